Source: an optimization exercise on an open RTL-to-GDS flow (aim: small area and a short achievable clock period). Production flows keep margins and buffers that such runs may drop. RTL that was checked went through simulation tests only; none was proved equivalent to the original. Order is by start time. A run may have started before the one above it ended, and the first run may already hold edits. Some runs may be left out. An edit can pass the tests and still lose a function that they never use. Function not checked in runs 1, 6, 8, 9, 15 to 19 and 22: the RTL went through the layout flow alone. Power is estimated from default activity; no workload was simulated.

--- flow/design.v ---
module axis_hdr_insert_top (
	input          clk,
	input          rst_n,
	input          valid_in,
	input  [127:0] data_in,
	input  [15:0]  keep_in,
	input          last_in,
	output         ready_in,
	output         valid_out,
	output [127:0] data_out,
	output [15:0]  keep_out,
	output         last_out,
	input          ready_out,
	input          valid_insert,
	input  [127:0] data_insert,
	input  [15:0]  keep_insert,
	input  [3:0]   byte_insert_cnt,
	output         ready_insert
);
axi_stream_insert_header #(
	.DATA_WD      (128),
	.DATA_BYTE_WD (16),
	.BYTE_CNT_WD  (4)
) u_core (
	.clk             (clk),
	.rst_n           (rst_n),
	.valid_in        (valid_in),
	.data_in         (data_in),
	.keep_in         (keep_in),
	.last_in         (last_in),
	.ready_in        (ready_in),
	.valid_out       (valid_out),
	.data_out        (data_out),
	.keep_out        (keep_out),
	.last_out        (last_out),
	.ready_out       (ready_out),
	.valid_insert    (valid_insert),
	.data_insert     (data_insert),
	.keep_insert     (keep_insert),
	.byte_insert_cnt (byte_insert_cnt),
	.ready_insert    (ready_insert)
);
endmodule

`timescale 1ns / 1ps
module axi_stream_insert_header 
#(
	parameter 						DATA_WD = 32,
	parameter 						DATA_BYTE_WD = DATA_WD / 8, 
	parameter 						BYTE_CNT_WD = $clog2(DATA_BYTE_WD) 
)(
	input 							clk,
	input 							rst_n,
	input 							valid_in,
	input 	[DATA_WD-1 : 0] 		data_in,
	input 	[DATA_BYTE_WD-1 : 0] 	keep_in,
	input 							last_in,
	output 							ready_in,
	output 							valid_out,
	output 	[DATA_WD-1 : 0] 		data_out,
	output 	[DATA_BYTE_WD-1 : 0] 	keep_out,
	output 							last_out,
	input 							ready_out,
	input 							valid_insert,
	input 	[DATA_WD-1 : 0] 		data_insert,
	input 	[DATA_BYTE_WD-1 : 0] 	keep_insert,
	input	[BYTE_CNT_WD-1 : 0]		byte_insert_cnt,
	output 							ready_insert
);
function [DATA_WD:0]swar;
    input [DATA_WD:0] data_in;
    reg [DATA_WD:0] i;
    begin
        i = data_in;
        i = (i & 32'h55555555) + ({0, i[DATA_WD:1]} & 32'h55555555);
        i = (i & 32'h33333333) + ({0, i[DATA_WD:2]} & 32'h33333333);
        i = (i & 32'h0F0F0F0F) + ({0, i[DATA_WD:4]} & 32'h0F0F0F0F);
        i = i * (32'h01010101);
        swar = i[31:24];    
    end        
endfunction
wire	w_insert_active;
wire	w_in_active;
wire	w_out_active;
wire	w_in_active_flag;
wire	w_out_cnt_active;
reg						r_ready_insert;
reg	[DATA_BYTE_WD-1:0]	r_keep_insert;
reg	[DATA_WD-1:0]		r_data;
reg	[DATA_WD-1:0]		r_data1;
reg	[DATA_BYTE_WD-1:0]	r_keep;
reg	[DATA_BYTE_WD-1:0]	r_keep1;
reg						r_in_active1;
reg						r_in_active2;
reg	[4:0]				r_out_cnt;
reg	[DATA_WD*2-1:0]		r_data01_out;
reg 					r_valid_out;
reg	[DATA_BYTE_WD-1:0]	r_keep_out;
reg 					r_last_out;
assign	w_insert_active = 	valid_insert && ready_insert;
assign  w_in_active 	= 	valid_in && ready_in;
assign	w_out_active 	= 	valid_out && ready_out;
assign	ready_insert 	= 	r_ready_insert;
assign	ready_in 		= 	~ready_insert;
assign	data_out 		= 	r_data01_out[DATA_WD-1:0];
assign	last_out		= 	r_last_out;
assign	keep_out		= 	r_keep_out;
assign	valid_out		= 	r_valid_out;
always@(posedge clk or negedge rst_n)begin
	if(!rst_n)
		r_ready_insert <= 1'b1;
	else if(w_insert_active)
		r_ready_insert <= 1'b0;
	else if(last_in)
		r_ready_insert <= 1'b1;
	else
		r_ready_insert <= r_ready_insert;
end
always@(posedge clk or negedge rst_n)begin
	if(!rst_n)
		r_keep_insert <= {DATA_BYTE_WD{1'b0}}; 
	else if(w_insert_active)
		r_keep_insert <= keep_insert;
	else
		r_keep_insert <= r_keep_insert;
end
always@(posedge clk or negedge rst_n)begin
	if(!rst_n)begin
		r_in_active1 <= 0;
		r_in_active2 <= 0;
	end
	else begin
		r_in_active1 <= w_in_active;
		r_in_active2 <= r_in_active1;
	end
end
assign w_in_active_flag = r_in_active1 && (~r_in_active2);
always@(posedge clk or negedge rst_n)begin
	if(!rst_n)begin
		r_data <= 0;
		r_keep <= 0;
	end
	else if(w_insert_active)begin
		r_data <= data_insert;
		r_keep <= keep_insert;
	end
	else if(w_in_active)begin
		r_data <= data_in;
		r_keep <= keep_in;
	end
	else begin
		r_data <= r_data;
		r_keep <= r_keep;
	end
end
always@(posedge clk or negedge rst_n)begin
	if(!rst_n)begin
		r_data1 <= 0;
		r_keep1 <= 0;
	end
	else begin
		r_data1 <= r_data;
		r_keep1 <= r_keep;
	end
end
always@(posedge clk or negedge rst_n)begin
	if(!rst_n)
		r_valid_out <= 1'b0;
	else if(w_in_active_flag)
		r_valid_out <= 1'b1;
	else if(last_out)
		r_valid_out <= 1'b0;
	else
		r_valid_out <= r_valid_out;
end
always@(posedge clk or negedge rst_n)begin
	if(!rst_n)
		r_out_cnt <= 0;
	else if(valid_out && last_out)
		r_out_cnt <= 0;
	else if(w_in_active_flag)
		r_out_cnt <= 0;
	else
		r_out_cnt <= r_out_cnt +1;
end
always@(posedge clk or negedge rst_n)begin
	if(!rst_n)
		r_last_out <= 1'b0;
	else if(valid_out && (r_out_cnt == 4))
		r_last_out <= 1'b1;
	else
		r_last_out <= 1'b0;
end
always@(posedge clk or negedge rst_n)begin
	if(!rst_n)
		r_data01_out <= 0;
	else if(w_in_active_flag || valid_out)
		r_data01_out <= {r_data1,r_data} >> swar(r_keep_insert)*8;
	else
		r_data01_out <= r_data01_out;
end
always@(posedge clk or negedge rst_n)begin
	if(!rst_n)
		r_keep_out <= 0;
	else if(w_in_active_flag)
		r_keep_out <= {DATA_BYTE_WD{1'b1}};
	else if( (r_out_cnt == 4) && w_out_active )
		r_keep_out <= r_keep1 << ( DATA_BYTE_WD - swar(r_keep_insert) );
	else 
		r_keep_out <= r_keep_out;
end
endmodule
--- flow/run.sh ---
#!/bin/bash
# synth_recipe.tcl (not shown) runs the flow's synth.tcl, then flattens the netlist and writes it again
# the make line also repeats each setting of config.mk as NAME=value (left out here)
make -C /OpenROAD-flow-scripts/flow DESIGN_CONFIG=/design/flow/config.mk WORK_HOME=/design/flow/orfs CLKGATE_MAP_FILE= SYNTH_SCRIPT=/design/flow/synth_recipe.tcl finish
--- flow/config.mk ---
export PLATFORM = sky130hd
export DESIGN_NAME = axis_hdr_insert_top
export DESIGN_NICKNAME = axis_hdr_insert_top
export VERILOG_FILES = /design/flow/design.v
export SDC_FILE = /design/flow/constraint.sdc
export NUM_CORES = 4
export LEC_CHECK = 0
export CAP_MARGIN = 20
export CORE_MARGIN = 2
export CORE_UTILIZATION = 40
export SLEW_MARGIN = 20
--- flow/constraint.sdc ---
create_clock -name core_clock -period 7.0 [get_ports {clk}]
set_input_delay 1.4000 -clock core_clock [delete_from_list [all_inputs] [get_ports {clk}]]
set_output_delay 1.4000 -clock core_clock [all_outputs]
set_load 0.01 [all_outputs]
==> results.sh, run 1 <==
export IMPL_area_growth_pct=26.5
export IMPL_end_kind="register"
export IMPL_routed_wl_um=150000
export IMPL_worst_ep_arrival_time_ps=7230
export IMPL_ctsResizeCount=0
export IMPL_critPathRequiredTime_ps=7540
export IMPL_htree_levels=2
export IMPL_rrSetupSlack_ps=310
export IMPL_path_class="register to register"
export IMPL_syn_num_nets=3130
export IMPL_antenna_found_initial=7
export IMPL_drtAntennaViolNets=0
export IMPL_maxSlewHeadroom=0.239
export IMPL_reg2reg_depth=21
export IMPL_ys_seq_area_frac=0.383
export IMPL_clk_pin_slew_worst_paths_ps=60
export IMPL_dieWidth_um=278
export IMPL_grt_pass1_vias=26951
export IMPL_wl_per_cell_um=35.5
export IMPL_tightest_slew_ps=1140
export IMPL_cp_depth=21
export IMPL_syn_area_um2=30000
export IMPL_finalHoldViolCount=0
export IMPL_crit_family="adder cells"
export IMPL_max_cap_violations=0
export IMPL_place_area_um2=36000
export IMPL_dpl_hpwl_um=113000
export IMPL_min_path_type="register to register"
export IMPL_crit_start="u_core.r_keep_insert[14]"
export IMPL_synth_yosys_warnings=1
export IMPL_core_region_area_um2=74300
export IMPL_max_freq_mhz=150
export IMPL_cts_buffer_depth=3
export IMPL_synthDistinctLibCells=75
export IMPL_tritoncts="done"
export IMPL_cp_max_fo=24
export IMPL_start_util=0.403
export IMPL_drtIter0Drc=4263
export IMPL_cts_buffers=54
export IMPL_cp_start_kind="register"
export IMPL_r2r_start="u_core.r_keep_insert[14]"
export IMPL_final_min_clock_period_ps=6690
export IMPL_critPathSlowestCell="fa_4"
export IMPL_grt_max_degree=211
export IMPL_ys_async_sr_fraction=1.00
export IMPL_gp_congestion=0.993
export IMPL_nNetsFinal=3544
export IMPL_tns_ps=0
export IMPL_slew_violations=0
export IMPL_mostFrequentLayoutCells="nand2_1 (473), dfrtp_1 (457), clkdlybuf4s50_1 (440)"
export IMPL_clock_skew_ps=32.7
export IMPL_row_count=100
export IMPL_final_area_um2=37900
export IMPL_synth_fa_ha_area_frac=0.0215
export IMPL_port_buffers=441
export IMPL_cp_num_buf_inv=5
export IMPL_syn_inst=2786
export IMPL_vias_per_cell=6.67
export IMPL_die_area_um2=77100
export IMPL_avgSynthCellArea_um2=10.8
export IMPL_layout_commonest_cell="nand2_1"
export IMPL_synth_top_family_by_area="multiplexers"
export IMPL_synth_compound_area_frac=0.152
export IMPL_root_buffer="clkbuf_16"
export IMPL_grt_usage=0.381
export IMPL_post_route_period_util=0.955
export IMPL_endpoint="u_core.r_data01_out[14]"
export IMPL_pin_count=446
export IMPL_synth_xor_area_share=0.00292
export IMPL_synth_area_mux_share=0.299
export IMPL_synth_edf_count=0
export IMPL_status="timing/DRC/antenna clean"
export IMPL_hold_slack_ps=372
export IMPL_cts_sinks=458
export IMPL_clkLatencyLatePin_ps=640
export IMPL_ys_flop_type="dfrtp_1"
export IMPL_yosys_register_bits=458
export IMPL_vias=28137
export IMPL_drc=0
export IMPL_layout_drive_gt1_share=0.177
export IMPL_grt_overflow_total=0
export IMPL_ctsHoldBuffers=0
export IMPL_die_y_um=278
export IMPL_r2r_end="u_core.r_data01_out[14]"
export IMPL_cp_slowest_stage_delay_ps=730
export IMPL_synth_simple_area_share=0.0994
export IMPL_rsz0062_at_grt="no"
export IMPL_path_cells="ha_1 > ha_1 > fa_1 > fa_1 > xor2_1 > ha_1 > inv_1 > fa_1 > inv_1 > ha_1 > inv_1 > fa_1 > inv_1 > ha_4 > fa_4 > buf_4 > nand2b_1 > o22ai_1 > a22o_1 > a221oi_1 > a21oi_1"
export IMPL_first_pass_iters=8
export IMPL_grt_first_pass_wirelength_um=210000
export IMPL_setup_viol_count_final=0
export IMPL_cts_setup_buffers=0
-- cell type report --
class                   instances  area [um^2]
multi-input cells            2062        17300
clock inverters                25          335
clock buffers                  76         1610
diodes                          3         7.51
flip-flops and latches        458        11500
well taps                     969         1210
repair buffers                597         5850
fillers                      6670        36400
inverters                      27          103
-- worst reg2reg max path, stage by stage, from the launching register on --
cell and delay [ps]:
dfrtp_1 380, ha_1 310, ha_1 240, fa_1 530
fa_1 420, xor2_1 220, ha_1 220, inv_1 70
fa_1 460, inv_1 70, ha_1 160, inv_1 70
fa_1 530, inv_1 60, ha_4 160, fa_4 730
buf_4 320, nand2b_1 500, o22ai_1 650, a22o_1 280
a221oi_1 90, a21oi_1 150
-- sequential cells by signal (all words and copies together) (netlist names) --
signal                 cells
u_core.r_data01_out      128
u_core.r_data1           128
u_core.r_data            128
u_core.r_keep1            16
u_core.r_keep             16
u_core.r_keep_insert      16
u_core.r_keep_out         16
u_core.r_out_cnt           5
u_core.r_in_active1        1
u_core.r_in_active2        1
u_core.r_last_out          1
u_core.r_ready_insert      1
u_core.r_valid_out         1
-- Yosys cell counts, drive strengths merged, types with 4 or more instances --
cell,instances,area (um^2)
nand2,473,1780
dfrtp,457,11400
mux2i,329,3290
o21ai,242,1210
mux4,233,5250
buf,129,781
a21oi,126,631
clkbuf,110,413
nor2,94,353
a22oi,57,428
o22ai,44,275
nor3,42,215
ha,37,463
mux2,36,413
nand3,31,155
o211ai,29,218
a221oi,28,251
inv,27,101
a211oi,26,195
a221o,25,250
o221ai,17,149
nand2b,15,93.8
o221a,14,158
nor2b,13,81.3
a22o,12,105
a21o,9,67.6
a2bb2oi,9,78.8
a31oi,9,56.3
fa,9,180
or2,8,50.1
or3,8,50.1
and2,7,43.8
o2111ai,7,61.3
o22a,7,61.3
a222oi,6,60.1
xor2,6,52.6
a2111oi,4,35.0
a32oi,4,35.0
o2bb2ai,4,35.0
o32a,4,40.0
xnor2,4,35.0
-- worst min path at each step --
stage                      from                 to  slack, ps  cells after the start
6_report       u_core.r_keep[8]  u_core.r_keep1[8]        370                      0
5_1_grt        u_core.r_keep[8]  u_core.r_keep1[8]        380                      0
4_1_cts        u_core.r_keep[8]  u_core.r_keep1[8]        370                      0
3_5_place_dp   u_core.r_keep[8]  u_core.r_keep1[8]        360                      0
3_3_place_gp   u_core.r_keep[7]  u_core.r_keep1[7]        360                      0
2_1_floorplan  u_core.r_keep[0]  u_core.r_keep1[0]        350                      0
-- cell families after synthesis --
kind of cell,after synthesis
and+or+nand+nor,709
AOI/OAI and AO/OA,699
muxes,598
DFF,458
buffers and inverters,266
adders and majority gates,46
xor gates and xnor gates,10
-- metal layers --
layer,vias up,part of all wire,GRT usage
li1,11430,-,-
met1,14342,0.44,0.588
met2,2085,0.40,0.513
met3,278,0.13,0.110
met4,2,0.033,0.110
met5,-,0.000047,0
-- metrics by stage --
stage / worst slack [ps] / instances / utilization
after floorplan: 1310 / 2786 / -
after global placement: 525 / 4113 / 0.484
after detailed placement: 507 / 4113 / 0.484
after CTS: 497 / 4214 / 0.510
after global routing: 93.5 / 4214 / 0.510
final: 312 / 4217 / 0.510
Power of run 1 is left out: the tool's default activity adds up to more than one toggle a clock period on the data nets, which glitch-free logic cannot reach.
==> run 2: changes to the inputs <==
==> flow/design.v (replaced) <==
module axis_hdr_insert_top (
	input          clk,
	input          rst_n,
	input          valid_in,
	input  [127:0] data_in,
	input  [15:0]  keep_in,
	input          last_in,
	output         ready_in,
	output         valid_out,
	output [127:0] data_out,
	output [15:0]  keep_out,
	output         last_out,
	input          ready_out,
	input          valid_insert,
	input  [127:0] data_insert,
	input  [15:0]  keep_insert,
	input  [3:0]   byte_insert_cnt,
	output         ready_insert
);
axi_stream_insert_header #(
	.DATA_WD      (128),
	.DATA_BYTE_WD (16),
	.BYTE_CNT_WD  (4)
) u_core (
	.clk             (clk),
	.rst_n           (rst_n),
	.valid_in        (valid_in),
	.data_in         (data_in),
	.keep_in         (keep_in),
	.last_in         (last_in),
	.ready_in        (ready_in),
	.valid_out       (valid_out),
	.data_out        (data_out),
	.keep_out        (keep_out),
	.last_out        (last_out),
	.ready_out       (ready_out),
	.valid_insert    (valid_insert),
	.data_insert     (data_insert),
	.keep_insert     (keep_insert),
	.byte_insert_cnt (byte_insert_cnt),
	.ready_insert    (ready_insert)
);
endmodule

module axi_stream_insert_header
#(
	parameter 						DATA_WD = 32,
	parameter 						DATA_BYTE_WD = DATA_WD / 8,
	parameter 						BYTE_CNT_WD = $clog2(DATA_BYTE_WD)
)(
	input 							clk,
	input 							rst_n,
	input 							valid_in,
	input 	[DATA_WD-1 : 0] 		data_in,
	input 	[DATA_BYTE_WD-1 : 0] 	keep_in,
	input 							last_in,
	output 							ready_in,
	output 							valid_out,
	output 	[DATA_WD-1 : 0] 		data_out,
	output 	[DATA_BYTE_WD-1 : 0] 	keep_out,
	output 							last_out,
	input 							ready_out,
	input 							valid_insert,
	input 	[DATA_WD-1 : 0] 		data_insert,
	input 	[DATA_BYTE_WD-1 : 0] 	keep_insert,
	input	[BYTE_CNT_WD-1 : 0]		byte_insert_cnt,
	output 							ready_insert
);
localparam NB = DATA_BYTE_WD;           
localparam SW = $clog2(NB + 1);         
function [SW-1:0] popcnt;
	input [NB-1:0] k;
	integer b;
	begin
		popcnt = 0;
		for (b = 0; b < NB; b = b + 1)
			popcnt = popcnt + k[b];
	end
endfunction
reg				r_ready_insert;
reg				r_in_active1;
reg				r_in_active2;
reg				r_valid_out;
reg				r_last_out;
reg	[2:0]		r_cnt;           
reg	[SW-1:0]	r_nhdr;          
reg	[DATA_WD-1:0]		r_data;
reg	[DATA_WD-1:0]		r_data1;
reg	[NB-1:0]	r_keep;
reg	[NB-1:0]	r_keep1;
reg	[DATA_WD-1:0]		r_data_out;
reg	[NB-1:0]	r_keep_out;
wire w_insert_active = valid_insert & r_ready_insert;
wire w_load         = r_ready_insert ? valid_insert : valid_in;
wire w_in_active    = valid_in & ~r_ready_insert;
wire w_flag         = r_in_active1 & ~r_in_active2;
wire w_out_en       = w_flag | r_valid_out;
assign ready_insert = r_ready_insert;
assign ready_in     = ~r_ready_insert;
assign valid_out    = r_valid_out;
assign last_out     = r_last_out;
assign data_out     = r_data_out;
assign keep_out     = r_keep_out;
always @(posedge clk or negedge rst_n) begin
	if (!rst_n) begin
		r_ready_insert <= 1'b1;
		r_in_active1   <= 1'b0;
		r_in_active2   <= 1'b0;
		r_valid_out    <= 1'b0;
		r_last_out     <= 1'b0;
	end else begin
		if (w_insert_active)
			r_ready_insert <= 1'b0;
		else if (last_in)
			r_ready_insert <= 1'b1;
		r_in_active1 <= w_in_active;
		r_in_active2 <= r_in_active1;
		if (w_flag)
			r_valid_out <= 1'b1;
		else if (r_last_out)
			r_valid_out <= 1'b0;
		r_last_out <= r_valid_out & (r_cnt == 3'd4);
	end
end
always @(posedge clk) begin
	if (w_flag)
		r_cnt <= 3'd0;
	else
		r_cnt <= r_cnt + 3'd1;
	if (w_insert_active)
		r_nhdr <= popcnt(keep_insert);
	if (w_load) begin
		r_data <= r_ready_insert ? data_insert : data_in;
		r_keep <= r_ready_insert ? keep_insert : keep_in;
	end
	r_data1 <= r_data;
	r_keep1 <= r_keep;
end
wire [2*DATA_WD-1:0] w_win = {r_data1, r_data};
wire [2*DATA_WD-1:0] w_s4  = {r_data1, r_nhdr[SW-1] ? r_data1 : r_data};
wire [2*DATA_WD-1:0] w_shift = w_s4 >> {r_nhdr[SW-2:0], 3'b000};
wire [2*NB-1:0] w_kwin = {r_keep1, {NB{1'b0}}};
wire [2*NB-1:0] w_kshift = w_kwin >> r_nhdr;
always @(posedge clk or negedge rst_n) begin
	if (!rst_n) begin
		r_data_out <= {DATA_WD{1'b0}};
		r_keep_out <= {NB{1'b0}};
	end else begin
		if (w_out_en)
			r_data_out <= w_shift[DATA_WD-1:0];
		if (w_flag)
			r_keep_out <= {NB{1'b1}};
		else if ((r_cnt == 3'd4) && r_valid_out && ready_out)
			r_keep_out <= w_kshift[NB-1:0];
	end
end
endmodule
==> results.sh, run 2 <==
export IMPL_yosys_register_bits=445
export IMPL_final_min_clock_period_ps=4790
export IMPL_use_met2=0.452
export IMPL_cp_num_buf_inv=2
export IMPL_row_count=93
export IMPL_cts_setup_buffers=0
export IMPL_cts_buffer_depth=3
export IMPL_r2r_end="u_core.r_data_out[114]"
export IMPL_end_kind="register"
export IMPL_syn_area_um2=25800
export IMPL_ir_drop_mv=0.187
export IMPL_clkLatencyLatePin_ps=610
export IMPL_tritoncts="done"
export IMPL_busiest_layer="met2"
export IMPL_synthTopCellsByCount="mux2_2 (264), nand2_1 (235), mux2i_1 (182)"
export IMPL_gp_congestion=0.980
export IMPL_grt_max_degree=134
export IMPL_mostFrequentLayoutCells="clkdlybuf4s50_1 (440), mux2_2 (264), nand2_1 (233)"
export IMPL_cp_max_fo=2
export IMPL_drc=0
export IMPL_avgSynthCellArea_um2=12.0
export IMPL_syn_num_nets=2462
export IMPL_rsz0062_at_grt="no"
export IMPL_clk_pin_slew_worst_paths_ps=60
export IMPL_wl_per_cell_um=29.4
export IMPL_fill_cells=5594
export IMPL_clock_skew_ps=15.2
export IMPL_yosys_area_top_type="edfxtp_1"
export IMPL_yosysMostFrequentCell="mux2_2"
export IMPL_cts_sinks=445
export IMPL_max_freq_mhz=209
export IMPL_crit_family="adder cells"
export IMPL_p_leak_nw=12.3
export IMPL_power_density_nw_per_um2=412
export IMPL_cts_buffers=48
export IMPL_path_class="primary input to register"
export IMPL_reg2reg_depth=6
export IMPL_status="timing/DRC/antenna clean"
export IMPL_slew_violations=0
export IMPL_ctsHoldBuffers=0
export IMPL_synth_yosys_warnings=1
export IMPL_start_util=0.402
export IMPL_layout_commonest_cell="clkdlybuf4s50_1"
export IMPL_grt_overflow_total=0
export IMPL_finalHoldViolCount=0
export IMPL_area_growth_pct=25.1
export IMPL_post_route_period_util=0.684
export IMPL_pin_count=446
export IMPL_r2r_start="u_core.r_nhdr[1]"
export IMPL_min_path_type="register to register"
export IMPL_layout_drive_gt1_share=0.224
export IMPL_synth_edf_count=149
export IMPL_ctsResizeCount=0
export IMPL_hp_start="u_core.r_keep[1]"
export IMPL_nNetsFinal=2799
export IMPL_crit_top_cell="fa_1"
export IMPL_min_to="u_core.r_keep1[1]"
export IMPL_grt_usage=0.296
export IMPL_die_y_um=258
export IMPL_root_buffer="clkbuf_16"
export IMPL_synthDistinctLibCells=57
export IMPL_grtUsageMet1=0.413
export IMPL_finalWorstSetupSlack_ps=2210
export IMPL_syn_inst=2147
export IMPL_antenna_found_initial=6
export IMPL_grt_pass1_vias=20079
export IMPL_path_cells="clkdlybuf4s50_1 > ha_1 > inv_1 > fa_1 > fa_1 > fa_1 > fa_1 > fa_1 > fa_1 > xnor2_1"
export IMPL_first_pass_iters=6
export IMPL_core_region_area_um2=64100
export IMPL_dp_slack_ps=1580
export IMPL_maxSlewHeadroom=0.194
export IMPL_tightest_slew_ps=1190
export IMPL_setup_viol_count_final=0
export IMPL_hold_depth=0
export IMPL_htree_levels=2
export IMPL_ys_seq_area_frac=0.432
export IMPL_cp_start_kind="primary input"
export IMPL_dieWidth_um=258
export IMPL_drtIter0Drc=1907
export IMPL_critPathRequiredTime_ps=7350
export IMPL_synth_top_area_frac=0.174
export IMPL_vias_per_cell=6.01
export IMPL_grt_first_pass_wirelength_um=143000
export IMPL_ys_top_cells_by_area="edfxtp_1 (17%), mux4_2 (15%), dfrtp_1 (14%)"
export IMPL_ys_flop_type="edfxtp_1"
export IMPL_tns_ps=0
export IMPL_ys_async_sr_fraction=0.335
export IMPL_rrSetupSlack_ps=3320
export IMPL_use_met3=0.0688
export IMPL_routed_wl_um=99400
export IMPL_drtAntennaViolNets=0
export IMPL_port_buffers=441
export IMPL_worst_ep_arrival_time_ps=5140
export IMPL_cp_slowest_stage_delay_ps=510
export IMPL_dpl_hpwl_um=76300
export IMPL_critPathSlowestCell="fa_1"
export IMPL_max_cap_violations=0
export IMPL_largestRegisters="u_core.r_data1 x128, u_core.r_data x128, u_core.r_data_out x128"
export IMPL_die_area_um2=66500
export IMPL_vias=20309
==> run 2: changes by cell type after synthesis, sizes merged, moves of 35 or more <==
cell,previous run,this run
a21oi,126,60
buf,129,91
dfrtp,457,148
dfxtp,0,147
edfxtp,0,149
mux2,36,272
mux2i,329,182
mux4,233,171
nand2,473,241
nor3,42,7
o21ai,242,109
==> run 2: metrics by stage <==
step	hold WS (ps)	util	area, um^2	instances	total power, mW
after floorplan	323	-	25800	2147	7.77
after detailed placement	328	0.479	30700	3289	10.6
after global routing	333	0.503	32200	3379	13.9
after CTS	334	0.503	32200	3379	13.2
final	338	0.503	32300	3381	13.3
after global placement	329	0.479	30700	3289	10.6
==> run 2: kinds of logic (layout without fill, tap and decap cells) <==
group	after synthesis	count (layout)	share of synthesized area
xor+xnor	3	3	0.00102
compound gates	377	377	0.0975
fa+ha+maj	17	17	0.0112
other cells	0	2	0
flops	445	445	0.432
mux	625	625	0.340
simple gates	452	452	0.0766
buf+inv	228	605	0.0414
==> run 2: worst max-delay path by stage <==
stage | slack [ps] | to | depth (start not counted) | startpoint
after floorplan | 2230 | u_core.r_nhdr[2] | 9 | keep_insert[0]
after global placement | 1590 | u_core.r_nhdr[2] | 10 | keep_insert[0]
after detailed placement | 1580 | u_core.r_nhdr[2] | 10 | keep_insert[0]
after CTS | 2210 | u_core.r_nhdr[2] | 10 | keep_insert[0]
after global routing | 2110 | u_core.r_nhdr[2] | 10 | keep_insert[0]
final | 2210 | u_core.r_nhdr[2] | 10 | keep_insert[0]
==> run 2: layout make-up <==
class	count	area, um^2	share of cell area
multi-input cells	1474	13600	0.421
flip-flops and latches	445	11200	0.346
repair buffers	471	4700	0.146
clock buffers	57	1270	0.0393
well taps	855	1070	0.0332
clock inverters	33	293	0.00908
inverters	44	173	0.00535
diodes	2	5.00	0.000155
==> run 2: power breakdown <==
group / switching [mW] / internal [mW]
sequential: 0.780 / 3.43
clock: 1.11 / 1.45
combinational: 3.56 / 2.93
total: 5.46 / 7.82
==> run 2: metal layers <==
metal / up-vias / part of all wire
met1: 10322 / 0.42
li1: 8858 / -
met5: - / 0
met4: 0 / 0.038
met2: 973 / 0.45
met3: 156 / 0.092
==> run 2: worst reg2reg max path: cells and delay by family, from the launching register on <==
family / cells / cell delay (ps)
AO/OA/AOI/OAI: 3 / 1840
buffers and inverters: 2 / 1280
flip-flops: 1 / 320
AND/OR/NAND/NOR: 1 / 160
==> run 3: changes to the inputs <==
--- a/flow/design.v
+++ b/flow/design.v
@@ -68,15 +68,6 @@
 );
 localparam NB = DATA_BYTE_WD;           
 localparam SW = $clog2(NB + 1);         
-function [SW-1:0] popcnt;
-	input [NB-1:0] k;
-	integer b;
-	begin
-		popcnt = 0;
-		for (b = 0; b < NB; b = b + 1)
-			popcnt = popcnt + k[b];
-	end
-endfunction
 reg				r_ready_insert;
 reg				r_in_active1;
 reg				r_in_active2;
@@ -93,6 +84,141 @@
 wire w_insert_active = valid_insert & r_ready_insert;
 wire w_load         = r_ready_insert ? valid_insert : valid_in;
 wire w_in_active    = valid_in & ~r_ready_insert;
+wire w_hold         = ~w_load;
+wire [NB-1:0] w_s0 = keep_insert;
+wire w_c0_h = w_s0[0] | w_s0[1];
+wire w_c0_l = w_s0[0] & w_s0[1];
+wire w_c1_h = w_s0[2] | w_s0[3];
+wire w_c1_l = w_s0[2] & w_s0[3];
+wire w_c2_h = w_c0_h | w_c1_h;
+wire w_c2_l = w_c0_h & w_c1_h;
+wire w_c3_h = w_c0_l | w_c1_l;
+wire w_c3_l = w_c0_l & w_c1_l;
+wire w_c4_h = w_c3_h | w_c2_l;
+wire w_c4_l = w_c3_h & w_c2_l;
+wire w_c5_h = w_s0[4] | w_s0[5];
+wire w_c5_l = w_s0[4] & w_s0[5];
+wire w_c6_h = w_s0[6] | w_s0[7];
+wire w_c6_l = w_s0[6] & w_s0[7];
+wire w_c7_h = w_c5_h | w_c6_h;
+wire w_c7_l = w_c5_h & w_c6_h;
+wire w_c8_h = w_c5_l | w_c6_l;
+wire w_c8_l = w_c5_l & w_c6_l;
+wire w_c9_h = w_c8_h | w_c7_l;
+wire w_c9_l = w_c8_h & w_c7_l;
+wire w_c10_h = w_c2_h | w_c7_h;
+wire w_c10_l = w_c2_h & w_c7_h;
+wire w_c11_h = w_c4_l | w_c9_l;
+wire w_c11_l = w_c4_l & w_c9_l;
+wire w_c12_h = w_c11_h | w_c10_l;
+wire w_c12_l = w_c11_h & w_c10_l;
+wire w_c13_h = w_c4_h | w_c9_h;
+wire w_c13_l = w_c4_h & w_c9_h;
+wire w_c14_h = w_c3_l | w_c8_l;
+wire w_c14_l = w_c3_l & w_c8_l;
+wire w_c15_h = w_c14_h | w_c13_l;
+wire w_c15_l = w_c14_h & w_c13_l;
+wire w_c16_h = w_c13_h | w_c12_h;
+wire w_c16_l = w_c13_h & w_c12_h;
+wire w_c17_h = w_c15_h | w_c12_l;
+wire w_c17_l = w_c15_h & w_c12_l;
+wire w_c18_h = w_c15_l | w_c11_l;
+wire w_c18_l = w_c15_l & w_c11_l;
+wire w_c19_h = w_s0[8] | w_s0[9];
+wire w_c19_l = w_s0[8] & w_s0[9];
+wire w_c20_h = w_s0[10] | w_s0[11];
+wire w_c20_l = w_s0[10] & w_s0[11];
+wire w_c21_h = w_c19_h | w_c20_h;
+wire w_c21_l = w_c19_h & w_c20_h;
+wire w_c22_h = w_c19_l | w_c20_l;
+wire w_c22_l = w_c19_l & w_c20_l;
+wire w_c23_h = w_c22_h | w_c21_l;
+wire w_c23_l = w_c22_h & w_c21_l;
+wire w_c24_h = w_s0[12] | w_s0[13];
+wire w_c24_l = w_s0[12] & w_s0[13];
+wire w_c25_h = w_s0[14] | w_s0[15];
+wire w_c25_l = w_s0[14] & w_s0[15];
+wire w_c26_h = w_c24_h | w_c25_h;
+wire w_c26_l = w_c24_h & w_c25_h;
+wire w_c27_h = w_c24_l | w_c25_l;
+wire w_c27_l = w_c24_l & w_c25_l;
+wire w_c28_h = w_c27_h | w_c26_l;
+wire w_c28_l = w_c27_h & w_c26_l;
+wire w_c29_h = w_c21_h | w_c26_h;
+wire w_c29_l = w_c21_h & w_c26_h;
+wire w_c30_h = w_c23_l | w_c28_l;
+wire w_c30_l = w_c23_l & w_c28_l;
+wire w_c31_h = w_c30_h | w_c29_l;
+wire w_c31_l = w_c30_h & w_c29_l;
+wire w_c32_h = w_c23_h | w_c28_h;
+wire w_c32_l = w_c23_h & w_c28_h;
+wire w_c33_h = w_c22_l | w_c27_l;
+wire w_c33_l = w_c22_l & w_c27_l;
+wire w_c34_h = w_c33_h | w_c32_l;
+wire w_c34_l = w_c33_h & w_c32_l;
+wire w_c35_h = w_c32_h | w_c31_h;
+wire w_c35_l = w_c32_h & w_c31_h;
+wire w_c36_h = w_c34_h | w_c31_l;
+wire w_c36_l = w_c34_h & w_c31_l;
+wire w_c37_h = w_c34_l | w_c30_l;
+wire w_c37_l = w_c34_l & w_c30_l;
+wire w_c38_h = w_c10_h | w_c29_h;
+wire w_c38_l = w_c10_h & w_c29_h;
+wire w_c39_h = w_c17_l | w_c36_l;
+wire w_c39_l = w_c17_l & w_c36_l;
+wire w_c40_h = w_c39_h | w_c38_l;
+wire w_c40_l = w_c39_h & w_c38_l;
+wire w_c41_h = w_c16_l | w_c35_l;
+wire w_c41_l = w_c16_l & w_c35_l;
+wire w_c42_h = w_c18_l | w_c37_l;
+wire w_c42_l = w_c18_l & w_c37_l;
+wire w_c43_h = w_c42_h | w_c41_l;
+wire w_c43_l = w_c42_h & w_c41_l;
+wire w_c44_h = w_c41_h | w_c40_h;
+wire w_c44_l = w_c41_h & w_c40_h;
+wire w_c45_h = w_c43_h | w_c40_l;
+wire w_c45_l = w_c43_h & w_c40_l;
+wire w_c46_h = w_c43_l | w_c39_l;
+wire w_c46_l = w_c43_l & w_c39_l;
+wire w_c47_h = w_c16_h | w_c35_h;
+wire w_c47_l = w_c16_h & w_c35_h;
+wire w_c48_h = w_c18_h | w_c37_h;
+wire w_c48_l = w_c18_h & w_c37_h;
+wire w_c49_h = w_c48_h | w_c47_l;
+wire w_c49_l = w_c48_h & w_c47_l;
+wire w_c50_h = w_c17_h | w_c36_h;
+wire w_c50_l = w_c17_h & w_c36_h;
+wire w_c51_h = w_c14_l | w_c33_l;
+wire w_c51_l = w_c14_l & w_c33_l;
+wire w_c52_h = w_c51_h | w_c50_l;
+wire w_c52_l = w_c51_h & w_c50_l;
+wire w_c53_h = w_c50_h | w_c49_h;
+wire w_c53_l = w_c50_h & w_c49_h;
+wire w_c54_h = w_c52_h | w_c49_l;
+wire w_c54_l = w_c52_h & w_c49_l;
+wire w_c55_h = w_c52_l | w_c48_l;
+wire w_c55_l = w_c52_l & w_c48_l;
+wire w_c56_h = w_c47_h | w_c44_h;
+wire w_c56_l = w_c47_h & w_c44_h;
+wire w_c57_h = w_c53_h | w_c44_l;
+wire w_c57_l = w_c53_h & w_c44_l;
+wire w_c58_h = w_c53_l | w_c45_h;
+wire w_c58_l = w_c53_l & w_c45_h;
+wire w_c59_h = w_c54_h | w_c45_l;
+wire w_c59_l = w_c54_h & w_c45_l;
+wire w_c60_h = w_c54_l | w_c46_h;
+wire w_c60_l = w_c54_l & w_c46_h;
+wire w_c61_h = w_c55_h | w_c46_l;
+wire w_c61_l = w_c55_h & w_c46_l;
+wire w_c62_h = w_c55_l | w_c42_l;
+wire w_c62_l = w_c55_l & w_c42_l;
+wire [NB-1:0] w_srt = {w_c51_l, w_c62_l, w_c62_h, w_c61_l, w_c61_h, w_c60_l, w_c60_h, w_c59_l, w_c59_h, w_c58_l, w_c58_h, w_c57_l, w_c57_h, w_c56_l, w_c56_h, w_c38_h};
+wire [SW-1:0] w_hdr_cnt;
+assign w_hdr_cnt[0] = (w_srt[0] & ~w_srt[1]) | (w_srt[2] & ~w_srt[3]) | (w_srt[4] & ~w_srt[5]) | (w_srt[6] & ~w_srt[7]) | (w_srt[8] & ~w_srt[9]) | (w_srt[10] & ~w_srt[11]) | (w_srt[12] & ~w_srt[13]) | (w_srt[14] & ~w_srt[15]);
+assign w_hdr_cnt[1] = (w_srt[1] & ~w_srt[3]) | (w_srt[5] & ~w_srt[7]) | (w_srt[9] & ~w_srt[11]) | (w_srt[13] & ~w_srt[15]);
+assign w_hdr_cnt[2] = (w_srt[3] & ~w_srt[7]) | (w_srt[11] & ~w_srt[15]);
+assign w_hdr_cnt[3] = (w_srt[7] & ~w_srt[15]);
+assign w_hdr_cnt[4] = (w_srt[15]);
 wire w_flag         = r_in_active1 & ~r_in_active2;
 wire w_out_en       = w_flag | r_valid_out;
 assign ready_insert = r_ready_insert;
@@ -128,11 +254,13 @@
 	else
 		r_cnt <= r_cnt + 3'd1;
 	if (w_insert_active)
-		r_nhdr <= popcnt(keep_insert);
-	if (w_load) begin
-		r_data <= r_ready_insert ? data_insert : data_in;
-		r_keep <= r_ready_insert ? keep_insert : keep_in;
-	end
+		r_nhdr <= w_hdr_cnt;
+	r_data <= ({DATA_WD{w_insert_active}} & data_insert) |
+	          ({DATA_WD{w_in_active}} & data_in) |
+	          ({DATA_WD{w_hold}} & r_data);
+	r_keep <= ({NB{w_insert_active}} & keep_insert) |
+	          ({NB{w_in_active}} & keep_in) |
+	          ({NB{w_hold}} & r_keep);
 	r_data1 <= r_data;
 	r_keep1 <= r_keep;
 end
==> results.sh, run 3 <==
export IMPL_dp_slack_ps=2550
export IMPL_drtIter0Drc=2124
export IMPL_ys_flop_type="dfxtp_1"
export IMPL_post_route_period_util=0.556
export IMPL_gp_congestion=0.989
export IMPL_cp_num_buf_inv=1
export IMPL_synth_top_area_frac=0.236
export IMPL_cp_max_fo=8
export IMPL_syn_area_um2=24700
export IMPL_synth_fa_ha_area_frac=0.00273
export IMPL_clkLatencyLatePin_ps=610
export IMPL_nNetsFinal=3493
export IMPL_ys_async_sr_fraction=0.335
export IMPL_clock_skew_ps=31.8
export IMPL_port_buffers=441
export IMPL_yosys_register_bits=445
export IMPL_yosysMostFrequentCell="nand2_1"
export IMPL_sequentialPowerShare=0.368
export IMPL_dr_max_layer_used="met4"
export IMPL_synth_simple_area_share=0.161
export IMPL_dieWidth_um=253
export IMPL_crit_top_cell="a21oi_1"
export IMPL_vias=22843
export IMPL_final_area_um2=31100
export IMPL_fin_cells=4024
export IMPL_cts_buffer_depth=3
export IMPL_first_pass_iters=6
export IMPL_core_region_area_um2=61400
export IMPL_fin_util=0.507
export IMPL_grt_overflow_total=0
export IMPL_ir_drop_mv=0.185
export IMPL_path_class="primary input to register"
export IMPL_sw_frac_of_total=0.385
export IMPL_place_area_um2=29400
export IMPL_path_cells="clkdlybuf4s50_1 > maj3_2 > a21oi_1 > a21oi_1 > nor4_1 > nor2_1 > nor3_1 > o22ai_1 > or3b_1"
export IMPL_antenna_found_initial=3
export IMPL_finalWorstSetupSlack_ps=3110
export IMPL_pin_count=446
export IMPL_synth_yosys_warnings=1
export IMPL_critPathRequiredTime_ps=7350
export IMPL_comb_power_share=0.398
export IMPL_cp_slowest_stage_delay_ps=580
export IMPL_hold_slack_ps=347
export IMPL_tns_ps=0
export IMPL_power_density_nw_per_um2=368
export IMPL_pwr_share_clk=0.234
export IMPL_grt_usage=0.279
export IMPL_routed_wl_um=91500
export IMPL_status="timing/DRC/antenna clean"
export IMPL_rsz0062_at_grt="no"
export IMPL_clk_pin_slew_worst_paths_ps=60
export IMPL_layout_drive_gt1_share=0.0916
export IMPL_p_leak_nw=12.8
export IMPL_crit_family="simple AND/OR/NAND/NOR gates"
export IMPL_final_min_clock_period_ps=3890
export IMPL_wl_met2_um=41000
export IMPL_layout_commonest_cell="nand2_1"
export IMPL_ctsResizeCount=0
export IMPL_min_path_type="register to register"
export IMPL_max_cap_violations=0
export IMPL_cp_start_kind="primary input"
export IMPL_slew_violations=0
export IMPL_grt_max_degree=157
export IMPL_cts_setup_buffers=0
export IMPL_vias_per_cell=5.68
export IMPL_die_y_um=253
export IMPL_tightest_slew_ps=1010
export IMPL_ctsHoldBuffers=0
export IMPL_setup_viol_count_final=0
export IMPL_syn_num_nets=3226
export IMPL_intPower_mw=7.03
export IMPL_row_count=91
export IMPL_tritoncts="done"
export IMPL_switchingPower_mw=4.40
export IMPL_ys_top_cells_by_area="dfxtp_1 (24%), dfrtp_1 (15%), mux2i_1 (11%)"
export IMPL_dpl_hpwl_um=71400
export IMPL_finalHoldViolCount=0
export IMPL_max_freq_mhz=257
export IMPL_yosys_area_top_type="dfxtp_1"
export IMPL_synth_compound_area_frac=0.197
export IMPL_place_inst=3933
export IMPL_wl_met1_um=42300
export IMPL_drc=0
export IMPL_drtAntennaViolNets=0
export IMPL_wl_per_cell_um=22.7
export IMPL_mostFrequentLayoutCells="nand2_1 (593), clkdlybuf4s50_1 (440), dfxtp_1 (291)"
export IMPL_end_kind="register"
export IMPL_grt_first_pass_wirelength_um=135000
export IMPL_finalPower_mw=11.4
export IMPL_synth_xor_area_share=0.00106
export IMPL_area_growth_pct=25.7
export IMPL_synth_edf_count=5
export IMPL_worst_ep_arrival_time_ps=4240
export IMPL_htree_levels=2
export IMPL_critPathSlowestCell="clkdlybuf4s50_1"
export IMPL_root_buffer="clkbuf_16"
export IMPL_maxSlewHeadroom=0.322
export IMPL_synthTopCellsByCount="nand2_1 (594), dfxtp_1 (291), mux2i_1 (282), nor2_1 (282), o21ai_0 (268)"
export IMPL_synth_area_mux_share=0.203
export IMPL_avgSynthCellArea_um2=8.45
export IMPL_syn_inst=2926
export IMPL_ys_seq_area_frac=0.392
export IMPL_met3WireLength_um=6190
export IMPL_die_area_um2=63800
export IMPL_cts_sinks=445
export IMPL_grt_pass1_vias=21199
export IMPL_start_util=0.403
export IMPL_largestRegisters="u_core.r_data1 x128, u_core.r_data x128, u_core.r_data_out x128"
export IMPL_synth_top_family_by_area="multiplexers"
export IMPL_cts_buffers=48
export IMPL_synthDistinctLibCells=67
## run 3: cell count changes in the layout (fill, tap and decap cells not counted), sizes merged, moves of 39 or more
cell	change
nand2	+353
nor2	+200
o21ai	+163
mux2	-145
dfxtp	+144
edfxtp	-144
mux4	-137
a22oi	+114
a21oi	+100
mux2i	+100
a211oi	+61
nand3	-40
inv	-39
## run 3: final cells by class
cell class,instances,area [um^2]
inverters,7,35.0
diodes,1,2.50
repair buffers,471,4690
flip-flops and latches,445,9710
multi-input cells,2220,14000
fillers,5807,30300
clock inverters,22,268
well taps,790,988
clock buffers,68,1390
## run 3: worst paths after layout
kind	from	to	slack, ps	depth (start not counted)
max	keep_insert[8]	u_core.r_nhdr[1]	3110	9
min	u_core.r_keep[15]	u_core.r_keep1[15]	350	0
max reg2reg	u_core.r_nhdr[0]	u_core.r_data_out[67]	3270	9
min reg2reg	u_core.r_keep[15]	u_core.r_keep1[15]	350	0
max in group asynchronous	rst_n	u_core.r_keep_out[9]	4690	2
min in group asynchronous	rst_n	u_core.r_data_out[94]	880	1
## run 3: per-layer routing
layer  up-vias  track usage
met5         -            0
met4         0       0.0651
met3        93       0.0423
met2       833        0.437
met1     10949        0.402
li1      10968            -
## run 3: power groups by stage
stage	sequential (mW)	clock [mW]	combinational (mW)
5_1_grt	4.28	2.82	4.94
3_5_place_dp	4.25	0	4.51
2_1_floorplan	4.02	0	2.41
6_report	4.20	2.68	4.55
4_1_cts	4.20	2.71	4.53
3_3_place_gp	4.22	0	4.47
## run 3: kinds of logic after synthesis
logic type,after synthesis
simple gates,982
xor+xnor,3
compound gates,786
buf+inv,261
flops,445
mux,443
fa+ha+maj,6
==> run 4: changes to the inputs <==
--- a/flow/config.mk
+++ b/flow/config.mk
@@ -8,4 +8,5 @@
 export CAP_MARGIN = 20
 export CORE_MARGIN = 2
 export CORE_UTILIZATION = 40
+export SETUP_SLACK_MARGIN = 4.3
 export SLEW_MARGIN = 20
==> results.sh, run 4 <==
export IMPL_pwr_share_clk=0.231
export IMPL_critPathSlowestCell="or4b_4"
export IMPL_vias=23729
export IMPL_port_buffers=441
export IMPL_clk_pin_slew_worst_paths_ps=60
export IMPL_die_y_um=253
export IMPL_cp_num_buf_inv=1
export IMPL_core_region_area_um2=61400
export IMPL_die_area_um2=63800
export IMPL_setup_viol_count_final=0
export IMPL_ys_seq_area_frac=0.392
export IMPL_intPower_mw=7.00
export IMPL_path_cells="buf_8 > maj3_2 > o21ai_4 > or4b_4 > o211a_1 > nor4_4 > or3_4 > o22ai_1 > or3b_1"
export IMPL_worst_ep_arrival_time_ps=3530
export IMPL_end_kind="register"
export IMPL_cts_buffer_depth=3
export IMPL_routed_wl_um=98700
export IMPL_rrSetupSlack_ps=4270
export IMPL_final_min_clock_period_ps=3200
export IMPL_mostFrequentLayoutCells="nand2_1 (592), dfxtp_1 (291), nor2_1 (278)"
export IMPL_drc=0
export IMPL_cp_start_kind="primary input"
export IMPL_critPathRequiredTime_ps=7340
export IMPL_sw_frac_of_total=0.394
export IMPL_row_count=91
export IMPL_htree_levels=2
export IMPL_grt_pass1_vias=21959
export IMPL_path_class="primary input to register"
export IMPL_ys_async_sr_fraction=0.335
export IMPL_grt_overflow_total=0
export IMPL_max_cap_violations=0
export IMPL_nNetsFinal=3571
export IMPL_pin_count=446
export IMPL_layout_commonest_cell="nand2_1"
export IMPL_grt_usage=0.295
export IMPL_power_density_nw_per_um2=354
export IMPL_ys_top_cells_by_area="dfxtp_1 (24%), dfrtp_1 (15%), mux2i_1 (11%)"
export IMPL_sequentialPowerShare=0.366
export IMPL_syn_num_nets=3226
export IMPL_hold_slack_ps=350
export IMPL_cp_max_fo=8
export IMPL_start_util=0.403
export IMPL_syn_area_um2=24700
export IMPL_syn_inst=2926
export IMPL_layout_drive_gt1_share=0.151
export IMPL_rsz0062_at_grt="yes"
export IMPL_ir_drop_mv=0.196
export IMPL_post_route_period_util=0.457
export IMPL_yosys_register_bits=445
export IMPL_clock_skew_ps=21.5
export IMPL_synth_yosys_warnings=1
export IMPL_status="timing/DRC/antenna clean"
export IMPL_tightest_slew_ps=928
export IMPL_comb_power_share=0.403
export IMPL_dpl_hpwl_um=71100
export IMPL_max_freq_mhz=313
export IMPL_dieWidth_um=253
export IMPL_antenna_found_initial=9
export IMPL_root_buffer="clkbuf_16"
export IMPL_cp_slowest_stage_delay_ps=560
export IMPL_grt_max_degree=127
export IMPL_tns_ps=0
export IMPL_drtIter0Drc=2067
export IMPL_synth_top_area_frac=0.236
export IMPL_p_leak_nw=13.7
export IMPL_min_path_type="register to register"
export IMPL_ctsHoldBuffers=0
export IMPL_gp_congestion=0.983
export IMPL_finalHoldViolCount=0
export IMPL_synthTopCellsByCount="nand2_1 (594), dfxtp_1 (291), mux2i_1 (282), nor2_1 (282), o21ai_0 (268)"
export IMPL_wl_per_cell_um=24.1
export IMPL_slew_violations=0
export IMPL_synthDistinctLibCells=67
export IMPL_largestRegisters="u_core.r_data1 x128, u_core.r_data x128, u_core.r_data_out x128"
export IMPL_yosys_area_top_type="dfxtp_1"
export IMPL_ys_flop_type="dfxtp_1"
export IMPL_vias_per_cell=5.79
export IMPL_yosysMostFrequentCell="nand2_1"
export IMPL_synth_edf_count=5
export IMPL_first_pass_iters=6
export IMPL_cts_buffers=48
export IMPL_clkLatencyLatePin_ps=600
export IMPL_avgSynthCellArea_um2=8.45
export IMPL_drtAntennaViolNets=0
export IMPL_switchingPower_mw=4.56
export IMPL_grt_first_pass_wirelength_um=142000
export IMPL_area_growth_pct=32.0
export IMPL_crit_family="simple AND/OR/NAND/NOR gates"
export IMPL_cts_sinks=445
export IMPL_maxSlewHeadroom=0.380
export IMPL_tritoncts="done"
-- run 4: cell counts after synthesis --
No cell type changed its count.
-- run 4: worst paths after layout --
check                                  startpoint                     end  cells past startpoint
worst max-delay path              keep_insert[15]        u_core.r_nhdr[1]                      9
worst min-delay path            u_core.r_keep[11]      u_core.r_keep1[11]                      0
worst max register to register   u_core.r_nhdr[0]   u_core.r_data_out[38]                     10
worst min register to register  u_core.r_keep[11]      u_core.r_keep1[11]                      0
max in group asynchronous                   rst_n   u_core.r_data_out[73]                      2
min in group asynchronous                   rst_n  u_core.r_data_out[109]                      1
-- run 4: kinds of logic after synthesis --
logic type / count (synthesis) / share of synthesized area
DFF: 445 / 0.392
xor gates and xnor gates: 3 / 0.00106
and+or+nand+nor: 982 / 0.161
adders and majority gates: 6 / 0.00273
muxes: 443 / 0.203
buffers and inverters: 261 / 0.0422
AOI/OAI and AO/OA: 786 / 0.197
-- run 4: layout make-up --
| type | count | area [um^2] |
|---|---|---|
| multi-input cells | 2222 | 14500 |
| repair buffers | 546 | 5720 |
| repair inverters | 1 | 8.76 |
| fillers | 5703 | 28700 |
| diodes | 1 | 2.50 |
| clock buffers | 69 | 1400 |
| well taps | 790 | 988 |
| inverters | 7 | 67.6 |
| flip-flops and latches | 445 | 9720 |
| clock inverters | 20 | 250 |
-- run 4: timing repair --
item                                    in CTS  in global routing
gates cloned                                 9                  9
resized for setup                          490                100
buffers inserted                            51                 15
pin swaps                                   37                  9
endpoints found under the setup margin     414                189
-- run 4: layer usage --
layer  GRT usage  wire (um)  part of all wire
met1       0.417      44100              0.45
met2       0.460      43800              0.44
met3      0.0548       7730             0.078
met4      0.0801       3030             0.031
met5           0         66           0.00067
-- run 4: power groups by stage --
stage	clock [mW]	sequential, mW	combinational [mW]
2_1_floorplan	0	4.02	2.41
3_3_place_gp	0	4.23	4.44
3_5_place_dp	0	4.26	4.49
4_1_cts	2.71	4.20	4.48
5_1_grt	2.81	4.29	5.03
6_report	2.67	4.23	4.66
-- run 4: stage by stage --
stage	utilization	worst slack, ps	cell area (um^2)	power (mW)	std cells
after floorplan	-	3450	24800	6.44	2926
after global placement	0.480	2580	29400	8.67	3927
after detailed placement	0.480	2590	29400	8.75	3927
after CTS	0.524	3910	32100	11.4	4076
after global routing	0.532	3720	32600	12.1	4100
final	0.532	3800	32600	11.6	4101
==> run 5: changes to the inputs <==
==> flow/flow/run.sh (new file) <==
#!/bin/bash
# Standard ORFS layout (standard.sh), except that the port buffers that
# global placement inserts on every input and output use a plain buffer cell.
set -euo pipefail
bash standard.sh "BUFFER_PORTS_ARGS=-buffer_cell sky130_fd_sc_hd__buf_2" finish > standard.log 2>&1
==> flow/standard.sh (new file) <==
#!/bin/bash
# synth_recipe.tcl (not shown) runs the flow's synth.tcl, then flattens the netlist and writes it again
# the make line also repeats each setting of config.mk as NAME=value (left out here)
make -C /OpenROAD-flow-scripts/flow DESIGN_CONFIG=/design/flow/config.mk WORK_HOME=/design/flow/orfs CLKGATE_MAP_FILE= SYNTH_SCRIPT=/design/flow/synth_recipe.tcl "${@:-finish}"
--- a/flow/config.mk
+++ b/flow/config.mk
@@ -8,5 +8,4 @@
 export CAP_MARGIN = 20
 export CORE_MARGIN = 2
 export CORE_UTILIZATION = 40
-export SETUP_SLACK_MARGIN = 4.3
 export SLEW_MARGIN = 20
removed: flow/run.sh
==> results.sh, run 5 <==
export IMPL_path_cells="buf_4 > inv_8 > buf_4 > nor2_1 > a21oi_1 > o21ai_0 > o21ai_0 > a21oi_1"
export IMPL_pin_count=446
export IMPL_clock_skew_ps=25.4
export IMPL_status="timing/DRC/antenna clean"
export IMPL_power_density_nw_per_um2=380
export IMPL_grt_usage=0.278
export IMPL_vias_per_cell=5.71
export IMPL_max_freq_mhz=258
export IMPL_yosysMostFrequentCell="nand2_1"
export IMPL_syn_area_um2=24700
export IMPL_dpl_hpwl_um=71100
export IMPL_grt_overflow_total=0
export IMPL_synth_yosys_warnings=1
export IMPL_finalWorstSetupSlack_ps=3130
export IMPL_tritoncts="done"
export IMPL_ctsHoldBuffers=0
export IMPL_r2r_end="u_core.r_data_out[113]"
export IMPL_area_growth_pct=17.0
export IMPL_rsz0062_at_grt="no"
export IMPL_avgSynthCellArea_um2=8.45
export IMPL_nNetsFinal=3489
export IMPL_clkLatencyLatePin_ps=610
export IMPL_r2r_start="u_core.r_nhdr[1]"
export IMPL_cts_sinks=445
export IMPL_ys_async_sr_fraction=0.335
export IMPL_drtIter0Drc=1994
export IMPL_drc=0
export IMPL_max_cap_violations=0
export IMPL_die_area_um2=63800
export IMPL_fin_cells=4023
export IMPL_row_count=91
export IMPL_syn_inst=2926
export IMPL_tightest_slew_ps=1140
export IMPL_slew_violations=0
export IMPL_layout_commonest_cell="nand2_1"
export IMPL_ir_drop_mv=0.189
export IMPL_mostFrequentLayoutCells="nand2_1 (593), buf_2 (440), dfxtp_1 (291)"
export IMPL_crit_start="u_core.r_nhdr[1]"
export IMPL_htree_levels=2
export IMPL_port_buffers=441
export IMPL_fin_util=0.471
export IMPL_critPathRequiredTime_ps=7440
export IMPL_cp_start_kind="register"
export IMPL_synth_edf_count=5
export IMPL_drtAntennaViolNets=0
export IMPL_clk_pin_slew_worst_paths_ps=60
export IMPL_syn_num_nets=3226
export IMPL_synthTopCellsByCount="nand2_1 (594), dfxtp_1 (291), mux2i_1 (282), nor2_1 (282), o21ai_0 (268)"
export IMPL_die_y_um=253
export IMPL_dieWidth_um=253
export IMPL_maxSlewHeadroom=0.230
export IMPL_core_region_area_um2=61400
export IMPL_endpoint="u_core.r_data_out[113]"
export IMPL_finalHoldViolCount=0
export IMPL_critPathSlowestCell="buf_4"
export IMPL_ys_seq_area_frac=0.392
export IMPL_cts_setup_buffers=0
export IMPL_setup_viol_count_final=0
export IMPL_cp_slowest_stage_delay_ps=880
export IMPL_end_kind="register"
export IMPL_dp_slack_ps=2980
export IMPL_gp_congestion=0.956
export IMPL_vias=22980
export IMPL_p_leak_nw=12.9
export IMPL_reg2reg_depth=8
export IMPL_yosys_register_bits=445
export IMPL_cts_buffer_depth=3
export IMPL_wl_per_cell_um=22.8
export IMPL_first_pass_iters=6
export IMPL_antenna_found_initial=8
export IMPL_grt_max_degree=251
export IMPL_min_path_type="register to register"
export IMPL_grt_pass1_vias=21031
export IMPL_worst_ep_arrival_time_ps=4310
export IMPL_yosys_area_top_type="dfxtp_1"
export IMPL_tns_ps=0
export IMPL_synthDistinctLibCells=67
export IMPL_path_class="register to register"
export IMPL_rrSetupSlack_ps=3130
export IMPL_grt_first_pass_wirelength_um=134000
export IMPL_cp_max_fo=140
export IMPL_root_buffer="clkbuf_16"
export IMPL_ys_flop_type="dfxtp_1"
export IMPL_cts_buffers=49
export IMPL_start_util=0.403
export IMPL_layout_drive_gt1_share=0.228
export IMPL_ctsResizeCount=0
export IMPL_routed_wl_um=91800
export IMPL_largestRegisters="u_core.r_data1 x128, u_core.r_data x128, u_core.r_data_out x128"
export IMPL_ys_top_cells_by_area="dfxtp_1 (24%), dfrtp_1 (15%), mux2i_1 (11%)"
export IMPL_post_route_period_util=0.553
export IMPL_synth_top_area_frac=0.236
export IMPL_final_min_clock_period_ps=3870
export IMPL_place_inst=3928
## run 5: cell counts after synthesis
Identical to the previous run, type by type.
## run 5: routing by layer
| layer | routed length (um) | vias to the layer above | global-route usage |
|---|---|---|---|
| li1 | - | 10974 | - |
| met1 | 42600 | 11024 | 0.404 |
| met2 | 40100 | 867 | 0.425 |
| met3 | 6540 | 113 | 0.0444 |
| met4 | 2560 | 2 | 0.0796 |
| met5 | 12 | - | 0 |
## run 5: worst min-delay path by stage
stage                           start                  to  depth (start not counted)
detailed placement   u_core.r_keep[4]   u_core.r_keep1[4]                          0
finish              u_core.r_keep[12]  u_core.r_keep1[12]                          0
CTS                 u_core.r_keep[12]  u_core.r_keep1[12]                          0
global route        u_core.r_keep[14]  u_core.r_keep1[14]                          0
global placement    u_core.r_keep[14]  u_core.r_keep1[14]                          0
floorplan            u_core.r_keep[0]   u_core.r_keep1[0]                          0
## run 5: power breakdown
group / switching, mW / internal, mW / leakage (nW)
Sequential: 0.806 / 3.38 / 4.25
Clock: 1.10 / 1.61 / 0.837
Combinational: 2.53 / 1.58 / 7.79
## run 5: metrics by stage
step           hold slack (ps)  total power, mW  instance area, um^2
2_1_floorplan              331             6.43                24700
6_report                   348             11.0                28900
3_3_place_gp               341             8.19                27200
5_1_grt                    355             11.6                28900
4_1_cts                    349             11.0                28900
3_5_place_dp               338             8.28                27200
## run 5: cell families (layout without fill, tap and decap cells)
| kind of cell | Yosys count | count (layout) | synth area share |
|---|---|---|---|
| buffers and inverters | 261 | 565 | 0.0422 |
| flip-flops | 445 | 445 | 0.392 |
| XOR/XNOR | 3 | 3 | 0.00106 |
| AND/OR/NAND/NOR | 982 | 982 | 0.161 |
| other | 0 | 3 | 0 |
| adder cells (fa/ha/maj) | 6 | 6 | 0.00273 |
| multiplexers | 443 | 443 | 0.203 |
| AO/OA/AOI/OAI | 786 | 786 | 0.197 |
## run 5: cell type report
cell class	count	area [um^2]
Tap cell	790	988
Clock inverter	19	198
Clock buffer	73	1510
Multi-Input combinational cell	2220	14000
Sequential cell	445	9710
Fill cell	6001	32400
Antenna cell	3	7.51
Timing Repair Buffer	466	2460
Inverter	7	35.0
## run 5: worst max-delay path, delay by kind of cell, from the launching register on
| kind | cells | cell delay (ps) |
|---|---|---|
| flops | 1 | 370 |
| simple gates | 1 | 120 |
| compound gates | 4 | 1140 |
| buf+inv | 3 | 2040 |
==> run 6: changes to the inputs <==
==> flow/design.v (replaced) <==
module axis_hdr_insert_top (
	input          clk,
	input          rst_n,
	input          valid_in,
	input  [127:0] data_in,
	input  [15:0]  keep_in,
	input          last_in,
	output         ready_in,
	output         valid_out,
	output [127:0] data_out,
	output [15:0]  keep_out,
	output         last_out,
	input          ready_out,
	input          valid_insert,
	input  [127:0] data_insert,
	input  [15:0]  keep_insert,
	input  [3:0]   byte_insert_cnt,
	output         ready_insert
);
axi_stream_insert_header #(
	.DATA_WD      (128),
	.DATA_BYTE_WD (16),
	.BYTE_CNT_WD  (4)
) u_core (
	.clk             (clk),
	.rst_n           (rst_n),
	.valid_in        (valid_in),
	.data_in         (data_in),
	.keep_in         (keep_in),
	.last_in         (last_in),
	.ready_in        (ready_in),
	.valid_out       (valid_out),
	.data_out        (data_out),
	.keep_out        (keep_out),
	.last_out        (last_out),
	.ready_out       (ready_out),
	.valid_insert    (valid_insert),
	.data_insert     (data_insert),
	.keep_insert     (keep_insert),
	.byte_insert_cnt (byte_insert_cnt),
	.ready_insert    (ready_insert)
);
endmodule

module axi_stream_insert_header
#(
	parameter 						DATA_WD = 32,
	parameter 						DATA_BYTE_WD = DATA_WD / 8,
	parameter 						BYTE_CNT_WD = $clog2(DATA_BYTE_WD)
)(
	input 							clk,
	input 							rst_n,
	input 							valid_in,
	input 	[DATA_WD-1 : 0] 		data_in,
	input 	[DATA_BYTE_WD-1 : 0] 	keep_in,
	input 							last_in,
	output 							ready_in,
	output 							valid_out,
	output 	[DATA_WD-1 : 0] 		data_out,
	output 	[DATA_BYTE_WD-1 : 0] 	keep_out,
	output 							last_out,
	input 							ready_out,
	input 							valid_insert,
	input 	[DATA_WD-1 : 0] 		data_insert,
	input 	[DATA_BYTE_WD-1 : 0] 	keep_insert,
	input	[BYTE_CNT_WD-1 : 0]		byte_insert_cnt,
	output 							ready_insert
);
localparam NB = DATA_BYTE_WD;           
localparam SW = $clog2(NB + 1);         
reg				r_ready_insert;
reg				r_in_active1;
reg				r_in_active2;
reg				r_valid_out;
reg				r_last_out;
reg	[2:0]		r_cnt;           
reg	[7:0]		r_tlo;           
reg	[7:0]		r_thi;           
reg	[DATA_WD-1:0]		r_data;
reg	[DATA_WD-1:0]		r_data1;
reg	[NB-1:0]	r_keep;
reg	[NB-1:0]	r_keep1;
reg	[DATA_WD-1:0]		r_data_out;
reg	[NB-1:0]	r_keep_out;
wire w_insert_active = valid_insert & r_ready_insert;
wire w_load         = r_ready_insert ? valid_insert : valid_in;
wire w_in_active    = valid_in & ~r_ready_insert;
wire w_hold         = ~w_load;
wire w_tlo_0_h = keep_insert[0] | keep_insert[1];
wire w_tlo_0_l = keep_insert[0] & keep_insert[1];
wire w_tlo_1_h = keep_insert[2] | keep_insert[3];
wire w_tlo_1_l = keep_insert[2] & keep_insert[3];
wire w_tlo_2_h = w_tlo_0_h | w_tlo_1_h;
wire w_tlo_2_l = w_tlo_0_h & w_tlo_1_h;
wire w_tlo_3_h = w_tlo_0_l | w_tlo_1_l;
wire w_tlo_3_l = w_tlo_0_l & w_tlo_1_l;
wire w_tlo_4_h = w_tlo_3_h | w_tlo_2_l;
wire w_tlo_4_l = w_tlo_3_h & w_tlo_2_l;
wire w_tlo_5_h = keep_insert[4] | keep_insert[5];
wire w_tlo_5_l = keep_insert[4] & keep_insert[5];
wire w_tlo_6_h = keep_insert[6] | keep_insert[7];
wire w_tlo_6_l = keep_insert[6] & keep_insert[7];
wire w_tlo_7_h = w_tlo_5_h | w_tlo_6_h;
wire w_tlo_7_l = w_tlo_5_h & w_tlo_6_h;
wire w_tlo_8_h = w_tlo_5_l | w_tlo_6_l;
wire w_tlo_8_l = w_tlo_5_l & w_tlo_6_l;
wire w_tlo_9_h = w_tlo_8_h | w_tlo_7_l;
wire w_tlo_9_l = w_tlo_8_h & w_tlo_7_l;
wire w_tlo_10_h = w_tlo_2_h | w_tlo_7_h;
wire w_tlo_10_l = w_tlo_2_h & w_tlo_7_h;
wire w_tlo_11_h = w_tlo_4_l | w_tlo_9_l;
wire w_tlo_11_l = w_tlo_4_l & w_tlo_9_l;
wire w_tlo_12_h = w_tlo_11_h | w_tlo_10_l;
wire w_tlo_12_l = w_tlo_11_h & w_tlo_10_l;
wire w_tlo_13_h = w_tlo_4_h | w_tlo_9_h;
wire w_tlo_13_l = w_tlo_4_h & w_tlo_9_h;
wire w_tlo_14_h = w_tlo_3_l | w_tlo_8_l;
wire w_tlo_14_l = w_tlo_3_l & w_tlo_8_l;
wire w_tlo_15_h = w_tlo_14_h | w_tlo_13_l;
wire w_tlo_15_l = w_tlo_14_h & w_tlo_13_l;
wire w_tlo_16_h = w_tlo_13_h | w_tlo_12_h;
wire w_tlo_16_l = w_tlo_13_h & w_tlo_12_h;
wire w_tlo_17_h = w_tlo_15_h | w_tlo_12_l;
wire w_tlo_17_l = w_tlo_15_h & w_tlo_12_l;
wire w_tlo_18_h = w_tlo_15_l | w_tlo_11_l;
wire w_tlo_18_l = w_tlo_15_l & w_tlo_11_l;
wire [7:0] w_tlo = {w_tlo_14_l, w_tlo_18_l, w_tlo_18_h, w_tlo_17_l, w_tlo_17_h, w_tlo_16_l, w_tlo_16_h, w_tlo_10_h};
wire w_thi_0_h = keep_insert[8] | keep_insert[9];
wire w_thi_0_l = keep_insert[8] & keep_insert[9];
wire w_thi_1_h = keep_insert[10] | keep_insert[11];
wire w_thi_1_l = keep_insert[10] & keep_insert[11];
wire w_thi_2_h = w_thi_0_h | w_thi_1_h;
wire w_thi_2_l = w_thi_0_h & w_thi_1_h;
wire w_thi_3_h = w_thi_0_l | w_thi_1_l;
wire w_thi_3_l = w_thi_0_l & w_thi_1_l;
wire w_thi_4_h = w_thi_3_h | w_thi_2_l;
wire w_thi_4_l = w_thi_3_h & w_thi_2_l;
wire w_thi_5_h = keep_insert[12] | keep_insert[13];
wire w_thi_5_l = keep_insert[12] & keep_insert[13];
wire w_thi_6_h = keep_insert[14] | keep_insert[15];
wire w_thi_6_l = keep_insert[14] & keep_insert[15];
wire w_thi_7_h = w_thi_5_h | w_thi_6_h;
wire w_thi_7_l = w_thi_5_h & w_thi_6_h;
wire w_thi_8_h = w_thi_5_l | w_thi_6_l;
wire w_thi_8_l = w_thi_5_l & w_thi_6_l;
wire w_thi_9_h = w_thi_8_h | w_thi_7_l;
wire w_thi_9_l = w_thi_8_h & w_thi_7_l;
wire w_thi_10_h = w_thi_2_h | w_thi_7_h;
wire w_thi_10_l = w_thi_2_h & w_thi_7_h;
wire w_thi_11_h = w_thi_4_l | w_thi_9_l;
wire w_thi_11_l = w_thi_4_l & w_thi_9_l;
wire w_thi_12_h = w_thi_11_h | w_thi_10_l;
wire w_thi_12_l = w_thi_11_h & w_thi_10_l;
wire w_thi_13_h = w_thi_4_h | w_thi_9_h;
wire w_thi_13_l = w_thi_4_h & w_thi_9_h;
wire w_thi_14_h = w_thi_3_l | w_thi_8_l;
wire w_thi_14_l = w_thi_3_l & w_thi_8_l;
wire w_thi_15_h = w_thi_14_h | w_thi_13_l;
wire w_thi_15_l = w_thi_14_h & w_thi_13_l;
wire w_thi_16_h = w_thi_13_h | w_thi_12_h;
wire w_thi_16_l = w_thi_13_h & w_thi_12_h;
wire w_thi_17_h = w_thi_15_h | w_thi_12_l;
wire w_thi_17_l = w_thi_15_h & w_thi_12_l;
wire w_thi_18_h = w_thi_15_l | w_thi_11_l;
wire w_thi_18_l = w_thi_15_l & w_thi_11_l;
wire [7:0] w_thi = {w_thi_14_l, w_thi_18_l, w_thi_18_h, w_thi_17_l, w_thi_17_h, w_thi_16_l, w_thi_16_h, w_thi_10_h};
wire w_flag         = r_in_active1 & ~r_in_active2;
wire w_out_en       = w_flag | r_valid_out;
assign ready_insert = r_ready_insert;
assign ready_in     = ~r_ready_insert;
assign valid_out    = r_valid_out;
assign last_out     = r_last_out;
assign data_out     = r_data_out;
assign keep_out     = r_keep_out;
always @(posedge clk or negedge rst_n) begin
	if (!rst_n) begin
		r_ready_insert <= 1'b1;
		r_in_active1   <= 1'b0;
		r_in_active2   <= 1'b0;
		r_valid_out    <= 1'b0;
		r_last_out     <= 1'b0;
	end else begin
		if (w_insert_active)
			r_ready_insert <= 1'b0;
		else if (last_in)
			r_ready_insert <= 1'b1;
		r_in_active1 <= w_in_active;
		r_in_active2 <= r_in_active1;
		if (w_flag)
			r_valid_out <= 1'b1;
		else if (r_last_out)
			r_valid_out <= 1'b0;
		r_last_out <= r_valid_out & (r_cnt == 3'd4);
	end
end
always @(posedge clk) begin
	if (w_flag)
		r_cnt <= 3'd0;
	else
		r_cnt <= r_cnt + 3'd1;
	if (w_insert_active) begin
		r_tlo <= w_tlo;
		r_thi <= w_thi;
	end
	r_data <= ({DATA_WD{w_insert_active}} & data_insert) |
	          ({DATA_WD{w_in_active}} & data_in) |
	          ({DATA_WD{w_hold}} & r_data);
	r_keep <= ({NB{w_insert_active}} & keep_insert) |
	          ({NB{w_in_active}} & keep_in) |
	          ({NB{w_hold}} & r_keep);
	r_data1 <= r_data;
	r_keep1 <= r_keep;
end
wire [8:0] w_ga = {r_tlo, 1'b1};    
wire [8:0] w_gb = {r_thi, 1'b1};
wire [16:1] w_tsum;
assign w_tsum[1] = (w_ga[0] & w_gb[1]) | (w_ga[1] & w_gb[0]);
assign w_tsum[2] = (w_ga[0] & w_gb[2]) | (w_ga[1] & w_gb[1]) | (w_ga[2] & w_gb[0]);
assign w_tsum[3] = (w_ga[0] & w_gb[3]) | (w_ga[1] & w_gb[2]) | (w_ga[2] & w_gb[1]) | (w_ga[3] & w_gb[0]);
assign w_tsum[4] = (w_ga[0] & w_gb[4]) | (w_ga[1] & w_gb[3]) | (w_ga[2] & w_gb[2]) | (w_ga[3] & w_gb[1]) | (w_ga[4] & w_gb[0]);
assign w_tsum[5] = (w_ga[0] & w_gb[5]) | (w_ga[1] & w_gb[4]) | (w_ga[2] & w_gb[3]) | (w_ga[3] & w_gb[2]) | (w_ga[4] & w_gb[1]) | (w_ga[5] & w_gb[0]);
assign w_tsum[6] = (w_ga[0] & w_gb[6]) | (w_ga[1] & w_gb[5]) | (w_ga[2] & w_gb[4]) | (w_ga[3] & w_gb[3]) | (w_ga[4] & w_gb[2]) | (w_ga[5] & w_gb[1]) | (w_ga[6] & w_gb[0]);
assign w_tsum[7] = (w_ga[0] & w_gb[7]) | (w_ga[1] & w_gb[6]) | (w_ga[2] & w_gb[5]) | (w_ga[3] & w_gb[4]) | (w_ga[4] & w_gb[3]) | (w_ga[5] & w_gb[2]) | (w_ga[6] & w_gb[1]) | (w_ga[7] & w_gb[0]);
assign w_tsum[8] = (w_ga[0] & w_gb[8]) | (w_ga[1] & w_gb[7]) | (w_ga[2] & w_gb[6]) | (w_ga[3] & w_gb[5]) | (w_ga[4] & w_gb[4]) | (w_ga[5] & w_gb[3]) | (w_ga[6] & w_gb[2]) | (w_ga[7] & w_gb[1]) | (w_ga[8] & w_gb[0]);
assign w_tsum[9] = (w_ga[1] & w_gb[8]) | (w_ga[2] & w_gb[7]) | (w_ga[3] & w_gb[6]) | (w_ga[4] & w_gb[5]) | (w_ga[5] & w_gb[4]) | (w_ga[6] & w_gb[3]) | (w_ga[7] & w_gb[2]) | (w_ga[8] & w_gb[1]);
assign w_tsum[10] = (w_ga[2] & w_gb[8]) | (w_ga[3] & w_gb[7]) | (w_ga[4] & w_gb[6]) | (w_ga[5] & w_gb[5]) | (w_ga[6] & w_gb[4]) | (w_ga[7] & w_gb[3]) | (w_ga[8] & w_gb[2]);
assign w_tsum[11] = (w_ga[3] & w_gb[8]) | (w_ga[4] & w_gb[7]) | (w_ga[5] & w_gb[6]) | (w_ga[6] & w_gb[5]) | (w_ga[7] & w_gb[4]) | (w_ga[8] & w_gb[3]);
assign w_tsum[12] = (w_ga[4] & w_gb[8]) | (w_ga[5] & w_gb[7]) | (w_ga[6] & w_gb[6]) | (w_ga[7] & w_gb[5]) | (w_ga[8] & w_gb[4]);
assign w_tsum[13] = (w_ga[5] & w_gb[8]) | (w_ga[6] & w_gb[7]) | (w_ga[7] & w_gb[6]) | (w_ga[8] & w_gb[5]);
assign w_tsum[14] = (w_ga[6] & w_gb[8]) | (w_ga[7] & w_gb[7]) | (w_ga[8] & w_gb[6]);
assign w_tsum[15] = (w_ga[7] & w_gb[8]) | (w_ga[8] & w_gb[7]);
assign w_tsum[16] = (w_ga[8] & w_gb[8]);
wire [SW-1:0] w_nhdr;
assign w_nhdr[0] = (w_tsum[1] & ~w_tsum[2]) | (w_tsum[3] & ~w_tsum[4]) | (w_tsum[5] & ~w_tsum[6]) | (w_tsum[7] & ~w_tsum[8]) | (w_tsum[9] & ~w_tsum[10]) | (w_tsum[11] & ~w_tsum[12]) | (w_tsum[13] & ~w_tsum[14]) | (w_tsum[15] & ~w_tsum[16]);
assign w_nhdr[1] = (w_tsum[2] & ~w_tsum[4]) | (w_tsum[6] & ~w_tsum[8]) | (w_tsum[10] & ~w_tsum[12]) | (w_tsum[14] & ~w_tsum[16]);
assign w_nhdr[2] = (w_tsum[4] & ~w_tsum[8]) | (w_tsum[12] & ~w_tsum[16]);
assign w_nhdr[3] = (w_tsum[8] & ~w_tsum[16]);
assign w_nhdr[4] = (w_tsum[16]);
wire [2*DATA_WD-1:0] w_win = {r_data1, r_data};
wire [2*DATA_WD-1:0] w_s4  = {r_data1, w_nhdr[SW-1] ? r_data1 : r_data};
wire [2*DATA_WD-1:0] w_shift = w_s4 >> {w_nhdr[SW-2:0], 3'b000};
wire [2*NB-1:0] w_kwin = {r_keep1, {NB{1'b0}}};
wire [2*NB-1:0] w_kshift = w_kwin >> w_nhdr;
always @(posedge clk or negedge rst_n) begin
	if (!rst_n) begin
		r_data_out <= {DATA_WD{1'b0}};
		r_keep_out <= {NB{1'b0}};
	end else begin
		if (w_out_en)
			r_data_out <= w_shift[DATA_WD-1:0];
		if (w_flag)
			r_keep_out <= {NB{1'b1}};
		else if ((r_cnt == 3'd4) && r_valid_out && ready_out)
			r_keep_out <= w_kshift[NB-1:0];
	end
end
endmodule
--- a/flow/config.mk
+++ b/flow/config.mk
@@ -8,4 +8,5 @@
 export CAP_MARGIN = 20
 export CORE_MARGIN = 2
 export CORE_UTILIZATION = 40
+export SETUP_SLACK_MARGIN = 4.4
 export SLEW_MARGIN = 20
==> results.sh, run 6 <==
export IMPL_nNetsFinal=3662
export IMPL_ys_top_cells_by_area="dfxtp_1 (23%), mux2i_1 (16%), dfrtp_1 (15%)"
export IMPL_maxSlewHeadroom=0.309
export IMPL_htree_levels=2
export IMPL_clkLatencyLatePin_ps=620
export IMPL_slew_violations=0
export IMPL_dieWidth_um=256
export IMPL_p_leak_nw=15.4
export IMPL_port_buffers=441
export IMPL_tritoncts="done"
export IMPL_pwr_share_clk=0.200
export IMPL_row_count=92
export IMPL_yosys_area_top_type="dfxtp_1"
export IMPL_grt_overflow_total=0
export IMPL_avgSynthCellArea_um2=8.95
export IMPL_cts_buffers=50
export IMPL_syn_inst=2831
export IMPL_final_min_clock_period_ps=3410
export IMPL_cts_buffer_depth=3
export IMPL_ys_seq_area_frac=0.396
export IMPL_synthDistinctLibCells=57
export IMPL_mostFrequentLayoutCells="nand2_1 (646), buf_2 (401), dfxtp_1 (291)"
export IMPL_die_area_um2=65400
export IMPL_r2r_end="u_core.r_data_out[65]"
export IMPL_layout_drive_gt1_share=0.395
export IMPL_dp_slack_ps=2690
export IMPL_wl_per_cell_um=30.5
export IMPL_yosysMostFrequentCell="nand2_1"
export IMPL_dpl_hpwl_um=84000
export IMPL_synth_edf_count=16
export IMPL_syn_area_um2=25300
export IMPL_fin_util=0.570
export IMPL_drc=0
export IMPL_synth_top_area_frac=0.230
export IMPL_cp_start_kind="register"
export IMPL_ir_drop_mv=0.192
export IMPL_clk_pin_slew_worst_paths_ps=70
export IMPL_largestRegisters="u_core.r_data1 x128, u_core.r_data x128, u_core.r_data_out x128"
export IMPL_synthTopCellsByCount="nand2_1 (669), mux2i_1 (417), dfxtp_1 (291)"
export IMPL_die_y_um=256
export IMPL_crit_start="u_core.r_thi[5]"
export IMPL_sw_frac_of_total=0.427
export IMPL_worst_ep_arrival_time_ps=3870
export IMPL_min_path_type="register to register"
export IMPL_tns_ps=0
export IMPL_grt_pass1_vias=24834
export IMPL_path_class="register to register"
export IMPL_endpoint="u_core.r_data_out[65]"
export IMPL_max_freq_mhz=293
export IMPL_vias_per_cell=6.25
export IMPL_setup_viol_count_final=0
export IMPL_r2r_start="u_core.r_thi[5]"
export IMPL_critPathRequiredTime_ps=7450
export IMPL_ys_async_sr_fraction=0.327
export IMPL_antenna_found_initial=5
export IMPL_power_density_nw_per_um2=396
export IMPL_fill_cells=5543
export IMPL_core_region_area_um2=62900
export IMPL_max_cap_violations=0
export IMPL_finalHoldViolCount=0
export IMPL_rrSetupSlack_ps=3590
export IMPL_area_growth_pct=41.4
export IMPL_cts_sinks=456
export IMPL_root_buffer="clkbuf_16"
export IMPL_ys_flop_type="dfxtp_1"
export IMPL_drtIter0Drc=3013
export IMPL_rsz0062_at_grt="yes"
export IMPL_pin_count=446
export IMPL_vias=26582
export IMPL_first_pass_iters=6
export IMPL_layout_commonest_cell="nand2_1"
export IMPL_status="timing/DRC/antenna clean"
export IMPL_yosys_register_bits=456
export IMPL_finalWorstSetupSlack_ps=3590
export IMPL_switchingPower_mw=6.07
export IMPL_grt_first_pass_wirelength_um=177000
export IMPL_intPower_mw=8.14
export IMPL_routed_wl_um=130000
export IMPL_start_util=0.403
export IMPL_clock_skew_ps=26.3
export IMPL_synth_yosys_warnings=1
export IMPL_cp_max_fo=11
export IMPL_tightest_slew_ps=1040
export IMPL_sequentialPowerShare=0.320
export IMPL_syn_num_nets=3131
export IMPL_grt_max_degree=110
export IMPL_reg2reg_depth=13
export IMPL_end_kind="register"
export IMPL_post_route_period_util=0.488
export IMPL_comb_power_share=0.480
export IMPL_grt_usage=0.369
export IMPL_drtAntennaViolNets=0
export IMPL_gp_congestion=1.00
run 6: what timing repair did:
item | in CTS | in global routing
setup endpoints to repair | 292 | 210
buffers inserted | 119 | 72
gates resized for setup | 479 | 257
pin swaps | 46 | 89
hold buffers | 0 | 0
cloned | 28 | 19
hold endpoints to repair | 0 | 0
run 6: routing by layer:
| layer | up-vias | part of all wire | global-route usage | wire (um) |
|---|---|---|---|---|
| met5 | - | 0 | 0 | 0 |
| met4 | 0 | 0.058 | 0.179 | 7470 |
| met3 | 346 | 0.12 | 0.0960 | 14900 |
| met2 | 1733 | 0.43 | 0.563 | 56400 |
| met1 | 13089 | 0.39 | 0.487 | 51000 |
| li1 | 11414 | - | - | - |
run 6: worst max-delay path, stage by stage, from the launching register on:
cell and delay, ps:
edfxtp_1 500, buf_4 190, a22oi_1 190, and3_1 310, a32oi_4 200, buf_6 160, nand3_4 100, buf_12 200
clkbuf_16 240, mux2_2 390, mux2i_2 210, o21ai_2 120, mux2i_4 280, a21oi_1 110
run 6: worst min path at each step:
stage	cells past startpoint	from	to	slack [ps]
after global routing	0	u_core.r_keep[10]	u_core.r_keep1[10]	360
final	0	u_core.r_keep[10]	u_core.r_keep1[10]	350
after CTS	0	u_core.r_keep[10]	u_core.r_keep1[10]	360
after detailed placement	0	u_core.r_keep[10]	u_core.r_keep1[10]	340
after global placement	0	u_core.r_keep[11]	u_core.r_keep1[11]	340
after floorplan	0	u_core.r_keep[0]	u_core.r_keep1[0]	330
run 6: kinds of logic (layout without fill, tap and decap cells):
group	count (synthesis)	after routing	synth area share
AND/OR/NAND/NOR	953	961	0.151
AO/OA/AOI/OAI	650	653	0.181
multiplexers	515	515	0.221
flip-flops	456	456	0.396
buffers and inverters	251	813	0.0486
adder cells (fa/ha/maj)	4	4	0.00178
XOR/XNOR	2	2	0.000691
other	0	5	0
run 6: power by group through the flow:
stage	sequential, mW	combinational, mW	clock [mW]
floorplan	4.11	2.82	0
global placement	4.40	4.66	0
detailed placement	4.43	4.68	0
CTS	4.44	5.92	2.86
global route	4.59	7.11	2.98
finish	4.55	6.82	2.84
run 6: final cells by class:
| type | instances | area [um^2] | area share |
|---|---|---|---|
| inverters | 11 | 45.0 | 0.00126 |
| flip-flops and latches | 456 | 10100 | 0.281 |
| repair buffers | 708 | 5790 | 0.161 |
| diodes | 5 | 12.5 | 0.000349 |
| clock buffers | 71 | 1550 | 0.0432 |
| well taps | 846 | 1060 | 0.0295 |
| clock inverters | 23 | 221 | 0.00618 |
| multi-input cells | 2135 | 17100 | 0.477 |
run 6: metrics by stage:
stage                     hold slack [ps]  instance area (um^2)  power [mW]  instances
after global routing                  359                 35800        14.7       4251
final                                 349                 35800        14.2       4255
after global placement                339                 28000        9.06       3918
after CTS                             355                 33500        13.2       4159
after detailed placement              341                 28000        9.11       3918
after floorplan                       331                 25500        6.93       2831
==> run 7: changes to the inputs <==
==> flow/design.v: back to that of run 3 <==
--- a/flow/config.mk
+++ b/flow/config.mk
@@ -8,5 +8,5 @@
 export CAP_MARGIN = 20
 export CORE_MARGIN = 2
 export CORE_UTILIZATION = 40
-export SETUP_SLACK_MARGIN = 4.4
+export SETUP_SLACK_MARGIN = 3.8
 export SLEW_MARGIN = 20
==> results.sh, run 7 <==
export IMPL_grt_first_pass_wirelength_um=134000
export IMPL_area_growth_pct=18.7
export IMPL_tightest_slew_ps=1140
export IMPL_final_min_clock_period_ps=3260
export IMPL_syn_area_um2=24700
export IMPL_clk_pin_slew_worst_paths_ps=70
export IMPL_path_cells="buf_4 > buf_12 > mux2i_1 > a21oi_1 > mux2_2 > nor2_1 > o311ai_0 > o21a_1"
export IMPL_end_kind="register"
export IMPL_max_freq_mhz=307
export IMPL_cp_start_kind="register"
export IMPL_cp_slowest_stage_delay_ps=970
export IMPL_ys_flop_type="dfxtp_1"
export IMPL_grt_pass1_vias=21290
export IMPL_grt_overflow_total=0
export IMPL_first_pass_iters=5
export IMPL_ys_async_sr_fraction=0.335
export IMPL_avgSynthCellArea_um2=8.45
export IMPL_vias=22931
export IMPL_cts_buffers=48
export IMPL_grt_usage=0.278
export IMPL_cp_max_fo=111
export IMPL_grt_max_degree=186
export IMPL_drtAntennaViolNets=0
export IMPL_worst_ep_arrival_time_ps=3820
export IMPL_met3WireLength_um=6670
export IMPL_status="timing/DRC/antenna clean"
export IMPL_synthDistinctLibCells=67
export IMPL_min_path_type="register to register"
export IMPL_die_y_um=253
export IMPL_wl_met2_um=40000
export IMPL_finalHoldViolCount=0
export IMPL_die_area_um2=63800
export IMPL_ys_top_cells_by_area="dfxtp_1 (24%), dfrtp_1 (15%), mux2i_1 (11%)"
export IMPL_finalWorstSetupSlack_ps=3740
export IMPL_drtIter0Drc=1995
export IMPL_syn_inst=2926
export IMPL_wl_met1_um=42900
export IMPL_dp_slack_ps=3050
export IMPL_ir_drop_mv=0.179
export IMPL_drc=0
export IMPL_syn_num_nets=3226
export IMPL_tritoncts="done"
export IMPL_routed_wl_um=92600
export IMPL_clkLatencyLatePin_ps=620
export IMPL_cts_sinks=445
export IMPL_mostFrequentLayoutCells="nand2_1 (593), buf_2 (424), dfxtp_1 (291)"
export IMPL_maxSlewHeadroom=0.227
export IMPL_core_region_area_um2=61400
export IMPL_port_buffers=441
export IMPL_max_cap_violations=0
export IMPL_row_count=91
export IMPL_clock_skew_ps=24.5
export IMPL_p_leak_nw=13.0
export IMPL_slew_violations=0
export IMPL_yosys_area_top_type="dfxtp_1"
export IMPL_dr_max_layer_used="met5"
export IMPL_start_util=0.403
export IMPL_hold_slack_ps=355
export IMPL_cts_buffer_depth=3
export IMPL_dieWidth_um=253
export IMPL_synthTopCellsByCount="nand2_1 (594), dfxtp_1 (291), mux2i_1 (282), nor2_1 (282), o21ai_0 (268)"
export IMPL_synth_edf_count=5
export IMPL_nNetsFinal=3507
export IMPL_critPathRequiredTime_ps=7560
export IMPL_wl_per_cell_um=22.9
export IMPL_path_class="register to register"
export IMPL_yosysMostFrequentCell="nand2_1"
export IMPL_synth_yosys_warnings=1
export IMPL_dpl_hpwl_um=70800
export IMPL_largestRegisters="u_core.r_data1 x128, u_core.r_data x128, u_core.r_data_out x128"
export IMPL_htree_levels=2
export IMPL_layout_drive_gt1_share=0.244
export IMPL_critPathSlowestCell="o311ai_0"
export IMPL_root_buffer="clkbuf_16"
export IMPL_power_density_nw_per_um2=372
export IMPL_pin_count=446
export IMPL_gp_congestion=0.939
export IMPL_antenna_found_initial=9
export IMPL_tns_ps=0
export IMPL_ys_seq_area_frac=0.392
export IMPL_rsz0062_at_grt="yes"
export IMPL_yosys_register_bits=445
export IMPL_layout_commonest_cell="nand2_1"
export IMPL_fin_util=0.478
export IMPL_synth_top_area_frac=0.236
export IMPL_setup_viol_count_final=0
export IMPL_vias_per_cell=5.68
export IMPL_post_route_period_util=0.466
run 7: power breakdown:
| part | total (mW) | internal (mW) | leakage, nW | switching, mW |
|---|---|---|---|---|
| sequential | 4.19 | 3.38 | 4.25 | 0.805 |
| clock | 2.59 | 1.45 | 0.776 | 1.14 |
| combinational | 4.16 | 1.61 | 7.99 | 2.55 |
| total | 10.9 | 6.44 | 13.0 | 4.49 |
run 7: final cells by class:
| type | count | area, um^2 |
|---|---|---|
| Antenna cell | 1 | 2.50 |
| Clock buffer | 62 | 1350 |
| Clock inverter | 26 | 255 |
| Fill cell | 5926 | 32000 |
| Inverter | 7 | 57.6 |
| Multi-Input combinational cell | 2221 | 14300 |
| Sequential cell | 445 | 9710 |
| Tap cell | 790 | 988 |
| Timing Repair Buffer | 483 | 2710 |
| Timing Repair inverter | 1 | 11.3 |
run 7: worst paths after layout:
kind                                  start                      to  slack (ps)  depth (start not counted)
max in group asynchronous             rst_n    u_core.r_keep_out[8]        4660                          2
min                        u_core.r_keep[3]       u_core.r_keep1[3]         350                          0
max                        u_core.r_nhdr[0]   u_core.r_data_out[37]        3740                          8
min in group asynchronous             rst_n  u_core.r_data_out[110]         900                          1
max reg2reg                u_core.r_nhdr[0]   u_core.r_data_out[37]        3740                          8
min reg2reg                u_core.r_keep[3]       u_core.r_keep1[3]         350                          0
run 7: critical path: cells and delay by family, from the launching register on:
kind | cells | cell delay, ps
compound gates | 3 | 1540
buf+inv | 2 | 640
mux | 2 | 520
flops | 1 | 320
simple gates | 1 | 40
run 7: repair_timing:
action | in CTS | in global routing
cloned | 0 | 3
setup endpoints to repair | 119 | 105
setup buffers | 4 | 12
resized for setup | 16 | 72
hold buffers | 0 | 0
pin swaps | 1 | 17
run 7: routing by layer:
metal / global-route usage / vias to the layer above
met1: 0.400 / 10932
met4: 0.0850 / 4
met2: 0.424 / 862
met3: 0.0473 / 130
li1: - / 11003
met5: 0 / -
run 7: stage by stage:
step           cells  power (mW)  instance area, um^2
2_1_floorplan   2926        6.44                24800
3_3_place_gp    3927        8.19                27300
3_5_place_dp    3927        8.27                27300
4_1_cts         4019        10.9                28900
5_1_grt         4035        11.5                29400
6_report        4036        10.9                29400
run 7: kinds of logic (layout without fill, tap and decap cells):
logic type	Yosys count	count (layout)	synth area share
muxes	443	443	0.203
other	0	1	0
and+or+nand+nor	982	983	0.161
xor gates and xnor gates	3	3	0.00106
DFF	445	445	0.392
buffers and inverters	261	579	0.0422
AOI/OAI and AO/OA	786	786	0.197
adders and majority gates	6	6	0.00273
==> run 8: changes to the inputs <==
==> flow/design.v (replaced) <==
module axis_hdr_insert_top (
	input          clk,
	input          rst_n,
	input          valid_in,
	input  [127:0] data_in,
	input  [15:0]  keep_in,
	input          last_in,
	output         ready_in,
	output         valid_out,
	output [127:0] data_out,
	output [15:0]  keep_out,
	output         last_out,
	input          ready_out,
	input          valid_insert,
	input  [127:0] data_insert,
	input  [15:0]  keep_insert,
	input  [3:0]   byte_insert_cnt,
	output         ready_insert
);
axi_stream_insert_header #(
	.DATA_WD      (128),
	.DATA_BYTE_WD (16),
	.BYTE_CNT_WD  (4)
) u_core (
	.clk             (clk),
	.rst_n           (rst_n),
	.valid_in        (valid_in),
	.data_in         (data_in),
	.keep_in         (keep_in),
	.last_in         (last_in),
	.ready_in        (ready_in),
	.valid_out       (valid_out),
	.data_out        (data_out),
	.keep_out        (keep_out),
	.last_out        (last_out),
	.ready_out       (ready_out),
	.valid_insert    (valid_insert),
	.data_insert     (data_insert),
	.keep_insert     (keep_insert),
	.byte_insert_cnt (byte_insert_cnt),
	.ready_insert    (ready_insert)
);
endmodule

module axi_stream_insert_header
#(
	parameter 						DATA_WD = 32,
	parameter 						DATA_BYTE_WD = DATA_WD / 8,
	parameter 						BYTE_CNT_WD = $clog2(DATA_BYTE_WD)
)(
	input 							clk,
	input 							rst_n,
	input 							valid_in,
	input 	[DATA_WD-1 : 0] 		data_in,
	input 	[DATA_BYTE_WD-1 : 0] 	keep_in,
	input 							last_in,
	output 							ready_in,
	output 							valid_out,
	output 	[DATA_WD-1 : 0] 		data_out,
	output 	[DATA_BYTE_WD-1 : 0] 	keep_out,
	output 							last_out,
	input 							ready_out,
	input 							valid_insert,
	input 	[DATA_WD-1 : 0] 		data_insert,
	input 	[DATA_BYTE_WD-1 : 0] 	keep_insert,
	input	[BYTE_CNT_WD-1 : 0]		byte_insert_cnt,
	output 							ready_insert
);
localparam NB = DATA_BYTE_WD;           
localparam SW = $clog2(NB + 1);         
reg				r_ready_insert;
reg				r_in_active1;
reg				r_in_active2;
reg				r_valid_out;
reg				r_last_out;
reg	[2:0]		r_cnt;           
reg	[7:0]		r_tlo;           
reg	[7:0]		r_thi;           
reg				r_n16;           
reg				r_n8;            
reg	[DATA_WD-1:0]		r_data;
reg	[DATA_WD-1:0]		r_data1;
reg	[NB-1:0]	r_keep;
reg	[NB-1:0]	r_keep1;
reg	[DATA_WD-1:0]		r_data_out;
reg	[NB-1:0]	r_keep_out;
wire w_insert_active = valid_insert & r_ready_insert;
wire w_load         = r_ready_insert ? valid_insert : valid_in;
wire w_in_active    = valid_in & ~r_ready_insert;
wire w_hold         = ~w_load;
wire w_tlo_0_h = keep_insert[0] | keep_insert[1];
wire w_tlo_0_l = keep_insert[0] & keep_insert[1];
wire w_tlo_1_h = keep_insert[2] | keep_insert[3];
wire w_tlo_1_l = keep_insert[2] & keep_insert[3];
wire w_tlo_2_h = w_tlo_0_h | w_tlo_1_h;
wire w_tlo_2_l = w_tlo_0_h & w_tlo_1_h;
wire w_tlo_3_h = w_tlo_0_l | w_tlo_1_l;
wire w_tlo_3_l = w_tlo_0_l & w_tlo_1_l;
wire w_tlo_4_h = w_tlo_3_h | w_tlo_2_l;
wire w_tlo_4_l = w_tlo_3_h & w_tlo_2_l;
wire w_tlo_5_h = keep_insert[4] | keep_insert[5];
wire w_tlo_5_l = keep_insert[4] & keep_insert[5];
wire w_tlo_6_h = keep_insert[6] | keep_insert[7];
wire w_tlo_6_l = keep_insert[6] & keep_insert[7];
wire w_tlo_7_h = w_tlo_5_h | w_tlo_6_h;
wire w_tlo_7_l = w_tlo_5_h & w_tlo_6_h;
wire w_tlo_8_h = w_tlo_5_l | w_tlo_6_l;
wire w_tlo_8_l = w_tlo_5_l & w_tlo_6_l;
wire w_tlo_9_h = w_tlo_8_h | w_tlo_7_l;
wire w_tlo_9_l = w_tlo_8_h & w_tlo_7_l;
wire w_tlo_10_h = w_tlo_2_h | w_tlo_7_h;
wire w_tlo_10_l = w_tlo_2_h & w_tlo_7_h;
wire w_tlo_11_h = w_tlo_4_l | w_tlo_9_l;
wire w_tlo_11_l = w_tlo_4_l & w_tlo_9_l;
wire w_tlo_12_h = w_tlo_11_h | w_tlo_10_l;
wire w_tlo_12_l = w_tlo_11_h & w_tlo_10_l;
wire w_tlo_13_h = w_tlo_4_h | w_tlo_9_h;
wire w_tlo_13_l = w_tlo_4_h & w_tlo_9_h;
wire w_tlo_14_h = w_tlo_3_l | w_tlo_8_l;
wire w_tlo_14_l = w_tlo_3_l & w_tlo_8_l;
wire w_tlo_15_h = w_tlo_14_h | w_tlo_13_l;
wire w_tlo_15_l = w_tlo_14_h & w_tlo_13_l;
wire w_tlo_16_h = w_tlo_13_h | w_tlo_12_h;
wire w_tlo_16_l = w_tlo_13_h & w_tlo_12_h;
wire w_tlo_17_h = w_tlo_15_h | w_tlo_12_l;
wire w_tlo_17_l = w_tlo_15_h & w_tlo_12_l;
wire w_tlo_18_h = w_tlo_15_l | w_tlo_11_l;
wire w_tlo_18_l = w_tlo_15_l & w_tlo_11_l;
wire [7:0] w_tlo = {w_tlo_14_l, w_tlo_18_l, w_tlo_18_h, w_tlo_17_l, w_tlo_17_h, w_tlo_16_l, w_tlo_16_h, w_tlo_10_h};
wire w_thi_0_h = keep_insert[8] | keep_insert[9];
wire w_thi_0_l = keep_insert[8] & keep_insert[9];
wire w_thi_1_h = keep_insert[10] | keep_insert[11];
wire w_thi_1_l = keep_insert[10] & keep_insert[11];
wire w_thi_2_h = w_thi_0_h | w_thi_1_h;
wire w_thi_2_l = w_thi_0_h & w_thi_1_h;
wire w_thi_3_h = w_thi_0_l | w_thi_1_l;
wire w_thi_3_l = w_thi_0_l & w_thi_1_l;
wire w_thi_4_h = w_thi_3_h | w_thi_2_l;
wire w_thi_4_l = w_thi_3_h & w_thi_2_l;
wire w_thi_5_h = keep_insert[12] | keep_insert[13];
wire w_thi_5_l = keep_insert[12] & keep_insert[13];
wire w_thi_6_h = keep_insert[14] | keep_insert[15];
wire w_thi_6_l = keep_insert[14] & keep_insert[15];
wire w_thi_7_h = w_thi_5_h | w_thi_6_h;
wire w_thi_7_l = w_thi_5_h & w_thi_6_h;
wire w_thi_8_h = w_thi_5_l | w_thi_6_l;
wire w_thi_8_l = w_thi_5_l & w_thi_6_l;
wire w_thi_9_h = w_thi_8_h | w_thi_7_l;
wire w_thi_9_l = w_thi_8_h & w_thi_7_l;
wire w_thi_10_h = w_thi_2_h | w_thi_7_h;
wire w_thi_10_l = w_thi_2_h & w_thi_7_h;
wire w_thi_11_h = w_thi_4_l | w_thi_9_l;
wire w_thi_11_l = w_thi_4_l & w_thi_9_l;
wire w_thi_12_h = w_thi_11_h | w_thi_10_l;
wire w_thi_12_l = w_thi_11_h & w_thi_10_l;
wire w_thi_13_h = w_thi_4_h | w_thi_9_h;
wire w_thi_13_l = w_thi_4_h & w_thi_9_h;
wire w_thi_14_h = w_thi_3_l | w_thi_8_l;
wire w_thi_14_l = w_thi_3_l & w_thi_8_l;
wire w_thi_15_h = w_thi_14_h | w_thi_13_l;
wire w_thi_15_l = w_thi_14_h & w_thi_13_l;
wire w_thi_16_h = w_thi_13_h | w_thi_12_h;
wire w_thi_16_l = w_thi_13_h & w_thi_12_h;
wire w_thi_17_h = w_thi_15_h | w_thi_12_l;
wire w_thi_17_l = w_thi_15_h & w_thi_12_l;
wire w_thi_18_h = w_thi_15_l | w_thi_11_l;
wire w_thi_18_l = w_thi_15_l & w_thi_11_l;
wire [7:0] w_thi = {w_thi_14_l, w_thi_18_l, w_thi_18_h, w_thi_17_l, w_thi_17_h, w_thi_16_l, w_thi_16_h, w_thi_10_h};
wire [8:0] w_ia = {w_tlo, 1'b1};
wire [8:0] w_ib = {w_thi, 1'b1};
wire w_in_n16 = w_tlo[7] & w_thi[7];
wire w_in_n8 = ((w_ia[0] & w_ib[8]) | (w_ia[1] & w_ib[7]) | (w_ia[2] & w_ib[6]) | (w_ia[3] & w_ib[5]) | (w_ia[4] & w_ib[4]) | (w_ia[5] & w_ib[3]) | (w_ia[6] & w_ib[2]) | (w_ia[7] & w_ib[1]) | (w_ia[8] & w_ib[0])) & ~w_in_n16;
wire w_flag         = r_in_active1 & ~r_in_active2;
wire w_out_en       = w_flag | r_valid_out;
assign ready_insert = r_ready_insert;
assign ready_in     = ~r_ready_insert;
assign valid_out    = r_valid_out;
assign last_out     = r_last_out;
assign data_out     = r_data_out;
assign keep_out     = r_keep_out;
always @(posedge clk or negedge rst_n) begin
	if (!rst_n) begin
		r_ready_insert <= 1'b1;
		r_in_active1   <= 1'b0;
		r_in_active2   <= 1'b0;
		r_valid_out    <= 1'b0;
		r_last_out     <= 1'b0;
	end else begin
		if (w_insert_active)
			r_ready_insert <= 1'b0;
		else if (last_in)
			r_ready_insert <= 1'b1;
		r_in_active1 <= w_in_active;
		r_in_active2 <= r_in_active1;
		if (w_flag)
			r_valid_out <= 1'b1;
		else if (r_last_out)
			r_valid_out <= 1'b0;
		r_last_out <= r_valid_out & (r_cnt == 3'd4);
	end
end
always @(posedge clk) begin
	if (w_flag)
		r_cnt <= 3'd0;
	else
		r_cnt <= r_cnt + 3'd1;
	if (w_insert_active) begin
		r_tlo <= w_tlo;
		r_thi <= w_thi;
		r_n16 <= w_in_n16;
		r_n8  <= w_in_n8;
	end
	r_data <= ({DATA_WD{w_insert_active}} & data_insert) |
	          ({DATA_WD{w_in_active}} & data_in) |
	          ({DATA_WD{w_hold}} & r_data);
	r_keep <= ({NB{w_insert_active}} & keep_insert) |
	          ({NB{w_in_active}} & keep_in) |
	          ({NB{w_hold}} & r_keep);
	r_data1 <= r_data;
	r_keep1 <= r_keep;
end
wire [8:0] w_ga = {r_tlo, 1'b1};    
wire [8:0] w_gb = {r_thi, 1'b1};
wire [16:1] w_tsum;
assign w_tsum[1] = (w_ga[0] & w_gb[1]) | (w_ga[1] & w_gb[0]);
assign w_tsum[2] = (w_ga[0] & w_gb[2]) | (w_ga[1] & w_gb[1]) | (w_ga[2] & w_gb[0]);
assign w_tsum[3] = (w_ga[0] & w_gb[3]) | (w_ga[1] & w_gb[2]) | (w_ga[2] & w_gb[1]) | (w_ga[3] & w_gb[0]);
assign w_tsum[4] = (w_ga[0] & w_gb[4]) | (w_ga[1] & w_gb[3]) | (w_ga[2] & w_gb[2]) | (w_ga[3] & w_gb[1]) | (w_ga[4] & w_gb[0]);
assign w_tsum[5] = (w_ga[0] & w_gb[5]) | (w_ga[1] & w_gb[4]) | (w_ga[2] & w_gb[3]) | (w_ga[3] & w_gb[2]) | (w_ga[4] & w_gb[1]) | (w_ga[5] & w_gb[0]);
assign w_tsum[6] = (w_ga[0] & w_gb[6]) | (w_ga[1] & w_gb[5]) | (w_ga[2] & w_gb[4]) | (w_ga[3] & w_gb[3]) | (w_ga[4] & w_gb[2]) | (w_ga[5] & w_gb[1]) | (w_ga[6] & w_gb[0]);
assign w_tsum[7] = (w_ga[0] & w_gb[7]) | (w_ga[1] & w_gb[6]) | (w_ga[2] & w_gb[5]) | (w_ga[3] & w_gb[4]) | (w_ga[4] & w_gb[3]) | (w_ga[5] & w_gb[2]) | (w_ga[6] & w_gb[1]) | (w_ga[7] & w_gb[0]);
assign w_tsum[8] = r_n8 | r_n16;
assign w_tsum[9] = (w_ga[1] & w_gb[8]) | (w_ga[2] & w_gb[7]) | (w_ga[3] & w_gb[6]) | (w_ga[4] & w_gb[5]) | (w_ga[5] & w_gb[4]) | (w_ga[6] & w_gb[3]) | (w_ga[7] & w_gb[2]) | (w_ga[8] & w_gb[1]);
assign w_tsum[10] = (w_ga[2] & w_gb[8]) | (w_ga[3] & w_gb[7]) | (w_ga[4] & w_gb[6]) | (w_ga[5] & w_gb[5]) | (w_ga[6] & w_gb[4]) | (w_ga[7] & w_gb[3]) | (w_ga[8] & w_gb[2]);
assign w_tsum[11] = (w_ga[3] & w_gb[8]) | (w_ga[4] & w_gb[7]) | (w_ga[5] & w_gb[6]) | (w_ga[6] & w_gb[5]) | (w_ga[7] & w_gb[4]) | (w_ga[8] & w_gb[3]);
assign w_tsum[12] = (w_ga[4] & w_gb[8]) | (w_ga[5] & w_gb[7]) | (w_ga[6] & w_gb[6]) | (w_ga[7] & w_gb[5]) | (w_ga[8] & w_gb[4]);
assign w_tsum[13] = (w_ga[5] & w_gb[8]) | (w_ga[6] & w_gb[7]) | (w_ga[7] & w_gb[6]) | (w_ga[8] & w_gb[5]);
assign w_tsum[14] = (w_ga[6] & w_gb[8]) | (w_ga[7] & w_gb[7]) | (w_ga[8] & w_gb[6]);
assign w_tsum[15] = (w_ga[7] & w_gb[8]) | (w_ga[8] & w_gb[7]);
assign w_tsum[16] = r_n16;
wire [SW-1:0] w_nhdr;
assign w_nhdr[4] = r_n16;
assign w_nhdr[3] = r_n8;
assign w_nhdr[0] = (w_tsum[1] & ~w_tsum[2]) | (w_tsum[3] & ~w_tsum[4]) | (w_tsum[5] & ~w_tsum[6]) | (w_tsum[7] & ~w_tsum[8]) | (w_tsum[9] & ~w_tsum[10]) | (w_tsum[11] & ~w_tsum[12]) | (w_tsum[13] & ~w_tsum[14]) | (w_tsum[15] & ~w_tsum[16]);
assign w_nhdr[1] = (w_tsum[2] & ~w_tsum[4]) | (w_tsum[6] & ~w_tsum[8]) | (w_tsum[10] & ~w_tsum[12]) | (w_tsum[14] & ~w_tsum[16]);
assign w_nhdr[2] = (w_tsum[4] & ~w_tsum[8]) | (w_tsum[12] & ~w_tsum[16]);
wire [2*DATA_WD-1:0] w_win  = {r_data1, r_data};
wire [2*NB-1:0]      w_kwin = {r_keep1, {NB{1'b0}}};
reg  [8*(2*NB-1)-1:0] w_s16;
reg  [8*(NB+7)-1:0]   w_s8;
reg  [8*(NB+3)-1:0]   w_s4;
reg  [8*(NB+1)-1:0]   w_s2;
reg  [8*NB-1:0]       w_shift;
reg  [2*NB-2:0]       w_k16;
reg  [NB+6:0]         w_k8;
reg  [NB+2:0]         w_k4;
reg  [NB:0]           w_k2;
reg  [NB-1:0]         w_kshift;
integer j;
always @* begin
	for (j = 0; j < NB; j = j + 1) begin
		w_s16[8*j +: 8] = w_nhdr[4] ? w_win[8*(j+NB) +: 8] : w_win[8*j +: 8];
		w_k16[j]        = w_nhdr[4] ? w_kwin[j+NB] : w_kwin[j];
	end
	for (j = NB; j < 2*NB-1; j = j + 1) begin
		w_s16[8*j +: 8] = w_win[8*j +: 8];
		w_k16[j]        = w_kwin[j];
	end
	for (j = 0; j < NB+7; j = j + 1) begin
		w_s8[8*j +: 8] = w_nhdr[3] ? w_s16[8*(j+8) +: 8] : w_s16[8*j +: 8];
		w_k8[j]        = w_nhdr[3] ? w_k16[j+8] : w_k16[j];
	end
	for (j = 0; j < NB+3; j = j + 1) begin
		w_s4[8*j +: 8] = w_nhdr[2] ? w_s8[8*(j+4) +: 8] : w_s8[8*j +: 8];
		w_k4[j]        = w_nhdr[2] ? w_k8[j+4] : w_k8[j];
	end
	for (j = 0; j < NB+1; j = j + 1) begin
		w_s2[8*j +: 8] = w_nhdr[1] ? w_s4[8*(j+2) +: 8] : w_s4[8*j +: 8];
		w_k2[j]        = w_nhdr[1] ? w_k4[j+2] : w_k4[j];
	end
	for (j = 0; j < NB; j = j + 1) begin
		w_shift[8*j +: 8] = w_nhdr[0] ? w_s2[8*(j+1) +: 8] : w_s2[8*j +: 8];
		w_kshift[j]       = w_nhdr[0] ? w_k2[j+1] : w_k2[j];
	end
end
always @(posedge clk or negedge rst_n) begin
	if (!rst_n) begin
		r_data_out <= {DATA_WD{1'b0}};
		r_keep_out <= {NB{1'b0}};
	end else begin
		if (w_out_en)
			r_data_out <= w_shift;
		if (w_flag)
			r_keep_out <= {NB{1'b1}};
		else if ((r_cnt == 3'd4) && r_valid_out && ready_out)
			r_keep_out <= w_kshift;
	end
end
endmodule
--- a/flow/config.mk
+++ b/flow/config.mk
@@ -8,5 +8,5 @@
 export CAP_MARGIN = 20
 export CORE_MARGIN = 2
 export CORE_UTILIZATION = 40
-export SETUP_SLACK_MARGIN = 3.8
+export SETUP_SLACK_MARGIN = 4.2
 export SLEW_MARGIN = 20
==> results.sh, run 8 <==
export IMPL_yosysMostFrequentCell="nand2_1"
export IMPL_mostFrequentLayoutCells="nand2_1 (589), buf_2 (439), dfxtp_1 (291)"
export IMPL_cp_start_kind="register"
export IMPL_ctsHoldBuffers=0
export IMPL_sw_frac_of_total=0.403
export IMPL_multi_input_area_um2=16000
export IMPL_avgSynthCellArea_um2=9.24
export IMPL_syn_area_um2=24100
export IMPL_post_route_period_util=0.455
export IMPL_drc=0
export IMPL_cts_buffers=49
export IMPL_root_buffer="clkbuf_16"
export IMPL_cp_max_fo=7
export IMPL_synth_yosys_warnings=1
export IMPL_ir_drop_mv=0.195
export IMPL_dpl_hpwl_um=68000
export IMPL_drtAntennaViolNets=0
export IMPL_layout_commonest_cell="nand2_1"
export IMPL_syn_inst=2607
export IMPL_sequentialPowerShare=0.336
export IMPL_cts_sinks=458
export IMPL_max_cap_violations=0
export IMPL_grt_max_degree=103
export IMPL_yosys_area_top_type="dfxtp_1"
export IMPL_yosys_register_bits=458
export IMPL_clk_pin_slew_worst_paths_ps=60
export IMPL_critPathRequiredTime_ps=7470
export IMPL_fin_cells=3872
export IMPL_clock_skew_ps=31.8
export IMPL_fin_util=0.570
export IMPL_p_leak_nw=14.4
export IMPL_ys_async_sr_fraction=0.325
export IMPL_pin_count=446
export IMPL_synth_top_area_frac=0.242
export IMPL_core_region_area_um2=59200
export IMPL_place_inst=3616
export IMPL_grt_overflow_total=0
export IMPL_antenna_found_initial=1
export IMPL_synthDistinctLibCells=79
export IMPL_grt_first_pass_wirelength_um=145000
export IMPL_grt_usage=0.309
export IMPL_htree_levels=2
export IMPL_path_class="register to register"
export IMPL_row_count=89
export IMPL_slew_violations=0
export IMPL_synth_edf_count=18
export IMPL_port_buffers=441
export IMPL_max_freq_mhz=314
export IMPL_power_density_nw_per_um2=367
export IMPL_final_min_clock_period_ps=3180
export IMPL_layout_drive_gt1_share=0.372
export IMPL_intPower_mw=7.39
export IMPL_ys_flop_type="dfxtp_1"
export IMPL_clkLatencyLatePin_ps=620
export IMPL_tns_ps=0
export IMPL_finalHoldViolCount=0
export IMPL_ys_top_cells_by_area="dfxtp_1 (24%), dfrtp_1 (15%), mux2i_1 (15%)"
export IMPL_worst_ep_arrival_time_ps=3650
export IMPL_tightest_slew_ps=1210
export IMPL_min_path_type="register to register"
export IMPL_synthTopCellsByCount="nand2_1 (591), mux2i_1 (358), dfxtp_1 (291)"
export IMPL_tritoncts="done"
export IMPL_ys_seq_area_frac=0.419
export IMPL_gp_congestion=1.00
export IMPL_cts_buffer_depth=3
export IMPL_wl_per_cell_um=26.6
export IMPL_syn_num_nets=2907
export IMPL_routed_wl_um=103000
export IMPL_status="timing/DRC/antenna clean"
export IMPL_nNetsFinal=3359
export IMPL_rsz0062_at_grt="yes"
export IMPL_setup_viol_count_final=0
export IMPL_grt_pass1_vias=21886
export IMPL_hold_slack_ps=352
export IMPL_drtIter0Drc=2860
export IMPL_switchingPower_mw=5.00
export IMPL_maxSlewHeadroom=0.187
export IMPL_first_pass_iters=7
export IMPL_fill_cells=5039
export IMPL_vias_per_cell=6.12
export IMPL_largestRegisters="u_core.r_data1 x128, u_core.r_data x128, u_core.r_data_out x128"
export IMPL_dieWidth_um=249
export IMPL_vias=23713
export IMPL_reg2reg_depth=12
export IMPL_regArea_um2=10100
export IMPL_end_kind="register"
export IMPL_area_growth_pct=40.2
export IMPL_die_area_um2=62200
export IMPL_comb_power_share=0.444
export IMPL_start_util=0.407
export IMPL_pwr_share_clk=0.220
export IMPL_die_y_um=249
export IMPL_hold_depth=0
## run 8: power groups by stage
| stage | registers, mW | logic (mW) | clock network, mW |
|---|---|---|---|
| after global placement | 4.15 | 3.74 | 0 |
| after detailed placement | 4.19 | 3.78 | 0 |
| final | 4.16 | 5.50 | 2.73 |
| after global routing | 4.23 | 5.73 | 2.86 |
| after floorplan | 4.08 | 2.20 | 0 |
| after CTS | 4.13 | 4.77 | 2.76 |
## run 8: logic make-up after synthesis
family,Yosys count,share of synthesized area
AND/OR/NAND/NOR,786,0.134
AO/OA/AOI/OAI,685,0.198
flip-flops,458,0.419
multiplexers,420,0.193
buffers and inverters,246,0.0499
adder cells (fa/ha/maj),10,0.00436
XOR/XNOR,2,0.000727
## run 8: cell type report
class | count | area share
repair buffers | 622 | 0.147
diodes | 1 | 0.0000741
well taps | 773 | 0.0286
clock buffers | 68 | 0.0411
multi-input cells | 1917 | 0.474
flip-flops and latches | 458 | 0.299
clock inverters | 22 | 0.00867
inverters | 11 | 0.00133
## run 8: path summary, 6_finish.rpt
check	start	slack, ps	to
worst max-delay path	u_core.r_thi[5]	3820	u_core.r_data_out[112]
worst min-delay path	u_core.r_keep[5]	350	u_core.r_keep1[5]
min in group asynchronous	rst_n	660	u_core.r_data_out[17]
worst max register to register	u_core.r_thi[5]	3820	u_core.r_data_out[112]
max in group asynchronous	rst_n	5040	u_core.r_data_out[103]
worst min register to register	u_core.r_keep[5]	350	u_core.r_keep1[5]
## run 8: per-layer routing
metal / wire [um] / global-route usage
met1: 41900 / 0.426
met2: 45200 / 0.463
met3: 10200 / 0.0658
met4: 5560 / 0.141
met5: 0 / 0
## run 8: per-stage QoR
| step | cell area [um^2] | power, mW | worst slack [ps] |
|---|---|---|---|
| 3_5_place_dp | 26500 | 7.97 | 2610 |
| 4_1_cts | 31900 | 11.7 | 4100 |
| 5_1_grt | 33800 | 12.8 | 3850 |
| 2_1_floorplan | 24100 | 6.29 | 3880 |
| 3_3_place_gp | 26500 | 7.88 | 2640 |
| 6_report | 33800 | 12.4 | 3820 |
## run 8: timing repair
item	CTS	global route
setup buffers	83	32
resized for setup	409	230
pin swaps	37	84
gates cloned	38	10
endpoints found under the setup margin	243	240
## run 8: critical path: stages, from the launching register on
cell       delay [ps]
edfxtp_1          390
a222oi_1          470
bufbuf_16         350
nand2_8            60
o21ai_4           140
buf_12            160
buf_12            110
buf_16            130
buf_16            160
mux2i_4           490
mux2i_2           210
mux2i_2           250
a21oi_1            90
==> run 9: changes to the inputs <==
==> flow/design.v (replaced) <==
module axis_hdr_insert_top (
	input          clk,
	input          rst_n,
	input          valid_in,
	input  [127:0] data_in,
	input  [15:0]  keep_in,
	input          last_in,
	output         ready_in,
	output         valid_out,
	output [127:0] data_out,
	output [15:0]  keep_out,
	output         last_out,
	input          ready_out,
	input          valid_insert,
	input  [127:0] data_insert,
	input  [15:0]  keep_insert,
	input  [3:0]   byte_insert_cnt,
	output         ready_insert
);
axi_stream_insert_header #(
	.DATA_WD      (128),
	.DATA_BYTE_WD (16),
	.BYTE_CNT_WD  (4)
) u_core (
	.clk             (clk),
	.rst_n           (rst_n),
	.valid_in        (valid_in),
	.data_in         (data_in),
	.keep_in         (keep_in),
	.last_in         (last_in),
	.ready_in        (ready_in),
	.valid_out       (valid_out),
	.data_out        (data_out),
	.keep_out        (keep_out),
	.last_out        (last_out),
	.ready_out       (ready_out),
	.valid_insert    (valid_insert),
	.data_insert     (data_insert),
	.keep_insert     (keep_insert),
	.byte_insert_cnt (byte_insert_cnt),
	.ready_insert    (ready_insert)
);
endmodule

module axi_stream_insert_header
#(
	parameter 						DATA_WD = 32,
	parameter 						DATA_BYTE_WD = DATA_WD / 8,
	parameter 						BYTE_CNT_WD = $clog2(DATA_BYTE_WD)
)(
	input 							clk,
	input 							rst_n,
	input 							valid_in,
	input 	[DATA_WD-1 : 0] 		data_in,
	input 	[DATA_BYTE_WD-1 : 0] 	keep_in,
	input 							last_in,
	output 							ready_in,
	output 							valid_out,
	output 	[DATA_WD-1 : 0] 		data_out,
	output 	[DATA_BYTE_WD-1 : 0] 	keep_out,
	output 							last_out,
	input 							ready_out,
	input 							valid_insert,
	input 	[DATA_WD-1 : 0] 		data_insert,
	input 	[DATA_BYTE_WD-1 : 0] 	keep_insert,
	input	[BYTE_CNT_WD-1 : 0]		byte_insert_cnt,
	output 							ready_insert
);
localparam NB = DATA_BYTE_WD;           
localparam SW = $clog2(NB + 1);         
reg				r_ready_insert;
reg				r_in_active1;
reg				r_in_active2;
reg				r_valid_out;
reg				r_last_out;
reg	[2:0]		r_cnt;           
reg	[SW-1:0]	r_nhdr;          
reg	[DATA_WD-1:0]		r_data;
reg	[DATA_WD-1:0]		r_data1;
reg	[NB-1:0]	r_keep;
reg	[NB-1:0]	r_keep1;
reg	[DATA_WD-1:0]		r_data_out;
reg	[NB-1:0]	r_keep_out;
wire w_insert_active = valid_insert & r_ready_insert;
wire w_load         = r_ready_insert ? valid_insert : valid_in;
wire w_in_active    = valid_in & ~r_ready_insert;
wire w_hold         = ~w_load;
wire [NB-1:0] w_s0 = keep_insert;
wire w_c0_h = w_s0[0] | w_s0[1];
wire w_c0_l = w_s0[0] & w_s0[1];
wire w_c1_h = w_s0[2] | w_s0[3];
wire w_c1_l = w_s0[2] & w_s0[3];
wire w_c2_h = w_c0_h | w_c1_h;
wire w_c2_l = w_c0_h & w_c1_h;
wire w_c3_h = w_c0_l | w_c1_l;
wire w_c3_l = w_c0_l & w_c1_l;
wire w_c4_h = w_c3_h | w_c2_l;
wire w_c4_l = w_c3_h & w_c2_l;
wire w_c5_h = w_s0[4] | w_s0[5];
wire w_c5_l = w_s0[4] & w_s0[5];
wire w_c6_h = w_s0[6] | w_s0[7];
wire w_c6_l = w_s0[6] & w_s0[7];
wire w_c7_h = w_c5_h | w_c6_h;
wire w_c7_l = w_c5_h & w_c6_h;
wire w_c8_h = w_c5_l | w_c6_l;
wire w_c8_l = w_c5_l & w_c6_l;
wire w_c9_h = w_c8_h | w_c7_l;
wire w_c9_l = w_c8_h & w_c7_l;
wire w_c10_h = w_c2_h | w_c7_h;
wire w_c10_l = w_c2_h & w_c7_h;
wire w_c11_h = w_c4_l | w_c9_l;
wire w_c11_l = w_c4_l & w_c9_l;
wire w_c12_h = w_c11_h | w_c10_l;
wire w_c12_l = w_c11_h & w_c10_l;
wire w_c13_h = w_c4_h | w_c9_h;
wire w_c13_l = w_c4_h & w_c9_h;
wire w_c14_h = w_c3_l | w_c8_l;
wire w_c14_l = w_c3_l & w_c8_l;
wire w_c15_h = w_c14_h | w_c13_l;
wire w_c15_l = w_c14_h & w_c13_l;
wire w_c16_h = w_c13_h | w_c12_h;
wire w_c16_l = w_c13_h & w_c12_h;
wire w_c17_h = w_c15_h | w_c12_l;
wire w_c17_l = w_c15_h & w_c12_l;
wire w_c18_h = w_c15_l | w_c11_l;
wire w_c18_l = w_c15_l & w_c11_l;
wire w_c19_h = w_s0[8] | w_s0[9];
wire w_c19_l = w_s0[8] & w_s0[9];
wire w_c20_h = w_s0[10] | w_s0[11];
wire w_c20_l = w_s0[10] & w_s0[11];
wire w_c21_h = w_c19_h | w_c20_h;
wire w_c21_l = w_c19_h & w_c20_h;
wire w_c22_h = w_c19_l | w_c20_l;
wire w_c22_l = w_c19_l & w_c20_l;
wire w_c23_h = w_c22_h | w_c21_l;
wire w_c23_l = w_c22_h & w_c21_l;
wire w_c24_h = w_s0[12] | w_s0[13];
wire w_c24_l = w_s0[12] & w_s0[13];
wire w_c25_h = w_s0[14] | w_s0[15];
wire w_c25_l = w_s0[14] & w_s0[15];
wire w_c26_h = w_c24_h | w_c25_h;
wire w_c26_l = w_c24_h & w_c25_h;
wire w_c27_h = w_c24_l | w_c25_l;
wire w_c27_l = w_c24_l & w_c25_l;
wire w_c28_h = w_c27_h | w_c26_l;
wire w_c28_l = w_c27_h & w_c26_l;
wire w_c29_h = w_c21_h | w_c26_h;
wire w_c29_l = w_c21_h & w_c26_h;
wire w_c30_h = w_c23_l | w_c28_l;
wire w_c30_l = w_c23_l & w_c28_l;
wire w_c31_h = w_c30_h | w_c29_l;
wire w_c31_l = w_c30_h & w_c29_l;
wire w_c32_h = w_c23_h | w_c28_h;
wire w_c32_l = w_c23_h & w_c28_h;
wire w_c33_h = w_c22_l | w_c27_l;
wire w_c33_l = w_c22_l & w_c27_l;
wire w_c34_h = w_c33_h | w_c32_l;
wire w_c34_l = w_c33_h & w_c32_l;
wire w_c35_h = w_c32_h | w_c31_h;
wire w_c35_l = w_c32_h & w_c31_h;
wire w_c36_h = w_c34_h | w_c31_l;
wire w_c36_l = w_c34_h & w_c31_l;
wire w_c37_h = w_c34_l | w_c30_l;
wire w_c37_l = w_c34_l & w_c30_l;
wire w_c38_h = w_c10_h | w_c29_h;
wire w_c38_l = w_c10_h & w_c29_h;
wire w_c39_h = w_c17_l | w_c36_l;
wire w_c39_l = w_c17_l & w_c36_l;
wire w_c40_h = w_c39_h | w_c38_l;
wire w_c40_l = w_c39_h & w_c38_l;
wire w_c41_h = w_c16_l | w_c35_l;
wire w_c41_l = w_c16_l & w_c35_l;
wire w_c42_h = w_c18_l | w_c37_l;
wire w_c42_l = w_c18_l & w_c37_l;
wire w_c43_h = w_c42_h | w_c41_l;
wire w_c43_l = w_c42_h & w_c41_l;
wire w_c44_h = w_c41_h | w_c40_h;
wire w_c44_l = w_c41_h & w_c40_h;
wire w_c45_h = w_c43_h | w_c40_l;
wire w_c45_l = w_c43_h & w_c40_l;
wire w_c46_h = w_c43_l | w_c39_l;
wire w_c46_l = w_c43_l & w_c39_l;
wire w_c47_h = w_c16_h | w_c35_h;
wire w_c47_l = w_c16_h & w_c35_h;
wire w_c48_h = w_c18_h | w_c37_h;
wire w_c48_l = w_c18_h & w_c37_h;
wire w_c49_h = w_c48_h | w_c47_l;
wire w_c49_l = w_c48_h & w_c47_l;
wire w_c50_h = w_c17_h | w_c36_h;
wire w_c50_l = w_c17_h & w_c36_h;
wire w_c51_h = w_c14_l | w_c33_l;
wire w_c51_l = w_c14_l & w_c33_l;
wire w_c52_h = w_c51_h | w_c50_l;
wire w_c52_l = w_c51_h & w_c50_l;
wire w_c53_h = w_c50_h | w_c49_h;
wire w_c53_l = w_c50_h & w_c49_h;
wire w_c54_h = w_c52_h | w_c49_l;
wire w_c54_l = w_c52_h & w_c49_l;
wire w_c55_h = w_c52_l | w_c48_l;
wire w_c55_l = w_c52_l & w_c48_l;
wire w_c56_h = w_c47_h | w_c44_h;
wire w_c56_l = w_c47_h & w_c44_h;
wire w_c57_h = w_c53_h | w_c44_l;
wire w_c57_l = w_c53_h & w_c44_l;
wire w_c58_h = w_c53_l | w_c45_h;
wire w_c58_l = w_c53_l & w_c45_h;
wire w_c59_h = w_c54_h | w_c45_l;
wire w_c59_l = w_c54_h & w_c45_l;
wire w_c60_h = w_c54_l | w_c46_h;
wire w_c60_l = w_c54_l & w_c46_h;
wire w_c61_h = w_c55_h | w_c46_l;
wire w_c61_l = w_c55_h & w_c46_l;
wire w_c62_h = w_c55_l | w_c42_l;
wire w_c62_l = w_c55_l & w_c42_l;
wire [NB-1:0] w_srt = {w_c51_l, w_c62_l, w_c62_h, w_c61_l, w_c61_h, w_c60_l, w_c60_h, w_c59_l, w_c59_h, w_c58_l, w_c58_h, w_c57_l, w_c57_h, w_c56_l, w_c56_h, w_c38_h};
wire [SW-1:0] w_hdr_cnt;
assign w_hdr_cnt[0] = (w_srt[0] & ~w_srt[1]) | (w_srt[2] & ~w_srt[3]) | (w_srt[4] & ~w_srt[5]) | (w_srt[6] & ~w_srt[7]) | (w_srt[8] & ~w_srt[9]) | (w_srt[10] & ~w_srt[11]) | (w_srt[12] & ~w_srt[13]) | (w_srt[14] & ~w_srt[15]);
assign w_hdr_cnt[1] = (w_srt[1] & ~w_srt[3]) | (w_srt[5] & ~w_srt[7]) | (w_srt[9] & ~w_srt[11]) | (w_srt[13] & ~w_srt[15]);
assign w_hdr_cnt[2] = (w_srt[3] & ~w_srt[7]) | (w_srt[11] & ~w_srt[15]);
assign w_hdr_cnt[3] = (w_srt[7] & ~w_srt[15]);
assign w_hdr_cnt[4] = (w_srt[15]);
wire w_flag         = r_in_active1 & ~r_in_active2;
wire w_out_en       = w_flag | r_valid_out;
assign ready_insert = r_ready_insert;
assign ready_in     = ~r_ready_insert;
assign valid_out    = r_valid_out;
assign last_out     = r_last_out;
assign data_out     = r_data_out;
assign keep_out     = r_keep_out;
always @(posedge clk or negedge rst_n) begin
	if (!rst_n) begin
		r_ready_insert <= 1'b1;
		r_in_active1   <= 1'b0;
		r_in_active2   <= 1'b0;
		r_valid_out    <= 1'b0;
		r_last_out     <= 1'b0;
	end else begin
		if (w_insert_active)
			r_ready_insert <= 1'b0;
		else if (last_in)
			r_ready_insert <= 1'b1;
		r_in_active1 <= w_in_active;
		r_in_active2 <= r_in_active1;
		if (w_flag)
			r_valid_out <= 1'b1;
		else if (r_last_out)
			r_valid_out <= 1'b0;
		r_last_out <= r_valid_out & (r_cnt == 3'd4);
	end
end
always @(posedge clk) begin
	if (w_flag)
		r_cnt <= 3'd0;
	else
		r_cnt <= r_cnt + 3'd1;
	if (w_insert_active)
		r_nhdr <= w_hdr_cnt;
	r_data <= ({DATA_WD{w_insert_active}} & data_insert) |
	          ({DATA_WD{w_in_active}} & data_in) |
	          ({DATA_WD{w_hold}} & r_data);
	r_keep <= ({NB{w_insert_active}} & keep_insert) |
	          ({NB{w_in_active}} & keep_in) |
	          ({NB{w_hold}} & r_keep);
	r_data1 <= r_data;
	r_keep1 <= r_keep;
end
wire [2*DATA_WD-1:0] w_win  = {r_data1, r_data};
wire [2*NB-1:0]      w_kwin = {r_keep1, {NB{1'b0}}};
reg  [8*(2*NB-1)-1:0] w_s16;
reg  [8*(NB+7)-1:0]   w_s8;
reg  [8*(NB+3)-1:0]   w_s4;
reg  [8*(NB+1)-1:0]   w_s2;
reg  [8*NB-1:0]       w_shift;
reg  [2*NB-2:0]       w_k16;
reg  [NB+6:0]         w_k8;
reg  [NB+2:0]         w_k4;
reg  [NB:0]           w_k2;
reg  [NB-1:0]         w_kshift;
integer j;
always @* begin
	for (j = 0; j < NB; j = j + 1) begin
		w_s16[8*j +: 8] = r_nhdr[4] ? w_win[8*(j+NB) +: 8] : w_win[8*j +: 8];
		w_k16[j]        = r_nhdr[4] ? w_kwin[j+NB] : w_kwin[j];
	end
	for (j = NB; j < 2*NB-1; j = j + 1) begin
		w_s16[8*j +: 8] = w_win[8*j +: 8];
		w_k16[j]        = w_kwin[j];
	end
	for (j = 0; j < NB+7; j = j + 1) begin
		w_s8[8*j +: 8] = r_nhdr[3] ? w_s16[8*(j+8) +: 8] : w_s16[8*j +: 8];
		w_k8[j]        = r_nhdr[3] ? w_k16[j+8] : w_k16[j];
	end
	for (j = 0; j < NB+3; j = j + 1) begin
		w_s4[8*j +: 8] = r_nhdr[2] ? w_s8[8*(j+4) +: 8] : w_s8[8*j +: 8];
		w_k4[j]        = r_nhdr[2] ? w_k8[j+4] : w_k8[j];
	end
	for (j = 0; j < NB+1; j = j + 1) begin
		w_s2[8*j +: 8] = r_nhdr[1] ? w_s4[8*(j+2) +: 8] : w_s4[8*j +: 8];
		w_k2[j]        = r_nhdr[1] ? w_k4[j+2] : w_k4[j];
	end
	for (j = 0; j < NB; j = j + 1) begin
		w_shift[8*j +: 8] = r_nhdr[0] ? w_s2[8*(j+1) +: 8] : w_s2[8*j +: 8];
		w_kshift[j]       = r_nhdr[0] ? w_k2[j+1] : w_k2[j];
	end
end
always @(posedge clk or negedge rst_n) begin
	if (!rst_n) begin
		r_data_out <= {DATA_WD{1'b0}};
		r_keep_out <= {NB{1'b0}};
	end else begin
		if (w_out_en)
			r_data_out <= w_shift;
		if (w_flag)
			r_keep_out <= {NB{1'b1}};
		else if ((r_cnt == 3'd4) && r_valid_out && ready_out)
			r_keep_out <= w_kshift;
	end
end
endmodule
--- a/flow/config.mk
+++ b/flow/config.mk
@@ -8,5 +8,5 @@
 export CAP_MARGIN = 20
 export CORE_MARGIN = 2
 export CORE_UTILIZATION = 40
-export SETUP_SLACK_MARGIN = 4.2
+export SETUP_SLACK_MARGIN = 3.9
 export SLEW_MARGIN = 20
==> results.sh, run 9 <==
export IMPL_hold_slack_ps=352
export IMPL_yosys_register_bits=445
export IMPL_row_count=88
export IMPL_antenna_found_initial=6
export IMPL_die_area_um2=59700
export IMPL_crit_start="keep_insert[8]"
export IMPL_clock_skew_ps=24.5
export IMPL_sequentialPowerShare=0.395
export IMPL_root_buffer="clkbuf_16"
export IMPL_multi_input_area_um2=12800
export IMPL_syn_num_nets=2886
export IMPL_finalHoldViolCount=0
export IMPL_core_region_area_um2=57400
export IMPL_pin_count=446
export IMPL_grt_pass1_vias=18577
export IMPL_r2r_start="u_core.r_nhdr[3]"
export IMPL_slew_violations=0
export IMPL_max_freq_mhz=309
export IMPL_synth_edf_count=5
export IMPL_post_route_period_util=0.462
export IMPL_end_kind="register"
export IMPL_tritoncts="done"
export IMPL_cp_start_kind="primary input"
export IMPL_port_buffers=441
export IMPL_p_leak_nw=12.6
export IMPL_gp_congestion=0.964
export IMPL_sw_frac_of_total=0.390
export IMPL_ys_flop_type="dfxtp_1"
export IMPL_layout_commonest_cell="nand2_1"
export IMPL_rsz0062_at_grt="yes"
export IMPL_fill_cells=5523
export IMPL_grt_overflow_total=0
export IMPL_mostFrequentLayoutCells="nand2_1 (539), buf_2 (433), nor2_1 (300)"
export IMPL_comb_power_share=0.356
export IMPL_vias=20414
export IMPL_ys_top_cells_by_area="dfxtp_1 (25%), dfrtp_1 (16%), mux2i_1 (13%)"
export IMPL_yosysMostFrequentCell="nand2_1"
export IMPL_synthDistinctLibCells=61
export IMPL_htree_levels=2
export IMPL_setup_viol_count_final=0
export IMPL_syn_inst=2586
export IMPL_clk_pin_slew_worst_paths_ps=60
export IMPL_grt_max_degree=241
export IMPL_worst_ep_arrival_time_ps=3560
export IMPL_min_path_type="register to register"
export IMPL_max_cap_violations=0
export IMPL_cp_max_fo=7
export IMPL_critPathRequiredTime_ps=7330
export IMPL_wl_per_cell_um=22.1
export IMPL_dieWidth_um=244
export IMPL_synth_top_area_frac=0.252
export IMPL_area_growth_pct=20.3
export IMPL_yosys_area_top_type="dfxtp_1"
export IMPL_crit_top_cell="buf_4"
export IMPL_cts_buffers=49
export IMPL_tns_ps=0
export IMPL_status="timing/DRC/antenna clean"
export IMPL_switchingPower_mw=3.97
export IMPL_start_util=0.402
export IMPL_largestRegisters="u_core.r_data1 x128, u_core.r_data x128, u_core.r_data_out x128"
export IMPL_pwr_share_clk=0.249
export IMPL_vias_per_cell=5.47
export IMPL_maxSlewHeadroom=0.332
export IMPL_ys_seq_area_frac=0.420
export IMPL_dpl_hpwl_um=62800
export IMPL_nNetsFinal=3225
export IMPL_path_cells="buf_6 > maj3_2 > buf_4 > o21ai_4 > o211ai_4 > nor4_4 > buf_4 > nor4_2 > a311o_1 > a211o_1"
export IMPL_drtAntennaViolNets=0
export IMPL_synthTopCellsByCount="nand2_1 (539), nor2_1 (305), dfxtp_1 (291)"
export IMPL_clkLatencyLatePin_ps=610
export IMPL_cts_buffer_depth=3
export IMPL_final_min_clock_period_ps=3230
export IMPL_final_area_um2=27800
export IMPL_grt_first_pass_wirelength_um=118000
export IMPL_grt_usage=0.263
export IMPL_path_class="primary input to register"
export IMPL_ys_async_sr_fraction=0.335
export IMPL_first_pass_iters=6
export IMPL_synth_yosys_warnings=1
export IMPL_power_density_nw_per_um2=366
export IMPL_syn_area_um2=23100
export IMPL_ir_drop_mv=0.235
export IMPL_drtIter0Drc=2070
export IMPL_regArea_um2=9710
export IMPL_cp_num_buf_inv=3
export IMPL_crit_family="compound AO/OA/AOI/OAI gates"
export IMPL_routed_wl_um=82400
export IMPL_layout_drive_gt1_share=0.264
export IMPL_place_area_um2=25700
export IMPL_avgSynthCellArea_um2=8.93
export IMPL_hp_start="u_core.r_keep[0]"
export IMPL_tightest_slew_ps=992
export IMPL_critPathSlowestCell="maj3_2"
export IMPL_intPower_mw=6.21
export IMPL_cts_sinks=445
export IMPL_cp_slowest_stage_delay_ps=360
export IMPL_die_y_um=244
export IMPL_drc=0
==> run 9: cell types whose count changed in the layout (fill, tap and decap cells not counted), sizes merged, moves of 26 or more <==
cell    before  now
o21ai      164  234
mux2i      358  289
a211oi      60    2
mux2        29  103
a21oi       58  133
buf        605  486
a22oi      246  147
mux4        33   59
nand2      599  539
nor2        91  305
==> run 9: final cells by class <==
type,count,share of cell area
Clock inverter,26,0.00743
Tap cell,765,0.0345
Timing Repair Buffer,488,0.0981
Inverter,7,0.00140
Multi-Input combinational cell,1934,0.459
Antenna cell,2,0.000180
Sequential cell,445,0.349
Clock buffer,65,0.0495
==> run 9: cell families after synthesis <==
logic type,Yosys count,synth area share
AND/OR/NAND/NOR,898,0.153
AO/OA/AOI/OAI,574,0.153
multiplexers,451,0.233
flip-flops,445,0.420
buffers and inverters,207,0.0357
adder cells (fa/ha/maj),6,0.00303
XOR/XNOR,5,0.00190
==> run 9: power by group through the flow <==
stage	Sequential, mW	Clock, mW	Combinational [mW]
global route	4.11	2.68	3.91
floorplan	4.00	0	2.00
global placement	4.02	0	3.50
CTS	4.02	2.58	3.56
detailed placement	4.07	0	3.53
finish	4.02	2.53	3.62
==> run 9: worst paths after layout <==
kind,end,slack (ps),cells after the start
setup / recovery,u_core.r_nhdr[0],3770,10
hold / removal,u_core.r_keep1[0],350,0
setup reg to reg,u_core.r_data_out[13],3900,7
min in group asynchronous,u_core.r_valid_out,870,1
max in group asynchronous,u_core.r_data_out[102],4760,2
hold reg to reg,u_core.r_keep1[0],350,0
==> run 9: what timing repair did <==
action	in CTS	in global routing
gates cloned	0	3
buffers inserted	16	8
pin swaps	16	13
hold buffers	0	0
resized for setup	35	32
endpoints found under the setup margin	104	73
==> run 9: metrics by stage <==
stage | setup WS [ps] | std cells | util | power, mW
final | 3770 | 3732 | 0.484 | 10.2
after global routing | 3730 | 3732 | 0.484 | 10.7
after CTS | 3830 | 3719 | 0.481 | 10.2
after detailed placement | 3010 | 3612 | 0.448 | 7.60
after global placement | 3030 | 3612 | 0.448 | 7.52
after floorplan | 3470 | 2586 | - | 6.00
==> run 9: metal layers <==
layer	GRT usage	up-vias	wire [um]
li1	-	9805	-
met3	0.0409	108	5890
met1	0.389	9760	38400
met2	0.400	739	36200
met4	0.0660	2	1920
met5	0	-	10
==> run 10: changes to the inputs <==
--- a/flow/design.v
+++ b/flow/design.v
@@ -74,7 +74,7 @@
 reg				r_valid_out;
 reg				r_last_out;
 reg	[2:0]		r_cnt;           
-reg	[SW-1:0]	r_nhdr;          
+reg	[NB-1:0]	r_thdr;          
 reg	[DATA_WD-1:0]		r_data;
 reg	[DATA_WD-1:0]		r_data1;
 reg	[NB-1:0]	r_keep;
@@ -213,12 +213,6 @@
 wire w_c62_h = w_c55_l | w_c42_l;
 wire w_c62_l = w_c55_l & w_c42_l;
 wire [NB-1:0] w_srt = {w_c51_l, w_c62_l, w_c62_h, w_c61_l, w_c61_h, w_c60_l, w_c60_h, w_c59_l, w_c59_h, w_c58_l, w_c58_h, w_c57_l, w_c57_h, w_c56_l, w_c56_h, w_c38_h};
-wire [SW-1:0] w_hdr_cnt;
-assign w_hdr_cnt[0] = (w_srt[0] & ~w_srt[1]) | (w_srt[2] & ~w_srt[3]) | (w_srt[4] & ~w_srt[5]) | (w_srt[6] & ~w_srt[7]) | (w_srt[8] & ~w_srt[9]) | (w_srt[10] & ~w_srt[11]) | (w_srt[12] & ~w_srt[13]) | (w_srt[14] & ~w_srt[15]);
-assign w_hdr_cnt[1] = (w_srt[1] & ~w_srt[3]) | (w_srt[5] & ~w_srt[7]) | (w_srt[9] & ~w_srt[11]) | (w_srt[13] & ~w_srt[15]);
-assign w_hdr_cnt[2] = (w_srt[3] & ~w_srt[7]) | (w_srt[11] & ~w_srt[15]);
-assign w_hdr_cnt[3] = (w_srt[7] & ~w_srt[15]);
-assign w_hdr_cnt[4] = (w_srt[15]);
 wire w_flag         = r_in_active1 & ~r_in_active2;
 wire w_out_en       = w_flag | r_valid_out;
 assign ready_insert = r_ready_insert;
@@ -254,7 +248,7 @@
 	else
 		r_cnt <= r_cnt + 3'd1;
 	if (w_insert_active)
-		r_nhdr <= w_hdr_cnt;
+		r_thdr <= w_srt;
 	r_data <= ({DATA_WD{w_insert_active}} & data_insert) |
 	          ({DATA_WD{w_in_active}} & data_in) |
 	          ({DATA_WD{w_hold}} & r_data);
@@ -264,43 +258,36 @@
 	r_data1 <= r_data;
 	r_keep1 <= r_keep;
 end
-wire [2*DATA_WD-1:0] w_win  = {r_data1, r_data};
-wire [2*NB-1:0]      w_kwin = {r_keep1, {NB{1'b0}}};
-reg  [8*(2*NB-1)-1:0] w_s16;
-reg  [8*(NB+7)-1:0]   w_s8;
-reg  [8*(NB+3)-1:0]   w_s4;
-reg  [8*(NB+1)-1:0]   w_s2;
-reg  [8*NB-1:0]       w_shift;
-reg  [2*NB-2:0]       w_k16;
-reg  [NB+6:0]         w_k8;
-reg  [NB+2:0]         w_k4;
-reg  [NB:0]           w_k2;
-reg  [NB-1:0]         w_kshift;
+wire [NB:1] w_t = r_thdr;        
+wire [3:0]  w_rot;               
+assign w_rot[3] = w_t[8] & ~w_t[16];
+assign w_rot[2] = (w_t[4] & ~w_t[8]) | (w_t[12] & ~w_t[16]);
+assign w_rot[1] = (w_t[2] & ~w_t[4]) | (w_t[6] & ~w_t[8]) | (w_t[10] & ~w_t[12]) | (w_t[14] & ~w_t[16]);
+assign w_rot[0] = (w_t[1] & ~w_t[2]) | (w_t[3] & ~w_t[4]) | (w_t[5] & ~w_t[6]) | (w_t[7] & ~w_t[8]) |
+                  (w_t[9] & ~w_t[10]) | (w_t[11] & ~w_t[12]) | (w_t[13] & ~w_t[14]) | (w_t[15] & ~w_t[16]);
+reg [DATA_WD-1:0] w_mix, w_r8, w_r4, w_r2, w_shift;
+reg [NB-1:0]      w_kmix, w_k8, w_k4, w_k2, w_kshift;
 integer j;
 always @* begin
 	for (j = 0; j < NB; j = j + 1) begin
-		w_s16[8*j +: 8] = r_nhdr[4] ? w_win[8*(j+NB) +: 8] : w_win[8*j +: 8];
-		w_k16[j]        = r_nhdr[4] ? w_kwin[j+NB] : w_kwin[j];
+		w_mix[8*j +: 8] = w_t[j+1] ? r_data1[8*j +: 8] : r_data[8*j +: 8];
+		w_kmix[j]       = w_t[j+1] & r_keep1[j];
 	end
-	for (j = NB; j < 2*NB-1; j = j + 1) begin
-		w_s16[8*j +: 8] = w_win[8*j +: 8];
-		w_k16[j]        = w_kwin[j];
-	end
-	for (j = 0; j < NB+7; j = j + 1) begin
-		w_s8[8*j +: 8] = r_nhdr[3] ? w_s16[8*(j+8) +: 8] : w_s16[8*j +: 8];
-		w_k8[j]        = r_nhdr[3] ? w_k16[j+8] : w_k16[j];
-	end
-	for (j = 0; j < NB+3; j = j + 1) begin
-		w_s4[8*j +: 8] = r_nhdr[2] ? w_s8[8*(j+4) +: 8] : w_s8[8*j +: 8];
-		w_k4[j]        = r_nhdr[2] ? w_k8[j+4] : w_k8[j];
-	end
-	for (j = 0; j < NB+1; j = j + 1) begin
-		w_s2[8*j +: 8] = r_nhdr[1] ? w_s4[8*(j+2) +: 8] : w_s4[8*j +: 8];
-		w_k2[j]        = r_nhdr[1] ? w_k4[j+2] : w_k4[j];
+	for (j = 0; j < NB; j = j + 1) begin
+		w_r8[8*j +: 8] = w_rot[3] ? w_mix[8*((j+8)%NB) +: 8] : w_mix[8*j +: 8];
+		w_k8[j]        = w_rot[3] ? w_kmix[(j+8)%NB] : w_kmix[j];
+	end
+	for (j = 0; j < NB; j = j + 1) begin
+		w_r4[8*j +: 8] = w_rot[2] ? w_r8[8*((j+4)%NB) +: 8] : w_r8[8*j +: 8];
+		w_k4[j]        = w_rot[2] ? w_k8[(j+4)%NB] : w_k8[j];
+	end
+	for (j = 0; j < NB; j = j + 1) begin
+		w_r2[8*j +: 8] = w_rot[1] ? w_r4[8*((j+2)%NB) +: 8] : w_r4[8*j +: 8];
+		w_k2[j]        = w_rot[1] ? w_k4[(j+2)%NB] : w_k4[j];
 	end
 	for (j = 0; j < NB; j = j + 1) begin
-		w_shift[8*j +: 8] = r_nhdr[0] ? w_s2[8*(j+1) +: 8] : w_s2[8*j +: 8];
-		w_kshift[j]       = r_nhdr[0] ? w_k2[j+1] : w_k2[j];
+		w_shift[8*j +: 8] = w_rot[0] ? w_r2[8*((j+1)%NB) +: 8] : w_r2[8*j +: 8];
+		w_kshift[j]       = w_rot[0] ? w_k2[(j+1)%NB] : w_k2[j];
 	end
 end
 always @(posedge clk or negedge rst_n) begin
--- a/flow/config.mk
+++ b/flow/config.mk
@@ -8,5 +8,4 @@
 export CAP_MARGIN = 20
 export CORE_MARGIN = 2
 export CORE_UTILIZATION = 40
-export SETUP_SLACK_MARGIN = 3.9
 export SLEW_MARGIN = 20
==> results.sh, run 10 <==
export IMPL_vias=17705
export IMPL_core_region_area_um2=55400
export IMPL_layout_drive_gt1_share=0.216
export IMPL_worst_ep_arrival_time_ps=4490
export IMPL_post_route_period_util=0.582
export IMPL_ys_flop_type="dfxtp_1"
export IMPL_grt_first_pass_wirelength_um=108000
export IMPL_path_class="register to register"
export IMPL_antenna_found_initial=0
export IMPL_synth_edf_count=16
export IMPL_grt_max_degree=123
export IMPL_clock_skew_ps=16.7
export IMPL_grtUsageMet1=0.370
export IMPL_intPower_mw=6.49
export IMPL_layout_commonest_cell="mux2i_1"
export IMPL_clkLatencyLatePin_ps=590
export IMPL_max_freq_mhz=245
export IMPL_tns_ps=0
export IMPL_grt_pass1_vias=16910
export IMPL_switchingPower_mw=3.94
export IMPL_use_met3=0.0256
export IMPL_drtIter0Drc=1255
export IMPL_diodes=0
export IMPL_min_path_type="register to register"
export IMPL_cp_start_kind="register"
export IMPL_die_area_um2=58200
export IMPL_tritoncts="done"
export IMPL_dpl_hpwl_um=59100
export IMPL_sw_frac_of_total=0.378
export IMPL_gp_congestion=0.967
export IMPL_vias_per_cell=5.29
export IMPL_ys_top_cells_by_area="mux2i_1 (30%), dfxtp_1 (26%), dfrtp_1 (16%)"
export IMPL_critPathRequiredTime_ps=7420
export IMPL_status="timing/DRC/antenna clean"
export IMPL_yosysMostFrequentCell="mux2i_1"
export IMPL_clk_pin_slew_worst_paths_ps=60
export IMPL_dieWidth_um=241
export IMPL_use_met2=0.394
export IMPL_ys_seq_area_frac=0.446
export IMPL_row_count=86
export IMPL_pin_count=446
export IMPL_syn_inst=2215
export IMPL_finalHoldViolCount=0
export IMPL_yosys_register_bits=456
export IMPL_tightest_slew_ps=1090
export IMPL_drtAntennaViolNets=0
export IMPL_mostFrequentLayoutCells="mux2i_1 (684), buf_2 (440), nand2_1 (324)"
export IMPL_busiest_layer="met2"
export IMPL_power_density_nw_per_um2=394
export IMPL_pwr_share_clk=0.267
export IMPL_maxSlewHeadroom=0.273
export IMPL_slew_violations=0
export IMPL_setup_viol_count_final=0
export IMPL_final_min_clock_period_ps=4070
export IMPL_routed_wl_um=74600
export IMPL_fin_util=0.478
export IMPL_ys_async_sr_fraction=0.327
export IMPL_drc=0
export IMPL_grt_usage=0.252
export IMPL_ir_drop_mv=0.176
export IMPL_syn_area_um2=22500
export IMPL_cts_buffers=48
export IMPL_cts_sinks=456
export IMPL_hold_depth=0
export IMPL_synthTopCellsByCount="mux2i_1 (684), nand2_1 (325), dfxtp_1 (291)"
export IMPL_sequentialPowerShare=0.385
export IMPL_max_cap_violations=0
export IMPL_cp_max_fo=42
export IMPL_area_growth_pct=17.6
export IMPL_yosys_area_top_type="mux2i_1"
export IMPL_syn_num_nets=2515
export IMPL_rsz0062_at_grt="no"
export IMPL_synth_top_area_frac=0.304
export IMPL_comb_power_share=0.348
export IMPL_start_util=0.406
export IMPL_cts_setup_buffers=0
export IMPL_p_leak_nw=12.8
export IMPL_grt_overflow_total=0
export IMPL_end_kind="register"
export IMPL_avgSynthCellArea_um2=10.2
export IMPL_port_buffers=441
export IMPL_synthDistinctLibCells=45
export IMPL_cts_buffer_depth=3
export IMPL_ctsHoldBuffers=0
export IMPL_root_buffer="clkbuf_16"
export IMPL_reg2reg_depth=7
export IMPL_htree_levels=2
export IMPL_die_y_um=241
export IMPL_largestRegisters="u_core.r_data1 x128, u_core.r_data x128, u_core.r_data_out x128"
export IMPL_ctsResizeCount=0
export IMPL_finalPower_mw=10.4
export IMPL_nNetsFinal=2862
export IMPL_first_pass_iters=7
export IMPL_wl_per_cell_um=22.3
export IMPL_synth_yosys_warnings=1
[run 10: power by group through the flow]
stage	Clock, mW	Combinational (mW)	Sequential, mW
after floorplan	0	2.02	4.07
after global placement	0	3.54	4.04
after detailed placement	0	3.58	4.08
after CTS	2.84	3.60	4.03
after global routing	2.95	3.93	4.11
final	2.79	3.63	4.02
[run 10: path summary, 6_finish.rpt]
kind | startpoint | endpoint | slack, ps
setup / recovery | u_core.r_thdr[15] | u_core.r_data_out[80] | 2930
hold / removal | u_core.r_keep[7] | u_core.r_keep1[7] | 350
setup reg to reg | u_core.r_thdr[15] | u_core.r_data_out[80] | 2930
hold reg to reg | u_core.r_keep[7] | u_core.r_keep1[7] | 350
max in group asynchronous | rst_n | u_core.r_keep_out[6] | 4820
min in group asynchronous | rst_n | u_core.r_data_out[71] | 920
[run 10: layout make-up]
class                      instances  area (um^2)
multi-input combinational       1585        11300
tap                              748          936
inverter                          12         45.0
sequential                       456        10000
clock inverter                    30          443
timing repair buffer             459         2370
clock buffer                      59         1310
fill                            5316        28900
[run 10: logic make-up (layout without fill, tap and decap cells)]
family / after synthesis / count (layout) / synth area share
AO/OA/AOI/OAI: 354 / 354 / 0.0994
XOR/XNOR: 1 / 1 / 0.000389
adder cells (fa/ha/maj): 2 / 2 / 0.00111
buffers and inverters: 174 / 560 / 0.0533
flip-flops: 456 / 456 / 0.446
multiplexers: 684 / 684 / 0.304
AND/OR/NAND/NOR: 544 / 544 / 0.0962
[run 10: per-stage QoR]
| stage | setup slack, ps | std cells | cell area [um^2] | hold WS, ps |
|---|---|---|---|---|
| floorplan | 4030 | 2215 | 22500 | 331 |
| global placement | 3100 | 3260 | 24700 | 338 |
| detailed placement | 3050 | 3260 | 24700 | 336 |
| CTS | 3020 | 3349 | 26500 | 349 |
| global route | 2810 | 3349 | 26500 | 359 |
| finish | 2930 | 3349 | 26500 | 351 |
[run 10: layer usage]
metal / vias to the layer above / wire [um]
met1: 8536 / 36600
met2: 508 / 33200
met3: 72 / 3130
met4: 0 / 1640
met5: - / 0
li1: 8589 / -
[run 10: worst max-delay path: stages (launching register included)]
cell and delay, ps:
edfxtp_1 990, nand2b_1 270, and2_4 650, buf_4 670, mux2i_1 560, mux2i_1 190
mux2i_1 440, a21oi_1 130
==> run 11: changes to the inputs <==
--- a/flow/config.mk
+++ b/flow/config.mk
@@ -8,4 +8,5 @@
 export CAP_MARGIN = 20
 export CORE_MARGIN = 2
 export CORE_UTILIZATION = 40
+export SETUP_SLACK_MARGIN = 3.9
 export SLEW_MARGIN = 20
==> results.sh, run 11 <==
export IMPL_finalHoldViolCount=0
export IMPL_grt_pass1_vias=17067
export IMPL_core_region_area_um2=55400
export IMPL_cts_sinks=456
export IMPL_root_buffer="clkbuf_16"
export IMPL_layout_drive_gt1_share=0.231
export IMPL_setup_viol_count_final=0
export IMPL_vias_per_cell=5.27
export IMPL_ys_top_cells_by_area="mux2i_1 (30%), dfxtp_1 (26%), dfrtp_1 (16%)"
export IMPL_yosys_register_bits=456
export IMPL_rsz0062_at_grt="yes"
export IMPL_cp_num_buf_inv=2
export IMPL_fin_util=0.483
export IMPL_syn_num_nets=2515
export IMPL_pwr_share_clk=0.265
export IMPL_pin_count=446
export IMPL_path_cells="buf_4 > nand2b_4 > buf_8 > mux2i_1 > mux2i_1 > mux2i_1 > mux2i_1 > a21oi_1"
export IMPL_fill_cells=5281
export IMPL_sw_frac_of_total=0.379
export IMPL_avgSynthCellArea_um2=10.2
export IMPL_path_class="register to register"
export IMPL_layout_commonest_cell="mux2i_1"
export IMPL_area_growth_pct=19.0
export IMPL_gp_congestion=0.967
export IMPL_dieWidth_um=241
export IMPL_post_route_period_util=0.435
export IMPL_cts_buffers=48
export IMPL_htree_levels=2
export IMPL_drtIter0Drc=1266
export IMPL_intPower_mw=6.52
export IMPL_vias=17773
export IMPL_critPathSlowestCell="buf_8"
export IMPL_routed_wl_um=75600
export IMPL_multi_input_area_um2=11400
export IMPL_mostFrequentLayoutCells="mux2i_1 (663), buf_2 (440), nand2_1 (324)"
export IMPL_end_kind="register"
export IMPL_synthDistinctLibCells=45
export IMPL_cp_max_fo=56
export IMPL_cp_start_kind="register"
export IMPL_largestRegisters="u_core.r_data1 x128, u_core.r_data x128, u_core.r_data_out x128"
export IMPL_switchingPower_mw=3.97
export IMPL_syn_inst=2215
export IMPL_crit_top_cell="mux2i_1"
export IMPL_power_density_nw_per_um2=392
export IMPL_clk_pin_slew_worst_paths_ps=60
export IMPL_grt_overflow_total=0
export IMPL_synth_yosys_warnings=1
export IMPL_diodes=0
export IMPL_regArea_um2=10000
export IMPL_tritoncts="done"
export IMPL_slew_violations=0
export IMPL_synthTopCellsByCount="mux2i_1 (684), nand2_1 (325), dfxtp_1 (291)"
export IMPL_final_min_clock_period_ps=3050
export IMPL_die_area_um2=58200
export IMPL_port_buffers=441
export IMPL_ys_seq_area_frac=0.446
export IMPL_antenna_found_initial=1
export IMPL_ys_async_sr_fraction=0.327
export IMPL_clock_skew_ps=14.3
export IMPL_cp_slowest_stage_delay_ps=490
export IMPL_maxSlewHeadroom=0.331
export IMPL_die_y_um=241
export IMPL_tightest_slew_ps=999
export IMPL_cts_buffer_depth=3
export IMPL_first_pass_iters=6
export IMPL_tns_ps=0
export IMPL_status="timing/DRC/antenna clean"
export IMPL_yosysMostFrequentCell="mux2i_1"
export IMPL_nNetsFinal=2883
export IMPL_grt_first_pass_wirelength_um=109000
export IMPL_crit_family="multiplexers"
export IMPL_sequentialPowerShare=0.382
export IMPL_worst_ep_arrival_time_ps=3530
export IMPL_synth_top_area_frac=0.304
export IMPL_synth_edf_count=16
export IMPL_row_count=86
export IMPL_syn_area_um2=22500
export IMPL_dpl_hpwl_um=59100
export IMPL_p_leak_nw=12.9
export IMPL_wl_per_cell_um=22.4
export IMPL_drtAntennaViolNets=0
export IMPL_critPathRequiredTime_ps=7480
export IMPL_ys_flop_type="dfxtp_1"
export IMPL_max_freq_mhz=328
export IMPL_yosys_area_top_type="mux2i_1"
export IMPL_start_util=0.406
export IMPL_comb_power_share=0.352
export IMPL_min_path_type="register to register"
export IMPL_grt_max_degree=123
export IMPL_ir_drop_mv=0.174
export IMPL_max_cap_violations=0
export IMPL_drc=0
export IMPL_clkLatencyLatePin_ps=590
export IMPL_grt_usage=0.254
==> run 11: cell counts after synthesis <==
Identical to the previous run, type by type.
==> run 11: path summary, 6_finish.rpt <==
path / startpoint / endpoint / slack [ps] / cells after the start
worst min-delay path: u_core.r_keep[7] / u_core.r_keep1[7] / 350 / 0
max in group asynchronous: rst_n / u_core.r_data_out[94] / 4830 / 2
worst min register to register: u_core.r_keep[7] / u_core.r_keep1[7] / 350 / 0
min in group asynchronous: rst_n / u_core.r_data_out[71] / 910 / 1
worst max-delay path: u_core.r_thdr[7] / u_core.r_data_out[26] / 3950 / 8
worst max register to register: u_core.r_thdr[7] / u_core.r_data_out[26] / 3950 / 8
==> run 11: area by class of cell <==
class | instances | area share
well taps | 748 | 0.0349
multi-input cells | 1587 | 0.427
clock inverters | 30 | 0.0165
clock buffers | 59 | 0.0490
repair buffers | 478 | 0.0964
inverters | 12 | 0.00168
flip-flops and latches | 456 | 0.375
==> run 11: cell families (layout without fill, tap and decap cells) <==
family,count (synthesis),count (layout),synth area share
buf+inv,174,579,0.0533
mux,684,684,0.304
compound gates,354,354,0.0994
simple gates,544,546,0.0962
fa+ha+maj,2,2,0.00111
flops,456,456,0.446
xor+xnor,1,1,0.000389
==> run 11: timing repair <==
item,4_1_cts,5_1_grt
pin swaps,2,0
resized for setup,24,14
cloned,2,0
hold buffers,0,0
endpoints found under the setup margin,158,65
setup buffers,14,5
==> run 11: power by group through the flow <==
stage	clock (mW)	sequential (mW)	combinational [mW]
2_1_floorplan	0	4.07	2.02
3_3_place_gp	0	4.04	3.54
3_5_place_dp	0	4.08	3.58
4_1_cts	2.84	4.02	3.64
5_1_grt	2.95	4.10	3.99
6_report	2.79	4.01	3.69
==> run 11: per-layer routing <==
metal / vias to the layer above / global-route usage / wire (um)
li1: 8624 / - / -
met1: 8518 / 0.371 / 36600
met2: 546 / 0.399 / 33800
met3: 83 / 0.0279 / 3430
met4: 2 / 0.0731 / 1810
met5: - / 0 / 13
==> run 11: metrics by stage <==
| step | total power [mW] | hold slack (ps) | cell area (um^2) | std cells | setup WS (ps) |
|---|---|---|---|---|---|
| floorplan | 6.09 | 331 | 22500 | 2215 | 4030 |
| global placement | 7.58 | 338 | 24700 | 3260 | 3100 |
| detailed placement | 7.66 | 336 | 24700 | 3260 | 3050 |
| CTS | 10.5 | 349 | 26700 | 3365 | 3930 |
| global route | 11.1 | 359 | 26800 | 3370 | 3860 |
| finish | 10.5 | 349 | 26800 | 3370 | 3950 |
==> run 12: changes to the inputs <==
--- a/flow/config.mk
+++ b/flow/config.mk
@@ -8,5 +8,5 @@
 export CAP_MARGIN = 20
 export CORE_MARGIN = 2
 export CORE_UTILIZATION = 40
-export SETUP_SLACK_MARGIN = 3.9
+export SETUP_SLACK_MARGIN = 4.6
 export SLEW_MARGIN = 20
==> results.sh, run 12 <==
export IMPL_drc=0
export IMPL_grt_max_degree=145
export IMPL_tritoncts="done"
export IMPL_die_y_um=241
export IMPL_yosysMostFrequentCell="mux2i_1"
export IMPL_tns_ps=0
export IMPL_worst_ep_arrival_time_ps=1310
export IMPL_syn_num_nets=2515
export IMPL_layout_drive_gt1_share=0.448
export IMPL_yosys_register_bits=456
export IMPL_p_leak_nw=14.6
export IMPL_tightest_slew_ps=1070
export IMPL_dpl_hpwl_um=58600
export IMPL_grt_usage=0.277
export IMPL_busiest_layer="met2"
export IMPL_pin_count=446
export IMPL_hold_depth=0
export IMPL_critPathRequiredTime_ps=5600
export IMPL_largestRegisters="u_core.r_data1 x128, u_core.r_data x128, u_core.r_data_out x128"
export IMPL_die_area_um2=58200
export IMPL_end_kind="output port"
export IMPL_cp_max_fo=3
export IMPL_path_class="register to output port"
export IMPL_dieWidth_um=241
export IMPL_place_inst=3257
export IMPL_area_growth_pct=51.7
export IMPL_ctsHoldBuffers=0
export IMPL_gp_congestion=0.956
export IMPL_clk_pin_slew_worst_paths_ps=60
export IMPL_vias_per_cell=5.63
export IMPL_yosys_area_top_type="mux2i_1"
export IMPL_cts_buffers=50
export IMPL_avgSynthCellArea_um2=10.2
export IMPL_slew_violations=0
export IMPL_min_path_type="register to register"
export IMPL_synth_edf_count=16
export IMPL_cp_start_kind="register"
export IMPL_syn_inst=2215
export IMPL_ys_flop_type="dfxtp_1"
export IMPL_row_count=86
export IMPL_maxSlewHeadroom=0.281
export IMPL_grt_pass1_vias=18214
export IMPL_rsz0062_at_grt="yes"
export IMPL_antenna_found_initial=0
export IMPL_max_freq_mhz=370
export IMPL_layout_commonest_cell="buf_2"
export IMPL_use_met2=0.429
export IMPL_final_min_clock_period_ps=2710
export IMPL_cts_buffer_depth=3
export IMPL_vias=20506
export IMPL_rrSetupSlack_ps=4340
export IMPL_ys_seq_area_frac=0.446
export IMPL_start_util=0.406
export IMPL_ys_top_cells_by_area="mux2i_1 (30%), dfxtp_1 (26%), dfrtp_1 (16%)"
export IMPL_final_area_um2=34200
export IMPL_drtIter0Drc=1871
export IMPL_root_buffer="clkbuf_16"
export IMPL_port_buffers=441
export IMPL_synth_yosys_warnings=1
export IMPL_cts_sinks=456
export IMPL_min_to="u_core.r_keep1[14]"
export IMPL_first_pass_iters=5
export IMPL_nNetsFinal=3157
export IMPL_grt_first_pass_wirelength_um=118000
export IMPL_dp_slack_ps=3090
export IMPL_wl_per_cell_um=25.6
export IMPL_ir_drop_mv=0.215
export IMPL_power_density_nw_per_um2=371
export IMPL_hp_start="u_core.r_keep[14]"
export IMPL_drtAntennaViolNets=0
export IMPL_max_cap_violations=0
export IMPL_finalHoldViolCount=0
export IMPL_clock_skew_ps=32.6
export IMPL_synth_top_area_frac=0.304
export IMPL_r2r_end="u_core.r_data_out[25]"
export IMPL_routed_wl_um=93400
export IMPL_status="timing/DRC/antenna clean"
export IMPL_finalWorstSetupSlack_ps=4290
export IMPL_reg2reg_depth=12
export IMPL_core_region_area_um2=55400
export IMPL_mostFrequentLayoutCells="buf_2 (400), nand2_1 (320), mux2i_1 (293)"
export IMPL_synthTopCellsByCount="mux2i_1 (684), nand2_1 (325), dfxtp_1 (291)"
export IMPL_fin_cells=3644
export IMPL_r2r_start="u_core.r_thdr[7]"
export IMPL_use_met3=0.0370
export IMPL_htree_levels=2
export IMPL_grt_overflow_total=0
export IMPL_post_route_period_util=0.386
export IMPL_clkLatencyLatePin_ps=610
export IMPL_place_area_um2=24900
export IMPL_diodes=0
export IMPL_synthDistinctLibCells=45
export IMPL_setup_viol_count_final=0
export IMPL_fin_util=0.616
export IMPL_syn_area_um2=22500
export IMPL_grtUsageMet1=0.391
export IMPL_ys_async_sr_fraction=0.327
-- run 12: layer usage --
| layer | up-vias | wire length (um) |
|---|---|---|
| li1 | 9224 | - |
| met1 | 9991 | 38900 |
| met2 | 1060 | 42400 |
| met3 | 231 | 7240 |
| met4 | 0 | 4850 |
| met5 | - | 0 |
-- run 12: area by class of cell --
class                           count  area, um^2
Fill cell                        4296       21300
Timing Repair Buffer              746        6150
Inverter                           12        47.5
Sequential cell                   456       10000
Clock buffer                       66        1340
Multi-Input combinational cell   1591       15400
Clock inverter                     25         220
Tap cell                          748         936
-- run 12: repair_timing --
action,in CTS,in global routing
gates resized for setup,326,540
endpoints found under the setup margin,393,464
pin swaps,14,121
gates cloned,23,17
setup buffers,133,123
-- run 12: cell families after synthesis --
kind of cell / synth area share
flip-flops: 0.446
AND/OR/NAND/NOR: 0.0962
adder cells (fa/ha/maj): 0.00111
AO/OA/AOI/OAI: 0.0994
multiplexers: 0.304
buffers and inverters: 0.0533
XOR/XNOR: 0.000389
-- run 12: worst max-delay path: stages (launching register included) --
cell and delay, ps:
dfstp_2 560, inv_2 50, buf_6 110
-- run 12: through the flow --
| step | power (mW) | hold WS [ps] |
|---|---|---|
| floorplan | 6.11 | 331 |
| global placement | 7.58 | 339 |
| CTS | 11.1 | 351 |
| detailed placement | 7.67 | 338 |
| finish | 12.7 | 350 |
| global route | 13.1 | 352 |
-- run 12: worst max-delay path by stage --
stage | start | slack [ps] | to | cells after the start
floorplan | keep_insert[7] | 4240 | u_core.r_thdr[5] | 7
finish | u_core.r_ready_insert | 4290 | ready_in | 2
global placement | u_core.r_thdr[15] | 3110 | u_core.r_data_out[65] | 7
global route | u_core.r_ready_insert | 4260 | ready_in | 2
detailed placement | u_core.r_thdr[15] | 3090 | u_core.r_data_out[65] | 7
CTS | u_core.r_ready_insert | 4270 | ready_in | 2
-- run 12: where the power goes --
part | internal [mW] | leakage [nW] | switching [mW]
Sequential | 3.47 | 4.30 | 0.584
Clock | 1.43 | 0.772 | 1.14
Combinational | 2.70 | 9.52 | 3.33
Total | 7.61 | 14.6 | 5.05
==> run 13: changes to the inputs <==
--- a/flow/config.mk
+++ b/flow/config.mk
@@ -8,5 +8,5 @@
 export CAP_MARGIN = 20
 export CORE_MARGIN = 2
 export CORE_UTILIZATION = 40
-export SETUP_SLACK_MARGIN = 4.6
+export SETUP_SLACK_MARGIN = 4.9
 export SLEW_MARGIN = 20
==> results.sh, run 13 <==
export IMPL_status="timing/DRC/antenna clean"
export IMPL_p_leak_nw=14.9
export IMPL_multi_input_area_um2=16600
export IMPL_post_route_period_util=0.400
export IMPL_ys_async_sr_fraction=0.327
export IMPL_nNetsFinal=3187
export IMPL_synth_xor_area_share=0.000389
export IMPL_layout_drive_gt1_share=0.526
export IMPL_synth_area_mux_share=0.304
export IMPL_drc=0
export IMPL_syn_area_um2=22500
export IMPL_rsz0062_at_grt="yes"
export IMPL_maxSlewHeadroom=0.384
export IMPL_tightest_slew_ps=898
export IMPL_synth_top_area_frac=0.304
export IMPL_slew_violations=0
export IMPL_root_buffer="clkbuf_16"
export IMPL_ys_flop_type="dfxtp_1"
export IMPL_ys_seq_area_frac=0.446
export IMPL_cts_buffer_depth=3
export IMPL_synthTopCellsByCount="mux2i_1 (684), nand2_1 (325), dfxtp_1 (291)"
export IMPL_path_class="register to register"
export IMPL_tns_ps=0
export IMPL_synth_top_family_by_area="multiplexers"
export IMPL_area_growth_pct=59.5
export IMPL_start_util=0.406
export IMPL_drtIter0Drc=1630
export IMPL_routed_wl_um=96600
export IMPL_grt_first_pass_wirelength_um=125000
export IMPL_synthDistinctLibCells=45
export IMPL_yosys_area_top_type="mux2i_1"
export IMPL_setup_viol_count_final=0
export IMPL_wl_per_cell_um=26.3
export IMPL_cp_max_fo=6
export IMPL_worst_ep_arrival_time_ps=3310
export IMPL_grt_pass1_vias=19206
export IMPL_synth_fa_ha_area_frac=0.00111
export IMPL_ir_drop_mv=0.208
export IMPL_tritoncts="done"
export IMPL_synth_compound_area_frac=0.0994
export IMPL_synth_edf_count=16
export IMPL_grt_max_degree=145
export IMPL_mostFrequentLayoutCells="buf_2 (402), nand2_1 (318), dfxtp_1 (291)"
export IMPL_finalWorstSetupSlack_ps=4200
export IMPL_power_density_nw_per_um2=363
export IMPL_clkLatencyLatePin_ps=600
export IMPL_die_y_um=241
export IMPL_synth_yosys_warnings=1
export IMPL_drtAntennaViolNets=0
export IMPL_htree_levels=2
export IMPL_cts_sinks=456
export IMPL_ys_top_cells_by_area="mux2i_1 (30%), dfxtp_1 (26%), dfrtp_1 (16%)"
export IMPL_hp_start="u_core.r_keep[3]"
export IMPL_synth_simple_area_share=0.0962
export IMPL_antenna_found_initial=2
export IMPL_first_pass_iters=5
export IMPL_crit_start="u_core.r_thdr[15]"
export IMPL_max_cap_violations=0
export IMPL_gp_congestion=0.976
export IMPL_critPathRequiredTime_ps=7510
export IMPL_clock_skew_ps=16.6
export IMPL_row_count=86
export IMPL_final_min_clock_period_ps=2800
export IMPL_cts_buffers=48
export IMPL_dpl_hpwl_um=59200
export IMPL_dieWidth_um=241
export IMPL_r2r_start="u_core.r_thdr[15]"
export IMPL_largestRegisters="u_core.r_data1 x128, u_core.r_data x128, u_core.r_data_out x128"
export IMPL_syn_inst=2215
export IMPL_dp_slack_ps=3120
export IMPL_regArea_um2=10000
export IMPL_cp_start_kind="register"
export IMPL_core_region_area_um2=55400
export IMPL_fill_cells=4105
export IMPL_layout_commonest_cell="buf_2"
export IMPL_grt_usage=0.293
export IMPL_yosysMostFrequentCell="mux2i_1"
export IMPL_min_path_type="register to register"
export IMPL_max_freq_mhz=357
export IMPL_vias_per_cell=5.58
export IMPL_grt_overflow_total=0
export IMPL_end_kind="register"
export IMPL_port_buffers=441
export IMPL_finalHoldViolCount=0
export IMPL_syn_num_nets=2515
export IMPL_avgSynthCellArea_um2=10.2
export IMPL_yosys_register_bits=456
export IMPL_vias=20499
export IMPL_die_area_um2=58200
export IMPL_clk_pin_slew_worst_paths_ps=60
export IMPL_pin_count=446
[run 13: kinds of logic (layout without fill, tap and decap cells)]
group,after synthesis,in the layout
xor+xnor,1,1
other cells,0,1
simple gates,544,547
flops,456,456
buf+inv,174,882
mux,684,684
fa+ha+maj,2,2
compound gates,354,354
[run 13: path summary, 6_finish.rpt]
path	to	slack (ps)	cells past startpoint
hold / removal	u_core.r_keep1[3]	350	0
max in group asynchronous	u_core.r_data_out[56]	5140	2
setup reg to reg	u_core.r_data_out[87]	4200	10
setup / recovery	u_core.r_data_out[87]	4200	10
hold reg to reg	u_core.r_keep1[3]	350	0
min in group asynchronous	u_core.r_valid_out	850	1
[run 13: timing repair]
action,CTS,global route
hold buffers,0,0
resized for setup,739,251
buffers inserted,190,92
endpoints found under the setup margin,520,520
gates cloned,27,19
pin swaps,164,66
[run 13: layout make-up]
cell class / instances / share of cell area
clock buffers: 69 / 0.0379
flip-flops and latches: 456 / 0.279
clock inverters: 20 / 0.00745
repair buffers: 781 / 0.185
well taps: 748 / 0.0260
multi-input cells: 1588 / 0.463
diodes: 1 / 0.0000696
inverters: 12 / 0.00132
[run 13: where the power goes]
group / internal, mW / total [mW] / switching (mW)
Combinational: 2.87 / 6.34 / 3.47
Sequential: 3.47 / 4.05 / 0.575
Clock: 1.55 / 2.66 / 1.10
[run 13: worst max-delay path: stages (launching register included)]
cell and delay, ps:
edfxtp_1 410, buf_4 160, buf_6 110, buf_6 100, nand2b_4 220, buf_16 190, mux2i_1 510, mux2i_1 350
mux2i_2 360, mux2i_1 150, a21oi_1 140
[run 13: metal layers]
layer	global-route usage	vias to the layer above	part of all wire
li1	-	9292	-
met1	0.401	10027	0.42
met2	0.459	933	0.46
met3	0.0488	245	0.066
met4	0.131	2	0.050
met5	0	-	0.00012
[run 13: metrics by stage]
| stage | hold slack [ps] | util | total power [mW] | cells | cell area (um^2) |
|---|---|---|---|---|---|
| after detailed placement | 337 | 0.463 | 7.75 | 3257 | 25600 |
| after CTS | 352 | 0.603 | 12.0 | 3563 | 33400 |
| after global placement | 339 | 0.463 | 7.66 | 3257 | 25600 |
| final | 351 | 0.648 | 13.0 | 3675 | 35900 |
| after global routing | 362 | 0.648 | 13.5 | 3674 | 35900 |
| after floorplan | 331 | - | 6.22 | 2215 | 23900 |
==> run 14: changes to the inputs <==
--- a/flow/config.mk
+++ b/flow/config.mk
@@ -8,5 +8,5 @@
 export CAP_MARGIN = 20
 export CORE_MARGIN = 2
 export CORE_UTILIZATION = 40
-export SETUP_SLACK_MARGIN = 4.9
+export SETUP_SLACK_MARGIN = 4.3
 export SLEW_MARGIN = 20
==> results.sh, run 14 <==
export IMPL_ir_drop_mv=0.200
export IMPL_synth_top_area_frac=0.304
export IMPL_clk_pin_slew_worst_paths_ps=60
export IMPL_grt_pass1_vias=17296
export IMPL_switchingPower_mw=4.07
export IMPL_crit_start="u_core.r_thdr[7]"
export IMPL_avgSynthCellArea_um2=10.2
export IMPL_clock_skew_ps=29.3
export IMPL_path_class="register to register"
export IMPL_tritoncts="done"
export IMPL_syn_area_um2=22500
export IMPL_die_y_um=241
export IMPL_r2r_start="u_core.r_thdr[7]"
export IMPL_layout_drive_gt1_share=0.272
export IMPL_post_route_period_util=0.395
export IMPL_sw_frac_of_total=0.389
export IMPL_grt_max_degree=139
export IMPL_syn_inst=2215
export IMPL_intPower_mw=6.40
export IMPL_synthDistinctLibCells=45
export IMPL_largestRegisters="u_core.r_data1 x128, u_core.r_data x128, u_core.r_data_out x128"
export IMPL_min_path_type="register to register"
export IMPL_comb_power_share=0.374
export IMPL_grt_first_pass_wirelength_um=113000
export IMPL_end_kind="register"
export IMPL_place_inst=3257
export IMPL_finalWorstSetupSlack_ps=4230
export IMPL_power_density_nw_per_um2=381
export IMPL_max_cap_violations=0
export IMPL_tns_ps=0
export IMPL_place_area_um2=24800
export IMPL_status="timing/DRC/antenna clean"
export IMPL_die_area_um2=58200
export IMPL_port_buffers=441
export IMPL_cp_max_fo=32
export IMPL_area_growth_pct=21.9
export IMPL_r2r_end="u_core.r_data_out[110]"
export IMPL_maxSlewHeadroom=0.332
export IMPL_start_util=0.406
export IMPL_fin_util=0.495
export IMPL_ys_flop_type="dfxtp_1"
export IMPL_max_freq_mhz=361
export IMPL_yosysMostFrequentCell="mux2i_1"
export IMPL_setup_viol_count_final=0
export IMPL_root_buffer="clkbuf_16"
export IMPL_endpoint="u_core.r_data_out[110]"
export IMPL_yosys_area_top_type="mux2i_1"
export IMPL_rrSetupSlack_ps=4230
export IMPL_pwr_share_clk=0.242
export IMPL_gp_congestion=0.972
export IMPL_fin_cells=3376
export IMPL_critPathRequiredTime_ps=7500
export IMPL_p_leak_nw=12.9
export IMPL_slew_violations=0
export IMPL_synth_edf_count=16
export IMPL_drtIter0Drc=1285
export IMPL_final_min_clock_period_ps=2770
export IMPL_grt_overflow_total=0
export IMPL_ys_seq_area_frac=0.446
export IMPL_layout_commonest_cell="mux2i_1"
export IMPL_finalPower_mw=10.5
export IMPL_synth_yosys_warnings=1
export IMPL_hold_slack_ps=347
export IMPL_ys_top_cells_by_area="mux2i_1 (30%), dfxtp_1 (26%), dfrtp_1 (16%)"
export IMPL_nNetsFinal=2889
export IMPL_dieWidth_um=241
export IMPL_first_pass_iters=5
export IMPL_synthTopCellsByCount="mux2i_1 (684), nand2_1 (325), dfxtp_1 (291)"
export IMPL_yosys_register_bits=456
export IMPL_mostFrequentLayoutCells="mux2i_1 (575), buf_2 (438), nand2_1 (324)"
export IMPL_worst_ep_arrival_time_ps=3270
export IMPL_routed_wl_um=78800
export IMPL_cp_start_kind="register"
export IMPL_row_count=86
export IMPL_dp_slack_ps=3290
export IMPL_clkLatencyLatePin_ps=610
export IMPL_rsz0062_at_grt="yes"
export IMPL_cts_sinks=456
export IMPL_grt_usage=0.264
export IMPL_diodes=0
export IMPL_wl_per_cell_um=23.3
export IMPL_reg2reg_depth=8
export IMPL_cts_buffer_depth=3
export IMPL_core_region_area_um2=55400
export IMPL_pin_count=446
export IMPL_htree_levels=2
export IMPL_sequentialPowerShare=0.383
export IMPL_vias_per_cell=5.38
export IMPL_vias=18146
export IMPL_finalHoldViolCount=0
export IMPL_ys_async_sr_fraction=0.327
export IMPL_drc=0
export IMPL_final_area_um2=27400
export IMPL_drtAntennaViolNets=0
export IMPL_cts_buffers=47
export IMPL_antenna_found_initial=0
export IMPL_tightest_slew_ps=1000
export IMPL_dpl_hpwl_um=59300
export IMPL_syn_num_nets=2515
run 14: cell counts after synthesis:
No cell type changed its count.
run 14: timing repair:
| item | CTS | global route |
|---|---|---|
| gates resized for setup | 113 | 37 |
| hold buffers | 0 | 0 |
| pin swaps | 2 | 1 |
| setup buffers | 17 | 3 |
| endpoints found under the setup margin | 236 | 190 |
| gates cloned | 10 | 1 |
run 14: layout make-up:
cell class              instances  area (um^2)
flip-flops and latches        456        10000
fillers                      5186        28000
clock inverters                21          226
clock buffers                  67         1350
inverters                      12         45.0
well taps                     748          936
repair buffers                481         2840
multi-input cells            1591        12000
run 14: how the worst min path moves through the flow:
stage	endpoint	depth (start not counted)	startpoint	slack, ps
after floorplan	u_core.r_keep1[0]	0	u_core.r_keep[0]	330
after global placement	u_core.r_keep1[14]	0	u_core.r_keep[14]	340
final	u_core.r_keep1[1]	0	u_core.r_keep[1]	350
after CTS	u_core.r_data1[63]	0	u_core.r_data[63]	350
after detailed placement	u_core.r_keep1[5]	0	u_core.r_keep[5]	340
after global routing	u_core.r_keep1[6]	0	u_core.r_keep[6]	360
run 14: power by group through the flow:
stage	Combinational (mW)	Sequential [mW]	Clock [mW]
after CTS	3.81	4.02	2.58
after detailed placement	3.59	4.08	0
after floorplan	2.03	4.07	0
after global routing	4.20	4.11	2.69
final	3.92	4.01	2.54
after global placement	3.54	4.05	0
run 14: cells by family after synthesis:
logic type / Yosys count / synth area share
buffers and inverters: 174 / 0.0533
XOR/XNOR: 1 / 0.000389
multiplexers: 684 / 0.304
AND/OR/NAND/NOR: 544 / 0.0962
flip-flops: 456 / 0.446
AO/OA/AOI/OAI: 354 / 0.0994
adder cells (fa/ha/maj): 2 / 0.00111
run 14: per-layer routing:
layer  GRT usage  part of all wire  vias to the layer above
li1            -                 -                     8634
met1       0.384              0.47                     8784
met2       0.409              0.45                      637
met3      0.0330             0.054                       91
met4      0.0836             0.030                        0
met5           0                 0                        -
run 14: worst max-delay path, stage by stage, from the launching register on:
cell and delay (ps):
edfxtp_1 380, buf_12 230, nor2b_4 290, buf_16 260, mux2i_2 450, mux2i_1 260, mux2i_1 340, mux2i_1 220
a21oi_1 190
==> run 15: changes to the inputs <==
--- a/flow/design.v
+++ b/flow/design.v
@@ -68,12 +68,13 @@
 );
 localparam NB = DATA_BYTE_WD;           
 localparam SW = $clog2(NB + 1);         
-reg				r_ready_insert;
+reg				r_busy;          
 reg				r_in_active1;
 reg				r_in_active2;
 reg				r_valid_out;
 reg				r_last_out;
 reg	[2:0]		r_cnt;           
+reg				r_rot8;          
 reg	[NB-1:0]	r_thdr;          
 reg	[DATA_WD-1:0]		r_data;
 reg	[DATA_WD-1:0]		r_data1;
@@ -81,9 +82,9 @@
 reg	[NB-1:0]	r_keep1;
 reg	[DATA_WD-1:0]		r_data_out;
 reg	[NB-1:0]	r_keep_out;
-wire w_insert_active = valid_insert & r_ready_insert;
-wire w_load         = r_ready_insert ? valid_insert : valid_in;
-wire w_in_active    = valid_in & ~r_ready_insert;
+wire w_insert_active = valid_insert & ~r_busy;
+wire w_load         = r_busy ? valid_in : valid_insert;
+wire w_in_active    = valid_in & r_busy;
 wire w_hold         = ~w_load;
 wire [NB-1:0] w_s0 = keep_insert;
 wire w_c0_h = w_s0[0] | w_s0[1];
@@ -215,24 +216,24 @@
 wire [NB-1:0] w_srt = {w_c51_l, w_c62_l, w_c62_h, w_c61_l, w_c61_h, w_c60_l, w_c60_h, w_c59_l, w_c59_h, w_c58_l, w_c58_h, w_c57_l, w_c57_h, w_c56_l, w_c56_h, w_c38_h};
 wire w_flag         = r_in_active1 & ~r_in_active2;
 wire w_out_en       = w_flag | r_valid_out;
-assign ready_insert = r_ready_insert;
-assign ready_in     = ~r_ready_insert;
+assign ready_insert = ~r_busy;
+assign ready_in     = r_busy;
 assign valid_out    = r_valid_out;
 assign last_out     = r_last_out;
 assign data_out     = r_data_out;
 assign keep_out     = r_keep_out;
 always @(posedge clk or negedge rst_n) begin
 	if (!rst_n) begin
-		r_ready_insert <= 1'b1;
+		r_busy         <= 1'b0;
 		r_in_active1   <= 1'b0;
 		r_in_active2   <= 1'b0;
 		r_valid_out    <= 1'b0;
 		r_last_out     <= 1'b0;
 	end else begin
 		if (w_insert_active)
-			r_ready_insert <= 1'b0;
+			r_busy <= 1'b1;
 		else if (last_in)
-			r_ready_insert <= 1'b1;
+			r_busy <= 1'b0;
 		r_in_active1 <= w_in_active;
 		r_in_active2 <= r_in_active1;
 		if (w_flag)
@@ -247,8 +248,10 @@
 		r_cnt <= 3'd0;
 	else
 		r_cnt <= r_cnt + 3'd1;
-	if (w_insert_active)
+	if (w_insert_active) begin
 		r_thdr <= w_srt;
+		r_rot8 <= w_srt[7] & ~w_srt[15];
+	end
 	r_data <= ({DATA_WD{w_insert_active}} & data_insert) |
 	          ({DATA_WD{w_in_active}} & data_in) |
 	          ({DATA_WD{w_hold}} & r_data);
@@ -260,7 +263,7 @@
 end
 wire [NB:1] w_t = r_thdr;        
 wire [3:0]  w_rot;               
-assign w_rot[3] = w_t[8] & ~w_t[16];
+assign w_rot[3] = r_rot8;
 assign w_rot[2] = (w_t[4] & ~w_t[8]) | (w_t[12] & ~w_t[16]);
 assign w_rot[1] = (w_t[2] & ~w_t[4]) | (w_t[6] & ~w_t[8]) | (w_t[10] & ~w_t[12]) | (w_t[14] & ~w_t[16]);
 assign w_rot[0] = (w_t[1] & ~w_t[2]) | (w_t[3] & ~w_t[4]) | (w_t[5] & ~w_t[6]) | (w_t[7] & ~w_t[8]) |
==> results.sh, run 15 <==
export IMPL_status="timing/DRC/antenna clean"
export IMPL_tightest_slew_ps=1050
export IMPL_synth_top_family_by_area="multiplexers"
export IMPL_vias_per_cell=5.53
export IMPL_synthTopCellsByCount="mux2i_1 (432), nand2_1 (323), dfxtp_1 (291)"
export IMPL_p_leak_nw=12.5
export IMPL_grt_pass1_vias=16988
export IMPL_finalPower_mw=10.9
export IMPL_finalHoldViolCount=0
export IMPL_maxSlewHeadroom=0.296
export IMPL_synth_compound_area_frac=0.0989
export IMPL_syn_inst=2085
export IMPL_synth_fa_ha_area_frac=0.00111
export IMPL_grt_max_degree=124
export IMPL_crit_start="u_core.r_thdr[12]"
export IMPL_cp_start_kind="register"
export IMPL_start_util=0.406
export IMPL_diodes=0
export IMPL_layout_drive_gt1_share=0.309
export IMPL_grt_first_pass_wirelength_um=111000
export IMPL_syn_num_nets=2385
export IMPL_ys_top_cells_by_area="dfxtp_1 (26%), mux2i_1 (19%), dfrtp_1 (17%)"
export IMPL_dpl_hpwl_um=59800
export IMPL_port_buffers=441
export IMPL_drtAntennaViolNets=0
export IMPL_cp_max_fo=11
export IMPL_yosys_area_top_type="dfxtp_1"
export IMPL_die_y_um=241
export IMPL_synth_edf_count=17
export IMPL_cts_buffers=47
export IMPL_post_route_period_util=0.383
export IMPL_row_count=86
export IMPL_first_pass_iters=5
export IMPL_pin_count=446
export IMPL_tritoncts="done"
export IMPL_drtIter0Drc=1763
export IMPL_synth_yosys_warnings=1
export IMPL_path_class="register to register"
export IMPL_ys_seq_area_frac=0.447
export IMPL_antenna_found_initial=0
export IMPL_mostFrequentLayoutCells="buf_2 (440), mux2i_1 (413), nand2_1 (320)"
export IMPL_hold_slack_ps=351
export IMPL_yosysMostFrequentCell="mux2i_1"
export IMPL_yosys_register_bits=457
export IMPL_cts_buffer_depth=3
export IMPL_clk_pin_slew_worst_paths_ps=60
export IMPL_ir_drop_mv=0.207
export IMPL_ys_flop_type="dfxtp_1"
export IMPL_place_area_um2=25200
export IMPL_setup_viol_count_final=0
export IMPL_wl_per_cell_um=24.1
export IMPL_synth_simple_area_share=0.0943
export IMPL_hp_start="u_core.r_keep[13]"
export IMPL_grt_usage=0.266
export IMPL_htree_levels=2
export IMPL_root_buffer="clkbuf_16"
export IMPL_routed_wl_um=78700
export IMPL_clock_skew_ps=18.1
export IMPL_vias=18012
export IMPL_area_growth_pct=22.6
export IMPL_cts_sinks=457
export IMPL_tns_ps=0
export IMPL_slew_violations=0
export IMPL_synth_area_mux_share=0.320
export IMPL_clkLatencyLatePin_ps=590
export IMPL_synthDistinctLibCells=41
export IMPL_syn_area_um2=22500
export IMPL_max_cap_violations=0
export IMPL_synth_xor_area_share=0.000389
export IMPL_dieWidth_um=241
export IMPL_worst_ep_arrival_time_ps=3190
export IMPL_synth_top_area_frac=0.259
export IMPL_largestRegisters="u_core.r_data1 x128, u_core.r_data x128, u_core.r_data_out x128"
export IMPL_min_path_type="register to register"
export IMPL_die_area_um2=58200
export IMPL_layout_commonest_cell="buf_2"
export IMPL_ys_async_sr_fraction=0.326
export IMPL_final_min_clock_period_ps=2680
export IMPL_gp_congestion=0.965
export IMPL_fin_util=0.498
export IMPL_final_area_um2=27600
export IMPL_critPathRequiredTime_ps=7510
export IMPL_avgSynthCellArea_um2=10.8
export IMPL_r2r_start="u_core.r_thdr[12]"
export IMPL_nNetsFinal=2773
export IMPL_power_density_nw_per_um2=396
export IMPL_grt_overflow_total=0
export IMPL_ctsHoldBuffers=0
export IMPL_core_region_area_um2=55400
export IMPL_drc=0
export IMPL_max_freq_mhz=373
export IMPL_rsz0062_at_grt="yes"
export IMPL_end_kind="register"
## run 15: cell count changes in the layout (fill, tap and decap cells not counted), sizes merged, moves of 14 or more
cell / delta
o21ai: +14
buf: +16
a21oi: -15
mux4: +128
nand3: +16
mux2i: -252
## run 15: worst max-delay path: stages (launching register included)
cell and delay (ps):
edfxtp_1 780, mux2i_1 350, mux4_2 600, mux2i_1 420, mux2i_1 250, a21oi_1 190
## run 15: what timing repair did
item / in CTS / in global routing
cloned: 6 / 3
pin swaps: 2 / 5
gates resized for setup: 28 / 14
setup buffers: 24 / 15
endpoints found under the hold margin: 0 / 0
setup endpoints to repair: 179 / 189
## run 15: stage by stage
step	cells	worst slack (ps)
2_1_floorplan	2085	4170
3_5_place_dp	3124	3200
6_report	3260	4320
3_3_place_gp	3124	3300
4_1_cts	3242	4290
5_1_grt	3260	4290
## run 15: worst paths after layout
path	cells after the start	to	slack, ps
min	0	u_core.r_keep1[13]	350
min in group asynchronous	1	u_core.r_in_active2	870
min reg2reg	0	u_core.r_keep1[13]	350
max in group asynchronous	2	u_core.r_data_out[63]	4760
max reg2reg	5	u_core.r_data_out[127]	4320
max	5	u_core.r_data_out[127]	4320
## run 15: cell families (layout without fill, tap and decap cells)
| group | Yosys count | in the layout |
|---|---|---|
| mux | 560 | 560 |
| simple gates | 536 | 539 |
| flops | 457 | 457 |
| compound gates | 354 | 354 |
| buf+inv | 175 | 599 |
| fa+ha+maj | 2 | 2 |
| xor+xnor | 1 | 1 |
## run 15: layout make-up
type	count	area, um^2
Tap cell	748	936
Multi-Input combinational cell	1456	11900
Clock inverter	29	350
Fill cell	5098	27800
Timing Repair Buffer	499	2910
Clock buffer	59	1380
Inverter	12	45.0
Sequential cell	457	10100
## run 15: report_power, final
group          switching, mW  internal, mW
Clock                   1.08          1.67
Sequential             0.512          3.49
Combinational           2.55          1.63
Total                   4.15          6.79
## run 15: per-layer routing
layer | share of wire | GRT usage | vias up
met5 | 0 | 0 | -
met4 | 0.026 | 0.0806 | 0
met3 | 0.072 | 0.0476 | 103
met2 | 0.46 | 0.423 | 722
met1 | 0.44 | 0.369 | 8786
li1 | - | - | 8401
==> run 16: changes to the inputs <==
--- a/flow/config.mk
+++ b/flow/config.mk
@@ -8,5 +8,6 @@
 export CAP_MARGIN = 20
 export CORE_MARGIN = 2
 export CORE_UTILIZATION = 40
+export CTS_BUF_LIST = sky130_fd_sc_hd__clkbuf_4
 export SETUP_SLACK_MARGIN = 4.3
 export SLEW_MARGIN = 20
==> results.sh, run 16 <==
export IMPL_avgSynthCellArea_um2=10.8
export IMPL_drtAntennaViolNets=0
export IMPL_dpl_hpwl_um=59800
export IMPL_htree_levels=3
export IMPL_first_pass_iters=5
export IMPL_grt_overflow_total=0
export IMPL_grt_first_pass_wirelength_um=113000
export IMPL_path_class="register to output port"
export IMPL_synth_yosys_warnings=1
export IMPL_ir_drop_mv=0.210
export IMPL_worst_ep_arrival_time_ps=1480
export IMPL_finalHoldViolCount=0
export IMPL_routed_wl_um=80500
export IMPL_tns_ps=0
export IMPL_end_kind="output port"
export IMPL_gp_congestion=0.965
export IMPL_ys_seq_area_frac=0.447
export IMPL_core_region_area_um2=55400
export IMPL_cp_start_kind="register"
export IMPL_syn_num_nets=2385
export IMPL_synth_edf_count=17
export IMPL_layout_commonest_cell="mux2i_1"
export IMPL_antenna_found_initial=2
export IMPL_nNetsFinal=2941
export IMPL_tritoncts="done"
export IMPL_ys_async_sr_fraction=0.326
export IMPL_pin_count=446
export IMPL_yosys_register_bits=457
export IMPL_cts_buffer_depth=3
export IMPL_status="timing/DRC/antenna clean"
export IMPL_grt_pass1_vias=17822
export IMPL_maxSlewHeadroom=0.311
export IMPL_area_growth_pct=26.1
export IMPL_max_cap_violations=0
export IMPL_synth_top_area_frac=0.259
export IMPL_clk_pin_slew_worst_paths_ps=80
export IMPL_die_y_um=241
export IMPL_power_density_nw_per_um2=388
export IMPL_hold_slack_ps=302
export IMPL_wl_per_cell_um=23.1
export IMPL_drtIter0Drc=1551
export IMPL_vias_per_cell=5.46
export IMPL_max_freq_mhz=347
export IMPL_clock_skew_ps=68.8
export IMPL_cts_sinks=457
export IMPL_min_path_type="register to register"
export IMPL_dieWidth_um=241
export IMPL_yosysMostFrequentCell="mux2i_1"
export IMPL_p_leak_nw=13.1
export IMPL_grt_max_degree=124
export IMPL_synthDistinctLibCells=41
export IMPL_tightest_slew_ps=1030
export IMPL_port_buffers=441
export IMPL_syn_area_um2=22500
export IMPL_critPathRequiredTime_ps=5600
export IMPL_largestRegisters="u_core.r_data1 x128, u_core.r_data x128, u_core.r_data_out x128"
export IMPL_root_buffer="clkbuf_4"
export IMPL_drc=0
export IMPL_final_min_clock_period_ps=2880
export IMPL_rsz0062_at_grt="yes"
export IMPL_cts_buffers=115
export IMPL_ys_flop_type="dfxtp_1"
export IMPL_start_util=0.406
export IMPL_clkLatencyLatePin_ps=900
export IMPL_die_area_um2=58200
export IMPL_ys_top_cells_by_area="dfxtp_1 (26%), mux2i_1 (19%), dfrtp_1 (17%)"
export IMPL_layout_drive_gt1_share=0.359
export IMPL_mostFrequentLayoutCells="mux2i_1 (407), buf_2 (401), nand2_1 (320)"
export IMPL_yosys_area_top_type="dfxtp_1"
export IMPL_grt_usage=0.270
export IMPL_syn_inst=2085
export IMPL_setup_viol_count_final=0
export IMPL_ctsHoldBuffers=0
export IMPL_row_count=86
export IMPL_post_route_period_util=0.411
export IMPL_cp_max_fo=3
export IMPL_slew_violations=0
export IMPL_vias=19022
export IMPL_synthTopCellsByCount="mux2i_1 (432), nand2_1 (323), dfxtp_1 (291)"
run 16: cell counts after synthesis:
Identical to the previous run, type by type.
run 16: cell type report:
| cell class | instances | area (um^2) |
|---|---|---|
| fillers | 5126 | 27000 |
| multi-input cells | 1455 | 12000 |
| flip-flops and latches | 457 | 10100 |
| repair buffers | 600 | 3940 |
| clock buffers | 170 | 1280 |
| well taps | 748 | 936 |
| clock inverters | 38 | 175 |
| inverters | 12 | 45.0 |
| diodes | 1 | 2.50 |
run 16: report_power, final:
| part | switching, mW | leakage, nW | internal [mW] | total, mW |
|---|---|---|---|---|
| clock | 1.07 | 0.872 | 1.12 | 2.19 |
| sequential | 0.538 | 4.31 | 3.49 | 4.03 |
| combinational | 2.67 | 7.87 | 2.11 | 4.79 |
| total | 4.28 | 13.1 | 6.72 | 11.0 |
run 16: per-layer routing:
layer | global-route usage | vias up | part of all wire
met1 | 0.369 | 9256 | 0.43
met3 | 0.0507 | 105 | 0.071
met2 | 0.427 | 830 | 0.47
met5 | 0 | - | 0
li1 | - | 8831 | -
met4 | 0.0986 | 0 | 0.029
run 16: metrics by stage:
step	utilization	worst slack (ps)	instance area, um^2	power, mW	std cells
final	0.512	4120	28400	11.0	3481
after global placement	0.455	3300	25200	7.98	3124
after detailed placement	0.455	3200	25200	8.07	3124
after floorplan	-	4170	22700	6.38	2085
after CTS	0.500	4040	27700	10.6	3432
after global routing	0.512	4050	28400	11.6	3481
run 16: critical path: stages, from the launching register on:
cell and delay (ps):
dfrtp_2 450, inv_2 80, buf_6 100
run 16: worst paths after layout:
path	startpoint	to	slack, ps	depth (start not counted)
setup / recovery	u_core.r_busy	ready_insert	4120	2
hold / removal	u_core.r_data[95]	u_core.r_data1[95]	300	0
setup reg to reg	u_core.r_thdr[0]	u_core.r_data_out[84]	4330	5
hold reg to reg	u_core.r_data[95]	u_core.r_data1[95]	300	0
max in group asynchronous	rst_n	u_core.r_data_out[74]	5040	2
min in group asynchronous	rst_n	u_core.r_keep_out[1]	560	1
run 16: logic make-up after synthesis:
kind of cell    Yosys count  share of synthesized area
xor+xnor                  1                   0.000389
mux                     560                      0.320
buf+inv                 175                     0.0385
simple gates            536                     0.0943
fa+ha+maj                 2                    0.00111
flops                   457                      0.447
compound gates          354                     0.0989
run 16: repair_timing:
action,CTS,global route
endpoints found under the setup margin,292,247
buffers inserted,93,46
cloned,7,2
gates resized for setup,33,54
pin swaps,5,2
==> run 17: changes to the inputs <==
--- a/flow/config.mk
+++ b/flow/config.mk
@@ -8,6 +8,6 @@
 export CAP_MARGIN = 20
 export CORE_MARGIN = 2
 export CORE_UTILIZATION = 40
-export CTS_BUF_LIST = sky130_fd_sc_hd__clkbuf_4
+export CTS_BUF_LIST = sky130_fd_sc_hd__clkbuf_8
 export SETUP_SLACK_MARGIN = 4.3
 export SLEW_MARGIN = 20
==> results.sh, run 17 <==
export IMPL_ys_top_cells_by_area="dfxtp_1 (26%), mux2i_1 (19%), dfrtp_1 (17%)"
export IMPL_max_cap_violations=0
export IMPL_ys_flop_type="dfxtp_1"
export IMPL_grt_overflow_total=0
export IMPL_ys_seq_area_frac=0.447
export IMPL_yosys_area_top_type="dfxtp_1"
export IMPL_synthTopCellsByCount="mux2i_1 (432), nand2_1 (323), dfxtp_1 (291)"
export IMPL_dieWidth_um=241
export IMPL_drtAntennaViolNets=0
export IMPL_mostFrequentLayoutCells="buf_2 (439), mux2i_1 (397), nand2_1 (320)"
export IMPL_cts_buffers=74
export IMPL_cts_sinks=457
export IMPL_grt_first_pass_wirelength_um=112000
export IMPL_slew_violations=0
export IMPL_grt_pass1_vias=17247
export IMPL_setup_viol_count_final=0
export IMPL_port_buffers=441
export IMPL_antenna_found_initial=2
export IMPL_min_path_type="register to register"
export IMPL_syn_inst=2085
export IMPL_yosys_register_bits=457
export IMPL_maxSlewHeadroom=0.289
export IMPL_die_y_um=241
export IMPL_tns_ps=0
export IMPL_cp_max_fo=28
export IMPL_final_min_clock_period_ps=2670
export IMPL_die_area_um2=58200
export IMPL_largestRegisters="u_core.r_data1 x128, u_core.r_data x128, u_core.r_data_out x128"
export IMPL_layout_drive_gt1_share=0.320
export IMPL_synth_edf_count=17
export IMPL_hold_slack_ps=351
export IMPL_synth_yosys_warnings=1
export IMPL_htree_levels=3
export IMPL_start_util=0.406
export IMPL_core_region_area_um2=55400
export IMPL_end_kind="register"
export IMPL_first_pass_iters=6
export IMPL_clk_pin_slew_worst_paths_ps=60
export IMPL_vias_per_cell=5.53
export IMPL_gp_congestion=0.965
export IMPL_ir_drop_mv=0.192
export IMPL_ctsHoldBuffers=0
export IMPL_path_class="register to register"
export IMPL_clkLatencyLatePin_ps=670
export IMPL_vias=18329
export IMPL_rsz0062_at_grt="yes"
export IMPL_pwr_share_clk=0.221
export IMPL_finalHoldViolCount=0
export IMPL_critPathSlowestCell="mux4_2"
export IMPL_sw_frac_of_total=0.392
export IMPL_cts_buffer_depth=3
export IMPL_p_leak_nw=12.5
export IMPL_post_route_period_util=0.382
export IMPL_tritoncts="done"
export IMPL_rrSetupSlack_ps=4330
export IMPL_dpl_hpwl_um=59800
export IMPL_intPower_mw=6.43
export IMPL_power_density_nw_per_um2=384
export IMPL_row_count=86
export IMPL_yosysMostFrequentCell="mux2i_1"
export IMPL_pin_count=446
export IMPL_sequentialPowerShare=0.379
export IMPL_syn_num_nets=2385
export IMPL_syn_area_um2=22500
export IMPL_switchingPower_mw=4.14
export IMPL_layout_commonest_cell="buf_2"
export IMPL_synth_top_area_frac=0.259
export IMPL_grt_usage=0.268
export IMPL_path_cells="buf_4 > o22ai_4 > buf_12 > buf_16 > mux4_2 > mux2i_2 > mux2i_1 > a21oi_1"
export IMPL_ys_async_sr_fraction=0.326
export IMPL_comb_power_share=0.400
export IMPL_tightest_slew_ps=1060
export IMPL_cp_start_kind="register"
export IMPL_status="timing/DRC/antenna clean"
export IMPL_wl_per_cell_um=24.0
export IMPL_critPathRequiredTime_ps=7570
export IMPL_routed_wl_um=79400
export IMPL_root_buffer="clkbuf_8"
export IMPL_avgSynthCellArea_um2=10.8
export IMPL_area_growth_pct=22.2
export IMPL_grt_max_degree=124
export IMPL_nNetsFinal=2801
export IMPL_drc=0
export IMPL_max_freq_mhz=374
export IMPL_clock_skew_ps=31.7
export IMPL_synthDistinctLibCells=41
export IMPL_drtIter0Drc=1598
export IMPL_worst_ep_arrival_time_ps=3240
export IMPL_cp_slowest_stage_delay_ps=600
-- run 17: power by group through the flow --
stage          clock network (mW)  registers [mW]  logic [mW]
2_1_floorplan                   0            4.10        2.28
3_3_place_gp                    0            4.05        3.93
3_5_place_dp                    0            4.08        3.99
4_1_cts                      2.41            4.01        4.11
5_1_grt                      2.52            4.10        4.54
6_report                     2.34            4.01        4.23
-- run 17: final timing paths --
kind                                   startpoint                     to  cells past startpoint
max in group asynchronous                   rst_n  u_core.r_data_out[50]                      2
min in group asynchronous                   rst_n   u_core.r_keep_out[0]                      1
worst max register to register   u_core.r_thdr[7]  u_core.r_data_out[39]                      8
worst min register to register  u_core.r_keep[10]     u_core.r_keep1[10]                      0
worst min-delay path            u_core.r_keep[10]     u_core.r_keep1[10]                      0
worst max-delay path             u_core.r_thdr[7]  u_core.r_data_out[39]                      8
-- run 17: cell families (layout without fill, tap and decap cells) --
logic type | Yosys count | count (layout) | share of synthesized area
muxes | 560 | 560 | 0.320
and+or+nand+nor | 536 | 539 | 0.0943
DFF | 457 | 457 | 0.447
AOI/OAI and AO/OA | 354 | 354 | 0.0989
buffers and inverters | 175 | 648 | 0.0385
adders and majority gates | 2 | 2 | 0.00111
xor gates and xnor gates | 1 | 1 | 0.000389
other | 0 | 3 | 0
-- run 17: metal layers --
layer	routed length (um)	part of all wire	vias to the layer above	global-route usage
li1	-	-	8474	-
met1	34500	0.43	8962	0.373
met5	0	0	-	0
met2	36600	0.46	795	0.422
met4	2210	0.028	0	0.0952
met3	6090	0.077	98	0.0461
-- run 17: worst max-delay path, delay by kind of cell, from the launching register on --
family                 cells  cell delay, ps
AO/OA/AOI/OAI              2             360
buffers and inverters      3             590
flip-flops                 1             470
multiplexers               3            1150
-- run 17: final cells by class --
class / instances / area, um^2
clock inverter: 43 / 250
sequential: 457 / 10100
fill: 5185 / 27900
multi-input combinational: 1456 / 12000
antenna: 3 / 7.51
tap: 748 / 936
inverter: 12 / 45.0
clock buffer: 93 / 1280
timing repair buffer: 500 / 2950
-- run 17: timing repair --
item	4_1_cts	5_1_grt
setup endpoints to repair	147	196
gates resized for setup	28	32
gates cloned	6	3
pin swaps	3	2
buffers inserted	26	14
-- run 17: stage by stage --
stage               total power [mW]  instances  cell area (um^2)  utilization  setup slack (ps)
floorplan                       6.38       2085             22700            -              4170
global placement                7.98       3124             25200        0.455              3300
detailed placement              8.07       3124             25200        0.455              3200
CTS                             10.5       3292             27200        0.492              4300
global route                    11.2       3310             27500        0.497              4280
finish                          10.6       3312             27500        0.497              4330
==> run 18: changes to the inputs <==
--- a/flow/design.v
+++ b/flow/design.v
@@ -74,6 +74,7 @@
 reg				r_valid_out;
 reg				r_last_out;
 reg	[2:0]		r_cnt;           
+reg	[NB-2:0]	r_ohdr;          
 reg				r_rot8;          
 reg	[NB-1:0]	r_thdr;          
 reg	[DATA_WD-1:0]		r_data;
@@ -250,6 +251,7 @@
 		r_cnt <= r_cnt + 3'd1;
 	if (w_insert_active) begin
 		r_thdr <= w_srt;
+		r_ohdr <= w_srt[NB-2:0] & ~w_srt[NB-1:1];
 		r_rot8 <= w_srt[7] & ~w_srt[15];
 	end
 	r_data <= ({DATA_WD{w_insert_active}} & data_insert) |
@@ -264,10 +266,10 @@
 wire [NB:1] w_t = r_thdr;        
 wire [3:0]  w_rot;               
 assign w_rot[3] = r_rot8;
-assign w_rot[2] = (w_t[4] & ~w_t[8]) | (w_t[12] & ~w_t[16]);
-assign w_rot[1] = (w_t[2] & ~w_t[4]) | (w_t[6] & ~w_t[8]) | (w_t[10] & ~w_t[12]) | (w_t[14] & ~w_t[16]);
-assign w_rot[0] = (w_t[1] & ~w_t[2]) | (w_t[3] & ~w_t[4]) | (w_t[5] & ~w_t[6]) | (w_t[7] & ~w_t[8]) |
-                  (w_t[9] & ~w_t[10]) | (w_t[11] & ~w_t[12]) | (w_t[13] & ~w_t[14]) | (w_t[15] & ~w_t[16]);
+wire [15:1] w_oh = r_ohdr;       
+assign w_rot[2] = w_oh[4] | w_oh[5] | w_oh[6] | w_oh[7] | w_oh[12] | w_oh[13] | w_oh[14] | w_oh[15];
+assign w_rot[1] = w_oh[2] | w_oh[3] | w_oh[6] | w_oh[7] | w_oh[10] | w_oh[11] | w_oh[14] | w_oh[15];
+assign w_rot[0] = w_oh[1] | w_oh[3] | w_oh[5] | w_oh[7] | w_oh[9] | w_oh[11] | w_oh[13] | w_oh[15];
 reg [DATA_WD-1:0] w_mix, w_r8, w_r4, w_r2, w_shift;
 reg [NB-1:0]      w_kmix, w_k8, w_k4, w_k2, w_kshift;
 integer j;
--- a/flow/config.mk
+++ b/flow/config.mk
@@ -9,5 +9,5 @@
 export CORE_MARGIN = 2
 export CORE_UTILIZATION = 40
 export CTS_BUF_LIST = sky130_fd_sc_hd__clkbuf_8
-export SETUP_SLACK_MARGIN = 4.3
+export SETUP_SLACK_MARGIN = 4.5
 export SLEW_MARGIN = 20
==> results.sh, run 18 <==
export IMPL_status="timing/DRC/antenna clean"
export IMPL_avgSynthCellArea_um2=10.1
export IMPL_grt_first_pass_wirelength_um=122000
export IMPL_first_pass_iters=5
export IMPL_layout_commonest_cell="buf_2"
export IMPL_clock_skew_ps=42.7
export IMPL_ys_top_cells_by_area="mux2i_1 (30%), dfxtp_1 (26%), dfrtp_1 (16%)"
export IMPL_ctsHoldBuffers=0
export IMPL_r2r_start="u_core.r_ohdr[5]"
export IMPL_tightest_slew_ps=1160
export IMPL_setup_viol_count_final=0
export IMPL_post_route_period_util=0.390
export IMPL_die_area_um2=58900
export IMPL_mostFrequentLayoutCells="buf_2 (388), mux2i_1 (351), nand2_1 (312)"
export IMPL_max_freq_mhz=366
export IMPL_p_leak_nw=14.9
export IMPL_dpl_hpwl_um=61400
export IMPL_final_area_um2=33900
export IMPL_rrSetupSlack_ps=4330
export IMPL_ys_async_sr_fraction=0.316
export IMPL_synth_edf_count=31
export IMPL_finalHoldViolCount=0
export IMPL_cts_sinks=471
export IMPL_grt_pass1_vias=18767
export IMPL_yosys_register_bits=471
export IMPL_drtAntennaViolNets=0
export IMPL_crit_start="keep_insert[9]"
export IMPL_power_density_nw_per_um2=345
export IMPL_path_class="primary input to register"
export IMPL_area_growth_pct=48.7
export IMPL_synthTopCellsByCount="mux2i_1 (688), nand2_1 (329), dfxtp_1 (291)"
export IMPL_clk_pin_slew_worst_paths_ps=60
export IMPL_tritoncts="done"
export IMPL_r2r_end="u_core.r_data_out[15]"
export IMPL_ys_flop_type="dfxtp_1"
export IMPL_final_min_clock_period_ps=2730
export IMPL_yosysMostFrequentCell="mux2i_1"
export IMPL_vias=20158
export IMPL_grt_overflow_total=0
export IMPL_nNetsFinal=3199
export IMPL_critPathSlowestCell="or3_4"
export IMPL_reg2reg_depth=9
export IMPL_drtIter0Drc=1504
export IMPL_cp_start_kind="primary input"
export IMPL_wl_per_cell_um=24.6
export IMPL_dieWidth_um=243
export IMPL_antenna_found_initial=2
export IMPL_root_buffer="clkbuf_8"
export IMPL_end_kind="register"
export IMPL_vias_per_cell=5.44
export IMPL_cp_slowest_stage_delay_ps=400
export IMPL_layout_drive_gt1_share=0.439
export IMPL_syn_area_um2=22800
export IMPL_slew_violations=0
export IMPL_core_region_area_um2=56400
export IMPL_endpoint="u_core.r_ohdr[3]"
export IMPL_critPathRequiredTime_ps=7440
export IMPL_die_y_um=243
export IMPL_cts_buffers=78
export IMPL_clkLatencyLatePin_ps=700
export IMPL_path_cells="buf_8 > or3_4 > o22a_4 > o31a_1 > buf_6 > or2_4 > nand2_2 > ha_2"
export IMPL_tns_ps=0
export IMPL_synth_yosys_warnings=1
export IMPL_gp_congestion=0.946
export IMPL_worst_ep_arrival_time_ps=3180
export IMPL_port_buffers=441
export IMPL_start_util=0.404
export IMPL_largestRegisters="u_core.r_data1 x128, u_core.r_data x128, u_core.r_data_out x128"
export IMPL_max_cap_violations=0
export IMPL_row_count=87
export IMPL_grt_max_degree=250
export IMPL_ys_seq_area_frac=0.460
export IMPL_fill_cells=4705
export IMPL_rsz0062_at_grt="yes"
export IMPL_syn_inst=2257
export IMPL_pin_count=446
export IMPL_routed_wl_um=91200
export IMPL_drc=0
export IMPL_synth_top_area_frac=0.302
export IMPL_synthDistinctLibCells=41
export IMPL_cts_buffer_depth=3
export IMPL_place_area_um2=25500
export IMPL_cp_max_fo=6
export IMPL_min_path_type="register to register"
export IMPL_htree_levels=3
export IMPL_grt_usage=0.279
export IMPL_ir_drop_mv=0.305
export IMPL_yosys_area_top_type="mux2i_1"
export IMPL_syn_num_nets=2569
export IMPL_maxSlewHeadroom=0.224
-- run 18: cell count changes after synthesis, moves of 5 or more --
cell,previous run,this run
mux4_2,128,0
clkbuf_1,83,97
and2_1,5,10
buf_2,42,36
or2_2,1,7
edfxtp_1,17,31
nand2_1,323,329
mux2i_1,432,688
buf_4,27,6
buf_1,3,15
ha_1,2,14
-- run 18: cell type report --
cell class | count | area, um^2 | area share
inverter | 12 | 45.0 | 0.00133
tap | 756 | 946 | 0.0279
sequential | 471 | 10500 | 0.310
multi-input combinational | 1619 | 15400 | 0.455
antenna | 3 | 7.51 | 0.000222
timing repair buffer | 705 | 5470 | 0.162
clock buffer | 93 | 1280 | 0.0378
clock inverter | 45 | 233 | 0.00687
-- run 18: how the worst min path moves through the flow --
stage / cells past startpoint / slack (ps) / from / endpoint
2_1_floorplan: 0 / 330 / u_core.r_keep[0] / u_core.r_keep1[0]
3_3_place_gp: 0 / 340 / u_core.r_keep[10] / u_core.r_keep1[10]
3_5_place_dp: 0 / 340 / u_core.r_keep[1] / u_core.r_keep1[1]
4_1_cts: 0 / 350 / u_core.r_keep[9] / u_core.r_keep1[9]
5_1_grt: 0 / 360 / u_core.r_keep[4] / u_core.r_keep1[4]
6_report: 0 / 350 / u_core.r_data[70] / u_core.r_data1[70]
-- run 18: through the flow --
| step | hold WS, ps | total power, mW | util | instances | worst slack, ps |
|---|---|---|---|---|---|
| floorplan | 331 | 5.95 | - | 2257 | 3820 |
| global placement | 341 | 7.50 | 0.453 | 3303 | 3410 |
| detailed placement | 339 | 7.57 | 0.453 | 3303 | 3430 |
| CTS | 353 | 10.8 | 0.540 | 3577 | 4270 |
| global route | 356 | 12.2 | 0.601 | 3702 | 4270 |
| finish | 350 | 11.7 | 0.601 | 3704 | 4270 |
-- run 18: kinds of logic after synthesis --
kind of cell,count (synthesis),share of synthesized area
compound gates,344,0.0953
mux,688,0.302
xor+xnor,1,0.000384
flops,471,0.460
fa+ha+maj,14,0.00769
buf+inv,173,0.0338
simple gates,566,0.101
-- run 18: routing by layer --
layer	up-vias	global-route usage	wire (um)	share of wire
li1	9341	-	-	-
met1	9818	0.390	39000	0.43
met2	829	0.449	42300	0.46
met3	168	0.0360	5890	0.065
met4	2	0.0926	4010	0.044
met5	-	0	13	0.00014
-- run 18: worst max-delay path: cells and delay by family --
family / cells / cell delay, ps
fa+ha+maj: 1 / 270
simple gates: 3 / 700
buf+inv: 2 / 250
compound gates: 2 / 560
-- run 18: what timing repair did --
item / 4_1_cts / 5_1_grt
buffers inserted: 120 / 95
cloned: 16 / 28
endpoints found under the setup margin: 343 / 323
gates resized for setup: 439 / 362
hold endpoints to repair: 0 / 0
pin swaps: 36 / 94
-- run 18: where the power goes --
group	switching [mW]	total, mW	internal [mW]
registers	0.558	4.14	3.59
logic	2.94	5.19	2.26
clock network	1.11	2.35	1.24
total	4.60	11.7	7.09
==> run 19: changes to the inputs <==
--- a/flow/config.mk
+++ b/flow/config.mk
@@ -9,5 +9,5 @@
 export CORE_MARGIN = 2
 export CORE_UTILIZATION = 40
 export CTS_BUF_LIST = sky130_fd_sc_hd__clkbuf_8
-export SETUP_SLACK_MARGIN = 4.5
+export SETUP_SLACK_MARGIN = 4.3
 export SLEW_MARGIN = 20
==> results.sh, run 19 <==
export IMPL_yosys_register_bits=471
export IMPL_core_region_area_um2=56400
export IMPL_drtAntennaViolNets=0
export IMPL_fill_cells=5378
export IMPL_setup_viol_count_final=0
export IMPL_tritoncts="done"
export IMPL_clkLatencyLatePin_ps=670
export IMPL_dp_slack_ps=3290
export IMPL_dr_max_layer_used="met5"
export IMPL_vias=18591
export IMPL_grt_overflow_total=0
export IMPL_dieWidth_um=243
export IMPL_end_kind="register"
export IMPL_grt_usage=0.259
export IMPL_layout_commonest_cell="mux2i_1"
export IMPL_gp_congestion=0.944
export IMPL_hp_start="u_core.r_keep[2]"
export IMPL_max_cap_violations=0
export IMPL_ir_drop_mv=0.164
export IMPL_multi_input_area_um2=12600
export IMPL_routed_wl_um=79900
export IMPL_finalWorstSetupSlack_ps=4230
export IMPL_ys_seq_area_frac=0.460
export IMPL_ctsHoldBuffers=0
export IMPL_wl_met2_um=36800
export IMPL_ys_top_cells_by_area="mux2i_1 (30%), dfxtp_1 (26%), dfrtp_1 (16%)"
export IMPL_yosys_area_top_type="mux2i_1"
export IMPL_cts_sinks=471
export IMPL_wl_per_cell_um=22.9
export IMPL_grt_first_pass_wirelength_um=114000
export IMPL_syn_inst=2257
export IMPL_mostFrequentLayoutCells="mux2i_1 (569), buf_2 (424), nand2_1 (317)"
export IMPL_area_growth_pct=25.3
export IMPL_clk_pin_slew_worst_paths_ps=60
export IMPL_ys_async_sr_fraction=0.316
export IMPL_yosysMostFrequentCell="mux2i_1"
export IMPL_dpl_hpwl_um=61100
export IMPL_r2r_start="u_core.r_thdr[4]"
export IMPL_final_area_um2=28500
export IMPL_ys_flop_type="dfxtp_1"
export IMPL_fin_util=0.506
export IMPL_maxSlewHeadroom=0.307
export IMPL_synthDistinctLibCells=41
export IMPL_post_route_period_util=0.396
export IMPL_power_density_nw_per_um2=356
export IMPL_root_buffer="clkbuf_8"
export IMPL_tightest_slew_ps=1040
export IMPL_avgSynthCellArea_um2=10.1
export IMPL_largestRegisters="u_core.r_data1 x128, u_core.r_data x128, u_core.r_data_out x128"
export IMPL_die_area_um2=58900
export IMPL_slew_violations=0
export IMPL_synth_edf_count=31
export IMPL_path_class="primary input to register"
export IMPL_clock_skew_ps=27.2
export IMPL_vias_per_cell=5.33
export IMPL_finalHoldViolCount=0
export IMPL_rsz0062_at_grt="yes"
export IMPL_drtIter0Drc=1298
export IMPL_synth_yosys_warnings=1
export IMPL_finalPower_mw=10.1
export IMPL_tns_ps=0
export IMPL_p_leak_nw=13.5
export IMPL_nNetsFinal=2975
export IMPL_row_count=87
export IMPL_pin_count=446
export IMPL_synthTopCellsByCount="mux2i_1 (688), nand2_1 (329), dfxtp_1 (291)"
export IMPL_critPathRequiredTime_ps=7500
export IMPL_grt_pass1_vias=17768
export IMPL_cts_buffer_depth=3
export IMPL_rrSetupSlack_ps=4270
export IMPL_wl_met1_um=36600
export IMPL_grt_max_degree=177
export IMPL_min_to="u_core.r_keep1[2]"
export IMPL_cts_buffers=79
export IMPL_hold_depth=0
export IMPL_place_area_um2=25500
export IMPL_place_inst=3307
export IMPL_r2r_end="u_core.r_data_out[78]"
export IMPL_cp_max_fo=7
export IMPL_cp_start_kind="primary input"
export IMPL_port_buffers=441
export IMPL_synth_top_area_frac=0.302
export IMPL_reg2reg_depth=6
export IMPL_fin_cells=3485
export IMPL_drc=0
export IMPL_syn_area_um2=22800
export IMPL_status="timing/DRC/antenna clean"
export IMPL_antenna_found_initial=4
export IMPL_met3WireLength_um=4590
export IMPL_die_y_um=243
export IMPL_layout_drive_gt1_share=0.294
export IMPL_first_pass_iters=5
export IMPL_final_min_clock_period_ps=2770
export IMPL_worst_ep_arrival_time_ps=3270
export IMPL_htree_levels=3
export IMPL_min_path_type="register to register"
export IMPL_start_util=0.404
export IMPL_syn_num_nets=2569
export IMPL_max_freq_mhz=361
export IMPL_hold_slack_ps=351
export IMPL_regArea_um2=10500
-- run 19: changes by cell type in the layout (fill, tap and decap cells not counted), moves of 23 or more --
cell,before,now
mux2i_4,205,14
buf_2,388,424
a21oi_1,121,144
mux2i_1,351,569
buf_4,199,25
buf_6,57,18
mux2i_2,132,105
-- run 19: final cells by class --
cell class / count / area share
tap: 756 / 0.0331
multi-input combinational: 1613 / 0.441
sequential: 471 / 0.367
clock buffer: 95 / 0.0458
inverter: 12 / 0.00158
timing repair buffer: 486 / 0.102
antenna: 1 / 0.0000877
clock inverter: 51 / 0.00903
-- run 19: repair_timing --
| action | in CTS | in global routing |
|---|---|---|
| buffers inserted | 15 | 6 |
| pin swaps | 16 | 23 |
| cloned | 3 | 7 |
| endpoints found under the setup margin | 247 | 235 |
| gates resized for setup | 103 | 165 |
-- run 19: cell families after synthesis --
logic type	Yosys count	synth area share
and+or+nand+nor	566	0.101
xor gates and xnor gates	1	0.000384
muxes	688	0.302
DFF	471	0.460
AOI/OAI and AO/OA	344	0.0953
buffers and inverters	173	0.0338
adders and majority gates	14	0.00769
-- run 19: power breakdown --
part           total (mW)  switching [mW]  leakage [nW]  internal [mW]
clock                2.37            1.09         0.950           1.27
sequential           4.15           0.567          4.45           3.59
combinational        3.63            2.30          8.08           1.33
-- run 19: how the worst max path moves through the flow --
stage / start / end / slack (ps) / cells after the start
2_1_floorplan: keep_insert[9] / u_core.r_ohdr[3] / 3820 / 7
3_3_place_gp: keep_insert[5] / u_core.r_ohdr[0] / 3290 / 9
3_5_place_dp: keep_insert[5] / u_core.r_ohdr[0] / 3290 / 9
4_1_cts: u_core.r_ohdr[14] / u_core.r_data_out[122] / 4230 / 7
5_1_grt: keep_insert[0] / u_core.r_ohdr[0] / 4220 / 10
6_report: keep_insert[6] / u_core.r_ohdr[0] / 4230 / 9
-- run 19: metal layers --
metal / vias to the layer above / track usage
met5: - / 0
met4: 4 / 0.0758
met3: 104 / 0.0418
met2: 586 / 0.414
met1: 9004 / 0.362
li1: 8893 / -
-- run 19: worst max-delay path: stages --
cell and delay [ps]:
buf_8 110, or3_4 380, o22a_4 260, o31a_1 340, or2_2 300, nor2_1 110, ha_1 150, inv_1 60
a21oi_2 160
==> run 20: changes to the inputs <==
--- a/flow/design.v
+++ b/flow/design.v
@@ -74,7 +74,6 @@
 reg				r_valid_out;
 reg				r_last_out;
 reg	[2:0]		r_cnt;           
-reg	[NB-2:0]	r_ohdr;          
 reg				r_rot8;          
 reg	[NB-1:0]	r_thdr;          
 reg	[DATA_WD-1:0]		r_data;
@@ -249,11 +248,10 @@
 		r_cnt <= 3'd0;
 	else
 		r_cnt <= r_cnt + 3'd1;
-	if (w_insert_active) begin
-		r_thdr <= w_srt;
-		r_ohdr <= w_srt[NB-2:0] & ~w_srt[NB-1:1];
-		r_rot8 <= w_srt[7] & ~w_srt[15];
-	end
+	r_thdr <= ({NB{w_insert_active}} & w_srt) | ({NB{r_busy}} & r_thdr) |
+	          ({NB{~valid_insert}} & r_thdr);
+	r_rot8 <= (w_insert_active & w_srt[7] & ~w_srt[15]) | (r_busy & r_rot8) |
+	          (~valid_insert & r_rot8);
 	r_data <= ({DATA_WD{w_insert_active}} & data_insert) |
 	          ({DATA_WD{w_in_active}} & data_in) |
 	          ({DATA_WD{w_hold}} & r_data);
@@ -266,10 +264,10 @@
 wire [NB:1] w_t = r_thdr;        
 wire [3:0]  w_rot;               
 assign w_rot[3] = r_rot8;
-wire [15:1] w_oh = r_ohdr;       
-assign w_rot[2] = w_oh[4] | w_oh[5] | w_oh[6] | w_oh[7] | w_oh[12] | w_oh[13] | w_oh[14] | w_oh[15];
-assign w_rot[1] = w_oh[2] | w_oh[3] | w_oh[6] | w_oh[7] | w_oh[10] | w_oh[11] | w_oh[14] | w_oh[15];
-assign w_rot[0] = w_oh[1] | w_oh[3] | w_oh[5] | w_oh[7] | w_oh[9] | w_oh[11] | w_oh[13] | w_oh[15];
+assign w_rot[2] = (w_t[4] & ~w_t[8]) | (w_t[12] & ~w_t[16]);
+assign w_rot[1] = (w_t[2] & ~w_t[4]) | (w_t[6] & ~w_t[8]) | (w_t[10] & ~w_t[12]) | (w_t[14] & ~w_t[16]);
+assign w_rot[0] = (w_t[1] & ~w_t[2]) | (w_t[3] & ~w_t[4]) | (w_t[5] & ~w_t[6]) | (w_t[7] & ~w_t[8]) |
+                  (w_t[9] & ~w_t[10]) | (w_t[11] & ~w_t[12]) | (w_t[13] & ~w_t[14]) | (w_t[15] & ~w_t[16]);
 reg [DATA_WD-1:0] w_mix, w_r8, w_r4, w_r2, w_shift;
 reg [NB-1:0]      w_kmix, w_k8, w_k4, w_k2, w_kshift;
 integer j;
==> results.sh, run 20 <==
export IMPL_finalHoldViolCount=0
export IMPL_drtAntennaViolNets=0
export IMPL_max_freq_mhz=367
export IMPL_yosys_register_bits=457
export IMPL_hold_depth=0
export IMPL_fin_cells=3290
export IMPL_yosysMostFrequentCell="mux2i_1"
export IMPL_use_met3=0.0495
export IMPL_core_region_area_um2=55300
export IMPL_cp_slowest_stage_delay_ps=800
export IMPL_rrSetupSlack_ps=4280
export IMPL_area_growth_pct=21.0
export IMPL_synth_top_area_frac=0.274
export IMPL_largestRegisters="u_core.r_data1 x128, u_core.r_data x128, u_core.r_data_out x128"
export IMPL_slew_violations=0
export IMPL_gp_congestion=0.941
export IMPL_use_met2=0.439
export IMPL_ys_top_cells_by_area="dfxtp_1 (27%), mux2i_1 (19%), dfrtp_1 (17%)"
export IMPL_max_cap_violations=0
export IMPL_worst_ep_arrival_time_ps=3210
export IMPL_ys_async_sr_fraction=0.326
export IMPL_cts_sinks=457
export IMPL_crit_top_cell="mux2i_1"
export IMPL_vias=18182
export IMPL_row_count=86
export IMPL_port_buffers=441
export IMPL_post_route_period_util=0.389
export IMPL_nNetsFinal=2788
export IMPL_pwr_share_clk=0.191
export IMPL_syn_num_nets=2399
export IMPL_grt_overflow_total=0
export IMPL_tightest_slew_ps=1040
export IMPL_synthTopCellsByCount="mux2i_1 (432), nand2_1 (322), dfxtp_1 (308)"
export IMPL_grt_usage=0.265
export IMPL_r2r_end="u_core.r_data_out[49]"
export IMPL_path_class="register to register"
export IMPL_pin_count=446
export IMPL_place_area_um2=25000
export IMPL_grtUsageMet1=0.346
export IMPL_ys_seq_area_frac=0.440
export IMPL_cts_buffers=77
export IMPL_clk_pin_slew_worst_paths_ps=60
export IMPL_routed_wl_um=78100
export IMPL_sequentialPowerShare=0.317
export IMPL_avgSynthCellArea_um2=10.7
export IMPL_dpl_hpwl_um=59000
export IMPL_antenna_found_initial=0
export IMPL_layout_drive_gt1_share=0.307
export IMPL_clock_skew_ps=38.9
export IMPL_grt_max_degree=235
export IMPL_switchingPower_mw=5.49
export IMPL_cts_buffer_depth=3
export IMPL_synthDistinctLibCells=39
export IMPL_first_pass_iters=6
export IMPL_final_min_clock_period_ps=2720
export IMPL_ys_flop_type="dfxtp_1"
export IMPL_power_density_nw_per_um2=479
export IMPL_min_path_type="register to register"
export IMPL_vias_per_cell=5.53
export IMPL_r2r_start="u_core.r_thdr[4]"
export IMPL_drtIter0Drc=1485
export IMPL_syn_inst=2099
export IMPL_maxSlewHeadroom=0.304
export IMPL_setup_viol_count_final=0
export IMPL_tns_ps=0
export IMPL_min_to="u_core.r_keep1[6]"
export IMPL_sw_frac_of_total=0.422
export IMPL_hold_slack_ps=347
export IMPL_htree_levels=3
export IMPL_hp_start="u_core.r_keep[6]"
export IMPL_wl_per_cell_um=23.7
export IMPL_rsz0062_at_grt="yes"
export IMPL_reg2reg_depth=5
export IMPL_mostFrequentLayoutCells="buf_2 (440), mux2i_1 (403), nand2_1 (321)"
export IMPL_grt_first_pass_wirelength_um=112000
export IMPL_status="timing/DRC/antenna clean"
export IMPL_dp_slack_ps=3220
export IMPL_yosys_area_top_type="dfxtp_1"
export IMPL_place_inst=3137
export IMPL_drc=0
export IMPL_path_cells="mux2i_1 > mux4_2 > mux2i_1 > mux2i_1 > a21oi_1"
export IMPL_finalWorstSetupSlack_ps=4280
export IMPL_cp_max_fo=12
export IMPL_ir_drop_mv=0.254
export IMPL_tritoncts="done"
export IMPL_end_kind="register"
export IMPL_syn_area_um2=22500
export IMPL_die_area_um2=58100
export IMPL_final_area_um2=27200
export IMPL_critPathSlowestCell="dfxtp_1"
export IMPL_p_leak_nw=12.7
export IMPL_cp_start_kind="register"
export IMPL_critPathRequiredTime_ps=7490
export IMPL_root_buffer="clkbuf_8"
export IMPL_synth_edf_count=0
export IMPL_synth_yosys_warnings=1
export IMPL_busiest_layer="met2"
export IMPL_dieWidth_um=241
export IMPL_comb_power_share=0.493
export IMPL_intPower_mw=7.53
export IMPL_die_y_um=241
export IMPL_layout_commonest_cell="buf_2"
export IMPL_clkLatencyLatePin_ps=680
export IMPL_start_util=0.406
export IMPL_grt_pass1_vias=17368
-- run 20: cell types whose count changed after synthesis, moves of 17 or more --
cell	delta
buf_4	+28
clkbuf_1	-18
mux2i_1	-256
mux4_2	+128
edfxtp_1	-31
dfxtp_1	+17
-- run 20: critical path, delay by kind of cell, from the launching register on --
family	cells	cell delay (ps)
AO/OA/AOI/OAI	1	140
flip-flops	1	800
multiplexers	4	1580
-- run 20: routing by layer --
| metal | vias to the layer above | share of wire |
|---|---|---|
| li1 | 8489 | - |
| met1 | 8837 | 0.42 |
| met2 | 752 | 0.48 |
| met3 | 104 | 0.071 |
| met4 | 0 | 0.032 |
| met5 | - | 0 |
-- run 20: how the worst max path moves through the flow --
stage | slack (ps) | startpoint | to
global placement | 3260 | valid_in | u_core.r_data[28]
global route | 4290 | u_core.r_thdr[3] | u_core.r_data_out[94]
floorplan | 4300 | keep_insert[3] | u_core.r_thdr[7]
finish | 4280 | u_core.r_thdr[4] | u_core.r_data_out[49]
CTS | 4270 | u_core.r_data_out[12] | data_out[12]
detailed placement | 3220 | valid_in | u_core.r_data[69]
-- run 20: layout make-up --
cell class / count / area [um^2]
clock inverters: 35 / 268
inverters: 12 / 45.0
multi-input cells: 1469 / 11900
flip-flops and latches: 457 / 9930
repair buffers: 471 / 2770
fillers: 5146 / 28100
clock buffers: 97 / 1340
diodes: 1 / 2.50
well taps: 748 / 936
-- run 20: timing repair --
item | CTS | global route
hold buffers | 0 | 0
gates cloned | 7 | 2
gates resized for setup | 42 | 21
endpoints found under the setup margin | 237 | 177
pin swaps | 2 | 1
buffers inserted | 8 | 3
-- run 20: power groups by stage --
stage	Clock [mW]	Sequential (mW)	Combinational [mW]
2_1_floorplan	0	4.13	3.80
3_3_place_gp	0	4.15	5.90
3_5_place_dp	0	4.19	5.98
4_1_cts	2.54	4.13	6.28
5_1_grt	2.65	4.21	6.79
6_report	2.48	4.12	6.41
-- run 20: cells by family after synthesis --
logic type | after synthesis | synth area share
and+or+nand+nor | 534 | 0.0942
buffers and inverters | 174 | 0.0397
xor gates and xnor gates | 1 | 0.000390
muxes | 560 | 0.321
DFF | 457 | 0.440
AOI/OAI and AO/OA | 371 | 0.104
adders and majority gates | 2 | 0.00111
-- run 20: stage by stage --
stage / power [mW] / utilization
finish: 13.0 / 0.492
global route: 13.7 / 0.492
CTS: 12.9 / 0.490
detailed placement: 10.2 / 0.453
global placement: 10.1 / 0.453
floorplan: 7.93 / -
==> run 21: changes to the inputs <==
--- a/flow/config.mk
+++ b/flow/config.mk
@@ -9,5 +9,5 @@
 export CORE_MARGIN = 2
 export CORE_UTILIZATION = 40
 export CTS_BUF_LIST = sky130_fd_sc_hd__clkbuf_8
-export SETUP_SLACK_MARGIN = 4.3
+export SETUP_SLACK_MARGIN = 4.5
 export SLEW_MARGIN = 20
==> results.sh, run 21 <==
export IMPL_pin_count=446
export IMPL_layout_drive_gt1_share=0.349
export IMPL_synth_top_area_frac=0.274
export IMPL_drc=0
export IMPL_worst_ep_arrival_time_ps=1240
export IMPL_tritoncts="done"
export IMPL_yosys_area_top_type="dfxtp_1"
export IMPL_cts_buffers=77
export IMPL_avgSynthCellArea_um2=10.7
export IMPL_drtAntennaViolNets=0
export IMPL_maxSlewHeadroom=0.214
export IMPL_yosys_register_bits=457
export IMPL_largestRegisters="u_core.r_data1 x128, u_core.r_data x128, u_core.r_data_out x128"
export IMPL_start_util=0.406
export IMPL_root_buffer="clkbuf_8"
export IMPL_core_region_area_um2=55300
export IMPL_final_min_clock_period_ps=2640
export IMPL_slew_violations=0
export IMPL_drtIter0Drc=1360
export IMPL_ys_seq_area_frac=0.440
export IMPL_cts_sinks=457
export IMPL_vias_per_cell=5.47
export IMPL_grt_overflow_total=0
export IMPL_fill_cells=4991
export IMPL_antenna_found_initial=0
export IMPL_nNetsFinal=2887
export IMPL_dpl_hpwl_um=58500
export IMPL_post_route_period_util=0.378
export IMPL_syn_num_nets=2399
export IMPL_die_area_um2=58100
export IMPL_syn_area_um2=22500
export IMPL_tns_ps=0
export IMPL_end_kind="output port"
export IMPL_ctsHoldBuffers=0
export IMPL_area_growth_pct=27.4
export IMPL_grt_pass1_vias=17499
export IMPL_synthDistinctLibCells=39
export IMPL_yosysMostFrequentCell="mux2i_1"
export IMPL_rsz0062_at_grt="yes"
export IMPL_synth_edf_count=0
export IMPL_finalHoldViolCount=0
export IMPL_cp_max_fo=3
export IMPL_ys_top_cells_by_area="dfxtp_1 (27%), mux2i_1 (19%), dfrtp_1 (17%)"
export IMPL_ir_drop_mv=0.233
export IMPL_path_class="register to output port"
export IMPL_htree_levels=3
export IMPL_critPathRequiredTime_ps=5600
export IMPL_syn_inst=2099
export IMPL_dieWidth_um=241
export IMPL_tightest_slew_ps=1180
export IMPL_min_path_type="register to register"
export IMPL_setup_viol_count_final=0
export IMPL_status="timing/DRC/antenna clean"
export IMPL_p_leak_nw=13.3
export IMPL_finalPower_mw=13.7
export IMPL_first_pass_iters=6
export IMPL_grt_first_pass_wirelength_um=112000
export IMPL_power_density_nw_per_um2=478
export IMPL_place_inst=3136
export IMPL_max_freq_mhz=378
export IMPL_max_cap_violations=0
export IMPL_hold_slack_ps=346
export IMPL_vias=18531
export IMPL_wl_per_cell_um=23.5
export IMPL_layout_commonest_cell="mux2i_1"
export IMPL_synth_yosys_warnings=1
export IMPL_clkLatencyLatePin_ps=670
export IMPL_clock_skew_ps=39.1
export IMPL_ys_flop_type="dfxtp_1"
export IMPL_mostFrequentLayoutCells="mux2i_1 (387), buf_2 (380), nand2_1 (318)"
export IMPL_ys_async_sr_fraction=0.326
export IMPL_row_count=86
export IMPL_routed_wl_um=79500
export IMPL_cp_start_kind="register"
export IMPL_gp_congestion=0.933
export IMPL_fin_cells=3390
export IMPL_cts_buffer_depth=3
export IMPL_grt_usage=0.266
export IMPL_clk_pin_slew_worst_paths_ps=60
export IMPL_port_buffers=441
export IMPL_synthTopCellsByCount="mux2i_1 (432), nand2_1 (322), dfxtp_1 (308)"
export IMPL_die_y_um=241
export IMPL_grt_max_degree=255
[run 21: power breakdown]
part	switching [mW]	internal (mW)	leakage [nW]
clock network	1.07	1.29	0.873
registers	0.607	3.52	4.31
logic	4.01	3.21	8.16
[run 21: critical path: stages (launching register included)]
cell and delay [ps]:
dfrtp_1 410, inv_2 80, buf_6 100
[run 21: layer usage]
layer  vias to the layer above  part of all wire  track usage
li1                       8687                 -            -
met1                      8991              0.42        0.352
met2                       748              0.48        0.440
met3                       105             0.065       0.0424
met4                         0             0.033       0.0982
met5                         -                 0            0
[run 21: timing repair]
item                                    4_1_cts  5_1_grt
gates cloned                                  8        3
pin swaps                                     7        5
endpoints found under the setup margin      305      278
buffers inserted                             64       45
gates resized for setup                     136       49
[run 21: per-stage QoR]
step,util,instance area [um^2],setup WS [ps]
5_1_grt,0.518,28600,4300
2_1_floorplan,-,22700,4410
6_report,0.518,28600,4360
3_5_place_dp,0.455,25200,3010
4_1_cts,0.506,28000,4300
3_3_place_gp,0.455,25200,3110
[run 21: final cells by class]
cell class	instances	area (um^2)	share of cell area
antenna	2	5.00	0.000175
clock buffer	94	1290	0.0452
multi-input combinational	1470	12200	0.428
sequential	457	9940	0.347
tap	748	936	0.0327
inverter	12	45.0	0.00157
timing repair buffer	569	3920	0.137
clock inverter	38	244	0.00852
[run 21: worst paths after layout]
kind                                   start               endpoint  slack (ps)  cells after the start
setup / recovery               u_core.r_busy           ready_insert        4360                      2
hold reg to reg            u_core.r_data[77]     u_core.r_data1[77]         350                      0
setup reg to reg            u_core.r_thdr[2]  u_core.r_data_out[85]        4510                      5
max in group asynchronous              rst_n  u_core.r_data_out[39]        4860                      2
min in group asynchronous              rst_n   u_core.r_keep_out[4]         830                      1
hold / removal             u_core.r_data[77]     u_core.r_data1[77]         350                      0
[run 21: kinds of logic (layout without fill, tap and decap cells)]
group / Yosys count / after routing / synth area share
adder cells (fa/ha/maj): 2 / 2 / 0.00111
multiplexers: 560 / 560 / 0.321
AO/OA/AOI/OAI: 371 / 371 / 0.104
flip-flops: 457 / 457 / 0.440
buffers and inverters: 174 / 713 / 0.0397
XOR/XNOR: 1 / 1 / 0.000390
other: 0 / 2 / 0
AND/OR/NAND/NOR: 534 / 536 / 0.0942
==> run 22: changes to the inputs <==
--- a/flow/design.v
+++ b/flow/design.v
@@ -252,12 +252,10 @@
 	          ({NB{~valid_insert}} & r_thdr);
 	r_rot8 <= (w_insert_active & w_srt[7] & ~w_srt[15]) | (r_busy & r_rot8) |
 	          (~valid_insert & r_rot8);
-	r_data <= ({DATA_WD{w_insert_active}} & data_insert) |
-	          ({DATA_WD{w_in_active}} & data_in) |
-	          ({DATA_WD{w_hold}} & r_data);
-	r_keep <= ({NB{w_insert_active}} & keep_insert) |
-	          ({NB{w_in_active}} & keep_in) |
-	          ({NB{w_hold}} & r_keep);
+	if (w_load) begin
+		r_data <= r_busy ? data_in : data_insert;
+		r_keep <= r_busy ? keep_in : keep_insert;
+	end
 	r_data1 <= r_data;
 	r_keep1 <= r_keep;
 end
--- a/flow/config.mk
+++ b/flow/config.mk
@@ -9,5 +9,5 @@
 export CORE_MARGIN = 2
 export CORE_UTILIZATION = 40
 export CTS_BUF_LIST = sky130_fd_sc_hd__clkbuf_8
-export SETUP_SLACK_MARGIN = 4.5
+export SETUP_SLACK_MARGIN = 4.4
 export SLEW_MARGIN = 20
==> results.sh, run 22 <==
export IMPL_worst_ep_arrival_time_ps=1330
export IMPL_power_density_nw_per_um2=438
export IMPL_tritoncts="done"
export IMPL_critPathRequiredTime_ps=5600
export IMPL_gp_congestion=0.901
export IMPL_grt_usage=0.243
export IMPL_synthTopCellsByCount="mux2i_1 (432), dfxtp_1 (164), nor2_1 (164)"
export IMPL_grtUsageMet1=0.345
export IMPL_busiest_layer="met2"
export IMPL_start_util=0.404
export IMPL_cp_num_buf_inv=1
export IMPL_path_class="register to output port"
export IMPL_synth_simple_area_share=0.0455
export IMPL_grt_pass1_vias=16386
export IMPL_yosys_area_top_type="edfxtp_1"
export IMPL_synth_xor_area_share=0.000376
export IMPL_syn_area_um2=23300
export IMPL_vias_per_cell=5.45
export IMPL_syn_inst=1780
export IMPL_grt_max_degree=105
export IMPL_status="timing/DRC/antenna clean"
export IMPL_dieWidth_um=245
export IMPL_clk_pin_slew_worst_paths_ps=70
export IMPL_p_leak_nw=12.9
export IMPL_use_met2=0.381
export IMPL_ys_async_sr_fraction=0.326
export IMPL_cp_slowest_stage_delay_ps=470
export IMPL_cp_start_kind="register"
export IMPL_die_area_um2=60200
export IMPL_synth_yosys_warnings=1
export IMPL_first_pass_iters=7
export IMPL_critPathSlowestCell="dfrtp_1"
export IMPL_synth_top_family_by_area="multiplexers"
export IMPL_routed_wl_um=75000
export IMPL_avgSynthCellArea_um2=13.1
export IMPL_nNetsFinal=2619
export IMPL_synth_top_area_frac=0.186
export IMPL_drc=0
export IMPL_final_min_clock_period_ps=2730
export IMPL_finalHoldViolCount=0
export IMPL_grt_overflow_total=0
export IMPL_largestRegisters="u_core.r_data1 x128, u_core.r_data x128, u_core.r_data_out x128"
export IMPL_die_y_um=245
export IMPL_drtIter0Drc=1560
export IMPL_ys_seq_area_frac=0.487
export IMPL_clock_skew_ps=41.6
export IMPL_ctsHoldBuffers=0
export IMPL_ys_top_cells_by_area="edfxtp_1 (19%), mux2i_1 (19%), dfrtp_1 (16%)"
export IMPL_drtAntennaViolNets=0
export IMPL_maxSlewHeadroom=0.285
export IMPL_regArea_um2=11400
export IMPL_post_route_period_util=0.390
export IMPL_port_buffers=441
export IMPL_fin_util=0.509
export IMPL_setup_viol_count_final=0
export IMPL_slew_violations=0
export IMPL_layout_commonest_cell="mux2i_1"
export IMPL_max_cap_violations=0
export IMPL_fill_cells=5024
export IMPL_path_cells="buf_2"
export IMPL_tightest_slew_ps=1070
export IMPL_mostFrequentLayoutCells="mux2i_1 (421), buf_2 (400), nor2_1 (163)"
export IMPL_cts_buffer_depth=3
export IMPL_cp_max_fo=2
export IMPL_rsz0062_at_grt="yes"
export IMPL_antenna_found_initial=1
export IMPL_synth_area_mux_share=0.379
export IMPL_syn_num_nets=2080
export IMPL_tns_ps=0
export IMPL_synth_edf_count=144
export IMPL_yosys_register_bits=457
export IMPL_crit_family="flip-flops"
export IMPL_pin_count=446
export IMPL_dpl_hpwl_um=55300
export IMPL_cts_buffers=81
export IMPL_clkLatencyLatePin_ps=680
export IMPL_row_count=88
export IMPL_end_kind="output port"
export IMPL_ys_flop_type="dfxtp_1"
export IMPL_place_inst=2871
export IMPL_ir_drop_mv=0.243
export IMPL_fin_cells=3152
export IMPL_grt_first_pass_wirelength_um=107000
export IMPL_core_region_area_um2=57600
export IMPL_multi_input_area_um2=11400
export IMPL_synth_compound_area_frac=0.0538
export IMPL_yosysMostFrequentCell="mux2i_1"
export IMPL_wl_per_cell_um=23.8
export IMPL_use_met3=0.0443
export IMPL_root_buffer="clkbuf_8"
export IMPL_cts_sinks=457
export IMPL_synth_fa_ha_area_frac=0.00107
export IMPL_layout_drive_gt1_share=0.436
export IMPL_synthDistinctLibCells=40
export IMPL_area_growth_pct=25.9
export IMPL_max_freq_mhz=366
export IMPL_vias=17189
export IMPL_min_path_type="register to register"
export IMPL_htree_levels=3
[run 22: cell types whose count changed after synthesis, moves of 4 or more]
cell,change
a22oi_1,-144
nand2_1,-288
nor4_1,-4
edfxtp_1,+144
dfxtp_1,-144
mux2_2,+144
buf_2,+5
clkbuf_1,-35
nor4_2,+4
[run 22: cell families after synthesis]
logic type,count (synthesis)
mux,704
simple gates,246
fa+ha+maj,2
xor+xnor,1
buf+inv,143
compound gates,227
flops,457
[run 22: area by class of cell]
class	count	share of cell area
sequential	457	0.388
inverter	12	0.00162
antenna	1	0.0000854
multi-input combinational	1182	0.389
tap	765	0.0327
timing repair buffer	585	0.130
clock inverter	54	0.0140
clock buffer	96	0.0451
[run 22: path summary, 6_finish.rpt]
check / from / end / slack (ps) / cells past startpoint
max in group asynchronous: rst_n / u_core.r_data_out[44] / 5390 / 2
worst min register to register: u_core.r_keep[0] / u_core.r_keep1[0] / 340 / 0
min in group asynchronous: rst_n / u_core.r_last_out / 610 / 1
worst min-delay path: u_core.r_keep[0] / u_core.r_keep1[0] / 340 / 0
worst max-delay path: u_core.r_data_out[38] / data_out[38] / 4270 / 1
worst max register to register: u_core.r_thdr[10] / u_core.r_data_out[98] / 4460 / 5
[run 22: routing by layer]
layer  vias up  routed length, um
li1       7857                  -
met1      8532              33500
met2       682              34700
met3       118               4980
met4         0               1910
met5         -                  0
[run 22: stage by stage]
stage          hold WS, ps  setup WS [ps]  power [mW]  instance area [um^2]
2_1_floorplan          323           3810        7.50                 23400
3_3_place_gp           326           3130        9.33                 26000
3_5_place_dp           328           3060        9.41                 26000
4_1_cts                342           4220        12.6                 28700
5_1_grt                345           4210        13.4                 29300
6_report               340           4270        12.8                 29300
[run 22: power by group]
group | internal [mW] | switching, mW
clock network | 1.51 | 1.13
logic | 2.80 | 3.34
registers | 3.52 | 0.527
[run 22: repair_timing]
| item | 4_1_cts | 5_1_grt |
|---|---|---|
| pin swaps | 2 | 3 |
| gates cloned | 3 | 2 |
| buffers inserted | 68 | 56 |
| setup endpoints to repair | 474 | 341 |
| resized for setup | 96 | 25 |
| hold endpoints to repair | 0 | 0 |
==> run 23: changes to the inputs <==
--- a/flow/design.v
+++ b/flow/design.v
@@ -252,10 +252,12 @@
 	          ({NB{~valid_insert}} & r_thdr);
 	r_rot8 <= (w_insert_active & w_srt[7] & ~w_srt[15]) | (r_busy & r_rot8) |
 	          (~valid_insert & r_rot8);
-	if (w_load) begin
-		r_data <= r_busy ? data_in : data_insert;
-		r_keep <= r_busy ? keep_in : keep_insert;
-	end
+	r_data <= ({DATA_WD{w_insert_active}} & data_insert) |
+	          ({DATA_WD{w_in_active}} & data_in) |
+	          ({DATA_WD{w_hold}} & r_data);
+	r_keep <= ({NB{w_insert_active}} & keep_insert) |
+	          ({NB{w_in_active}} & keep_in) |
+	          ({NB{w_hold}} & r_keep);
 	r_data1 <= r_data;
 	r_keep1 <= r_keep;
 end
--- a/flow/config.mk
+++ b/flow/config.mk
@@ -8,6 +8,7 @@
 export CAP_MARGIN = 20
 export CORE_MARGIN = 2
 export CORE_UTILIZATION = 40
-export CTS_BUF_LIST = sky130_fd_sc_hd__clkbuf_8
+export CTS_CLUSTER_DIAMETER = 150
+export CTS_CLUSTER_SIZE = 30
 export SETUP_SLACK_MARGIN = 4.4
 export SLEW_MARGIN = 20
==> results.sh, run 23 <==
export IMPL_diodes=0
export IMPL_drtAntennaViolNets=0
export IMPL_layout_commonest_cell="buf_2"
export IMPL_cts_sinks=457
export IMPL_path_class="register to register"
export IMPL_die_y_um=241
export IMPL_die_area_um2=58100
export IMPL_ctsHoldBuffers=0
export IMPL_pin_count=446
export IMPL_syn_inst=2099
export IMPL_busiest_layer="met2"
export IMPL_grt_pass1_vias=17016
export IMPL_rsz0062_at_grt="yes"
export IMPL_tritoncts="done"
export IMPL_port_buffers=441
export IMPL_ys_seq_area_frac=0.440
export IMPL_p_leak_nw=12.1
export IMPL_finalPower_mw=12.1
export IMPL_cts_buffers=19
export IMPL_synth_yosys_warnings=1
export IMPL_maxSlewHeadroom=0.326
export IMPL_ys_top_cells_by_area="dfxtp_1 (27%), mux2i_1 (19%), dfrtp_1 (17%)"
export IMPL_grt_usage=0.264
export IMPL_synth_edf_count=0
export IMPL_hold_slack_ps=353
export IMPL_critPathRequiredTime_ps=7420
export IMPL_final_min_clock_period_ps=2640
export IMPL_finalHoldViolCount=0
export IMPL_grtUsageMet1=0.353
export IMPL_ys_async_sr_fraction=0.326
export IMPL_drc=0
export IMPL_vias_per_cell=5.66
export IMPL_setup_viol_count_final=0
export IMPL_clock_skew_ps=23.3
export IMPL_synthTopCellsByCount="mux2i_1 (432), nand2_1 (322), dfxtp_1 (308)"
export IMPL_layout_drive_gt1_share=0.304
export IMPL_cp_slowest_stage_delay_ps=750
export IMPL_first_pass_iters=7
export IMPL_grt_first_pass_wirelength_um=112000
export IMPL_vias=18057
export IMPL_wl_per_cell_um=24.5
export IMPL_post_route_period_util=0.377
export IMPL_max_freq_mhz=379
export IMPL_start_util=0.406
export IMPL_mostFrequentLayoutCells="buf_2 (439), mux2i_1 (369), nand2_1 (320)"
export IMPL_grt_max_degree=223
export IMPL_critPathSlowestCell="mux2i_1"
export IMPL_nNetsFinal=2735
export IMPL_row_count=86
export IMPL_gp_congestion=0.914
export IMPL_yosys_area_top_type="dfxtp_1"
export IMPL_status="timing/DRC/antenna clean"
export IMPL_routed_wl_um=78100
export IMPL_use_met3=0.0342
export IMPL_area_growth_pct=17.9
export IMPL_end_kind="register"
export IMPL_avgSynthCellArea_um2=10.7
export IMPL_clk_pin_slew_worst_paths_ps=110
export IMPL_grt_overflow_total=0
export IMPL_tns_ps=0
export IMPL_crit_top_cell="mux2i_1"
export IMPL_max_cap_violations=0
export IMPL_min_path_type="register to register"
export IMPL_power_density_nw_per_um2=455
export IMPL_tightest_slew_ps=1010
export IMPL_synth_top_area_frac=0.274
export IMPL_slew_violations=0
export IMPL_fill_cells=5248
export IMPL_syn_num_nets=2399
export IMPL_dpl_hpwl_um=59600
export IMPL_antenna_found_initial=2
export IMPL_cp_start_kind="register"
export IMPL_syn_area_um2=22500
export IMPL_cts_buffer_depth=3
export IMPL_cp_max_fo=12
export IMPL_drtIter0Drc=1632
export IMPL_yosys_register_bits=457
export IMPL_root_buffer="clkbuf_16"
export IMPL_core_region_area_um2=55300
export IMPL_dieWidth_um=241
export IMPL_largestRegisters="u_core.r_data1 x128, u_core.r_data x128, u_core.r_data_out x128"
export IMPL_ir_drop_mv=0.323
export IMPL_ys_flop_type="dfxtp_1"
export IMPL_use_met2=0.448
export IMPL_clkLatencyLatePin_ps=570
export IMPL_yosysMostFrequentCell="mux2i_1"
export IMPL_synthDistinctLibCells=39
export IMPL_worst_ep_arrival_time_ps=3050
export IMPL_htree_levels=1
export IMPL_path_cells="mux2i_1 > mux4_2 > mux2i_1 > mux2i_1 > a21oi_1"
## run 23: changes by cell type in the layout (fill, tap and decap cells not counted), sizes merged, moves of 2 or more
cell    change
a22oi     +144
buf       -111
bufbuf      +3
bufinv      -7
clkbuf     -70
clkinv     -17
dfxtp     +144
edfxtp    -144
inv        -28
mux2      -144
nand2     +288
nor2        +3
or2         -2
## run 23: routing by layer
layer	up-vias	share of wire
met2	687	0.48
met1	8930	0.42
met5	-	0.0012
li1	8329	-
met3	105	0.063
met4	6	0.034
## run 23: power by group
| part | switching (mW) | internal [mW] | leakage, nW |
|---|---|---|---|
| clock network | 0.826 | 0.526 | 0.262 |
| registers | 0.568 | 3.51 | 4.31 |
| logic | 3.91 | 2.72 | 7.53 |
## run 23: timing repair
| item | CTS | global route |
|---|---|---|
| endpoints found under the setup margin | 272 | 97 |
| gates resized for setup | 64 | 59 |
| pin swaps | 3 | 4 |
| buffers inserted | 7 | 4 |
| gates cloned | 10 | 0 |
| hold endpoints to repair | 0 | 0 |
## run 23: cells by family (layout without fill, tap and decap cells)
group / count (synthesis) / count (layout) / synth area share
multiplexers: 560 / 560 / 0.321
XOR/XNOR: 1 / 1 / 0.000390
flip-flops: 457 / 457 / 0.440
AND/OR/NAND/NOR: 534 / 537 / 0.0942
AO/OA/AOI/OAI: 371 / 371 / 0.104
adder cells (fa/ha/maj): 2 / 2 / 0.00111
buffers and inverters: 174 / 517 / 0.0397
## run 23: final timing paths
| path | startpoint | end | slack (ps) | depth (start not counted) |
|---|---|---|---|---|
| worst max-delay path | u_core.r_thdr[5] | u_core.r_data_out[46] | 4360 | 5 |
| worst min-delay path | u_core.r_keep[12] | u_core.r_keep1[12] | 350 | 0 |
| worst max register to register | u_core.r_thdr[5] | u_core.r_data_out[46] | 4360 | 5 |
| worst min register to register | u_core.r_keep[12] | u_core.r_keep1[12] | 350 | 0 |
| max in group asynchronous | rst_n | u_core.r_data_out[31] | 4770 | 2 |
| min in group asynchronous | rst_n | u_core.r_data_out[123] | 890 | 1 |
## run 23: worst max-delay path: cells and delay by family (launching register included)
family             cells  cell delay (ps)
muxes                  4             1790
DFF                    1              530
AOI/OAI and AO/OA      1              150
## run 23: area by class of cell
cell class                      instances  area [um^2]  area share
Multi-Input combinational cell       1471        12200       0.462
Sequential cell                       457         9930       0.374
Timing Repair Buffer                  474         2810       0.106
Tap cell                              748          936      0.0353
Clock buffer                           29          513      0.0193
Inverter                               12         45.0     0.00170
Clock inverter                          2         38.8     0.00146
## run 23: stage by stage
stage | cell area (um^2) | worst slack, ps | cells | util
after floorplan | 22600 | 4390 | 2099 | -
after global placement | 25100 | 3350 | 3141 | 0.455
after detailed placement | 25100 | 3280 | 3141 | 0.455
after CTS | 26200 | 4380 | 3189 | 0.474
after global routing | 26500 | 4360 | 3193 | 0.479
final | 26500 | 4360 | 3193 | 0.479
==> run 24: changes to the inputs <==
--- a/flow/config.mk
+++ b/flow/config.mk
@@ -8,7 +8,7 @@
 export CAP_MARGIN = 20
 export CORE_MARGIN = 2
 export CORE_UTILIZATION = 40
-export CTS_CLUSTER_DIAMETER = 150
+export CTS_CLUSTER_DIAMETER = 110
 export CTS_CLUSTER_SIZE = 30
 export SETUP_SLACK_MARGIN = 4.4
 export SLEW_MARGIN = 20
==> results.sh, run 24 <==
export IMPL_synthTopCellsByCount="mux2i_1 (432), nand2_1 (322), dfxtp_1 (308)"
export IMPL_min_path_type="register to register"
export IMPL_maxSlewHeadroom=0.332
export IMPL_synth_fa_ha_area_frac=0.00111
export IMPL_routed_wl_um=78200
export IMPL_ys_top_cells_by_area="dfxtp_1 (27%), mux2i_1 (19%), dfrtp_1 (17%)"
export IMPL_p_leak_nw=12.1
export IMPL_path_class="register to register"
export IMPL_start_util=0.406
export IMPL_gp_congestion=0.914
export IMPL_clkLatencyLatePin_ps=570
export IMPL_layout_commonest_cell="buf_2"
export IMPL_wl_per_cell_um=24.5
export IMPL_status="timing/DRC/antenna clean"
export IMPL_synth_simple_area_share=0.0942
export IMPL_die_y_um=241
export IMPL_dp_slack_ps=3280
export IMPL_antenna_found_initial=1
export IMPL_syn_area_um2=22500
export IMPL_nNetsFinal=2737
export IMPL_vias_per_cell=5.61
export IMPL_layout_drive_gt1_share=0.301
export IMPL_grt_first_pass_wirelength_um=112000
export IMPL_root_buffer="clkbuf_16"
export IMPL_finalHoldViolCount=0
export IMPL_synth_area_mux_share=0.321
export IMPL_synth_edf_count=0
export IMPL_syn_inst=2099
export IMPL_tns_ps=0
export IMPL_grt_usage=0.263
export IMPL_rsz0062_at_grt="yes"
export IMPL_reg2reg_depth=5
export IMPL_max_cap_violations=0
export IMPL_pin_count=446
export IMPL_clk_pin_slew_worst_paths_ps=110
export IMPL_syn_num_nets=2399
export IMPL_ys_flop_type="dfxtp_1"
export IMPL_synthDistinctLibCells=39
export IMPL_rrSetupSlack_ps=4340
export IMPL_vias=17911
export IMPL_drtAntennaViolNets=0
export IMPL_ys_async_sr_fraction=0.326
export IMPL_synth_xor_area_share=0.000390
export IMPL_clock_skew_ps=33.0
export IMPL_slew_violations=0
export IMPL_drc=0
export IMPL_ir_drop_mv=0.266
export IMPL_critPathSlowestCell="mux2i_1"
export IMPL_cts_sinks=457
export IMPL_post_route_period_util=0.380
export IMPL_yosys_register_bits=457
export IMPL_tightest_slew_ps=999
export IMPL_r2r_start="u_core.r_thdr[5]"
export IMPL_drtIter0Drc=1630
export IMPL_dpl_hpwl_um=59600
export IMPL_yosys_area_top_type="dfxtp_1"
export IMPL_hold_depth=0
export IMPL_yosysMostFrequentCell="mux2i_1"
export IMPL_end_kind="register"
export IMPL_port_buffers=441
export IMPL_grt_max_degree=223
export IMPL_cp_max_fo=12
export IMPL_cts_buffers=19
export IMPL_core_region_area_um2=55300
export IMPL_synth_top_family_by_area="multiplexers"
export IMPL_largestRegisters="u_core.r_data1 x128, u_core.r_data x128, u_core.r_data_out x128"
export IMPL_grt_pass1_vias=17011
export IMPL_worst_ep_arrival_time_ps=3060
export IMPL_first_pass_iters=6
export IMPL_finalWorstSetupSlack_ps=4340
export IMPL_ctsHoldBuffers=0
export IMPL_grt_overflow_total=0
export IMPL_cp_start_kind="register"
export IMPL_area_growth_pct=17.8
export IMPL_max_freq_mhz=376
export IMPL_cp_slowest_stage_delay_ps=740
export IMPL_synth_top_area_frac=0.274
export IMPL_hp_start="u_core.r_keep[12]"
export IMPL_mostFrequentLayoutCells="buf_2 (438), mux2i_1 (379), nand2_1 (320)"
export IMPL_ys_seq_area_frac=0.440
export IMPL_place_area_um2=25100
export IMPL_min_to="u_core.r_keep1[12]"
export IMPL_cts_buffer_depth=3
export IMPL_path_cells="mux2i_1 > mux4_2 > mux2i_1 > mux2i_1 > a21oi_1"
export IMPL_crit_top_cell="mux2i_1"
export IMPL_final_min_clock_period_ps=2660
export IMPL_dieWidth_um=241
export IMPL_final_area_um2=26500
export IMPL_critPathRequiredTime_ps=7400
export IMPL_avgSynthCellArea_um2=10.7
export IMPL_r2r_end="u_core.r_data_out[46]"
export IMPL_tritoncts="done"
export IMPL_synth_yosys_warnings=1
export IMPL_power_density_nw_per_um2=453
export IMPL_row_count=86
export IMPL_synth_compound_area_frac=0.104
export IMPL_die_area_um2=58100
export IMPL_htree_levels=1
export IMPL_setup_viol_count_final=0
-- run 24: timing repair --
action                                 in CTS  in global routing
pin swaps                                   3                  7
setup endpoints to repair                 272                202
buffers inserted                            7                  5
endpoints found under the hold margin       0                  0
gates cloned                                9                  2
resized for setup                          57                 57
-- run 24: metrics by stage --
| stage | power, mW | utilization | cells | hold slack [ps] |
|---|---|---|---|---|
| 2_1_floorplan | 7.93 | - | 2099 | 331 |
| 3_3_place_gp | 10.1 | 0.455 | 3141 | 336 |
| 3_5_place_dp | 10.2 | 0.455 | 3141 | 339 |
| 4_1_cts | 11.9 | 0.473 | 3187 | 338 |
| 5_1_grt | 12.6 | 0.479 | 3194 | 341 |
| 6_report | 12.0 | 0.479 | 3195 | 337 |
-- run 24: how the worst max path moves through the flow --
stage                            end                   from  cells past startpoint
4_1_cts                 data_out[17]  u_core.r_data_out[17]                      1
2_1_floorplan       u_core.r_thdr[7]         keep_insert[8]                      6
6_report       u_core.r_data_out[46]       u_core.r_thdr[5]                      5
5_1_grt        u_core.r_data_out[15]      u_core.r_thdr[11]                      9
3_5_place_dp       u_core.r_data[74]           valid_insert                      6
3_3_place_gp    u_core.r_data_out[1]       u_core.r_thdr[3]                      7
-- run 24: where the power goes --
group / total [mW] / switching, mW / internal (mW) / leakage, nW
clock: 1.35 / 0.823 / 0.523 / 0.261
combinational: 6.58 / 3.89 / 2.69 / 7.56
sequential: 4.07 / 0.563 / 3.51 / 4.31
total: 12.0 / 5.28 / 6.72 / 12.1
-- run 24: logic make-up (layout without fill, tap and decap cells) --
kind of cell / count (synthesis) / in the layout
multiplexers: 560 / 560
AND/OR/NAND/NOR: 534 / 538
flip-flops: 457 / 457
AO/OA/AOI/OAI: 371 / 371
buffers and inverters: 174 / 517
adder cells (fa/ha/maj): 2 / 2
XOR/XNOR: 1 / 1
other: 0 / 1
-- run 24: area by class of cell --
type | count | area (um^2)
antenna | 1 | 2.50
clock inverter | 3 | 36.3
timing repair buffer | 475 | 2810
fill | 5252 | 28800
multi-input combinational | 1472 | 12200
inverter | 12 | 45.0
clock buffer | 27 | 505
tap | 748 | 936
sequential | 457 | 9930
-- run 24: worst max-delay path, delay by kind of cell (launching register included) --
kind / cells / cell delay, ps
flip-flops: 1 / 530
multiplexers: 4 / 1810
AO/OA/AOI/OAI: 1 / 150
-- run 24: metal layers --
layer	vias up	global-route usage	wire [um]
li1	8337	-	-
met1	8847	0.352	33100
met2	650	0.451	38300
met3	75	0.0319	4800
met4	2	0.0715	2020
met5	-	0	11
==> run 25: changes to the inputs <==
--- a/flow/config.mk
+++ b/flow/config.mk
@@ -8,7 +8,7 @@
 export CAP_MARGIN = 20
 export CORE_MARGIN = 2
 export CORE_UTILIZATION = 40
-export CTS_CLUSTER_DIAMETER = 110
-export CTS_CLUSTER_SIZE = 30
+export CTS_CLUSTER_DIAMETER = 150
+export CTS_CLUSTER_SIZE = 25
 export SETUP_SLACK_MARGIN = 4.4
 export SLEW_MARGIN = 20
==> results.sh, run 25 <==
export IMPL_grt_first_pass_wirelength_um=111000
export IMPL_nNetsFinal=2744
export IMPL_power_density_nw_per_um2=458
export IMPL_post_route_period_util=0.372
export IMPL_synth_area_mux_share=0.321
export IMPL_grt_pass1_vias=17044
export IMPL_grt_usage=0.263
export IMPL_cp_start_kind="register"
export IMPL_end_kind="output port"
export IMPL_tns_ps=0
export IMPL_grt_overflow_total=0
export IMPL_max_cap_violations=0
export IMPL_vias=17939
export IMPL_first_pass_iters=6
export IMPL_switchingPower_mw=5.36
export IMPL_ys_top_cells_by_area="dfxtp_1 (27%), mux2i_1 (19%), dfrtp_1 (17%)"
export IMPL_cts_buffer_depth=3
export IMPL_min_path_type="register to register"
export IMPL_ys_flop_type="dfxtp_1"
export IMPL_synthTopCellsByCount="mux2i_1 (432), nand2_1 (322), dfxtp_1 (308)"
export IMPL_sw_frac_of_total=0.439
export IMPL_cts_sinks=457
export IMPL_ys_seq_area_frac=0.440
export IMPL_fill_cells=5228
export IMPL_grt_max_degree=223
export IMPL_intPower_mw=6.86
export IMPL_drtIter0Drc=1557
export IMPL_row_count=86
export IMPL_clk_pin_slew_worst_paths_ps=110
export IMPL_finalWorstSetupSlack_ps=4400
export IMPL_critPathSlowestCell="dfrtp_1"
export IMPL_critPathRequiredTime_ps=5600
export IMPL_dp_slack_ps=3280
export IMPL_comb_power_share=0.548
export IMPL_final_min_clock_period_ps=2600
export IMPL_cp_max_fo=2
export IMPL_drtAntennaViolNets=0
export IMPL_largestRegisters="u_core.r_data1 x128, u_core.r_data x128, u_core.r_data_out x128"
export IMPL_die_area_um2=58100
export IMPL_root_buffer="clkbuf_16"
export IMPL_finalHoldViolCount=0
export IMPL_dpl_hpwl_um=59600
export IMPL_worst_ep_arrival_time_ps=1200
export IMPL_synth_top_family_by_area="multiplexers"
export IMPL_crit_family="flip-flops"
export IMPL_rsz0062_at_grt="yes"
export IMPL_routed_wl_um=78200
export IMPL_dieWidth_um=241
export IMPL_wl_per_cell_um=24.4
export IMPL_hold_slack_ps=335
export IMPL_syn_area_um2=22500
export IMPL_synth_compound_area_frac=0.104
export IMPL_mostFrequentLayoutCells="buf_2 (439), mux2i_1 (361), nand2_1 (320)"
export IMPL_layout_drive_gt1_share=0.311
export IMPL_vias_per_cell=5.60
export IMPL_path_class="register to output port"
export IMPL_syn_inst=2099
export IMPL_max_freq_mhz=384
export IMPL_slew_violations=0
export IMPL_clkLatencyLatePin_ps=580
export IMPL_port_buffers=441
export IMPL_synth_edf_count=0
export IMPL_setup_viol_count_final=0
export IMPL_yosys_area_top_type="dfxtp_1"
export IMPL_htree_levels=1
export IMPL_tightest_slew_ps=998
export IMPL_synth_yosys_warnings=1
export IMPL_cp_num_buf_inv=1
export IMPL_pin_count=446
export IMPL_p_leak_nw=12.1
export IMPL_pwr_share_clk=0.118
export IMPL_cp_slowest_stage_delay_ps=450
export IMPL_drc=0
export IMPL_synth_fa_ha_area_frac=0.00111
export IMPL_status="timing/DRC/antenna clean"
export IMPL_layout_commonest_cell="buf_2"
export IMPL_place_area_um2=25100
export IMPL_synthDistinctLibCells=39
export IMPL_ys_async_sr_fraction=0.326
export IMPL_tritoncts="done"
export IMPL_clock_skew_ps=22.4
export IMPL_ir_drop_mv=0.269
export IMPL_path_cells="buf_2"
export IMPL_antenna_found_initial=3
export IMPL_final_area_um2=26700
export IMPL_die_y_um=241
export IMPL_yosys_register_bits=457
export IMPL_cts_buffers=22
export IMPL_syn_num_nets=2399
export IMPL_synth_top_area_frac=0.274
export IMPL_sequentialPowerShare=0.333
export IMPL_maxSlewHeadroom=0.332
export IMPL_core_region_area_um2=55300
export IMPL_area_growth_pct=18.7
export IMPL_start_util=0.406
export IMPL_yosysMostFrequentCell="mux2i_1"
export IMPL_gp_congestion=0.914
export IMPL_synth_simple_area_share=0.0942
export IMPL_synth_xor_area_share=0.000390
export IMPL_avgSynthCellArea_um2=10.7
-- run 25: cell counts after synthesis --
Identical to the previous run, type by type.
-- run 25: per-layer routing --
layer / up-vias / share of wire / GRT usage
met2: 720 / 0.47 / 0.430
met1: 8744 / 0.41 / 0.339
li1: 8360 / - / -
met4: 2 / 0.048 / 0.111
met3: 113 / 0.073 / 0.0550
met5: - / 0.00017 / 0
-- run 25: logic make-up after synthesis --
kind of cell               after synthesis
muxes                                  560
and+or+nand+nor                        534
DFF                                    457
AOI/OAI and AO/OA                      371
buffers and inverters                  174
adders and majority gates                2
xor gates and xnor gates                 1
-- run 25: final timing paths --
| kind | from | end | slack (ps) | depth (start not counted) |
|---|---|---|---|---|
| worst max-delay path | u_core.r_data_out[17] | data_out[17] | 4400 | 1 |
| worst min-delay path | u_core.r_keep[2] | u_core.r_keep1[2] | 340 | 0 |
| worst max register to register | u_core.r_thdr[6] | u_core.r_data_out[40] | 4410 | 5 |
| worst min register to register | u_core.r_keep[2] | u_core.r_keep1[2] | 340 | 0 |
| max in group asynchronous | rst_n | u_core.r_data_out[48] | 4780 | 2 |
| min in group asynchronous | rst_n | u_core.r_data_out[123] | 900 | 1 |
-- run 25: metrics by stage --
stage                     total power [mW]   util  std cells
after floorplan                       7.93      -       2099
after global placement                10.1  0.455       3141
after detailed placement              10.2  0.455       3141
after CTS                             12.0  0.475       3191
after global routing                  12.8  0.482       3202
final                                 12.2  0.482       3203
-- run 25: power by group through the flow --
stage          Combinational, mW  Clock (mW)  Sequential, mW
2_1_floorplan               3.81           0            4.13
3_3_place_gp                6.00           0            4.11
3_5_place_dp                6.07           0            4.14
4_1_cts                     6.41        1.49            4.09
5_1_grt                     7.10        1.58            4.17
6_report                    6.70        1.45            4.07
-- run 25: timing repair --
action / 4_1_cts / 5_1_grt
setup endpoints to repair: 269 / 170
cloned: 9 / 2
hold buffers: 0 / 0
setup buffers: 7 / 9
gates resized for setup: 70 / 68
pin swaps: 3 / 5
-- run 25: area by class of cell --
type	count	area [um^2]	area share
diodes	1	2.50	0.0000938
clock buffers	32	588	0.0220
clock inverters	2	36.3	0.00136
multi-input cells	1471	12300	0.462
inverters	12	45.0	0.00169
well taps	748	936	0.0351
flip-flops and latches	457	9930	0.372
repair buffers	480	2830	0.106
==> run 26: changes to the inputs <==
==> flow/flow/run.sh (replaced) <==
#!/bin/bash
# Standard ORFS layout (standard.sh), except that the port buffers that
# global placement inserts on every input and output use a plain buffer cell.
set -euo pipefail
bash standard.sh "BUFFER_PORTS_ARGS=-buffer_cell sky130_fd_sc_hd__buf_1" finish > standard.log 2>&1
==> results.sh, run 26 <==
export IMPL_synth_yosys_warnings=1
export IMPL_dpl_hpwl_um=59000
export IMPL_place_inst=3137
export IMPL_min_to="u_core.r_keep1[2]"
export IMPL_max_freq_mhz=385
export IMPL_final_min_clock_period_ps=2600
export IMPL_clk_pin_slew_worst_paths_ps=100
export IMPL_start_util=0.406
export IMPL_port_buffers=441
export IMPL_post_route_period_util=0.371
export IMPL_end_kind="register"
export IMPL_grt_first_pass_wirelength_um=111000
export IMPL_nNetsFinal=2746
export IMPL_cp_max_fo=16
export IMPL_hold_depth=0
export IMPL_cts_buffer_depth=3
export IMPL_fin_util=0.471
export IMPL_switchingPower_mw=5.29
export IMPL_synth_area_mux_share=0.321
export IMPL_tightest_slew_ps=1120
export IMPL_fin_cells=3206
export IMPL_synthTopCellsByCount="mux2i_1 (432), nand2_1 (322), dfxtp_1 (308)"
export IMPL_largestRegisters="u_core.r_data1 x128, u_core.r_data x128, u_core.r_data_out x128"
export IMPL_antenna_found_initial=3
export IMPL_tns_ps=0
export IMPL_p_leak_nw=11.1
export IMPL_critPathRequiredTime_ps=7430
export IMPL_ys_async_sr_fraction=0.326
export IMPL_routed_wl_um=78700
export IMPL_yosys_area_top_type="dfxtp_1"
export IMPL_ys_seq_area_frac=0.440
export IMPL_cts_sinks=457
export IMPL_drc=0
export IMPL_cts_buffers=22
export IMPL_pwr_share_clk=0.123
export IMPL_min_path_type="register to register"
export IMPL_synth_xor_area_share=0.000390
export IMPL_syn_inst=2099
export IMPL_drtIter0Drc=1478
export IMPL_root_buffer="clkbuf_16"
export IMPL_tritoncts="done"
export IMPL_synth_top_family_by_area="multiplexers"
export IMPL_synth_simple_area_share=0.0942
export IMPL_synth_compound_area_frac=0.104
export IMPL_ys_top_cells_by_area="dfxtp_1 (27%), mux2i_1 (19%), dfrtp_1 (17%)"
export IMPL_cp_start_kind="register"
export IMPL_status="timing/DRC/antenna clean"
export IMPL_pin_count=446
export IMPL_htree_levels=1
export IMPL_wl_per_cell_um=24.5
export IMPL_slew_violations=0
export IMPL_drtAntennaViolNets=0
export IMPL_yosys_register_bits=457
export IMPL_layout_drive_gt1_share=0.129
export IMPL_clock_skew_ps=21.7
export IMPL_setup_viol_count_final=0
export IMPL_hp_start="u_core.r_keep[2]"
export IMPL_r2r_start="u_core.r_thdr[9]"
export IMPL_vias_per_cell=5.66
export IMPL_grt_usage=0.260
export IMPL_rsz0062_at_grt="yes"
export IMPL_die_y_um=241
export IMPL_mostFrequentLayoutCells="buf_1 (411), mux2i_1 (398), nand2_1 (321)"
export IMPL_maxSlewHeadroom=0.255
export IMPL_yosysMostFrequentCell="mux2i_1"
export IMPL_intPower_mw=6.67
export IMPL_path_class="register to register"
export IMPL_fill_cells=5215
export IMPL_max_cap_violations=0
export IMPL_core_region_area_um2=55300
export IMPL_synthDistinctLibCells=39
export IMPL_first_pass_iters=5
export IMPL_synth_fa_ha_area_frac=0.00111
export IMPL_ys_flop_type="dfxtp_1"
export IMPL_grt_max_degree=245
export IMPL_grt_overflow_total=0
export IMPL_area_growth_pct=15.8
export IMPL_r2r_end="u_core.r_data_out[2]"
export IMPL_sw_frac_of_total=0.442
export IMPL_synth_edf_count=0
export IMPL_syn_area_um2=22500
export IMPL_layout_commonest_cell="buf_1"
export IMPL_row_count=86
export IMPL_ir_drop_mv=0.270
export IMPL_reg2reg_depth=6
export IMPL_vias=18156
export IMPL_die_area_um2=58100
export IMPL_synth_top_area_frac=0.274
export IMPL_avgSynthCellArea_um2=10.7
export IMPL_grt_pass1_vias=16906
export IMPL_dieWidth_um=241
export IMPL_power_density_nw_per_um2=459
export IMPL_clkLatencyLatePin_ps=590
export IMPL_comb_power_share=0.534
export IMPL_sequentialPowerShare=0.343
export IMPL_finalHoldViolCount=0
export IMPL_worst_ep_arrival_time_ps=3030
export IMPL_gp_congestion=0.927
export IMPL_rrSetupSlack_ps=4400
export IMPL_syn_num_nets=2399
## run 26: cell counts after synthesis
No cell type changed its count.
## run 26: final cells by class
class                           instances  area, um^2  area share
Antenna cell                            2        5.00    0.000192
Clock buffer                           32         609      0.0234
Clock inverter                          2        32.5     0.00125
Inverter                               12        45.0     0.00173
Multi-Input combinational cell       1473       12100       0.465
Sequential cell                       457        9940       0.382
Tap cell                              748         936      0.0359
Timing Repair Buffer                  480        2370      0.0910
## run 26: cells by family after synthesis
family                     count (synthesis)
buffers and inverters                    174
xor gates and xnor gates                   1
AOI/OAI and AO/OA                        371
adders and majority gates                  2
muxes                                    560
and+or+nand+nor                          534
DFF                                      457
## run 26: critical path, cell delays in order (launching register included)
cell     delay [ps]
dfxtp_4         540
inv_1            90
a22oi_2         370
and4_4          410
buf_4           380
mux2i_1         500
a21oi_1         130
## run 26: what timing repair did
item / in CTS / in global routing
gates cloned: 8 / 4
gates resized for setup: 65 / 54
hold buffers: 0 / 0
endpoints found under the setup margin: 249 / 225
buffers inserted: 9 / 12
pin swaps: 3 / 2
## run 26: how the worst max path moves through the flow
stage                                startpoint  slack, ps                      to  depth (start not counted)
final                          u_core.r_thdr[9]       4400    u_core.r_data_out[2]                          6
after global routing      u_core.r_data_out[58]       4370            data_out[58]                          1
after CTS                     u_core.r_thdr[15]       4340   u_core.r_data_out[62]                          6
after detailed placement       u_core.r_thdr[7]       3090  u_core.r_data_out[114]                          6
after global placement         u_core.r_thdr[7]       3140   u_core.r_data_out[62]                          6
after floorplan                  keep_insert[8]       4390        u_core.r_thdr[7]                          6
## run 26: through the flow
step	setup WS, ps	cell area [um^2]	total power [mW]	hold slack (ps)
3_3_place_gp	3140	24600	9.95	336
6_report	4400	26000	12.0	351
2_1_floorplan	4390	22600	7.93	331
3_5_place_dp	3090	24600	10.1	339
5_1_grt	4370	26000	12.6	362
4_1_cts	4340	25700	11.8	352
## run 26: routing by layer
layer | part of all wire | global-route usage | wire length [um]
met2 | 0.47 | 0.435 | 37200
met4 | 0.035 | 0.0789 | 2770
met5 | 0 | 0 | 0
met3 | 0.074 | 0.0405 | 5790
met1 | 0.42 | 0.347 | 32900
## run 26: power groups by stage
stage	logic (mW)	clock network, mW	registers (mW)
after floorplan	3.81	0	4.13
after global placement	5.79	0	4.16
after detailed placement	5.87	0	4.20
after CTS	6.18	1.51	4.12
after global routing	6.79	1.59	4.20
final	6.38	1.48	4.10
==> run 27: changes to the inputs <==
==> flow/flow/run.sh (replaced) <==
#!/bin/bash
# Standard ORFS layout (standard.sh), except that the port buffers that
# global placement inserts on every input and output use a plain buffer cell.
set -euo pipefail
bash standard.sh "BUFFER_PORTS_ARGS=-buffer_cell sky130_fd_sc_hd__buf_2" finish > standard.log 2>&1
--- a/flow/config.mk
+++ b/flow/config.mk
@@ -7,8 +7,9 @@
 export LEC_CHECK = 0
 export CAP_MARGIN = 20
 export CORE_MARGIN = 2
-export CORE_UTILIZATION = 40
+export CORE_UTILIZATION = 60
 export CTS_CLUSTER_DIAMETER = 150
 export CTS_CLUSTER_SIZE = 25
+export PLACE_DENSITY = 0.72
 export SETUP_SLACK_MARGIN = 4.4
 export SLEW_MARGIN = 20
==> results.sh, run 27 <==
export IMPL_layout_drive_gt1_share=0.291
export IMPL_vias_per_cell=6.30
export IMPL_clkLatencyLatePin_ps=580
export IMPL_wl_per_cell_um=24.5
export IMPL_place_area_um2=24800
export IMPL_largestRegisters="u_core.r_data1 x128, u_core.r_data x128, u_core.r_data_out x128"
export IMPL_root_buffer="clkbuf_16"
export IMPL_setup_viol_count_final=0
export IMPL_critPathRequiredTime_ps=7410
export IMPL_ys_async_sr_fraction=0.326
export IMPL_path_class="register to register"
export IMPL_layout_commonest_cell="buf_2"
export IMPL_r2r_end="u_core.r_data_out[64]"
export IMPL_fin_cells=2919
export IMPL_slew_violations=0
export IMPL_synth_top_area_frac=0.274
export IMPL_tightest_slew_ps=1050
export IMPL_hp_start="u_core.r_keep[12]"
export IMPL_syn_num_nets=2399
export IMPL_hold_depth=0
export IMPL_max_cap_violations=0
export IMPL_critPathSlowestCell="dfxtp_1"
export IMPL_power_density_nw_per_um2=457
export IMPL_avgSynthCellArea_um2=10.7
export IMPL_ys_top_cells_by_area="dfxtp_1 (27%), mux2i_1 (19%), dfrtp_1 (17%)"
export IMPL_place_inst=2857
export IMPL_grt_pass1_vias=16845
export IMPL_core_region_area_um2=36800
export IMPL_ir_drop_mv=0.240
export IMPL_drtIter0Drc=1685
export IMPL_first_pass_iters=7
export IMPL_r2r_start="u_core.r_thdr[8]"
export IMPL_synthDistinctLibCells=39
export IMPL_die_area_um2=39000
export IMPL_end_kind="register"
export IMPL_tns_ps=0
export IMPL_final_min_clock_period_ps=2610
export IMPL_p_leak_nw=12.2
export IMPL_clock_skew_ps=22.7
export IMPL_dpl_hpwl_um=53200
export IMPL_vias=18383
export IMPL_grt_max_degree=257
export IMPL_finalPower_mw=11.9
export IMPL_syn_inst=2099
export IMPL_clk_pin_slew_worst_paths_ps=90
export IMPL_grt_overflow_total=0
export IMPL_pin_count=446
export IMPL_routed_wl_um=71600
export IMPL_synth_yosys_warnings=1
export IMPL_cp_max_fo=12
export IMPL_regArea_um2=9930
export IMPL_rsz0062_at_grt="yes"
export IMPL_yosys_area_top_type="dfxtp_1"
export IMPL_rrSetupSlack_ps=4390
export IMPL_status="timing/DRC/antenna clean"
export IMPL_worst_ep_arrival_time_ps=3020
export IMPL_synthTopCellsByCount="mux2i_1 (432), nand2_1 (322), dfxtp_1 (308)"
export IMPL_row_count=70
export IMPL_cts_buffers=22
export IMPL_antenna_found_initial=1
export IMPL_mostFrequentLayoutCells="buf_2 (439), mux2i_1 (404), nand2_1 (321)"
export IMPL_dieWidth_um=198
export IMPL_drtAntennaViolNets=0
export IMPL_nNetsFinal=2740
export IMPL_reg2reg_depth=5
export IMPL_area_growth_pct=15.9
export IMPL_cts_buffer_depth=3
export IMPL_final_area_um2=26100
export IMPL_ctsHoldBuffers=0
export IMPL_tritoncts="done"
export IMPL_ys_seq_area_frac=0.440
export IMPL_min_path_type="register to register"
export IMPL_drc=0
export IMPL_htree_levels=1
export IMPL_max_freq_mhz=382
export IMPL_path_cells="mux2i_1 > mux4_2 > mux2i_1 > mux2i_1 > a21oi_1"
export IMPL_grt_first_pass_wirelength_um=103000
export IMPL_finalWorstSetupSlack_ps=4390
export IMPL_post_route_period_util=0.373
export IMPL_dp_slack_ps=3170
export IMPL_yosys_register_bits=457
export IMPL_maxSlewHeadroom=0.303
export IMPL_syn_area_um2=22500
export IMPL_port_buffers=441
export IMPL_ys_flop_type="dfxtp_1"
export IMPL_die_y_um=198
export IMPL_fill_cells=2827
export IMPL_yosysMostFrequentCell="mux2i_1"
export IMPL_gp_congestion=1.02
export IMPL_grt_usage=0.357
export IMPL_min_to="u_core.r_keep1[12]"
export IMPL_multi_input_area_um2=12100
export IMPL_synth_edf_count=0
export IMPL_start_util=0.611
export IMPL_crit_start="u_core.r_thdr[8]"
export IMPL_fin_util=0.709
export IMPL_cp_start_kind="register"
export IMPL_hold_slack_ps=352
export IMPL_cts_sinks=457
export IMPL_cp_slowest_stage_delay_ps=840
export IMPL_finalHoldViolCount=0
export IMPL_crit_top_cell="mux2i_1"
==> run 27: cell counts after synthesis <==
Identical to the previous run, type by type.
==> run 27: worst max path at each step <==
stage,cells after the start,slack [ps],endpoint
after floorplan,6,4390,u_core.r_thdr[7]
after global placement,8,3230,u_core.r_data[73]
after detailed placement,8,3170,u_core.r_data[82]
after CTS,5,4400,u_core.r_data_out[122]
after global routing,7,4390,u_core.r_thdr[12]
final,5,4390,u_core.r_data_out[64]
==> run 27: layout make-up <==
type                       count  area share
clock buffer                  32      0.0226
antenna                        1   0.0000960
clock inverter                 2     0.00139
inverter                      12     0.00173
tap                          468      0.0225
timing repair buffer         477       0.108
multi-input combinational   1470       0.463
sequential                   457       0.381
==> run 27: worst max-delay path: cells and delay by family (launching register included) <==
kind	cells	cell delay [ps]
mux	4	1470
compound gates	1	120
flops	1	840
==> run 27: timing repair <==
| item | CTS | global route |
|---|---|---|
| gates cloned | 8 | 2 |
| setup buffers | 7 | 10 |
| gates resized for setup | 59 | 23 |
| endpoints found under the setup margin | 284 | 193 |
| pin swaps | 4 | 3 |
| endpoints found under the hold margin | 0 | 0 |
==> run 27: power breakdown <==
part | total (mW) | switching, mW | internal [mW]
clock | 1.42 | 0.820 | 0.598
sequential | 4.10 | 0.590 | 3.51
combinational | 6.38 | 3.76 | 2.62
total | 11.9 | 5.17 | 6.73
==> run 27: routing by layer <==
| metal | wire [um] | up-vias | track usage |
|---|---|---|---|
| met5 | 9 | - | 0 |
| met4 | 3040 | 2 | 0.123 |
| met3 | 6840 | 127 | 0.0731 |
| met2 | 32900 | 958 | 0.564 |
| met1 | 28800 | 8942 | 0.491 |
| li1 | - | 8354 | - |
==> run 27: cells by family after synthesis <==
logic type | share of synthesized area
multiplexers | 0.321
adder cells (fa/ha/maj) | 0.00111
XOR/XNOR | 0.000390
AO/OA/AOI/OAI | 0.104
AND/OR/NAND/NOR | 0.0942
buffers and inverters | 0.0397
flip-flops | 0.440
==> run 28: changes to the inputs <==
==> flow/flow/run.sh (replaced) <==
#!/bin/bash
# Standard ORFS layout (standard.sh), except that the port buffers that
# global placement inserts on every input and output use a plain buffer cell.
set -euo pipefail
bash standard.sh "BUFFER_PORTS_ARGS=-buffer_cell sky130_fd_sc_hd__buf_1" finish > standard.log 2>&1
--- a/flow/config.mk
+++ b/flow/config.mk
@@ -7,9 +7,8 @@
 export LEC_CHECK = 0
 export CAP_MARGIN = 20
 export CORE_MARGIN = 2
-export CORE_UTILIZATION = 60
+export CORE_UTILIZATION = 40
 export CTS_CLUSTER_DIAMETER = 150
 export CTS_CLUSTER_SIZE = 25
-export PLACE_DENSITY = 0.72
-export SETUP_SLACK_MARGIN = 4.4
+export SETUP_SLACK_MARGIN = 4.45
 export SLEW_MARGIN = 20
==> results.sh, run 28 <==
export IMPL_root_buffer="clkbuf_16"
export IMPL_end_kind="output port"
export IMPL_path_class="register to output port"
export IMPL_clk_pin_slew_worst_paths_ps=110
export IMPL_sw_frac_of_total=0.434
export IMPL_area_growth_pct=18.8
export IMPL_cp_slowest_stage_delay_ps=440
export IMPL_grt_first_pass_wirelength_um=110000
export IMPL_yosys_area_top_type="dfxtp_1"
export IMPL_clkLatencyLatePin_ps=590
export IMPL_ys_top_cells_by_area="dfxtp_1 (27%), mux2i_1 (19%), dfrtp_1 (17%)"
export IMPL_slew_violations=0
export IMPL_synth_xor_area_share=0.000390
export IMPL_worst_ep_arrival_time_ps=1210
export IMPL_pin_count=446
export IMPL_dpl_hpwl_um=58600
export IMPL_core_region_area_um2=55300
export IMPL_p_leak_nw=11.7
export IMPL_synth_top_area_frac=0.274
export IMPL_synth_fa_ha_area_frac=0.00111
export IMPL_grt_overflow_total=0
export IMPL_synthTopCellsByCount="mux2i_1 (432), nand2_1 (322), dfxtp_1 (308)"
export IMPL_switchingPower_mw=5.34
export IMPL_tns_ps=0
export IMPL_place_inst=3140
export IMPL_synth_top_family_by_area="multiplexers"
export IMPL_port_buffers=441
export IMPL_syn_area_um2=22500
export IMPL_synth_edf_count=0
export IMPL_synth_simple_area_share=0.0942
export IMPL_yosysMostFrequentCell="mux2i_1"
export IMPL_synth_area_mux_share=0.321
export IMPL_die_y_um=241
export IMPL_ys_async_sr_fraction=0.326
export IMPL_intPower_mw=6.96
export IMPL_grt_max_degree=247
export IMPL_vias_per_cell=5.60
export IMPL_synth_yosys_warnings=1
export IMPL_cp_start_kind="register"
export IMPL_max_freq_mhz=384
export IMPL_diodes=0
export IMPL_finalPower_mw=12.3
export IMPL_synth_compound_area_frac=0.104
export IMPL_sequentialPowerShare=0.333
export IMPL_cts_buffers=22
export IMPL_antenna_found_initial=0
export IMPL_critPathRequiredTime_ps=5600
export IMPL_pwr_share_clk=0.118
export IMPL_comb_power_share=0.549
export IMPL_cts_sinks=457
export IMPL_setup_viol_count_final=0
export IMPL_rsz0062_at_grt="yes"
export IMPL_mostFrequentLayoutCells="mux2i_1 (395), buf_1 (323), nand2_1 (319)"
export IMPL_drc=0
export IMPL_drtAntennaViolNets=0
export IMPL_avgSynthCellArea_um2=10.7
export IMPL_post_route_period_util=0.373
export IMPL_cp_max_fo=5
export IMPL_cts_buffer_depth=3
export IMPL_layout_drive_gt1_share=0.186
export IMPL_clock_skew_ps=32.1
export IMPL_maxSlewHeadroom=0.276
export IMPL_status="timing/DRC/antenna clean"
export IMPL_min_path_type="register to register"
export IMPL_path_cells="inv_2 > buf_6"
export IMPL_wl_per_cell_um=23.7
export IMPL_first_pass_iters=5
export IMPL_fill_cells=5161
export IMPL_drtIter0Drc=1664
export IMPL_routed_wl_um=77000
export IMPL_yosys_register_bits=457
export IMPL_htree_levels=1
export IMPL_crit_family="flip-flops"
export IMPL_dieWidth_um=241
export IMPL_syn_num_nets=2399
export IMPL_row_count=86
export IMPL_cp_num_buf_inv=2
export IMPL_critPathSlowestCell="dfrtp_2"
export IMPL_final_min_clock_period_ps=2610
export IMPL_gp_congestion=0.984
export IMPL_start_util=0.406
export IMPL_power_density_nw_per_um2=461
export IMPL_tritoncts="done"
export IMPL_max_cap_violations=0
export IMPL_fin_cells=3252
export IMPL_ir_drop_mv=0.252
export IMPL_nNetsFinal=2793
export IMPL_grt_usage=0.257
export IMPL_vias=18225
export IMPL_ctsHoldBuffers=0
export IMPL_grt_pass1_vias=16893
export IMPL_syn_inst=2099
export IMPL_tightest_slew_ps=1090
export IMPL_largestRegisters="u_core.r_data1 x128, u_core.r_data x128, u_core.r_data_out x128"
export IMPL_die_area_um2=58100
export IMPL_layout_commonest_cell="mux2i_1"
export IMPL_finalHoldViolCount=0
export IMPL_ys_flop_type="dfxtp_1"
export IMPL_ys_seq_area_frac=0.440
export IMPL_synthDistinctLibCells=39
[run 28: cell counts after synthesis]
No cell type changed its count.
[run 28: area by class of cell]
cell class                 count  area (um^2)  share of cell area
clock inverter                 2         36.3             0.00136
tap                          748          936              0.0350
multi-input combinational   1471        12200               0.456
sequential                   457         9930               0.372
inverter                      12         45.0             0.00169
clock buffer                  33          592              0.0222
timing repair buffer         529         2970               0.111
[run 28: power by group through the flow]
stage / registers, mW / clock network (mW) / logic (mW)
detailed placement: 4.18 / 0 / 5.87
finish: 4.10 / 1.46 / 6.75
global placement: 4.14 / 0 / 5.78
global route: 4.19 / 1.58 / 7.16
CTS: 4.12 / 1.49 / 6.38
floorplan: 4.13 / 0 / 3.81
[run 28: through the flow]
stage	utilization	worst slack, ps	area (um^2)	hold WS (ps)
floorplan	-	4390	22700	331
global placement	0.445	3090	24600	333
detailed placement	0.445	2990	24600	337
CTS	0.473	4380	26100	352
global route	0.483	4360	26700	354
finish	0.483	4390	26700	346
[run 28: what timing repair did]
action / in CTS / in global routing
gates resized for setup: 157 / 96
setup endpoints to repair: 358 / 338
gates cloned: 8 / 3
buffers inserted: 32 / 34
pin swaps: 4 / 2
[run 28: final timing paths]
check	from	to	slack [ps]	depth (start not counted)
min reg2reg	u_core.r_keep[2]	u_core.r_keep1[2]	350	0
max in group asynchronous	rst_n	u_core.r_data_out[41]	4760	2
min	u_core.r_keep[2]	u_core.r_keep1[2]	350	0
max reg2reg	u_core.r_thdr[3]	u_core.r_data_out[41]	4530	6
min in group asynchronous	rst_n	u_core.r_data_out[0]	920	1
max	u_core.r_busy	ready_insert	4390	2
[run 28: routing by layer]
| metal | up-vias | GRT usage | wire length [um] |
|---|---|---|---|
| li1 | 8472 | - | - |
| met1 | 8901 | 0.347 | 32400 |
| met2 | 760 | 0.425 | 36400 |
| met3 | 92 | 0.0357 | 5370 |
| met4 | 0 | 0.0845 | 2870 |
| met5 | - | 0 | 0 |
[run 28: cell families (layout without fill, tap and decap cells)]
family / Yosys count / after routing
compound gates: 371 / 371
xor+xnor: 1 / 1
fa+ha+maj: 2 / 2
buf+inv: 174 / 576
flops: 457 / 457
mux: 560 / 560
simple gates: 534 / 537
==> run 29: changes to the inputs <==
--- a/flow/config.mk
+++ b/flow/config.mk
@@ -12,3 +12,4 @@
 export CTS_CLUSTER_SIZE = 25
 export SETUP_SLACK_MARGIN = 4.45
 export SLEW_MARGIN = 20
+export TNS_END_PERCENT = 20
==> results.sh, run 29 <==
export IMPL_antenna_found_initial=1
export IMPL_status="timing/DRC/antenna clean"
export IMPL_ir_drop_mv=0.248
export IMPL_synth_edf_count=0
export IMPL_synth_top_family_by_area="multiplexers"
export IMPL_slew_violations=0
export IMPL_switchingPower_mw=5.35
export IMPL_synthTopCellsByCount="mux2i_1 (432), nand2_1 (322), dfxtp_1 (308)"
export IMPL_ys_top_cells_by_area="dfxtp_1 (27%), mux2i_1 (19%), dfrtp_1 (17%)"
export IMPL_largestRegisters="u_core.r_data1 x128, u_core.r_data x128, u_core.r_data_out x128"
export IMPL_critPathSlowestCell="mux2i_1"
export IMPL_drc=0
export IMPL_vias=18191
export IMPL_min_path_type="register to register"
export IMPL_syn_area_um2=22500
export IMPL_critPathRequiredTime_ps=7410
export IMPL_cts_sinks=457
export IMPL_synth_area_mux_share=0.321
export IMPL_gp_congestion=0.939
export IMPL_vias_per_cell=5.66
export IMPL_finalPower_mw=12.0
export IMPL_synthDistinctLibCells=39
export IMPL_tns_ps=0
export IMPL_cp_slowest_stage_delay_ps=560
export IMPL_yosys_register_bits=457
export IMPL_mostFrequentLayoutCells="buf_1 (419), mux2i_1 (398), nand2_1 (319)"
export IMPL_synth_compound_area_frac=0.104
export IMPL_synth_yosys_warnings=1
export IMPL_synth_xor_area_share=0.000390
export IMPL_power_density_nw_per_um2=460
export IMPL_ys_flop_type="dfxtp_1"
export IMPL_clk_pin_slew_worst_paths_ps=100
export IMPL_grt_usage=0.261
export IMPL_grt_overflow_total=0
export IMPL_grt_first_pass_wirelength_um=111000
export IMPL_sequentialPowerShare=0.338
export IMPL_synth_simple_area_share=0.0942
export IMPL_max_freq_mhz=378
export IMPL_p_leak_nw=11.2
export IMPL_cp_start_kind="register"
export IMPL_post_route_period_util=0.377
export IMPL_tritoncts="done"
export IMPL_yosysMostFrequentCell="mux2i_1"
export IMPL_core_region_area_um2=55300
export IMPL_dpl_hpwl_um=58500
export IMPL_maxSlewHeadroom=0.227
export IMPL_layout_drive_gt1_share=0.133
export IMPL_layout_commonest_cell="buf_1"
export IMPL_end_kind="register"
export IMPL_start_util=0.406
export IMPL_syn_num_nets=2399
export IMPL_max_cap_violations=0
export IMPL_fill_cells=5249
export IMPL_grt_pass1_vias=16865
export IMPL_avgSynthCellArea_um2=10.7
export IMPL_ctsHoldBuffers=0
export IMPL_drtAntennaViolNets=0
export IMPL_wl_per_cell_um=24.8
export IMPL_place_inst=3138
export IMPL_ys_seq_area_frac=0.440
export IMPL_cts_buffers=22
export IMPL_fin_cells=3215
export IMPL_yosys_area_top_type="dfxtp_1"
export IMPL_root_buffer="clkbuf_16"
export IMPL_row_count=86
export IMPL_tightest_slew_ps=1160
export IMPL_htree_levels=1
export IMPL_path_cells="inv_1 > a22oi_2 > and4_4 > buf_4 > mux2i_1 > a21oi_1"
export IMPL_die_y_um=241
export IMPL_die_area_um2=58100
export IMPL_syn_inst=2099
export IMPL_sw_frac_of_total=0.444
export IMPL_finalHoldViolCount=0
export IMPL_setup_viol_count_final=0
export IMPL_routed_wl_um=79800
export IMPL_comb_power_share=0.540
export IMPL_path_class="register to register"
export IMPL_cp_max_fo=12
export IMPL_nNetsFinal=2753
export IMPL_synth_top_area_frac=0.274
export IMPL_clock_skew_ps=36.2
export IMPL_port_buffers=441
export IMPL_first_pass_iters=6
export IMPL_pwr_share_clk=0.122
export IMPL_finalWorstSetupSlack_ps=4360
export IMPL_ys_async_sr_fraction=0.326
export IMPL_grt_max_degree=257
export IMPL_intPower_mw=6.69
export IMPL_cts_buffer_depth=3
export IMPL_clkLatencyLatePin_ps=600
export IMPL_final_min_clock_period_ps=2640
export IMPL_rsz0062_at_grt="yes"
export IMPL_dp_slack_ps=3110
export IMPL_dieWidth_um=241
export IMPL_drtIter0Drc=1716
export IMPL_synth_fa_ha_area_frac=0.00111
export IMPL_worst_ep_arrival_time_ps=3050
export IMPL_pin_count=446
export IMPL_area_growth_pct=16.6
-- run 29: power groups by stage --
| stage | logic, mW | registers, mW | clock network, mW |
|---|---|---|---|
| 2_1_floorplan | 3.80 | 4.13 | 0 |
| 3_5_place_dp | 5.89 | 4.15 | 0 |
| 3_3_place_gp | 5.80 | 4.12 | 0 |
| 4_1_cts | 6.28 | 4.09 | 1.50 |
| 5_1_grt | 6.87 | 4.18 | 1.59 |
| 6_report | 6.50 | 4.08 | 1.47 |
-- run 29: cells by family (layout without fill, tap and decap cells) --
group	Yosys count	count (layout)
muxes	560	560
and+or+nand+nor	534	539
DFF	457	457
AOI/OAI and AO/OA	371	371
buffers and inverters	174	535
adders and majority gates	2	2
xor gates and xnor gates	1	1
other	0	2
-- run 29: worst paths after layout --
kind | start | to | slack [ps] | depth (start not counted)
setup / recovery | u_core.r_thdr[15] | u_core.r_data_out[73] | 4360 | 6
min in group asynchronous | rst_n | u_core.r_data_out[13] | 820 | 1
hold / removal | u_core.r_keep[5] | u_core.r_keep1[5] | 350 | 0
setup reg to reg | u_core.r_thdr[15] | u_core.r_data_out[73] | 4360 | 6
hold reg to reg | u_core.r_keep[5] | u_core.r_keep1[5] | 350 | 0
max in group asynchronous | rst_n | u_core.r_data_out[55] | 4890 | 2
-- run 29: critical path: cells and delay by family, from the launching register on --
kind / cells / cell delay (ps)
mux: 1 / 560
compound gates: 2 / 530
flops: 1 / 510
simple gates: 1 / 470
buf+inv: 2 / 380
-- run 29: metal layers --
metal / wire length [um] / part of all wire / GRT usage
met3: 5450 / 0.068 / 0.0360
met2: 37600 / 0.47 / 0.430
met5: 0 / 0 / 0
met4: 2800 / 0.035 / 0.0859
met1: 34000 / 0.43 / 0.356
-- run 29: layout make-up --
class | count | area, um^2 | area share
Clock inverter | 2 | 36.3 | 0.00138
Sequential cell | 457 | 9940 | 0.379
Clock buffer | 34 | 596 | 0.0227
Antenna cell | 2 | 5.00 | 0.000191
Timing Repair Buffer | 487 | 2430 | 0.0927
Multi-Input combinational cell | 1473 | 12200 | 0.466
Tap cell | 748 | 936 | 0.0357
Inverter | 12 | 45.0 | 0.00172
-- run 29: metrics by stage --
stage | utilization | hold slack [ps] | area (um^2)
6_report | 0.474 | 349 | 26200
5_1_grt | 0.474 | 360 | 26200
4_1_cts | 0.466 | 352 | 25800
3_5_place_dp | 0.443 | 335 | 24500
3_3_place_gp | 0.443 | 337 | 24500
2_1_floorplan | - | 331 | 22600
-- run 29: timing repair --
action                                  4_1_cts  5_1_grt
gates cloned                                 11        6
pin swaps                                     6        5
endpoints found under the setup margin      341      367
resized for setup                            69       77
buffers inserted                             14        8
==> run 30: changes to the inputs <==
--- a/flow/config.mk
+++ b/flow/config.mk
@@ -10,6 +10,6 @@
 export CORE_UTILIZATION = 40
 export CTS_CLUSTER_DIAMETER = 150
 export CTS_CLUSTER_SIZE = 25
-export SETUP_SLACK_MARGIN = 4.45
+export GPL_ROUTABILITY_DRIVEN = 0
+export SETUP_SLACK_MARGIN = 4.4
 export SLEW_MARGIN = 20
-export TNS_END_PERCENT = 20
==> results.sh, run 30 <==
export IMPL_status="timing/DRC/antenna clean"
export IMPL_post_route_period_util=0.371
export IMPL_ys_seq_area_frac=0.440
export IMPL_vias=17999
export IMPL_pin_count=446
export IMPL_rsz0062_at_grt="yes"
export IMPL_dieWidth_um=241
export IMPL_hold_depth=0
export IMPL_r2r_start="u_core.r_thdr[4]"
export IMPL_place_area_um2=24600
export IMPL_cts_buffers=22
export IMPL_clock_skew_ps=35.6
export IMPL_first_pass_iters=5
export IMPL_cp_start_kind="register"
export IMPL_synth_top_area_frac=0.274
export IMPL_maxSlewHeadroom=0.280
export IMPL_grtUsageMet1=0.332
export IMPL_routed_wl_um=76100
export IMPL_ys_top_cells_by_area="dfxtp_1 (27%), mux2i_1 (19%), dfrtp_1 (17%)"
export IMPL_layout_commonest_cell="mux2i_1"
export IMPL_tritoncts="done"
export IMPL_largestRegisters="u_core.r_data1 x128, u_core.r_data x128, u_core.r_data_out x128"
export IMPL_synth_yosys_warnings=1
export IMPL_grt_usage=0.251
export IMPL_final_area_um2=26000
export IMPL_cp_max_fo=12
export IMPL_die_area_um2=58100
export IMPL_syn_num_nets=2399
export IMPL_area_growth_pct=15.5
export IMPL_ys_flop_type="dfxtp_1"
export IMPL_p_leak_nw=11.1
export IMPL_final_min_clock_period_ps=2600
export IMPL_row_count=86
export IMPL_grt_overflow_total=0
export IMPL_min_to="u_core.r_keep1[3]"
export IMPL_cts_sinks=457
export IMPL_syn_inst=2099
export IMPL_grt_first_pass_wirelength_um=107000
export IMPL_synthTopCellsByCount="mux2i_1 (432), nand2_1 (322), dfxtp_1 (308)"
export IMPL_busiest_layer="met2"
export IMPL_min_path_type="register to register"
export IMPL_finalHoldViolCount=0
export IMPL_clkLatencyLatePin_ps=590
export IMPL_use_met2=0.411
export IMPL_avgSynthCellArea_um2=10.7
export IMPL_drtIter0Drc=1561
export IMPL_max_cap_violations=0
export IMPL_drc=0
export IMPL_cts_buffer_depth=3
export IMPL_r2r_end="u_core.r_data_out[49]"
export IMPL_max_freq_mhz=385
export IMPL_synth_edf_count=0
export IMPL_slew_violations=0
export IMPL_vias_per_cell=5.62
export IMPL_rrSetupSlack_ps=4400
export IMPL_worst_ep_arrival_time_ps=3030
export IMPL_yosys_area_top_type="dfxtp_1"
export IMPL_diodes=0
export IMPL_syn_area_um2=22500
export IMPL_ys_async_sr_fraction=0.326
export IMPL_wl_per_cell_um=23.8
export IMPL_reg2reg_depth=5
export IMPL_die_y_um=241
export IMPL_use_met3=0.0437
export IMPL_setup_viol_count_final=0
export IMPL_dpl_hpwl_um=57900
export IMPL_layout_drive_gt1_share=0.128
export IMPL_grt_pass1_vias=16584
export IMPL_tns_ps=0
export IMPL_synthDistinctLibCells=39
export IMPL_power_density_nw_per_um2=456
export IMPL_finalWorstSetupSlack_ps=4400
export IMPL_dp_slack_ps=3300
export IMPL_drtAntennaViolNets=0
export IMPL_path_class="register to register"
export IMPL_hp_start="u_core.r_keep[3]"
export IMPL_grt_max_degree=164
export IMPL_mostFrequentLayoutCells="mux2i_1 (403), buf_1 (401), nand2_1 (321)"
export IMPL_critPathRequiredTime_ps=7430
export IMPL_tightest_slew_ps=1080
export IMPL_clk_pin_slew_worst_paths_ps=100
export IMPL_ir_drop_mv=0.192
export IMPL_yosysMostFrequentCell="mux2i_1"
export IMPL_core_region_area_um2=55300
export IMPL_end_kind="register"
export IMPL_root_buffer="clkbuf_16"
export IMPL_htree_levels=1
export IMPL_nNetsFinal=2743
export IMPL_yosys_register_bits=457
export IMPL_port_buffers=441
export IMPL_start_util=0.406
export IMPL_antenna_found_initial=3
## run 30: what timing repair did
action                                  in CTS  in global routing
setup buffers                               11                  9
hold buffers                                 0                  0
endpoints found under the setup margin     246                191
pin swaps                                    2                  1
gates resized for setup                     67                 70
gates cloned                                 5                  3
hold endpoints to repair                     0                  0
## run 30: layout make-up
cell class	count	area (um^2)
clock buffer	31	584
fill	5269	29300
clock inverter	2	36.3
tap	748	936
timing repair buffer	481	2340
multi-input combinational	1469	12100
sequential	457	9930
inverter	12	45.0
## run 30: through the flow
step | hold slack [ps] | power [mW] | instances | utilization
2_1_floorplan | 331 | 7.93 | 2099 | -
4_1_cts | 352 | 11.7 | 3188 | 0.464
6_report | 346 | 11.8 | 3200 | 0.469
3_3_place_gp | 337 | 9.84 | 3139 | 0.444
3_5_place_dp | 337 | 9.97 | 3139 | 0.444
5_1_grt | 353 | 12.5 | 3200 | 0.469
## run 30: critical path, stage by stage, from the launching register on
cell and delay (ps):
dfxtp_1 770, mux2i_1 660, mux4_2 390, mux2i_1 90
mux2i_1 410, a21oi_1 130
## run 30: worst max-delay path by stage
stage | depth (start not counted) | from | endpoint | slack [ps]
4_1_cts | 1 | u_core.r_data_out[72] | data_out[72] | 4370
5_1_grt | 5 | u_core.r_thdr[4] | u_core.r_data_out[56] | 4370
6_report | 5 | u_core.r_thdr[4] | u_core.r_data_out[49] | 4400
3_3_place_gp | 6 | u_core.r_thdr[7] | u_core.r_data_out[40] | 3370
2_1_floorplan | 6 | keep_insert[8] | u_core.r_thdr[7] | 4390
3_5_place_dp | 7 | u_core.r_thdr[3] | u_core.r_data_out[11] | 3300
## run 30: where the power goes
part	total [mW]	leakage [nW]	internal [mW]	switching [mW]
combinational	6.29	6.49	2.51	3.78
sequential	4.10	4.31	3.51	0.592
clock	1.44	0.298	0.597	0.845
## run 30: metal layers
metal	up-vias	share of wire
met5	-	0.000092
li1	8354	-
met4	2	0.045
met2	833	0.47
met1	8691	0.41
met3	119	0.082
## run 30: cell families after synthesis
family | count (synthesis) | share of synthesized area
compound gates | 371 | 0.104
xor+xnor | 1 | 0.000390
fa+ha+maj | 2 | 0.00111
buf+inv | 174 | 0.0397
flops | 457 | 0.440
mux | 560 | 0.321
simple gates | 534 | 0.0942
==> run 31: changes to the inputs <==
--- a/flow/config.mk
+++ b/flow/config.mk
@@ -5,11 +5,11 @@
 export SDC_FILE = /design/flow/constraint.sdc
 export NUM_CORES = 4
 export LEC_CHECK = 0
-export CAP_MARGIN = 20
+export CAP_MARGIN = 0
 export CORE_MARGIN = 2
 export CORE_UTILIZATION = 40
 export CTS_CLUSTER_DIAMETER = 150
 export CTS_CLUSTER_SIZE = 25
 export GPL_ROUTABILITY_DRIVEN = 0
 export SETUP_SLACK_MARGIN = 4.4
-export SLEW_MARGIN = 20
+export SLEW_MARGIN = 0
==> results.sh, run 31 <==
export IMPL_end_kind="register"
export IMPL_vias_per_cell=5.62
export IMPL_row_count=86
export IMPL_p_leak_nw=11.1
export IMPL_wl_per_cell_um=23.8
export IMPL_cts_buffers=22
export IMPL_die_y_um=241
export IMPL_intPower_mw=6.61
export IMPL_grt_overflow_total=0
export IMPL_comb_power_share=0.532
export IMPL_clk_pin_slew_worst_paths_ps=100
export IMPL_yosysMostFrequentCell="mux2i_1"
export IMPL_tns_ps=0
export IMPL_grt_pass1_vias=16584
export IMPL_ys_top_cells_by_area="dfxtp_1 (27%), mux2i_1 (19%), dfrtp_1 (17%)"
export IMPL_min_path_type="register to register"
export IMPL_worst_ep_arrival_time_ps=3030
export IMPL_antenna_found_initial=3
export IMPL_yosys_area_top_type="dfxtp_1"
export IMPL_pwr_share_clk=0.122
export IMPL_synthTopCellsByCount="mux2i_1 (432), nand2_1 (322), dfxtp_1 (308)"
export IMPL_path_class="register to register"
export IMPL_clock_skew_ps=35.6
export IMPL_hold_depth=0
export IMPL_crit_top_cell="mux2i_1"
export IMPL_ys_seq_area_frac=0.440
export IMPL_drtIter0Drc=1561
export IMPL_core_region_area_um2=55300
export IMPL_ir_drop_mv=0.192
export IMPL_grt_max_degree=164
export IMPL_first_pass_iters=5
export IMPL_slew_violations=0
export IMPL_mostFrequentLayoutCells="mux2i_1 (403), buf_1 (401), nand2_1 (321)"
export IMPL_tritoncts="done"
export IMPL_critPathSlowestCell="dfxtp_1"
export IMPL_hold_slack_ps=346
export IMPL_htree_levels=1
export IMPL_finalHoldViolCount=0
export IMPL_syn_area_um2=22500
export IMPL_layout_commonest_cell="mux2i_1"
export IMPL_grt_usage=0.251
export IMPL_rsz0062_at_grt="yes"
export IMPL_maxSlewHeadroom=0.280
export IMPL_dieWidth_um=241
export IMPL_synth_yosys_warnings=1
export IMPL_cp_max_fo=12
export IMPL_switchingPower_mw=5.21
export IMPL_layout_drive_gt1_share=0.128
export IMPL_power_density_nw_per_um2=456
export IMPL_vias=17999
export IMPL_final_min_clock_period_ps=2600
export IMPL_yosys_register_bits=457
export IMPL_max_cap_violations=0
export IMPL_ys_async_sr_fraction=0.326
export IMPL_hp_start="u_core.r_keep[3]"
export IMPL_avgSynthCellArea_um2=10.7
export IMPL_post_route_period_util=0.371
export IMPL_synth_top_area_frac=0.274
export IMPL_dpl_hpwl_um=57900
export IMPL_crit_start="u_core.r_thdr[4]"
export IMPL_max_freq_mhz=385
export IMPL_reg2reg_depth=5
export IMPL_setup_viol_count_final=0
export IMPL_area_growth_pct=15.5
export IMPL_fill_cells=5269
export IMPL_die_area_um2=58100
export IMPL_clkLatencyLatePin_ps=590
export IMPL_place_inst=3139
export IMPL_tightest_slew_ps=1080
export IMPL_grt_first_pass_wirelength_um=107000
export IMPL_start_util=0.406
export IMPL_critPathRequiredTime_ps=7430
export IMPL_status="timing/DRC/antenna clean"
export IMPL_root_buffer="clkbuf_16"
export IMPL_sequentialPowerShare=0.347
export IMPL_largestRegisters="u_core.r_data1 x128, u_core.r_data x128, u_core.r_data_out x128"
export IMPL_synthDistinctLibCells=39
export IMPL_sw_frac_of_total=0.441
export IMPL_diodes=0
export IMPL_cts_buffer_depth=3
export IMPL_ys_flop_type="dfxtp_1"
export IMPL_cts_sinks=457
export IMPL_cp_start_kind="register"
export IMPL_path_cells="mux2i_1 > mux4_2 > mux2i_1 > mux2i_1 > a21oi_1"
export IMPL_r2r_start="u_core.r_thdr[4]"
export IMPL_cp_slowest_stage_delay_ps=770
export IMPL_routed_wl_um=76100
export IMPL_drtAntennaViolNets=0
export IMPL_pin_count=446
export IMPL_nNetsFinal=2743
export IMPL_port_buffers=441
export IMPL_syn_inst=2099
export IMPL_drc=0
export IMPL_syn_num_nets=2399
export IMPL_synth_edf_count=0
export IMPL_fin_util=0.469
export IMPL_ctsHoldBuffers=0
export IMPL_fin_cells=3200
run 31: logic make-up after synthesis:
logic type	after synthesis	synth area share
muxes	560	0.321
DFF	457	0.440
AOI/OAI and AO/OA	371	0.104
adders and majority gates	2	0.00111
and+or+nand+nor	534	0.0942
xor gates and xnor gates	1	0.000390
buffers and inverters	174	0.0397
run 31: timing repair:
action | 4_1_cts | 5_1_grt
gates resized for setup | 67 | 70
endpoints found under the setup margin | 246 | 191
gates cloned | 5 | 3
setup buffers | 11 | 9
pin swaps | 2 | 1
run 31: power groups by stage:
| stage | clock, mW | combinational, mW | sequential (mW) |
|---|---|---|---|
| after floorplan | 0 | 3.81 | 4.13 |
| after global placement | 0 | 5.68 | 4.16 |
| after detailed placement | 0 | 5.78 | 4.20 |
| after CTS | 1.49 | 6.08 | 4.11 |
| after global routing | 1.58 | 6.67 | 4.20 |
| final | 1.44 | 6.29 | 4.10 |
run 31: worst max-delay path, delay by kind of cell (launching register included):
family / cells / cell delay [ps]
muxes: 4 / 1550
DFF: 1 / 770
AOI/OAI and AO/OA: 1 / 130
run 31: final cells by class:
type | instances | area [um^2] | area share
clock buffers | 31 | 584 | 0.0225
well taps | 748 | 936 | 0.0361
clock inverters | 2 | 36.3 | 0.00140
flip-flops and latches | 457 | 9930 | 0.383
multi-input cells | 1469 | 12100 | 0.465
inverters | 12 | 45.0 | 0.00174
repair buffers | 481 | 2340 | 0.0903
run 31: per-layer routing:
metal / vias up / global-route usage / share of wire
li1: 8354 / - / -
met1: 8691 / 0.332 / 0.41
met2: 833 / 0.411 / 0.47
met3: 119 / 0.0437 / 0.082
met4: 2 / 0.0988 / 0.045
met5: - / 0 / 0.000092
run 31: worst paths after layout:
kind                            slack, ps                      to
max in group asynchronous            5350   u_core.r_data_out[28]
worst min register to register        350       u_core.r_keep1[3]
worst min-delay path                  350       u_core.r_keep1[3]
worst max-delay path                 4400   u_core.r_data_out[49]
min in group asynchronous             960  u_core.r_data_out[127]
worst max register to register       4400   u_core.r_data_out[49]
run 31: stage by stage:
stage / total power [mW] / area, um^2 / setup WS (ps)
2_1_floorplan: 7.93 / 22600 / 4390
3_3_place_gp: 9.84 / 24600 / 3370
3_5_place_dp: 9.97 / 24600 / 3300
4_1_cts: 11.7 / 25600 / 4370
5_1_grt: 12.5 / 26000 / 4370
6_report: 11.8 / 26000 / 4400
==> run 32: changes to the inputs <==
--- a/flow/config.mk
+++ b/flow/config.mk
@@ -10,6 +10,5 @@
 export CORE_UTILIZATION = 40
 export CTS_CLUSTER_DIAMETER = 150
 export CTS_CLUSTER_SIZE = 25
-export GPL_ROUTABILITY_DRIVEN = 0
-export SETUP_SLACK_MARGIN = 4.4
+export SETUP_SLACK_MARGIN = 4.45
 export SLEW_MARGIN = 0
==> results.sh, run 32 <==
export IMPL_status="timing/DRC/antenna clean"
export IMPL_tritoncts="done"
export IMPL_ctsHoldBuffers=0
export IMPL_nNetsFinal=2793
export IMPL_ys_flop_type="dfxtp_1"
export IMPL_drtAntennaViolNets=0
export IMPL_slew_violations=0
export IMPL_end_kind="output port"
export IMPL_syn_inst=2099
export IMPL_dpl_hpwl_um=58600
export IMPL_critPathRequiredTime_ps=5600
export IMPL_row_count=86
export IMPL_setup_viol_count_final=0
export IMPL_pwr_share_clk=0.118
export IMPL_cp_slowest_stage_delay_ps=440
export IMPL_vias=18225
export IMPL_wl_per_cell_um=23.7
export IMPL_htree_levels=1
export IMPL_synth_top_area_frac=0.274
export IMPL_first_pass_iters=5
export IMPL_yosys_register_bits=457
export IMPL_layout_drive_gt1_share=0.186
export IMPL_maxSlewHeadroom=0.276
export IMPL_final_min_clock_period_ps=2610
export IMPL_start_util=0.406
export IMPL_path_cells="inv_2 > buf_6"
export IMPL_grt_max_degree=247
export IMPL_area_growth_pct=18.8
export IMPL_layout_commonest_cell="mux2i_1"
export IMPL_antenna_found_initial=0
export IMPL_critPathSlowestCell="dfrtp_2"
export IMPL_post_route_period_util=0.373
export IMPL_routed_wl_um=77000
export IMPL_path_class="register to output port"
export IMPL_clk_pin_slew_worst_paths_ps=110
export IMPL_die_area_um2=58100
export IMPL_core_region_area_um2=55300
export IMPL_cts_sinks=457
export IMPL_die_y_um=241
export IMPL_gp_congestion=0.984
export IMPL_cts_buffer_depth=3
export IMPL_max_freq_mhz=384
export IMPL_root_buffer="clkbuf_16"
export IMPL_sw_frac_of_total=0.434
export IMPL_sequentialPowerShare=0.333
export IMPL_syn_area_um2=22500
export IMPL_p_leak_nw=11.7
export IMPL_synth_yosys_warnings=1
export IMPL_ys_top_cells_by_area="dfxtp_1 (27%), mux2i_1 (19%), dfrtp_1 (17%)"
export IMPL_min_path_type="register to register"
export IMPL_yosysMostFrequentCell="mux2i_1"
export IMPL_pin_count=446
export IMPL_rsz0062_at_grt="yes"
export IMPL_port_buffers=441
export IMPL_cp_max_fo=5
export IMPL_avgSynthCellArea_um2=10.7
export IMPL_fin_util=0.483
export IMPL_finalHoldViolCount=0
export IMPL_ys_seq_area_frac=0.440
export IMPL_vias_per_cell=5.60
export IMPL_tns_ps=0
export IMPL_synth_edf_count=0
export IMPL_diodes=0
export IMPL_syn_num_nets=2399
export IMPL_ir_drop_mv=0.252
export IMPL_grt_overflow_total=0
export IMPL_dieWidth_um=241
export IMPL_worst_ep_arrival_time_ps=1210
export IMPL_grt_usage=0.257
export IMPL_drc=0
export IMPL_cp_start_kind="register"
export IMPL_largestRegisters="u_core.r_data1 x128, u_core.r_data x128, u_core.r_data_out x128"
export IMPL_max_cap_violations=0
export IMPL_mostFrequentLayoutCells="mux2i_1 (395), buf_1 (323), nand2_1 (319)"
export IMPL_cts_buffers=22
export IMPL_yosys_area_top_type="dfxtp_1"
export IMPL_clock_skew_ps=32.1
export IMPL_comb_power_share=0.549
export IMPL_clkLatencyLatePin_ps=590
export IMPL_tightest_slew_ps=1090
export IMPL_switchingPower_mw=5.34
export IMPL_fill_cells=5161
export IMPL_ys_async_sr_fraction=0.326
export IMPL_drtIter0Drc=1664
export IMPL_grt_pass1_vias=16893
export IMPL_synthDistinctLibCells=39
export IMPL_synthTopCellsByCount="mux2i_1 (432), nand2_1 (322), dfxtp_1 (308)"
export IMPL_power_density_nw_per_um2=461
export IMPL_intPower_mw=6.96
export IMPL_grt_first_pass_wirelength_um=110000
==> run 32: cell counts after synthesis <==
Identical to the previous run, type by type.
==> run 32: logic make-up after synthesis <==
kind of cell,share of synthesized area
AOI/OAI and AO/OA,0.104
xor gates and xnor gates,0.000390
adders and majority gates,0.00111
buffers and inverters,0.0397
DFF,0.440
muxes,0.321
and+or+nand+nor,0.0942
==> run 32: critical path, delay by kind of cell (launching register included) <==
family                 cells  cell delay (ps)
buffers and inverters      2              180
DFF                        1              440
==> run 32: power by group through the flow <==
| stage | sequential, mW | clock (mW) | combinational (mW) |
|---|---|---|---|
| floorplan | 4.13 | 0 | 3.81 |
| global placement | 4.14 | 0 | 5.78 |
| detailed placement | 4.18 | 0 | 5.87 |
| CTS | 4.12 | 1.49 | 6.38 |
| global route | 4.19 | 1.58 | 7.16 |
| finish | 4.10 | 1.46 | 6.75 |
==> run 32: worst paths after layout <==
| kind | from | endpoint | slack, ps | depth (start not counted) |
|---|---|---|---|---|
| min reg2reg | u_core.r_keep[2] | u_core.r_keep1[2] | 350 | 0 |
| max in group asynchronous | rst_n | u_core.r_data_out[41] | 4760 | 2 |
| max | u_core.r_busy | ready_insert | 4390 | 2 |
| min | u_core.r_keep[2] | u_core.r_keep1[2] | 350 | 0 |
| min in group asynchronous | rst_n | u_core.r_data_out[0] | 920 | 1 |
| max reg2reg | u_core.r_thdr[3] | u_core.r_data_out[41] | 4530 | 6 |
==> run 32: metrics by stage <==
stage	instances	cell area, um^2	power, mW	worst slack, ps	hold WS, ps
floorplan	2099	22700	7.94	4390	331
global placement	3140	24600	9.92	3090	333
detailed placement	3140	24600	10.0	2990	337
CTS	3215	26100	12.0	4380	352
global route	3252	26700	12.9	4360	354
finish	3252	26700	12.3	4390	346
==> run 32: final cells by class <==
type | count | area (um^2) | area share
multi-input cells | 1471 | 12200 | 0.456
flip-flops and latches | 457 | 9930 | 0.372
repair buffers | 529 | 2970 | 0.111
well taps | 748 | 936 | 0.0350
clock buffers | 33 | 592 | 0.0222
inverters | 12 | 45.0 | 0.00169
clock inverters | 2 | 36.3 | 0.00136
==> run 32: timing repair <==
action	4_1_cts	5_1_grt
endpoints found under the hold margin	0	0
resized for setup	157	96
pin swaps	4	2
setup buffers	32	34
cloned	8	3
endpoints found under the setup margin	358	338
==> run 32: routing by layer <==
metal  track usage  share of wire
met1         0.347           0.42
met2         0.425           0.47
met3        0.0357          0.070
met4        0.0845          0.037
met5             0              0
==> run 33: changes to the inputs <==
--- a/flow/config.mk
+++ b/flow/config.mk
@@ -10,5 +10,5 @@
 export CORE_UTILIZATION = 40
 export CTS_CLUSTER_DIAMETER = 150
 export CTS_CLUSTER_SIZE = 25
-export SETUP_SLACK_MARGIN = 4.45
+export SETUP_SLACK_MARGIN = 4.4
 export SLEW_MARGIN = 0
==> results.sh, run 33 <==
export IMPL_ctsHoldBuffers=0
export IMPL_finalPower_mw=11.8
export IMPL_layout_commonest_cell="mux2i_1"
export IMPL_avgSynthCellArea_um2=10.7
export IMPL_critPathRequiredTime_ps=7420
export IMPL_largestRegisters="u_core.r_data1 x128, u_core.r_data x128, u_core.r_data_out x128"
export IMPL_synth_top_family_by_area="multiplexers"
export IMPL_maxSlewHeadroom=0.261
export IMPL_dieWidth_um=241
export IMPL_antenna_found_initial=1
export IMPL_vias=18040
export IMPL_htree_levels=1
export IMPL_sequentialPowerShare=0.347
export IMPL_post_route_period_util=0.371
export IMPL_r2r_start="u_core.r_thdr[15]"
export IMPL_gp_congestion=0.927
export IMPL_endpoint="u_core.r_data_out[71]"
export IMPL_setup_viol_count_final=0
export IMPL_vias_per_cell=5.64
export IMPL_reg2reg_depth=6
export IMPL_use_met2=0.444
export IMPL_ys_seq_area_frac=0.440
export IMPL_path_class="register to register"
export IMPL_synth_simple_area_share=0.0942
export IMPL_synthDistinctLibCells=39
export IMPL_status="timing/DRC/antenna clean"
export IMPL_tritoncts="done"
export IMPL_syn_area_um2=22500
export IMPL_synth_yosys_warnings=1
export IMPL_max_cap_violations=0
export IMPL_grtUsageMet1=0.353
export IMPL_grt_pass1_vias=16785
export IMPL_die_y_um=241
export IMPL_max_freq_mhz=385
export IMPL_start_util=0.406
export IMPL_yosys_area_top_type="dfxtp_1"
export IMPL_tightest_slew_ps=1110
export IMPL_pin_count=446
export IMPL_synth_xor_area_share=0.000390
export IMPL_core_region_area_um2=55300
export IMPL_grt_first_pass_wirelength_um=111000
export IMPL_comb_power_share=0.531
export IMPL_cp_start_kind="register"
export IMPL_ys_flop_type="dfxtp_1"
export IMPL_ys_async_sr_fraction=0.326
export IMPL_area_growth_pct=15.2
export IMPL_slew_violations=0
export IMPL_layout_drive_gt1_share=0.122
export IMPL_yosysMostFrequentCell="mux2i_1"
export IMPL_ys_top_cells_by_area="dfxtp_1 (27%), mux2i_1 (19%), dfrtp_1 (17%)"
export IMPL_drc=0
export IMPL_final_min_clock_period_ps=2600
export IMPL_pwr_share_clk=0.122
export IMPL_synth_compound_area_frac=0.104
export IMPL_rrSetupSlack_ps=4400
export IMPL_end_kind="register"
export IMPL_min_path_type="register to register"
export IMPL_drtIter0Drc=1693
export IMPL_nNetsFinal=2742
export IMPL_ir_drop_mv=0.271
export IMPL_routed_wl_um=78000
export IMPL_sw_frac_of_total=0.443
export IMPL_drtAntennaViolNets=0
export IMPL_crit_start="u_core.r_thdr[15]"
export IMPL_synth_fa_ha_area_frac=0.00111
export IMPL_synthTopCellsByCount="mux2i_1 (432), nand2_1 (322), dfxtp_1 (308)"
export IMPL_power_density_nw_per_um2=456
export IMPL_p_leak_nw=11.1
export IMPL_clkLatencyLatePin_ps=570
export IMPL_syn_inst=2099
export IMPL_root_buffer="clkbuf_16"
export IMPL_busiest_layer="met2"
export IMPL_die_area_um2=58100
export IMPL_cp_max_fo=16
export IMPL_synth_edf_count=0
export IMPL_worst_ep_arrival_time_ps=3020
export IMPL_first_pass_iters=5
export IMPL_wl_per_cell_um=24.4
export IMPL_synth_area_mux_share=0.321
export IMPL_cts_buffers=22
export IMPL_grt_max_degree=245
export IMPL_grt_usage=0.261
export IMPL_clock_skew_ps=24.1
export IMPL_r2r_end="u_core.r_data_out[71]"
export IMPL_row_count=86
export IMPL_port_buffers=441
export IMPL_synth_top_area_frac=0.274
export IMPL_switchingPower_mw=5.24
export IMPL_mostFrequentLayoutCells="mux2i_1 (414), buf_1 (409), nand2_1 (321)"
export IMPL_use_met3=0.0319
export IMPL_dpl_hpwl_um=58900
export IMPL_grt_overflow_total=0
export IMPL_yosys_register_bits=457
export IMPL_cts_buffer_depth=3
export IMPL_tns_ps=0
export IMPL_rsz0062_at_grt="yes"
export IMPL_syn_num_nets=2399
export IMPL_clk_pin_slew_worst_paths_ps=100
export IMPL_intPower_mw=6.59
export IMPL_finalHoldViolCount=0
export IMPL_cts_sinks=457
==> run 33: cell counts after synthesis <==
Identical to the previous run, type by type.
==> run 33: kinds of logic after synthesis <==
| family | count (synthesis) |
|---|---|
| DFF | 457 |
| adders and majority gates | 2 |
| muxes | 560 |
| and+or+nand+nor | 534 |
| buffers and inverters | 174 |
| AOI/OAI and AO/OA | 371 |
| xor gates and xnor gates | 1 |
==> run 33: metrics by stage <==
step / worst slack, ps / area (um^2) / hold WS [ps] / std cells / util
floorplan: 4390 / 22600 / 331 / 2099 / -
global placement: 3140 / 24600 / 336 / 3136 / 0.444
detailed placement: 3090 / 24600 / 338 / 3136 / 0.444
CTS: 4380 / 25700 / 333 / 3189 / 0.464
global route: 4350 / 25900 / 331 / 3200 / 0.468
finish: 4400 / 25900 / 333 / 3201 / 0.468
==> run 33: layout make-up <==
class | instances | area, um^2
Multi-Input combinational cell | 1473 | 12100
Timing Repair Buffer | 476 | 2300
Clock buffer | 32 | 588
Tap cell | 748 | 936
Antenna cell | 1 | 2.50
Inverter | 12 | 45.0
Clock inverter | 2 | 36.3
Sequential cell | 457 | 9940
Fill cell | 5255 | 29400
==> run 33: how the worst min path moves through the flow <==
stage | from | to | cells past startpoint
finish | u_core.r_keep[9] | u_core.r_keep1[9] | 0
global route | u_core.r_keep[9] | u_core.r_keep1[9] | 0
CTS | u_core.r_keep[2] | u_core.r_keep1[2] | 0
detailed placement | u_core.r_keep[1] | u_core.r_keep1[1] | 0
global placement | u_core.r_keep[2] | u_core.r_keep1[2] | 0
floorplan | u_core.r_keep[0] | u_core.r_keep1[0] | 0
==> run 33: timing repair <==
item | in CTS | in global routing
gates cloned | 9 | 1
setup buffers | 10 | 10
pin swaps | 3 | 3
setup endpoints to repair | 300 | 214
resized for setup | 60 | 42
==> run 33: worst max-delay path: stages (launching register included) <==
cell and delay (ps):
dfxtp_4 500, inv_1 150, a22oi_2 340, and4_4 400, buf_4 350, mux2i_1 550, a21oi_1 140
==> run 33: power groups by stage <==
stage	logic (mW)	clock network [mW]	registers (mW)
2_1_floorplan	3.81	0	4.13
3_3_place_gp	5.79	0	4.16
3_5_place_dp	5.85	0	4.20
4_1_cts	6.16	1.49	4.12
5_1_grt	6.68	1.57	4.20
6_report	6.28	1.44	4.10
==> run 33: per-layer routing <==
metal	wire length, um	vias to the layer above
met4	2020	0
li1	-	8375
met1	33300	8858
met5	0	-
met3	5080	83
met2	37700	724

## static timing again, ports no longer ideal
The results above use ideal ports. As a check the final layouts listed here were re-extracted and re-timed, cells and wires unchanged.
Step 1 (the two cells are an assumption about what drives the block):
set clk [get_ports {clk}]
set_driving_cell -lib_cell sky130_fd_sc_hd__clkbuf_16 $clk
set_driving_cell -lib_cell sky130_fd_sc_hd__buf_2 [delete_from_list [all_inputs] $clk]
Step 2 adds t to the input delays and takes it off the output delays; t is the mean of the earliest and latest rising clock arrival at the registers after step 1. Input paths then give back, and output paths get back, about the clock's delay inside the block.
Three values: ideal, step 1, step 2; two values: the first two.
run	t, ns	setup WS [ns]	clock arrival spread, ns	slew at the worst register clock pin (ns)
run 1	0.686	0.312 / 0.312 / 0.312	0.033 / 0.033	0.07 / 0.07
run 2	0.661	2.211 / 2.245 / 1.584	0.017 / 0.016	0.07 / 0.07
run 3	0.653	3.109 / 3.131 / 2.478	0.033 / 0.033	0.07 / 0.07
run 4	0.650	3.801 / 3.787 / 3.137	0.022 / 0.022	0.07 / 0.07
run 5	0.654	3.126 / 3.126 / 2.862	0.025 / 0.026	0.07 / 0.07
run 6	0.669	3.587 / 3.587 / 3.587	0.029 / 0.029	0.07 / 0.07
run 7	0.666	3.738 / 3.738 / 3.191	0.025 / 0.026	0.07 / 0.07
run 8	0.665	3.818 / 3.818 / 3.588	0.032 / 0.032	0.07 / 0.07
run 9	0.659	3.768 / 3.805 / 3.145	0.025 / 0.025	0.07 / 0.07
run 10	0.643	2.926 / 2.926 / 2.926	0.017 / 0.017	0.07 / 0.07
run 11	0.646	3.953 / 3.953 / 3.431	0.015 / 0.016	0.07 / 0.07
run 12	0.660	4.295 / 4.231 / 3.971	0.033 / 0.032	0.07 / 0.07
run 13	0.655	4.199 / 4.199 / 3.917	0.018 / 0.018	0.07 / 0.07
run 14	0.653	4.232 / 4.197 / 3.846	0.030 / 0.030	0.07 / 0.07
run 15	0.642	4.319 / 4.299 / 3.820	0.020 / 0.020	0.07 / 0.07
run 16	0.918	4.122 / 4.071 / 3.583	0.070 / 0.070	0.08 / 0.08
run 17	0.703	4.329 / 4.282 / 3.820	0.035 / 0.036	0.07 / 0.07
run 18	0.728	4.267 / 4.252 / 3.555	0.050 / 0.051	0.07 / 0.07
run 19	0.708	4.228 / 4.240 / 3.533	0.028 / 0.027	0.07 / 0.07
run 20	0.718	4.279 / 4.253 / 3.715	0.040 / 0.040	0.08 / 0.08
run 21	0.705	4.356 / 4.301 / 3.845	0.043 / 0.044	0.07 / 0.07
run 22	0.719	4.270 / 4.210 / 3.864	0.042 / 0.042	0.07 / 0.07
run 23	0.619	4.362 / 4.335 / 3.893	0.029 / 0.029	0.12 / 0.12
run 24	0.616	4.339 / 4.339 / 3.847	0.034 / 0.034	0.12 / 0.12
run 25	0.627	4.395 / 4.337 / 3.872	0.029 / 0.029	0.11 / 0.11
run 26	0.639	4.403 / 4.348 / 3.914	0.023 / 0.023	0.11 / 0.11
run 27	0.623	4.386 / 4.366 / 3.908	0.023 / 0.024	0.10 / 0.10
run 28	0.634	4.392 / 4.335 / 3.916	0.036 / 0.036	0.11 / 0.11
run 29	0.637	4.358 / 4.325 / 3.863	0.040 / 0.040	0.11 / 0.11
run 30	0.636	4.404 / 4.351 / 3.887	0.036 / 0.036	0.12 / 0.12
run 31	0.636	4.404 / 4.351 / 3.887	0.036 / 0.036	0.12 / 0.12
run 32	0.634	4.392 / 4.335 / 3.916	0.036 / 0.036	0.11 / 0.11
run 33	0.627	4.400 / 4.364 / 3.901	0.033 / 0.033	0.10 / 0.10
After both steps setup and hold are still met in every run listed. The setup slack of run 18, which loses most, moves by -0.015 ns with the drivers and by -0.712 ns with both steps.
